Background: an optimization exercise with open tools, aiming at small area and a short achievable clock period. Do not read the settings as production practice.
RTL that was checked went through simulation tests only; none was proved equivalent to the original.
Order is by start time. A run may have started before the one above it ended, and the first run may already hold edits.
The series may have gaps, and a smaller design here may also do less where the tests do not look.
Function not checked in runs 2 to 4, 6, 10, 12 and 13: the RTL went through the layout flow alone.
No activity file was given, so power comes from the tool's default toggle rates.

===== run.sh =====
#!/bin/bash
# synth_recipe.tcl (not shown) runs the flow's synth.tcl, then flattens the netlist and writes it again
# the make line also repeats each setting of config.mk as NAME=value (left out here)
make -C /OpenROAD-flow-scripts/flow DESIGN_CONFIG=/design/flow/config.mk WORK_HOME=/design/flow/orfs CLKGATE_MAP_FILE= SYNTH_SCRIPT=/design/flow/synth_recipe.tcl finish

===== config.mk =====
export PLATFORM = sky130hd
export DESIGN_NAME = SCPU
export DESIGN_NICKNAME = SCPU
export VERILOG_FILES = /design/flow/design.v
export SDC_FILE = /design/flow/constraint.sdc
export NUM_CORES = 4
export LEC_CHECK = 0
export CAP_MARGIN = 20
export CORE_MARGIN = 2
export CORE_UTILIZATION = 40
export SLEW_MARGIN = 20

===== constraint.sdc =====
create_clock -name core_clock -period 6.8 [get_ports {clk}]
set_input_delay 1.3600 -clock core_clock [delete_from_list [all_inputs] [get_ports {clk}]]
set_output_delay 1.3600 -clock core_clock [all_outputs]
set_load 0.01 [all_outputs]

===== design.v =====
module SCPU(
    clk,
    rst_n,
    in_valid,
    instruction,
    MEM_out,
    busy,
    out_valid,
    out0,
    out1,
    out2,
    out3,
    out4,
    out5,
    out6,
    out7,
    out8,
    out9,
    out10,
    out11,
    out12,
    out13,
    out14,
    out15,
    WEN,
    ADDR,
    MEM_in
);
input clk, rst_n, in_valid;
input [18:0] instruction;
output reg busy, out_valid;
output reg signed [15:0] out0, out1, out2, out3, out4, out5, out6, out7, out8, out9, out10, out11, out12, out13, out14, out15;
input signed [15:0] MEM_out;
output reg WEN;
output reg signed [15:0] MEM_in;
output reg [12:0] ADDR;
reg [2:0] opcode;
reg [3:0] rs_s1, rt_s1, rd_s1, rl_s1;
reg [3:0] rs_s2, rt_s2, rd_s2, rl_s2;
reg [3:0] rt_s3, rd_s3, rl_s3;
reg [3:0] rt_s4, rd_s4, rl_s4;
reg [3:0] rt_s5, rd_s5, rl_s5;
reg [3:0] func;
reg signed [7:0] imm_s1, imm_s2, imm_s3;
reg in_valid_s1, in_valid_s2, in_valid_s3, in_valid_s4, in_valid_s5;
reg signed [18:0] instruction_s1;
reg [4:0] calculate_s1, calculate_s2, calculate_s3, calculate_s4, calculate_s5;
reg signed [15:0] register [15:0];
reg signed [15:0] rs_data_s2, rt_data_s2, rd_data_s2, rl_data_s2;
reg signed [15:0] rs_data_s3, rt_data_s3, rd_data_s3, rl_data_s3;
reg signed [31:0] alu_result, alu_result_s4, alu_result_s5;
reg signed [15:0] load_memory, load_memory_s5;
parameter IDLE = 0;
parameter AND = 1;
parameter OR = 2;
parameter XOR = 3;
parameter ADD = 4;
parameter SUB = 5;
parameter MULT = 6;
parameter BEQ = 7;
parameter SLT = 8;
parameter ADDI = 9;
parameter SUBI = 10;
parameter STORE = 11;
parameter LOAD = 12;
always@(posedge clk,negedge rst_n)begin
	if(!rst_n)begin
		in_valid_s1 <= 0;
		in_valid_s2 <= 0;
		in_valid_s3 <= 0;
		in_valid_s4 <= 0;
		in_valid_s5 <= 0;
		instruction_s1 <= 0;
		busy <= 0;
		out_valid <= 0;
		out0 <= 0;
		out1 <= 0;
		out2 <= 0;
		out3 <= 0;
		out4 <= 0;
		out5 <= 0;
		out6 <= 0;
		out7 <= 0;
		out8 <= 0;
		out9 <= 0;
		out10 <= 0;
		out11 <= 0;
		out12 <= 0;
		out13 <= 0;
		out14 <= 0;
		out15 <= 0;
		WEN <= 1;
		calculate_s2 <= IDLE;
		calculate_s3 <= IDLE;
		calculate_s4 <= IDLE;
		calculate_s5 <= IDLE;
	end
	else begin
		busy <= 0;
		out0 <= register[0];
		out1 <= register[1];
		out2 <= register[2];
		out3 <= register[3];
		out4 <= register[4];
		out5 <= register[5];
		out6 <= register[6];
		out7 <= register[7];
		out8 <= register[8];
		out9 <= register[9];
		out10 <= register[10];
		out11 <= register[11];
		out12 <= register[12];
		out13 <= register[13];
		out14 <= register[14];
		out15 <= register[15];
		in_valid_s1 <= in_valid;
		instruction_s1 <= instruction;
		in_valid_s2 <= in_valid_s1;
		rs_s2 <= rs_s1;
		rt_s2 <= rt_s1;
		rd_s2 <= rd_s1;
		rl_s2 <= rl_s1;
		imm_s2 <= imm_s1;
		calculate_s2 <= calculate_s1;
		in_valid_s3 <= in_valid_s2;
		rt_s3 <= rt_s2;
		rd_s3 <= rd_s2;
		rl_s3 <= rl_s2;
		rs_data_s3 <= rs_data_s2;
		rt_data_s3 <= rt_data_s2;
		rd_data_s3 <= rd_data_s2;
		rl_data_s3 <= rl_data_s2;
		imm_s3 <= imm_s2;
		calculate_s3 <= calculate_s2;
		if( calculate_s2 == STORE ) begin
			WEN <= 0;
		end
		else begin
			WEN <= 1;
		end
		MEM_in <= rt_data_s2;
		in_valid_s4 <= in_valid_s3;
		rt_s4 <= rt_s3;
		rd_s4 <= rd_s3;
		rl_s4 <= rl_s3;
		alu_result_s4 <= alu_result;
		calculate_s4 <= calculate_s3;
		in_valid_s5 <= in_valid_s4;
		rt_s5 <= rt_s4;
		rd_s5 <= rd_s4;
		rl_s5 <= rl_s4;
		alu_result_s5 <= alu_result_s4;
		calculate_s5 <= calculate_s4;
		load_memory_s5 <= load_memory;
		out_valid <= in_valid_s5;
	end
end
always@(*) begin
	register[0] = out0;
	register[1] = out1;
	register[2] = out2;
	register[3] = out3;
	register[4] = out4;
	register[5] = out5;
	register[6] = out6;
	register[7] = out7;
	register[8] = out8;
	register[9] = out9;
	register[10] = out10;
	register[11] = out11;
	register[12] = out12;
	register[13] = out13;
	register[14] = out14;
	register[15] = out15;
	calculate_s1 = IDLE;	
	rs_s1 = instruction_s1[15:12];
	rt_s1 = instruction_s1[11:8];
	rd_s1 = instruction_s1[7:4];
	rl_s1 = instruction_s1[3:0];
	imm_s1 = instruction_s1[7:0];
	rs_data_s2 = 0;
	rt_data_s2 = 0;
	rd_data_s2 = 0;
	rl_data_s2 = 0;
	alu_result = 0;
	load_memory = 0;
	ADDR = 0;
	if( in_valid_s1 ) begin
		case( instruction_s1[18:16] )
			3'b000: begin
				case( instruction_s1[3:0] )
					4'b0000: begin
						calculate_s1 = AND;
					end
					4'b0001: begin
						calculate_s1 = OR;
					end
					4'b0010: begin
						calculate_s1 = XOR;
					end
					4'b0011: begin
						calculate_s1 = ADD;
					end
					4'b0100: begin
						calculate_s1 = SUB;
					end
				endcase
			end
			3'b001: begin
				calculate_s1 = MULT;
			end
			3'b010: begin
				calculate_s1 = BEQ;
			end
			3'b111: begin
				calculate_s1 = SLT;
			end
			3'b011: begin
				calculate_s1 = ADDI;
			end
			3'b100: begin
				calculate_s1 = SUBI;
			end
			3'b101: begin
				calculate_s1 = STORE;
			end
			3'b110: begin
				calculate_s1 = LOAD;
			end
		endcase
	end
	rs_data_s2 = register[rs_s2];
	rt_data_s2 = register[rt_s2];
	rd_data_s2 = register[rd_s2];
	rl_data_s2 = register[rl_s2];
	case( calculate_s3 )
		AND: begin
			alu_result = rs_data_s3 & rt_data_s3;
		end
		OR: begin
			alu_result = rs_data_s3 | rt_data_s3;
		end
		XOR: begin
			alu_result = rs_data_s3 ^ rt_data_s3; 
		end
		ADD: begin
			alu_result = rs_data_s3 + rt_data_s3;
		end
		SUB: begin
			alu_result = rs_data_s3 - rt_data_s3;
		end
		MULT: begin
			alu_result = rs_data_s3 * rt_data_s3;
		end
		BEQ: begin
			if( rs_data_s3 == rt_data_s3 ) begin
				alu_result = 1;
			end
			else begin
				alu_result = 0;
			end
		end
		SLT: begin
			if( rs_data_s3 < rt_data_s3 ) begin
				alu_result = 1;
			end
			else begin
				alu_result = 0;
			end
		end
		ADDI: begin
			alu_result = rs_data_s3 + imm_s3;
		end
		SUBI: begin
			alu_result = rs_data_s3 - imm_s3;
		end
		STORE: begin
			alu_result = rs_data_s3[12:0] + imm_s3;
			ADDR = alu_result[12:0];
		end
		LOAD: begin
			alu_result = rs_data_s3[12:0] + imm_s3;
			ADDR = alu_result[12:0];
		end
	endcase
	if( calculate_s4 == LOAD ) begin
		load_memory = MEM_out;
	end
	case( calculate_s5 )
		AND, OR, XOR, ADD, SUB: begin
			register[rd_s5] = alu_result_s5[15:0];
		end
		MULT: begin
			register[rd_s5] = alu_result_s5[31:16];
			register[rl_s5] = alu_result_s5[15:0];
		end
		BEQ: begin
			if( alu_result_s5 == 1 ) begin
				register[rd_s5] = 1;
				register[rl_s5] = 0;
			end
			else begin
				register[rd_s5] = 0;
				register[rl_s5] = 1;
			end
		end
		SLT: begin
			if( alu_result_s5 == 1 ) begin
				register[rd_s5] = 1;
				register[rl_s5] = 0;
			end
			else begin
				register[rd_s5] = 0;
				register[rl_s5] = 1;
			end
		end
		ADDI, SUBI: begin
			register[rt_s5] = alu_result_s5[15:0];
		end
		LOAD: begin
			register[rt_s5] = load_memory_s5;
		end
	endcase
end
endmodule

==> results of run 1 <==
## logic make-up after synthesis
| kind of cell | after synthesis |
|---|---|
| compound gates | 1074 |
| flops | 462 |
| simple gates | 1083 |
| other cells | 1 |
| buf+inv | 689 |
| xor+xnor | 74 |
| fa+ha+maj | 430 |
| mux | 283 |
## synth_stat cells, types with 48 or more instances
cell,count,area (sq um)
inv_1,374,1400
edfxtp_1,164,4920
nand4_1,55,344
dfrtp_1,297,7430
ha_1,164,2050
nand2_1,396,1490
mux2i_1,100,1000
a22oi_1,204,1530
o21ai_0,237,1190
clkbuf_1,191,717
fa_1,266,5330
mux2_2,164,1850
xnor2_1,48,420
a31oi_1,126,788
a21oi_1,181,906
nor2_1,389,1460
buf_2,75,375
## through the flow
stage	setup TNS [ns]	setup WS (ns)
floorplan	0	0.162
global placement	-0.0530	-0.0530
detailed placement	-0.175	-0.175
CTS	0	0.0477
global route	0	0.000163
finish	0	0.112
## layer usage
layer,global-route usage (%),up-vias
met4,20.8,4
met2,52.6,2724
met1,44.9,17600
li1,-,15000
met5,0.919,-
met3,10.2,708
## path summary, 6_finish.rpt
| path | to | slack [ns] | depth (start not counted) |
|---|---|---|---|
| max in group asynchronous | out9[13] | 4.74 | 2 |
| min reg2reg | in_valid_s3 | 0.34 | 0 |
| min in group asynchronous | out13[3] | 0.70 | 1 |
| min | in_valid_s3 | 0.34 | 0 |
| max reg2reg | alu_result_s4[14] | 0.11 | 21 |
| max | alu_result_s4[14] | 0.11 | 21 |
## repair_timing
item | 4_1_cts | 5_1_grt
endpoints found under the hold margin | 0 | 0
setup endpoints to repair | 1 | 2
gates resized for setup | 2 | 3
buffers inserted | 0 | 0
## area by class of cell
| cell class | instances | area (sq um) | area share [%] |
|---|---|---|---|
| diodes | 7 | 17.5 | 0.0385 |
| clock buffers | 82 | 1550 | 3.40 |
| clock inverters | 21 | 240 | 0.528 |
| inverters | 386 | 1450 | 3.19 |
| multi-input cells | 2945 | 23500 | 51.6 |
| flip-flops and latches | 462 | 12400 | 27.2 |
| well taps | 1265 | 1580 | 3.48 |
| repair buffers | 520 | 4810 | 10.6 |
==> results.tsv, run 1 <==
stage	metric	value	unit
run_status	status	complete, no violations	
cells_and_area	n_fill_cell	8993	
cells_and_area	area_delta_synth_final	18.5	%
detailed_routing	vias	36000	
setup_path	critical_path.startpoint_type	flop	
global_route	grt_pass1_vias	34700	
clock_tree	clk-insertion-delay-late	0.65	ns
cells_and_area	final_area	45500	sq um
hold_path	hp-class	flop to flop	
detailed_routing	routed_wl	176000	um
setup_path	crit_required	7.19	ns
yosys	yosys.area_share.simple	12.6	%
global_route	antenna_found_initial	8	
cells_and_area	nets	4838	
sta	finalCriticalPeriod	6.69	ns
setup_path	cpPeakStageDelay	0.53	ns
yosys	synthesis.area	38400	sq um
detailed_routing	dr_wl_met3	22700	um
sta	finalCritPeriodShare	98.4	%
clock_tree	numCtsBuffers	55	
setup_path	cp_common_cell	fa_1	
yosys	muxShareOfSynthArea	8.07	%
global_route	grt_pass1_wl	251000	um
cells_and_area	final_core_util	47.8	%
hold_path	hp-start	in_valid_s2	
detailed_routing	ant_nets	0	
yosys	synth_cells	4096	
yosys	synthArstFlopShare	64.5	%
global_route	grt_max_degree	127	
yosys	synth-compound-area-share	19.0	%
placement	dp_cells	5577	
detailed_routing	drcViolationCount	0	
global_route	track_usage	35.1	%
setup_path	r2r-start	rt_data_s3[5]	
sta	timing.fmax	150	MHz
clock_tree	cts.sinks	462	
placement	gp_congestion	0.982	
sta	rsz0062_at_grt	false	
clock_tree	h-tree-depth	2	
detailed_routing	met1_length	65300	um
setup_path	cp-end-kind	flop	
die	core	95200	sq um
clock_tree	ctsHoldBuffers	0	
detailed_routing	drtIter0Drc	5295	
die	die_w	314	um
die	initial_utilization	40.4	%
job	max_cap_violations	0	
placement	hpwlAfterDp	123000	um
sta	setup_violations	0	
yosys	synth-main-ff-cell	dfrtp_1	
die	die_area	98500	sq um
yosys	yosysWarnings	2	
setup_path	crit_type	flop to flop	
clock_tree	clock_path_buffers	3	
yosys	synth_cell_type_count	110	
setup_path	critical-path-top-delay-family	adder cells	
cells_and_area	fin_cells	5688	
sta	slew_headroom	20.9	%
cells_and_area	layout-drive-gt1-share	12.8	%
yosys	synth_top_family_by_area	adder cells	
cells_and_area	reg_top3	alu_result_s4 x32, alu_result_s5 x32, instruction_s1 x19	
yosys	synth-adder-area-share	19.2	%
setup_path	cp_slowest_cell	fa_1	
cells_and_area	layout_commonest_cell	nand2_1	
yosys	synth_seq_cells	462	
detailed_routing	via_per_inst	6.33	
setup_path	startpoint	rt_data_s3[5]	
sta	slew_violations	0	
die	die_y	314	um
yosys	yosysSeqAreaShare	32.2	%
die	io_pins	326	
sta	worstMarginPinSlew	1.18	ns
sta	whs	0.340	ns
detailed_routing	wl_per_cell	30.9	um
setup_path	crit_path_max_fanout	10	
placement	placed_area	43700	sq um
clock_tree	cts_tree	built	
global_route	overflow	0	
detailed_routing	dr.pass1.iters	9	
clock_tree	clk_pin_slew	0.06	ns
detailed_routing	highest_layer	met5	
setup_path	cp.buffers_inverters	6	
yosys	syn-num-nets	4564	
sta	finClkSkew	0.0149	ns
yosys	synth_xor_area_share	1.69	%
placement	port_buffers	324	
cells_and_area	mostFrequentLayoutCells	nand2_1 (396), nor2_1 (382), inv_1 (374), clkdlybuf4s50_1 (323), dfrtp_1 (297)	
setup_path	arrival	7.08	ns
sta	hold_violations	0	
clock_tree	ctsRootBufferMaster	clkbuf_16	
yosys	synth_edf_count	164	
die	rows	113	
yosys	avgSynthCellArea	9.38	sq um
detailed_routing	route.met2.wl	74600	um
setup_path	path_cells	inv_1 > nor2_1 > fa_1 > inv_1 > fa_1 > fa_1 > inv_1 > fa_1 > fa_1 > inv_1 > fa_1 > inv_1 > ha_1 > a21oi_2 > o21ai_0 > a31o_2 > or2_2 > xnor2_2 > buf_4 > o221ai_1 > a311o_1	
Power of run 1 is not shown: default switching activity piles up to over one toggle a cycle in this logic, so the estimate is an artifact.
==> run 2, diff against run 1 <==
==> design.v (replaced) <==
module SCPU(
    clk, rst_n, in_valid, instruction, MEM_out,
    busy, out_valid,
    out0, out1, out2, out3, out4, out5, out6, out7,
    out8, out9, out10, out11, out12, out13, out14, out15,
    WEN, ADDR, MEM_in
);
input clk, rst_n, in_valid;
input [18:0] instruction;
input signed [15:0] MEM_out;
output busy;
output reg out_valid;
output reg signed [15:0] out0, out1, out2, out3, out4, out5, out6, out7,
                         out8, out9, out10, out11, out12, out13, out14, out15;
output reg WEN;
output signed [15:0] MEM_in;
output reg [12:0] ADDR;
assign busy = 1'b0;
wire [15:0] rf [0:15];
assign rf[0] = out0;
assign rf[1] = out1;
assign rf[2] = out2;
assign rf[3] = out3;
assign rf[4] = out4;
assign rf[5] = out5;
assign rf[6] = out6;
assign rf[7] = out7;
assign rf[8] = out8;
assign rf[9] = out9;
assign rf[10] = out10;
assign rf[11] = out11;
assign rf[12] = out12;
assign rf[13] = out13;
assign rf[14] = out14;
assign rf[15] = out15;
reg v1;
reg [18:0] i1;
always @(posedge clk or negedge rst_n)
    if (!rst_n) v1 <= 1'b0; else v1 <= in_valid;
always @(posedge clk) i1 <= instruction;
reg v2;
reg [2:0] op2;
reg [3:0] rs2, rt2;
reg [7:0] imm2;
always @(posedge clk or negedge rst_n)
    if (!rst_n) v2 <= 1'b0; else v2 <= v1;
always @(posedge clk) begin
    op2  <= i1[18:16];
    rs2  <= i1[15:12];
    rt2  <= i1[11:8];
    imm2 <= i1[7:0];
end
wire [15:0] rs_val = rf[rs2];
wire [15:0] rt_val = rf[rt2];
wire imm_op2 = (op2 == 3'b011) | (op2 == 3'b100);       
wire [15:0] b_val = imm_op2 ? {{8{imm2[7]}}, imm2} : rt_val;
wire [12:0] addr_n = rs_val[12:0] + {5'd0, imm2};
wire dst_rt2 = imm_op2 | (op2 == 3'b110);
wire [3:0] d_n = dst_rt2 ? rt2 : imm2[7:4];
reg v3;
reg [2:0] op3;
reg [3:0] d3, l3;
reg [15:0] A3, B3;
always @(posedge clk or negedge rst_n)
    if (!rst_n) begin
        v3 <= 1'b0;
        WEN <= 1'b1;
    end else begin
        v3 <= v2;
        WEN <= ~(v2 & (op2 == 3'b101));
    end
always @(posedge clk) begin
    op3 <= op2;
    d3 <= d_n;
    l3 <= imm2[3:0];
    A3 <= rs_val;
    B3 <= b_val;
    ADDR <= addr_n;
end
assign MEM_in = B3;
wire is_rr3 = (op3 == 3'b000);
wire sub3 = (is_rr3 & (l3 == 4'd4)) | (op3 == 3'b100) | (op3 == 3'b111);
wire [15:0] sum3 = A3 + (sub3 ? ~B3 : B3) + {15'd0, sub3};
wire eq3 = (A3 == B3);
wire lt3 = (A3[15] ^ B3[15]) ? A3[15] : sum3[15];
reg [15:0] alu3;
always @(*) begin
    case (op3)
        3'b000: case (l3[1:0])
                    2'd0: alu3 = l3[2] ? sum3 : (A3 & B3);
                    2'd1: alu3 = A3 | B3;
                    2'd2: alu3 = A3 ^ B3;
                    default: alu3 = sum3;
                endcase
        3'b010: alu3 = {15'd0, eq3};
        3'b111: alu3 = {15'd0, lt3};
        default: alu3 = sum3;
    endcase
end
wire wrd_n = v3 & (is_rr3 ? (l3 < 4'd5) : (op3 != 3'b101));
wire wrl_n = v3 & ((op3 == 3'b001) | (op3 == 3'b010) | (op3 == 3'b111));
wire m_0 = B3[1];
wire m_1 = B3[0] ^ 1'b0;
wire m_2 = (B3[1] & ~B3[0] & ~1'b0) | (~B3[1] & B3[0] & 1'b0);
wire m_3 = ((m_1 & A3[0]) | (m_2 & 1'b0)) ^ m_0;
wire m_4 = ((m_1 & A3[1]) | (m_2 & A3[0])) ^ m_0;
wire m_5 = ((m_1 & A3[2]) | (m_2 & A3[1])) ^ m_0;
wire m_6 = ((m_1 & A3[3]) | (m_2 & A3[2])) ^ m_0;
wire m_7 = ((m_1 & A3[4]) | (m_2 & A3[3])) ^ m_0;
wire m_8 = ((m_1 & A3[5]) | (m_2 & A3[4])) ^ m_0;
wire m_9 = ((m_1 & A3[6]) | (m_2 & A3[5])) ^ m_0;
wire m_10 = ((m_1 & A3[7]) | (m_2 & A3[6])) ^ m_0;
wire m_11 = ((m_1 & A3[8]) | (m_2 & A3[7])) ^ m_0;
wire m_12 = ((m_1 & A3[9]) | (m_2 & A3[8])) ^ m_0;
wire m_13 = ((m_1 & A3[10]) | (m_2 & A3[9])) ^ m_0;
wire m_14 = ((m_1 & A3[11]) | (m_2 & A3[10])) ^ m_0;
wire m_15 = ((m_1 & A3[12]) | (m_2 & A3[11])) ^ m_0;
wire m_16 = ((m_1 & A3[13]) | (m_2 & A3[12])) ^ m_0;
wire m_17 = ((m_1 & A3[14]) | (m_2 & A3[13])) ^ m_0;
wire m_18 = ((m_1 & A3[15]) | (m_2 & A3[14])) ^ m_0;
wire m_19 = ~(((m_1 & A3[15]) | (m_2 & A3[15])) ^ m_0);
wire m_20 = B3[3];
wire m_21 = B3[2] ^ B3[1];
wire m_22 = (B3[3] & ~B3[2] & ~B3[1]) | (~B3[3] & B3[2] & B3[1]);
wire m_23 = ((m_21 & A3[0]) | (m_22 & 1'b0)) ^ m_20;
wire m_24 = ((m_21 & A3[1]) | (m_22 & A3[0])) ^ m_20;
wire m_25 = ((m_21 & A3[2]) | (m_22 & A3[1])) ^ m_20;
wire m_26 = ((m_21 & A3[3]) | (m_22 & A3[2])) ^ m_20;
wire m_27 = ((m_21 & A3[4]) | (m_22 & A3[3])) ^ m_20;
wire m_28 = ((m_21 & A3[5]) | (m_22 & A3[4])) ^ m_20;
wire m_29 = ((m_21 & A3[6]) | (m_22 & A3[5])) ^ m_20;
wire m_30 = ((m_21 & A3[7]) | (m_22 & A3[6])) ^ m_20;
wire m_31 = ((m_21 & A3[8]) | (m_22 & A3[7])) ^ m_20;
wire m_32 = ((m_21 & A3[9]) | (m_22 & A3[8])) ^ m_20;
wire m_33 = ((m_21 & A3[10]) | (m_22 & A3[9])) ^ m_20;
wire m_34 = ((m_21 & A3[11]) | (m_22 & A3[10])) ^ m_20;
wire m_35 = ((m_21 & A3[12]) | (m_22 & A3[11])) ^ m_20;
wire m_36 = ((m_21 & A3[13]) | (m_22 & A3[12])) ^ m_20;
wire m_37 = ((m_21 & A3[14]) | (m_22 & A3[13])) ^ m_20;
wire m_38 = ((m_21 & A3[15]) | (m_22 & A3[14])) ^ m_20;
wire m_39 = ~(((m_21 & A3[15]) | (m_22 & A3[15])) ^ m_20);
wire m_40 = B3[5];
wire m_41 = B3[4] ^ B3[3];
wire m_42 = (B3[5] & ~B3[4] & ~B3[3]) | (~B3[5] & B3[4] & B3[3]);
wire m_43 = ((m_41 & A3[0]) | (m_42 & 1'b0)) ^ m_40;
wire m_44 = ((m_41 & A3[1]) | (m_42 & A3[0])) ^ m_40;
wire m_45 = ((m_41 & A3[2]) | (m_42 & A3[1])) ^ m_40;
wire m_46 = ((m_41 & A3[3]) | (m_42 & A3[2])) ^ m_40;
wire m_47 = ((m_41 & A3[4]) | (m_42 & A3[3])) ^ m_40;
wire m_48 = ((m_41 & A3[5]) | (m_42 & A3[4])) ^ m_40;
wire m_49 = ((m_41 & A3[6]) | (m_42 & A3[5])) ^ m_40;
wire m_50 = ((m_41 & A3[7]) | (m_42 & A3[6])) ^ m_40;
wire m_51 = ((m_41 & A3[8]) | (m_42 & A3[7])) ^ m_40;
wire m_52 = ((m_41 & A3[9]) | (m_42 & A3[8])) ^ m_40;
wire m_53 = ((m_41 & A3[10]) | (m_42 & A3[9])) ^ m_40;
wire m_54 = ((m_41 & A3[11]) | (m_42 & A3[10])) ^ m_40;
wire m_55 = ((m_41 & A3[12]) | (m_42 & A3[11])) ^ m_40;
wire m_56 = ((m_41 & A3[13]) | (m_42 & A3[12])) ^ m_40;
wire m_57 = ((m_41 & A3[14]) | (m_42 & A3[13])) ^ m_40;
wire m_58 = ((m_41 & A3[15]) | (m_42 & A3[14])) ^ m_40;
wire m_59 = ~(((m_41 & A3[15]) | (m_42 & A3[15])) ^ m_40);
wire m_60 = B3[7];
wire m_61 = B3[6] ^ B3[5];
wire m_62 = (B3[7] & ~B3[6] & ~B3[5]) | (~B3[7] & B3[6] & B3[5]);
wire m_63 = ((m_61 & A3[0]) | (m_62 & 1'b0)) ^ m_60;
wire m_64 = ((m_61 & A3[1]) | (m_62 & A3[0])) ^ m_60;
wire m_65 = ((m_61 & A3[2]) | (m_62 & A3[1])) ^ m_60;
wire m_66 = ((m_61 & A3[3]) | (m_62 & A3[2])) ^ m_60;
wire m_67 = ((m_61 & A3[4]) | (m_62 & A3[3])) ^ m_60;
wire m_68 = ((m_61 & A3[5]) | (m_62 & A3[4])) ^ m_60;
wire m_69 = ((m_61 & A3[6]) | (m_62 & A3[5])) ^ m_60;
wire m_70 = ((m_61 & A3[7]) | (m_62 & A3[6])) ^ m_60;
wire m_71 = ((m_61 & A3[8]) | (m_62 & A3[7])) ^ m_60;
wire m_72 = ((m_61 & A3[9]) | (m_62 & A3[8])) ^ m_60;
wire m_73 = ((m_61 & A3[10]) | (m_62 & A3[9])) ^ m_60;
wire m_74 = ((m_61 & A3[11]) | (m_62 & A3[10])) ^ m_60;
wire m_75 = ((m_61 & A3[12]) | (m_62 & A3[11])) ^ m_60;
wire m_76 = ((m_61 & A3[13]) | (m_62 & A3[12])) ^ m_60;
wire m_77 = ((m_61 & A3[14]) | (m_62 & A3[13])) ^ m_60;
wire m_78 = ((m_61 & A3[15]) | (m_62 & A3[14])) ^ m_60;
wire m_79 = ~(((m_61 & A3[15]) | (m_62 & A3[15])) ^ m_60);
wire m_80 = B3[9];
wire m_81 = B3[8] ^ B3[7];
wire m_82 = (B3[9] & ~B3[8] & ~B3[7]) | (~B3[9] & B3[8] & B3[7]);
wire m_83 = ((m_81 & A3[0]) | (m_82 & 1'b0)) ^ m_80;
wire m_84 = ((m_81 & A3[1]) | (m_82 & A3[0])) ^ m_80;
wire m_85 = ((m_81 & A3[2]) | (m_82 & A3[1])) ^ m_80;
wire m_86 = ((m_81 & A3[3]) | (m_82 & A3[2])) ^ m_80;
wire m_87 = ((m_81 & A3[4]) | (m_82 & A3[3])) ^ m_80;
wire m_88 = ((m_81 & A3[5]) | (m_82 & A3[4])) ^ m_80;
wire m_89 = ((m_81 & A3[6]) | (m_82 & A3[5])) ^ m_80;
wire m_90 = ((m_81 & A3[7]) | (m_82 & A3[6])) ^ m_80;
wire m_91 = ((m_81 & A3[8]) | (m_82 & A3[7])) ^ m_80;
wire m_92 = ((m_81 & A3[9]) | (m_82 & A3[8])) ^ m_80;
wire m_93 = ((m_81 & A3[10]) | (m_82 & A3[9])) ^ m_80;
wire m_94 = ((m_81 & A3[11]) | (m_82 & A3[10])) ^ m_80;
wire m_95 = ((m_81 & A3[12]) | (m_82 & A3[11])) ^ m_80;
wire m_96 = ((m_81 & A3[13]) | (m_82 & A3[12])) ^ m_80;
wire m_97 = ((m_81 & A3[14]) | (m_82 & A3[13])) ^ m_80;
wire m_98 = ((m_81 & A3[15]) | (m_82 & A3[14])) ^ m_80;
wire m_99 = ~(((m_81 & A3[15]) | (m_82 & A3[15])) ^ m_80);
wire m_100 = B3[11];
wire m_101 = B3[10] ^ B3[9];
wire m_102 = (B3[11] & ~B3[10] & ~B3[9]) | (~B3[11] & B3[10] & B3[9]);
wire m_103 = ((m_101 & A3[0]) | (m_102 & 1'b0)) ^ m_100;
wire m_104 = ((m_101 & A3[1]) | (m_102 & A3[0])) ^ m_100;
wire m_105 = ((m_101 & A3[2]) | (m_102 & A3[1])) ^ m_100;
wire m_106 = ((m_101 & A3[3]) | (m_102 & A3[2])) ^ m_100;
wire m_107 = ((m_101 & A3[4]) | (m_102 & A3[3])) ^ m_100;
wire m_108 = ((m_101 & A3[5]) | (m_102 & A3[4])) ^ m_100;
wire m_109 = ((m_101 & A3[6]) | (m_102 & A3[5])) ^ m_100;
wire m_110 = ((m_101 & A3[7]) | (m_102 & A3[6])) ^ m_100;
wire m_111 = ((m_101 & A3[8]) | (m_102 & A3[7])) ^ m_100;
wire m_112 = ((m_101 & A3[9]) | (m_102 & A3[8])) ^ m_100;
wire m_113 = ((m_101 & A3[10]) | (m_102 & A3[9])) ^ m_100;
wire m_114 = ((m_101 & A3[11]) | (m_102 & A3[10])) ^ m_100;
wire m_115 = ((m_101 & A3[12]) | (m_102 & A3[11])) ^ m_100;
wire m_116 = ((m_101 & A3[13]) | (m_102 & A3[12])) ^ m_100;
wire m_117 = ((m_101 & A3[14]) | (m_102 & A3[13])) ^ m_100;
wire m_118 = ((m_101 & A3[15]) | (m_102 & A3[14])) ^ m_100;
wire m_119 = ~(((m_101 & A3[15]) | (m_102 & A3[15])) ^ m_100);
wire m_120 = B3[13];
wire m_121 = B3[12] ^ B3[11];
wire m_122 = (B3[13] & ~B3[12] & ~B3[11]) | (~B3[13] & B3[12] & B3[11]);
wire m_123 = ((m_121 & A3[0]) | (m_122 & 1'b0)) ^ m_120;
wire m_124 = ((m_121 & A3[1]) | (m_122 & A3[0])) ^ m_120;
wire m_125 = ((m_121 & A3[2]) | (m_122 & A3[1])) ^ m_120;
wire m_126 = ((m_121 & A3[3]) | (m_122 & A3[2])) ^ m_120;
wire m_127 = ((m_121 & A3[4]) | (m_122 & A3[3])) ^ m_120;
wire m_128 = ((m_121 & A3[5]) | (m_122 & A3[4])) ^ m_120;
wire m_129 = ((m_121 & A3[6]) | (m_122 & A3[5])) ^ m_120;
wire m_130 = ((m_121 & A3[7]) | (m_122 & A3[6])) ^ m_120;
wire m_131 = ((m_121 & A3[8]) | (m_122 & A3[7])) ^ m_120;
wire m_132 = ((m_121 & A3[9]) | (m_122 & A3[8])) ^ m_120;
wire m_133 = ((m_121 & A3[10]) | (m_122 & A3[9])) ^ m_120;
wire m_134 = ((m_121 & A3[11]) | (m_122 & A3[10])) ^ m_120;
wire m_135 = ((m_121 & A3[12]) | (m_122 & A3[11])) ^ m_120;
wire m_136 = ((m_121 & A3[13]) | (m_122 & A3[12])) ^ m_120;
wire m_137 = ((m_121 & A3[14]) | (m_122 & A3[13])) ^ m_120;
wire m_138 = ((m_121 & A3[15]) | (m_122 & A3[14])) ^ m_120;
wire m_139 = ~(((m_121 & A3[15]) | (m_122 & A3[15])) ^ m_120);
wire m_140 = B3[15];
wire m_141 = B3[14] ^ B3[13];
wire m_142 = (B3[15] & ~B3[14] & ~B3[13]) | (~B3[15] & B3[14] & B3[13]);
wire m_143 = ((m_141 & A3[0]) | (m_142 & 1'b0)) ^ m_140;
wire m_144 = ((m_141 & A3[1]) | (m_142 & A3[0])) ^ m_140;
wire m_145 = ((m_141 & A3[2]) | (m_142 & A3[1])) ^ m_140;
wire m_146 = ((m_141 & A3[3]) | (m_142 & A3[2])) ^ m_140;
wire m_147 = ((m_141 & A3[4]) | (m_142 & A3[3])) ^ m_140;
wire m_148 = ((m_141 & A3[5]) | (m_142 & A3[4])) ^ m_140;
wire m_149 = ((m_141 & A3[6]) | (m_142 & A3[5])) ^ m_140;
wire m_150 = ((m_141 & A3[7]) | (m_142 & A3[6])) ^ m_140;
wire m_151 = ((m_141 & A3[8]) | (m_142 & A3[7])) ^ m_140;
wire m_152 = ((m_141 & A3[9]) | (m_142 & A3[8])) ^ m_140;
wire m_153 = ((m_141 & A3[10]) | (m_142 & A3[9])) ^ m_140;
wire m_154 = ((m_141 & A3[11]) | (m_142 & A3[10])) ^ m_140;
wire m_155 = ((m_141 & A3[12]) | (m_142 & A3[11])) ^ m_140;
wire m_156 = ((m_141 & A3[13]) | (m_142 & A3[12])) ^ m_140;
wire m_157 = ((m_141 & A3[14]) | (m_142 & A3[13])) ^ m_140;
wire m_158 = ((m_141 & A3[15]) | (m_142 & A3[14])) ^ m_140;
wire m_159 = ~(((m_141 & A3[15]) | (m_142 & A3[15])) ^ m_140);
wire m_160 = m_100 ^ m_103;
wire m_161 = m_100 & m_103;
wire m_162 = m_104 ^ m_86;
wire m_163 = m_104 & m_86;
wire m_164 = m_120 ^ m_123 ^ m_105;
wire m_165 = (m_120 & m_123) | (m_105 & (m_120 ^ m_123));
wire m_166 = m_87 ^ m_69;
wire m_167 = m_87 & m_69;
wire m_168 = m_124 ^ m_106 ^ m_88;
wire m_169 = (m_124 & m_106) | (m_88 & (m_124 ^ m_106));
wire m_170 = m_70 ^ m_52;
wire m_171 = m_70 & m_52;
wire m_172 = m_140 ^ m_143 ^ m_125;
wire m_173 = (m_140 & m_143) | (m_125 & (m_140 ^ m_143));
wire m_174 = m_107 ^ m_89 ^ m_71;
wire m_175 = (m_107 & m_89) | (m_71 & (m_107 ^ m_89));
wire m_176 = m_53 ^ m_35;
wire m_177 = m_53 & m_35;
wire m_178 = m_144 ^ m_126 ^ m_108;
wire m_179 = (m_144 & m_126) | (m_108 & (m_144 ^ m_126));
wire m_180 = m_90 ^ m_72 ^ m_54;
wire m_181 = (m_90 & m_72) | (m_54 & (m_90 ^ m_72));
wire m_182 = m_36 ^ m_18;
wire m_183 = m_36 & m_18;
wire m_184 = m_145 ^ m_127 ^ m_109;
wire m_185 = (m_145 & m_127) | (m_109 & (m_145 ^ m_127));
wire m_186 = m_91 ^ m_73 ^ m_55;
wire m_187 = (m_91 & m_73) | (m_55 & (m_91 ^ m_73));
wire m_188 = m_37 ^ m_19 ^ 1'b1;
wire m_189 = (m_37 & m_19) | (1'b1 & (m_37 ^ m_19));
wire m_190 = m_146 ^ m_128 ^ m_110;
wire m_191 = (m_146 & m_128) | (m_110 & (m_146 ^ m_128));
wire m_192 = m_92 ^ m_74 ^ m_56;
wire m_193 = (m_92 & m_74) | (m_56 & (m_92 ^ m_74));
wire m_194 = m_38 ^ 1'b1;
wire m_195 = m_38 & 1'b1;
wire m_196 = m_147 ^ m_129 ^ m_111;
wire m_197 = (m_147 & m_129) | (m_111 & (m_147 ^ m_129));
wire m_198 = m_93 ^ m_75 ^ m_57;
wire m_199 = (m_93 & m_75) | (m_57 & (m_93 ^ m_75));
wire m_200 = m_148 ^ m_130 ^ m_112;
wire m_201 = (m_148 & m_130) | (m_112 & (m_148 ^ m_130));
wire m_202 = m_94 ^ m_76;
wire m_203 = m_94 & m_76;
wire m_204 = m_149 ^ m_131 ^ m_113;
wire m_205 = (m_149 & m_131) | (m_113 & (m_149 ^ m_131));
wire m_206 = m_150 ^ m_132;
wire m_207 = m_150 & m_132;
wire m_208 = m_60 ^ m_63;
wire m_209 = m_60 & m_63;
wire m_210 = m_64 ^ m_46;
wire m_211 = m_64 & m_46;
wire m_212 = m_80 ^ m_83 ^ m_65;
wire m_213 = (m_80 & m_83) | (m_65 & (m_80 ^ m_83));
wire m_214 = m_47 ^ m_29;
wire m_215 = m_47 & m_29;
wire m_216 = m_84 ^ m_66 ^ m_48;
wire m_217 = (m_84 & m_66) | (m_48 & (m_84 ^ m_66));
wire m_218 = m_30 ^ m_12;
wire m_219 = m_30 & m_12;
wire m_220 = m_160 ^ m_85 ^ m_67;
wire m_221 = (m_160 & m_85) | (m_67 & (m_160 ^ m_85));
wire m_222 = m_49 ^ m_31 ^ m_13;
wire m_223 = (m_49 & m_31) | (m_13 & (m_49 ^ m_31));
wire m_224 = m_161 ^ m_162 ^ m_68;
wire m_225 = (m_161 & m_162) | (m_68 & (m_161 ^ m_162));
wire m_226 = m_50 ^ m_32 ^ m_14;
wire m_227 = (m_50 & m_32) | (m_14 & (m_50 ^ m_32));
wire m_228 = m_163 ^ m_166 ^ m_164;
wire m_229 = (m_163 & m_166) | (m_164 & (m_163 ^ m_166));
wire m_230 = m_51 ^ m_33 ^ m_15;
wire m_231 = (m_51 & m_33) | (m_15 & (m_51 ^ m_33));
wire m_232 = m_167 ^ m_165 ^ m_170;
wire m_233 = (m_167 & m_165) | (m_170 & (m_167 ^ m_165));
wire m_234 = m_168 ^ m_34 ^ m_16;
wire m_235 = (m_168 & m_34) | (m_16 & (m_168 ^ m_34));
wire m_236 = m_171 ^ m_169 ^ m_176;
wire m_237 = (m_171 & m_169) | (m_176 & (m_171 ^ m_169));
wire m_238 = m_174 ^ m_172 ^ m_17;
wire m_239 = (m_174 & m_172) | (m_17 & (m_174 ^ m_172));
wire m_240 = m_177 ^ m_175 ^ m_173;
wire m_241 = (m_177 & m_175) | (m_173 & (m_177 ^ m_175));
wire m_242 = m_182 ^ m_180 ^ m_178;
wire m_243 = (m_182 & m_180) | (m_178 & (m_182 ^ m_180));
wire m_244 = m_183 ^ m_181 ^ m_179;
wire m_245 = (m_183 & m_181) | (m_179 & (m_183 ^ m_181));
wire m_246 = m_188 ^ m_186 ^ m_184;
wire m_247 = (m_188 & m_186) | (m_184 & (m_188 ^ m_186));
wire m_248 = m_189 ^ m_187 ^ m_185;
wire m_249 = (m_189 & m_187) | (m_185 & (m_189 ^ m_187));
wire m_250 = m_194 ^ m_192 ^ m_190;
wire m_251 = (m_194 & m_192) | (m_190 & (m_194 ^ m_192));
wire m_252 = m_195 ^ m_193 ^ m_191;
wire m_253 = (m_195 & m_193) | (m_191 & (m_195 ^ m_193));
wire m_254 = m_198 ^ m_196 ^ m_39;
wire m_255 = (m_198 & m_196) | (m_39 & (m_198 ^ m_196));
wire m_256 = m_199 ^ m_197 ^ m_202;
wire m_257 = (m_199 & m_197) | (m_202 & (m_199 ^ m_197));
wire m_258 = m_200 ^ m_58 ^ 1'b1;
wire m_259 = (m_200 & m_58) | (1'b1 & (m_200 ^ m_58));
wire m_260 = m_203 ^ m_201 ^ m_204;
wire m_261 = (m_203 & m_201) | (m_204 & (m_203 ^ m_201));
wire m_262 = m_95 ^ m_77 ^ m_59;
wire m_263 = (m_95 & m_77) | (m_59 & (m_95 ^ m_77));
wire m_264 = m_205 ^ m_206 ^ m_114;
wire m_265 = (m_205 & m_206) | (m_114 & (m_205 ^ m_206));
wire m_266 = m_96 ^ m_78 ^ 1'b1;
wire m_267 = (m_96 & m_78) | (1'b1 & (m_96 ^ m_78));
wire m_268 = m_207 ^ m_151 ^ m_133;
wire m_269 = (m_207 & m_151) | (m_133 & (m_207 ^ m_151));
wire m_270 = m_115 ^ m_97 ^ m_79;
wire m_271 = (m_115 & m_97) | (m_79 & (m_115 ^ m_97));
wire m_272 = m_152 ^ m_134 ^ m_116;
wire m_273 = (m_152 & m_134) | (m_116 & (m_152 ^ m_134));
wire m_274 = m_98 ^ 1'b1;
wire m_275 = m_98 & 1'b1;
wire m_276 = m_153 ^ m_135 ^ m_117;
wire m_277 = (m_153 & m_135) | (m_117 & (m_153 ^ m_135));
wire m_278 = m_154 ^ m_136;
wire m_279 = m_154 & m_136;
wire m_280 = m_40 ^ m_43;
wire m_281 = m_40 & m_43;
wire m_282 = m_44 ^ m_26;
wire m_283 = m_44 & m_26;
wire m_284 = m_208 ^ m_45 ^ m_27;
wire m_285 = (m_208 & m_45) | (m_27 & (m_208 ^ m_45));
wire m_286 = m_209 ^ m_210 ^ m_28;
wire m_287 = (m_209 & m_210) | (m_28 & (m_209 ^ m_210));
wire m_288 = m_211 ^ m_214 ^ m_212;
wire m_289 = (m_211 & m_214) | (m_212 & (m_211 ^ m_214));
wire m_290 = m_215 ^ m_213 ^ m_218;
wire m_291 = (m_215 & m_213) | (m_218 & (m_215 ^ m_213));
wire m_292 = m_219 ^ m_217 ^ m_222;
wire m_293 = (m_219 & m_217) | (m_222 & (m_219 ^ m_217));
wire m_294 = m_223 ^ m_221 ^ m_226;
wire m_295 = (m_223 & m_221) | (m_226 & (m_223 ^ m_221));
wire m_296 = m_227 ^ m_225 ^ m_230;
wire m_297 = (m_227 & m_225) | (m_230 & (m_227 ^ m_225));
wire m_298 = m_231 ^ m_229 ^ m_234;
wire m_299 = (m_231 & m_229) | (m_234 & (m_231 ^ m_229));
wire m_300 = m_235 ^ m_233 ^ m_238;
wire m_301 = (m_235 & m_233) | (m_238 & (m_235 ^ m_233));
wire m_302 = m_239 ^ m_237 ^ m_242;
wire m_303 = (m_239 & m_237) | (m_242 & (m_239 ^ m_237));
wire m_304 = m_243 ^ m_241 ^ m_246;
wire m_305 = (m_243 & m_241) | (m_246 & (m_243 ^ m_241));
wire m_306 = m_247 ^ m_245 ^ m_250;
wire m_307 = (m_247 & m_245) | (m_250 & (m_247 ^ m_245));
wire m_308 = m_251 ^ m_249 ^ m_254;
wire m_309 = (m_251 & m_249) | (m_254 & (m_251 ^ m_249));
wire m_310 = m_255 ^ m_253 ^ m_258;
wire m_311 = (m_255 & m_253) | (m_258 & (m_255 ^ m_253));
wire m_312 = m_259 ^ m_257 ^ m_262;
wire m_313 = (m_259 & m_257) | (m_262 & (m_259 ^ m_257));
wire m_314 = m_263 ^ m_261 ^ m_266;
wire m_315 = (m_263 & m_261) | (m_266 & (m_263 ^ m_261));
wire m_316 = m_267 ^ m_265 ^ m_270;
wire m_317 = (m_267 & m_265) | (m_270 & (m_267 ^ m_265));
wire m_318 = m_271 ^ m_269 ^ m_274;
wire m_319 = (m_271 & m_269) | (m_274 & (m_271 ^ m_269));
wire m_320 = m_275 ^ m_273 ^ m_276;
wire m_321 = (m_275 & m_273) | (m_276 & (m_275 ^ m_273));
wire m_322 = m_277 ^ m_278 ^ m_118;
wire m_323 = (m_277 & m_278) | (m_118 & (m_277 ^ m_278));
wire m_324 = m_279 ^ m_155 ^ m_137;
wire m_325 = (m_279 & m_155) | (m_137 & (m_279 ^ m_155));
wire m_326 = m_156 ^ m_138;
wire m_327 = m_156 & m_138;
reg v4, wrd4, wrl4;
reg mul4, ld4;
reg [3:0] d4, l4;
reg [15:0] alu4;
always @(posedge clk or negedge rst_n)
    if (!rst_n) begin
        v4 <= 1'b0; wrd4 <= 1'b0; wrl4 <= 1'b0;
    end else begin
        v4 <= v3; wrd4 <= wrd_n; wrl4 <= wrl_n;
    end
always @(posedge clk) begin
    mul4 <= (op3 == 3'b001);
    ld4 <= (op3 == 3'b110);
    d4 <= d3;
    l4 <= l3;
    alu4 <= alu3;
end
reg mq_0, mq_1, mq_2, mq_3, mq_4, mq_5, mq_6, mq_7, mq_8, mq_9, mq_10, mq_11, mq_12, mq_13, mq_14, mq_15, mq_16, mq_17, mq_18, mq_19, mq_20, mq_21, mq_22, mq_23, mq_24, mq_25, mq_26, mq_27, mq_28, mq_29, mq_30, mq_31, mq_32, mq_33, mq_34, mq_35, mq_36, mq_37, mq_38, mq_39, mq_40, mq_41, mq_42, mq_43, mq_44, mq_45, mq_46, mq_47, mq_48, mq_49, mq_50, mq_51, mq_52, mq_53, mq_54, mq_55, mq_56, mq_57, mq_58, mq_59, mq_60, mq_61, mq_62, mq_63, mq_64, mq_65, mq_66, mq_67, mq_68, mq_69, mq_70, mq_71, mq_72, mq_73, mq_74, mq_75, mq_76, mq_77, mq_78, mq_79, mq_80, mq_81, mq_82;
always @(posedge clk) begin
    mq_0 <= m_3;
    mq_1 <= m_0;
    mq_2 <= m_4;
    mq_3 <= m_5;
    mq_4 <= m_23;
    mq_5 <= m_20;
    mq_6 <= m_6;
    mq_7 <= m_24;
    mq_8 <= m_7;
    mq_9 <= m_25;
    mq_10 <= m_280;
    mq_11 <= m_8;
    mq_12 <= m_282;
    mq_13 <= m_281;
    mq_14 <= m_9;
    mq_15 <= m_284;
    mq_16 <= m_283;
    mq_17 <= m_10;
    mq_18 <= m_286;
    mq_19 <= m_285;
    mq_20 <= m_11;
    mq_21 <= m_288;
    mq_22 <= m_287;
    mq_23 <= m_216;
    mq_24 <= m_290;
    mq_25 <= m_289;
    mq_26 <= m_220;
    mq_27 <= m_292;
    mq_28 <= m_291;
    mq_29 <= m_224;
    mq_30 <= m_294;
    mq_31 <= m_293;
    mq_32 <= m_228;
    mq_33 <= m_296;
    mq_34 <= m_295;
    mq_35 <= m_232;
    mq_36 <= m_298;
    mq_37 <= m_297;
    mq_38 <= m_236;
    mq_39 <= m_300;
    mq_40 <= m_299;
    mq_41 <= m_240;
    mq_42 <= m_302;
    mq_43 <= m_301;
    mq_44 <= m_244;
    mq_45 <= m_304;
    mq_46 <= m_303;
    mq_47 <= m_248;
    mq_48 <= m_306;
    mq_49 <= m_305;
    mq_50 <= m_252;
    mq_51 <= m_308;
    mq_52 <= m_307;
    mq_53 <= m_256;
    mq_54 <= m_310;
    mq_55 <= m_309;
    mq_56 <= m_260;
    mq_57 <= m_312;
    mq_58 <= m_311;
    mq_59 <= m_264;
    mq_60 <= m_314;
    mq_61 <= m_313;
    mq_62 <= m_268;
    mq_63 <= m_316;
    mq_64 <= m_315;
    mq_65 <= m_272;
    mq_66 <= m_318;
    mq_67 <= m_317;
    mq_68 <= m_99;
    mq_69 <= m_320;
    mq_70 <= m_319;
    mq_71 <= m_322;
    mq_72 <= m_321;
    mq_73 <= m_119;
    mq_74 <= m_324;
    mq_75 <= m_323;
    mq_76 <= m_326;
    mq_77 <= m_325;
    mq_78 <= m_139;
    mq_79 <= m_157;
    mq_80 <= m_327;
    mq_81 <= m_158;
    mq_82 <= m_159;
end
wire m_328 = mq_5 ^ mq_4;
wire m_329 = mq_5 & mq_4;
wire m_330 = mq_7 ^ mq_6;
wire m_331 = mq_7 & mq_6;
wire m_332 = mq_10 ^ mq_9 ^ mq_8;
wire m_333 = (mq_10 & mq_9) | (mq_8 & (mq_10 ^ mq_9));
wire m_334 = mq_13 ^ mq_12 ^ mq_11;
wire m_335 = (mq_13 & mq_12) | (mq_11 & (mq_13 ^ mq_12));
wire m_336 = mq_16 ^ mq_15 ^ mq_14;
wire m_337 = (mq_16 & mq_15) | (mq_14 & (mq_16 ^ mq_15));
wire m_338 = mq_19 ^ mq_18 ^ mq_17;
wire m_339 = (mq_19 & mq_18) | (mq_17 & (mq_19 ^ mq_18));
wire m_340 = mq_22 ^ mq_21 ^ mq_20;
wire m_341 = (mq_22 & mq_21) | (mq_20 & (mq_22 ^ mq_21));
wire m_342 = mq_25 ^ mq_24 ^ mq_23;
wire m_343 = (mq_25 & mq_24) | (mq_23 & (mq_25 ^ mq_24));
wire m_344 = mq_28 ^ mq_27 ^ mq_26;
wire m_345 = (mq_28 & mq_27) | (mq_26 & (mq_28 ^ mq_27));
wire m_346 = mq_31 ^ mq_30 ^ mq_29;
wire m_347 = (mq_31 & mq_30) | (mq_29 & (mq_31 ^ mq_30));
wire m_348 = mq_34 ^ mq_33 ^ mq_32;
wire m_349 = (mq_34 & mq_33) | (mq_32 & (mq_34 ^ mq_33));
wire m_350 = mq_37 ^ mq_36 ^ mq_35;
wire m_351 = (mq_37 & mq_36) | (mq_35 & (mq_37 ^ mq_36));
wire m_352 = mq_40 ^ mq_39 ^ mq_38;
wire m_353 = (mq_40 & mq_39) | (mq_38 & (mq_40 ^ mq_39));
wire m_354 = mq_43 ^ mq_42 ^ mq_41;
wire m_355 = (mq_43 & mq_42) | (mq_41 & (mq_43 ^ mq_42));
wire m_356 = mq_46 ^ mq_45 ^ mq_44;
wire m_357 = (mq_46 & mq_45) | (mq_44 & (mq_46 ^ mq_45));
wire m_358 = mq_49 ^ mq_48 ^ mq_47;
wire m_359 = (mq_49 & mq_48) | (mq_47 & (mq_49 ^ mq_48));
wire m_360 = mq_52 ^ mq_51 ^ mq_50;
wire m_361 = (mq_52 & mq_51) | (mq_50 & (mq_52 ^ mq_51));
wire m_362 = mq_55 ^ mq_54 ^ mq_53;
wire m_363 = (mq_55 & mq_54) | (mq_53 & (mq_55 ^ mq_54));
wire m_364 = mq_58 ^ mq_57 ^ mq_56;
wire m_365 = (mq_58 & mq_57) | (mq_56 & (mq_58 ^ mq_57));
wire m_366 = mq_61 ^ mq_60 ^ mq_59;
wire m_367 = (mq_61 & mq_60) | (mq_59 & (mq_61 ^ mq_60));
wire m_368 = mq_64 ^ mq_63 ^ mq_62;
wire m_369 = (mq_64 & mq_63) | (mq_62 & (mq_64 ^ mq_63));
wire m_370 = mq_67 ^ mq_66 ^ mq_65;
wire m_371 = (mq_67 & mq_66) | (mq_65 & (mq_67 ^ mq_66));
wire m_372 = mq_70 ^ mq_69 ^ mq_68;
wire m_373 = (mq_70 & mq_69) | (mq_68 & (mq_70 ^ mq_69));
wire m_374 = mq_72 ^ mq_71 ^ 1'b1;
wire m_375 = (mq_72 & mq_71) | (1'b1 & (mq_72 ^ mq_71));
wire m_376 = mq_75 ^ mq_74 ^ mq_73;
wire m_377 = (mq_75 & mq_74) | (mq_73 & (mq_75 ^ mq_74));
wire m_378 = mq_77 ^ mq_76 ^ 1'b1;
wire m_379 = (mq_77 & mq_76) | (1'b1 & (mq_77 ^ mq_76));
wire m_380 = mq_80 ^ mq_79 ^ mq_78;
wire m_381 = (mq_80 & mq_79) | (mq_78 & (mq_80 ^ mq_79));
wire m_382 = mq_81 ^ 1'b1;
wire m_383 = mq_81 & 1'b1;
wire [31:0] mrow0 = {1'b1, mq_82, m_382, m_380, m_378, m_376, m_374, m_372, m_370, m_368, m_366, m_364, m_362, m_360, m_358, m_356, m_354, m_352, m_350, m_348, m_346, m_344, m_342, m_340, m_338, m_336, m_334, m_332, m_330, mq_3, mq_2, mq_0};
wire [31:0] mrow1 = {1'b0, m_383, m_381, m_379, m_377, m_375, m_373, m_371, m_369, m_367, m_365, m_363, m_361, m_359, m_357, m_355, m_353, m_351, m_349, m_347, m_345, m_343, m_341, m_339, m_337, m_335, m_333, m_331, m_329, m_328, 1'b0, mq_1};
wire [31:0] prod4 = mrow0 + mrow1;
wire [15:0] resd_n = ld4 ? MEM_out : (mul4 ? prod4[31:16] : alu4);
wire [15:0] resl_n = mul4 ? prod4[15:0] : {15'd0, ~alu4[0]};
reg v5, wrd5, wrl5;
reg [3:0] d5, l5;
reg [15:0] resd5, resl5;
always @(posedge clk or negedge rst_n)
    if (!rst_n) begin
        v5 <= 1'b0; wrd5 <= 1'b0; wrl5 <= 1'b0;
    end else begin
        v5 <= v4; wrd5 <= wrd4; wrl5 <= wrl4;
    end
always @(posedge clk) begin
    d5 <= d4;
    l5 <= l4;
    resd5 <= resd_n;
    resl5 <= resl_n;
end
always @(posedge clk or negedge rst_n)
    if (!rst_n) out_valid <= 1'b0; else out_valid <= v5;
always @(posedge clk or negedge rst_n)
    if (!rst_n) out0 <= 16'd0;
    else if (wrl5 && l5 == 4'd0) out0 <= resl5;
    else if (wrd5 && d5 == 4'd0) out0 <= resd5;
always @(posedge clk or negedge rst_n)
    if (!rst_n) out1 <= 16'd0;
    else if (wrl5 && l5 == 4'd1) out1 <= resl5;
    else if (wrd5 && d5 == 4'd1) out1 <= resd5;
always @(posedge clk or negedge rst_n)
    if (!rst_n) out2 <= 16'd0;
    else if (wrl5 && l5 == 4'd2) out2 <= resl5;
    else if (wrd5 && d5 == 4'd2) out2 <= resd5;
always @(posedge clk or negedge rst_n)
    if (!rst_n) out3 <= 16'd0;
    else if (wrl5 && l5 == 4'd3) out3 <= resl5;
    else if (wrd5 && d5 == 4'd3) out3 <= resd5;
always @(posedge clk or negedge rst_n)
    if (!rst_n) out4 <= 16'd0;
    else if (wrl5 && l5 == 4'd4) out4 <= resl5;
    else if (wrd5 && d5 == 4'd4) out4 <= resd5;
always @(posedge clk or negedge rst_n)
    if (!rst_n) out5 <= 16'd0;
    else if (wrl5 && l5 == 4'd5) out5 <= resl5;
    else if (wrd5 && d5 == 4'd5) out5 <= resd5;
always @(posedge clk or negedge rst_n)
    if (!rst_n) out6 <= 16'd0;
    else if (wrl5 && l5 == 4'd6) out6 <= resl5;
    else if (wrd5 && d5 == 4'd6) out6 <= resd5;
always @(posedge clk or negedge rst_n)
    if (!rst_n) out7 <= 16'd0;
    else if (wrl5 && l5 == 4'd7) out7 <= resl5;
    else if (wrd5 && d5 == 4'd7) out7 <= resd5;
always @(posedge clk or negedge rst_n)
    if (!rst_n) out8 <= 16'd0;
    else if (wrl5 && l5 == 4'd8) out8 <= resl5;
    else if (wrd5 && d5 == 4'd8) out8 <= resd5;
always @(posedge clk or negedge rst_n)
    if (!rst_n) out9 <= 16'd0;
    else if (wrl5 && l5 == 4'd9) out9 <= resl5;
    else if (wrd5 && d5 == 4'd9) out9 <= resd5;
always @(posedge clk or negedge rst_n)
    if (!rst_n) out10 <= 16'd0;
    else if (wrl5 && l5 == 4'd10) out10 <= resl5;
    else if (wrd5 && d5 == 4'd10) out10 <= resd5;
always @(posedge clk or negedge rst_n)
    if (!rst_n) out11 <= 16'd0;
    else if (wrl5 && l5 == 4'd11) out11 <= resl5;
    else if (wrd5 && d5 == 4'd11) out11 <= resd5;
always @(posedge clk or negedge rst_n)
    if (!rst_n) out12 <= 16'd0;
    else if (wrl5 && l5 == 4'd12) out12 <= resl5;
    else if (wrd5 && d5 == 4'd12) out12 <= resd5;
always @(posedge clk or negedge rst_n)
    if (!rst_n) out13 <= 16'd0;
    else if (wrl5 && l5 == 4'd13) out13 <= resl5;
    else if (wrd5 && d5 == 4'd13) out13 <= resd5;
always @(posedge clk or negedge rst_n)
    if (!rst_n) out14 <= 16'd0;
    else if (wrl5 && l5 == 4'd14) out14 <= resl5;
    else if (wrd5 && d5 == 4'd14) out14 <= resd5;
always @(posedge clk or negedge rst_n)
    if (!rst_n) out15 <= 16'd0;
    else if (wrl5 && l5 == 4'd15) out15 <= resl5;
    else if (wrd5 && d5 == 4'd15) out15 <= resd5;
endmodule
==> run 2 against run 1 <==
Largest cell class unchanged. Synthesized area is 18% lower. Die area is 18% lower. Core utilization increased by 0.51 points. Cell count is 14% lower. Sequential share of layout area grew 3.6 points. Highest routed layer unchanged. Still clean on timing, DRC and antenna. Design area shrank 17%. Routed wire length decreased by 13%. Register-to-register slack better by 2.4 ns. First-iteration DRC count is 24% lower. Global-route usage is 1.8 points higher.
==> results.tsv, run 2 <==
stage	metric	value	unit
clock_tree	clk-insertion-delay-late	0.65	ns
yosys	synth_commonest_cells	nor2_1 (414), a21oi_1 (390), clkbuf_1 (302), dfrtp_1 (266), mux2i_1 (262)	
yosys	yosysMostFrequentCell	nor2_1	
setup_path	critical-path-top-delay-family	simple AND/OR/NAND/NOR gates	
cells_and_area	largest_register	i1	
setup_path	r2r-end	ADDR[12]	
hold_path	hp-start	i1[8]	
clock_tree	h-tree-depth	2	
cells_and_area	nets	4019	
setup_path	rrSetupSlack	2.52	ns
hold_path	hold-path-endpoint	rt2[0]	
global_route	grt_pass1_vias	28300	
setup_path	path_cells	nand2b_1 > nor2_1 > buf_4 > a22oi_1 > nand4_1 > o22a_1 > ha_1 > inv_1 > fa_1 > nor2b_1 > o21ai_0 > a21boi_0 > o21a_1 > o21ai_0 > nand2b_1 > a21o_1 > and3_1 > xor2_1	
clock_tree	cts_setup_buffers	0	
global_route	grt_max_degree	152	
job	max_cap_violations	0	
yosys	yosysWarnings	1	
die	die_y	285	um
setup_path	r2r-start	rs2[1]	
cells_and_area	mostFrequentLayoutCells	nor2_1 (405), a21oi_1 (390), clkdlybuf4s50_1 (323), dfrtp_1 (266), mux2i_1 (262)	
yosys	ys_top_cells_by_area	dfrtp_1 (21%), dfxtp_1 (15%), mux2i_1 (8.3%)	
clock_tree	cts_tree	built	
detailed_routing	routed_wl	154000	um
setup_path	arrival	4.83	ns
run_status	status	complete, no violations	
sta	hold_violations	0	
sta	timing.fmax	234	MHz
detailed_routing	drtIter0Drc	4015	
sta	slew_headroom	26.5	%
pwr	powerDensity	591	nW/um^2
yosys	synth_seq_cells	510	
setup_path	crit_required	7.35	ns
sta	finalCritPeriodShare	62.9	%
setup_path	crit_path_max_fanout	11	
die	rows	102	
global_route	overflow	0	
yosys	syn-num-nets	3891	
die	core	77700	sq um
detailed_routing	vias	30900	
setup_path	crit_type	flop to flop	
hold_path	min_path_cells	0	
yosys	synth_edf_count	0	
yosys	synth_cells	3656	
global_route	track_usage	36.9	%
cells_and_area	final_area	37600	sq um
yosys	yosys.area.top_type	dfrtp_1	
sta	fin_tns_setup	0	ns
clock_tree	ctsHoldBuffers	0	
die	initial_utilization	40.5	%
setup_path	cpPeakStageDelay	0.67	ns
clock_tree	clock_path_buffers	3	
pwr	leakage	15.7	nW
setup_path	critical_path.startpoint_type	flop	
global_route	antenna_found_initial	4	
setup_path	cp-end-kind	flop	
global_route	grt_pass1_wl	217000	um
sta	setup_violations	0	
yosys	yosysSeqAreaShare	36.7	%
detailed_routing	dr.pass1.iters	7	
placement	placed_area	35600	sq um
cells_and_area	layout-drive-gt1-share	7.12	%
sta	finClkSkew	0.0359	ns
cells_and_area	largest_reg_flops	19	
cells_and_area	area_delta_synth_final	19.4	%
setup_path	cp_slowest_cell	nor2_1	
die	io_pins	326	
detailed_routing	ant_nets	0	
clock_tree	ctsRootBufferMaster	clkbuf_16	
placement	hpwlAfterDp	110000	um
sta	slew_violations	0	
setup_path	rr_worst_depth	18	
detailed_routing	wl_per_cell	31.5	um
clock_tree	cts-resized-gates	0	
sta	finalCriticalPeriod	4.28	ns
cells_and_area	final_core_util	48.3	%
die	die_w	285	um
pwr	peakVddDrop	285	uV
clock_tree	cts.sinks	510	
die	die_area	81000	sq um
hold_path	hp-class	flop to flop	
yosys	synth-main-ff-cell	dfrtp_1	
placement	gp_congestion	1.03	
yosys	avgSynthCellArea	8.61	sq um
sta	whs	0.326	ns
clock_tree	clk_pin_slew	0.06	ns
yosys	synth_cell_type_count	84	
cells_and_area	layout_commonest_cell	nor2_1	
yosys	synthesis.area	31500	sq um
yosys	synthArstFlopShare	52.4	%
detailed_routing	drcViolationCount	0	
yosys	synth.top_cell.area_share	21.1	%
placement	port_buffers	324	
detailed_routing	via_per_inst	6.34	
pwr	total_power	0.0222	W
clock_tree	numCtsBuffers	57	
setup_path	cp.buffers_inverters	2	
sta	worstMarginPinSlew	1.10	ns
sta	rsz0062_at_grt	false	
==> run 2: changes by cell type after synthesis, sizes merged, moves of 162 or more <==
cell / previous run / this run
a21oi: 189 / 390
mux2: 183 / 7
nand2: 397 / 235
inv: 375 / 127
mux2i: 100 / 262
fa: 266 / 85
dfxtp: 0 / 243
edfxtp: 164 / 0
==> run 2: worst max path at each step <==
stage,slack (ns),to,cells after the start,start
global route,2.18,ADDR[12],18,rs2[1]
detailed placement,2.58,ADDR[12],18,rs2[1]
finish,2.52,ADDR[12],18,rs2[1]
CTS,2.54,ADDR[12],18,rs2[1]
floorplan,3.21,ADDR[12],18,rs2[0]
global placement,2.67,ADDR[12],18,rs2[1]
==> run 2: routing by layer <==
layer / track usage (%) / part of all wire, % / up-vias
li1: - / - / 13400
met1: 47.9 / 39 / 15000
met2: 58.1 / 45 / 2047
met3: 7.67 / 9.6 / 460
met4: 18.8 / 6.1 / 2
met5: 0 / 0.0065 / -
==> run 2: metrics by stage <==
stage | setup WS [ns] | instances
global placement | 2.67 | 4765
floorplan | 3.21 | 3656
CTS | 2.54 | 4872
global route | 2.18 | 4872
detailed placement | 2.58 | 4765
finish | 2.52 | 4874
==> run 2: final cells by class <==
class / count / area, sq um
Fill cell: 7280 / 40100
Clock buffer: 80 / 1630
Inverter: 130 / 488
Antenna cell: 2 / 5.00
Timing Repair Buffer: 428 / 4040
Multi-Input combinational cell: 2657 / 18200
Clock inverter: 27 / 362
Sequential cell: 510 / 11600
Tap cell: 1040 / 1300
==> run 2: cells by family (layout without fill, tap and decap cells) <==
| logic type | after synthesis | count (layout) | synth area share, % |
|---|---|---|---|
| AO/OA/AOI/OAI | 1232 | 1232 | 24.5 |
| XOR/XNOR | 71 | 71 | 1.98 |
| adder cells (fa/ha/maj) | 198 | 198 | 9.89 |
| buffers and inverters | 489 | 665 | 5.99 |
| flip-flops | 510 | 510 | 36.7 |
| multiplexers | 270 | 270 | 8.65 |
| other | 1 | 3 | 0.0119 |
| AND/OR/NAND/NOR | 885 | 885 | 12.3 |
==> run 2: where the power goes <==
part / switching [W] / internal, W / leakage (nW)
clock network: 0.00139 / 0.00195 / 0.975
registers: 0.00288 / 0.00431 / 5.40
logic: 0.00663 / 0.00506 / 9.29
total: 0.0109 / 0.0113 / 15.7
==> run 2: worst register-to-register path, stage by stage, from the launching register on <==
cell	delay [ns]
dfxtp_1	0.61
nand2b_1	0.20
nor2_1	0.67
buf_4	0.34
a22oi_1	0.09
nand4_1	0.14
o22a_1	0.18
ha_1	0.18
inv_1	0.06
fa_1	0.43
nor2b_1	0.12
o21ai_0	0.10
a21boi_0	0.25
o21a_1	0.16
o21ai_0	0.08
nand2b_1	0.08
a21o_1	0.17
and3_1	0.19
xor2_1	0.13
==> run 3, diff against run 2 <==
--- a/config.mk
+++ b/config.mk
@@ -7,2 +7,3 @@
 export LEC_CHECK = 0
+export ABC_CLOCK_PERIOD_IN_PS = 2800
 export CAP_MARGIN = 20
@@ -10,2 +11,3 @@
 export CORE_UTILIZATION = 40
+export SETUP_SLACK_MARGIN = 4.0
 export SLEW_MARGIN = 20
==> run 3 against run 2 <==
Synthesized cell count did not move. Cell count rose by 8.7%. Maximum frequency rose by 28%. Design area rose by 17%. Clock power fell by 4%. First-iteration DRC count rose by 19%. Critical path type unchanged. Critical path depth rose by 1. Via count rose by 9.7%. Sequential share of layout area fell by 3.6 points. Power rose by 17%. Clock skew rose by 0.014 ns.
==> results.tsv, run 3 <==
stage	metric	value	unit
run_status	status	complete, no violations	
yosys	ys_top_cells_by_area	dfrtp_1 (21%), dfxtp_1 (15%), mux2i_1 (8.3%)	
hold_path	hp-class	flop to flop	
yosys	synthArstFlopShare	52.4	%
yosys	syn-num-nets	3891	
sta	fin_tns_setup	0	ns
job	max_cap_violations	0	
sta	whs	0.319	ns
global_route	overflow	0	
sta	finClkSkew	0.0499	ns
cells_and_area	mostFrequentLayoutCells	buf_4 (403), nor2_1 (386), a21oi_1 (362), mux2i_1 (261), dlygate4sd2_1 (247)	
cells_and_area	n_fill_cell	6746	
cells_and_area	nets	4444	
clock_tree	clk-insertion-delay-late	0.66	ns
yosys	synth_cells	3656	
clock_tree	cts_tree	built	
pwr	leakage	19.1	nW
global_route	grt_max_degree	118	
yosys	synth_seq_cells	510	
cells_and_area	area_delta_synth_final	39.6	%
placement	dp_slack	2.79	ns
cells_and_area	multiInputGateArea	20100	sq um
sta	slew_violations	0	
sta	finalCritPeriodShare	49.2	%
cells_and_area	final_core_util	56.6	%
detailed_routing	dr.pass1.iters	9	
detailed_routing	ant_nets	0	
clock_tree	clk_pin_slew	0.07	ns
sta	setup_violations	0	
yosys	yosys.area.top_type	dfrtp_1	
die	die_area	81000	sq um
yosys	muxShareOfSynthArea	8.65	%
detailed_routing	drcViolationCount	0	
yosys	yosysWarnings	1	
die	die_w	285	um
setup_path	critical_path.startpoint_type	flop	
sta	rsz0062_at_grt	true	
yosys	synth-adder-area-share	9.89	%
cells_and_area	fin_cells	5300	
setup_path	arrival	3.85	ns
detailed_routing	vias	33900	
yosys	synthesis.area	31500	sq um
die	core	77700	sq um
yosys	synth_edf_count	0	
yosys	synth-compound-area-share	24.5	%
global_route	grt_pass1_vias	30600	
die	initial_utilization	40.5	%
setup_path	crit_path_max_fanout	7	
yosys	avgSynthCellArea	8.61	sq um
yosys	synth_cell_type_count	84	
setup_path	rr_worst_depth	19	
yosys	yosysSeqAreaShare	36.7	%
detailed_routing	drtIter0Drc	4782	
sta	finalCriticalPeriod	3.34	ns
setup_path	cp_slowest_cell	dfxtp_4	
placement	port_buffers	324	
setup_path	crit_required	7.31	ns
yosys	synth.top_cell.area_share	21.1	%
setup_path	crit_type	flop to flop	
sta	hold_violations	0	
sta	layout_setup_ws	3.46	ns
cells_and_area	layout-drive-gt1-share	29.2	%
pwr	peakVddDrop	386	uV
clock_tree	h-tree-depth	2	
global_route	grt_pass1_wl	226000	um
detailed_routing	via_per_inst	6.39	
sta	timing.fmax	299	MHz
sta	worstMarginPinSlew	1.16	ns
yosys	yosysMostFrequentCell	nor2_1	
setup_path	cpPeakStageDelay	0.38	ns
setup_path	cp-end-kind	flop	
cells_and_area	largest_reg_flops	19	
cells_and_area	layout_commonest_cell	buf_4	
die	io_pins	326	
clock_tree	numCtsBuffers	56	
placement	dp_cells	4751	
detailed_routing	routed_wl	165000	um
clock_tree	ctsRootBufferMaster	clkbuf_16	
yosys	synth_xor_area_share	1.98	%
detailed_routing	wl_per_cell	31.1	um
cells_and_area	register_area	12000	sq um
hold_path	min_path_cells	0	
placement	hpwlAfterDp	104000	um
placement	gp_congestion	1.01	
yosys	yosys.area_share.simple	12.3	%
yosys	synth_commonest_cells	nor2_1 (414), a21oi_1 (390), clkbuf_1 (302), dfrtp_1 (266), mux2i_1 (262)	
global_route	track_usage	38.1	%
cells_and_area	largest_register	i1	
clock_tree	cts.sinks	510	
pwr	powerDensity	594	nW/um^2
global_route	antenna_found_initial	13	
yosys	synth-main-ff-cell	dfrtp_1	
die	die_y	285	um
yosys	synth_top_family_by_area	compound AO/OA/AOI/OAI gates	
die	rows	102	
sta	slew_headroom	22.5	%
setup_path	path_cells	nand2b_4 > nor3_2 > buf_6 > a22o_1 > a221oi_2 > nand3_1 > o22a_2 > ha_4 > inv_2 > fa_2 > nor2b_1 > o21ai_1 > a21boi_2 > o21a_1 > o21ai_2 > nand2b_1 > a21o_1 > and3_4 > xor2_1	
clock_tree	clock_path_buffers	3	
run 3: cell counts after synthesis:
Identical to the previous run, type by type.
run 3: cell families after synthesis:
logic type / Yosys count
compound gates: 1232
buf+inv: 489
mux: 270
simple gates: 885
fa+ha+maj: 198
xor+xnor: 71
other cells: 1
flops: 510
run 3: worst max-delay path, delay by kind of cell (launching register included):
kind / cells / cell delay [ns]
DFF: 1 / 0.38
and+or+nand+nor: 6 / 0.61
AOI/OAI and AO/OA: 8 / 1.53
xor gates and xnor gates: 1 / 0.13
buffers and inverters: 2 / 0.19
adders and majority gates: 2 / 0.38
run 3: final timing paths:
kind | startpoint | endpoint | slack [ns]
worst max-delay path | rs2[2] | ADDR[12] | 3.46
worst min-delay path | l4[2] | l5[2] | 0.32
worst max register to register | rs2[2] | ADDR[12] | 3.46
worst min register to register | l4[2] | l5[2] | 0.32
max in group asynchronous | rst_n | out11[10] | 4.71
min in group asynchronous | rst_n | out2[5] | 0.72
run 3: layout make-up:
class                      instances  share of cell area (%)
clock buffer                      79                    3.54
multi-input combinational       2661                    45.7
inverter                         130                    1.18
timing repair buffer             850                    18.6
clock inverter                    25                   0.737
antenna                            5                  0.0285
sequential                       510                    27.2
tap                             1040                    2.96
run 3: routing by layer:
layer  up-vias  wire, um  part of all wire (%)  track usage (%)
met4        14     12300                   7.5             20.3
met1     16400     62600                    38             49.2
met2      2559     71200                    43             58.7
li1      14200         -                     -                -
met3       708     18800                    11             9.36
met5         -        85                 0.052                0
run 3: per-stage QoR:
step,instance area (sq um),total power [W]
6_report,44000,0.0261
3_3_place_gp,35700,0.0184
4_1_cts,41800,0.0238
5_1_grt,43900,0.0273
3_5_place_dp,35700,0.0185
2_1_floorplan,32000,0.0131
run 3: where the power goes:
group          internal (W)  total, W  switching [W]
sequential          0.00449   0.00656        0.00208
combinational       0.00724    0.0163        0.00910
clock               0.00180   0.00319        0.00139
total                0.0135    0.0261         0.0126
run 3: timing repair:
action | CTS | global route
endpoints found under the setup margin | 382 | 96
gates cloned | 18 | 13
resized for setup | 874 | 266
pin swaps | 92 | 131
hold buffers | 0 | 0
buffers inserted | 316 | 93
==> run 4, diff against run 3 <==
==> design.v (replaced) <==
module SCPU(
    clk, rst_n, in_valid, instruction, MEM_out,
    busy, out_valid,
    out0, out1, out2, out3, out4, out5, out6, out7,
    out8, out9, out10, out11, out12, out13, out14, out15,
    WEN, ADDR, MEM_in
);
input clk, rst_n, in_valid;
input [18:0] instruction;
input signed [15:0] MEM_out;
output busy;
output reg out_valid;
output reg signed [15:0] out0, out1, out2, out3, out4, out5, out6, out7,
                         out8, out9, out10, out11, out12, out13, out14, out15;
output reg WEN;
output signed [15:0] MEM_in;
output reg [12:0] ADDR;
assign busy = 1'b0;
wire [15:0] rf [0:15];
assign rf[0] = out0;
assign rf[1] = out1;
assign rf[2] = out2;
assign rf[3] = out3;
assign rf[4] = out4;
assign rf[5] = out5;
assign rf[6] = out6;
assign rf[7] = out7;
assign rf[8] = out8;
assign rf[9] = out9;
assign rf[10] = out10;
assign rf[11] = out11;
assign rf[12] = out12;
assign rf[13] = out13;
assign rf[14] = out14;
assign rf[15] = out15;
reg v1;
reg [18:0] i1;
always @(posedge clk or negedge rst_n)
    if (!rst_n) v1 <= 1'b0; else v1 <= in_valid;
always @(posedge clk) i1 <= instruction;
reg v2;
reg [2:0] op2;
reg [3:0] rs2, rt2;
reg [7:0] imm2;
always @(posedge clk or negedge rst_n)
    if (!rst_n) v2 <= 1'b0; else v2 <= v1;
always @(posedge clk) begin
    op2  <= i1[18:16];
    rs2  <= i1[15:12];
    rt2  <= i1[11:8];
    imm2 <= i1[7:0];
end
wire [15:0] rs_val = rf[rs2];
wire [15:0] rt_val = rf[rt2];
wire imm_op2 = (op2 == 3'b011) | (op2 == 3'b100);       
wire [15:0] b_val = imm_op2 ? {{8{imm2[7]}}, imm2} : rt_val;
wire [8:0] addr_lo = {1'b0, rs_val[7:0]} + {1'b0, imm2};
wire [4:0] addr_hi1 = rs_val[12:8] + 5'd1;
wire [12:0] addr_n = {addr_lo[8] ? addr_hi1 : rs_val[12:8], addr_lo[7:0]};
wire rr2 = (op2 == 3'b000);
wire [3:0] fn2 = imm2[3:0];
wire dst_rt2 = imm_op2 | (op2 == 3'b110);
wire [3:0] d_n = dst_rt2 ? rt2 : imm2[7:4];
wire wrd_n = v2 & (rr2 ? (fn2 < 4'd5) : (op2 != 3'b101));
wire wrl_n = v2 & ((op2 == 3'b001) | (op2 == 3'b010) | (op2 == 3'b111));
wire mb_0 = rt_val[1];
wire mb_1 = rt_val[0] ^ 1'b0;
wire mb_2 = (rt_val[1] & ~rt_val[0] & ~1'b0) | (~rt_val[1] & rt_val[0] & 1'b0);
wire mb_3 = rt_val[3];
wire mb_4 = rt_val[2] ^ rt_val[1];
wire mb_5 = (rt_val[3] & ~rt_val[2] & ~rt_val[1]) | (~rt_val[3] & rt_val[2] & rt_val[1]);
wire mb_6 = rt_val[5];
wire mb_7 = rt_val[4] ^ rt_val[3];
wire mb_8 = (rt_val[5] & ~rt_val[4] & ~rt_val[3]) | (~rt_val[5] & rt_val[4] & rt_val[3]);
wire mb_9 = rt_val[7];
wire mb_10 = rt_val[6] ^ rt_val[5];
wire mb_11 = (rt_val[7] & ~rt_val[6] & ~rt_val[5]) | (~rt_val[7] & rt_val[6] & rt_val[5]);
wire mb_12 = rt_val[9];
wire mb_13 = rt_val[8] ^ rt_val[7];
wire mb_14 = (rt_val[9] & ~rt_val[8] & ~rt_val[7]) | (~rt_val[9] & rt_val[8] & rt_val[7]);
wire mb_15 = rt_val[11];
wire mb_16 = rt_val[10] ^ rt_val[9];
wire mb_17 = (rt_val[11] & ~rt_val[10] & ~rt_val[9]) | (~rt_val[11] & rt_val[10] & rt_val[9]);
wire mb_18 = rt_val[13];
wire mb_19 = rt_val[12] ^ rt_val[11];
wire mb_20 = (rt_val[13] & ~rt_val[12] & ~rt_val[11]) | (~rt_val[13] & rt_val[12] & rt_val[11]);
wire mb_21 = rt_val[15];
wire mb_22 = rt_val[14] ^ rt_val[13];
wire mb_23 = (rt_val[15] & ~rt_val[14] & ~rt_val[13]) | (~rt_val[15] & rt_val[14] & rt_val[13]);
reg v3, wrd3, wrl3;
reg [3:0] d3, l3;
reg [15:0] A3, B3;
reg sub3, s_and3, s_or3, s_xor3, s_sum3, s_eq3, s_lt3, mul3, ld3;
always @(posedge clk or negedge rst_n)
    if (!rst_n) begin
        v3 <= 1'b0; wrd3 <= 1'b0; wrl3 <= 1'b0;
        WEN <= 1'b1;
    end else begin
        v3 <= v2; wrd3 <= wrd_n; wrl3 <= wrl_n;
        WEN <= ~(v2 & (op2 == 3'b101));
    end
always @(posedge clk) begin
    d3 <= d_n;
    l3 <= fn2;
    A3 <= rs_val;
    B3 <= b_val;
    ADDR <= addr_n;
    sub3 <= (rr2 & (fn2 == 4'd4)) | (op2 == 3'b100) | (op2 == 3'b111);
    s_and3 <= rr2 & (fn2 == 4'd0);
    s_or3 <= rr2 & (fn2 == 4'd1);
    s_xor3 <= rr2 & (fn2 == 4'd2);
    s_sum3 <= (rr2 & (fn2 == 4'd3 | fn2 == 4'd4)) | imm_op2;
    s_eq3 <= (op2 == 3'b010);
    s_lt3 <= (op2 == 3'b111);
    mul3 <= (op2 == 3'b001);
    ld3 <= (op2 == 3'b110);
end
assign MEM_in = B3;
reg [7:0] bneg3, bone3, btwo3;
always @(posedge clk) begin
    bneg3[0] <= mb_0;
    bone3[0] <= mb_1;
    btwo3[0] <= mb_2;
    bneg3[1] <= mb_3;
    bone3[1] <= mb_4;
    btwo3[1] <= mb_5;
    bneg3[2] <= mb_6;
    bone3[2] <= mb_7;
    btwo3[2] <= mb_8;
    bneg3[3] <= mb_9;
    bone3[3] <= mb_10;
    btwo3[3] <= mb_11;
    bneg3[4] <= mb_12;
    bone3[4] <= mb_13;
    btwo3[4] <= mb_14;
    bneg3[5] <= mb_15;
    bone3[5] <= mb_16;
    btwo3[5] <= mb_17;
    bneg3[6] <= mb_18;
    bone3[6] <= mb_19;
    btwo3[6] <= mb_20;
    bneg3[7] <= mb_21;
    bone3[7] <= mb_22;
    btwo3[7] <= mb_23;
end
wire [15:0] sum3 = A3 + (B3 ^ {16{sub3}}) + {15'd0, sub3};
wire eq3 = (A3 == B3);
wire lt3 = (A3[15] ^ B3[15]) ? A3[15] : sum3[15];
wire [15:0] alu3 = ({16{s_and3}} & (A3 & B3)) | ({16{s_or3}} & (A3 | B3))
                 | ({16{s_xor3}} & (A3 ^ B3)) | ({16{s_sum3}} & sum3)
                 | {15'd0, (s_eq3 & eq3) | (s_lt3 & lt3)};
wire m_0 = ((bone3[0] & A3[0]) | (btwo3[0] & 1'b0)) ^ bneg3[0];
wire m_1 = ((bone3[0] & A3[1]) | (btwo3[0] & A3[0])) ^ bneg3[0];
wire m_2 = ((bone3[0] & A3[2]) | (btwo3[0] & A3[1])) ^ bneg3[0];
wire m_3 = ((bone3[0] & A3[3]) | (btwo3[0] & A3[2])) ^ bneg3[0];
wire m_4 = ((bone3[0] & A3[4]) | (btwo3[0] & A3[3])) ^ bneg3[0];
wire m_5 = ((bone3[0] & A3[5]) | (btwo3[0] & A3[4])) ^ bneg3[0];
wire m_6 = ((bone3[0] & A3[6]) | (btwo3[0] & A3[5])) ^ bneg3[0];
wire m_7 = ((bone3[0] & A3[7]) | (btwo3[0] & A3[6])) ^ bneg3[0];
wire m_8 = ((bone3[0] & A3[8]) | (btwo3[0] & A3[7])) ^ bneg3[0];
wire m_9 = ((bone3[0] & A3[9]) | (btwo3[0] & A3[8])) ^ bneg3[0];
wire m_10 = ((bone3[0] & A3[10]) | (btwo3[0] & A3[9])) ^ bneg3[0];
wire m_11 = ((bone3[0] & A3[11]) | (btwo3[0] & A3[10])) ^ bneg3[0];
wire m_12 = ((bone3[0] & A3[12]) | (btwo3[0] & A3[11])) ^ bneg3[0];
wire m_13 = ((bone3[0] & A3[13]) | (btwo3[0] & A3[12])) ^ bneg3[0];
wire m_14 = ((bone3[0] & A3[14]) | (btwo3[0] & A3[13])) ^ bneg3[0];
wire m_15 = ((bone3[0] & A3[15]) | (btwo3[0] & A3[14])) ^ bneg3[0];
wire m_16 = ~(((bone3[0] & A3[15]) | (btwo3[0] & A3[15])) ^ bneg3[0]);
wire m_17 = ((bone3[1] & A3[0]) | (btwo3[1] & 1'b0)) ^ bneg3[1];
wire m_18 = ((bone3[1] & A3[1]) | (btwo3[1] & A3[0])) ^ bneg3[1];
wire m_19 = ((bone3[1] & A3[2]) | (btwo3[1] & A3[1])) ^ bneg3[1];
wire m_20 = ((bone3[1] & A3[3]) | (btwo3[1] & A3[2])) ^ bneg3[1];
wire m_21 = ((bone3[1] & A3[4]) | (btwo3[1] & A3[3])) ^ bneg3[1];
wire m_22 = ((bone3[1] & A3[5]) | (btwo3[1] & A3[4])) ^ bneg3[1];
wire m_23 = ((bone3[1] & A3[6]) | (btwo3[1] & A3[5])) ^ bneg3[1];
wire m_24 = ((bone3[1] & A3[7]) | (btwo3[1] & A3[6])) ^ bneg3[1];
wire m_25 = ((bone3[1] & A3[8]) | (btwo3[1] & A3[7])) ^ bneg3[1];
wire m_26 = ((bone3[1] & A3[9]) | (btwo3[1] & A3[8])) ^ bneg3[1];
wire m_27 = ((bone3[1] & A3[10]) | (btwo3[1] & A3[9])) ^ bneg3[1];
wire m_28 = ((bone3[1] & A3[11]) | (btwo3[1] & A3[10])) ^ bneg3[1];
wire m_29 = ((bone3[1] & A3[12]) | (btwo3[1] & A3[11])) ^ bneg3[1];
wire m_30 = ((bone3[1] & A3[13]) | (btwo3[1] & A3[12])) ^ bneg3[1];
wire m_31 = ((bone3[1] & A3[14]) | (btwo3[1] & A3[13])) ^ bneg3[1];
wire m_32 = ((bone3[1] & A3[15]) | (btwo3[1] & A3[14])) ^ bneg3[1];
wire m_33 = ~(((bone3[1] & A3[15]) | (btwo3[1] & A3[15])) ^ bneg3[1]);
wire m_34 = ((bone3[2] & A3[0]) | (btwo3[2] & 1'b0)) ^ bneg3[2];
wire m_35 = ((bone3[2] & A3[1]) | (btwo3[2] & A3[0])) ^ bneg3[2];
wire m_36 = ((bone3[2] & A3[2]) | (btwo3[2] & A3[1])) ^ bneg3[2];
wire m_37 = ((bone3[2] & A3[3]) | (btwo3[2] & A3[2])) ^ bneg3[2];
wire m_38 = ((bone3[2] & A3[4]) | (btwo3[2] & A3[3])) ^ bneg3[2];
wire m_39 = ((bone3[2] & A3[5]) | (btwo3[2] & A3[4])) ^ bneg3[2];
wire m_40 = ((bone3[2] & A3[6]) | (btwo3[2] & A3[5])) ^ bneg3[2];
wire m_41 = ((bone3[2] & A3[7]) | (btwo3[2] & A3[6])) ^ bneg3[2];
wire m_42 = ((bone3[2] & A3[8]) | (btwo3[2] & A3[7])) ^ bneg3[2];
wire m_43 = ((bone3[2] & A3[9]) | (btwo3[2] & A3[8])) ^ bneg3[2];
wire m_44 = ((bone3[2] & A3[10]) | (btwo3[2] & A3[9])) ^ bneg3[2];
wire m_45 = ((bone3[2] & A3[11]) | (btwo3[2] & A3[10])) ^ bneg3[2];
wire m_46 = ((bone3[2] & A3[12]) | (btwo3[2] & A3[11])) ^ bneg3[2];
wire m_47 = ((bone3[2] & A3[13]) | (btwo3[2] & A3[12])) ^ bneg3[2];
wire m_48 = ((bone3[2] & A3[14]) | (btwo3[2] & A3[13])) ^ bneg3[2];
wire m_49 = ((bone3[2] & A3[15]) | (btwo3[2] & A3[14])) ^ bneg3[2];
wire m_50 = ~(((bone3[2] & A3[15]) | (btwo3[2] & A3[15])) ^ bneg3[2]);
wire m_51 = ((bone3[3] & A3[0]) | (btwo3[3] & 1'b0)) ^ bneg3[3];
wire m_52 = ((bone3[3] & A3[1]) | (btwo3[3] & A3[0])) ^ bneg3[3];
wire m_53 = ((bone3[3] & A3[2]) | (btwo3[3] & A3[1])) ^ bneg3[3];
wire m_54 = ((bone3[3] & A3[3]) | (btwo3[3] & A3[2])) ^ bneg3[3];
wire m_55 = ((bone3[3] & A3[4]) | (btwo3[3] & A3[3])) ^ bneg3[3];
wire m_56 = ((bone3[3] & A3[5]) | (btwo3[3] & A3[4])) ^ bneg3[3];
wire m_57 = ((bone3[3] & A3[6]) | (btwo3[3] & A3[5])) ^ bneg3[3];
wire m_58 = ((bone3[3] & A3[7]) | (btwo3[3] & A3[6])) ^ bneg3[3];
wire m_59 = ((bone3[3] & A3[8]) | (btwo3[3] & A3[7])) ^ bneg3[3];
wire m_60 = ((bone3[3] & A3[9]) | (btwo3[3] & A3[8])) ^ bneg3[3];
wire m_61 = ((bone3[3] & A3[10]) | (btwo3[3] & A3[9])) ^ bneg3[3];
wire m_62 = ((bone3[3] & A3[11]) | (btwo3[3] & A3[10])) ^ bneg3[3];
wire m_63 = ((bone3[3] & A3[12]) | (btwo3[3] & A3[11])) ^ bneg3[3];
wire m_64 = ((bone3[3] & A3[13]) | (btwo3[3] & A3[12])) ^ bneg3[3];
wire m_65 = ((bone3[3] & A3[14]) | (btwo3[3] & A3[13])) ^ bneg3[3];
wire m_66 = ((bone3[3] & A3[15]) | (btwo3[3] & A3[14])) ^ bneg3[3];
wire m_67 = ~(((bone3[3] & A3[15]) | (btwo3[3] & A3[15])) ^ bneg3[3]);
wire m_68 = ((bone3[4] & A3[0]) | (btwo3[4] & 1'b0)) ^ bneg3[4];
wire m_69 = ((bone3[4] & A3[1]) | (btwo3[4] & A3[0])) ^ bneg3[4];
wire m_70 = ((bone3[4] & A3[2]) | (btwo3[4] & A3[1])) ^ bneg3[4];
wire m_71 = ((bone3[4] & A3[3]) | (btwo3[4] & A3[2])) ^ bneg3[4];
wire m_72 = ((bone3[4] & A3[4]) | (btwo3[4] & A3[3])) ^ bneg3[4];
wire m_73 = ((bone3[4] & A3[5]) | (btwo3[4] & A3[4])) ^ bneg3[4];
wire m_74 = ((bone3[4] & A3[6]) | (btwo3[4] & A3[5])) ^ bneg3[4];
wire m_75 = ((bone3[4] & A3[7]) | (btwo3[4] & A3[6])) ^ bneg3[4];
wire m_76 = ((bone3[4] & A3[8]) | (btwo3[4] & A3[7])) ^ bneg3[4];
wire m_77 = ((bone3[4] & A3[9]) | (btwo3[4] & A3[8])) ^ bneg3[4];
wire m_78 = ((bone3[4] & A3[10]) | (btwo3[4] & A3[9])) ^ bneg3[4];
wire m_79 = ((bone3[4] & A3[11]) | (btwo3[4] & A3[10])) ^ bneg3[4];
wire m_80 = ((bone3[4] & A3[12]) | (btwo3[4] & A3[11])) ^ bneg3[4];
wire m_81 = ((bone3[4] & A3[13]) | (btwo3[4] & A3[12])) ^ bneg3[4];
wire m_82 = ((bone3[4] & A3[14]) | (btwo3[4] & A3[13])) ^ bneg3[4];
wire m_83 = ((bone3[4] & A3[15]) | (btwo3[4] & A3[14])) ^ bneg3[4];
wire m_84 = ~(((bone3[4] & A3[15]) | (btwo3[4] & A3[15])) ^ bneg3[4]);
wire m_85 = ((bone3[5] & A3[0]) | (btwo3[5] & 1'b0)) ^ bneg3[5];
wire m_86 = ((bone3[5] & A3[1]) | (btwo3[5] & A3[0])) ^ bneg3[5];
wire m_87 = ((bone3[5] & A3[2]) | (btwo3[5] & A3[1])) ^ bneg3[5];
wire m_88 = ((bone3[5] & A3[3]) | (btwo3[5] & A3[2])) ^ bneg3[5];
wire m_89 = ((bone3[5] & A3[4]) | (btwo3[5] & A3[3])) ^ bneg3[5];
wire m_90 = ((bone3[5] & A3[5]) | (btwo3[5] & A3[4])) ^ bneg3[5];
wire m_91 = ((bone3[5] & A3[6]) | (btwo3[5] & A3[5])) ^ bneg3[5];
wire m_92 = ((bone3[5] & A3[7]) | (btwo3[5] & A3[6])) ^ bneg3[5];
wire m_93 = ((bone3[5] & A3[8]) | (btwo3[5] & A3[7])) ^ bneg3[5];
wire m_94 = ((bone3[5] & A3[9]) | (btwo3[5] & A3[8])) ^ bneg3[5];
wire m_95 = ((bone3[5] & A3[10]) | (btwo3[5] & A3[9])) ^ bneg3[5];
wire m_96 = ((bone3[5] & A3[11]) | (btwo3[5] & A3[10])) ^ bneg3[5];
wire m_97 = ((bone3[5] & A3[12]) | (btwo3[5] & A3[11])) ^ bneg3[5];
wire m_98 = ((bone3[5] & A3[13]) | (btwo3[5] & A3[12])) ^ bneg3[5];
wire m_99 = ((bone3[5] & A3[14]) | (btwo3[5] & A3[13])) ^ bneg3[5];
wire m_100 = ((bone3[5] & A3[15]) | (btwo3[5] & A3[14])) ^ bneg3[5];
wire m_101 = ~(((bone3[5] & A3[15]) | (btwo3[5] & A3[15])) ^ bneg3[5]);
wire m_102 = ((bone3[6] & A3[0]) | (btwo3[6] & 1'b0)) ^ bneg3[6];
wire m_103 = ((bone3[6] & A3[1]) | (btwo3[6] & A3[0])) ^ bneg3[6];
wire m_104 = ((bone3[6] & A3[2]) | (btwo3[6] & A3[1])) ^ bneg3[6];
wire m_105 = ((bone3[6] & A3[3]) | (btwo3[6] & A3[2])) ^ bneg3[6];
wire m_106 = ((bone3[6] & A3[4]) | (btwo3[6] & A3[3])) ^ bneg3[6];
wire m_107 = ((bone3[6] & A3[5]) | (btwo3[6] & A3[4])) ^ bneg3[6];
wire m_108 = ((bone3[6] & A3[6]) | (btwo3[6] & A3[5])) ^ bneg3[6];
wire m_109 = ((bone3[6] & A3[7]) | (btwo3[6] & A3[6])) ^ bneg3[6];
wire m_110 = ((bone3[6] & A3[8]) | (btwo3[6] & A3[7])) ^ bneg3[6];
wire m_111 = ((bone3[6] & A3[9]) | (btwo3[6] & A3[8])) ^ bneg3[6];
wire m_112 = ((bone3[6] & A3[10]) | (btwo3[6] & A3[9])) ^ bneg3[6];
wire m_113 = ((bone3[6] & A3[11]) | (btwo3[6] & A3[10])) ^ bneg3[6];
wire m_114 = ((bone3[6] & A3[12]) | (btwo3[6] & A3[11])) ^ bneg3[6];
wire m_115 = ((bone3[6] & A3[13]) | (btwo3[6] & A3[12])) ^ bneg3[6];
wire m_116 = ((bone3[6] & A3[14]) | (btwo3[6] & A3[13])) ^ bneg3[6];
wire m_117 = ((bone3[6] & A3[15]) | (btwo3[6] & A3[14])) ^ bneg3[6];
wire m_118 = ~(((bone3[6] & A3[15]) | (btwo3[6] & A3[15])) ^ bneg3[6]);
wire m_119 = ((bone3[7] & A3[0]) | (btwo3[7] & 1'b0)) ^ bneg3[7];
wire m_120 = ((bone3[7] & A3[1]) | (btwo3[7] & A3[0])) ^ bneg3[7];
wire m_121 = ((bone3[7] & A3[2]) | (btwo3[7] & A3[1])) ^ bneg3[7];
wire m_122 = ((bone3[7] & A3[3]) | (btwo3[7] & A3[2])) ^ bneg3[7];
wire m_123 = ((bone3[7] & A3[4]) | (btwo3[7] & A3[3])) ^ bneg3[7];
wire m_124 = ((bone3[7] & A3[5]) | (btwo3[7] & A3[4])) ^ bneg3[7];
wire m_125 = ((bone3[7] & A3[6]) | (btwo3[7] & A3[5])) ^ bneg3[7];
wire m_126 = ((bone3[7] & A3[7]) | (btwo3[7] & A3[6])) ^ bneg3[7];
wire m_127 = ((bone3[7] & A3[8]) | (btwo3[7] & A3[7])) ^ bneg3[7];
wire m_128 = ((bone3[7] & A3[9]) | (btwo3[7] & A3[8])) ^ bneg3[7];
wire m_129 = ((bone3[7] & A3[10]) | (btwo3[7] & A3[9])) ^ bneg3[7];
wire m_130 = ((bone3[7] & A3[11]) | (btwo3[7] & A3[10])) ^ bneg3[7];
wire m_131 = ((bone3[7] & A3[12]) | (btwo3[7] & A3[11])) ^ bneg3[7];
wire m_132 = ((bone3[7] & A3[13]) | (btwo3[7] & A3[12])) ^ bneg3[7];
wire m_133 = ((bone3[7] & A3[14]) | (btwo3[7] & A3[13])) ^ bneg3[7];
wire m_134 = ((bone3[7] & A3[15]) | (btwo3[7] & A3[14])) ^ bneg3[7];
wire m_135 = ~(((bone3[7] & A3[15]) | (btwo3[7] & A3[15])) ^ bneg3[7]);
wire m_136 = bneg3[5] ^ m_85;
wire m_137 = bneg3[5] & m_85;
wire m_138 = m_86 ^ m_71;
wire m_139 = m_86 & m_71;
wire m_140 = bneg3[6] ^ m_102 ^ m_87;
wire m_141 = (bneg3[6] & m_102) | (m_87 & (bneg3[6] ^ m_102));
wire m_142 = m_72 ^ m_57;
wire m_143 = m_72 & m_57;
wire m_144 = m_103 ^ m_88 ^ m_73;
wire m_145 = (m_103 & m_88) | (m_73 & (m_103 ^ m_88));
wire m_146 = m_58 ^ m_43;
wire m_147 = m_58 & m_43;
wire m_148 = bneg3[7] ^ m_119 ^ m_104;
wire m_149 = (bneg3[7] & m_119) | (m_104 & (bneg3[7] ^ m_119));
wire m_150 = m_89 ^ m_74 ^ m_59;
wire m_151 = (m_89 & m_74) | (m_59 & (m_89 ^ m_74));
wire m_152 = m_44 ^ m_29;
wire m_153 = m_44 & m_29;
wire m_154 = m_120 ^ m_105 ^ m_90;
wire m_155 = (m_120 & m_105) | (m_90 & (m_120 ^ m_105));
wire m_156 = m_75 ^ m_60 ^ m_45;
wire m_157 = (m_75 & m_60) | (m_45 & (m_75 ^ m_60));
wire m_158 = m_30 ^ m_15;
wire m_159 = m_30 & m_15;
wire m_160 = m_121 ^ m_106 ^ m_91;
wire m_161 = (m_121 & m_106) | (m_91 & (m_121 ^ m_106));
wire m_162 = m_76 ^ m_61 ^ m_46;
wire m_163 = (m_76 & m_61) | (m_46 & (m_76 ^ m_61));
wire m_164 = m_31 ^ m_16 ^ 1'b1;
wire m_165 = (m_31 & m_16) | (1'b1 & (m_31 ^ m_16));
wire m_166 = m_122 ^ m_107 ^ m_92;
wire m_167 = (m_122 & m_107) | (m_92 & (m_122 ^ m_107));
wire m_168 = m_77 ^ m_62 ^ m_47;
wire m_169 = (m_77 & m_62) | (m_47 & (m_77 ^ m_62));
wire m_170 = m_32 ^ 1'b1;
wire m_171 = m_32 & 1'b1;
wire m_172 = m_123 ^ m_108 ^ m_93;
wire m_173 = (m_123 & m_108) | (m_93 & (m_123 ^ m_108));
wire m_174 = m_78 ^ m_63 ^ m_48;
wire m_175 = (m_78 & m_63) | (m_48 & (m_78 ^ m_63));
wire m_176 = m_124 ^ m_109 ^ m_94;
wire m_177 = (m_124 & m_109) | (m_94 & (m_124 ^ m_109));
wire m_178 = m_79 ^ m_64;
wire m_179 = m_79 & m_64;
wire m_180 = m_125 ^ m_110 ^ m_95;
wire m_181 = (m_125 & m_110) | (m_95 & (m_125 ^ m_110));
wire m_182 = m_126 ^ m_111;
wire m_183 = m_126 & m_111;
wire m_184 = bneg3[3] ^ m_51;
wire m_185 = bneg3[3] & m_51;
wire m_186 = m_52 ^ m_37;
wire m_187 = m_52 & m_37;
wire m_188 = bneg3[4] ^ m_68 ^ m_53;
wire m_189 = (bneg3[4] & m_68) | (m_53 & (bneg3[4] ^ m_68));
wire m_190 = m_38 ^ m_23;
wire m_191 = m_38 & m_23;
wire m_192 = m_69 ^ m_54 ^ m_39;
wire m_193 = (m_69 & m_54) | (m_39 & (m_69 ^ m_54));
wire m_194 = m_24 ^ m_9;
wire m_195 = m_24 & m_9;
wire m_196 = m_136 ^ m_70 ^ m_55;
wire m_197 = (m_136 & m_70) | (m_55 & (m_136 ^ m_70));
wire m_198 = m_40 ^ m_25 ^ m_10;
wire m_199 = (m_40 & m_25) | (m_10 & (m_40 ^ m_25));
wire m_200 = m_137 ^ m_138 ^ m_56;
wire m_201 = (m_137 & m_138) | (m_56 & (m_137 ^ m_138));
wire m_202 = m_41 ^ m_26 ^ m_11;
wire m_203 = (m_41 & m_26) | (m_11 & (m_41 ^ m_26));
wire m_204 = m_139 ^ m_142 ^ m_140;
wire m_205 = (m_139 & m_142) | (m_140 & (m_139 ^ m_142));
wire m_206 = m_42 ^ m_27 ^ m_12;
wire m_207 = (m_42 & m_27) | (m_12 & (m_42 ^ m_27));
wire m_208 = m_143 ^ m_141 ^ m_146;
wire m_209 = (m_143 & m_141) | (m_146 & (m_143 ^ m_141));
wire m_210 = m_144 ^ m_28 ^ m_13;
wire m_211 = (m_144 & m_28) | (m_13 & (m_144 ^ m_28));
wire m_212 = m_147 ^ m_145 ^ m_152;
wire m_213 = (m_147 & m_145) | (m_152 & (m_147 ^ m_145));
wire m_214 = m_150 ^ m_148 ^ m_14;
wire m_215 = (m_150 & m_148) | (m_14 & (m_150 ^ m_148));
wire m_216 = m_153 ^ m_151 ^ m_149;
wire m_217 = (m_153 & m_151) | (m_149 & (m_153 ^ m_151));
wire m_218 = m_158 ^ m_156 ^ m_154;
wire m_219 = (m_158 & m_156) | (m_154 & (m_158 ^ m_156));
wire m_220 = m_159 ^ m_157 ^ m_155;
wire m_221 = (m_159 & m_157) | (m_155 & (m_159 ^ m_157));
wire m_222 = m_164 ^ m_162 ^ m_160;
wire m_223 = (m_164 & m_162) | (m_160 & (m_164 ^ m_162));
wire m_224 = m_165 ^ m_163 ^ m_161;
wire m_225 = (m_165 & m_163) | (m_161 & (m_165 ^ m_163));
wire m_226 = m_170 ^ m_168 ^ m_166;
wire m_227 = (m_170 & m_168) | (m_166 & (m_170 ^ m_168));
wire m_228 = m_171 ^ m_169 ^ m_167;
wire m_229 = (m_171 & m_169) | (m_167 & (m_171 ^ m_169));
wire m_230 = m_174 ^ m_172 ^ m_33;
wire m_231 = (m_174 & m_172) | (m_33 & (m_174 ^ m_172));
wire m_232 = m_175 ^ m_173 ^ m_178;
wire m_233 = (m_175 & m_173) | (m_178 & (m_175 ^ m_173));
wire m_234 = m_176 ^ m_49 ^ 1'b1;
wire m_235 = (m_176 & m_49) | (1'b1 & (m_176 ^ m_49));
wire m_236 = m_179 ^ m_177 ^ m_180;
wire m_237 = (m_179 & m_177) | (m_180 & (m_179 ^ m_177));
wire m_238 = m_80 ^ m_65 ^ m_50;
wire m_239 = (m_80 & m_65) | (m_50 & (m_80 ^ m_65));
wire m_240 = m_181 ^ m_182 ^ m_96;
wire m_241 = (m_181 & m_182) | (m_96 & (m_181 ^ m_182));
wire m_242 = m_81 ^ m_66 ^ 1'b1;
wire m_243 = (m_81 & m_66) | (1'b1 & (m_81 ^ m_66));
wire m_244 = m_183 ^ m_127 ^ m_112;
wire m_245 = (m_183 & m_127) | (m_112 & (m_183 ^ m_127));
wire m_246 = m_97 ^ m_82 ^ m_67;
wire m_247 = (m_97 & m_82) | (m_67 & (m_97 ^ m_82));
wire m_248 = m_128 ^ m_113 ^ m_98;
wire m_249 = (m_128 & m_113) | (m_98 & (m_128 ^ m_113));
wire m_250 = m_83 ^ 1'b1;
wire m_251 = m_83 & 1'b1;
wire m_252 = m_129 ^ m_114 ^ m_99;
wire m_253 = (m_129 & m_114) | (m_99 & (m_129 ^ m_114));
wire m_254 = m_130 ^ m_115;
wire m_255 = m_130 & m_115;
wire m_256 = bneg3[2] ^ m_34;
wire m_257 = bneg3[2] & m_34;
wire m_258 = m_35 ^ m_20;
wire m_259 = m_35 & m_20;
wire m_260 = m_184 ^ m_36 ^ m_21;
wire m_261 = (m_184 & m_36) | (m_21 & (m_184 ^ m_36));
wire m_262 = m_185 ^ m_186 ^ m_22;
wire m_263 = (m_185 & m_186) | (m_22 & (m_185 ^ m_186));
wire m_264 = m_187 ^ m_190 ^ m_188;
wire m_265 = (m_187 & m_190) | (m_188 & (m_187 ^ m_190));
wire m_266 = m_191 ^ m_189 ^ m_194;
wire m_267 = (m_191 & m_189) | (m_194 & (m_191 ^ m_189));
wire m_268 = m_195 ^ m_193 ^ m_198;
wire m_269 = (m_195 & m_193) | (m_198 & (m_195 ^ m_193));
wire m_270 = m_199 ^ m_197 ^ m_202;
wire m_271 = (m_199 & m_197) | (m_202 & (m_199 ^ m_197));
wire m_272 = m_203 ^ m_201 ^ m_206;
wire m_273 = (m_203 & m_201) | (m_206 & (m_203 ^ m_201));
wire m_274 = m_207 ^ m_205 ^ m_210;
wire m_275 = (m_207 & m_205) | (m_210 & (m_207 ^ m_205));
wire m_276 = m_211 ^ m_209 ^ m_214;
wire m_277 = (m_211 & m_209) | (m_214 & (m_211 ^ m_209));
wire m_278 = m_215 ^ m_213 ^ m_218;
wire m_279 = (m_215 & m_213) | (m_218 & (m_215 ^ m_213));
wire m_280 = m_219 ^ m_217 ^ m_222;
wire m_281 = (m_219 & m_217) | (m_222 & (m_219 ^ m_217));
wire m_282 = m_223 ^ m_221 ^ m_226;
wire m_283 = (m_223 & m_221) | (m_226 & (m_223 ^ m_221));
wire m_284 = m_227 ^ m_225 ^ m_230;
wire m_285 = (m_227 & m_225) | (m_230 & (m_227 ^ m_225));
wire m_286 = m_231 ^ m_229 ^ m_234;
wire m_287 = (m_231 & m_229) | (m_234 & (m_231 ^ m_229));
wire m_288 = m_235 ^ m_233 ^ m_238;
wire m_289 = (m_235 & m_233) | (m_238 & (m_235 ^ m_233));
wire m_290 = m_239 ^ m_237 ^ m_242;
wire m_291 = (m_239 & m_237) | (m_242 & (m_239 ^ m_237));
wire m_292 = m_243 ^ m_241 ^ m_246;
wire m_293 = (m_243 & m_241) | (m_246 & (m_243 ^ m_241));
wire m_294 = m_247 ^ m_245 ^ m_250;
wire m_295 = (m_247 & m_245) | (m_250 & (m_247 ^ m_245));
wire m_296 = m_251 ^ m_249 ^ m_252;
wire m_297 = (m_251 & m_249) | (m_252 & (m_251 ^ m_249));
wire m_298 = m_253 ^ m_254 ^ m_100;
wire m_299 = (m_253 & m_254) | (m_100 & (m_253 ^ m_254));
wire m_300 = m_255 ^ m_131 ^ m_116;
wire m_301 = (m_255 & m_131) | (m_116 & (m_255 ^ m_131));
wire m_302 = m_132 ^ m_117;
wire m_303 = m_132 & m_117;
reg v4, wrd4, wrl4;
reg mul4, ld4;
reg [3:0] d4, l4;
reg [15:0] alu4;
always @(posedge clk or negedge rst_n)
    if (!rst_n) begin
        v4 <= 1'b0; wrd4 <= 1'b0; wrl4 <= 1'b0;
    end else begin
        v4 <= v3; wrd4 <= wrd3; wrl4 <= wrl3;
    end
always @(posedge clk) begin
    mul4 <= mul3;
    ld4 <= ld3;
    d4 <= d3;
    l4 <= l3;
    alu4 <= alu3;
end
reg mq_0, mq_1, mq_2, mq_3, mq_4, mq_5, mq_6, mq_7, mq_8, mq_9, mq_10, mq_11, mq_12, mq_13, mq_14, mq_15, mq_16, mq_17, mq_18, mq_19, mq_20, mq_21, mq_22, mq_23, mq_24, mq_25, mq_26, mq_27, mq_28, mq_29, mq_30, mq_31, mq_32, mq_33, mq_34, mq_35, mq_36, mq_37, mq_38, mq_39, mq_40, mq_41, mq_42, mq_43, mq_44, mq_45, mq_46, mq_47, mq_48, mq_49, mq_50, mq_51, mq_52, mq_53, mq_54, mq_55, mq_56, mq_57, mq_58, mq_59, mq_60, mq_61, mq_62, mq_63, mq_64, mq_65, mq_66, mq_67, mq_68, mq_69, mq_70, mq_71, mq_72, mq_73, mq_74, mq_75, mq_76, mq_77, mq_78, mq_79, mq_80, mq_81, mq_82;
always @(posedge clk) begin
    mq_0 <= m_0;
    mq_1 <= bneg3[0];
    mq_2 <= m_1;
    mq_3 <= m_2;
    mq_4 <= m_17;
    mq_5 <= bneg3[1];
    mq_6 <= m_3;
    mq_7 <= m_18;
    mq_8 <= m_4;
    mq_9 <= m_19;
    mq_10 <= m_256;
    mq_11 <= m_5;
    mq_12 <= m_258;
    mq_13 <= m_257;
    mq_14 <= m_6;
    mq_15 <= m_260;
    mq_16 <= m_259;
    mq_17 <= m_7;
    mq_18 <= m_262;
    mq_19 <= m_261;
    mq_20 <= m_8;
    mq_21 <= m_264;
    mq_22 <= m_263;
    mq_23 <= m_192;
    mq_24 <= m_266;
    mq_25 <= m_265;
    mq_26 <= m_196;
    mq_27 <= m_268;
    mq_28 <= m_267;
    mq_29 <= m_200;
    mq_30 <= m_270;
    mq_31 <= m_269;
    mq_32 <= m_204;
    mq_33 <= m_272;
    mq_34 <= m_271;
    mq_35 <= m_208;
    mq_36 <= m_274;
    mq_37 <= m_273;
    mq_38 <= m_212;
    mq_39 <= m_276;
    mq_40 <= m_275;
    mq_41 <= m_216;
    mq_42 <= m_278;
    mq_43 <= m_277;
    mq_44 <= m_220;
    mq_45 <= m_280;
    mq_46 <= m_279;
    mq_47 <= m_224;
    mq_48 <= m_282;
    mq_49 <= m_281;
    mq_50 <= m_228;
    mq_51 <= m_284;
    mq_52 <= m_283;
    mq_53 <= m_232;
    mq_54 <= m_286;
    mq_55 <= m_285;
    mq_56 <= m_236;
    mq_57 <= m_288;
    mq_58 <= m_287;
    mq_59 <= m_240;
    mq_60 <= m_290;
    mq_61 <= m_289;
    mq_62 <= m_244;
    mq_63 <= m_292;
    mq_64 <= m_291;
    mq_65 <= m_248;
    mq_66 <= m_294;
    mq_67 <= m_293;
    mq_68 <= m_84;
    mq_69 <= m_296;
    mq_70 <= m_295;
    mq_71 <= m_298;
    mq_72 <= m_297;
    mq_73 <= m_101;
    mq_74 <= m_300;
    mq_75 <= m_299;
    mq_76 <= m_302;
    mq_77 <= m_301;
    mq_78 <= m_118;
    mq_79 <= m_133;
    mq_80 <= m_303;
    mq_81 <= m_134;
    mq_82 <= m_135;
end
wire n_0 = mq_5 ^ mq_4;
wire n_1 = mq_5 & mq_4;
wire n_2 = mq_7 ^ mq_6;
wire n_3 = mq_7 & mq_6;
wire n_4 = mq_10 ^ mq_9 ^ mq_8;
wire n_5 = (mq_10 & mq_9) | (mq_8 & (mq_10 ^ mq_9));
wire n_6 = mq_13 ^ mq_12 ^ mq_11;
wire n_7 = (mq_13 & mq_12) | (mq_11 & (mq_13 ^ mq_12));
wire n_8 = mq_16 ^ mq_15 ^ mq_14;
wire n_9 = (mq_16 & mq_15) | (mq_14 & (mq_16 ^ mq_15));
wire n_10 = mq_19 ^ mq_18 ^ mq_17;
wire n_11 = (mq_19 & mq_18) | (mq_17 & (mq_19 ^ mq_18));
wire n_12 = mq_22 ^ mq_21 ^ mq_20;
wire n_13 = (mq_22 & mq_21) | (mq_20 & (mq_22 ^ mq_21));
wire n_14 = mq_25 ^ mq_24 ^ mq_23;
wire n_15 = (mq_25 & mq_24) | (mq_23 & (mq_25 ^ mq_24));
wire n_16 = mq_28 ^ mq_27 ^ mq_26;
wire n_17 = (mq_28 & mq_27) | (mq_26 & (mq_28 ^ mq_27));
wire n_18 = mq_31 ^ mq_30 ^ mq_29;
wire n_19 = (mq_31 & mq_30) | (mq_29 & (mq_31 ^ mq_30));
wire n_20 = mq_34 ^ mq_33 ^ mq_32;
wire n_21 = (mq_34 & mq_33) | (mq_32 & (mq_34 ^ mq_33));
wire n_22 = mq_37 ^ mq_36 ^ mq_35;
wire n_23 = (mq_37 & mq_36) | (mq_35 & (mq_37 ^ mq_36));
wire n_24 = mq_40 ^ mq_39 ^ mq_38;
wire n_25 = (mq_40 & mq_39) | (mq_38 & (mq_40 ^ mq_39));
wire n_26 = mq_43 ^ mq_42 ^ mq_41;
wire n_27 = (mq_43 & mq_42) | (mq_41 & (mq_43 ^ mq_42));
wire n_28 = mq_46 ^ mq_45 ^ mq_44;
wire n_29 = (mq_46 & mq_45) | (mq_44 & (mq_46 ^ mq_45));
wire n_30 = mq_49 ^ mq_48 ^ mq_47;
wire n_31 = (mq_49 & mq_48) | (mq_47 & (mq_49 ^ mq_48));
wire n_32 = mq_52 ^ mq_51 ^ mq_50;
wire n_33 = (mq_52 & mq_51) | (mq_50 & (mq_52 ^ mq_51));
wire n_34 = mq_55 ^ mq_54 ^ mq_53;
wire n_35 = (mq_55 & mq_54) | (mq_53 & (mq_55 ^ mq_54));
wire n_36 = mq_58 ^ mq_57 ^ mq_56;
wire n_37 = (mq_58 & mq_57) | (mq_56 & (mq_58 ^ mq_57));
wire n_38 = mq_61 ^ mq_60 ^ mq_59;
wire n_39 = (mq_61 & mq_60) | (mq_59 & (mq_61 ^ mq_60));
wire n_40 = mq_64 ^ mq_63 ^ mq_62;
wire n_41 = (mq_64 & mq_63) | (mq_62 & (mq_64 ^ mq_63));
wire n_42 = mq_67 ^ mq_66 ^ mq_65;
wire n_43 = (mq_67 & mq_66) | (mq_65 & (mq_67 ^ mq_66));
wire n_44 = mq_70 ^ mq_69 ^ mq_68;
wire n_45 = (mq_70 & mq_69) | (mq_68 & (mq_70 ^ mq_69));
wire n_46 = mq_72 ^ mq_71 ^ 1'b1;
wire n_47 = (mq_72 & mq_71) | (1'b1 & (mq_72 ^ mq_71));
wire n_48 = mq_75 ^ mq_74 ^ mq_73;
wire n_49 = (mq_75 & mq_74) | (mq_73 & (mq_75 ^ mq_74));
wire n_50 = mq_77 ^ mq_76 ^ 1'b1;
wire n_51 = (mq_77 & mq_76) | (1'b1 & (mq_77 ^ mq_76));
wire n_52 = mq_80 ^ mq_79 ^ mq_78;
wire n_53 = (mq_80 & mq_79) | (mq_78 & (mq_80 ^ mq_79));
wire n_54 = mq_81 ^ 1'b1;
wire n_55 = mq_81 & 1'b1;
wire [31:0] mrow0 = {1'b1, mq_82, n_54, n_52, n_50, n_48, n_46, n_44, n_42, n_40, n_38, n_36, n_34, n_32, n_30, n_28, n_26, n_24, n_22, n_20, n_18, n_16, n_14, n_12, n_10, n_8, n_6, n_4, n_2, mq_3, mq_2, mq_0};
wire [31:0] mrow1 = {1'b0, n_55, n_53, n_51, n_49, n_47, n_45, n_43, n_41, n_39, n_37, n_35, n_33, n_31, n_29, n_27, n_25, n_23, n_21, n_19, n_17, n_15, n_13, n_11, n_9, n_7, n_5, n_3, n_1, n_0, 1'b0, mq_1};
wire [31:0] prod4 = mrow0 + mrow1;
wire [15:0] resd_n = ld4 ? MEM_out : (mul4 ? prod4[31:16] : alu4);
wire [15:0] resl_n = mul4 ? prod4[15:0] : {15'd0, ~alu4[0]};
reg v5, wrd5, wrl5;
reg [3:0] d5, l5;
reg [15:0] resd5, resl5;
always @(posedge clk or negedge rst_n)
    if (!rst_n) begin
        v5 <= 1'b0; wrd5 <= 1'b0; wrl5 <= 1'b0;
    end else begin
        v5 <= v4; wrd5 <= wrd4; wrl5 <= wrl4;
    end
always @(posedge clk) begin
    d5 <= d4;
    l5 <= l4;
    resd5 <= resd_n;
    resl5 <= resl_n;
end
always @(posedge clk or negedge rst_n)
    if (!rst_n) out_valid <= 1'b0; else out_valid <= v5;
always @(posedge clk or negedge rst_n)
    if (!rst_n) out0 <= 16'd0;
    else if (wrl5 && l5 == 4'd0) out0 <= resl5;
    else if (wrd5 && d5 == 4'd0) out0 <= resd5;
always @(posedge clk or negedge rst_n)
    if (!rst_n) out1 <= 16'd0;
    else if (wrl5 && l5 == 4'd1) out1 <= resl5;
    else if (wrd5 && d5 == 4'd1) out1 <= resd5;
always @(posedge clk or negedge rst_n)
    if (!rst_n) out2 <= 16'd0;
    else if (wrl5 && l5 == 4'd2) out2 <= resl5;
    else if (wrd5 && d5 == 4'd2) out2 <= resd5;
always @(posedge clk or negedge rst_n)
    if (!rst_n) out3 <= 16'd0;
    else if (wrl5 && l5 == 4'd3) out3 <= resl5;
    else if (wrd5 && d5 == 4'd3) out3 <= resd5;
always @(posedge clk or negedge rst_n)
    if (!rst_n) out4 <= 16'd0;
    else if (wrl5 && l5 == 4'd4) out4 <= resl5;
    else if (wrd5 && d5 == 4'd4) out4 <= resd5;
always @(posedge clk or negedge rst_n)
    if (!rst_n) out5 <= 16'd0;
    else if (wrl5 && l5 == 4'd5) out5 <= resl5;
    else if (wrd5 && d5 == 4'd5) out5 <= resd5;
always @(posedge clk or negedge rst_n)
    if (!rst_n) out6 <= 16'd0;
    else if (wrl5 && l5 == 4'd6) out6 <= resl5;
    else if (wrd5 && d5 == 4'd6) out6 <= resd5;
always @(posedge clk or negedge rst_n)
    if (!rst_n) out7 <= 16'd0;
    else if (wrl5 && l5 == 4'd7) out7 <= resl5;
    else if (wrd5 && d5 == 4'd7) out7 <= resd5;
always @(posedge clk or negedge rst_n)
    if (!rst_n) out8 <= 16'd0;
    else if (wrl5 && l5 == 4'd8) out8 <= resl5;
    else if (wrd5 && d5 == 4'd8) out8 <= resd5;
always @(posedge clk or negedge rst_n)
    if (!rst_n) out9 <= 16'd0;
    else if (wrl5 && l5 == 4'd9) out9 <= resl5;
    else if (wrd5 && d5 == 4'd9) out9 <= resd5;
always @(posedge clk or negedge rst_n)
    if (!rst_n) out10 <= 16'd0;
    else if (wrl5 && l5 == 4'd10) out10 <= resl5;
    else if (wrd5 && d5 == 4'd10) out10 <= resd5;
always @(posedge clk or negedge rst_n)
    if (!rst_n) out11 <= 16'd0;
    else if (wrl5 && l5 == 4'd11) out11 <= resl5;
    else if (wrd5 && d5 == 4'd11) out11 <= resd5;
always @(posedge clk or negedge rst_n)
    if (!rst_n) out12 <= 16'd0;
    else if (wrl5 && l5 == 4'd12) out12 <= resl5;
    else if (wrd5 && d5 == 4'd12) out12 <= resd5;
always @(posedge clk or negedge rst_n)
    if (!rst_n) out13 <= 16'd0;
    else if (wrl5 && l5 == 4'd13) out13 <= resl5;
    else if (wrd5 && d5 == 4'd13) out13 <= resd5;
always @(posedge clk or negedge rst_n)
    if (!rst_n) out14 <= 16'd0;
    else if (wrl5 && l5 == 4'd14) out14 <= resl5;
    else if (wrd5 && d5 == 4'd14) out14 <= resd5;
always @(posedge clk or negedge rst_n)
    if (!rst_n) out15 <= 16'd0;
    else if (wrl5 && l5 == 4'd15) out15 <= resl5;
    else if (wrd5 && d5 == 4'd15) out15 <= resd5;
endmodule
--- a/config.mk
+++ b/config.mk
@@ -7,3 +7,2 @@
 export LEC_CHECK = 0
-export ABC_CLOCK_PERIOD_IN_PS = 2800
 export CAP_MARGIN = 20
@@ -11,3 +10,2 @@
 export CORE_UTILIZATION = 40
-export SETUP_SLACK_MARGIN = 4.0
 export SLEW_MARGIN = 20
==> run 4 against run 3 <==
Still clean on timing, DRC and antenna. Global-route usage down 3.0 points. Critical path depth down 9. First-iteration DRC count down 25%. Routed wire length down 11%. Clock skew up 0.0012 ns. Combinational power down 31%. Cell count down 12%. Largest cell class unchanged.
==> results.tsv, run 4 <==
stage	metric	value	unit
global_route	track_usage	35.0	%
cells_and_area	mostFrequentLayoutCells	clkdlybuf4s50_1 (323), mux2i_1 (298), nor2_1 (292), a21oi_1 (272), dfrtp_1 (268)	
job	max_cap_violations	0	
yosys	ys_top_cells_by_area	dfrtp_1 (21%), dfxtp_1 (17%), mux2i_1 (9.4%)	
die	initial_utilization	40.2	%
setup_path	crit_type	flop to flop	
clock_tree	clock_path_buffers	3	
sta	finClkSkew	0.0511	ns
yosys	synth-main-ff-cell	dfxtp_1	
die	die_area	81400	sq um
yosys	synth.top_cell.area_share	21.2	%
placement	dp_slack	1.87	ns
sta	finalCriticalPeriod	5.12	ns
die	core	78700	sq um
placement	gp_congestion	1.08	
sta	slew_violations	0	
setup_path	arrival	5.68	ns
global_route	grt_max_degree	163	
setup_path	rrSetupSlack	1.68	ns
setup_path	crit_path_max_fanout	38	
die	die_y	285	um
yosys	yosysMostFrequentCell	nor2_1	
cells_and_area	register_area	12200	sq um
die	io_pins	326	
setup_path	critical_path.startpoint_type	flop	
setup_path	cp-end-kind	flop	
placement	port_buffers	324	
detailed_routing	drcViolationCount	0	
yosys	synthArstFlopShare	49.6	%
sta	layout_setup_ws	1.68	ns
cells_and_area	layout-drive-gt1-share	7.16	%
yosys	synth_commonest_cells	nor2_1 (301), mux2i_1 (298), dfxtp_1 (273), a21oi_1 (272), dfrtp_1 (268)	
run_status	status	complete, no violations	
cells_and_area	n_fill_cell	7395	
detailed_routing	vias	28600	
clock_tree	cts_tree	built	
sta	hold_violations	0	
placement	hpwlAfterDp	108000	um
clock_tree	ctsRootBufferMaster	clkbuf_16	
pwr	leakage	16.0	nW
cells_and_area	layout_commonest_cell	clkdlybuf4s50_1	
yosys	synth_seq_cells	542	
clock_tree	cts.sinks	542	
global_route	overflow	0	
pwr	peakVddDrop	354	uV
global_route	grt_pass1_vias	26900	
yosys	yosys.area.top_type	dfrtp_1	
pwr	powerDensity	587	nW/um^2
cells_and_area	largest_register	i1	
detailed_routing	ant_nets	0	
detailed_routing	routed_wl	146000	um
sta	setup_violations	0	
hold_path	min_path_cells	0	
clock_tree	h-tree-depth	2	
global_route	antenna_found_initial	2	
hold_path	hp-class	flop to flop	
detailed_routing	via_per_inst	6.12	
cells_and_area	largest_reg_flops	19	
cells_and_area	multiInputGateArea	17700	sq um
yosys	synth_cells	3416	
clock_tree	ctsHoldBuffers	0	
yosys	synth_cell_type_count	74	
yosys	yosysWarnings	1	
detailed_routing	drtIter0Drc	3576	
yosys	yosysSeqAreaShare	38.5	%
sta	slew_headroom	21.3	%
yosys	syn-num-nets	3645	
global_route	grt_pass1_wl	207000	um
clock_tree	cts_setup_buffers	0	
cells_and_area	nets	3797	
setup_path	rr_worst_depth	10	
sta	rsz0062_at_grt	false	
clock_tree	clk-insertion-delay-late	0.67	ns
clock_tree	cts-resized-gates	0	
yosys	synth_edf_count	0	
cells_and_area	area_delta_synth_final	19.0	%
cells_and_area	final_core_util	47.9	%
sta	finalCritPeriodShare	75.3	%
sta	fin_tns_setup	0	ns
sta	timing.fmax	195	MHz
clock_tree	numCtsBuffers	59	
yosys	avgSynthCellArea	9.27	sq um
yosys	synthesis.area	31700	sq um
sta	worstMarginPinSlew	1.17	ns
detailed_routing	dr.pass1.iters	7	
setup_path	crit_required	7.36	ns
clock_tree	clk_pin_slew	0.06	ns
die	rows	103	
die	die_w	285	um
detailed_routing	wl_per_cell	31.3	um
run 4: routing by layer:
| layer | routed length (um) | vias up | track usage, % |
|---|---|---|---|
| li1 | - | 12400 | - |
| met3 | 13700 | 357 | 5.87 |
| met5 | 72 | - | 0.581 |
| met2 | 66200 | 1750 | 56.0 |
| met1 | 58700 | 14100 | 46.5 |
| met4 | 7660 | 4 | 15.8 |
run 4: cell families (layout without fill, tap and decap cells):
group                      after synthesis  count (layout)  synth area share (%)
buffers and inverters                  455             655                  5.71
xor gates and xnor gates               206             206                  5.70
DFF                                    542             542                  38.5
other                                    1               5                0.0118
adders and majority gates              191             191                  9.56
AOI/OAI and AO/OA                      938             938                  18.8
and+or+nand+nor                        742             742                  10.4
muxes                                  341             341                  11.3
run 4: layout make-up:
cell class,instances,share of cell area [%]
inverter,144,1.43
antenna,4,0.0266
clock buffer,85,4.61
tap,1050,3.49
timing repair buffer,402,10.2
clock inverter,24,0.820
sequential,542,32.4
multi-input combinational,2419,47.0
run 4: power by group:
group	switching, W	internal [W]
registers	0.00295	0.00454
clock network	0.00142	0.00194
logic	0.00617	0.00511
total	0.0105	0.0116
run 4: path summary, 6_finish.rpt:
check	from	end
worst max register to register	rs2[0]	ADDR[9]
max in group asynchronous	rst_n	out8[8]
min in group asynchronous	rst_n	out2[3]
worst min register to register	d3[1]	d4[1]
worst min-delay path	d3[1]	d4[1]
worst max-delay path	rs2[0]	ADDR[9]
run 4: through the flow:
step | cell area [sq um] | total power (W) | instances | hold slack (ns)
5_1_grt | 37700 | 0.0234 | 4666 | 0.333
3_3_place_gp | 35600 | 0.0185 | 4556 | 0.310
3_5_place_dp | 35600 | 0.0186 | 4556 | 0.312
4_1_cts | 37700 | 0.0220 | 4665 | 0.323
2_1_floorplan | 31700 | 0.0129 | 3416 | 0.310
6_report | 37700 | 0.0221 | 4670 | 0.318
run 4: critical path: stages (launching register included):
cell	delay [ns]
dfxtp_2	0.98
buf_4	0.43
nor2_1	0.16
a2111oi_0	0.91
a21oi_1	0.27
ha_1	0.40
a21o_1	0.19
a21oi_1	0.23
o21ai_0	0.17
o41ai_1	0.82
mux2_2	0.42
==> run 5, diff against run 4 <==
--- a/design.v
+++ b/design.v
@@ -52,4 +52,18 @@
 end
-wire [15:0] rs_val = rf[rs2];
-wire [15:0] rt_val = rf[rt2];
+wire [15:0] rs_oh2 = 16'd1 << rs2;
+reg [15:0] rs_val;
+integer rs_i;
+always @(*) begin
+    rs_val = 16'd0;
+    for (rs_i = 0; rs_i < 16; rs_i = rs_i + 1)
+        rs_val = rs_val | ({16{rs_oh2[rs_i]}} & rf[rs_i]);
+end
+wire [15:0] rt_oh2 = 16'd1 << rt2;
+reg [15:0] rt_val;
+integer rt_i;
+always @(*) begin
+    rt_val = 16'd0;
+    for (rt_i = 0; rt_i < 16; rt_i = rt_i + 1)
+        rt_val = rt_val | ({16{rt_oh2[rt_i]}} & rf[rt_i]);
+end
 wire imm_op2 = (op2 == 3'b011) | (op2 == 3'b100);       
--- a/config.mk
+++ b/config.mk
@@ -7,2 +7,3 @@
 export LEC_CHECK = 0
+export ABC_AREA = 1
 export CAP_MARGIN = 20
@@ -10,2 +11,3 @@
 export CORE_UTILIZATION = 40
+export SETUP_SLACK_MARGIN = 3.6
 export SLEW_MARGIN = 20
==> run 5 against run 4 <==
Highest routed layer unchanged. Sequential power shrank 16%. Die area shrank 1.3%. Flip-flop and latch count unchanged.
==> results.tsv, run 5 <==
stage	metric	value	unit
die	core	77300	sq um
detailed_routing	dr_wl_met3	25500	um
hold_path	hp-class	flop to flop	
sta	finalCriticalPeriod	3.25	ns
yosys	synthesis.area	31200	sq um
placement	placed_area	35400	sq um
clock_tree	h-tree-depth	2	
pwr	power_frac_clock	16.9	%
global_route	grt_pass1_vias	30600	
detailed_routing	drtIter0Drc	5130	
yosys	yosys.area.top_type	dfrtp_1	
sta	timing.fmax	307	MHz
global_route	track_usage	43.4	%
pwr	p_int	0.0104	W
global_route	overflow	0	
cells_and_area	area_delta_synth_final	22.2	%
clock_tree	clk-insertion-delay-late	0.67	ns
placement	port_buffers	324	
pwr	peakVddDrop	299	uV
clock_tree	clk_pin_slew	0.06	ns
setup_path	cpPeakStageDelay	0.64	ns
sta	whs	0.326	ns
job	max_cap_violations	0	
pwr	powerDensity	546	nW/um^2
cells_and_area	nets	4600	
clock_tree	clock_path_buffers	3	
yosys	synth-main-ff-cell	dfxtp_1	
cells_and_area	multiInputGateArea	16500	sq um
sta	finClkSkew	0.0217	ns
setup_path	cp.buffers_inverters	1	
clock_tree	cts.sinks	542	
clock_tree	numCtsBuffers	60	
detailed_routing	routed_wl	180000	um
pwr	leakage	17.3	nW
sta	worstMarginPinSlew	1.31	ns
setup_path	arrival	1.89	ns
sta	rsz0062_at_grt	true	
cells_and_area	largest_register	i1	
setup_path	cp-end-kind	output pin	
placement	dp_slack	2.45	ns
detailed_routing	route.met2.wl	69500	um
detailed_routing	via_per_inst	6.05	
yosys	synth.top_cell.area_share	21.5	%
detailed_routing	wl_per_cell	32.9	um
die	die_w	283	um
detailed_routing	met1_length	75500	um
cells_and_area	mostFrequentLayoutCells	nand2_1 (779), o21ai_0 (564), inv_1 (513), clkdlybuf4s50_1 (323), nor2_1 (316)	
yosys	avgSynthCellArea	7.64	sq um
pwr	p_comb_share	52.7	%
run_status	status	complete, no violations	
setup_path	critical-path-top-delay-family	buffers and inverters	
detailed_routing	highest_layer	met5	
sta	slew_violations	0	
sta	layout_setup_ws	3.55	ns
cells_and_area	final_area	38200	sq um
yosys	yosysSeqAreaShare	39.0	%
sta	slew_headroom	12.9	%
die	io_pins	326	
setup_path	crit_required	5.44	ns
cells_and_area	register_area	12300	sq um
yosys	synth_edf_count	0	
placement	gp_congestion	1.10	
yosys	yosysMostFrequentCell	nand2_1	
global_route	grt_pass1_wl	245000	um
yosys	ys_top_cells_by_area	dfrtp_1 (21%), dfxtp_1 (17%), nand2_1 (9.4%)	
cells_and_area	final_core_util	49.4	%
setup_path	cp_slowest_cell	clkdlybuf4s50_1	
setup_path	crit_type	flop to output pin	
yosys	synth_cell_type_count	51	
detailed_routing	vias	33000	
die	die_y	283	um
yosys	synthArstFlopShare	49.6	%
cells_and_area	layout_commonest_cell	nand2_1	
yosys	yosysWarnings	1	
global_route	grt_max_degree	127	
sta	hold_violations	0	
pwr	p_sw	0.0105	W
clock_tree	ctsRootBufferMaster	clkbuf_16	
placement	hpwlAfterDp	140000	um
pwr	swShare	50.2	%
cells_and_area	n_fill_cell	7681	
clock_tree	ctsHoldBuffers	0	
detailed_routing	dr.pass1.iters	9	
cells_and_area	largest_reg_flops	19	
yosys	synth_seq_cells	542	
clock_tree	cts_tree	built	
sta	fin_tns_setup	0	ns
detailed_routing	ant_nets	0	
sta	setup_violations	0	
detailed_routing	drcViolationCount	0	
die	rows	102	
yosys	syn-num-nets	4318	
pwr	p_seq_share	30.4	%
sta	finalCritPeriodShare	47.9	%
setup_path	crit_path_max_fanout	4	
die	initial_utilization	40.4	%
setup_path	critical_path.startpoint_type	flop	
cells_and_area	layout-drive-gt1-share	7.83	%
yosys	synth_cells	4089	
global_route	antenna_found_initial	20	
setup_path	path_cells	clkdlybuf4s50_1	
die	die_area	80300	sq um
yosys	synth_commonest_cells	nand2_1 (784), o21ai_0 (565), inv_1 (519), nor2_1 (320), dfxtp_1 (273)	
[run 5: cells by family after synthesis]
logic type	Yosys count	share of synthesized area (%)
AND/OR/NAND/NOR	1382	18.3
AO/OA/AOI/OAI	1064	19.2
buffers and inverters	743	9.08
flip-flops	542	39.0
adder cells (fa/ha/maj)	191	9.69
XOR/XNOR	164	4.60
multiplexers	2	0.0721
other	1	0.0120
[run 5: worst paths after layout]
check / slack (ns) / start / depth (start not counted) / to
min in group asynchronous: 0.74 / rst_n / 1 / out13[5]
worst max register to register: 3.65 / rt2[2] / 12 / btwo3[5]
worst max-delay path: 3.55 / out7[14] / 1 / out7[14]
worst min register to register: 0.33 / l4[0] / 0 / l5[0]
worst min-delay path: 0.33 / l4[0] / 0 / l5[0]
max in group asynchronous: 4.74 / rst_n / 2 / out4[15]
[run 5: area by class of cell]
type	instances	share of cell area, %
tap	1040	3.41
sequential	542	32.1
multi-input combinational	2804	43.2
clock inverter	32	1.11
antenna	4	0.0262
timing repair buffer	395	9.99
clock buffer	77	4.37
inverter	568	5.76
[run 5: what timing repair did]
item                                    CTS  global route
endpoints found under the hold margin     0             0
cloned                                    0             0
endpoints found under the setup margin   71            30
buffers inserted                         21             8
resized for setup                        92            36
pin swaps                                 4            10
[run 5: stage by stage]
| step | total power [W] | instances |
|---|---|---|
| floorplan | 0.0111 | 4089 |
| global placement | 0.0167 | 5320 |
| detailed placement | 0.0167 | 5320 |
| CTS | 0.0203 | 5450 |
| global route | 0.0218 | 5458 |
| finish | 0.0208 | 5462 |
[run 5: per-layer routing]
layer / up-vias / GRT usage (%)
li1: 14100 / -
met1: 16100 / 61.5
met2: 2417 / 58.2
met3: 400 / 16.4
met4: 16 / 19.0
met5: - / 0.298
[run 5: power by group through the flow]
stage	logic, W	registers, W	clock network, W
after CTS	0.0106	0.00616	0.00352
final	0.0110	0.00632	0.00352
after global placement	0.0105	0.00621	0
after global routing	0.0119	0.00628	0.00365
after detailed placement	0.0105	0.00617	0
after floorplan	0.00574	0.00537	0
==> run 6, diff against run 5 <==
--- a/design.v
+++ b/design.v
@@ -52,3 +52,4 @@
 end
-wire [15:0] rs_oh2 = 16'd1 << rs2;
+reg [15:0] rs_oh2;
+always @(posedge clk) rs_oh2 <= 16'd1 << i1[15:12];
 reg [15:0] rs_val;
==> flow/run.sh (new file) <==
#!/bin/bash
# The standard layout (standard.sh, standard synthesis included), except that
# the input and output ports are buffered with plain buffers (buf_2) instead of
# the delay cells buffer_ports picks by default. The make output goes to
# standard.log; ORFS keeps each tool's own log under orfs/logs/.
set -euo pipefail
export BUFFER_PORTS_ARGS="-buffer_cell sky130_fd_sc_hd__buf_2"
bash standard.sh > standard.log 2>&1
==> standard.sh (new file) <==
#!/bin/bash
# synth_recipe.tcl (not shown) runs the flow's synth.tcl, then flattens the netlist and writes it again
# the make line also repeats each setting of config.mk as NAME=value (left out here)
make -C /OpenROAD-flow-scripts/flow DESIGN_CONFIG=/design/flow/config.mk WORK_HOME=/design/flow/orfs CLKGATE_MAP_FILE= SYNTH_SCRIPT=/design/flow/synth_recipe.tcl "${@:-finish}"
--- a/config.mk
+++ b/config.mk
@@ -11,3 +11,3 @@
 export CORE_UTILIZATION = 40
-export SETUP_SLACK_MARGIN = 3.6
+export SETUP_SLACK_MARGIN = 4.1
 export SLEW_MARGIN = 20
removed: run.sh
==> run 6 against run 5 <==
Design area barely moved. Die area rose by 0.15%. Core utilization fell by 0.062 points. Register-to-register slack improved by 0.37 ns. Via count rose by 0.64%. First-iteration DRC count fell by 14%. Hold slack got worse by 0.00059 ns. Critical path type is now flop to flop. Highest routed layer unchanged.
==> results.tsv, run 6 <==
stage	metric	value	unit
run_status	status	complete, no violations	
setup_path	cp_slowest_cell	dfxtp_2	
placement	hpwlAfterDp	134000	um
hold_path	hp-class	flop to flop	
yosys	synth_seq_cells	554	
cells_and_area	nets	4638	
hold_path	hold-path-endpoint	l5[0]	
clock_tree	numCtsBuffers	67	
detailed_routing	drtIter0Drc	4437	
sta	finClkSkew	0.0286	ns
die	die_area	80500	sq um
detailed_routing	drcViolationCount	0	
pwr	peakVddDrop	242	uV
cells_and_area	final_core_util	49.3	%
die	die_w	284	um
sta	layout_setup_ws	4.02	ns
pwr	powerDensity	541	nW/um^2
clock_tree	h-tree-depth	3	
setup_path	crit_path_max_fanout	14	
clock_tree	clock_path_buffers	3	
clock_tree	ctsHoldBuffers	0	
sta	timing.fmax	359	MHz
yosys	yosysSeqAreaShare	39.8	%
sta	rsz0062_at_grt	true	
yosys	synth_cells	4048	
yosys	yosysWarnings	1	
detailed_routing	highest_layer	met5	
yosys	synth-main-ff-cell	dfxtp_1	
cells_and_area	area_delta_synth_final	22.1	%
clock_tree	clk_pin_slew	0.06	ns
detailed_routing	routed_wl	175000	um
setup_path	r2r-start	rt2[2]	
setup_path	critical_path.startpoint_type	flop	
yosys	synthArstFlopShare	48.6	%
detailed_routing	dr.pass1.iters	6	
yosys	synth_cell_type_count	47	
sta	fin_tns_setup	0	ns
detailed_routing	met1_length	67000	um
job	max_cap_violations	0	
cells_and_area	largest_register	i1	
setup_path	cp_common_cell	inv_2	
sta	slew_violations	0	
pwr	p_int	0.0104	W
detailed_routing	dr_wl_met3	21000	um
yosys	yosys.area.top_type	dfrtp_1	
sta	slew_headroom	21.9	%
setup_path	crit_type	flop to flop	
setup_path	critical-path-top-delay-family	simple AND/OR/NAND/NOR gates	
detailed_routing	wl_per_cell	31.8	um
cells_and_area	largest_reg_flops	19	
clock_tree	clk-insertion-delay-late	0.63	ns
pwr	p_sw	0.0103	W
pwr	p_seq_share	31.3	%
setup_path	path_cells	inv_2 > nand3_1 > inv_2 > nand2_1 > nand4_1 > nor2_1 > nor2b_1 > o21ai_0	
clock_tree	cts_tree	built	
pwr	leakage	18.1	nW
die	rows	102	
cells_and_area	layout_commonest_cell	nand2_1	
die	io_pins	326	
yosys	avgSynthCellArea	7.73	sq um
hold_path	min_path_cells	0	
sta	finalCriticalPeriod	2.78	ns
global_route	grt_pass1_vias	30900	
clock_tree	cts.sinks	554	
yosys	synth_edf_count	0	
setup_path	rrSetupSlack	4.02	ns
yosys	synthesis.area	31300	sq um
sta	hold_violations	0	
setup_path	cpPeakStageDelay	0.57	ns
placement	dp_slack	3.51	ns
placement	gp_congestion	1.07	
placement	port_buffers	324	
sta	finalCritPeriodShare	41.0	%
global_route	overflow	0	
hold_path	hp-start	l4[0]	
yosys	yosysMostFrequentCell	nand2_1	
die	initial_utilization	40.4	%
setup_path	arrival	3.26	ns
cells_and_area	mostFrequentLayoutCells	nand2_1 (810), o21ai_0 (496), inv_1 (468), buf_2 (323), nor2_1 (275)	
sta	setup_violations	0	
die	die_y	284	um
yosys	synth.top_cell.area_share	21.4	%
detailed_routing	via_per_inst	6.04	
setup_path	cp-end-kind	flop	
sta	worstMarginPinSlew	1.17	ns
pwr	power_frac_clock	18.6	%
die	core	77500	sq um
global_route	grt_max_degree	154	
detailed_routing	ant_nets	0	
detailed_routing	route.met2.wl	75300	um
setup_path	cp.buffers_inverters	2	
yosys	syn-num-nets	4277	
pwr	swShare	49.8	%
setup_path	r2r-end	B3[15]	
yosys	ys_top_cells_by_area	dfrtp_1 (21%), dfxtp_1 (18%), nand2_1 (9.8%)	
detailed_routing	vias	33300	
yosys	synth_commonest_cells	nand2_1 (820), inv_1 (501), o21ai_0 (499), nor2_1 (299), dfxtp_1 (285)	
setup_path	rr_worst_depth	8	
global_route	grt_pass1_wl	240000	um
pwr	p_comb_share	50.1	%
global_route	track_usage	42.0	%
cells_and_area	layout-drive-gt1-share	20.9	%
global_route	antenna_found_initial	12	
setup_path	crit_required	7.27	ns
clock_tree	ctsRootBufferMaster	clkbuf_16	
-- run 6: layout make-up --
| cell class | count | area, sq um |
|---|---|---|
| Multi-Input combinational cell | 2765 | 16800 |
| Timing Repair Buffer | 476 | 2870 |
| Sequential cell | 554 | 12600 |
| Inverter | 544 | 2220 |
| Tap cell | 1040 | 1300 |
| Antenna cell | 5 | 12.5 |
| Fill cell | 7669 | 39300 |
| Clock inverter | 27 | 367 |
| Timing Repair inverter | 1 | 7.51 |
| Clock buffer | 96 | 1980 |
-- run 6: metal layers --
layer	global-route usage (%)	up-vias
li1	-	14200
met1	54.6	16200
met4	23.1	14
met3	11.2	490
met5	0.476	-
met2	63.5	2404
-- run 6: power groups by stage --
stage | registers [W] | clock network [W] | logic [W]
after floorplan | 0.00545 | 0 | 0.00547
after global placement | 0.00629 | 0 | 0.00918
after detailed placement | 0.00627 | 0 | 0.00925
after CTS | 0.00631 | 0.00385 | 0.00965
after global routing | 0.00643 | 0.00399 | 0.0112
final | 0.00647 | 0.00383 | 0.0104
-- run 6: logic make-up (layout without fill, tap and decap cells) --
group	Yosys count	in the layout	synth area share, %
xor gates and xnor gates	167	167	4.68
and+or+nand+nor	1405	1405	18.5
DFF	554	554	39.8
AOI/OAI and AO/OA	999	999	18.5
adders and majority gates	191	191	9.68
buffers and inverters	729	1144	8.83
other	1	6	0.0120
muxes	2	2	0.0720
-- run 6: stage by stage --
step / cells / cell area (sq um) / hold WS [ns] / total power, W
final: 5508 / 38200 / 0.325 / 0.0207
after global routing: 5503 / 38200 / 0.331 / 0.0216
after CTS: 5468 / 37300 / 0.327 / 0.0198
after detailed placement: 5279 / 33900 / 0.312 / 0.0155
after global placement: 5279 / 33900 / 0.310 / 0.0155
after floorplan: 4048 / 31300 / 0.310 / 0.0109
-- run 6: worst max path at each step --
stage / from / to / slack (ns) / cells past startpoint
2_1_floorplan: bneg3[5] / mq_42 / 4.10 / 7
3_3_place_gp: rs_oh2[0] / ADDR[12] / 3.52 / 16
3_5_place_dp: A3[6] / mq_45 / 3.51 / 7
4_1_cts: A3[8] / mq_45 / 4.07 / 7
5_1_grt: bone3[6] / mq_51 / 3.97 / 8
6_report: rt2[2] / B3[15] / 4.02 / 8
-- run 6: repair_timing --
item | 4_1_cts | 5_1_grt
setup endpoints to repair | 220 | 109
hold endpoints to repair | 0 | 0
buffers inserted | 65 | 35
pin swaps | 8 | 40
gates resized for setup | 224 | 143
cloned | 1 | 0
==> run 7, diff against run 6 <==
--- a/design.v
+++ b/design.v
@@ -61,3 +61,4 @@
 end
-wire [15:0] rt_oh2 = 16'd1 << rt2;
+reg [15:0] rt_oh2;
+always @(posedge clk) rt_oh2 <= 16'd1 << i1[11:8];
 reg [15:0] rt_val;
@@ -629,5 +630,258 @@
 wire n_55 = mq_81 & 1'b1;
-wire [31:0] mrow0 = {1'b1, mq_82, n_54, n_52, n_50, n_48, n_46, n_44, n_42, n_40, n_38, n_36, n_34, n_32, n_30, n_28, n_26, n_24, n_22, n_20, n_18, n_16, n_14, n_12, n_10, n_8, n_6, n_4, n_2, mq_3, mq_2, mq_0};
-wire [31:0] mrow1 = {1'b0, n_55, n_53, n_51, n_49, n_47, n_45, n_43, n_41, n_39, n_37, n_35, n_33, n_31, n_29, n_27, n_25, n_23, n_21, n_19, n_17, n_15, n_13, n_11, n_9, n_7, n_5, n_3, n_1, n_0, 1'b0, mq_1};
-wire [31:0] prod4 = mrow0 + mrow1;
+wire n_56 = mq_0 ^ mq_1;
+wire n_57 = mq_2 ^ 1'b0;
+wire n_58 = mq_3 ^ n_0;
+wire n_59 = n_2 ^ n_1;
+wire n_60 = n_4 ^ n_3;
+wire n_61 = n_6 ^ n_5;
+wire n_62 = n_8 ^ n_7;
+wire n_63 = n_10 ^ n_9;
+wire n_64 = n_12 ^ n_11;
+wire n_65 = n_14 ^ n_13;
+wire n_66 = n_16 ^ n_15;
+wire n_67 = n_18 ^ n_17;
+wire n_68 = n_20 ^ n_19;
+wire n_69 = n_22 ^ n_21;
+wire n_70 = n_24 ^ n_23;
+wire n_71 = n_26 ^ n_25;
+wire n_72 = n_28 ^ n_27;
+wire n_73 = n_30 ^ n_29;
+wire n_74 = n_32 ^ n_31;
+wire n_75 = n_34 ^ n_33;
+wire n_76 = n_36 ^ n_35;
+wire n_77 = n_38 ^ n_37;
+wire n_78 = n_40 ^ n_39;
+wire n_79 = n_42 ^ n_41;
+wire n_80 = n_44 ^ n_43;
+wire n_81 = n_46 ^ n_45;
+wire n_82 = n_48 ^ n_47;
+wire n_83 = n_50 ^ n_49;
+wire n_84 = n_52 ^ n_51;
+wire n_85 = n_54 ^ n_53;
+wire n_86 = mq_82 ^ n_55;
+wire n_87 = 1'b1 ^ 1'b0;
+wire n_88 = mq_0 & mq_1;
+wire n_89 = mq_2 & 1'b0;
+wire n_90 = mq_3 & n_0;
+wire n_91 = n_2 & n_1;
+wire n_92 = n_4 & n_3;
+wire n_93 = n_6 & n_5;
+wire n_94 = n_8 & n_7;
+wire n_95 = n_10 & n_9;
+wire n_96 = n_12 & n_11;
+wire n_97 = n_14 & n_13;
+wire n_98 = n_16 & n_15;
+wire n_99 = n_18 & n_17;
+wire n_100 = n_20 & n_19;
+wire n_101 = n_22 & n_21;
+wire n_102 = n_24 & n_23;
+wire n_103 = n_26 & n_25;
+wire n_104 = n_28 & n_27;
+wire n_105 = n_30 & n_29;
+wire n_106 = n_32 & n_31;
+wire n_107 = n_34 & n_33;
+wire n_108 = n_36 & n_35;
+wire n_109 = n_38 & n_37;
+wire n_110 = n_40 & n_39;
+wire n_111 = n_42 & n_41;
+wire n_112 = n_44 & n_43;
+wire n_113 = n_46 & n_45;
+wire n_114 = n_48 & n_47;
+wire n_115 = n_50 & n_49;
+wire n_116 = n_52 & n_51;
+wire n_117 = n_54 & n_53;
+wire n_118 = mq_82 & n_55;
+wire n_119 = 1'b1 & 1'b0;
+wire n_120 = n_89 | (n_57 & n_88);
+wire n_121 = n_57 & n_56;
+wire n_122 = n_91 | (n_59 & n_90);
+wire n_123 = n_59 & n_58;
+wire n_124 = n_93 | (n_61 & n_92);
+wire n_125 = n_61 & n_60;
+wire n_126 = n_95 | (n_63 & n_94);
+wire n_127 = n_63 & n_62;
+wire n_128 = n_97 | (n_65 & n_96);
+wire n_129 = n_65 & n_64;
+wire n_130 = n_99 | (n_67 & n_98);
+wire n_131 = n_67 & n_66;
+wire n_132 = n_101 | (n_69 & n_100);
+wire n_133 = n_69 & n_68;
+wire n_134 = n_103 | (n_71 & n_102);
+wire n_135 = n_71 & n_70;
+wire n_136 = n_105 | (n_73 & n_104);
+wire n_137 = n_73 & n_72;
+wire n_138 = n_107 | (n_75 & n_106);
+wire n_139 = n_75 & n_74;
+wire n_140 = n_109 | (n_77 & n_108);
+wire n_141 = n_77 & n_76;
+wire n_142 = n_111 | (n_79 & n_110);
+wire n_143 = n_79 & n_78;
+wire n_144 = n_113 | (n_81 & n_112);
+wire n_145 = n_81 & n_80;
+wire n_146 = n_115 | (n_83 & n_114);
+wire n_147 = n_83 & n_82;
+wire n_148 = n_117 | (n_85 & n_116);
+wire n_149 = n_85 & n_84;
+wire n_150 = n_119 | (n_87 & n_118);
+wire n_151 = n_87 & n_86;
+wire n_152 = n_90 | (n_58 & n_120);
+wire n_153 = n_58 & n_121;
+wire n_154 = n_122 | (n_123 & n_120);
+wire n_155 = n_123 & n_121;
+wire n_156 = n_94 | (n_62 & n_124);
+wire n_157 = n_62 & n_125;
+wire n_158 = n_126 | (n_127 & n_124);
+wire n_159 = n_127 & n_125;
+wire n_160 = n_98 | (n_66 & n_128);
+wire n_161 = n_66 & n_129;
+wire n_162 = n_130 | (n_131 & n_128);
+wire n_163 = n_131 & n_129;
+wire n_164 = n_102 | (n_70 & n_132);
+wire n_165 = n_70 & n_133;
+wire n_166 = n_134 | (n_135 & n_132);
+wire n_167 = n_135 & n_133;
+wire n_168 = n_106 | (n_74 & n_136);
+wire n_169 = n_74 & n_137;
+wire n_170 = n_138 | (n_139 & n_136);
+wire n_171 = n_139 & n_137;
+wire n_172 = n_110 | (n_78 & n_140);
+wire n_173 = n_78 & n_141;
+wire n_174 = n_142 | (n_143 & n_140);
+wire n_175 = n_143 & n_141;
+wire n_176 = n_114 | (n_82 & n_144);
+wire n_177 = n_82 & n_145;
+wire n_178 = n_146 | (n_147 & n_144);
+wire n_179 = n_147 & n_145;
+wire n_180 = n_118 | (n_86 & n_148);
+wire n_181 = n_86 & n_149;
+wire n_182 = n_150 | (n_151 & n_148);
+wire n_183 = n_151 & n_149;
+wire n_184 = n_92 | (n_60 & n_154);
+wire n_185 = n_60 & n_155;
+wire n_186 = n_124 | (n_125 & n_154);
+wire n_187 = n_125 & n_155;
+wire n_188 = n_156 | (n_157 & n_154);
+wire n_189 = n_157 & n_155;
+wire n_190 = n_158 | (n_159 & n_154);
+wire n_191 = n_159 & n_155;
+wire n_192 = n_100 | (n_68 & n_162);
+wire n_193 = n_68 & n_163;
+wire n_194 = n_132 | (n_133 & n_162);
+wire n_195 = n_133 & n_163;
+wire n_196 = n_164 | (n_165 & n_162);
+wire n_197 = n_165 & n_163;
+wire n_198 = n_166 | (n_167 & n_162);
+wire n_199 = n_167 & n_163;
+wire n_200 = n_108 | (n_76 & n_170);
+wire n_201 = n_76 & n_171;
+wire n_202 = n_140 | (n_141 & n_170);
+wire n_203 = n_141 & n_171;
+wire n_204 = n_172 | (n_173 & n_170);
+wire n_205 = n_173 & n_171;
+wire n_206 = n_174 | (n_175 & n_170);
+wire n_207 = n_175 & n_171;
+wire n_208 = n_116 | (n_84 & n_178);
+wire n_209 = n_84 & n_179;
+wire n_210 = n_148 | (n_149 & n_178);
+wire n_211 = n_149 & n_179;
+wire n_212 = n_180 | (n_181 & n_178);
+wire n_213 = n_181 & n_179;
+wire n_214 = n_182 | (n_183 & n_178);
+wire n_215 = n_183 & n_179;
+wire n_216 = n_96 | (n_64 & n_190);
+wire n_217 = n_64 & n_191;
+wire n_218 = n_128 | (n_129 & n_190);
+wire n_219 = n_129 & n_191;
+wire n_220 = n_160 | (n_161 & n_190);
+wire n_221 = n_161 & n_191;
+wire n_222 = n_162 | (n_163 & n_190);
+wire n_223 = n_163 & n_191;
+wire n_224 = n_192 | (n_193 & n_190);
+wire n_225 = n_193 & n_191;
+wire n_226 = n_194 | (n_195 & n_190);
+wire n_227 = n_195 & n_191;
+wire n_228 = n_196 | (n_197 & n_190);
+wire n_229 = n_197 & n_191;
+wire n_230 = n_198 | (n_199 & n_190);
+wire n_231 = n_199 & n_191;
+wire n_232 = n_112 | (n_80 & n_206);
+wire n_233 = n_80 & n_207;
+wire n_234 = n_144 | (n_145 & n_206);
+wire n_235 = n_145 & n_207;
+wire n_236 = n_176 | (n_177 & n_206);
+wire n_237 = n_177 & n_207;
+wire n_238 = n_178 | (n_179 & n_206);
+wire n_239 = n_179 & n_207;
+wire n_240 = n_208 | (n_209 & n_206);
+wire n_241 = n_209 & n_207;
+wire n_242 = n_210 | (n_211 & n_206);
+wire n_243 = n_211 & n_207;
+wire n_244 = n_212 | (n_213 & n_206);
+wire n_245 = n_213 & n_207;
+wire n_246 = n_214 | (n_215 & n_206);
+wire n_247 = n_215 & n_207;
+wire n_248 = n_104 | (n_72 & n_230);
+wire n_249 = n_72 & n_231;
+wire n_250 = n_136 | (n_137 & n_230);
+wire n_251 = n_137 & n_231;
+wire n_252 = n_168 | (n_169 & n_230);
+wire n_253 = n_169 & n_231;
+wire n_254 = n_170 | (n_171 & n_230);
+wire n_255 = n_171 & n_231;
+wire n_256 = n_200 | (n_201 & n_230);
+wire n_257 = n_201 & n_231;
+wire n_258 = n_202 | (n_203 & n_230);
+wire n_259 = n_203 & n_231;
+wire n_260 = n_204 | (n_205 & n_230);
+wire n_261 = n_205 & n_231;
+wire n_262 = n_206 | (n_207 & n_230);
+wire n_263 = n_207 & n_231;
+wire n_264 = n_232 | (n_233 & n_230);
+wire n_265 = n_233 & n_231;
+wire n_266 = n_234 | (n_235 & n_230);
+wire n_267 = n_235 & n_231;
+wire n_268 = n_236 | (n_237 & n_230);
+wire n_269 = n_237 & n_231;
+wire n_270 = n_238 | (n_239 & n_230);
+wire n_271 = n_239 & n_231;
+wire n_272 = n_240 | (n_241 & n_230);
+wire n_273 = n_241 & n_231;
+wire n_274 = n_242 | (n_243 & n_230);
+wire n_275 = n_243 & n_231;
+wire n_276 = n_244 | (n_245 & n_230);
+wire n_277 = n_245 & n_231;
+wire n_278 = n_246 | (n_247 & n_230);
+wire n_279 = n_247 & n_231;
+wire n_280 = n_57 ^ n_88;
+wire n_281 = n_58 ^ n_120;
+wire n_282 = n_59 ^ n_152;
+wire n_283 = n_60 ^ n_154;
+wire n_284 = n_61 ^ n_184;
+wire n_285 = n_62 ^ n_186;
+wire n_286 = n_63 ^ n_188;
+wire n_287 = n_64 ^ n_190;
+wire n_288 = n_65 ^ n_216;
+wire n_289 = n_66 ^ n_218;
+wire n_290 = n_67 ^ n_220;
+wire n_291 = n_68 ^ n_222;
+wire n_292 = n_69 ^ n_224;
+wire n_293 = n_70 ^ n_226;
+wire n_294 = n_71 ^ n_228;
+wire n_295 = n_72 ^ n_230;
+wire n_296 = n_73 ^ n_248;
+wire n_297 = n_74 ^ n_250;
+wire n_298 = n_75 ^ n_252;
+wire n_299 = n_76 ^ n_254;
+wire n_300 = n_77 ^ n_256;
+wire n_301 = n_78 ^ n_258;
+wire n_302 = n_79 ^ n_260;
+wire n_303 = n_80 ^ n_262;
+wire n_304 = n_81 ^ n_264;
+wire n_305 = n_82 ^ n_266;
+wire n_306 = n_83 ^ n_268;
+wire n_307 = n_84 ^ n_270;
+wire n_308 = n_85 ^ n_272;
+wire n_309 = n_86 ^ n_274;
+wire n_310 = n_87 ^ n_276;
+wire [31:0] prod4 = {n_310, n_309, n_308, n_307, n_306, n_305, n_304, n_303, n_302, n_301, n_300, n_299, n_298, n_297, n_296, n_295, n_294, n_293, n_292, n_291, n_290, n_289, n_288, n_287, n_286, n_285, n_284, n_283, n_282, n_281, n_280, n_56};
 wire [15:0] resd_n = ld4 ? MEM_out : (mul4 ? prod4[31:16] : alu4);
@@ -651,66 +905,84 @@
     if (!rst_n) out_valid <= 1'b0; else out_valid <= v5;
+wire [15:0] l5_oh = {15'd0, wrl5} << l5;
+wire [15:0] d5_oh = {15'd0, wrd5} << d5;
+wire wl_0 = l5_oh[0];
+wire wd_0 = d5_oh[0] & ~l5_oh[0];
 always @(posedge clk or negedge rst_n)
     if (!rst_n) out0 <= 16'd0;
-    else if (wrl5 && l5 == 4'd0) out0 <= resl5;
-    else if (wrd5 && d5 == 4'd0) out0 <= resd5;
+    else out0 <= ({16{wl_0}} & resl5) | ({16{wd_0}} & resd5) | ({16{~(wl_0 | wd_0)}} & out0);
+wire wl_1 = l5_oh[1];
+wire wd_1 = d5_oh[1] & ~l5_oh[1];
 always @(posedge clk or negedge rst_n)
     if (!rst_n) out1 <= 16'd0;
-    else if (wrl5 && l5 == 4'd1) out1 <= resl5;
-    else if (wrd5 && d5 == 4'd1) out1 <= resd5;
+    else out1 <= ({16{wl_1}} & resl5) | ({16{wd_1}} & resd5) | ({16{~(wl_1 | wd_1)}} & out1);
+wire wl_2 = l5_oh[2];
+wire wd_2 = d5_oh[2] & ~l5_oh[2];
 always @(posedge clk or negedge rst_n)
     if (!rst_n) out2 <= 16'd0;
-    else if (wrl5 && l5 == 4'd2) out2 <= resl5;
-    else if (wrd5 && d5 == 4'd2) out2 <= resd5;
+    else out2 <= ({16{wl_2}} & resl5) | ({16{wd_2}} & resd5) | ({16{~(wl_2 | wd_2)}} & out2);
+wire wl_3 = l5_oh[3];
+wire wd_3 = d5_oh[3] & ~l5_oh[3];
 always @(posedge clk or negedge rst_n)
     if (!rst_n) out3 <= 16'd0;
-    else if (wrl5 && l5 == 4'd3) out3 <= resl5;
-    else if (wrd5 && d5 == 4'd3) out3 <= resd5;
+    else out3 <= ({16{wl_3}} & resl5) | ({16{wd_3}} & resd5) | ({16{~(wl_3 | wd_3)}} & out3);
+wire wl_4 = l5_oh[4];
+wire wd_4 = d5_oh[4] & ~l5_oh[4];
 always @(posedge clk or negedge rst_n)
     if (!rst_n) out4 <= 16'd0;
-    else if (wrl5 && l5 == 4'd4) out4 <= resl5;
-    else if (wrd5 && d5 == 4'd4) out4 <= resd5;
+    else out4 <= ({16{wl_4}} & resl5) | ({16{wd_4}} & resd5) | ({16{~(wl_4 | wd_4)}} & out4);
+wire wl_5 = l5_oh[5];
+wire wd_5 = d5_oh[5] & ~l5_oh[5];
 always @(posedge clk or negedge rst_n)
     if (!rst_n) out5 <= 16'd0;
-    else if (wrl5 && l5 == 4'd5) out5 <= resl5;
-    else if (wrd5 && d5 == 4'd5) out5 <= resd5;
+    else out5 <= ({16{wl_5}} & resl5) | ({16{wd_5}} & resd5) | ({16{~(wl_5 | wd_5)}} & out5);
+wire wl_6 = l5_oh[6];
+wire wd_6 = d5_oh[6] & ~l5_oh[6];
 always @(posedge clk or negedge rst_n)
     if (!rst_n) out6 <= 16'd0;
-    else if (wrl5 && l5 == 4'd6) out6 <= resl5;
-    else if (wrd5 && d5 == 4'd6) out6 <= resd5;
+    else out6 <= ({16{wl_6}} & resl5) | ({16{wd_6}} & resd5) | ({16{~(wl_6 | wd_6)}} & out6);
+wire wl_7 = l5_oh[7];
+wire wd_7 = d5_oh[7] & ~l5_oh[7];
 always @(posedge clk or negedge rst_n)
     if (!rst_n) out7 <= 16'd0;
-    else if (wrl5 && l5 == 4'd7) out7 <= resl5;
-    else if (wrd5 && d5 == 4'd7) out7 <= resd5;
+    else out7 <= ({16{wl_7}} & resl5) | ({16{wd_7}} & resd5) | ({16{~(wl_7 | wd_7)}} & out7);
+wire wl_8 = l5_oh[8];
+wire wd_8 = d5_oh[8] & ~l5_oh[8];
 always @(posedge clk or negedge rst_n)
     if (!rst_n) out8 <= 16'd0;
-    else if (wrl5 && l5 == 4'd8) out8 <= resl5;
-    else if (wrd5 && d5 == 4'd8) out8 <= resd5;
+    else out8 <= ({16{wl_8}} & resl5) | ({16{wd_8}} & resd5) | ({16{~(wl_8 | wd_8)}} & out8);
+wire wl_9 = l5_oh[9];
+wire wd_9 = d5_oh[9] & ~l5_oh[9];
 always @(posedge clk or negedge rst_n)
     if (!rst_n) out9 <= 16'd0;
-    else if (wrl5 && l5 == 4'd9) out9 <= resl5;
-    else if (wrd5 && d5 == 4'd9) out9 <= resd5;
+    else out9 <= ({16{wl_9}} & resl5) | ({16{wd_9}} & resd5) | ({16{~(wl_9 | wd_9)}} & out9);
+wire wl_10 = l5_oh[10];
+wire wd_10 = d5_oh[10] & ~l5_oh[10];
 always @(posedge clk or negedge rst_n)
     if (!rst_n) out10 <= 16'd0;
-    else if (wrl5 && l5 == 4'd10) out10 <= resl5;
-    else if (wrd5 && d5 == 4'd10) out10 <= resd5;
+    else out10 <= ({16{wl_10}} & resl5) | ({16{wd_10}} & resd5) | ({16{~(wl_10 | wd_10)}} & out10);
+wire wl_11 = l5_oh[11];
+wire wd_11 = d5_oh[11] & ~l5_oh[11];
 always @(posedge clk or negedge rst_n)
     if (!rst_n) out11 <= 16'd0;
-    else if (wrl5 && l5 == 4'd11) out11 <= resl5;
-    else if (wrd5 && d5 == 4'd11) out11 <= resd5;
+    else out11 <= ({16{wl_11}} & resl5) | ({16{wd_11}} & resd5) | ({16{~(wl_11 | wd_11)}} & out11);
+wire wl_12 = l5_oh[12];
+wire wd_12 = d5_oh[12] & ~l5_oh[12];
 always @(posedge clk or negedge rst_n)
     if (!rst_n) out12 <= 16'd0;
-    else if (wrl5 && l5 == 4'd12) out12 <= resl5;
-    else if (wrd5 && d5 == 4'd12) out12 <= resd5;
+    else out12 <= ({16{wl_12}} & resl5) | ({16{wd_12}} & resd5) | ({16{~(wl_12 | wd_12)}} & out12);
+wire wl_13 = l5_oh[13];
+wire wd_13 = d5_oh[13] & ~l5_oh[13];
 always @(posedge clk or negedge rst_n)
     if (!rst_n) out13 <= 16'd0;
-    else if (wrl5 && l5 == 4'd13) out13 <= resl5;
-    else if (wrd5 && d5 == 4'd13) out13 <= resd5;
+    else out13 <= ({16{wl_13}} & resl5) | ({16{wd_13}} & resd5) | ({16{~(wl_13 | wd_13)}} & out13);
+wire wl_14 = l5_oh[14];
+wire wd_14 = d5_oh[14] & ~l5_oh[14];
 always @(posedge clk or negedge rst_n)
     if (!rst_n) out14 <= 16'd0;
-    else if (wrl5 && l5 == 4'd14) out14 <= resl5;
-    else if (wrd5 && d5 == 4'd14) out14 <= resd5;
+    else out14 <= ({16{wl_14}} & resl5) | ({16{wd_14}} & resd5) | ({16{~(wl_14 | wd_14)}} & out14);
+wire wl_15 = l5_oh[15];
+wire wd_15 = d5_oh[15] & ~l5_oh[15];
 always @(posedge clk or negedge rst_n)
     if (!rst_n) out15 <= 16'd0;
-    else if (wrl5 && l5 == 4'd15) out15 <= resl5;
-    else if (wrd5 && d5 == 4'd15) out15 <= resd5;
+    else out15 <= ({16{wl_15}} & resl5) | ({16{wd_15}} & resd5) | ({16{~(wl_15 | wd_15)}} & out15);
 endmodule
==> flow/run.sh (replaced) <==
#!/bin/bash
# The standard layout (standard.sh, standard synthesis included), except that
# the input and output ports are buffered with plain buffers (buf_1) instead of
# the delay cells buffer_ports picks by default. The make output goes to
# standard.log; ORFS keeps each tool's own log under orfs/logs/.
set -euo pipefail
export BUFFER_PORTS_ARGS="-buffer_cell sky130_fd_sc_hd__buf_1"
bash standard.sh > standard.log 2>&1
--- a/config.mk
+++ b/config.mk
@@ -11,3 +11,3 @@
 export CORE_UTILIZATION = 40
-export SETUP_SLACK_MARGIN = 4.1
+export SETUP_SLACK_MARGIN = 4.0
 export SLEW_MARGIN = 20
==> run 7 against run 6 <==
Still clean. Die area shrank 2.9%. First-iteration DRC count shrank 8.2%. Hold slack lost 0.0084 ns. Sequential power shrank 9.1%. Cell count shrank 13%. Clock-buffer cell count shrank 7. Routed wire length shrank 19%. Via count shrank 13%. Worst setup slack lost 0.034 ns. Clock skew grew 0.015 ns. Design area shrank 7.2%. Critical path type unchanged.
==> results.tsv, run 7 <==
stage	metric	value	unit
detailed_routing	drcViolationCount	0	
yosys	synth_seq_cells	570	
yosys	synth_edf_count	0	
global_route	track_usage	35.2	%
setup_path	cp.buffers_inverters	1	
yosys	synth_cells	3455	
setup_path	rrSetupSlack	3.98	ns
setup_path	critical_path.startpoint_type	flop	
yosys	synth.top_cell.area_share	22.1	%
global_route	grt_max_degree	123	
yosys	synth-main-ff-cell	dfxtp_1	
sta	slew_violations	0	
global_route	antenna_found_initial	2	
setup_path	arrival	3.33	ns
clock_tree	clk_pin_slew	0.06	ns
cells_and_area	largest_register	i1	
die	rows	101	
pwr	leakage	15.6	nW
global_route	overflow	0	
die	die_w	280	um
placement	gp_congestion	1.01	
cells_and_area	layout_commonest_cell	nand2_1	
sta	finalCritPeriodShare	41.5	%
setup_path	cpPeakStageDelay	0.75	ns
sta	rsz0062_at_grt	true	
cells_and_area	largest_reg_flops	19	
yosys	synth_commonest_cells	nand2_1 (885), inv_1 (307), dfxtp_1 (301), dfrtp_1 (268), o221ai_1 (198)	
setup_path	crit_required	7.31	ns
detailed_routing	drtIter0Drc	4074	
sta	hold_violations	0	
sta	worstMarginPinSlew	1.21	ns
clock_tree	cts.sinks	570	
hold_path	hp-class	flop to flop	
sta	finalCriticalPeriod	2.82	ns
yosys	synthesis.area	30400	sq um
yosys	yosysSeqAreaShare	42.0	%
yosys	yosysWarnings	1	
detailed_routing	dr.pass1.iters	8	
sta	fin_tns_setup	0	ns
pwr	powerDensity	474	nW/um^2
detailed_routing	via_per_inst	6.09	
die	io_pins	326	
setup_path	crit_type	flop to flop	
clock_tree	numCtsBuffers	61	
die	die_y	280	um
detailed_routing	wl_per_cell	29.6	um
setup_path	critical-path-top-delay-family	simple AND/OR/NAND/NOR gates	
cells_and_area	nets	3976	
detailed_routing	routed_wl	141000	um
yosys	yosys.area.top_type	dfrtp_1	
global_route	grt_pass1_vias	27100	
sta	slew_headroom	19.1	%
yosys	synth_cell_type_count	60	
clock_tree	cts_tree	built	
yosys	yosysMostFrequentCell	nand2_1	
yosys	ys_top_cells_by_area	dfrtp_1 (22%), dfxtp_1 (20%), nand2_1 (11%)	
setup_path	rr_worst_depth	4	
cells_and_area	mostFrequentLayoutCells	nand2_1 (875), buf_1 (313), inv_1 (288), dfxtp_1 (269), dfrtp_1 (264)	
job	max_cap_violations	0	
pwr	peakVddDrop	222	uV
die	core	75600	sq um
run_status	status	complete, no violations	
yosys	synthArstFlopShare	47.2	%
detailed_routing	vias	29100	
cells_and_area	layout-drive-gt1-share	12.8	%
clock_tree	ctsRootBufferMaster	clkbuf_16	
die	die_area	78100	sq um
sta	finClkSkew	0.0435	ns
pwr	total_power	0.0168	W
clock_tree	clock_path_buffers	3	
yosys	avgSynthCellArea	8.79	sq um
global_route	grt_pass1_wl	199000	um
hold_path	min_path_cells	0	
placement	port_buffers	324	
setup_path	cp-end-kind	flop	
setup_path	crit_path_max_fanout	18	
sta	timing.fmax	355	MHz
setup_path	worstSetupPathDepth	4	
die	initial_utilization	40.2	%
sta	setup_violations	0	
yosys	syn-num-nets	3688	
clock_tree	h-tree-depth	2	
placement	hpwlAfterDp	105000	um
setup_path	path_cells	inv_2 > nand3_2 > nand2_1 > o221ai_1	
detailed_routing	ant_nets	0	
setup_path	cp_slowest_cell	nand2_1	
cells_and_area	area_delta_synth_final	16.7	%
clock_tree	clk-insertion-delay-late	0.66	ns
-- run 7: worst register-to-register path: cells and delay by family, from the launching register on --
kind / cells / cell delay (ns)
and+or+nand+nor: 2 / 1.27
DFF: 1 / 0.67
AOI/OAI and AO/OA: 1 / 0.51
buffers and inverters: 1 / 0.24
-- run 7: cell families (layout without fill, tap and decap cells) --
logic type	count (synthesis)	in the layout	synth area share (%)
flip-flops	570	570	42.0
multiplexers	3	3	0.111
adder cells (fa/ha/maj)	195	195	10.2
buffers and inverters	561	901	7.49
other	1	2	0.0124
AND/OR/NAND/NOR	1293	1293	17.9
AO/OA/AOI/OAI	665	665	17.4
XOR/XNOR	167	167	4.82
-- run 7: metal layers --
layer,wire [um],part of all wire [%],vias to the layer above,global-route usage [%]
met4,9060,6.4,4,17.6
met1,55300,39,14100,47.4
met5,27,0.019,-,0
met3,17700,13,438,10.3
li1,-,-,12400,-
met2,59200,42,2093,51.6
-- run 7: power by group --
group	leakage [nW]	internal, W	switching (W)
Combinational	8.50	0.00268	0.00471
Sequential	6.10	0.00435	0.00153
Clock	1.04	0.00206	0.00146
Total	15.6	0.00909	0.00770
-- run 7: worst paths after layout --
path                            start        to
min in group asynchronous       rst_n   out9[8]
worst min-delay path            d4[2]     d5[2]
worst max register to register  l5[3]  out4[13]
worst max-delay path            l5[3]  out4[13]
max in group asynchronous       rst_n   out9[2]
worst min register to register  d4[2]     d5[2]
-- run 7: metrics by stage --
step / area [sq um] / hold WS (ns) / util, % / std cells / worst slack (ns)
2_1_floorplan: 30400 / 0.310 / - / 3455 / 4.08
3_3_place_gp: 32000 / 0.310 / 42.4 / 4576 / 3.52
3_5_place_dp: 32000 / 0.312 / 42.4 / 4576 / 3.46
4_1_cts: 34600 / 0.322 / 45.8 / 4723 / 3.99
5_1_grt: 35400 / 0.324 / 46.9 / 4773 / 3.90
6_report: 35400 / 0.317 / 46.9 / 4774 / 3.98
-- run 7: layout make-up --
type                       count  area (sq um)
tap                          978          1220
timing repair buffer         425          2060
fill                        7302         40200
inverter                     361          1480
antenna                        1          2.50
clock inverter                26           287
clock buffer                  89          1840
multi-input combinational   2324         15700
sequential                   570         12800
-- run 7: what timing repair did --
action,4_1_cts,5_1_grt
resized for setup,77,96
hold buffers,0,0
endpoints found under the setup margin,63,76
pin swaps,6,25
setup buffers,32,48
==> run 8, diff against run 7 <==
--- a/config.mk
+++ b/config.mk
@@ -11,2 +11,4 @@
 export CORE_UTILIZATION = 40
+export CTS_CLUSTER_DIAMETER = 100
+export CTS_CLUSTER_SIZE = 16
 export SETUP_SLACK_MARGIN = 4.0
==> run 8 against run 7 <==
Largest cell class unchanged. Critical endpoint is now out5[4]. Sequential share of layout area increased by 0.90 points. Highest routed layer unchanged. Still clean on timing, DRC and antenna. Critical path type is now flop to output pin. Design area decreased by 2.5%. Synthesized cell count unchanged. Hold slack improved by 0.010 ns.
==> results.tsv, run 8 <==
stage	metric	value	unit
run_status	status	complete, no violations	
die	die_w	280	um
yosys	yosysSeqAreaShare	42.0	%
clock_tree	h-tree-depth	2	
sta	finalCritPeriodShare	41.7	%
global_route	antenna_found_initial	2	
yosys	synth-main-ff-cell	dfxtp_1	
sta	finalCriticalPeriod	2.83	ns
yosys	synth-compound-area-share	17.4	%
clock_tree	clock_path_buffers	3	
detailed_routing	dr.pass1.iters	8	
yosys	yosysWarnings	1	
detailed_routing	via_per_inst	6.13	
job	max_cap_violations	0	
yosys	avgSynthCellArea	8.79	sq um
yosys	synth_cell_type_count	60	
clock_tree	ctsRootBufferMaster	clkbuf_16	
global_route	overflow	0	
cells_and_area	final_area	34500	sq um
cells_and_area	layout_commonest_cell	nand2_1	
sta	rsz0062_at_grt	true	
sta	setup_violations	0	
hold_path	min_path_cells	0	
global_route	grt_max_degree	123	
yosys	synth_cells	3455	
setup_path	r2r-start	l5[3]	
clock_tree	ctsHoldBuffers	0	
global_route	track_usage	35.1	%
sta	layout_setup_ws	3.97	ns
setup_path	cp.buffers_inverters	1	
sta	slew_violations	0	
detailed_routing	drcViolationCount	0	
cells_and_area	layout-drive-gt1-share	11.6	%
die	die_area	78100	sq um
detailed_routing	vias	29000	
detailed_routing	drtIter0Drc	4076	
setup_path	cp_slowest_cell	dfrtp_1	
hold_path	hold-path-endpoint	imm2[2]	
hold_path	hp-start	i1[2]	
yosys	synth_commonest_cells	nand2_1 (885), inv_1 (307), dfxtp_1 (301), dfrtp_1 (268), o221ai_1 (198)	
sta	worstMarginPinSlew	1.19	ns
yosys	synth_seq_cells	570	
clock_tree	clk-insertion-delay-late	0.61	ns
placement	gp_congestion	1.01	
sta	hold_violations	0	
die	initial_utilization	40.2	%
setup_path	crit_required	5.44	ns
detailed_routing	ant_nets	0	
yosys	synth_top_family_by_area	simple AND/OR/NAND/NOR gates	
global_route	grt_pass1_vias	26900	
cells_and_area	largest_reg_flops	19	
yosys	ys_top_cells_by_area	dfrtp_1 (22%), dfxtp_1 (20%), nand2_1 (11%)	
sta	finClkSkew	0.0317	ns
yosys	synth_xor_area_share	4.82	%
yosys	synthArstFlopShare	47.2	%
cells_and_area	nets	3963	
cells_and_area	area_delta_synth_final	13.8	%
yosys	synthesis.area	30400	sq um
yosys	yosysMostFrequentCell	nand2_1	
placement	port_buffers	324	
setup_path	path_cells	buf_1	
cells_and_area	largest_register	i1	
placement	dp_slack	3.46	ns
placement	hpwlAfterDp	105000	um
sta	fin_tns_setup	0	ns
clock_tree	cts.sinks	570	
hold_path	hp-class	flop to flop	
clock_tree	clk_pin_slew	0.08	ns
setup_path	cpPeakStageDelay	0.44	ns
sta	whs	0.327	ns
die	io_pins	326	
setup_path	rr_worst_depth	4	
die	core	75600	sq um
yosys	synth.top_cell.area_share	22.1	%
yosys	yosys.area_share.simple	17.9	%
cells_and_area	final_core_util	45.7	%
setup_path	arrival	1.47	ns
cells_and_area	n_fill_cell	7392	
sta	timing.fmax	353	MHz
clock_tree	cts_tree	built	
placement	placed_area	32000	sq um
yosys	muxShareOfSynthArea	0.111	%
clock_tree	numCtsBuffers	42	
setup_path	crit_type	flop to output pin	
cells_and_area	mostFrequentLayoutCells	nand2_1 (876), buf_1 (320), inv_1 (289), dfxtp_1 (268), dfrtp_1 (264)	
setup_path	rrSetupSlack	3.99	ns
detailed_routing	routed_wl	141000	um
die	rows	101	
die	die_y	280	um
setup_path	critical_path.startpoint_type	flop	
pwr	leakage	15.2	nW
setup_path	cp-end-kind	output pin	
yosys	yosys.area.top_type	dfrtp_1	
setup_path	critical-path-top-delay-family	flip-flops	
global_route	grt_pass1_wl	198000	um
yosys	syn-num-nets	3688	
setup_path	r2r-end	out4[13]	
yosys	synth_edf_count	0	
setup_path	crit_path_max_fanout	4	
detailed_routing	wl_per_cell	29.7	um
sta	slew_headroom	20.4	%
pwr	peakVddDrop	232	uV
pwr	powerDensity	455	nW/um^2
yosys	synth-adder-area-share	10.2	%
## run 8: cell counts after synthesis
No cell type changed its count.
## run 8: final cells by class
type / instances / area, sq um / share of cell area [%]
multi-input combinational: 2324 / 15700 / 45.5
sequential: 570 / 12800 / 37.2
timing repair buffer: 431 / 2090 / 6.05
inverter: 361 / 1470 / 4.26
tap: 978 / 1220 / 3.54
clock buffer: 67 / 1180 / 3.40
clock inverter: 3 / 36.3 / 0.105
antenna: 1 / 2.50 / 0.00724
## run 8: worst max path at each step
stage / startpoint / endpoint / slack [ns] / cells after the start
6_report: out5[4] / out5[4] / 3.97 / 1
5_1_grt: rs_oh2[14] / ADDR[12] / 3.86 / 15
4_1_cts: rs_oh2[15] / ADDR[12] / 3.98 / 15
3_5_place_dp: rs_oh2[0] / ADDR[12] / 3.46 / 15
3_3_place_gp: rs_oh2[0] / ADDR[12] / 3.52 / 15
2_1_floorplan: A3[4] / mq_48 / 4.08 / 8
## run 8: report_power, final
part           leakage, nW  switching (W)  internal, W
sequential            6.10        0.00153      0.00434
combinational         8.48        0.00470      0.00267
clock                0.582        0.00128      0.00119
total                 15.2        0.00751      0.00821
## run 8: cells by family after synthesis
group | after synthesis
and+or+nand+nor | 1293
buffers and inverters | 561
muxes | 3
adders and majority gates | 195
xor gates and xnor gates | 167
other | 1
AOI/OAI and AO/OA | 665
DFF | 570
## run 8: what timing repair did
action,in CTS,in global routing
cloned,0,0
pin swaps,6,28
gates resized for setup,73,95
buffers inserted,34,52
endpoints found under the setup margin,57,70
## run 8: stage by stage
step | power (W) | instances
floorplan | 0.00959 | 3455
global placement | 0.0124 | 4576
detailed placement | 0.0125 | 4576
CTS | 0.0151 | 4680
global route | 0.0166 | 4734
finish | 0.0157 | 4735
## run 8: routing by layer
metal	wire length, um	up-vias	track usage [%]
met5	14	-	0
met4	8790	2	18.2
met3	16900	399	9.92
met2	59200	2035	51.2
met1	56000	14200	47.4
li1	-	12300	-
==> run 9, diff against run 8 <==
--- a/design.v
+++ b/design.v
@@ -471,2 +471,30 @@
 wire m_303 = m_132 & m_117;
+wire m_304 = bneg3[1] ^ m_17;
+wire m_305 = bneg3[1] & m_17;
+wire m_306 = m_18 ^ m_3;
+wire m_307 = m_18 & m_3;
+wire m_308 = m_256 ^ m_19 ^ m_4;
+wire m_309 = (m_256 & m_19) | (m_4 & (m_256 ^ m_19));
+wire m_310 = m_257 ^ m_258 ^ m_5;
+wire m_311 = (m_257 & m_258) | (m_5 & (m_257 ^ m_258));
+wire m_312 = m_259 ^ m_260 ^ m_6;
+wire m_313 = (m_259 & m_260) | (m_6 & (m_259 ^ m_260));
+wire m_314 = m_261 ^ m_262 ^ m_7;
+wire m_315 = (m_261 & m_262) | (m_7 & (m_261 ^ m_262));
+wire m_316 = m_263 ^ m_264 ^ m_8;
+wire m_317 = (m_263 & m_264) | (m_8 & (m_263 ^ m_264));
+wire m_318 = m_265 ^ m_266 ^ m_192;
+wire m_319 = (m_265 & m_266) | (m_192 & (m_265 ^ m_266));
+wire m_320 = m_267 ^ m_268 ^ m_196;
+wire m_321 = (m_267 & m_268) | (m_196 & (m_267 ^ m_268));
+wire m_322 = m_297 ^ m_298 ^ 1'b1;
+wire m_323 = (m_297 & m_298) | (1'b1 & (m_297 ^ m_298));
+wire m_324 = m_299 ^ m_300 ^ m_101;
+wire m_325 = (m_299 & m_300) | (m_101 & (m_299 ^ m_300));
+wire m_326 = m_301 ^ m_302 ^ 1'b1;
+wire m_327 = (m_301 & m_302) | (1'b1 & (m_301 ^ m_302));
+wire m_328 = m_303 ^ m_133 ^ m_118;
+wire m_329 = (m_303 & m_133) | (m_118 & (m_303 ^ m_133));
+wire m_330 = m_134 ^ 1'b1;
+wire m_331 = m_134 & 1'b1;
 reg v4, wrd4, wrl4;
@@ -488,208 +516,200 @@
 end
-reg mq_0, mq_1, mq_2, mq_3, mq_4, mq_5, mq_6, mq_7, mq_8, mq_9, mq_10, mq_11, mq_12, mq_13, mq_14, mq_15, mq_16, mq_17, mq_18, mq_19, mq_20, mq_21, mq_22, mq_23, mq_24, mq_25, mq_26, mq_27, mq_28, mq_29, mq_30, mq_31, mq_32, mq_33, mq_34, mq_35, mq_36, mq_37, mq_38, mq_39, mq_40, mq_41, mq_42, mq_43, mq_44, mq_45, mq_46, mq_47, mq_48, mq_49, mq_50, mq_51, mq_52, mq_53, mq_54, mq_55, mq_56, mq_57, mq_58, mq_59, mq_60, mq_61, mq_62, mq_63, mq_64, mq_65, mq_66, mq_67, mq_68, mq_69, mq_70, mq_71, mq_72, mq_73, mq_74, mq_75, mq_76, mq_77, mq_78, mq_79, mq_80, mq_81, mq_82;
+reg mq_0, mq_1, mq_2, mq_3, mq_4, mq_5, mq_6, mq_7, mq_8, mq_9, mq_10, mq_11, mq_12, mq_13, mq_14, mq_15, mq_16, mq_17, mq_18, mq_19, mq_20, mq_21, mq_22, mq_23, mq_24, mq_25, mq_26, mq_27, mq_28, mq_29, mq_30, mq_31, mq_32, mq_33, mq_34, mq_35, mq_36, mq_37, mq_38, mq_39, mq_40, mq_41, mq_42, mq_43, mq_44, mq_45, mq_46, mq_47, mq_48, mq_49, mq_50, mq_51, mq_52, mq_53, mq_54, mq_55, mq_56, mq_57, mq_58, mq_59, mq_60, mq_61, mq_62, mq_63, mq_64, mq_65, mq_66, mq_67, mq_68, mq_69, mq_70, mq_71, mq_72, mq_73, mq_74;
 always @(posedge clk) begin
-    mq_0 <= m_0;
-    mq_1 <= bneg3[0];
-    mq_2 <= m_1;
-    mq_3 <= m_2;
-    mq_4 <= m_17;
-    mq_5 <= bneg3[1];
-    mq_6 <= m_3;
-    mq_7 <= m_18;
-    mq_8 <= m_4;
-    mq_9 <= m_19;
-    mq_10 <= m_256;
-    mq_11 <= m_5;
-    mq_12 <= m_258;
-    mq_13 <= m_257;
-    mq_14 <= m_6;
-    mq_15 <= m_260;
-    mq_16 <= m_259;
-    mq_17 <= m_7;
-    mq_18 <= m_262;
-    mq_19 <= m_261;
-    mq_20 <= m_8;
-    mq_21 <= m_264;
-    mq_22 <= m_263;
-    mq_23 <= m_192;
-    mq_24 <= m_266;
-    mq_25 <= m_265;
-    mq_26 <= m_196;
-    mq_27 <= m_268;
-    mq_28 <= m_267;
-    mq_29 <= m_200;
-    mq_30 <= m_270;
-    mq_31 <= m_269;
-    mq_32 <= m_204;
-    mq_33 <= m_272;
-    mq_34 <= m_271;
-    mq_35 <= m_208;
-    mq_36 <= m_274;
-    mq_37 <= m_273;
-    mq_38 <= m_212;
-    mq_39 <= m_276;
-    mq_40 <= m_275;
-    mq_41 <= m_216;
-    mq_42 <= m_278;
-    mq_43 <= m_277;
-    mq_44 <= m_220;
-    mq_45 <= m_280;
-    mq_46 <= m_279;
-    mq_47 <= m_224;
-    mq_48 <= m_282;
-    mq_49 <= m_281;
-    mq_50 <= m_228;
-    mq_51 <= m_284;
-    mq_52 <= m_283;
-    mq_53 <= m_232;
-    mq_54 <= m_286;
-    mq_55 <= m_285;
-    mq_56 <= m_236;
-    mq_57 <= m_288;
-    mq_58 <= m_287;
-    mq_59 <= m_240;
-    mq_60 <= m_290;
-    mq_61 <= m_289;
-    mq_62 <= m_244;
-    mq_63 <= m_292;
-    mq_64 <= m_291;
-    mq_65 <= m_248;
-    mq_66 <= m_294;
-    mq_67 <= m_293;
-    mq_68 <= m_84;
-    mq_69 <= m_296;
-    mq_70 <= m_295;
-    mq_71 <= m_298;
-    mq_72 <= m_297;
-    mq_73 <= m_101;
-    mq_74 <= m_300;
-    mq_75 <= m_299;
-    mq_76 <= m_302;
-    mq_77 <= m_301;
-    mq_78 <= m_118;
-    mq_79 <= m_133;
-    mq_80 <= m_303;
-    mq_81 <= m_134;
-    mq_82 <= m_135;
+    mq_0 <= m_269;
+    mq_1 <= m_270;
+    mq_2 <= m_200;
+    mq_3 <= m_271;
+    mq_4 <= m_272;
+    mq_5 <= m_204;
+    mq_6 <= m_273;
+    mq_7 <= m_274;
+    mq_8 <= m_208;
+    mq_9 <= m_275;
+    mq_10 <= m_276;
+    mq_11 <= m_212;
+    mq_12 <= m_277;
+    mq_13 <= m_278;
+    mq_14 <= m_216;
+    mq_15 <= m_279;
+    mq_16 <= m_280;
+    mq_17 <= m_220;
+    mq_18 <= m_281;
+    mq_19 <= m_282;
+    mq_20 <= m_224;
+    mq_21 <= m_283;
+    mq_22 <= m_284;
+    mq_23 <= m_228;
+    mq_24 <= m_285;
+    mq_25 <= m_286;
+    mq_26 <= m_232;
+    mq_27 <= m_287;
+    mq_28 <= m_288;
+    mq_29 <= m_236;
+    mq_30 <= m_289;
+    mq_31 <= m_290;
+    mq_32 <= m_240;
+    mq_33 <= m_291;
+    mq_34 <= m_292;
+    mq_35 <= m_244;
+    mq_36 <= m_293;
+    mq_37 <= m_294;
+    mq_38 <= m_248;
+    mq_39 <= m_295;
+    mq_40 <= m_296;
+    mq_41 <= m_84;
+    mq_42 <= m_0;
+    mq_43 <= bneg3[0];
+    mq_44 <= m_1;
+    mq_45 <= m_2;
+    mq_46 <= m_304;
+    mq_47 <= m_306;
+    mq_48 <= m_305;
+    mq_49 <= m_308;
+    mq_50 <= m_307;
+    mq_51 <= m_310;
+    mq_52 <= m_309;
+    mq_53 <= m_312;
+    mq_54 <= m_311;
+    mq_55 <= m_314;
+    mq_56 <= m_313;
+    mq_57 <= m_316;
+    mq_58 <= m_315;
+    mq_59 <= m_318;
+    mq_60 <= m_317;
+    mq_61 <= m_320;
+    mq_62 <= m_319;
+    mq_63 <= m_321;
+    mq_64 <= m_322;
+    mq_65 <= m_324;
+    mq_66 <= m_323;
+    mq_67 <= m_326;
+    mq_68 <= m_325;
+    mq_69 <= m_328;
+    mq_70 <= m_327;
+    mq_71 <= m_330;
+    mq_72 <= m_329;
+    mq_73 <= m_135;
+    mq_74 <= m_331;
 end
-wire n_0 = mq_5 ^ mq_4;
-wire n_1 = mq_5 & mq_4;
-wire n_2 = mq_7 ^ mq_6;
-wire n_3 = mq_7 & mq_6;
-wire n_4 = mq_10 ^ mq_9 ^ mq_8;
-wire n_5 = (mq_10 & mq_9) | (mq_8 & (mq_10 ^ mq_9));
-wire n_6 = mq_13 ^ mq_12 ^ mq_11;
-wire n_7 = (mq_13 & mq_12) | (mq_11 & (mq_13 ^ mq_12));
-wire n_8 = mq_16 ^ mq_15 ^ mq_14;
-wire n_9 = (mq_16 & mq_15) | (mq_14 & (mq_16 ^ mq_15));
-wire n_10 = mq_19 ^ mq_18 ^ mq_17;
-wire n_11 = (mq_19 & mq_18) | (mq_17 & (mq_19 ^ mq_18));
-wire n_12 = mq_22 ^ mq_21 ^ mq_20;
-wire n_13 = (mq_22 & mq_21) | (mq_20 & (mq_22 ^ mq_21));
-wire n_14 = mq_25 ^ mq_24 ^ mq_23;
-wire n_15 = (mq_25 & mq_24) | (mq_23 & (mq_25 ^ mq_24));
-wire n_16 = mq_28 ^ mq_27 ^ mq_26;
-wire n_17 = (mq_28 & mq_27) | (mq_26 & (mq_28 ^ mq_27));
-wire n_18 = mq_31 ^ mq_30 ^ mq_29;
-wire n_19 = (mq_31 & mq_30) | (mq_29 & (mq_31 ^ mq_30));
-wire n_20 = mq_34 ^ mq_33 ^ mq_32;
-wire n_21 = (mq_34 & mq_33) | (mq_32 & (mq_34 ^ mq_33));
-wire n_22 = mq_37 ^ mq_36 ^ mq_35;
-wire n_23 = (mq_37 & mq_36) | (mq_35 & (mq_37 ^ mq_36));
-wire n_24 = mq_40 ^ mq_39 ^ mq_38;
-wire n_25 = (mq_40 & mq_39) | (mq_38 & (mq_40 ^ mq_39));
-wire n_26 = mq_43 ^ mq_42 ^ mq_41;
-wire n_27 = (mq_43 & mq_42) | (mq_41 & (mq_43 ^ mq_42));
-wire n_28 = mq_46 ^ mq_45 ^ mq_44;
-wire n_29 = (mq_46 & mq_45) | (mq_44 & (mq_46 ^ mq_45));
-wire n_30 = mq_49 ^ mq_48 ^ mq_47;
-wire n_31 = (mq_49 & mq_48) | (mq_47 & (mq_49 ^ mq_48));
-wire n_32 = mq_52 ^ mq_51 ^ mq_50;
-wire n_33 = (mq_52 & mq_51) | (mq_50 & (mq_52 ^ mq_51));
-wire n_34 = mq_55 ^ mq_54 ^ mq_53;
-wire n_35 = (mq_55 & mq_54) | (mq_53 & (mq_55 ^ mq_54));
-wire n_36 = mq_58 ^ mq_57 ^ mq_56;
-wire n_37 = (mq_58 & mq_57) | (mq_56 & (mq_58 ^ mq_57));
-wire n_38 = mq_61 ^ mq_60 ^ mq_59;
-wire n_39 = (mq_61 & mq_60) | (mq_59 & (mq_61 ^ mq_60));
-wire n_40 = mq_64 ^ mq_63 ^ mq_62;
-wire n_41 = (mq_64 & mq_63) | (mq_62 & (mq_64 ^ mq_63));
-wire n_42 = mq_67 ^ mq_66 ^ mq_65;
-wire n_43 = (mq_67 & mq_66) | (mq_65 & (mq_67 ^ mq_66));
-wire n_44 = mq_70 ^ mq_69 ^ mq_68;
-wire n_45 = (mq_70 & mq_69) | (mq_68 & (mq_70 ^ mq_69));
-wire n_46 = mq_72 ^ mq_71 ^ 1'b1;
-wire n_47 = (mq_72 & mq_71) | (1'b1 & (mq_72 ^ mq_71));
-wire n_48 = mq_75 ^ mq_74 ^ mq_73;
-wire n_49 = (mq_75 & mq_74) | (mq_73 & (mq_75 ^ mq_74));
-wire n_50 = mq_77 ^ mq_76 ^ 1'b1;
-wire n_51 = (mq_77 & mq_76) | (1'b1 & (mq_77 ^ mq_76));
-wire n_52 = mq_80 ^ mq_79 ^ mq_78;
-wire n_53 = (mq_80 & mq_79) | (mq_78 & (mq_80 ^ mq_79));
-wire n_54 = mq_81 ^ 1'b1;
-wire n_55 = mq_81 & 1'b1;
-wire n_56 = mq_0 ^ mq_1;
-wire n_57 = mq_2 ^ 1'b0;
-wire n_58 = mq_3 ^ n_0;
-wire n_59 = n_2 ^ n_1;
-wire n_60 = n_4 ^ n_3;
-wire n_61 = n_6 ^ n_5;
-wire n_62 = n_8 ^ n_7;
-wire n_63 = n_10 ^ n_9;
-wire n_64 = n_12 ^ n_11;
-wire n_65 = n_14 ^ n_13;
-wire n_66 = n_16 ^ n_15;
-wire n_67 = n_18 ^ n_17;
-wire n_68 = n_20 ^ n_19;
-wire n_69 = n_22 ^ n_21;
-wire n_70 = n_24 ^ n_23;
-wire n_71 = n_26 ^ n_25;
-wire n_72 = n_28 ^ n_27;
-wire n_73 = n_30 ^ n_29;
-wire n_74 = n_32 ^ n_31;
-wire n_75 = n_34 ^ n_33;
-wire n_76 = n_36 ^ n_35;
-wire n_77 = n_38 ^ n_37;
-wire n_78 = n_40 ^ n_39;
-wire n_79 = n_42 ^ n_41;
-wire n_80 = n_44 ^ n_43;
-wire n_81 = n_46 ^ n_45;
-wire n_82 = n_48 ^ n_47;
-wire n_83 = n_50 ^ n_49;
-wire n_84 = n_52 ^ n_51;
-wire n_85 = n_54 ^ n_53;
-wire n_86 = mq_82 ^ n_55;
-wire n_87 = 1'b1 ^ 1'b0;
-wire n_88 = mq_0 & mq_1;
-wire n_89 = mq_2 & 1'b0;
-wire n_90 = mq_3 & n_0;
-wire n_91 = n_2 & n_1;
-wire n_92 = n_4 & n_3;
-wire n_93 = n_6 & n_5;
-wire n_94 = n_8 & n_7;
-wire n_95 = n_10 & n_9;
-wire n_96 = n_12 & n_11;
-wire n_97 = n_14 & n_13;
-wire n_98 = n_16 & n_15;
-wire n_99 = n_18 & n_17;
-wire n_100 = n_20 & n_19;
-wire n_101 = n_22 & n_21;
-wire n_102 = n_24 & n_23;
-wire n_103 = n_26 & n_25;
-wire n_104 = n_28 & n_27;
-wire n_105 = n_30 & n_29;
-wire n_106 = n_32 & n_31;
-wire n_107 = n_34 & n_33;
-wire n_108 = n_36 & n_35;
-wire n_109 = n_38 & n_37;
-wire n_110 = n_40 & n_39;
-wire n_111 = n_42 & n_41;
-wire n_112 = n_44 & n_43;
-wire n_113 = n_46 & n_45;
-wire n_114 = n_48 & n_47;
-wire n_115 = n_50 & n_49;
-wire n_116 = n_52 & n_51;
-wire n_117 = n_54 & n_53;
-wire n_118 = mq_82 & n_55;
-wire n_119 = 1'b1 & 1'b0;
+wire n_0 = mq_0 ^ mq_1 ^ mq_2;
+wire n_1 = (mq_0 & mq_1) | (mq_2 & (mq_0 ^ mq_1));
+wire n_2 = mq_3 ^ mq_4 ^ mq_5;
+wire n_3 = (mq_3 & mq_4) | (mq_5 & (mq_3 ^ mq_4));
+wire n_4 = mq_6 ^ mq_7 ^ mq_8;
+wire n_5 = (mq_6 & mq_7) | (mq_8 & (mq_6 ^ mq_7));
+wire n_6 = mq_9 ^ mq_10 ^ mq_11;
+wire n_7 = (mq_9 & mq_10) | (mq_11 & (mq_9 ^ mq_10));
+wire n_8 = mq_12 ^ mq_13 ^ mq_14;
+wire n_9 = (mq_12 & mq_13) | (mq_14 & (mq_12 ^ mq_13));
+wire n_10 = mq_15 ^ mq_16 ^ mq_17;
+wire n_11 = (mq_15 & mq_16) | (mq_17 & (mq_15 ^ mq_16));
+wire n_12 = mq_18 ^ mq_19 ^ mq_20;
+wire n_13 = (mq_18 & mq_19) | (mq_20 & (mq_18 ^ mq_19));
+wire n_14 = mq_21 ^ mq_22 ^ mq_23;
+wire n_15 = (mq_21 & mq_22) | (mq_23 & (mq_21 ^ mq_22));
+wire n_16 = mq_24 ^ mq_25 ^ mq_26;
+wire n_17 = (mq_24 & mq_25) | (mq_26 & (mq_24 ^ mq_25));
+wire n_18 = mq_27 ^ mq_28 ^ mq_29;
+wire n_19 = (mq_27 & mq_28) | (mq_29 & (mq_27 ^ mq_28));
+wire n_20 = mq_30 ^ mq_31 ^ mq_32;
+wire n_21 = (mq_30 & mq_31) | (mq_32 & (mq_30 ^ mq_31));
+wire n_22 = mq_33 ^ mq_34 ^ mq_35;
+wire n_23 = (mq_33 & mq_34) | (mq_35 & (mq_33 ^ mq_34));
+wire n_24 = mq_36 ^ mq_37 ^ mq_38;
+wire n_25 = (mq_36 & mq_37) | (mq_38 & (mq_36 ^ mq_37));
+wire n_26 = mq_39 ^ mq_40 ^ mq_41;
+wire n_27 = (mq_39 & mq_40) | (mq_41 & (mq_39 ^ mq_40));
+wire n_28 = mq_42 ^ mq_43;
+wire n_29 = mq_44 ^ 1'b0;
+wire n_30 = mq_45 ^ mq_46;
+wire n_31 = mq_47 ^ mq_48;
+wire n_32 = mq_49 ^ mq_50;
+wire n_33 = mq_51 ^ mq_52;
+wire n_34 = mq_53 ^ mq_54;
+wire n_35 = mq_55 ^ mq_56;
+wire n_36 = mq_57 ^ mq_58;
+wire n_37 = mq_59 ^ mq_60;
+wire n_38 = mq_61 ^ mq_62;
+wire n_39 = n_0 ^ mq_63;
+wire n_40 = n_2 ^ n_1;
+wire n_41 = n_4 ^ n_3;
+wire n_42 = n_6 ^ n_5;
+wire n_43 = n_8 ^ n_7;
+wire n_44 = n_10 ^ n_9;
+wire n_45 = n_12 ^ n_11;
+wire n_46 = n_14 ^ n_13;
+wire n_47 = n_16 ^ n_15;
+wire n_48 = n_18 ^ n_17;
+wire n_49 = n_20 ^ n_19;
+wire n_50 = n_22 ^ n_21;
+wire n_51 = n_24 ^ n_23;
+wire n_52 = n_26 ^ n_25;
+wire n_53 = mq_64 ^ n_27;
+wire n_54 = mq_65 ^ mq_66;
+wire n_55 = mq_67 ^ mq_68;
+wire n_56 = mq_69 ^ mq_70;
+wire n_57 = mq_71 ^ mq_72;
+wire n_58 = mq_73 ^ mq_74;
+wire n_59 = 1'b1 ^ 1'b0;
+wire n_60 = mq_42 & mq_43;
+wire n_61 = mq_44 & 1'b0;
+wire n_62 = mq_45 & mq_46;
+wire n_63 = mq_47 & mq_48;
+wire n_64 = mq_49 & mq_50;
+wire n_65 = mq_51 & mq_52;
+wire n_66 = mq_53 & mq_54;
+wire n_67 = mq_55 & mq_56;
+wire n_68 = mq_57 & mq_58;
+wire n_69 = mq_59 & mq_60;
+wire n_70 = mq_61 & mq_62;
+wire n_71 = n_0 & mq_63;
+wire n_72 = n_2 & n_1;
+wire n_73 = n_4 & n_3;
+wire n_74 = n_6 & n_5;
+wire n_75 = n_8 & n_7;
+wire n_76 = n_10 & n_9;
+wire n_77 = n_12 & n_11;
+wire n_78 = n_14 & n_13;
+wire n_79 = n_16 & n_15;
+wire n_80 = n_18 & n_17;
+wire n_81 = n_20 & n_19;
+wire n_82 = n_22 & n_21;
+wire n_83 = n_24 & n_23;
+wire n_84 = n_26 & n_25;
+wire n_85 = mq_64 & n_27;
+wire n_86 = mq_65 & mq_66;
+wire n_87 = mq_67 & mq_68;
+wire n_88 = mq_69 & mq_70;
+wire n_89 = mq_71 & mq_72;
+wire n_90 = mq_73 & mq_74;
+wire n_91 = 1'b1 & 1'b0;
+wire n_92 = n_61 | (n_29 & n_60);
+wire n_93 = n_29 & n_28;
+wire n_94 = n_63 | (n_31 & n_62);
+wire n_95 = n_31 & n_30;
+wire n_96 = n_65 | (n_33 & n_64);
+wire n_97 = n_33 & n_32;
+wire n_98 = n_67 | (n_35 & n_66);
+wire n_99 = n_35 & n_34;
+wire n_100 = n_69 | (n_37 & n_68);
+wire n_101 = n_37 & n_36;
+wire n_102 = n_71 | (n_39 & n_70);
+wire n_103 = n_39 & n_38;
+wire n_104 = n_73 | (n_41 & n_72);
+wire n_105 = n_41 & n_40;
+wire n_106 = n_75 | (n_43 & n_74);
+wire n_107 = n_43 & n_42;
+wire n_108 = n_77 | (n_45 & n_76);
+wire n_109 = n_45 & n_44;
+wire n_110 = n_79 | (n_47 & n_78);
+wire n_111 = n_47 & n_46;
+wire n_112 = n_81 | (n_49 & n_80);
+wire n_113 = n_49 & n_48;
+wire n_114 = n_83 | (n_51 & n_82);
+wire n_115 = n_51 & n_50;
+wire n_116 = n_85 | (n_53 & n_84);
+wire n_117 = n_53 & n_52;
+wire n_118 = n_87 | (n_55 & n_86);
+wire n_119 = n_55 & n_54;
 wire n_120 = n_89 | (n_57 & n_88);
@@ -698,30 +718,30 @@
 wire n_123 = n_59 & n_58;
-wire n_124 = n_93 | (n_61 & n_92);
-wire n_125 = n_61 & n_60;
-wire n_126 = n_95 | (n_63 & n_94);
-wire n_127 = n_63 & n_62;
-wire n_128 = n_97 | (n_65 & n_96);
-wire n_129 = n_65 & n_64;
-wire n_130 = n_99 | (n_67 & n_98);
-wire n_131 = n_67 & n_66;
-wire n_132 = n_101 | (n_69 & n_100);
-wire n_133 = n_69 & n_68;
-wire n_134 = n_103 | (n_71 & n_102);
-wire n_135 = n_71 & n_70;
-wire n_136 = n_105 | (n_73 & n_104);
-wire n_137 = n_73 & n_72;
-wire n_138 = n_107 | (n_75 & n_106);
-wire n_139 = n_75 & n_74;
-wire n_140 = n_109 | (n_77 & n_108);
-wire n_141 = n_77 & n_76;
-wire n_142 = n_111 | (n_79 & n_110);
-wire n_143 = n_79 & n_78;
-wire n_144 = n_113 | (n_81 & n_112);
-wire n_145 = n_81 & n_80;
-wire n_146 = n_115 | (n_83 & n_114);
-wire n_147 = n_83 & n_82;
-wire n_148 = n_117 | (n_85 & n_116);
-wire n_149 = n_85 & n_84;
-wire n_150 = n_119 | (n_87 & n_118);
-wire n_151 = n_87 & n_86;
+wire n_124 = n_62 | (n_30 & n_92);
+wire n_125 = n_30 & n_93;
+wire n_126 = n_94 | (n_95 & n_92);
+wire n_127 = n_95 & n_93;
+wire n_128 = n_66 | (n_34 & n_96);
+wire n_129 = n_34 & n_97;
+wire n_130 = n_98 | (n_99 & n_96);
+wire n_131 = n_99 & n_97;
+wire n_132 = n_70 | (n_38 & n_100);
+wire n_133 = n_38 & n_101;
+wire n_134 = n_102 | (n_103 & n_100);
+wire n_135 = n_103 & n_101;
+wire n_136 = n_74 | (n_42 & n_104);
+wire n_137 = n_42 & n_105;
+wire n_138 = n_106 | (n_107 & n_104);
+wire n_139 = n_107 & n_105;
+wire n_140 = n_78 | (n_46 & n_108);
+wire n_141 = n_46 & n_109;
+wire n_142 = n_110 | (n_111 & n_108);
+wire n_143 = n_111 & n_109;
+wire n_144 = n_82 | (n_50 & n_112);
+wire n_145 = n_50 & n_113;
+wire n_146 = n_114 | (n_115 & n_112);
+wire n_147 = n_115 & n_113;
+wire n_148 = n_86 | (n_54 & n_116);
+wire n_149 = n_54 & n_117;
+wire n_150 = n_118 | (n_119 & n_116);
+wire n_151 = n_119 & n_117;
 wire n_152 = n_90 | (n_58 & n_120);
@@ -730,42 +750,42 @@
 wire n_155 = n_123 & n_121;
-wire n_156 = n_94 | (n_62 & n_124);
-wire n_157 = n_62 & n_125;
-wire n_158 = n_126 | (n_127 & n_124);
-wire n_159 = n_127 & n_125;
-wire n_160 = n_98 | (n_66 & n_128);
-wire n_161 = n_66 & n_129;
-wire n_162 = n_130 | (n_131 & n_128);
-wire n_163 = n_131 & n_129;
-wire n_164 = n_102 | (n_70 & n_132);
-wire n_165 = n_70 & n_133;
-wire n_166 = n_134 | (n_135 & n_132);
-wire n_167 = n_135 & n_133;
-wire n_168 = n_106 | (n_74 & n_136);
-wire n_169 = n_74 & n_137;
-wire n_170 = n_138 | (n_139 & n_136);
-wire n_171 = n_139 & n_137;
-wire n_172 = n_110 | (n_78 & n_140);
-wire n_173 = n_78 & n_141;
-wire n_174 = n_142 | (n_143 & n_140);
-wire n_175 = n_143 & n_141;
-wire n_176 = n_114 | (n_82 & n_144);
-wire n_177 = n_82 & n_145;
-wire n_178 = n_146 | (n_147 & n_144);
-wire n_179 = n_147 & n_145;
-wire n_180 = n_118 | (n_86 & n_148);
-wire n_181 = n_86 & n_149;
-wire n_182 = n_150 | (n_151 & n_148);
-wire n_183 = n_151 & n_149;
-wire n_184 = n_92 | (n_60 & n_154);
-wire n_185 = n_60 & n_155;
-wire n_186 = n_124 | (n_125 & n_154);
-wire n_187 = n_125 & n_155;
-wire n_188 = n_156 | (n_157 & n_154);
-wire n_189 = n_157 & n_155;
-wire n_190 = n_158 | (n_159 & n_154);
-wire n_191 = n_159 & n_155;
-wire n_192 = n_100 | (n_68 & n_162);
-wire n_193 = n_68 & n_163;
-wire n_194 = n_132 | (n_133 & n_162);
-wire n_195 = n_133 & n_163;
+wire n_156 = n_64 | (n_32 & n_126);
+wire n_157 = n_32 & n_127;
+wire n_158 = n_96 | (n_97 & n_126);
+wire n_159 = n_97 & n_127;
+wire n_160 = n_128 | (n_129 & n_126);
+wire n_161 = n_129 & n_127;
+wire n_162 = n_130 | (n_131 & n_126);
+wire n_163 = n_131 & n_127;
+wire n_164 = n_72 | (n_40 & n_134);
+wire n_165 = n_40 & n_135;
+wire n_166 = n_104 | (n_105 & n_134);
+wire n_167 = n_105 & n_135;
+wire n_168 = n_136 | (n_137 & n_134);
+wire n_169 = n_137 & n_135;
+wire n_170 = n_138 | (n_139 & n_134);
+wire n_171 = n_139 & n_135;
+wire n_172 = n_80 | (n_48 & n_142);
+wire n_173 = n_48 & n_143;
+wire n_174 = n_112 | (n_113 & n_142);
+wire n_175 = n_113 & n_143;
+wire n_176 = n_144 | (n_145 & n_142);
+wire n_177 = n_145 & n_143;
+wire n_178 = n_146 | (n_147 & n_142);
+wire n_179 = n_147 & n_143;
+wire n_180 = n_88 | (n_56 & n_150);
+wire n_181 = n_56 & n_151;
+wire n_182 = n_120 | (n_121 & n_150);
+wire n_183 = n_121 & n_151;
+wire n_184 = n_152 | (n_153 & n_150);
+wire n_185 = n_153 & n_151;
+wire n_186 = n_154 | (n_155 & n_150);
+wire n_187 = n_155 & n_151;
+wire n_188 = n_68 | (n_36 & n_162);
+wire n_189 = n_36 & n_163;
+wire n_190 = n_100 | (n_101 & n_162);
+wire n_191 = n_101 & n_163;
+wire n_192 = n_132 | (n_133 & n_162);
+wire n_193 = n_133 & n_163;
+wire n_194 = n_134 | (n_135 & n_162);
+wire n_195 = n_135 & n_163;
 wire n_196 = n_164 | (n_165 & n_162);
@@ -774,14 +794,14 @@
 wire n_199 = n_167 & n_163;
-wire n_200 = n_108 | (n_76 & n_170);
-wire n_201 = n_76 & n_171;
-wire n_202 = n_140 | (n_141 & n_170);
-wire n_203 = n_141 & n_171;
-wire n_204 = n_172 | (n_173 & n_170);
-wire n_205 = n_173 & n_171;
-wire n_206 = n_174 | (n_175 & n_170);
-wire n_207 = n_175 & n_171;
-wire n_208 = n_116 | (n_84 & n_178);
-wire n_209 = n_84 & n_179;
-wire n_210 = n_148 | (n_149 & n_178);
-wire n_211 = n_149 & n_179;
+wire n_200 = n_168 | (n_169 & n_162);
+wire n_201 = n_169 & n_163;
+wire n_202 = n_170 | (n_171 & n_162);
+wire n_203 = n_171 & n_163;
+wire n_204 = n_84 | (n_52 & n_178);
+wire n_205 = n_52 & n_179;
+wire n_206 = n_116 | (n_117 & n_178);
+wire n_207 = n_117 & n_179;
+wire n_208 = n_148 | (n_149 & n_178);
+wire n_209 = n_149 & n_179;
+wire n_210 = n_150 | (n_151 & n_178);
+wire n_211 = n_151 & n_179;
 wire n_212 = n_180 | (n_181 & n_178);
@@ -790,98 +810,70 @@
 wire n_215 = n_183 & n_179;
-wire n_216 = n_96 | (n_64 & n_190);
-wire n_217 = n_64 & n_191;
-wire n_218 = n_128 | (n_129 & n_190);
-wire n_219 = n_129 & n_191;
-wire n_220 = n_160 | (n_161 & n_190);
-wire n_221 = n_161 & n_191;
-wire n_222 = n_162 | (n_163 & n_190);
-wire n_223 = n_163 & n_191;
-wire n_224 = n_192 | (n_193 & n_190);
-wire n_225 = n_193 & n_191;
-wire n_226 = n_194 | (n_195 & n_190);
-wire n_227 = n_195 & n_191;
-wire n_228 = n_196 | (n_197 & n_190);
-wire n_229 = n_197 & n_191;
-wire n_230 = n_198 | (n_199 & n_190);
-wire n_231 = n_199 & n_191;
-wire n_232 = n_112 | (n_80 & n_206);
-wire n_233 = n_80 & n_207;
-wire n_234 = n_144 | (n_145 & n_206);
-wire n_235 = n_145 & n_207;
-wire n_236 = n_176 | (n_177 & n_206);
-wire n_237 = n_177 & n_207;
-wire n_238 = n_178 | (n_179 & n_206);
-wire n_239 = n_179 & n_207;
-wire n_240 = n_208 | (n_209 & n_206);
-wire n_241 = n_209 & n_207;
-wire n_242 = n_210 | (n_211 & n_206);
-wire n_243 = n_211 & n_207;
-wire n_244 = n_212 | (n_213 & n_206);
-wire n_245 = n_213 & n_207;
-wire n_246 = n_214 | (n_215 & n_206);
-wire n_247 = n_215 & n_207;
-wire n_248 = n_104 | (n_72 & n_230);
-wire n_249 = n_72 & n_231;
-wire n_250 = n_136 | (n_137 & n_230);
-wire n_251 = n_137 & n_231;
-wire n_252 = n_168 | (n_169 & n_230);
-wire n_253 = n_169 & n_231;
-wire n_254 = n_170 | (n_171 & n_230);
-wire n_255 = n_171 & n_231;
-wire n_256 = n_200 | (n_201 & n_230);
-wire n_257 = n_201 & n_231;
-wire n_258 = n_202 | (n_203 & n_230);
-wire n_259 = n_203 & n_231;
-wire n_260 = n_204 | (n_205 & n_230);
-wire n_261 = n_205 & n_231;
-wire n_262 = n_206 | (n_207 & n_230);
-wire n_263 = n_207 & n_231;
-wire n_264 = n_232 | (n_233 & n_230);
-wire n_265 = n_233 & n_231;
-wire n_266 = n_234 | (n_235 & n_230);
-wire n_267 = n_235 & n_231;
-wire n_268 = n_236 | (n_237 & n_230);
-wire n_269 = n_237 & n_231;
-wire n_270 = n_238 | (n_239 & n_230);
-wire n_271 = n_239 & n_231;
-wire n_272 = n_240 | (n_241 & n_230);
-wire n_273 = n_241 & n_231;
-wire n_274 = n_242 | (n_243 & n_230);
-wire n_275 = n_243 & n_231;
-wire n_276 = n_244 | (n_245 & n_230);
-wire n_277 = n_245 & n_231;
-wire n_278 = n_246 | (n_247 & n_230);
-wire n_279 = n_247 & n_231;
-wire n_280 = n_57 ^ n_88;
-wire n_281 = n_58 ^ n_120;
-wire n_282 = n_59 ^ n_152;
-wire n_283 = n_60 ^ n_154;
-wire n_284 = n_61 ^ n_184;
-wire n_285 = n_62 ^ n_186;
-wire n_286 = n_63 ^ n_188;
-wire n_287 = n_64 ^ n_190;
-wire n_288 = n_65 ^ n_216;
-wire n_289 = n_66 ^ n_218;
-wire n_290 = n_67 ^ n_220;
-wire n_291 = n_68 ^ n_222;
-wire n_292 = n_69 ^ n_224;
-wire n_293 = n_70 ^ n_226;
-wire n_294 = n_71 ^ n_228;
-wire n_295 = n_72 ^ n_230;
-wire n_296 = n_73 ^ n_248;
-wire n_297 = n_74 ^ n_250;
-wire n_298 = n_75 ^ n_252;
-wire n_299 = n_76 ^ n_254;
-wire n_300 = n_77 ^ n_256;
-wire n_301 = n_78 ^ n_258;
-wire n_302 = n_79 ^ n_260;
-wire n_303 = n_80 ^ n_262;
-wire n_304 = n_81 ^ n_264;
-wire n_305 = n_82 ^ n_266;
-wire n_306 = n_83 ^ n_268;
-wire n_307 = n_84 ^ n_270;
-wire n_308 = n_85 ^ n_272;
-wire n_309 = n_86 ^ n_274;
-wire n_310 = n_87 ^ n_276;
-wire [31:0] prod4 = {n_310, n_309, n_308, n_307, n_306, n_305, n_304, n_303, n_302, n_301, n_300, n_299, n_298, n_297, n_296, n_295, n_294, n_293, n_292, n_291, n_290, n_289, n_288, n_287, n_286, n_285, n_284, n_283, n_282, n_281, n_280, n_56};
+wire n_216 = n_184 | (n_185 & n_178);
+wire n_217 = n_185 & n_179;
+wire n_218 = n_186 | (n_187 & n_178);
+wire n_219 = n_187 & n_179;
+wire n_220 = n_76 | (n_44 & n_202);
+wire n_221 = n_44 & n_203;
+wire n_222 = n_108 | (n_109 & n_202);
+wire n_223 = n_109 & n_203;
+wire n_224 = n_140 | (n_141 & n_202);
+wire n_225 = n_141 & n_203;
+wire n_226 = n_142 | (n_143 & n_202);
+wire n_227 = n_143 & n_203;
+wire n_228 = n_172 | (n_173 & n_202);
+wire n_229 = n_173 & n_203;
+wire n_230 = n_174 | (n_175 & n_202);
+wire n_231 = n_175 & n_203;
+wire n_232 = n_176 | (n_177 & n_202);
+wire n_233 = n_177 & n_203;
+wire n_234 = n_178 | (n_179 & n_202);
+wire n_235 = n_179 & n_203;
+wire n_236 = n_204 | (n_205 & n_202);
+wire n_237 = n_205 & n_203;
+wire n_238 = n_206 | (n_207 & n_202);
+wire n_239 = n_207 & n_203;
+wire n_240 = n_208 | (n_209 & n_202);
+wire n_241 = n_209 & n_203;
+wire n_242 = n_210 | (n_211 & n_202);
+wire n_243 = n_211 & n_203;
+wire n_244 = n_212 | (n_213 & n_202);
+wire n_245 = n_213 & n_203;
+wire n_246 = n_214 | (n_215 & n_202);
+wire n_247 = n_215 & n_203;
+wire n_248 = n_216 | (n_217 & n_202);
+wire n_249 = n_217 & n_203;
+wire n_250 = n_218 | (n_219 & n_202);
+wire n_251 = n_219 & n_203;
+wire n_252 = n_29 ^ n_60;
+wire n_253 = n_30 ^ n_92;
+wire n_254 = n_31 ^ n_124;
+wire n_255 = n_32 ^ n_126;
+wire n_256 = n_33 ^ n_156;
+wire n_257 = n_34 ^ n_158;
+wire n_258 = n_35 ^ n_160;
+wire n_259 = n_36 ^ n_162;
+wire n_260 = n_37 ^ n_188;
+wire n_261 = n_38 ^ n_190;
+wire n_262 = n_39 ^ n_192;
+wire n_263 = n_40 ^ n_194;
+wire n_264 = n_41 ^ n_196;
+wire n_265 = n_42 ^ n_198;
+wire n_266 = n_43 ^ n_200;
+wire n_267 = n_44 ^ n_202;
+wire n_268 = n_45 ^ n_220;
+wire n_269 = n_46 ^ n_222;
+wire n_270 = n_47 ^ n_224;
+wire n_271 = n_48 ^ n_226;
+wire n_272 = n_49 ^ n_228;
+wire n_273 = n_50 ^ n_230;
+wire n_274 = n_51 ^ n_232;
+wire n_275 = n_52 ^ n_234;
+wire n_276 = n_53 ^ n_236;
+wire n_277 = n_54 ^ n_238;
+wire n_278 = n_55 ^ n_240;
+wire n_279 = n_56 ^ n_242;
+wire n_280 = n_57 ^ n_244;
+wire n_281 = n_58 ^ n_246;
+wire n_282 = n_59 ^ n_248;
+wire [31:0] prod4 = {n_282, n_281, n_280, n_279, n_278, n_277, n_276, n_275, n_274, n_273, n_272, n_271, n_270, n_269, n_268, n_267, n_266, n_265, n_264, n_263, n_262, n_261, n_260, n_259, n_258, n_257, n_256, n_255, n_254, n_253, n_252, n_28};
 wire [15:0] resd_n = ld4 ? MEM_out : (mul4 ? prod4[31:16] : alu4);
@@ -889,3 +881,3 @@
 reg v5, wrd5, wrl5;
-reg [3:0] d5, l5;
+reg [3:0] d5a, d5b, l5a, l5b;
 reg [15:0] resd5, resl5;
@@ -895,7 +887,9 @@
     end else begin
-        v5 <= v4; wrd5 <= wrd4; wrl5 <= wrl4;
+        v5 <= v4; wrd5 <= wrd4 & ~(wrl4 & (d4 == l4)); wrl5 <= wrl4;
     end
 always @(posedge clk) begin
-    d5 <= d4;
-    l5 <= l4;
+    d5a <= 4'd1 << d4[1:0];
+    d5b <= 4'd1 << d4[3:2];
+    l5a <= 4'd1 << l4[1:0];
+    l5b <= 4'd1 << l4[3:2];
     resd5 <= resd_n;
@@ -905,6 +899,4 @@
     if (!rst_n) out_valid <= 1'b0; else out_valid <= v5;
-wire [15:0] l5_oh = {15'd0, wrl5} << l5;
-wire [15:0] d5_oh = {15'd0, wrd5} << d5;
-wire wl_0 = l5_oh[0];
-wire wd_0 = d5_oh[0] & ~l5_oh[0];
+wire wl_0 = wrl5 & l5a[0] & l5b[0];
+wire wd_0 = wrd5 & d5a[0] & d5b[0];
 always @(posedge clk or negedge rst_n)
@@ -912,4 +904,4 @@
     else out0 <= ({16{wl_0}} & resl5) | ({16{wd_0}} & resd5) | ({16{~(wl_0 | wd_0)}} & out0);
-wire wl_1 = l5_oh[1];
-wire wd_1 = d5_oh[1] & ~l5_oh[1];
+wire wl_1 = wrl5 & l5a[1] & l5b[0];
+wire wd_1 = wrd5 & d5a[1] & d5b[0];
 always @(posedge clk or negedge rst_n)
@@ -917,4 +909,4 @@
     else out1 <= ({16{wl_1}} & resl5) | ({16{wd_1}} & resd5) | ({16{~(wl_1 | wd_1)}} & out1);
-wire wl_2 = l5_oh[2];
-wire wd_2 = d5_oh[2] & ~l5_oh[2];
+wire wl_2 = wrl5 & l5a[2] & l5b[0];
+wire wd_2 = wrd5 & d5a[2] & d5b[0];
 always @(posedge clk or negedge rst_n)
@@ -922,4 +914,4 @@
     else out2 <= ({16{wl_2}} & resl5) | ({16{wd_2}} & resd5) | ({16{~(wl_2 | wd_2)}} & out2);
-wire wl_3 = l5_oh[3];
-wire wd_3 = d5_oh[3] & ~l5_oh[3];
+wire wl_3 = wrl5 & l5a[3] & l5b[0];
+wire wd_3 = wrd5 & d5a[3] & d5b[0];
 always @(posedge clk or negedge rst_n)
@@ -927,4 +919,4 @@
     else out3 <= ({16{wl_3}} & resl5) | ({16{wd_3}} & resd5) | ({16{~(wl_3 | wd_3)}} & out3);
-wire wl_4 = l5_oh[4];
-wire wd_4 = d5_oh[4] & ~l5_oh[4];
+wire wl_4 = wrl5 & l5a[0] & l5b[1];
+wire wd_4 = wrd5 & d5a[0] & d5b[1];
 always @(posedge clk or negedge rst_n)
@@ -932,4 +924,4 @@
     else out4 <= ({16{wl_4}} & resl5) | ({16{wd_4}} & resd5) | ({16{~(wl_4 | wd_4)}} & out4);
-wire wl_5 = l5_oh[5];
-wire wd_5 = d5_oh[5] & ~l5_oh[5];
+wire wl_5 = wrl5 & l5a[1] & l5b[1];
+wire wd_5 = wrd5 & d5a[1] & d5b[1];
 always @(posedge clk or negedge rst_n)
@@ -937,4 +929,4 @@
     else out5 <= ({16{wl_5}} & resl5) | ({16{wd_5}} & resd5) | ({16{~(wl_5 | wd_5)}} & out5);
-wire wl_6 = l5_oh[6];
-wire wd_6 = d5_oh[6] & ~l5_oh[6];
+wire wl_6 = wrl5 & l5a[2] & l5b[1];
+wire wd_6 = wrd5 & d5a[2] & d5b[1];
 always @(posedge clk or negedge rst_n)
@@ -942,4 +934,4 @@
     else out6 <= ({16{wl_6}} & resl5) | ({16{wd_6}} & resd5) | ({16{~(wl_6 | wd_6)}} & out6);
-wire wl_7 = l5_oh[7];
-wire wd_7 = d5_oh[7] & ~l5_oh[7];
+wire wl_7 = wrl5 & l5a[3] & l5b[1];
+wire wd_7 = wrd5 & d5a[3] & d5b[1];
 always @(posedge clk or negedge rst_n)
@@ -947,4 +939,4 @@
     else out7 <= ({16{wl_7}} & resl5) | ({16{wd_7}} & resd5) | ({16{~(wl_7 | wd_7)}} & out7);
-wire wl_8 = l5_oh[8];
-wire wd_8 = d5_oh[8] & ~l5_oh[8];
+wire wl_8 = wrl5 & l5a[0] & l5b[2];
+wire wd_8 = wrd5 & d5a[0] & d5b[2];
 always @(posedge clk or negedge rst_n)
@@ -952,4 +944,4 @@
     else out8 <= ({16{wl_8}} & resl5) | ({16{wd_8}} & resd5) | ({16{~(wl_8 | wd_8)}} & out8);
-wire wl_9 = l5_oh[9];
-wire wd_9 = d5_oh[9] & ~l5_oh[9];
+wire wl_9 = wrl5 & l5a[1] & l5b[2];
+wire wd_9 = wrd5 & d5a[1] & d5b[2];
 always @(posedge clk or negedge rst_n)
@@ -957,4 +949,4 @@
     else out9 <= ({16{wl_9}} & resl5) | ({16{wd_9}} & resd5) | ({16{~(wl_9 | wd_9)}} & out9);
-wire wl_10 = l5_oh[10];
-wire wd_10 = d5_oh[10] & ~l5_oh[10];
+wire wl_10 = wrl5 & l5a[2] & l5b[2];
+wire wd_10 = wrd5 & d5a[2] & d5b[2];
 always @(posedge clk or negedge rst_n)
@@ -962,4 +954,4 @@
     else out10 <= ({16{wl_10}} & resl5) | ({16{wd_10}} & resd5) | ({16{~(wl_10 | wd_10)}} & out10);
-wire wl_11 = l5_oh[11];
-wire wd_11 = d5_oh[11] & ~l5_oh[11];
+wire wl_11 = wrl5 & l5a[3] & l5b[2];
+wire wd_11 = wrd5 & d5a[3] & d5b[2];
 always @(posedge clk or negedge rst_n)
@@ -967,4 +959,4 @@
     else out11 <= ({16{wl_11}} & resl5) | ({16{wd_11}} & resd5) | ({16{~(wl_11 | wd_11)}} & out11);
-wire wl_12 = l5_oh[12];
-wire wd_12 = d5_oh[12] & ~l5_oh[12];
+wire wl_12 = wrl5 & l5a[0] & l5b[3];
+wire wd_12 = wrd5 & d5a[0] & d5b[3];
 always @(posedge clk or negedge rst_n)
@@ -972,4 +964,4 @@
     else out12 <= ({16{wl_12}} & resl5) | ({16{wd_12}} & resd5) | ({16{~(wl_12 | wd_12)}} & out12);
-wire wl_13 = l5_oh[13];
-wire wd_13 = d5_oh[13] & ~l5_oh[13];
+wire wl_13 = wrl5 & l5a[1] & l5b[3];
+wire wd_13 = wrd5 & d5a[1] & d5b[3];
 always @(posedge clk or negedge rst_n)
@@ -977,4 +969,4 @@
     else out13 <= ({16{wl_13}} & resl5) | ({16{wd_13}} & resd5) | ({16{~(wl_13 | wd_13)}} & out13);
-wire wl_14 = l5_oh[14];
-wire wd_14 = d5_oh[14] & ~l5_oh[14];
+wire wl_14 = wrl5 & l5a[2] & l5b[3];
+wire wd_14 = wrd5 & d5a[2] & d5b[3];
 always @(posedge clk or negedge rst_n)
@@ -982,4 +974,4 @@
     else out14 <= ({16{wl_14}} & resl5) | ({16{wd_14}} & resd5) | ({16{~(wl_14 | wd_14)}} & out14);
-wire wl_15 = l5_oh[15];
-wire wd_15 = d5_oh[15] & ~l5_oh[15];
+wire wl_15 = wrl5 & l5a[3] & l5b[3];
+wire wd_15 = wrd5 & d5a[3] & d5b[3];
 always @(posedge clk or negedge rst_n)
==> run 9 against run 8 <==
Still clean on timing, DRC and antenna. First-iteration DRC count shrank 15%. Non-clock buffer count is the same. Core utilization is essentially flat. Synthesized area shrank 0.97%. Routed wire length shrank 6.9%. Design area shrank 1.4%. Hold slack lost 0.0012 ns. Critical path depth is the same. Flip-flop and latch count is the same. Die area shrank 0.95%. Clock power is essentially flat. Critical path type unchanged. Largest cell class unchanged.
==> results.tsv, run 9 <==
stage	metric	value	unit
cells_and_area	final_core_util	45.8	%
setup_path	critical_path.startpoint_type	flop	
run_status	status	complete, no violations	
yosys	synth_edf_count	0	
clock_tree	clk_pin_slew	0.08	ns
detailed_routing	ant_nets	0	
sta	finalCritPeriodShare	41.3	%
cells_and_area	area_delta_synth_final	13.3	%
yosys	synthArstFlopShare	47.2	%
setup_path	path_cells	buf_1	
global_route	antenna_found_initial	1	
global_route	met2_usage	47.1	%
die	die_area	77400	sq um
global_route	track_usage	32.5	%
cells_and_area	fin_cells	4715	
global_route	grt_pass1_wl	186000	um
setup_path	cp-end-kind	output pin	
sta	timing.fmax	356	MHz
yosys	avgSynthCellArea	8.74	sq um
placement	dp_cells	4549	
cells_and_area	mostFrequentLayoutCells	nand2_1 (883), buf_1 (320), inv_1 (296), dfxtp_1 (260)	
yosys	synth_commonest_cells	nand2_1 (892), inv_1 (314), dfxtp_1 (301), dfrtp_1 (268), o221ai_1 (257)	
yosys	synth-main-ff-cell	dfxtp_1	
yosys	synth_cell_type_count	63	
setup_path	crit_type	flop to output pin	
setup_path	crit_required	5.44	ns
sta	finClkSkew	0.0280	ns
clock_tree	cts_tree	built	
placement	port_buffers	324	
detailed_routing	routed_wl	131000	um
detailed_routing	vias	28700	
sta	worstMarginPinSlew	1.06	ns
clock_tree	ctsRootBufferMaster	clkbuf_16	
detailed_routing	via_per_inst	6.09	
global_route	overflow	0	
job	max_cap_violations	0	
yosys	synth_cells	3442	
clock_tree	clk-insertion-delay-late	0.61	ns
clock_tree	ctsHoldBuffers	0	
clock_tree	h-tree-depth	2	
sta	slew_headroom	29.4	%
cells_and_area	register_area	12900	sq um
die	die_y	278	um
yosys	yosysSeqAreaShare	42.4	%
cells_and_area	nets	3948	
cells_and_area	largest_register	i1	
die	rows	100	
cells_and_area	largest_reg_flops	19	
global_route	grt_util_met1	44.9	%
pwr	powerDensity	444	nW/um^2
die	core	74400	sq um
hold_path	hp-class	flop to flop	
setup_path	cp_slowest_cell	dfrtp_1	
sta	setup_violations	0	
sta	hold_violations	0	
yosys	ys_top_cells_by_area	dfrtp_1 (22%), dfxtp_1 (20%), nand2_1 (11%)	
yosys	syn-num-nets	3674	
setup_path	cpPeakStageDelay	0.49	ns
detailed_routing	drtIter0Drc	3469	
cells_and_area	n_fill_cell	7271	
cells_and_area	multiInputGateArea	15200	sq um
clock_tree	clock_path_buffers	3	
sta	fin_tns_setup	0	ns
clock_tree	numCtsBuffers	42	
pwr	peakVddDrop	251	uV
clock_tree	cts.sinks	570	
yosys	synth.top_cell.area_share	22.3	%
setup_path	crit_path_max_fanout	4	
yosys	yosysMostFrequentCell	nand2_1	
setup_path	cp.buffers_inverters	1	
global_route	grt_max_degree	114	
detailed_routing	drcViolationCount	0	
sta	slew_violations	0	
cells_and_area	layout_commonest_cell	nand2_1	
detailed_routing	dr.pass1.iters	6	
sta	finalCriticalPeriod	2.81	ns
global_route	grt_pass1_vias	26300	
die	io_pins	326	
yosys	synth_seq_cells	570	
global_route	use_met3	8.40	%
placement	gp_congestion	1.02	
global_route	busiest_layer	met2	
setup_path	critical-path-top-delay-family	flip-flops	
sta	rsz0062_at_grt	true	
yosys	synthesis.area	30100	sq um
die	initial_utilization	40.4	%
setup_path	arrival	1.45	ns
detailed_routing	wl_per_cell	27.8	um
yosys	yosysWarnings	1	
pwr	leakage	15.3	nW
die	die_w	278	um
placement	hpwlAfterDp	98000	um
cells_and_area	layout-drive-gt1-share	9.35	%
yosys	yosys.area.top_type	dfrtp_1	
[run 9: final timing paths]
kind,depth (start not counted),startpoint,to,slack (ns)
hold / removal,0,i1[6],imm2[6],0.33
max in group asynchronous,2,rst_n,out0[5],4.66
setup / recovery,1,out1[6],out1[6],3.99
hold reg to reg,0,i1[6],imm2[6],0.33
setup reg to reg,7,bone3[7],mq_19,4.03
min in group asynchronous,1,rst_n,out15[1],0.88
[run 9: cells by family after synthesis]
kind of cell    after synthesis  share of synthesized area [%]
compound gates              647                           16.2
xor+xnor                    169                           4.92
fa+ha+maj                   194                           10.3
buf+inv                     548                           7.70
flops                       570                           42.4
mux                           3                          0.150
other cells                   1                         0.0125
simple gates               1310                           18.3
[run 9: per-stage QoR]
step           hold WS (ns)  instance area, sq um  setup slack [ns]  power [W]
6_report              0.326                 34100              3.99     0.0151
2_1_floorplan         0.310                 30100              4.06    0.00933
3_3_place_gp          0.310                 31600              3.66     0.0118
3_5_place_dp          0.312                 31600              3.60     0.0120
4_1_cts               0.326                 33300              3.98     0.0146
5_1_grt               0.331                 34100              3.96     0.0160
[run 9: final cells by class]
type,instances,area share (%)
Sequential cell,570,37.8
Inverter,343,4.15
Antenna cell,1,0.00735
Timing Repair Buffer,431,6.25
Multi-Input combinational cell,2325,44.6
Timing Repair inverter,3,0.0514
Tap cell,969,3.56
Clock inverter,6,0.162
Clock buffer,67,3.45
[run 9: timing repair]
item	4_1_cts	5_1_grt
cloned	1	3
gates resized for setup	72	89
setup endpoints to repair	43	77
pin swaps	8	16
setup buffers	29	59
[run 9: power by group]
part           internal (W)  total [W]  switching [W]
registers           0.00433    0.00577        0.00145
logic               0.00247    0.00686        0.00439
clock network       0.00120    0.00247        0.00128
[run 9: per-layer routing]
layer	share of wire, %	vias up
met5	0.0084	-
met4	6.4	2
met3	12	384
met2	41	2040
met1	40	14000
li1	-	12300
==> run 10, diff against run 9 <==
--- a/design.v
+++ b/design.v
@@ -880,4 +880,4 @@
 wire [15:0] resl_n = mul4 ? prod4[15:0] : {15'd0, ~alu4[0]};
-reg v5, wrd5, wrl5;
-reg [3:0] d5a, d5b, l5a, l5b;
+reg v5;
+reg [15:0] wl5, wd5;
 reg [15:0] resd5, resl5;
@@ -885,11 +885,9 @@
     if (!rst_n) begin
-        v5 <= 1'b0; wrd5 <= 1'b0; wrl5 <= 1'b0;
+        v5 <= 1'b0; wl5 <= 16'd0; wd5 <= 16'd0;
     end else begin
-        v5 <= v4; wrd5 <= wrd4 & ~(wrl4 & (d4 == l4)); wrl5 <= wrl4;
+        v5 <= v4;
+        wl5 <= {15'd0, wrl4} << l4;
+        wd5 <= ({15'd0, wrd4} << d4) & ~({15'd0, wrl4} << l4);
     end
 always @(posedge clk) begin
-    d5a <= 4'd1 << d4[1:0];
-    d5b <= 4'd1 << d4[3:2];
-    l5a <= 4'd1 << l4[1:0];
-    l5b <= 4'd1 << l4[3:2];
     resd5 <= resd_n;
@@ -899,82 +897,50 @@
     if (!rst_n) out_valid <= 1'b0; else out_valid <= v5;
-wire wl_0 = wrl5 & l5a[0] & l5b[0];
-wire wd_0 = wrd5 & d5a[0] & d5b[0];
 always @(posedge clk or negedge rst_n)
     if (!rst_n) out0 <= 16'd0;
-    else out0 <= ({16{wl_0}} & resl5) | ({16{wd_0}} & resd5) | ({16{~(wl_0 | wd_0)}} & out0);
-wire wl_1 = wrl5 & l5a[1] & l5b[0];
-wire wd_1 = wrd5 & d5a[1] & d5b[0];
+    else out0 <= ({16{wl5[0]}} & resl5) | ({16{wd5[0]}} & resd5) | ({16{~(wl5[0] | wd5[0])}} & out0);
 always @(posedge clk or negedge rst_n)
     if (!rst_n) out1 <= 16'd0;
-    else out1 <= ({16{wl_1}} & resl5) | ({16{wd_1}} & resd5) | ({16{~(wl_1 | wd_1)}} & out1);
-wire wl_2 = wrl5 & l5a[2] & l5b[0];
-wire wd_2 = wrd5 & d5a[2] & d5b[0];
+    else out1 <= ({16{wl5[1]}} & resl5) | ({16{wd5[1]}} & resd5) | ({16{~(wl5[1] | wd5[1])}} & out1);
 always @(posedge clk or negedge rst_n)
     if (!rst_n) out2 <= 16'd0;
-    else out2 <= ({16{wl_2}} & resl5) | ({16{wd_2}} & resd5) | ({16{~(wl_2 | wd_2)}} & out2);
-wire wl_3 = wrl5 & l5a[3] & l5b[0];
-wire wd_3 = wrd5 & d5a[3] & d5b[0];
+    else out2 <= ({16{wl5[2]}} & resl5) | ({16{wd5[2]}} & resd5) | ({16{~(wl5[2] | wd5[2])}} & out2);
 always @(posedge clk or negedge rst_n)
     if (!rst_n) out3 <= 16'd0;
-    else out3 <= ({16{wl_3}} & resl5) | ({16{wd_3}} & resd5) | ({16{~(wl_3 | wd_3)}} & out3);
-wire wl_4 = wrl5 & l5a[0] & l5b[1];
-wire wd_4 = wrd5 & d5a[0] & d5b[1];
+    else out3 <= ({16{wl5[3]}} & resl5) | ({16{wd5[3]}} & resd5) | ({16{~(wl5[3] | wd5[3])}} & out3);
 always @(posedge clk or negedge rst_n)
     if (!rst_n) out4 <= 16'd0;
-    else out4 <= ({16{wl_4}} & resl5) | ({16{wd_4}} & resd5) | ({16{~(wl_4 | wd_4)}} & out4);
-wire wl_5 = wrl5 & l5a[1] & l5b[1];
-wire wd_5 = wrd5 & d5a[1] & d5b[1];
+    else out4 <= ({16{wl5[4]}} & resl5) | ({16{wd5[4]}} & resd5) | ({16{~(wl5[4] | wd5[4])}} & out4);
 always @(posedge clk or negedge rst_n)
     if (!rst_n) out5 <= 16'd0;
-    else out5 <= ({16{wl_5}} & resl5) | ({16{wd_5}} & resd5) | ({16{~(wl_5 | wd_5)}} & out5);
-wire wl_6 = wrl5 & l5a[2] & l5b[1];
-wire wd_6 = wrd5 & d5a[2] & d5b[1];
+    else out5 <= ({16{wl5[5]}} & resl5) | ({16{wd5[5]}} & resd5) | ({16{~(wl5[5] | wd5[5])}} & out5);
 always @(posedge clk or negedge rst_n)
     if (!rst_n) out6 <= 16'd0;
-    else out6 <= ({16{wl_6}} & resl5) | ({16{wd_6}} & resd5) | ({16{~(wl_6 | wd_6)}} & out6);
-wire wl_7 = wrl5 & l5a[3] & l5b[1];
-wire wd_7 = wrd5 & d5a[3] & d5b[1];
+    else out6 <= ({16{wl5[6]}} & resl5) | ({16{wd5[6]}} & resd5) | ({16{~(wl5[6] | wd5[6])}} & out6);
 always @(posedge clk or negedge rst_n)
     if (!rst_n) out7 <= 16'd0;
-    else out7 <= ({16{wl_7}} & resl5) | ({16{wd_7}} & resd5) | ({16{~(wl_7 | wd_7)}} & out7);
-wire wl_8 = wrl5 & l5a[0] & l5b[2];
-wire wd_8 = wrd5 & d5a[0] & d5b[2];
+    else out7 <= ({16{wl5[7]}} & resl5) | ({16{wd5[7]}} & resd5) | ({16{~(wl5[7] | wd5[7])}} & out7);
 always @(posedge clk or negedge rst_n)
     if (!rst_n) out8 <= 16'd0;
-    else out8 <= ({16{wl_8}} & resl5) | ({16{wd_8}} & resd5) | ({16{~(wl_8 | wd_8)}} & out8);
-wire wl_9 = wrl5 & l5a[1] & l5b[2];
-wire wd_9 = wrd5 & d5a[1] & d5b[2];
+    else out8 <= ({16{wl5[8]}} & resl5) | ({16{wd5[8]}} & resd5) | ({16{~(wl5[8] | wd5[8])}} & out8);
 always @(posedge clk or negedge rst_n)
     if (!rst_n) out9 <= 16'd0;
-    else out9 <= ({16{wl_9}} & resl5) | ({16{wd_9}} & resd5) | ({16{~(wl_9 | wd_9)}} & out9);
-wire wl_10 = wrl5 & l5a[2] & l5b[2];
-wire wd_10 = wrd5 & d5a[2] & d5b[2];
+    else out9 <= ({16{wl5[9]}} & resl5) | ({16{wd5[9]}} & resd5) | ({16{~(wl5[9] | wd5[9])}} & out9);
 always @(posedge clk or negedge rst_n)
     if (!rst_n) out10 <= 16'd0;
-    else out10 <= ({16{wl_10}} & resl5) | ({16{wd_10}} & resd5) | ({16{~(wl_10 | wd_10)}} & out10);
-wire wl_11 = wrl5 & l5a[3] & l5b[2];
-wire wd_11 = wrd5 & d5a[3] & d5b[2];
+    else out10 <= ({16{wl5[10]}} & resl5) | ({16{wd5[10]}} & resd5) | ({16{~(wl5[10] | wd5[10])}} & out10);
 always @(posedge clk or negedge rst_n)
     if (!rst_n) out11 <= 16'd0;
-    else out11 <= ({16{wl_11}} & resl5) | ({16{wd_11}} & resd5) | ({16{~(wl_11 | wd_11)}} & out11);
-wire wl_12 = wrl5 & l5a[0] & l5b[3];
-wire wd_12 = wrd5 & d5a[0] & d5b[3];
+    else out11 <= ({16{wl5[11]}} & resl5) | ({16{wd5[11]}} & resd5) | ({16{~(wl5[11] | wd5[11])}} & out11);
 always @(posedge clk or negedge rst_n)
     if (!rst_n) out12 <= 16'd0;
-    else out12 <= ({16{wl_12}} & resl5) | ({16{wd_12}} & resd5) | ({16{~(wl_12 | wd_12)}} & out12);
-wire wl_13 = wrl5 & l5a[1] & l5b[3];
-wire wd_13 = wrd5 & d5a[1] & d5b[3];
+    else out12 <= ({16{wl5[12]}} & resl5) | ({16{wd5[12]}} & resd5) | ({16{~(wl5[12] | wd5[12])}} & out12);
 always @(posedge clk or negedge rst_n)
     if (!rst_n) out13 <= 16'd0;
-    else out13 <= ({16{wl_13}} & resl5) | ({16{wd_13}} & resd5) | ({16{~(wl_13 | wd_13)}} & out13);
-wire wl_14 = wrl5 & l5a[2] & l5b[3];
-wire wd_14 = wrd5 & d5a[2] & d5b[3];
+    else out13 <= ({16{wl5[13]}} & resl5) | ({16{wd5[13]}} & resd5) | ({16{~(wl5[13] | wd5[13])}} & out13);
 always @(posedge clk or negedge rst_n)
     if (!rst_n) out14 <= 16'd0;
-    else out14 <= ({16{wl_14}} & resl5) | ({16{wd_14}} & resd5) | ({16{~(wl_14 | wd_14)}} & out14);
-wire wl_15 = wrl5 & l5a[3] & l5b[3];
-wire wd_15 = wrd5 & d5a[3] & d5b[3];
+    else out14 <= ({16{wl5[14]}} & resl5) | ({16{wd5[14]}} & resd5) | ({16{~(wl5[14] | wd5[14])}} & out14);
 always @(posedge clk or negedge rst_n)
     if (!rst_n) out15 <= 16'd0;
-    else out15 <= ({16{wl_15}} & resl5) | ({16{wd_15}} & resd5) | ({16{~(wl_15 | wd_15)}} & out15);
+    else out15 <= ({16{wl5[15]}} & resl5) | ({16{wd5[15]}} & resd5) | ({16{~(wl5[15] | wd5[15])}} & out15);
 endmodule
==> run 10 against run 9 <==
Combinational power down 2%. Power grew 1.1%. Design area rose by 1.4%. Synthesized cell count rose by 1.1%. Register-to-register slack lost 0.12 ns. Maximum frequency decreased by 2.9%. Largest cell class unchanged.
==> results.tsv, run 10 <==
stage	metric	value	unit
placement	placed_area	32200	sq um
yosys	synth_seq_cells	584	
die	die_y	280	um
pwr	p_seq_share	39.3	%
detailed_routing	via_per_inst	6.08	
die	rows	101	
sta	setup_violations	0	
cells_and_area	nets	4003	
detailed_routing	drtIter0Drc	4157	
yosys	yosys.area.top_type	dfrtp_1	
clock_tree	clock_path_buffers	3	
die	initial_utilization	40.2	%
setup_path	cpPeakStageDelay	0.50	ns
cells_and_area	final_area	34600	sq um
yosys	ys_top_cells_by_area	dfrtp_1 (25%), dfxtp_1 (19%), nand2_1 (7.5%)	
setup_path	crit_required	7.29	ns
yosys	yosysMostFrequentCell	nand2_1	
sta	finClkSkew	0.0375	ns
die	die_w	280	um
placement	gp_congestion	1.02	
sta	finalCriticalPeriod	2.89	ns
cells_and_area	largest_reg_flops	19	
pwr	power_frac_clock	16.7	%
sta	rsz0062_at_grt	true	
sta	hold_violations	0	
yosys	synth-main-ff-cell	dfrtp_1	
global_route	antenna_found_initial	4	
clock_tree	cts_tree	built	
pwr	peakVddDrop	240	uV
clock_tree	h-tree-depth	2	
clock_tree	numCtsBuffers	43	
yosys	syn-num-nets	3711	
global_route	grt_max_degree	167	
sta	slew_violations	0	
sta	layout_setup_ws	3.91	ns
pwr	p_comb_share	43.9	%
pwr	powerDensity	442	nW/um^2
cells_and_area	fin_cells	4779	
yosys	synth_commonest_cells	nand2_1 (608), inv_1 (342), o21ai_0 (325), dfrtp_1 (298), dfxtp_1 (285)	
cells_and_area	layout_commonest_cell	nand2_1	
detailed_routing	wl_per_cell	30.4	um
detailed_routing	dr.pass1.iters	6	
die	core	75600	sq um
clock_tree	ctsHoldBuffers	0	
pwr	swShare	47.3	%
job	max_cap_violations	0	
placement	dp_slack	3.51	ns
cells_and_area	layout-drive-gt1-share	9.21	%
yosys	synthesis.area	30400	sq um
cells_and_area	final_core_util	45.7	%
sta	worstMarginPinSlew	1.22	ns
placement	hpwlAfterDp	108000	um
setup_path	arrival	3.38	ns
global_route	grt_pass1_vias	26900	
clock_tree	clk-insertion-delay-late	0.63	ns
global_route	overflow	0	
detailed_routing	routed_wl	145000	um
die	die_area	78200	sq um
setup_path	critical_path.startpoint_type	flop	
pwr	leakage	15.3	nW
yosys	yosysWarnings	1	
detailed_routing	vias	29000	
yosys	synth_cell_type_count	59	
yosys	avgSynthCellArea	8.74	sq um
clock_tree	clk_pin_slew	0.07	ns
yosys	synth.top_cell.area_share	24.5	%
detailed_routing	drcViolationCount	0	
setup_path	crit_type	flop to flop	
cells_and_area	largest_register	i1	
global_route	track_usage	35.9	%
setup_path	path_cells	nand2_1 > nand3_1 > a221oi_1 > nand3_2 > ha_1 > nand2_1 > a21oi_1 > a211oi_2 > nand2_4 > nand2_2 > nor2_1 > nand2_1 > nand2_1 > nand2_1	
run_status	status	complete, no violations	
setup_path	cp-end-kind	flop	
sta	finalCritPeriodShare	42.5	%
yosys	synth_edf_count	0	
sta	slew_headroom	18.5	%
sta	timing.fmax	346	MHz
die	io_pins	326	
yosys	synthArstFlopShare	51.2	%
setup_path	cp_common_cell	nand2_1	
detailed_routing	ant_nets	0	
yosys	synth_cells	3479	
yosys	yosysSeqAreaShare	43.4	%
pwr	p_sw	0.00723	W
cells_and_area	mostFrequentLayoutCells	nand2_1 (595), o21ai_0 (324), inv_1 (321), buf_1 (321), dfrtp_1 (294)	
global_route	grt_pass1_wl	201000	um
placement	port_buffers	324	
cells_and_area	area_delta_synth_final	13.7	%
setup_path	crit_path_max_fanout	16	
clock_tree	cts.sinks	584	
placement	dp_cells	4617	
clock_tree	ctsRootBufferMaster	clkbuf_16	
pwr	p_int	0.00805	W
sta	fin_tns_setup	0	ns
setup_path	cp_slowest_cell	dfxtp_2	
hold_path	hp-class	flop to flop	
[run 10: cell count changes in the layout (fill, tap and decap cells not counted), sizes merged, moves of 15 or more]
cell,previous run,this run
nand3,133,108
a22oi,0,256
buf,428,443
nor3,25,48
dfrtp,268,298
nand2,905,623
o221ai,257,1
o21ai,61,331
nor2,179,197
dfxtp,301,285
inv,314,338
[run 10: cells by family after synthesis]
group | count (synthesis) | share of synthesized area, %
xor+xnor | 168 | 4.84
fa+ha+maj | 194 | 10.2
flops | 584 | 43.4
simple gates | 1044 | 14.5
buf+inv | 571 | 7.68
other cells | 1 | 0.0123
compound gates | 913 | 19.2
mux | 4 | 0.198
[run 10: path summary, 6_finish.rpt]
path	startpoint	endpoint	slack, ns	cells past startpoint
worst max-delay path	rs_oh2[11]	ADDR[12]	3.91	14
worst min-delay path	i1[6]	imm2[6]	0.33	0
worst max register to register	rs_oh2[11]	ADDR[12]	3.91	14
worst min register to register	i1[6]	imm2[6]	0.33	0
max in group asynchronous	rst_n	out7[12]	4.61	2
min in group asynchronous	rst_n	wd5[4]	0.74	1
[run 10: layout make-up]
class,instances,area (sq um)
Fill cell,7485,41000
Multi-Input combinational cell,2324,15100
Sequential cell,584,13300
Timing Repair Buffer,445,2150
Inverter,367,1510
Tap cell,978,1220
Clock buffer,68,1170
Clock inverter,6,82.6
Timing Repair inverter,6,32.5
Antenna cell,1,2.50
[run 10: through the flow]
stage | hold WS (ns) | total power [W]
after floorplan | 0.310 | 0.00932
after global placement | 0.310 | 0.0120
after detailed placement | 0.312 | 0.0120
after CTS | 0.329 | 0.0148
after global routing | 0.332 | 0.0162
final | 0.328 | 0.0153
[run 10: critical path, delay by kind of cell, from the launching register on]
kind / cells / cell delay, ns
adders and majority gates: 1 / 0.41
DFF: 1 / 0.50
and+or+nand+nor: 10 / 1.07
AOI/OAI and AO/OA: 3 / 0.77
[run 10: power by group through the flow]
stage,registers [W],clock network [W],logic (W)
5_1_grt,0.00601,0.00271,0.00746
3_5_place_dp,0.00589,0,0.00614
2_1_floorplan,0.00530,0,0.00402
6_report,0.00601,0.00256,0.00672
4_1_cts,0.00587,0.00258,0.00638
3_3_place_gp,0.00591,0,0.00606
[run 10: timing repair]
| action | 4_1_cts | 5_1_grt |
|---|---|---|
| setup buffers | 39 | 42 |
| gates resized for setup | 81 | 73 |
| pin swaps | 7 | 15 |
| gates cloned | 0 | 6 |
| endpoints found under the setup margin | 40 | 34 |
[run 10: metal layers]
metal	vias up	part of all wire, %	track usage [%]
li1	12400	-	-
met1	14000	39	47.0
met2	2112	43	54.2
met3	509	12	9.53
met4	4	6.9	19.4
met5	-	0.019	0
==> run 11, diff against run 10 <==
==> design.v: back to that of run 9 <==
--- a/config.mk
+++ b/config.mk
@@ -13,3 +13,3 @@
 export CTS_CLUSTER_SIZE = 16
-export SETUP_SLACK_MARGIN = 4.0
+export SETUP_SLACK_MARGIN = 4.1
 export SLEW_MARGIN = 20
==> run 11 against run 10 <==
Still clean on timing, DRC and antenna. Die area decreased by 1.0%. Routed wire length decreased by 8.7%. First-iteration DRC count decreased by 8.4%. Power increased by 0.65%. Register-to-register slack improved by 0.17 ns. Synthesized area decreased by 1.1%. Sequential share of layout area decreased by 1.2 points. Largest cell class unchanged. Highest routed layer is now met4.
==> results.tsv, run 11 <==
stage	metric	value	unit
yosys	synth_seq_cells	570	
detailed_routing	via_per_inst	6.08	
setup_path	r2r-start	bone3[5]	
global_route	grt_pass1_wl	188000	um
global_route	antenna_found_initial	0	
sta	worstMarginPinSlew	1.14	ns
die	io_pins	326	
yosys	synth.top_cell.area_share	22.3	%
global_route	grt_pass1_vias	26600	
hold_path	min_path_cells	0	
setup_path	rr_worst_depth	7	
sta	timing.fmax	365	MHz
detailed_routing	wl_per_cell	27.9	um
setup_path	crit_required	5.44	ns
setup_path	r2r-end	mq_19	
placement	dp_slack	3.57	ns
die	die_y	278	um
sta	finClkSkew	0.0587	ns
sta	finalCriticalPeriod	2.74	ns
yosys	synth_edf_count	0	
setup_path	crit_type	flop to output pin	
yosys	synth_cells	3442	
job	max_cap_violations	0	
sta	finalCritPeriodShare	40.3	%
detailed_routing	drtIter0Drc	3806	
die	rows	100	
hold_path	hp-start	i1[6]	
cells_and_area	mostFrequentLayoutCells	nand2_1 (878), inv_1 (290), buf_1 (289), o221ai_1 (257), dfxtp_1 (247)	
global_route	grt_max_degree	174	
sta	setup_violations	0	
yosys	synthArstFlopShare	47.2	%
clock_tree	clk_pin_slew	0.07	ns
clock_tree	cts.sinks	570	
pwr	peakVddDrop	229	uV
die	die_area	77400	sq um
detailed_routing	drcViolationCount	0	
clock_tree	ctsHoldBuffers	0	
cells_and_area	final_core_util	46.8	%
setup_path	rrSetupSlack	4.08	ns
clock_tree	clock_path_buffers	3	
detailed_routing	vias	28800	
sta	fin_tns_setup	0	ns
detailed_routing	dr.pass1.iters	7	
sta	hold_violations	0	
yosys	synth-main-ff-cell	dfxtp_1	
pwr	total_power	0.0154	W
hold_path	hold-path-endpoint	imm2[6]	
yosys	synthesis.area	30100	sq um
sta	rsz0062_at_grt	true	
sta	slew_violations	0	
yosys	synth_commonest_cells	nand2_1 (892), inv_1 (314), dfxtp_1 (301), dfrtp_1 (268), o221ai_1 (257)	
die	core	74400	sq um
clock_tree	h-tree-depth	2	
yosys	syn-num-nets	3674	
global_route	overflow	0	
die	initial_utilization	40.4	%
yosys	yosys.area.top_type	dfrtp_1	
die	die_w	278	um
clock_tree	cts_tree	built	
setup_path	critical_path.startpoint_type	flop	
placement	dp_cells	4556	
cells_and_area	largest_register	i1	
setup_path	cp-end-kind	output pin	
global_route	track_usage	33.0	%
clock_tree	numCtsBuffers	43	
placement	hpwlAfterDp	97700	um
cells_and_area	layout_commonest_cell	nand2_1	
sta	slew_headroom	22.2	%
cells_and_area	layout-drive-gt1-share	13.5	%
clock_tree	clk-insertion-delay-late	0.63	ns
cells_and_area	n_antenna_cell	0	
setup_path	crit_path_max_fanout	4	
cells_and_area	n_fill_cell	7230	
cells_and_area	nets	3976	
pwr	leakage	15.5	nW
yosys	avgSynthCellArea	8.74	sq um
yosys	yosysWarnings	1	
pwr	powerDensity	442	nW/um^2
placement	gp_congestion	1.01	
yosys	synth_cell_type_count	63	
cells_and_area	largest_reg_flops	19	
yosys	yosysSeqAreaShare	42.4	%
detailed_routing	ant_nets	0	
cells_and_area	fin_cells	4743	
placement	port_buffers	324	
yosys	yosysMostFrequentCell	nand2_1	
cells_and_area	area_delta_synth_final	15.8	%
yosys	ys_top_cells_by_area	dfrtp_1 (22%), dfxtp_1 (20%), nand2_1 (11%)	
run_status	status	complete, no violations	
hold_path	hp-class	flop to flop	
setup_path	arrival	1.38	ns
detailed_routing	routed_wl	132000	um
clock_tree	ctsRootBufferMaster	clkbuf_16	
sta	layout_setup_ws	4.06	ns
run 11: cell count changes in the layout (fill, tap and decap cells not counted), sizes merged, moves of 16 or more:
cell / before / now
clkbuf: 70 / 89
nor3: 48 / 25
inv: 338 / 314
nand3: 108 / 133
nor2: 197 / 179
nand2: 623 / 904
a22oi: 256 / 0
o221ai: 1 / 257
dfrtp: 298 / 268
dfxtp: 285 / 301
o21ai: 331 / 61
run 11: cell type report:
cell class                 count  area, sq um  share of cell area (%)
inverter                     343         1460                    4.20
clock buffer                  69         1170                    3.37
tap                          969         1210                    3.48
timing repair inverter         8         57.6                   0.165
sequential                   570        13000                    37.2
timing repair buffer         454         2320                    6.66
multi-input combinational   2324        15600                    44.7
clock inverter                 6         81.3                   0.234
run 11: worst max path at each step:
stage / start / end / slack [ns] / depth (start not counted)
6_report: out0[5] / out0[5] / 4.06 / 2
5_1_grt: bone3[5] / mq_19 / 4.01 / 7
4_1_cts: btwo3[3] / mq_19 / 4.01 / 7
3_5_place_dp: rs_oh2[2] / ADDR[12] / 3.57 / 16
3_3_place_gp: rs_oh2[2] / ADDR[12] / 3.66 / 16
2_1_floorplan: A3[3] / mq_16 / 4.08 / 8
run 11: logic make-up (layout without fill, tap and decap cells):
group	count (synthesis)	count (layout)	synth area share (%)
flops	570	570	42.4
other cells	1	1	0.0125
fa+ha+maj	194	194	10.3
simple gates	1310	1310	18.3
xor+xnor	169	169	4.92
compound gates	647	647	16.2
buf+inv	548	880	7.70
mux	3	3	0.150
run 11: power breakdown:
part,switching [W],total [W],leakage (nW),internal (W)
logic,0.00446,0.00707,8.88,0.00261
registers,0.00147,0.00583,6.05,0.00436
clock network,0.00128,0.00248,0.593,0.00120
run 11: routing by layer:
layer  share of wire, %  vias up  track usage (%)
met5                  0        -                0
met4                6.8        0             19.0
met3                 12      411             7.87
met2                 41     2056             47.4
met1                 40    14000             45.3
li1                   -    12300                -
run 11: timing repair:
item / CTS / global route
hold endpoints to repair: 0 / 0
gates resized for setup: 170 / 180
setup buffers: 58 / 46
gates cloned: 7 / 1
pin swaps: 14 / 51
endpoints found under the setup margin: 98 / 108
run 11: per-stage QoR:
step	instance area (sq um)	hold slack (ns)
final	34800	0.323
after global routing	34800	0.335
after CTS	33800	0.325
after detailed placement	31700	0.312
after global placement	31700	0.310
after floorplan	30100	0.310
run 11: worst max-delay path, cell delays in order (launching register included):
cell and delay [ns]:
dfrtp_1 0.42, buf_4 0.14, buf_1 0.25
==> run 12, diff against run 11 <==
==> design.v: back to that of run 10 <==
==> run 12 against run 11 <==
Sequential share of layout area up 0.61 points. Routed wire length is 8.4% higher. Power is 1.7% higher. Largest cell class unchanged.
==> results.tsv, run 12 <==
stage	metric	value	unit
detailed_routing	via_per_inst	6.08	
setup_path	crit_path_max_fanout	5	
yosys	yosysWarnings	1	
sta	worstMarginPinSlew	1.27	ns
yosys	yosysSeqAreaShare	43.4	%
sta	hold_violations	0	
clock_tree	numCtsBuffers	44	
run_status	status	complete, no violations	
clock_tree	clk_pin_slew	0.08	ns
detailed_routing	dr_wl_met3	16600	um
placement	hpwlAfterDp	107000	um
clock_tree	ctsRootBufferMaster	clkbuf_16	
die	rows	101	
detailed_routing	highest_layer	met5	
placement	port_buffers	324	
setup_path	arrival	3.22	ns
yosys	synth-main-ff-cell	dfrtp_1	
detailed_routing	drtIter0Drc	4212	
sta	finClkSkew	0.0500	ns
global_route	overflow	0	
setup_path	cp-end-kind	flop	
yosys	yosys.area_share.simple	14.5	%
global_route	antenna_found_initial	4	
global_route	track_usage	35.7	%
pwr	powerDensity	443	nW/um^2
yosys	synth-compound-area-share	19.2	%
cells_and_area	largest_register	i1	
placement	gp_congestion	1.02	
detailed_routing	dr.pass1.iters	6	
cells_and_area	register_area	13400	sq um
hold_path	hp-class	flop to flop	
global_route	grt_pass1_wl	201000	um
sta	rsz0062_at_grt	true	
setup_path	crit_required	7.28	ns
pwr	total_power	0.0156	W
clock_tree	cts.sinks	584	
pwr	leakage	15.6	nW
global_route	grt_max_degree	114	
sta	slew_violations	0	
yosys	synth_cell_type_count	59	
sta	finalCriticalPeriod	2.74	ns
cells_and_area	largest_reg_flops	19	
detailed_routing	drcViolationCount	0	
detailed_routing	route.met2.wl	62500	um
cells_and_area	n_fill_cell	7433	
yosys	synth_seq_cells	584	
detailed_routing	met1_length	54200	um
placement	dp_cells	4611	
yosys	yosysMostFrequentCell	nand2_1	
yosys	ys_top_cells_by_area	dfrtp_1 (25%), dfxtp_1 (19%), nand2_1 (7.5%)	
clock_tree	clk-insertion-delay-late	0.63	ns
cells_and_area	nets	4023	
die	die_area	78200	sq um
yosys	yosys.area.top_type	dfrtp_1	
die	core	75600	sq um
detailed_routing	vias	29200	
sta	setup_violations	0	
yosys	synth-adder-area-share	10.2	%
die	initial_utilization	40.2	%
yosys	muxShareOfSynthArea	0.198	%
yosys	synth.top_cell.area_share	24.5	%
yosys	synth_top_family_by_area	compound AO/OA/AOI/OAI gates	
clock_tree	cts_tree	built	
yosys	synthArstFlopShare	51.2	%
cells_and_area	mostFrequentLayoutCells	nand2_1 (582), o21ai_0 (323), inv_1 (319), buf_1 (292), a22oi_1 (256)	
yosys	avgSynthCellArea	8.74	sq um
pwr	peakVddDrop	224	uV
die	die_y	280	um
sta	finalCritPeriodShare	40.3	%
clock_tree	h-tree-depth	2	
job	max_cap_violations	0	
yosys	syn-num-nets	3711	
sta	slew_headroom	15.3	%
cells_and_area	area_delta_synth_final	16.3	%
cells_and_area	layout-drive-gt1-share	13.7	%
setup_path	crit_type	flop to flop	
sta	layout_setup_ws	4.06	ns
sta	timing.fmax	365	MHz
sta	fin_tns_setup	0	ns
cells_and_area	final_core_util	46.8	%
yosys	synth_commonest_cells	nand2_1 (608), inv_1 (342), o21ai_0 (325), dfrtp_1 (298), dfxtp_1 (285)	
yosys	synth_edf_count	0	
detailed_routing	routed_wl	144000	um
global_route	grt_pass1_vias	27300	
detailed_routing	wl_per_cell	29.9	um
clock_tree	clock_path_buffers	3	
die	die_w	280	um
die	io_pins	326	
cells_and_area	fin_cells	4805	
detailed_routing	ant_nets	0	
placement	dp_slack	3.45	ns
yosys	synth_xor_area_share	4.84	%
cells_and_area	layout_commonest_cell	nand2_1	
yosys	synthesis.area	30400	sq um
cells_and_area	multiInputGateArea	15500	sq um
setup_path	critical_path.startpoint_type	flop	
yosys	synth_cells	3479	
==> run 12: cell count changes after synthesis, sizes merged, moves of 16 or more <==
| cell | before | now |
|---|---|---|
| inv | 322 | 349 |
| nand3 | 133 | 108 |
| nor2 | 179 | 197 |
| dfxtp | 301 | 285 |
| o221ai | 257 | 1 |
| dfrtp | 268 | 298 |
| nand2 | 904 | 623 |
| a22oi | 0 | 256 |
| o21ai | 61 | 331 |
| nor3 | 25 | 48 |
==> run 12: kinds of logic after synthesis <==
group,Yosys count
multiplexers,4
AND/OR/NAND/NOR,1044
adder cells (fa/ha/maj),194
buffers and inverters,571
other,1
AO/OA/AOI/OAI,913
XOR/XNOR,168
flip-flops,584
==> run 12: final timing paths <==
| path | from | endpoint | slack (ns) | cells past startpoint |
|---|---|---|---|---|
| max | btwo3[5] | mq_13 | 4.06 | 7 |
| min | i1[18] | op2[2] | 0.32 | 0 |
| min in group asynchronous | rst_n | wrd3 | 0.79 | 1 |
| max reg2reg | btwo3[5] | mq_13 | 4.06 | 7 |
| min reg2reg | i1[18] | op2[2] | 0.32 | 0 |
| max in group asynchronous | rst_n | out8[13] | 4.69 | 2 |
==> run 12: through the flow <==
| step | hold slack, ns | area [sq um] |
|---|---|---|
| 2_1_floorplan | 0.310 | 30400 |
| 3_3_place_gp | 0.310 | 32200 |
| 3_5_place_dp | 0.312 | 32200 |
| 4_1_cts | 0.327 | 34500 |
| 5_1_grt | 0.336 | 35300 |
| 6_report | 0.323 | 35300 |
==> run 12: power by group <==
group,internal [W],switching (W)
Combinational,0.00263,0.00439
Clock,0.00127,0.00133
Sequential,0.00443,0.00161
Total,0.00832,0.00733
==> run 12: area by class of cell <==
class	instances	share of cell area, %
multi-input combinational	2324	43.8
sequential	584	37.8
timing repair buffer	467	6.80
inverter	367	4.33
clock buffer	70	3.51
tap	978	3.46
clock inverter	7	0.181
timing repair inverter	3	0.0566
antenna	5	0.0354
==> run 12: per-layer routing <==
layer	track usage [%]	vias to the layer above
met4	20.3	4
li1	-	12500
met3	10.2	500
met5	0.250	-
met1	45.5	14200
met2	54.3	2050
==> run 12: repair_timing <==
item	CTS	global route
cloned	3	0
endpoints found under the hold margin	0	0
gates resized for setup	188	142
setup endpoints to repair	114	82
setup buffers	72	37
hold buffers	0	0
pin swaps	18	57
==> run 12: critical path, stage by stage (launching register included) <==
cell,delay [ns]
dfxtp_4,0.40
clkinvlp_4,0.23
o22ai_1,0.25
xor2_1,0.12
fa_1,0.56
inv_1,0.06
fa_1,0.51
fa_1,0.48
==> run 13, diff against run 12 <==
--- a/design.v
+++ b/design.v
@@ -135,2 +135,3 @@
 reg [7:0] bneg3, bone3, btwo3;
+reg [7:0] bnegn3, bonen3, btwon3;    
 always @(posedge clk) begin
@@ -160,2 +161,26 @@
     btwo3[7] <= mb_23;
+    bnegn3[0] <= ~mb_0;
+    bonen3[0] <= ~mb_1;
+    btwon3[0] <= ~mb_2;
+    bnegn3[1] <= ~mb_3;
+    bonen3[1] <= ~mb_4;
+    btwon3[1] <= ~mb_5;
+    bnegn3[2] <= ~mb_6;
+    bonen3[2] <= ~mb_7;
+    btwon3[2] <= ~mb_8;
+    bnegn3[3] <= ~mb_9;
+    bonen3[3] <= ~mb_10;
+    btwon3[3] <= ~mb_11;
+    bnegn3[4] <= ~mb_12;
+    bonen3[4] <= ~mb_13;
+    btwon3[4] <= ~mb_14;
+    bnegn3[5] <= ~mb_15;
+    bonen3[5] <= ~mb_16;
+    btwon3[5] <= ~mb_17;
+    bnegn3[6] <= ~mb_18;
+    bonen3[6] <= ~mb_19;
+    btwon3[6] <= ~mb_20;
+    bnegn3[7] <= ~mb_21;
+    bonen3[7] <= ~mb_22;
+    btwon3[7] <= ~mb_23;
 end
@@ -176,10 +201,10 @@
 wire m_8 = ((bone3[0] & A3[8]) | (btwo3[0] & A3[7])) ^ bneg3[0];
-wire m_9 = ((bone3[0] & A3[9]) | (btwo3[0] & A3[8])) ^ bneg3[0];
-wire m_10 = ((bone3[0] & A3[10]) | (btwo3[0] & A3[9])) ^ bneg3[0];
-wire m_11 = ((bone3[0] & A3[11]) | (btwo3[0] & A3[10])) ^ bneg3[0];
-wire m_12 = ((bone3[0] & A3[12]) | (btwo3[0] & A3[11])) ^ bneg3[0];
-wire m_13 = ((bone3[0] & A3[13]) | (btwo3[0] & A3[12])) ^ bneg3[0];
-wire m_14 = ((bone3[0] & A3[14]) | (btwo3[0] & A3[13])) ^ bneg3[0];
-wire m_15 = ((bone3[0] & A3[15]) | (btwo3[0] & A3[14])) ^ bneg3[0];
-wire m_16 = ~(((bone3[0] & A3[15]) | (btwo3[0] & A3[15])) ^ bneg3[0]);
+wire m_9 = ((~bonen3[0] & A3[9]) | (~btwon3[0] & A3[8])) ^ ~bnegn3[0];
+wire m_10 = ((~bonen3[0] & A3[10]) | (~btwon3[0] & A3[9])) ^ ~bnegn3[0];
+wire m_11 = ((~bonen3[0] & A3[11]) | (~btwon3[0] & A3[10])) ^ ~bnegn3[0];
+wire m_12 = ((~bonen3[0] & A3[12]) | (~btwon3[0] & A3[11])) ^ ~bnegn3[0];
+wire m_13 = ((~bonen3[0] & A3[13]) | (~btwon3[0] & A3[12])) ^ ~bnegn3[0];
+wire m_14 = ((~bonen3[0] & A3[14]) | (~btwon3[0] & A3[13])) ^ ~bnegn3[0];
+wire m_15 = ((~bonen3[0] & A3[15]) | (~btwon3[0] & A3[14])) ^ ~bnegn3[0];
+wire m_16 = ~(((~bonen3[0] & A3[15]) | (~btwon3[0] & A3[15])) ^ ~bnegn3[0]);
 wire m_17 = ((bone3[1] & A3[0]) | (btwo3[1] & 1'b0)) ^ bneg3[1];
@@ -193,10 +218,10 @@
 wire m_25 = ((bone3[1] & A3[8]) | (btwo3[1] & A3[7])) ^ bneg3[1];
-wire m_26 = ((bone3[1] & A3[9]) | (btwo3[1] & A3[8])) ^ bneg3[1];
-wire m_27 = ((bone3[1] & A3[10]) | (btwo3[1] & A3[9])) ^ bneg3[1];
-wire m_28 = ((bone3[1] & A3[11]) | (btwo3[1] & A3[10])) ^ bneg3[1];
-wire m_29 = ((bone3[1] & A3[12]) | (btwo3[1] & A3[11])) ^ bneg3[1];
-wire m_30 = ((bone3[1] & A3[13]) | (btwo3[1] & A3[12])) ^ bneg3[1];
-wire m_31 = ((bone3[1] & A3[14]) | (btwo3[1] & A3[13])) ^ bneg3[1];
-wire m_32 = ((bone3[1] & A3[15]) | (btwo3[1] & A3[14])) ^ bneg3[1];
-wire m_33 = ~(((bone3[1] & A3[15]) | (btwo3[1] & A3[15])) ^ bneg3[1]);
+wire m_26 = ((~bonen3[1] & A3[9]) | (~btwon3[1] & A3[8])) ^ ~bnegn3[1];
+wire m_27 = ((~bonen3[1] & A3[10]) | (~btwon3[1] & A3[9])) ^ ~bnegn3[1];
+wire m_28 = ((~bonen3[1] & A3[11]) | (~btwon3[1] & A3[10])) ^ ~bnegn3[1];
+wire m_29 = ((~bonen3[1] & A3[12]) | (~btwon3[1] & A3[11])) ^ ~bnegn3[1];
+wire m_30 = ((~bonen3[1] & A3[13]) | (~btwon3[1] & A3[12])) ^ ~bnegn3[1];
+wire m_31 = ((~bonen3[1] & A3[14]) | (~btwon3[1] & A3[13])) ^ ~bnegn3[1];
+wire m_32 = ((~bonen3[1] & A3[15]) | (~btwon3[1] & A3[14])) ^ ~bnegn3[1];
+wire m_33 = ~(((~bonen3[1] & A3[15]) | (~btwon3[1] & A3[15])) ^ ~bnegn3[1]);
 wire m_34 = ((bone3[2] & A3[0]) | (btwo3[2] & 1'b0)) ^ bneg3[2];
@@ -210,10 +235,10 @@
 wire m_42 = ((bone3[2] & A3[8]) | (btwo3[2] & A3[7])) ^ bneg3[2];
-wire m_43 = ((bone3[2] & A3[9]) | (btwo3[2] & A3[8])) ^ bneg3[2];
-wire m_44 = ((bone3[2] & A3[10]) | (btwo3[2] & A3[9])) ^ bneg3[2];
-wire m_45 = ((bone3[2] & A3[11]) | (btwo3[2] & A3[10])) ^ bneg3[2];
-wire m_46 = ((bone3[2] & A3[12]) | (btwo3[2] & A3[11])) ^ bneg3[2];
-wire m_47 = ((bone3[2] & A3[13]) | (btwo3[2] & A3[12])) ^ bneg3[2];
-wire m_48 = ((bone3[2] & A3[14]) | (btwo3[2] & A3[13])) ^ bneg3[2];
-wire m_49 = ((bone3[2] & A3[15]) | (btwo3[2] & A3[14])) ^ bneg3[2];
-wire m_50 = ~(((bone3[2] & A3[15]) | (btwo3[2] & A3[15])) ^ bneg3[2]);
+wire m_43 = ((~bonen3[2] & A3[9]) | (~btwon3[2] & A3[8])) ^ ~bnegn3[2];
+wire m_44 = ((~bonen3[2] & A3[10]) | (~btwon3[2] & A3[9])) ^ ~bnegn3[2];
+wire m_45 = ((~bonen3[2] & A3[11]) | (~btwon3[2] & A3[10])) ^ ~bnegn3[2];
+wire m_46 = ((~bonen3[2] & A3[12]) | (~btwon3[2] & A3[11])) ^ ~bnegn3[2];
+wire m_47 = ((~bonen3[2] & A3[13]) | (~btwon3[2] & A3[12])) ^ ~bnegn3[2];
+wire m_48 = ((~bonen3[2] & A3[14]) | (~btwon3[2] & A3[13])) ^ ~bnegn3[2];
+wire m_49 = ((~bonen3[2] & A3[15]) | (~btwon3[2] & A3[14])) ^ ~bnegn3[2];
+wire m_50 = ~(((~bonen3[2] & A3[15]) | (~btwon3[2] & A3[15])) ^ ~bnegn3[2]);
 wire m_51 = ((bone3[3] & A3[0]) | (btwo3[3] & 1'b0)) ^ bneg3[3];
@@ -227,10 +252,10 @@
 wire m_59 = ((bone3[3] & A3[8]) | (btwo3[3] & A3[7])) ^ bneg3[3];
-wire m_60 = ((bone3[3] & A3[9]) | (btwo3[3] & A3[8])) ^ bneg3[3];
-wire m_61 = ((bone3[3] & A3[10]) | (btwo3[3] & A3[9])) ^ bneg3[3];
-wire m_62 = ((bone3[3] & A3[11]) | (btwo3[3] & A3[10])) ^ bneg3[3];
-wire m_63 = ((bone3[3] & A3[12]) | (btwo3[3] & A3[11])) ^ bneg3[3];
-wire m_64 = ((bone3[3] & A3[13]) | (btwo3[3] & A3[12])) ^ bneg3[3];
-wire m_65 = ((bone3[3] & A3[14]) | (btwo3[3] & A3[13])) ^ bneg3[3];
-wire m_66 = ((bone3[3] & A3[15]) | (btwo3[3] & A3[14])) ^ bneg3[3];
-wire m_67 = ~(((bone3[3] & A3[15]) | (btwo3[3] & A3[15])) ^ bneg3[3]);
+wire m_60 = ((~bonen3[3] & A3[9]) | (~btwon3[3] & A3[8])) ^ ~bnegn3[3];
+wire m_61 = ((~bonen3[3] & A3[10]) | (~btwon3[3] & A3[9])) ^ ~bnegn3[3];
+wire m_62 = ((~bonen3[3] & A3[11]) | (~btwon3[3] & A3[10])) ^ ~bnegn3[3];
+wire m_63 = ((~bonen3[3] & A3[12]) | (~btwon3[3] & A3[11])) ^ ~bnegn3[3];
+wire m_64 = ((~bonen3[3] & A3[13]) | (~btwon3[3] & A3[12])) ^ ~bnegn3[3];
+wire m_65 = ((~bonen3[3] & A3[14]) | (~btwon3[3] & A3[13])) ^ ~bnegn3[3];
+wire m_66 = ((~bonen3[3] & A3[15]) | (~btwon3[3] & A3[14])) ^ ~bnegn3[3];
+wire m_67 = ~(((~bonen3[3] & A3[15]) | (~btwon3[3] & A3[15])) ^ ~bnegn3[3]);
 wire m_68 = ((bone3[4] & A3[0]) | (btwo3[4] & 1'b0)) ^ bneg3[4];
@@ -244,10 +269,10 @@
 wire m_76 = ((bone3[4] & A3[8]) | (btwo3[4] & A3[7])) ^ bneg3[4];
-wire m_77 = ((bone3[4] & A3[9]) | (btwo3[4] & A3[8])) ^ bneg3[4];
-wire m_78 = ((bone3[4] & A3[10]) | (btwo3[4] & A3[9])) ^ bneg3[4];
-wire m_79 = ((bone3[4] & A3[11]) | (btwo3[4] & A3[10])) ^ bneg3[4];
-wire m_80 = ((bone3[4] & A3[12]) | (btwo3[4] & A3[11])) ^ bneg3[4];
-wire m_81 = ((bone3[4] & A3[13]) | (btwo3[4] & A3[12])) ^ bneg3[4];
-wire m_82 = ((bone3[4] & A3[14]) | (btwo3[4] & A3[13])) ^ bneg3[4];
-wire m_83 = ((bone3[4] & A3[15]) | (btwo3[4] & A3[14])) ^ bneg3[4];
-wire m_84 = ~(((bone3[4] & A3[15]) | (btwo3[4] & A3[15])) ^ bneg3[4]);
+wire m_77 = ((~bonen3[4] & A3[9]) | (~btwon3[4] & A3[8])) ^ ~bnegn3[4];
+wire m_78 = ((~bonen3[4] & A3[10]) | (~btwon3[4] & A3[9])) ^ ~bnegn3[4];
+wire m_79 = ((~bonen3[4] & A3[11]) | (~btwon3[4] & A3[10])) ^ ~bnegn3[4];
+wire m_80 = ((~bonen3[4] & A3[12]) | (~btwon3[4] & A3[11])) ^ ~bnegn3[4];
+wire m_81 = ((~bonen3[4] & A3[13]) | (~btwon3[4] & A3[12])) ^ ~bnegn3[4];
+wire m_82 = ((~bonen3[4] & A3[14]) | (~btwon3[4] & A3[13])) ^ ~bnegn3[4];
+wire m_83 = ((~bonen3[4] & A3[15]) | (~btwon3[4] & A3[14])) ^ ~bnegn3[4];
+wire m_84 = ~(((~bonen3[4] & A3[15]) | (~btwon3[4] & A3[15])) ^ ~bnegn3[4]);
 wire m_85 = ((bone3[5] & A3[0]) | (btwo3[5] & 1'b0)) ^ bneg3[5];
@@ -261,10 +286,10 @@
 wire m_93 = ((bone3[5] & A3[8]) | (btwo3[5] & A3[7])) ^ bneg3[5];
-wire m_94 = ((bone3[5] & A3[9]) | (btwo3[5] & A3[8])) ^ bneg3[5];
-wire m_95 = ((bone3[5] & A3[10]) | (btwo3[5] & A3[9])) ^ bneg3[5];
-wire m_96 = ((bone3[5] & A3[11]) | (btwo3[5] & A3[10])) ^ bneg3[5];
-wire m_97 = ((bone3[5] & A3[12]) | (btwo3[5] & A3[11])) ^ bneg3[5];
-wire m_98 = ((bone3[5] & A3[13]) | (btwo3[5] & A3[12])) ^ bneg3[5];
-wire m_99 = ((bone3[5] & A3[14]) | (btwo3[5] & A3[13])) ^ bneg3[5];
-wire m_100 = ((bone3[5] & A3[15]) | (btwo3[5] & A3[14])) ^ bneg3[5];
-wire m_101 = ~(((bone3[5] & A3[15]) | (btwo3[5] & A3[15])) ^ bneg3[5]);
+wire m_94 = ((~bonen3[5] & A3[9]) | (~btwon3[5] & A3[8])) ^ ~bnegn3[5];
+wire m_95 = ((~bonen3[5] & A3[10]) | (~btwon3[5] & A3[9])) ^ ~bnegn3[5];
+wire m_96 = ((~bonen3[5] & A3[11]) | (~btwon3[5] & A3[10])) ^ ~bnegn3[5];
+wire m_97 = ((~bonen3[5] & A3[12]) | (~btwon3[5] & A3[11])) ^ ~bnegn3[5];
+wire m_98 = ((~bonen3[5] & A3[13]) | (~btwon3[5] & A3[12])) ^ ~bnegn3[5];
+wire m_99 = ((~bonen3[5] & A3[14]) | (~btwon3[5] & A3[13])) ^ ~bnegn3[5];
+wire m_100 = ((~bonen3[5] & A3[15]) | (~btwon3[5] & A3[14])) ^ ~bnegn3[5];
+wire m_101 = ~(((~bonen3[5] & A3[15]) | (~btwon3[5] & A3[15])) ^ ~bnegn3[5]);
 wire m_102 = ((bone3[6] & A3[0]) | (btwo3[6] & 1'b0)) ^ bneg3[6];
@@ -278,10 +303,10 @@
 wire m_110 = ((bone3[6] & A3[8]) | (btwo3[6] & A3[7])) ^ bneg3[6];
-wire m_111 = ((bone3[6] & A3[9]) | (btwo3[6] & A3[8])) ^ bneg3[6];
-wire m_112 = ((bone3[6] & A3[10]) | (btwo3[6] & A3[9])) ^ bneg3[6];
-wire m_113 = ((bone3[6] & A3[11]) | (btwo3[6] & A3[10])) ^ bneg3[6];
-wire m_114 = ((bone3[6] & A3[12]) | (btwo3[6] & A3[11])) ^ bneg3[6];
-wire m_115 = ((bone3[6] & A3[13]) | (btwo3[6] & A3[12])) ^ bneg3[6];
-wire m_116 = ((bone3[6] & A3[14]) | (btwo3[6] & A3[13])) ^ bneg3[6];
-wire m_117 = ((bone3[6] & A3[15]) | (btwo3[6] & A3[14])) ^ bneg3[6];
-wire m_118 = ~(((bone3[6] & A3[15]) | (btwo3[6] & A3[15])) ^ bneg3[6]);
+wire m_111 = ((~bonen3[6] & A3[9]) | (~btwon3[6] & A3[8])) ^ ~bnegn3[6];
+wire m_112 = ((~bonen3[6] & A3[10]) | (~btwon3[6] & A3[9])) ^ ~bnegn3[6];
+wire m_113 = ((~bonen3[6] & A3[11]) | (~btwon3[6] & A3[10])) ^ ~bnegn3[6];
+wire m_114 = ((~bonen3[6] & A3[12]) | (~btwon3[6] & A3[11])) ^ ~bnegn3[6];
+wire m_115 = ((~bonen3[6] & A3[13]) | (~btwon3[6] & A3[12])) ^ ~bnegn3[6];
+wire m_116 = ((~bonen3[6] & A3[14]) | (~btwon3[6] & A3[13])) ^ ~bnegn3[6];
+wire m_117 = ((~bonen3[6] & A3[15]) | (~btwon3[6] & A3[14])) ^ ~bnegn3[6];
+wire m_118 = ~(((~bonen3[6] & A3[15]) | (~btwon3[6] & A3[15])) ^ ~bnegn3[6]);
 wire m_119 = ((bone3[7] & A3[0]) | (btwo3[7] & 1'b0)) ^ bneg3[7];
@@ -295,10 +320,10 @@
 wire m_127 = ((bone3[7] & A3[8]) | (btwo3[7] & A3[7])) ^ bneg3[7];
-wire m_128 = ((bone3[7] & A3[9]) | (btwo3[7] & A3[8])) ^ bneg3[7];
-wire m_129 = ((bone3[7] & A3[10]) | (btwo3[7] & A3[9])) ^ bneg3[7];
-wire m_130 = ((bone3[7] & A3[11]) | (btwo3[7] & A3[10])) ^ bneg3[7];
-wire m_131 = ((bone3[7] & A3[12]) | (btwo3[7] & A3[11])) ^ bneg3[7];
-wire m_132 = ((bone3[7] & A3[13]) | (btwo3[7] & A3[12])) ^ bneg3[7];
-wire m_133 = ((bone3[7] & A3[14]) | (btwo3[7] & A3[13])) ^ bneg3[7];
-wire m_134 = ((bone3[7] & A3[15]) | (btwo3[7] & A3[14])) ^ bneg3[7];
-wire m_135 = ~(((bone3[7] & A3[15]) | (btwo3[7] & A3[15])) ^ bneg3[7]);
+wire m_128 = ((~bonen3[7] & A3[9]) | (~btwon3[7] & A3[8])) ^ ~bnegn3[7];
+wire m_129 = ((~bonen3[7] & A3[10]) | (~btwon3[7] & A3[9])) ^ ~bnegn3[7];
+wire m_130 = ((~bonen3[7] & A3[11]) | (~btwon3[7] & A3[10])) ^ ~bnegn3[7];
+wire m_131 = ((~bonen3[7] & A3[12]) | (~btwon3[7] & A3[11])) ^ ~bnegn3[7];
+wire m_132 = ((~bonen3[7] & A3[13]) | (~btwon3[7] & A3[12])) ^ ~bnegn3[7];
+wire m_133 = ((~bonen3[7] & A3[14]) | (~btwon3[7] & A3[13])) ^ ~bnegn3[7];
+wire m_134 = ((~bonen3[7] & A3[15]) | (~btwon3[7] & A3[14])) ^ ~bnegn3[7];
+wire m_135 = ~(((~bonen3[7] & A3[15]) | (~btwon3[7] & A3[15])) ^ ~bnegn3[7]);
 wire m_136 = bneg3[5] ^ m_85;
==> run 13 against run 12 <==
Still clean. Register-to-register slack improved by 0.03 ns. Worst setup slack improved by 0.0042 ns. Via count rose by 2.4%. Flip-flop and latch count rose by 24. Combinational power fell by 6.6%. Critical path depth fell by 6. Power fell by 1.4%. Sequential share of layout area rose by 1.0 points. Critical endpoint is now out10[14]. Largest cell class unchanged. Highest routed layer unchanged.
==> results.tsv, run 13 <==
stage	metric	value	unit
run_status	status	complete, no violations	
detailed_routing	drcViolationCount	0	
sta	worstMarginPinSlew	1.32	ns
sta	slew_violations	0	
clock_tree	h-tree-depth	2	
clock_tree	numCtsBuffers	44	
die	io_pins	326	
cells_and_area	largest_reg_flops	19	
die	die_w	282	um
yosys	synth-main-ff-cell	dfxtp_1	
setup_path	worstSetupPathDepth	1	
hold_path	hp-class	flop to flop	
sta	finClkSkew	0.0540	ns
pwr	peakVddDrop	230	uV
clock_tree	cts.sinks	608	
detailed_routing	drtIter0Drc	4187	
setup_path	crit_path_max_fanout	4	
yosys	synthesis.area	31000	sq um
clock_tree	clock_path_buffers	3	
yosys	yosysSeqAreaShare	44.1	%
yosys	ys_top_cells_by_area	dfrtp_1 (24%), dfxtp_1 (20%), nand2_1 (7.4%)	
setup_path	r2r-start	rs_oh2[13]	
yosys	yosys.area.top_type	dfrtp_1	
yosys	synth_edf_count	0	
sta	setup_violations	0	
sta	fin_tns_setup	0	ns
yosys	synthArstFlopShare	49.2	%
yosys	synth_cells	3506	
sta	hold_violations	0	
hold_path	hp-start	l3[2]	
setup_path	crit_type	flop to output pin	
setup_path	cpPeakStageDelay	0.51	ns
yosys	synth_seq_cells	608	
sta	finalCritPeriodShare	40.2	%
global_route	grt_pass1_vias	27600	
sta	finalCriticalPeriod	2.73	ns
placement	port_buffers	324	
global_route	track_usage	37.2	%
clock_tree	clk_pin_slew	0.08	ns
die	die_y	282	um
global_route	overflow	0	
placement	hpwlAfterDp	109000	um
yosys	avgSynthCellArea	8.83	sq um
cells_and_area	area_delta_synth_final	14.6	%
setup_path	startpoint	out10[14]	
cells_and_area	layout-drive-gt1-share	10.5	%
detailed_routing	dr.pass1.iters	7	
yosys	synth_cell_type_count	60	
clock_tree	ctsHoldBuffers	0	
setup_path	rr_worst_depth	12	
job	max_cap_violations	0	
sta	slew_headroom	12.2	%
cells_and_area	nets	4017	
detailed_routing	routed_wl	153000	um
detailed_routing	wl_per_cell	31.4	um
cells_and_area	mostFrequentLayoutCells	nand2_1 (598), inv_1 (344), buf_1 (306), o21ai_0 (305), dfxtp_1 (277)	
detailed_routing	via_per_inst	6.15	
setup_path	critical_path.startpoint_type	flop	
die	initial_utilization	40.2	%
cells_and_area	fin_cells	4865	
setup_path	crit_required	5.44	ns
clock_tree	ctsRootBufferMaster	clkbuf_16	
die	die_area	79600	sq um
die	rows	102	
clock_tree	cts_tree	built	
cells_and_area	largest_register	i1	
global_route	grt_pass1_wl	208000	um
setup_path	cp_slowest_cell	dfrtp_1	
yosys	yosysMostFrequentCell	nand2_1	
detailed_routing	ant_nets	0	
setup_path	cp-end-kind	output pin	
clock_tree	clk-insertion-delay-late	0.64	ns
pwr	powerDensity	435	nW/um^2
setup_path	path_cells	buf_2	
detailed_routing	vias	29900	
placement	dp_cells	4731	
pwr	leakage	15.8	nW
sta	rsz0062_at_grt	true	
die	core	77100	sq um
yosys	syn-num-nets	3738	
setup_path	arrival	1.37	ns
yosys	synth.top_cell.area_share	24.1	%
yosys	yosysWarnings	1	
setup_path	rrSetupSlack	4.09	ns
cells_and_area	layout_commonest_cell	nand2_1	
setup_path	cp.buffers_inverters	1	
yosys	synth_commonest_cells	nand2_1 (613), inv_1 (348), dfxtp_1 (309), o21ai_0 (305), dfrtp_1 (298)	
placement	gp_congestion	1.06	
global_route	antenna_found_initial	8	
global_route	grt_max_degree	144	
sta	timing.fmax	366	MHz
hold_path	min_path_cells	0	
setup_path	critical-path-top-delay-family	flip-flops	
## run 13: routing by layer
layer / vias to the layer above / part of all wire, % / global-route usage (%) / wire length, um
met2: 2402 / 40 / 51.6 / 61400
met5: - / 0.12 / 1.77 / 182
met1: 14400 / 38 / 48.1 / 58500
li1: 12500 / - / - / -
met4: 10 / 8.0 / 25.7 / 12200
met3: 598 / 13 / 12.9 / 20500
## run 13: worst paths after layout
| kind | endpoint |
|---|---|
| hold reg to reg | l4[2] |
| max in group asynchronous | out7[2] |
| setup / recovery | out10[14] |
| hold / removal | l4[2] |
| min in group asynchronous | out4[7] |
| setup reg to reg | ADDR[12] |
## run 13: cells by family after synthesis
family          count (synthesis)  share of synthesized area, %
other cells                     1                        0.0121
xor+xnor                      160                          4.53
buf+inv                       583                          7.92
compound gates                913                          19.1
fa+ha+maj                     194                          10.0
mux                             5                         0.230
simple gates                 1042                          14.1
flops                         608                          44.1
## run 13: per-stage QoR
stage | worst slack, ns | util (%) | hold slack (ns) | total power, W | instance area [sq um]
2_1_floorplan | 4.09 | - | 0.310 | 0.00954 | 31000
3_3_place_gp | 3.64 | 42.7 | 0.310 | 0.0120 | 32900
3_5_place_dp | 3.58 | 42.7 | 0.313 | 0.0121 | 33000
4_1_cts | 4.05 | 45.0 | 0.326 | 0.0150 | 34700
5_1_grt | 3.99 | 46.0 | 0.335 | 0.0164 | 35500
6_report | 4.07 | 46.0 | 0.326 | 0.0154 | 35500
## run 13: timing repair
| action | in CTS | in global routing |
|---|---|---|
| resized for setup | 116 | 130 |
| setup endpoints to repair | 87 | 61 |
| gates cloned | 0 | 2 |
| buffers inserted | 15 | 31 |
| pin swaps | 18 | 19 |
## run 13: final cells by class
| cell class | count | area (sq um) |
|---|---|---|
| antenna | 13 | 32.5 |
| clock buffer | 70 | 1270 |
| clock inverter | 3 | 55.1 |
| fill | 7718 | 41600 |
| inverter | 384 | 1540 |
| multi-input combinational | 2315 | 15300 |
| sequential | 608 | 13800 |
| tap | 1040 | 1300 |
| timing repair buffer | 430 | 2190 |
| timing repair inverter | 2 | 10.0 |
## run 13: report_power, final
part           internal (W)  leakage [nW]  switching [W]  total, W
clock               0.00132         0.638        0.00134   0.00267
sequential          0.00460          6.53        0.00159   0.00620
combinational       0.00242          8.63        0.00414   0.00656
total               0.00835          15.8        0.00708    0.0154
==> run 14, diff against run 13 <==
==> design.v: back to that of run 9 <==
--- a/config.mk
+++ b/config.mk
@@ -13,2 +13,3 @@
 export CTS_CLUSTER_SIZE = 16
+export PLACE_DENSITY = 0.8
 export SETUP_SLACK_MARGIN = 4.1
==> run 14 against run 13 <==
Synthesized area shrank 2.9%. Sequential share of layout area down 1.5 points. Clock-buffer cell count decreased by 5. Core utilization increased by 0.61 points. Critical path depth rose by 6. Power is 1.4% higher. Clock power fell by about 10%. First-iteration DRC count increased by 26%. Maximum frequency down 5.1%. Global-route usage down 3.7 points. Hold slack got worse by 0.011 ns. Clock skew decreased by 0.0011 ns. Critical path type is now flop to flop.
==> results.tsv, run 14 <==
stage	metric	value	unit
run_status	status	complete, no violations	
yosys	yosysSeqAreaShare	42.4	%
setup_path	crit_required	7.28	ns
global_route	grt_util_met1	43.7	%
yosys	ys_top_cells_by_area	dfrtp_1 (22%), dfxtp_1 (20%), nand2_1 (11%)	
global_route	grt_pass1_wl	190000	um
sta	hold_violations	0	
cells_and_area	layout_commonest_cell	nand2_1	
die	rows	100	
setup_path	crit_path_max_fanout	7	
cells_and_area	largest_reg_flops	19	
sta	worstMarginPinSlew	1.26	ns
sta	finClkSkew	0.0529	ns
sta	layout_setup_ws	3.92	ns
clock_tree	clk-insertion-delay-late	0.62	ns
pwr	leakage	15.4	nW
cells_and_area	n_fill_cell	6802	
setup_path	arrival	3.36	ns
hold_path	min_path_cells	0	
yosys	yosys.area.top_type	dfrtp_1	
cells_and_area	final_area	34700	sq um
yosys	synthesis.area	30100	sq um
die	die_w	278	um
clock_tree	clock_path_buffers	3	
detailed_routing	via_per_inst	6.33	
job	max_cap_violations	0	
sta	whs	0.315	ns
sta	fin_tns_setup	0	ns
detailed_routing	drtIter0Drc	5279	
sta	finalCritPeriodShare	42.3	%
cells_and_area	nets	3978	
hold_path	hp-start	ld3	
yosys	yosysMostFrequentCell	nand2_1	
sta	timing.fmax	347	MHz
clock_tree	h-tree-depth	2	
setup_path	rr_worst_depth	7	
hold_path	hold-path-endpoint	ld4	
setup_path	crit_type	flop to flop	
setup_path	critical_path.startpoint_type	flop	
placement	port_buffers	324	
die	die_area	77400	sq um
setup_path	cp-end-kind	flop	
yosys	synth_seq_cells	570	
global_route	track_usage	33.5	%
setup_path	r2r-end	mq_13	
clock_tree	cts_tree	built	
setup_path	r2r-start	bone3[6]	
cells_and_area	mostFrequentLayoutCells	nand2_1 (875), buf_1 (296), inv_1 (289), o221ai_1 (257), dfxtp_1 (246)	
placement	dp_slack	3.55	ns
yosys	synth.top_cell.area_share	22.3	%
global_route	use_met3	12.4	%
die	die_y	278	um
sta	slew_headroom	13.9	%
yosys	synth_cell_type_count	63	
global_route	grt_pass1_vias	27000	
pwr	peakVddDrop	247	uV
detailed_routing	ant_nets	0	
detailed_routing	dr.pass1.iters	12	
die	initial_utilization	40.4	%
cells_and_area	multiInputGateArea	15500	sq um
detailed_routing	drcViolationCount	0	
pwr	powerDensity	451	nW/um^2
yosys	synthArstFlopShare	47.2	%
clock_tree	clk_pin_slew	0.07	ns
yosys	syn-num-nets	3674	
clock_tree	numCtsBuffers	41	
yosys	synth_edf_count	0	
placement	gp_congestion	1.02	
die	io_pins	326	
global_route	grt_max_degree	105	
detailed_routing	routed_wl	138000	um
placement	placed_area	31600	sq um
die	core	74400	sq um
sta	setup_violations	0	
global_route	antenna_found_initial	7	
global_route	overflow	0	
hold_path	hp-class	flop to flop	
global_route	met2_usage	46.7	%
global_route	busiest_layer	met2	
yosys	synth-main-ff-cell	dfxtp_1	
sta	rsz0062_at_grt	true	
detailed_routing	wl_per_cell	29.2	um
cells_and_area	n_antenna_cell	0	
placement	hpwlAfterDp	98500	um
cells_and_area	register_area	13000	sq um
sta	slew_violations	0	
cells_and_area	area_delta_synth_final	15.4	%
cells_and_area	largest_register	i1	
yosys	synth_cells	3442	
detailed_routing	vias	30000	
setup_path	rrSetupSlack	3.92	ns
yosys	synth_commonest_cells	nand2_1 (892), inv_1 (314), dfxtp_1 (301), dfrtp_1 (268), o221ai_1 (257)	
yosys	avgSynthCellArea	8.74	sq um
cells_and_area	layout-drive-gt1-share	13.7	%
clock_tree	ctsHoldBuffers	0	
clock_tree	ctsRootBufferMaster	clkbuf_16	
clock_tree	cts.sinks	570	
sta	finalCriticalPeriod	2.88	ns
yosys	yosysWarnings	1	
## run 14: timing repair
item	CTS	global route
gates resized for setup	156	176
setup buffers	59	58
endpoints found under the setup margin	102	168
gates cloned	2	3
pin swaps	19	54
## run 14: worst max-delay path: stages, from the launching register on
cell        delay [ns]
dfxtp_2           0.36
clkinvlp_4        0.22
o22ai_1           0.41
xor2_1            0.17
fa_1              0.55
inv_1             0.06
fa_1              0.50
fa_1              0.48
## run 14: kinds of logic (layout without fill, tap and decap cells)
kind of cell / after synthesis / in the layout / synth area share (%)
xor+xnor: 169 / 169 / 4.92
mux: 3 / 3 / 0.150
fa+ha+maj: 194 / 194 / 10.3
compound gates: 647 / 647 / 16.2
flops: 570 / 570 / 42.4
other cells: 1 / 1 / 0.0125
simple gates: 1310 / 1310 / 18.3
buf+inv: 548 / 876 / 7.70
## run 14: report_power, final
group          internal (W)  switching, W
sequential          0.00436       0.00158
combinational       0.00265       0.00466
clock               0.00115       0.00125
## run 14: layout make-up
| type | count | share of cell area, % |
|---|---|---|
| Multi-Input combinational cell | 2324 | 44.7 |
| Sequential cell | 570 | 37.3 |
| Clock buffer | 65 | 3.28 |
| Tap cell | 969 | 3.49 |
| Timing Repair Buffer | 461 | 6.95 |
| Inverter | 343 | 4.16 |
| Clock inverter | 2 | 0.0505 |
| Timing Repair inverter | 5 | 0.0865 |
## run 14: how the worst max path moves through the flow
stage | start | slack [ns] | end | cells past startpoint
4_1_cts | mq_2 | 4.07 | resd5[6] | 13
6_report | bone3[6] | 3.92 | mq_13 | 7
3_3_place_gp | rs_oh2[8] | 3.62 | ADDR[12] | 13
2_1_floorplan | A3[3] | 4.08 | mq_16 | 8
3_5_place_dp | rs_oh2[0] | 3.55 | ADDR[12] | 16
5_1_grt | btwo3[3] | 3.92 | mq_19 | 8
## run 14: per-stage QoR
stage / utilization (%) / total power [W] / cells
after floorplan: - / 0.00934 / 3442
after global placement: 42.5 / 0.0117 / 4550
after detailed placement: 42.5 / 0.0120 / 4550
after CTS: 45.2 / 0.0147 / 4678
after global routing: 46.6 / 0.0164 / 4739
final: 46.6 / 0.0156 / 4739
## run 14: per-layer routing
metal	vias up	wire length [um]	share of wire [%]
met5	-	85	0.061
met4	14	11900	8.6
met3	626	20100	15
met2	2674	55400	40
met1	14300	51000	37
li1	12300	-	-
==> run 15, diff against run 14 <==
--- a/config.mk
+++ b/config.mk
@@ -13,3 +13,3 @@
 export CTS_CLUSTER_SIZE = 16
-export PLACE_DENSITY = 0.8
+export PLACE_DENSITY = 0.45
 export SETUP_SLACK_MARGIN = 4.1
==> run 15 against run 14 <==
Via count shrank 4.1%. Largest power group unchanged. Clock power grew 5%. Power grew 0.46%. Sequential power shrank 3%. Highest routed layer is now met4. Largest cell class unchanged.
==> results.tsv, run 15 <==
stage	metric	value	unit
yosys	avgSynthCellArea	8.74	sq um
yosys	synth_cell_type_count	63	
yosys	synthArstFlopShare	47.2	%
cells_and_area	layout_commonest_cell	nand2_1	
hold_path	hp-start	d3[3]	
cells_and_area	fin_cells	4764	
die	die_area	77400	sq um
global_route	antenna_found_initial	2	
sta	hold_violations	0	
setup_path	critical_path.startpoint_type	flop	
detailed_routing	via_per_inst	6.04	
hold_path	hp-class	flop to flop	
clock_tree	ctsRootBufferMaster	clkbuf_16	
die	core	74400	sq um
hold_path	hold-path-endpoint	d4[3]	
setup_path	path_cells	clkinvlp_4 > buf_4 > buf_4 > o22ai_1 > xor2_1 > xor2_1 > fa_1 > inv_1 > fa_1	
sta	rsz0062_at_grt	true	
setup_path	critical-path-top-delay-family	adder cells	
clock_tree	clk_pin_slew	0.07	ns
setup_path	rrSetupSlack	4.06	ns
sta	slew_violations	0	
pwr	p_sw	0.00742	W
yosys	yosysSeqAreaShare	42.4	%
sta	worstMarginPinSlew	1.27	ns
setup_path	cp-end-kind	flop	
placement	port_buffers	324	
die	die_w	278	um
yosys	ys_top_cells_by_area	dfrtp_1 (22%), dfxtp_1 (20%), nand2_1 (11%)	
placement	hpwlAfterDp	108000	um
die	rows	100	
clock_tree	ctsHoldBuffers	0	
run_status	status	complete, no violations	
sta	slew_headroom	15.2	%
cells_and_area	area_delta_synth_final	16.3	%
yosys	yosys.area.top_type	dfrtp_1	
yosys	yosysWarnings	1	
pwr	powerDensity	449	nW/um^2
setup_path	r2r-end	mq_7	
cells_and_area	layout-drive-gt1-share	14.0	%
setup_path	cp.buffers_inverters	4	
sta	timing.fmax	365	MHz
yosys	synth_cells	3442	
clock_tree	cts.sinks	570	
setup_path	rr_worst_depth	9	
setup_path	r2r-start	btwo3[5]	
hold_path	min_path_cells	0	
clock_tree	cts_tree	built	
yosys	synth_xor_area_share	4.92	%
sta	fin_tns_setup	0	ns
cells_and_area	largest_register	i1	
clock_tree	numCtsBuffers	42	
job	max_cap_violations	0	
yosys	synth_seq_cells	570	
yosys	synth_top_family_by_area	simple AND/OR/NAND/NOR gates	
yosys	synth-main-ff-cell	dfxtp_1	
global_route	track_usage	36.7	%
setup_path	cpPeakStageDelay	0.45	ns
placement	dp_slack	3.41	ns
detailed_routing	drtIter0Drc	3392	
detailed_routing	wl_per_cell	30.7	um
placement	placed_area	31800	sq um
setup_path	arrival	3.21	ns
die	die_y	278	um
global_route	overflow	0	
setup_path	crit_required	7.27	ns
cells_and_area	nets	3997	
yosys	synth.top_cell.area_share	22.3	%
pwr	power_frac_clock	16.1	%
detailed_routing	dr.pass1.iters	5	
setup_path	crit_type	flop to flop	
setup_path	worstSetupPathDepth	9	
setup_path	crit_path_max_fanout	5	
sta	finClkSkew	0.0424	ns
placement	dp_cells	4567	
clock_tree	h-tree-depth	2	
detailed_routing	ant_nets	0	
detailed_routing	routed_wl	146000	um
global_route	grt_pass1_vias	27900	
global_route	grt_pass1_wl	207000	um
yosys	yosysMostFrequentCell	nand2_1	
yosys	synth-compound-area-share	16.2	%
sta	finalCritPeriodShare	40.3	%
clock_tree	clk-insertion-delay-late	0.63	ns
die	io_pins	326	
yosys	muxShareOfSynthArea	0.150	%
yosys	yosys.area_share.simple	18.3	%
pwr	swShare	47.2	%
pwr	p_seq_share	36.6	%
cells_and_area	largest_reg_flops	19	
sta	layout_setup_ws	4.06	ns
pwr	p_comb_share	47.3	%
sta	finalCriticalPeriod	2.74	ns
cells_and_area	final_area	35000	sq um
setup_path	cp_slowest_cell	xor2_1	
detailed_routing	vias	28800	
global_route	grt_max_degree	137	
pwr	p_int	0.00830	W
yosys	synth_commonest_cells	nand2_1 (892), inv_1 (314), dfxtp_1 (301), dfrtp_1 (268), o221ai_1 (257)	
yosys	synth_edf_count	0	
die	initial_utilization	40.4	%
yosys	syn-num-nets	3674	
pwr	peakVddDrop	212	uV
setup_path	startpoint	btwo3[5]	
cells_and_area	final_core_util	47.0	%
pwr	leakage	15.5	nW
placement	gp_congestion	0.983	
yosys	synth-adder-area-share	10.3	%
yosys	synthesis.area	30100	sq um
cells_and_area	mostFrequentLayoutCells	nand2_1 (871), buf_1 (296), inv_1 (290), o221ai_1 (257), dfxtp_1 (250)	
clock_tree	clock_path_buffers	3	
detailed_routing	drcViolationCount	0	
sta	setup_violations	0	
## run 15: routing by layer
layer | vias to the layer above | track usage, % | routed length [um]
met1 | 14300 | 47.4 | 58300
met2 | 1671 | 59.9 | 68000
met4 | 0 | 15.1 | 7170
met3 | 370 | 7.58 | 12700
met5 | - | 0 | 0
li1 | 12400 | - | -
## run 15: kinds of logic after synthesis
| kind of cell | count (synthesis) |
|---|---|
| AND/OR/NAND/NOR | 1310 |
| buffers and inverters | 548 |
| XOR/XNOR | 169 |
| AO/OA/AOI/OAI | 647 |
| multiplexers | 3 |
| flip-flops | 570 |
| other | 1 |
| adder cells (fa/ha/maj) | 194 |
## run 15: how the worst max path moves through the flow
stage	end	slack [ns]
6_report	mq_7	4.06
5_1_grt	mq_19	4.00
4_1_cts	ADDR[12]	4.03
3_5_place_dp	ADDR[12]	3.41
3_3_place_gp	ADDR[12]	3.44
2_1_floorplan	mq_16	4.08
## run 15: final cells by class
cell class | count | area, sq um
Antenna cell | 1 | 2.50
Clock buffer | 70 | 1210
Clock inverter | 3 | 32.5
Fill cell | 7280 | 39500
Inverter | 343 | 1450
Multi-Input combinational cell | 2324 | 15600
Sequential cell | 570 | 12900
Tap cell | 969 | 1210
Timing Repair Buffer | 477 | 2510
Timing Repair inverter | 7 | 47.5
## run 15: stage by stage
step	total power (W)	hold slack, ns
6_report	0.0157	0.321
2_1_floorplan	0.00934	0.310
3_3_place_gp	0.0120	0.310
3_5_place_dp	0.0121	0.312
4_1_cts	0.0152	0.327
5_1_grt	0.0167	0.334
## run 15: power by group through the flow
stage	clock network, W	registers [W]	logic (W)
6_report	0.00252	0.00576	0.00743
5_1_grt	0.00268	0.00580	0.00819
4_1_cts	0.00255	0.00567	0.00697
3_3_place_gp	0	0.00567	0.00637
3_5_place_dp	0	0.00566	0.00649
2_1_floorplan	0	0.00521	0.00412
## run 15: worst register-to-register path, delay by kind of cell (launching register included)
family                   cells  cell delay, ns
adder cells (fa/ha/maj)      2            0.74
XOR/XNOR                     2            0.70
buffers and inverters        4            0.60
AO/OA/AOI/OAI                1            0.18
flip-flops                   1            0.41
## run 15: repair_timing
item | CTS | global route
endpoints found under the setup margin | 104 | 84
resized for setup | 174 | 165
pin swaps | 16 | 37
setup buffers | 92 | 24
gates cloned | 5 | 2
endpoints found under the hold margin | 0 | 0

==> what the ideal ports hide <==
No port has a modelled driver above. Below, the same layouts with a new extraction and two added sets of constraints.
Step 1: set_driving_cell puts a clkbuf_16 on clk and a buf_2 on each other input, an assumption about the parent block.
Step 2, shift: input delay + t, output delay - t, t = (earliest + latest rising clock arrival at the registers) / 2. This alone moves slack from input paths to output paths.
Slacks: ideal ports / drivers / drivers and shift; pairs: ideal ports / drivers.
run	t, ns	setup WS [ns]	hold slack, ns	worst register clock-pin slew, ns
run 1	0.702	0.112 / 0.112 / 0.112	0.340 / 0.340 / 0.340	0.07 / 0.07
run 2	0.705	2.525 / 2.525 / 2.525	0.326 / 0.326 / 0.326	0.08 / 0.08
run 3	0.709	3.456 / 3.456 / 3.456	0.319 / 0.319 / 0.319	0.07 / 0.07
run 4	0.712	1.680 / 1.680 / 1.680	0.318 / 0.318 / 0.318	0.07 / 0.07
run 5	0.726	3.545 / 3.478 / 3.651	0.326 / 0.326 / 0.326	0.08 / 0.08
run 6	0.684	4.015 / 4.015 / 4.015	0.325 / 0.325 / 0.325	0.07 / 0.07
run 7	0.702	3.981 / 3.919 / 3.981	0.317 / 0.317 / 0.317	0.07 / 0.07
run 8	0.664	3.965 / 3.898 / 3.987	0.327 / 0.327 / 0.327	0.09 / 0.09
run 9	0.673	3.993 / 3.920 / 4.033	0.326 / 0.326 / 0.326	0.08 / 0.08
run 10	0.683	3.908 / 3.908 / 3.908	0.328 / 0.328 / 0.328	0.09 / 0.09
run 11	0.674	4.059 / 3.985 / 3.772	0.323 / 0.323 / 0.323	0.09 / 0.09
run 12	0.684	4.063 / 4.002 / 4.049	0.323 / 0.323 / 0.323	0.09 / 0.09
run 13	0.686	4.067 / 3.991 / 3.995	0.326 / 0.326 / 0.326	0.08 / 0.08
run 14	0.664	3.921 / 3.921 / 3.831	0.315 / 0.315 / 0.315	0.08 / 0.08
run 15	0.680	4.057 / 4.033 / 4.057	0.321 / 0.321 / 0.321	0.09 / 0.09
After both steps every run listed still meets setup and hold. For run 11, which loses most, drivers alone change the setup slack by -0.074 ns; drivers and shift together by -0.287 ns. The worst setup slack also covers recovery checks on asynchronous resets.
